This is an optimization exercise on Yosys and OpenROAD, whose aim is small area and a short achievable clock period, not a production implementation.
Where RTL was checked, it was by simulation tests only, not by an equivalence proof against the original.
The runs stand in the order in which they began. Some may have run side by side, so a run need not build on the results above it, and the first need not be the original design.
Some runs may be left out. An edit can pass the tests and still lose a function that they never use.
Only the layout flow was run in runs 4 to 6, 9 to 12, 16, 17, 21, 23, 24, 26 and 29 to 31; the RTL was not checked for function there.
Power figures rest on the tool's default switching activity, not on a simulated workload.

$ cat flow/config.mk
export PLATFORM = sky130hd
export DESIGN_NAME = FIR_filter
export DESIGN_NICKNAME = FIR_filter
export VERILOG_FILES = /design/flow/design.v
export SDC_FILE = /design/flow/constraint.sdc
export NUM_CORES = 4
export LEC_CHECK = 0
export CAP_MARGIN = 20
export CORE_MARGIN = 2
export CORE_UTILIZATION = 40
export PLACE_DENSITY = 0.6
export SLEW_MARGIN = 20
$ cat flow/constraint.sdc
create_clock -name core_clock -period 12.0 [get_ports {clk}]
set_input_delay 2.4000 -clock core_clock [delete_from_list [all_inputs] [get_ports {clk}]]
set_output_delay 2.4000 -clock core_clock [all_outputs]
set_load 0.01 [all_outputs]
$ cat flow/design.v
`timescale 1ns / 1ps
module FIR_filter #(
    parameter  N1   = 8,    
    parameter  N2 = 16 ,
    parameter integer N3  = 32    
)(
    input  wire                      clk,
    input  wire                      rst,
    input  wire                      enable,
    input  wire signed [N2-1:0]    input_data,
    output  signed [N3-1:0]   sampleT,
   output   signed [N3-1:0] output_data
);
  reg signed [N3-1:0] output_data_reg;
  reg signed [N1-1:0] b [0:7] ;
  reg signed [N2-1:0] samples[0:6] ;
  integer i ;
   initial 
   begin   $readmemb("coeff.mem", b);
      end
    always @(posedge clk ) begin
        if (rst) begin
            for (i = 0; i < N1-1; i = i + 1) 
            samples[i]<= 7'b0 ;
            output_data_reg<= 0 ;
        end
         else if (enable) begin
            output_data_reg<=b[0]*input_data 
                            +b[1]*samples[0]
                            +b[2]*samples[1]
                            +b[3]*samples[2]
                            +b[4]*samples[3]
                            +b[5]*samples[4]
                            +b[6]*samples[5]
                            +b[7]*samples[6] ;
              samples[0]<=input_data ;
              samples[1]<=samples[0] ;
              samples[2]<=samples[1] ;
              samples[3]<=samples[2] ;
              samples[4]<=samples[3] ;
              samples[5]<=samples[4] ;
              samples[6]<=samples[5] ;
              end
              end
         assign output_data=output_data_reg ;
         assign sampleT=samples[0];
              endmodule
$ cat flow/coeff.mem
11111011
00001011
00100101
01010101
01010101
00100101
00001011
11111011
$ cat flow/run.sh
#!/bin/bash
# synth_recipe.tcl (not shown) runs the flow's synth.tcl, then flattens the netlist and writes it again
# the make line also repeats each setting of config.mk as NAME=value (left out here)
make -C /OpenROAD-flow-scripts/flow DESIGN_CONFIG=/design/flow/config.mk WORK_HOME=/design/flow/orfs CLKGATE_MAP_FILE= SYNTH_SCRIPT=/design/flow/synth_recipe.tcl finish
==> run summary, run 1 <==
Post-DRT Antenna Nets 0; Post-CTS Setup Inserts 0; Cells after Synth 2632; CTS H-Tree Depth 4; routability cong. 0.879; number of synthesized flops with an enable pin 0; Syn-to-layout area delta 8.34%; clk slew on worst S/H paths 0.06 ns; Worst slew margin 32.9%; die width 263 µm; Sink Count 143; Max Root-Sink Buffers 2; Fin Setup TNS 0 ns; initial drt markers 656; post-DR wirelength/cell 16.9 µm; CP endpoint kind register; register area share after synthesis 10.6%; Synthesis Warnings 2; Worst Setup Start Kind input pin; Rows 95; HP Class reg -> reg; final hold vios 0; max reg flops 112; largest net degree at the start of global routing 83; worst slack at placement 1.15 ns; final setup vio count 0; Ports 83; Layout Skew 0.0165 ns; die area 0.0693 mm²; worst-margin pin slew 1.01 ns; Yosys reg bits 143; chip height 263 µm; number of global-route vias before repair 19100; Post-Syn Area 0.0269 mm²; GR Overflow Total 0; post-synthesis cell type count 57; Resize count post-CTS 0; R2R cell count 26; CTS tree yes; share of cells above drive strength 1 1.86%; RSZ-0062 raised after global routing false; total iterations of the first detailed-routing run 5; fmax 96.9 MHz; initial antenna violation count 0; # diodes 0; Arr. time, crit path 10.70 ns; Vias/cell 4.67; core area 0.0668 mm²; Syn Area/Cell 10.2 µm²; first-pass GRT wire length 102000 µm; Slew Viols, Final 0; Num CTS Buffers 17; Post-Route WL 60300 µm; Post-synth top flop dfxtp_1; Post-Route Utilization 43.6%; # port buffers 82; critical path required time 12.38 ns; max cap viols 0; async set-reset flop share out of synthesis 0%; Crit Path Category in -> reg; Final period util 86.0%; Initial Util 40.2%; dpl hpwl 52200 µm; outcome timing/DRC/antenna clean; Period minus WS final 10.32 ns; register-to-register setup slack 3.66 ns; WHS Path Cells 2; Vias 16600; Worst Path Max Fanout 8; CTS root buffer clkbuf_16; Skew-Pair Late Insertion Delay 0.50 ns; final worst slack 1.68 ns; fin nets 3704; CTS Hold Bufs 0; DRC 0; GRT Util Overall 18.9%
## per-stage QoR
stage | cells | area [µm²] | hold slack [ns]
finish | 3566 | 29100 | 0.459
global route | 3566 | 29100 | 0.488
CTS | 3566 | 29100 | 0.461
detailed placement | 3534 | 28600 | 0.451
global placement | 3534 | 28600 | 0.445
floorplan | 2632 | 26900 | 0.472
## path summary, 6_finish.rpt
check,startpoint,to
setup / recovery,input_data[1],output_data_reg[30]
hold / removal,output_data_reg[24],output_data_reg[24]
setup reg to reg,samples[6][3],output_data_reg[26]
hold reg to reg,output_data_reg[24],output_data_reg[24]
## synthesized netlist by cell type (8+ instances only)
master / count / area share (%)
inv_1: 916 / 13
fa_1: 580 / 43
ha_1: 425 / 20
nor2_1: 145 / 2.0
dfxtp_1: 143 / 11
mux2i_1: 128 / 4.8
a21oi_1: 36 / 0.67
nand2_1: 29 / 0.40
clkbuf_1: 23 / 0.32
buf_4: 17 / 0.47
xnor2_1: 17 / 0.55
xor2_1: 17 / 0.55
o21ai_1: 16 / 0.30
buf_1: 15 / 0.21
a21o_1: 14 / 0.39
nand3_1: 10 / 0.19
a31oi_1: 9 / 0.21
o21ai_0: 9 / 0.17
nand2b_1: 8 / 0.19
## final cells by class
cell class / instances / area (µm²)
Inverter: 916 / 3440
Clock inverter: 12 / 136
Timing Repair Buffer: 88 / 867
Sequential cell: 143 / 2860
Clock buffer: 20 / 437
Fill cell: 6436 / 37700
Multi-Input combinational cell: 1514 / 20300
Tap cell: 873 / 1090
## cell usage in the layout (no fill, tap or decap), types with 10 or more instances in the layout
cell type / instances
nor2_1: 145
xnor2_1: 17
xor2_1: 17
a21oi_1: 36
clkbuf_16: 17
a21o_1: 14
inv_1: 916
o21ai_1: 16
nand3_1: 10
mux2i_1: 128
ha_1: 425
nand2_1: 29
clkdlybuf4s50_1: 80
fa_1: 580
dfxtp_1: 143
## logic make-up after synthesis
kind of cell | share of synthesized area, %
buffers and inverters | 13.9
adders and majority gates | 63.0
xor gates and xnor gates | 1.11
DFF | 10.6
muxes | 4.77
AOI/OAI and AO/OA | 2.90
and+or+nand+nor | 3.73
## critical path: stages
cell and delay (ns):
clkdlybuf4s50_1 0.77, inv_1 0.13, fa_1 0.61, inv_1 0.07, fa_1 0.53, inv_1 0.05
fa_1 0.46, fa_1 0.51, inv_1 0.05, fa_1 0.50, inv_1 0.05, fa_1 0.47
inv_1 0.05, fa_1 0.48, fa_1 0.50, fa_1 0.49, inv_1 0.05, fa_1 0.51
inv_1 0.05, ha_1 0.44, nand4b_2 0.23, a2111oi_4 0.44, o2111ai_2 0.22, a21oi_2 0.22
nor2_1 0.07, a2111oi_2 0.33
## per-layer routing
metal,vias up,wire (µm),track usage [%]
met5,-,0,0
met4,0,1470,5.95
met3,72,1460,2.24
met2,232,31300,33.4
met1,8546,26000,24.2
li1,7787,-,-
Power of run 1 is left out: the tool's default activity adds up to more than one toggle a clock period on the data nets, which glitch-free logic cannot reach.
==> run 2: changes to the inputs <==
==> flow/design.v (replaced) <==
`timescale 1ns / 1ps
module FIR_filter #(
    parameter  N1   = 8,
    parameter  N2 = 16 ,
    parameter integer N3  = 32
)(
    input  wire                      clk,
    input  wire                      rst,
    input  wire                      enable,
    input  wire signed [N2-1:0]    input_data,
    output  signed [N3-1:0]   sampleT,
   output   signed [N3-1:0] output_data
);
  reg [15:0] s0;
  reg [16:0] u0, u1, u2, u3, u4, u5;
  reg [24:0] yr;
  wire vs1, vc2;
  fir_fa u_vs1 (.a(u1[0]), .b(u3[0]), .c(~s0[0]), .s(vs1), .co(vc2));
  wire vs3, vc4;
  fir_fa u_vs3 (.a(u1[1]), .b(u3[1]), .c(~s0[1]), .s(vs3), .co(vc4));
  wire vs5, vc6;
  fir_fa u_vs5 (.a(~u5[1]), .b(vc2), .c(vs3), .s(vs5), .co(vc6));
  wire vs7, vc8;
  fir_fa u_vs7 (.a(u1[2]), .b(u3[2]), .c(~s0[2]), .s(vs7), .co(vc8));
  wire vs9, vc10;
  fir_fa u_vs9 (.a(~u5[2]), .b(vc4), .c(vs7), .s(vs9), .co(vc10));
  wire vs11, vc12;
  fir_fa u_vs11 (.a(u1[3]), .b(u3[3]), .c(~s0[3]), .s(vs11), .co(vc12));
  wire vs13, vc14;
  fir_fa u_vs13 (.a(~u5[3]), .b(vc8), .c(vs11), .s(vs13), .co(vc14));
  wire vs15, vc16;
  fir_fa u_vs15 (.a(u1[4]), .b(u3[4]), .c(~s0[4]), .s(vs15), .co(vc16));
  wire vs17, vc18;
  fir_fa u_vs17 (.a(~u5[4]), .b(vc12), .c(vs15), .s(vs17), .co(vc18));
  wire vs19, vc20;
  fir_fa u_vs19 (.a(u1[5]), .b(u3[5]), .c(~s0[5]), .s(vs19), .co(vc20));
  wire vs21, vc22;
  fir_fa u_vs21 (.a(~u5[5]), .b(vc16), .c(vs19), .s(vs21), .co(vc22));
  wire vs23, vc24;
  fir_fa u_vs23 (.a(u1[6]), .b(u3[6]), .c(~s0[6]), .s(vs23), .co(vc24));
  wire vs25, vc26;
  fir_fa u_vs25 (.a(~u5[6]), .b(vc20), .c(vs23), .s(vs25), .co(vc26));
  wire vs27, vc28;
  fir_fa u_vs27 (.a(u1[7]), .b(u3[7]), .c(~s0[7]), .s(vs27), .co(vc28));
  wire vs29, vc30;
  fir_fa u_vs29 (.a(~u5[7]), .b(vc24), .c(vs27), .s(vs29), .co(vc30));
  wire vs31, vc32;
  fir_fa u_vs31 (.a(u1[8]), .b(u3[8]), .c(~s0[8]), .s(vs31), .co(vc32));
  wire vs33, vc34;
  fir_fa u_vs33 (.a(~u5[8]), .b(vc28), .c(vs31), .s(vs33), .co(vc34));
  wire vs35, vc36;
  fir_fa u_vs35 (.a(u1[9]), .b(u3[9]), .c(~s0[9]), .s(vs35), .co(vc36));
  wire vs37, vc38;
  fir_fa u_vs37 (.a(~u5[9]), .b(vc32), .c(vs35), .s(vs37), .co(vc38));
  wire vs39, vc40;
  fir_fa u_vs39 (.a(u1[10]), .b(u3[10]), .c(~s0[10]), .s(vs39), .co(vc40));
  wire vs41, vc42;
  fir_fa u_vs41 (.a(~u5[10]), .b(vc36), .c(vs39), .s(vs41), .co(vc42));
  wire vs43, vc44;
  fir_fa u_vs43 (.a(u1[11]), .b(u3[11]), .c(~s0[11]), .s(vs43), .co(vc44));
  wire vs45, vc46;
  fir_fa u_vs45 (.a(~u5[11]), .b(vc40), .c(vs43), .s(vs45), .co(vc46));
  wire vs47, vc48;
  fir_fa u_vs47 (.a(u1[12]), .b(u3[12]), .c(~s0[12]), .s(vs47), .co(vc48));
  wire vs49, vc50;
  fir_fa u_vs49 (.a(~u5[12]), .b(vc44), .c(vs47), .s(vs49), .co(vc50));
  wire vs51, vc52;
  fir_fa u_vs51 (.a(u1[13]), .b(u3[13]), .c(~s0[13]), .s(vs51), .co(vc52));
  wire vs53, vc54;
  fir_fa u_vs53 (.a(~u5[13]), .b(vc48), .c(vs51), .s(vs53), .co(vc54));
  wire vs55, vc56;
  fir_fa u_vs55 (.a(u1[14]), .b(u3[14]), .c(~s0[14]), .s(vs55), .co(vc56));
  wire vs57, vc58;
  fir_fa u_vs57 (.a(~u5[14]), .b(vc52), .c(vs55), .s(vs57), .co(vc58));
  wire vs59, vc60;
  fir_fa u_vs59 (.a(u1[15]), .b(u3[15]), .c(s0[15]), .s(vs59), .co(vc60));
  wire vs61, vc62;
  fir_fa u_vs61 (.a(~u5[15]), .b(vc56), .c(vs59), .s(vs61), .co(vc62));
  wire vs63, vc64;
  fir_fa u_vs63 (.a(~u1[16]), .b(~u3[16]), .c(u5[16]), .s(vs63), .co(vc64));
  wire vs65, vc66;
  fir_ha u_vs65 (.a(vc60), .b(vs63), .s(vs65), .co(vc66));
  wire qs67 = ~(~u5[0] ^ vs1);
  wire qc68 = ~u5[0] | vs1;
  wire qs69 = ~(qc68 ^ vs5);
  wire qc70 = qc68 | vs5;
  wire qs71 = ~(~u5[0] ^ vs1);
  wire qc72 = ~u5[0] | vs1;
  wire qs73, qc74;
  fir_fa u_qs73 (.a(vc6), .b(vs9), .c(qs71), .s(qs73), .co(qc74));
  wire qs75, qc76;
  fir_fa u_qs75 (.a(qc70), .b(qs73), .c(~input_data[0]), .s(qs75), .co(qc76));
  wire qs77 = ~(vc10 ^ qc72);
  wire qc78 = vc10 | qc72;
  wire qs79, qc80;
  fir_fa u_qs79 (.a(vs5), .b(vs13), .c(qc74), .s(qs79), .co(qc80));
  wire qs81, qc82;
  fir_fa u_qs81 (.a(qs77), .b(qs79), .c(~input_data[1]), .s(qs81), .co(qc82));
  wire qs83, qc84;
  fir_fa u_qs83 (.a(~input_data[3]), .b(qc76), .c(qs81), .s(qs83), .co(qc84));
  wire qs85, qc86;
  fir_fa u_qs85 (.a(u0[0]), .b(u1[0]), .c(u3[0]), .s(qs85), .co(qc86));
  wire qs87, qc88;
  fir_fa u_qs87 (.a(u4[0]), .b(qs85), .c(vc6), .s(qs87), .co(qc88));
  wire qs89, qc90;
  fir_fa u_qs89 (.a(vc14), .b(vs9), .c(vs17), .s(qs89), .co(qc90));
  wire qs91, qc92;
  fir_fa u_qs91 (.a(qc78), .b(qs87), .c(qs89), .s(qs91), .co(qc92));
  wire qs93, qc94;
  fir_fa u_qs93 (.a(qc80), .b(qs91), .c(~input_data[2]), .s(qs93), .co(qc94));
  wire qs95, qc96;
  fir_fa u_qs95 (.a(~input_data[4]), .b(qc82), .c(qs93), .s(qs95), .co(qc96));
  wire qs97, qc98;
  fir_fa u_qs97 (.a(u0[1]), .b(u1[1]), .c(u3[1]), .s(qs97), .co(qc98));
  wire qs99, qc100;
  fir_fa u_qs99 (.a(u4[1]), .b(qc86), .c(qs97), .s(qs99), .co(qc100));
  wire qs101, qc102;
  fir_fa u_qs101 (.a(vc10), .b(vc18), .c(vs13), .s(qs101), .co(qc102));
  wire qs103, qc104;
  fir_fa u_qs103 (.a(vs21), .b(qs99), .c(qc88), .s(qs103), .co(qc104));
  wire qs105, qc106;
  fir_fa u_qs105 (.a(qc90), .b(qs101), .c(qs103), .s(qs105), .co(qc106));
  wire qs107, qc108;
  fir_fa u_qs107 (.a(qc92), .b(qs105), .c(~input_data[3]), .s(qs107), .co(qc108));
  wire qs109, qc110;
  fir_fa u_qs109 (.a(~input_data[5]), .b(qc94), .c(qs107), .s(qs109), .co(qc110));
  wire qs111, qc112;
  fir_fa u_qs111 (.a(u0[2]), .b(u1[2]), .c(u3[2]), .s(qs111), .co(qc112));
  wire qs113, qc114;
  fir_fa u_qs113 (.a(u4[2]), .b(u2[0]), .c(qc98), .s(qs113), .co(qc114));
  wire qs115, qc116;
  fir_fa u_qs115 (.a(qs111), .b(vc14), .c(vc22), .s(qs115), .co(qc116));
  wire qs117, qc118;
  fir_fa u_qs117 (.a(qc100), .b(qs113), .c(vs17), .s(qs117), .co(qc118));
  wire qs119, qc120;
  fir_fa u_qs119 (.a(vs25), .b(qc102), .c(qs115), .s(qs119), .co(qc120));
  wire qs121, qc122;
  fir_fa u_qs121 (.a(qs117), .b(qc104), .c(qs119), .s(qs121), .co(qc122));
  wire qs123, qc124;
  fir_fa u_qs123 (.a(qc106), .b(~input_data[4]), .c(~input_data[6]), .s(qs123), .co(qc124));
  wire qs125, qc126;
  fir_fa u_qs125 (.a(qs121), .b(qc108), .c(qs123), .s(qs125), .co(qc126));
  wire qs127, qc128;
  fir_fa u_qs127 (.a(u0[3]), .b(u1[3]), .c(u3[3]), .s(qs127), .co(qc128));
  wire qs129, qc130;
  fir_fa u_qs129 (.a(u4[3]), .b(u2[1]), .c(qc112), .s(qs129), .co(qc130));
  wire qs131, qc132;
  fir_fa u_qs131 (.a(qs127), .b(qc114), .c(vc18), .s(qs131), .co(qc132));
  wire qs133, qc134;
  fir_fa u_qs133 (.a(vc26), .b(qs129), .c(vs21), .s(qs133), .co(qc134));
  wire qs135, qc136;
  fir_fa u_qs135 (.a(vs29), .b(qc116), .c(qc118), .s(qs135), .co(qc136));
  wire qs137, qc138;
  fir_fa u_qs137 (.a(qs131), .b(qs133), .c(qc120), .s(qs137), .co(qc138));
  wire qs139, qc140;
  fir_fa u_qs139 (.a(qs135), .b(qc122), .c(qs137), .s(qs139), .co(qc140));
  wire qs141, qc142;
  fir_fa u_qs141 (.a(~input_data[5]), .b(~input_data[7]), .c(qc124), .s(qs141), .co(qc142));
  wire qs143, qc144;
  fir_fa u_qs143 (.a(qs139), .b(qc126), .c(qs141), .s(qs143), .co(qc144));
  wire qs145, qc146;
  fir_fa u_qs145 (.a(u0[4]), .b(u1[4]), .c(u3[4]), .s(qs145), .co(qc146));
  wire qs147, qc148;
  fir_fa u_qs147 (.a(u4[4]), .b(u2[2]), .c(qc128), .s(qs147), .co(qc148));
  wire qs149, qc150;
  fir_fa u_qs149 (.a(qs145), .b(qc130), .c(vc22), .s(qs149), .co(qc150));
  wire qs151, qc152;
  fir_fa u_qs151 (.a(vc30), .b(qs147), .c(vs25), .s(qs151), .co(qc152));
  wire qs153, qc154;
  fir_fa u_qs153 (.a(vs33), .b(qc132), .c(qc134), .s(qs153), .co(qc154));
  wire qs155, qc156;
  fir_fa u_qs155 (.a(qs149), .b(qs151), .c(qc136), .s(qs155), .co(qc156));
  wire qs157, qc158;
  fir_fa u_qs157 (.a(qs153), .b(qc138), .c(qs155), .s(qs157), .co(qc158));
  wire qs159, qc160;
  fir_fa u_qs159 (.a(~input_data[6]), .b(~input_data[8]), .c(qc140), .s(qs159), .co(qc160));
  wire qs161, qc162;
  fir_fa u_qs161 (.a(qs157), .b(qc142), .c(qs159), .s(qs161), .co(qc162));
  wire qs163, qc164;
  fir_fa u_qs163 (.a(u0[5]), .b(u1[5]), .c(u3[5]), .s(qs163), .co(qc164));
  wire qs165, qc166;
  fir_fa u_qs165 (.a(u4[5]), .b(u2[3]), .c(qc146), .s(qs165), .co(qc166));
  wire qs167, qc168;
  fir_fa u_qs167 (.a(qs163), .b(qc148), .c(vc26), .s(qs167), .co(qc168));
  wire qs169, qc170;
  fir_fa u_qs169 (.a(vc34), .b(qs165), .c(vs29), .s(qs169), .co(qc170));
  wire qs171, qc172;
  fir_fa u_qs171 (.a(vs37), .b(qc150), .c(qc152), .s(qs171), .co(qc172));
  wire qs173, qc174;
  fir_fa u_qs173 (.a(qs167), .b(qs169), .c(qc154), .s(qs173), .co(qc174));
  wire qs175, qc176;
  fir_fa u_qs175 (.a(qs171), .b(qc156), .c(qs173), .s(qs175), .co(qc176));
  wire qs177, qc178;
  fir_fa u_qs177 (.a(~input_data[7]), .b(~input_data[9]), .c(qc158), .s(qs177), .co(qc178));
  wire qs179, qc180;
  fir_fa u_qs179 (.a(qs175), .b(qc160), .c(qs177), .s(qs179), .co(qc180));
  wire qs181, qc182;
  fir_fa u_qs181 (.a(u0[6]), .b(u1[6]), .c(u3[6]), .s(qs181), .co(qc182));
  wire qs183, qc184;
  fir_fa u_qs183 (.a(u4[6]), .b(u2[4]), .c(qc164), .s(qs183), .co(qc184));
  wire qs185, qc186;
  fir_fa u_qs185 (.a(qs181), .b(qc166), .c(vc30), .s(qs185), .co(qc186));
  wire qs187, qc188;
  fir_fa u_qs187 (.a(vc38), .b(qs183), .c(vs33), .s(qs187), .co(qc188));
  wire qs189, qc190;
  fir_fa u_qs189 (.a(vs41), .b(qc168), .c(qc170), .s(qs189), .co(qc190));
  wire qs191, qc192;
  fir_fa u_qs191 (.a(qs185), .b(qs187), .c(qc172), .s(qs191), .co(qc192));
  wire qs193, qc194;
  fir_fa u_qs193 (.a(qs189), .b(qc174), .c(qs191), .s(qs193), .co(qc194));
  wire qs195, qc196;
  fir_fa u_qs195 (.a(~input_data[8]), .b(~input_data[10]), .c(qc176), .s(qs195), .co(qc196));
  wire qs197, qc198;
  fir_fa u_qs197 (.a(qs193), .b(qc178), .c(qs195), .s(qs197), .co(qc198));
  wire qs199, qc200;
  fir_fa u_qs199 (.a(u0[7]), .b(u1[7]), .c(u3[7]), .s(qs199), .co(qc200));
  wire qs201, qc202;
  fir_fa u_qs201 (.a(u4[7]), .b(u2[5]), .c(qc182), .s(qs201), .co(qc202));
  wire qs203, qc204;
  fir_fa u_qs203 (.a(qs199), .b(qc184), .c(vc34), .s(qs203), .co(qc204));
  wire qs205, qc206;
  fir_fa u_qs205 (.a(vc42), .b(qs201), .c(vs37), .s(qs205), .co(qc206));
  wire qs207, qc208;
  fir_fa u_qs207 (.a(vs45), .b(qc186), .c(qc188), .s(qs207), .co(qc208));
  wire qs209, qc210;
  fir_fa u_qs209 (.a(qs203), .b(qs205), .c(qc190), .s(qs209), .co(qc210));
  wire qs211, qc212;
  fir_fa u_qs211 (.a(qs207), .b(qc192), .c(qs209), .s(qs211), .co(qc212));
  wire qs213, qc214;
  fir_fa u_qs213 (.a(~input_data[9]), .b(~input_data[11]), .c(qc194), .s(qs213), .co(qc214));
  wire qs215, qc216;
  fir_fa u_qs215 (.a(qs211), .b(qc196), .c(qs213), .s(qs215), .co(qc216));
  wire qs217, qc218;
  fir_fa u_qs217 (.a(u0[8]), .b(u1[8]), .c(u3[8]), .s(qs217), .co(qc218));
  wire qs219, qc220;
  fir_fa u_qs219 (.a(u4[8]), .b(u2[6]), .c(qc200), .s(qs219), .co(qc220));
  wire qs221, qc222;
  fir_fa u_qs221 (.a(qs217), .b(qc202), .c(vc38), .s(qs221), .co(qc222));
  wire qs223, qc224;
  fir_fa u_qs223 (.a(vc46), .b(qs219), .c(vs41), .s(qs223), .co(qc224));
  wire qs225, qc226;
  fir_fa u_qs225 (.a(vs49), .b(qc204), .c(qc206), .s(qs225), .co(qc226));
  wire qs227, qc228;
  fir_fa u_qs227 (.a(qs221), .b(qs223), .c(qc208), .s(qs227), .co(qc228));
  wire qs229, qc230;
  fir_fa u_qs229 (.a(qs225), .b(qc210), .c(qs227), .s(qs229), .co(qc230));
  wire qs231, qc232;
  fir_fa u_qs231 (.a(~input_data[10]), .b(~input_data[12]), .c(qc212), .s(qs231), .co(qc232));
  wire qs233, qc234;
  fir_fa u_qs233 (.a(qs229), .b(qc214), .c(qs231), .s(qs233), .co(qc234));
  wire qs235, qc236;
  fir_fa u_qs235 (.a(u0[9]), .b(u1[9]), .c(u3[9]), .s(qs235), .co(qc236));
  wire qs237, qc238;
  fir_fa u_qs237 (.a(u4[9]), .b(u2[7]), .c(qc218), .s(qs237), .co(qc238));
  wire qs239, qc240;
  fir_fa u_qs239 (.a(qs235), .b(qc220), .c(vc42), .s(qs239), .co(qc240));
  wire qs241, qc242;
  fir_fa u_qs241 (.a(vc50), .b(qs237), .c(vs45), .s(qs241), .co(qc242));
  wire qs243, qc244;
  fir_fa u_qs243 (.a(vs53), .b(qc222), .c(qc224), .s(qs243), .co(qc244));
  wire qs245, qc246;
  fir_fa u_qs245 (.a(qs239), .b(qs241), .c(qc226), .s(qs245), .co(qc246));
  wire qs247, qc248;
  fir_fa u_qs247 (.a(qs243), .b(qc228), .c(qs245), .s(qs247), .co(qc248));
  wire qs249, qc250;
  fir_fa u_qs249 (.a(~input_data[11]), .b(~input_data[13]), .c(qc230), .s(qs249), .co(qc250));
  wire qs251, qc252;
  fir_fa u_qs251 (.a(qs247), .b(qc232), .c(qs249), .s(qs251), .co(qc252));
  wire qs253, qc254;
  fir_fa u_qs253 (.a(u0[10]), .b(u1[10]), .c(u3[10]), .s(qs253), .co(qc254));
  wire qs255, qc256;
  fir_fa u_qs255 (.a(u4[10]), .b(u2[8]), .c(qc236), .s(qs255), .co(qc256));
  wire qs257, qc258;
  fir_fa u_qs257 (.a(qs253), .b(qc238), .c(vc46), .s(qs257), .co(qc258));
  wire qs259, qc260;
  fir_fa u_qs259 (.a(vc54), .b(qs255), .c(vs49), .s(qs259), .co(qc260));
  wire qs261, qc262;
  fir_fa u_qs261 (.a(vs57), .b(qc240), .c(qc242), .s(qs261), .co(qc262));
  wire qs263, qc264;
  fir_fa u_qs263 (.a(qs257), .b(qs259), .c(qc244), .s(qs263), .co(qc264));
  wire qs265, qc266;
  fir_fa u_qs265 (.a(qs261), .b(qc246), .c(qs263), .s(qs265), .co(qc266));
  wire qs267, qc268;
  fir_fa u_qs267 (.a(~input_data[12]), .b(~input_data[14]), .c(qc248), .s(qs267), .co(qc268));
  wire qs269, qc270;
  fir_fa u_qs269 (.a(qs265), .b(qc250), .c(qs267), .s(qs269), .co(qc270));
  wire qs271, qc272;
  fir_fa u_qs271 (.a(u0[11]), .b(u1[11]), .c(u3[11]), .s(qs271), .co(qc272));
  wire qs273, qc274;
  fir_fa u_qs273 (.a(u4[11]), .b(u2[9]), .c(qc254), .s(qs273), .co(qc274));
  wire qs275, qc276;
  fir_fa u_qs275 (.a(qs271), .b(qc256), .c(vc50), .s(qs275), .co(qc276));
  wire qs277, qc278;
  fir_fa u_qs277 (.a(vc58), .b(qs273), .c(vs53), .s(qs277), .co(qc278));
  wire qs279, qc280;
  fir_fa u_qs279 (.a(vs61), .b(qc258), .c(qc260), .s(qs279), .co(qc280));
  wire qs281, qc282;
  fir_fa u_qs281 (.a(qs275), .b(qs277), .c(qc262), .s(qs281), .co(qc282));
  wire qs283, qc284;
  fir_fa u_qs283 (.a(qs279), .b(qc264), .c(qs281), .s(qs283), .co(qc284));
  wire qs285, qc286;
  fir_fa u_qs285 (.a(~input_data[13]), .b(input_data[15]), .c(qc266), .s(qs285), .co(qc286));
  wire qs287, qc288;
  fir_fa u_qs287 (.a(qs283), .b(qc268), .c(qs285), .s(qs287), .co(qc288));
  wire qs289, qc290;
  fir_fa u_qs289 (.a(u0[12]), .b(u1[12]), .c(u3[12]), .s(qs289), .co(qc290));
  wire qs291, qc292;
  fir_fa u_qs291 (.a(u4[12]), .b(u2[10]), .c(qc272), .s(qs291), .co(qc292));
  wire qs293, qc294;
  fir_fa u_qs293 (.a(qs289), .b(vs65), .c(qc274), .s(qs293), .co(qc294));
  wire qs295, qc296;
  fir_fa u_qs295 (.a(vc54), .b(vc62), .c(qs291), .s(qs295), .co(qc296));
  wire qs297, qc298;
  fir_fa u_qs297 (.a(vs57), .b(qc276), .c(qs293), .s(qs297), .co(qc298));
  wire qs299, qc300;
  fir_fa u_qs299 (.a(qc278), .b(qs295), .c(qs297), .s(qs299), .co(qc300));
  wire qs301, qc302;
  fir_fa u_qs301 (.a(qc280), .b(qc282), .c(qs299), .s(qs301), .co(qc302));
  wire qs303, qc304;
  fir_fa u_qs303 (.a(~input_data[14]), .b(qc284), .c(qs301), .s(qs303), .co(qc304));
  wire qs305, qc306;
  fir_ha u_qs305 (.a(qc286), .b(qs303), .s(qs305), .co(qc306));
  wire qs307, qc308;
  fir_fa u_qs307 (.a(u0[13]), .b(u1[13]), .c(u3[13]), .s(qs307), .co(qc308));
  wire qs309, qc310;
  fir_fa u_qs309 (.a(u4[13]), .b(u2[11]), .c(vc64), .s(qs309), .co(qc310));
  wire qs311, qc312;
  fir_fa u_qs311 (.a(qc290), .b(qs307), .c(vc66), .s(qs311), .co(qc312));
  wire qs313, qc314;
  fir_fa u_qs313 (.a(qc292), .b(vc58), .c(qs309), .s(qs313), .co(qc314));
  wire qs315, qc316;
  fir_fa u_qs315 (.a(vs61), .b(qs311), .c(qc294), .s(qs315), .co(qc316));
  wire qs317, qc318;
  fir_fa u_qs317 (.a(qc296), .b(qs313), .c(qc298), .s(qs317), .co(qc318));
  wire qs319, qc320;
  fir_fa u_qs319 (.a(qs315), .b(qc300), .c(qs317), .s(qs319), .co(qc320));
  wire qs321, qc322;
  fir_fa u_qs321 (.a(input_data[15]), .b(qc302), .c(qs319), .s(qs321), .co(qc322));
  wire qs323, qc324;
  fir_fa u_qs323 (.a(qc304), .b(qs321), .c(qc306), .s(qs323), .co(qc324));
  wire qs325, qc326;
  fir_fa u_qs325 (.a(u0[14]), .b(u1[14]), .c(u3[14]), .s(qs325), .co(qc326));
  wire qs327 = ~(u4[14] ^ u2[12]);
  wire qc328 = u4[14] | u2[12];
  wire qs329, qc330;
  fir_fa u_qs329 (.a(qc308), .b(qs325), .c(qs327), .s(qs329), .co(qc330));
  wire qs331, qc332;
  fir_fa u_qs331 (.a(vs65), .b(qc310), .c(vc62), .s(qs331), .co(qc332));
  wire qs333, qc334;
  fir_fa u_qs333 (.a(qs329), .b(qc312), .c(qc314), .s(qs333), .co(qc334));
  wire qs335, qc336;
  fir_fa u_qs335 (.a(qs331), .b(qc316), .c(qs333), .s(qs335), .co(qc336));
  wire qs337, qc338;
  fir_fa u_qs337 (.a(qc318), .b(qs335), .c(qc320), .s(qs337), .co(qc338));
  wire qs339, qc340;
  fir_ha u_qs339 (.a(qc322), .b(qs337), .s(qs339), .co(qc340));
  wire qs341, qc342;
  fir_fa u_qs341 (.a(u0[15]), .b(u1[15]), .c(u3[15]), .s(qs341), .co(qc342));
  wire qs343 = ~(u4[15] ^ u2[13]);
  wire qc344 = u4[15] | u2[13];
  wire qs345, qc346;
  fir_fa u_qs345 (.a(vc64), .b(qc326), .c(qc328), .s(qs345), .co(qc346));
  wire qs347, qc348;
  fir_fa u_qs347 (.a(qs341), .b(qs343), .c(vc66), .s(qs347), .co(qc348));
  wire qs349, qc350;
  fir_fa u_qs349 (.a(qc330), .b(qs345), .c(qs347), .s(qs349), .co(qc350));
  wire qs351, qc352;
  fir_fa u_qs351 (.a(qc332), .b(qs349), .c(qc334), .s(qs351), .co(qc352));
  wire qs353, qc354;
  fir_fa u_qs353 (.a(qc336), .b(qs351), .c(qc338), .s(qs353), .co(qc354));
  wire qs355, qc356;
  fir_fa u_qs355 (.a(~u0[16]), .b(~u1[16]), .c(~u3[16]), .s(qs355), .co(qc356));
  wire qs357, qc358;
  fir_fa u_qs357 (.a(~u4[16]), .b(u2[14]), .c(qc342), .s(qs357), .co(qc358));
  wire qs359, qc360;
  fir_fa u_qs359 (.a(qc344), .b(qs355), .c(qc346), .s(qs359), .co(qc360));
  wire qs361, qc362;
  fir_fa u_qs361 (.a(qs357), .b(qc348), .c(qs359), .s(qs361), .co(qc362));
  wire qs363, qc364;
  fir_fa u_qs363 (.a(qc350), .b(qs361), .c(qc352), .s(qs363), .co(qc364));
  wire qs365 = ~(u2[15] ^ qc356);
  wire qc366 = u2[15] | qc356;
  wire qs367, qc368;
  fir_fa u_qs367 (.a(qc358), .b(qs365), .c(qc360), .s(qs367), .co(qc368));
  wire qs369, qc370;
  fir_ha u_qs369 (.a(qc362), .b(qs367), .s(qs369), .co(qc370));
  wire qs371 = ~(~u2[16] ^ qc366);
  wire qc372 = ~u2[16] | qc366;
  wire qs373, qc374;
  fir_fa u_qs373 (.a(qs371), .b(qc368), .c(qc370), .s(qs373), .co(qc374));
  wire [24:0] qa = {1'b1, qc372, qs373, qs369, qs363, qc340, qs339, qs323, qs305, qc270, qc252, qc234, qc216, qc198, qc180, qc162, qc144, qs143, qc110, qc96, qc84, qs83, ~input_data[2], qs69, qs67};
  wire [24:0] qb = {1'b0, qc374, 1'b0, qc364, qc354, qs353, qc324, 1'b0, qc288, qs287, qs269, qs251, qs233, qs215, qs197, qs179, qs161, 1'b0, qs125, qs109, qs95, 1'b0, qs75, ~input_data[1], ~input_data[0]};
  wire [24:0] y_next_p = qa ^ qb;
  wire [24:0] y_next_g = qa & qb;
  wire [23:0] y_next_c;
  fir_pfx_y_next u_pfx_y_next (.p(y_next_p[23:0]), .g(y_next_g[23:0]), .c(y_next_c));
  wire [24:0] y_next = y_next_p ^ {y_next_c, 1'b0};
  wire [16:0] ui_a = {input_data[15], input_data};
  wire [16:0] ui_b = {s0[15], s0};
  wire [16:0] u_in_p = ui_a ^ ui_b;
  wire [16:0] u_in_g = ui_a & ui_b;
  wire [15:0] u_in_c;
  fir_pfx_u_in u_pfx_u_in (.p(u_in_p[15:0]), .g(u_in_g[15:0]), .c(u_in_c));
  wire [16:0] u_in = u_in_p ^ {u_in_c, 1'b0};
  always @(posedge clk) begin
    if (rst) begin
      s0 <= 16'd0;
      u0 <= 17'd0; u1 <= 17'd0; u2 <= 17'd0; u3 <= 17'd0; u4 <= 17'd0; u5 <= 17'd0;
      yr <= 25'd0;
    end else if (enable) begin
      yr <= y_next;
      s0 <= input_data;
      u0 <= u_in; u1 <= u0; u2 <= u1; u3 <= u2; u4 <= u3; u5 <= u4;
    end
  end
  assign output_data = {{7{yr[24]}}, yr};
  assign sampleT = {{16{s0[15]}}, s0};
endmodule
module fir_fa (input wire a, input wire b, input wire c, output wire s, output wire co);
  assign s = a ^ b ^ c;
  assign co = (a & b) | (a & c) | (b & c);
endmodule
module fir_ha (input wire a, input wire b, output wire s, output wire co);
  assign s = a ^ b;
  assign co = a & b;
endmodule
module fir_pfx_y_next (input wire [23:0] p, input wire [23:0] g, output wire [23:0] c);
  wire G1 = g[1] | (p[1] & g[0]);
  wire P2 = p[1] & p[0];
  wire G3 = g[3] | (p[3] & g[2]);
  wire P4 = p[3] & p[2];
  wire G5 = g[5] | (p[5] & g[4]);
  wire P6 = p[5] & p[4];
  wire G7 = g[7] | (p[7] & g[6]);
  wire P8 = p[7] & p[6];
  wire G9 = g[9] | (p[9] & g[8]);
  wire P10 = p[9] & p[8];
  wire G11 = g[11] | (p[11] & g[10]);
  wire P12 = p[11] & p[10];
  wire G13 = g[13] | (p[13] & g[12]);
  wire P14 = p[13] & p[12];
  wire G15 = g[15] | (p[15] & g[14]);
  wire P16 = p[15] & p[14];
  wire G17 = g[17] | (p[17] & g[16]);
  wire P18 = p[17] & p[16];
  wire G19 = g[19] | (p[19] & g[18]);
  wire P20 = p[19] & p[18];
  wire G21 = g[21] | (p[21] & g[20]);
  wire P22 = p[21] & p[20];
  wire G23 = g[23] | (p[23] & g[22]);
  wire P24 = p[23] & p[22];
  wire G25 = g[2] | (p[2] & G1);
  wire P26 = p[2] & P2;
  wire G27 = G3 | (P4 & G1);
  wire P28 = P4 & P2;
  wire G29 = g[6] | (p[6] & G5);
  wire P30 = p[6] & P6;
  wire G31 = G7 | (P8 & G5);
  wire P32 = P8 & P6;
  wire G33 = g[10] | (p[10] & G9);
  wire P34 = p[10] & P10;
  wire G35 = G11 | (P12 & G9);
  wire P36 = P12 & P10;
  wire G37 = g[14] | (p[14] & G13);
  wire P38 = p[14] & P14;
  wire G39 = G15 | (P16 & G13);
  wire P40 = P16 & P14;
  wire G41 = g[18] | (p[18] & G17);
  wire P42 = p[18] & P18;
  wire G43 = G19 | (P20 & G17);
  wire P44 = P20 & P18;
  wire G45 = g[22] | (p[22] & G21);
  wire P46 = p[22] & P22;
  wire G47 = G23 | (P24 & G21);
  wire P48 = P24 & P22;
  wire G49 = g[4] | (p[4] & G27);
  wire P50 = p[4] & P28;
  wire G51 = G5 | (P6 & G27);
  wire P52 = P6 & P28;
  wire G53 = G29 | (P30 & G27);
  wire P54 = P30 & P28;
  wire G55 = G31 | (P32 & G27);
  wire P56 = P32 & P28;
  wire G57 = g[12] | (p[12] & G35);
  wire P58 = p[12] & P36;
  wire G59 = G13 | (P14 & G35);
  wire P60 = P14 & P36;
  wire G61 = G37 | (P38 & G35);
  wire P62 = P38 & P36;
  wire G63 = G39 | (P40 & G35);
  wire P64 = P40 & P36;
  wire G65 = g[20] | (p[20] & G43);
  wire P66 = p[20] & P44;
  wire G67 = G21 | (P22 & G43);
  wire P68 = P22 & P44;
  wire G69 = G45 | (P46 & G43);
  wire P70 = P46 & P44;
  wire G71 = G47 | (P48 & G43);
  wire P72 = P48 & P44;
  wire G73 = g[8] | (p[8] & G55);
  wire P74 = p[8] & P56;
  wire G75 = G9 | (P10 & G55);
  wire P76 = P10 & P56;
  wire G77 = G33 | (P34 & G55);
  wire P78 = P34 & P56;
  wire G79 = G35 | (P36 & G55);
  wire P80 = P36 & P56;
  wire G81 = G57 | (P58 & G55);
  wire P82 = P58 & P56;
  wire G83 = G59 | (P60 & G55);
  wire P84 = P60 & P56;
  wire G85 = G61 | (P62 & G55);
  wire P86 = P62 & P56;
  wire G87 = G63 | (P64 & G55);
  wire P88 = P64 & P56;
  wire G89 = g[16] | (p[16] & G87);
  wire P90 = p[16] & P88;
  wire G91 = G17 | (P18 & G87);
  wire P92 = P18 & P88;
  wire G93 = G41 | (P42 & G87);
  wire P94 = P42 & P88;
  wire G95 = G43 | (P44 & G87);
  wire P96 = P44 & P88;
  wire G97 = G65 | (P66 & G87);
  wire P98 = P66 & P88;
  wire G99 = G67 | (P68 & G87);
  wire P100 = P68 & P88;
  wire G101 = G69 | (P70 & G87);
  wire P102 = P70 & P88;
  wire G103 = G71 | (P72 & G87);
  wire P104 = P72 & P88;
  assign c = {G103, G101, G99, G97, G95, G93, G91, G89, G87, G85, G83, G81, G79, G77, G75, G73, G55, G53, G51, G49, G27, G25, G1, g[0]};
endmodule
module fir_pfx_u_in (input wire [15:0] p, input wire [15:0] g, output wire [15:0] c);
  wire G1 = g[1] | (p[1] & g[0]);
  wire P2 = p[1] & p[0];
  wire G3 = g[3] | (p[3] & g[2]);
  wire P4 = p[3] & p[2];
  wire G5 = g[5] | (p[5] & g[4]);
  wire P6 = p[5] & p[4];
  wire G7 = g[7] | (p[7] & g[6]);
  wire P8 = p[7] & p[6];
  wire G9 = g[9] | (p[9] & g[8]);
  wire P10 = p[9] & p[8];
  wire G11 = g[11] | (p[11] & g[10]);
  wire P12 = p[11] & p[10];
  wire G13 = g[13] | (p[13] & g[12]);
  wire P14 = p[13] & p[12];
  wire G15 = g[15] | (p[15] & g[14]);
  wire P16 = p[15] & p[14];
  wire G17 = g[2] | (p[2] & G1);
  wire P18 = p[2] & P2;
  wire G19 = G3 | (P4 & G1);
  wire P20 = P4 & P2;
  wire G21 = g[6] | (p[6] & G5);
  wire P22 = p[6] & P6;
  wire G23 = G7 | (P8 & G5);
  wire P24 = P8 & P6;
  wire G25 = g[10] | (p[10] & G9);
  wire P26 = p[10] & P10;
  wire G27 = G11 | (P12 & G9);
  wire P28 = P12 & P10;
  wire G29 = g[14] | (p[14] & G13);
  wire P30 = p[14] & P14;
  wire G31 = G15 | (P16 & G13);
  wire P32 = P16 & P14;
  wire G33 = g[4] | (p[4] & G19);
  wire P34 = p[4] & P20;
  wire G35 = G5 | (P6 & G19);
  wire P36 = P6 & P20;
  wire G37 = G21 | (P22 & G19);
  wire P38 = P22 & P20;
  wire G39 = G23 | (P24 & G19);
  wire P40 = P24 & P20;
  wire G41 = g[12] | (p[12] & G27);
  wire P42 = p[12] & P28;
  wire G43 = G13 | (P14 & G27);
  wire P44 = P14 & P28;
  wire G45 = G29 | (P30 & G27);
  wire P46 = P30 & P28;
  wire G47 = G31 | (P32 & G27);
  wire P48 = P32 & P28;
  wire G49 = g[8] | (p[8] & G39);
  wire P50 = p[8] & P40;
  wire G51 = G9 | (P10 & G39);
  wire P52 = P10 & P40;
  wire G53 = G25 | (P26 & G39);
  wire P54 = P26 & P40;
  wire G55 = G27 | (P28 & G39);
  wire P56 = P28 & P40;
  wire G57 = G41 | (P42 & G39);
  wire P58 = P42 & P40;
  wire G59 = G43 | (P44 & G39);
  wire P60 = P44 & P40;
  wire G61 = G45 | (P46 & G39);
  wire P62 = P46 & P40;
  wire G63 = G47 | (P48 & G39);
  wire P64 = P48 & P40;
  assign c = {G63, G61, G59, G57, G55, G53, G51, G49, G39, G37, G35, G33, G19, G17, G1, g[0]};
endmodule
--- a/flow/config.mk
+++ b/flow/config.mk
@@ -11,2 +11,4 @@
 export PLACE_DENSITY = 0.6
 export SLEW_MARGIN = 20
+export SYNTH_HIERARCHICAL = 1
+export SYNTH_MINIMUM_KEEP_SIZE = 0
removed: flow/coeff.mem
==> run summary, run 2 <==
outcome timing/DRC/antenna clean (unchanged); Worst slew margin 37.2% (was 32.9%); async set-reset flop share out of synthesis 0% (unchanged); Period minus WS final 6.04 ns (was 10.32 ns); Layout Skew 0.0175 ns (was 0.0165 ns); GR Overflow Total 0 (unchanged); Post-CTS Setup Inserts 0 (unchanged); CTS H-Tree Depth 4 (unchanged); Fin Setup TNS 0 ns (unchanged); most frequent cells in the layout fa_1 (175), dfxtp_1 (143), nor2_1 (129) (was inv_1 (916), fa_1 (580), ha_1 (425)); routability cong. 0.779 (was 0.879); RSZ-0062 raised after global routing false (unchanged); most frequent cell after synthesis fa_1 (was inv_1); Ports 83 (unchanged); post-synthesis cell type count 43 (was 57); Rows 61 (was 95); HP Start yr[1] (was output_data_reg[24]); DRC 0 (unchanged); Post-Syn Area 0.0112 mm² (was 0.0269 mm²); Skew-Pair Late Insertion Delay 0.43 ns (was 0.50 ns); Worst Setup SP s0[12] (was input_data[1]); CTS root buffer clkbuf_16 (unchanged); core area 0.0276 mm² (was 0.0668 mm²); Vias/cell 4.72 (was 4.67); CTS Hold Bufs 0 (unchanged); Sink Count 143 (unchanged); initial antenna violation count 1 (was 0); Slew Viols, Final 0 (unchanged); Largest Register yr; number of global-route vias before repair 6718 (was 19100); die area 0.0293 mm² (was 0.0693 mm²); Crit Path Category reg -> reg (was in -> reg); Initial Util 40.4% (was 40.2%); Arr. time, crit path 6.39 ns (was 10.70 ns); max cap viols 0 (unchanged); die width 171 µm (was 263 µm); CTS tree yes (unchanged); Synthesis Warnings 7 (was 2); top cells by count, synth fa_1 (175), dfxtp_1 (143), nor2_1 (129) (was inv_1 (916), fa_1 (580), ha_1 (425)); final setup vio count 0 (unchanged); critical path required time 12.35 ns (was 12.38 ns); Cells after Synth 973 (was 2632); Syn-to-layout area delta 9.65% (was 8.34%); Post-Route WL 21400 µm (was 60300 µm); most common cell after layout, fill and taps aside fa_1 (was inv_1); fin nets 1224 (was 3704); Resize count post-CTS 0 (unchanged); clk slew on worst S/H paths 0.07 ns (was 0.06 ns); fillcell total 2649 (was 6436); largest net degree at the start of global routing 82 (was 83); GRT Util Overall 15.6% (was 18.9%); Max Root-Sink Buffers 2 (unchanged); Worst Setup Start Kind register (was input pin); Worst Path Max Fanout 4 (was 8); Post-DRT Antenna Nets 0 (unchanged); first-pass GRT wire length 35100 µm (was 102000 µm); Post-synth top flop dfxtp_1 (unchanged); max reg flops 25 (was 112); HP Class reg -> reg (unchanged); number of synthesized flops with an enable pin 0 (unchanged); worst-margin pin slew 0.941 ns (was 1.01 ns); Synth area leader fa_1 (unchanged); register area share after synthesis 25.7% (was 10.6%); dpl hpwl 16700 µm (was 52200 µm); share of cells above drive strength 1 9.44% (was 1.86%); top cell type's share of synthesized area 31.4% (was 43.2%); Vias 6492 (was 16600); # port buffers 82 (unchanged); chip height 171 µm (was 263 µm); top post-synthesis cells by area fa_1 (31%), dfxtp_1 (26%), mux2i_1 (9.2%) (was fa_1 (43%), ha_1 (20%), inv_1 (13%)); CP endpoint kind register (unchanged); final hold vios 0 (unchanged); Final period util 50.3% (was 86.0%); Num CTS Buffers 17 (unchanged); post-DR wirelength/cell 15.5 µm (was 16.9 µm); total iterations of the first detailed-routing run 4 (was 5); initial drt markers 313 (was 656); Yosys reg bits 143 (unchanged); R2R Path Start s0[12] (was samples[6][3]); fmax 166 MHz (was 96.9 MHz); Syn Area/Cell 11.5 µm² (was 10.2 µm²)
[run 2: cell count changes in the layout (fill, tap and decap cells not counted), moves of 19 or more]
cell      delta
fa_1       -405
inv_1      -840
a211oi_2    +27
ha_1       -378
xnor2_1     +22
a21oi_1     -19
nor2_2      +25
mux2i_1     -25
[run 2: path summary, 6_finish.rpt]
check | endpoint | slack, ns | depth (start not counted)
setup / recovery | yr[22] | 5.96 | 19
hold / removal | yr[1] | 0.49 | 2
setup reg to reg | yr[22] | 5.96 | 19
hold reg to reg | yr[1] | 0.49 | 2
[run 2: cells by family (layout without fill, tap and decap cells)]
kind of cell    count (synthesis)  count (layout)  share of synthesized area (%)
xor+xnor                       39              39                           3.06
flops                         143             143                           25.7
mux                           103             103                           9.24
simple gates                  183             183                           7.07
fa+ha+maj                     222             222                           36.7
buf+inv                       176             194                           10.1
compound gates                106             106                           8.20
other cells                     1               7                         0.0336
[run 2: area by class of cell]
type,count,area [µm²],share of cell area (%)
Antenna cell,1,2.50,0.0204
Clock buffer,18,429,3.51
Clock inverter,14,144,1.18
Inverter,77,289,2.36
Multi-Input combinational cell,659,7190,58.8
Sequential cell,143,2860,23.4
Tap cell,378,473,3.87
Timing Repair Buffer,85,846,6.91
[run 2: through the flow]
step | cell area (µm²) | instances | setup WS, ns | hold WS, ns | utilization [%]
6_report | 12200 | 1375 | 5.96 | 0.493 | 44.3
5_1_grt | 12200 | 1374 | 5.64 | 0.515 | 44.3
4_1_cts | 12200 | 1374 | 5.94 | 0.498 | 44.3
3_5_place_dp | 11700 | 1342 | 5.72 | 0.484 | 42.2
3_3_place_gp | 11700 | 1342 | 5.72 | 0.472 | 42.2
2_1_floorplan | 11200 | 978 | 6.27 | 0.460 | -
[run 2: critical path: stages (launching register included)]
cell and delay (ns):
dfxtp_1 0.41, inv_1 0.10, fa_1 0.48, fa_1 0.46
fa_1 0.43, fa_1 0.53, fa_1 0.43, fa_1 0.51
fa_1 0.41, ha_1 0.20, fa_1 0.36, ha_1 0.34
inv_1 0.07, o21bai_1 0.21, nor3_1 0.10, nor2_1 0.21
nor3_1 0.07, a311oi_1 0.29, xnor2_1 0.13, a211oi_2 0.21
[run 2: routing by layer]
layer	vias to the layer above	global-route usage (%)	wire (µm)	share of wire, %
li1	3130	-	-	-
met1	3275	20.5	9880	46
met2	77	26.6	10800	50
met3	10	2.87	540	2.5
met4	0	3.87	165	0.77
met5	-	0	0	0
[run 2: Yosys stat by module (local to each module, per instance)]
module	cell area, µm²	copies in the design
fir_ha	12.5	4
fir_pfx_u_in	382	1
fir_pfx_y_next	614	1
FIR_filter	6610	1
fir_fa	20.0	175
Power of run 2 is not shown: the default activity estimate is doubtful for this run.
==> run 3: changes to the inputs <==
--- a/flow/config.mk
+++ b/flow/config.mk
@@ -8,6 +8,9 @@
 export CAP_MARGIN = 20
 export CORE_MARGIN = 2
-export CORE_UTILIZATION = 40
-export PLACE_DENSITY = 0.6
+export CORE_UTILIZATION = 60
+export CTS_BUF_LIST = sky130_fd_sc_hd__clkbuf_8
+export CTS_CLUSTER_DIAMETER = 100
+export CTS_CLUSTER_SIZE = 40
+export PLACE_DENSITY = 0.7
 export SLEW_MARGIN = 20
 export SYNTH_HIERARCHICAL = 1
==> run summary, run 3 <==
Post-Syn Area 0.0112 mm² (unchanged); Syn-to-layout area delta 6.47% (was 9.65%); number of synthesized flops with an enable pin 0 (unchanged); Initial Util 61.7% (was 40.4%); share of cells above drive strength 1 9.44% (unchanged); max cap viols 0 (unchanged); top post-synthesis cells by area fa_1 (31%), dfxtp_1 (26%), mux2i_1 (9.2%) (unchanged); Crit path largest cell delay 0.52 ns (was 0.53 ns); Yosys reg bits 143 (unchanged); final worst slack 5.97 ns (was 5.96 ns); max reg flops 25 (unchanged); total iterations of the first detailed-routing run 5 (was 4); HP Class reg -> reg (unchanged); die width 140 µm (was 171 µm); top cells by count, synth fa_1 (175), dfxtp_1 (143), nor2_1 (129) (unchanged); Ports 83 (unchanged); async set-reset flop share out of synthesis 0% (unchanged); crit-path cells fa_1 -> ha_1 -> fa_1 -> fa_1 -> fa_1 -> fa_1 -> fa_1 -> ha_1 -> fa_1 -> ha_1 -> inv_1 -> o21bai_1 -> nor3_1 -> nor2_1 -> nor3_1 -> a311oi_1 -> xnor2_1 -> a211oi_2 (was inv_1 -> fa_1 -> fa_1 -> fa_1 -> fa_1 -> fa_1 -> fa_1 -> fa_1 -> ha_1 -> fa_1 -> ha_1 -> inv_1 -> o21bai_1 -> nor3_1 -> nor2_1 -> nor3_1 -> a311oi_1 -> xnor2_1 -> a211oi_2); initial antenna violation count 0 (was 1); Worst Setup Start Kind register (unchanged); post-DR wirelength/cell 16.2 µm (was 15.5 µm); core area 0.0181 mm² (was 0.0276 mm²); Worst Path Max Fanout 20 (was 4); # diodes 0 (was 1); R2R cell count 18 (was 19); Crit Path Category reg -> reg (unchanged); Fin Setup TNS 0 ns (unchanged); Resize count post-CTS 0 (unchanged); CTS tree yes (unchanged); Sink Count 143 (unchanged); fillcell total 1441 (was 2649); Post-DRT Antenna Nets 0 (unchanged); Skew-Pair Late Insertion Delay 0.46 ns (was 0.43 ns); Synth area leader fa_1 (unchanged); top cell type's share of synthesized area 31.4% (unchanged); routability cong. 0.765 (was 0.779); RSZ-0062 raised after global routing false (unchanged); CTS root buffer clkbuf_8 (was clkbuf_16); Final period util 50.3% (about the same); Placement Cell Area 0.0115 mm² (was 0.0117 mm²); most used cell, CP fa_1 (unchanged); worst slack at placement 5.81 ns (was 5.72 ns); Synthesis Warnings 7 (unchanged); chip height 140 µm (was 171 µm); Vias/cell 5.27 (was 4.72); post-synthesis cell type count 43 (unchanged); Num CTS Buffers 17 (unchanged); number of global-route vias before repair 6821 (was 6718); DRC 0 (unchanged); CTS H-Tree Depth 4 (unchanged); first-pass GRT wire length 33400 µm (was 35100 µm); Worst slew margin 36.0% (was 37.2%); Syn Area/Cell 11.5 µm² (unchanged); fin nets 1224 (unchanged); worst-margin pin slew 0.960 ns (was 0.941 ns); Arr. time, crit path 6.41 ns (was 6.39 ns); GRT Util Overall 21.5% (was 15.6%); critical path required time 12.38 ns (was 12.35 ns); die area 0.0197 mm² (was 0.0293 mm²); Largest Register yr (unchanged); most frequent cell after synthesis fa_1 (unchanged); outcome timing/DRC/antenna clean (unchanged); fmax 166 MHz (about the same); CTS Hold Bufs 0 (unchanged); slowest cell on the critical path fa_1 (unchanged); largest net degree at the start of global routing 79 (was 82); # port buffers 82 (unchanged); CP endpoint kind register (unchanged); most common cell after layout, fill and taps aside fa_1 (unchanged); register area share after synthesis 25.7% (unchanged); Max Root-Sink Buffers 2 (unchanged); M1 GR Usage 27.3% (was 20.5%); Cells after Synth 973 (unchanged); clk slew on worst S/H paths 0.09 ns (was 0.07 ns); Post-Route WL 19900 µm (was 21400 µm); Vias 6456 (was 6492); Post-CTS Setup Inserts 0 (unchanged); Post-synth top flop dfxtp_1 (unchanged); Most Crowded Layer GR met2 (unchanged); met2 Use GR 38.3% (was 26.6%); Rows 49 (was 61); dpl hpwl 15600 µm (was 16700 µm); routing usage on met3 3.56% (was 2.87%); Layout Skew 0.0159 ns (was 0.0175 ns); most frequent cells in the layout fa_1 (175), dfxtp_1 (143), nor2_1 (129) (unchanged); final setup vio count 0 (unchanged); Finished Cell Area 0.0119 mm² (was 0.0122 mm²); Slew Viols, Final 0 (unchanged); final hold vios 0 (unchanged); GR Overflow Total 0 (unchanged); WHS Path Cells 2 (unchanged); initial drt markers 347 (was 313); Period minus WS final 6.03 ns (was 6.04 ns)
## run 3: cell type report
type | instances | area [µm²] | share of cell area, %
Clock buffer | 20 | 275 | 2.32
Clock inverter | 12 | 133 | 1.12
Inverter | 77 | 289 | 2.43
Multi-Input combinational cell | 659 | 7190 | 60.5
Sequential cell | 143 | 2860 | 24.1
Tap cell | 229 | 287 | 2.41
Timing Repair Buffer | 85 | 845 | 7.11
## run 3: routing by layer
metal  vias up  share of wire [%]  wire length [µm]
met5         -                  0                 0
met4         0                1.4               287
met3        19                2.4               472
met2        76                 52             10300
met1      3234                 44              8780
li1       3127                  -                 -
## run 3: worst paths after layout
kind	startpoint	end	slack, ns
min	yr[1]	yr[1]	0.49
max	s0[15]	yr[22]	5.97
min reg2reg	yr[1]	yr[1]	0.49
max reg2reg	s0[15]	yr[22]	5.97
## run 3: worst max-delay path: cells and delay by family (launching register included)
family | cells | cell delay (ns)
AOI/OAI and AO/OA | 3 | 0.73
xor gates and xnor gates | 1 | 0.13
adders and majority gates | 10 | 4.14
buffers and inverters | 1 | 0.07
DFF | 1 | 0.51
and+or+nand+nor | 3 | 0.38
## run 3: logic make-up (layout without fill, tap and decap cells)
logic type                 count (synthesis)  in the layout  synth area share [%]
adders and majority gates                222            222                  36.7
and+or+nand+nor                          183            183                  7.07
buffers and inverters                    176            194                  10.1
DFF                                      143            143                  25.7
AOI/OAI and AO/OA                        106            106                  8.20
muxes                                    103            103                  9.24
xor gates and xnor gates                  39             39                  3.06
other                                      1              6                0.0336
## run 3: Yosys stat by module (local to each module, per instance)
module / cells / cell area (µm²)
FIR_filter: 641 / 6610
fir_pfx_y_next: 96 / 614
fir_pfx_u_in: 57 / 382
fir_fa: 1 / 20.0
fir_ha: 1 / 12.5
## run 3: through the flow
step,util [%],hold slack [ns],cells
after floorplan,-,0.460,978
after global placement,63.4,0.474,1193
after detailed placement,63.4,0.483,1193
after CTS,65.7,0.500,1225
after global routing,65.7,0.524,1225
final,65.7,0.493,1225
Power of run 3 is not shown: the default activity estimate is doubtful for this run.
==> run 4: changes to the inputs <==
--- a/flow/design.v
+++ b/flow/design.v
@@ -14,5 +14,7 @@
   reg [15:0] s0;
   reg [16:0] u0, u1, u2, u3, u4, u5;
-  reg [24:0] yr;
+  reg [7:0] ylo;
+  reg yc;
+  reg [16:0] yha, yhb;
   wire vs1, vc2;
   fir_fa u_vs1 (.a(u1[0]), .b(u3[0]), .c(~s0[0]), .s(vs1), .co(vc2));
@@ -389,11 +391,13 @@
   wire qs373, qc374;
   fir_fa u_qs373 (.a(qs371), .b(qc368), .c(qc370), .s(qs373), .co(qc374));
-  wire [24:0] qa = {1'b1, qc372, qs373, qs369, qs363, qc340, qs339, qs323, qs305, qc270, qc252, qc234, qc216, qc198, qc180, qc162, qc144, qs143, qc110, qc96, qc84, qs83, ~input_data[2], qs69, qs67};
-  wire [24:0] qb = {1'b0, qc374, 1'b0, qc364, qc354, qs353, qc324, 1'b0, qc288, qs287, qs269, qs251, qs233, qs215, qs197, qs179, qs161, 1'b0, qs125, qs109, qs95, 1'b0, qs75, ~input_data[1], ~input_data[0]};
-  wire [24:0] y_next_p = qa ^ qb;
-  wire [24:0] y_next_g = qa & qb;
-  wire [23:0] y_next_c;
-  fir_pfx_y_next u_pfx_y_next (.p(y_next_p[23:0]), .g(y_next_g[23:0]), .c(y_next_c));
-  wire [24:0] y_next = y_next_p ^ {y_next_c, 1'b0};
+  wire [8:0] qa = {1'b0, qs143, qc110, qc96, qc84, qs83, ~input_data[2], qs69, qs67};
+  wire [8:0] qb = {1'b0, 1'b0, qs125, qs109, qs95, 1'b0, qs75, ~input_data[1], ~input_data[0]};
+  wire [8:0] ylo_next_p = qa ^ qb;
+  wire [8:0] ylo_next_g = qa & qb;
+  wire [7:0] ylo_next_c;
+  fir_pfx_ylo_next u_pfx_ylo_next (.p(ylo_next_p[7:0]), .g(ylo_next_g[7:0]), .c(ylo_next_c));
+  wire [8:0] ylo_next = ylo_next_p ^ {ylo_next_c, 1'b0};
+  wire [16:0] yha_next = {1'b1, qc372, qs373, qs369, qs363, qc340, qs339, qs323, qs305, qc270, qc252, qc234, qc216, qc198, qc180, qc162, qc144};
+  wire [16:0] yhb_next = {1'b0, qc374, 1'b0, qc364, qc354, qs353, qc324, 1'b0, qc288, qs287, qs269, qs251, qs233, qs215, qs197, qs179, qs161};
   wire [16:0] ui_a = {input_data[15], input_data};
   wire [16:0] ui_b = {s0[15], s0};
@@ -403,16 +407,24 @@
   fir_pfx_u_in u_pfx_u_in (.p(u_in_p[15:0]), .g(u_in_g[15:0]), .c(u_in_c));
   wire [16:0] u_in = u_in_p ^ {u_in_c, 1'b0};
+  wire [17:0] yo_a = {yha, yc};
+  wire [17:0] yo_b = {yhb, yc};
+  wire [17:0] yo_p = yo_a ^ yo_b;
+  wire [17:0] yo_g = yo_a & yo_b;
+  wire [16:0] yo_c;
+  fir_pfx_yo u_pfx_yo (.p(yo_p[16:0]), .g(yo_g[16:0]), .c(yo_c));
+  wire [17:0] yo = yo_p ^ {yo_c, 1'b0};
+  wire [24:0] y = {yo[17:1], ylo};
   always @(posedge clk) begin
     if (rst) begin
       s0 <= 16'd0;
       u0 <= 17'd0; u1 <= 17'd0; u2 <= 17'd0; u3 <= 17'd0; u4 <= 17'd0; u5 <= 17'd0;
-      yr <= 25'd0;
+      ylo <= 8'd0; yc <= 1'b0; yha <= 17'd0; yhb <= 17'd0;
     end else if (enable) begin
-      yr <= y_next;
+      ylo <= ylo_next[7:0]; yc <= ylo_next[8]; yha <= yha_next; yhb <= yhb_next;
       s0 <= input_data;
       u0 <= u_in; u1 <= u0; u2 <= u1; u3 <= u2; u4 <= u3; u5 <= u4;
     end
   end
-  assign output_data = {{7{yr[24]}}, yr};
+  assign output_data = {{7{y[24]}}, y};
   assign sampleT = {{16{s0[15]}}, s0};
 endmodule
@@ -425,5 +437,32 @@
   assign co = a & b;
 endmodule
-module fir_pfx_y_next (input wire [23:0] p, input wire [23:0] g, output wire [23:0] c);
+module fir_pfx_ylo_next (input wire [7:0] p, input wire [7:0] g, output wire [7:0] c);
+  wire G1 = g[1] | (p[1] & g[0]);
+  wire P2 = p[1] & p[0];
+  wire G3 = g[3] | (p[3] & g[2]);
+  wire P4 = p[3] & p[2];
+  wire G5 = g[5] | (p[5] & g[4]);
+  wire P6 = p[5] & p[4];
+  wire G7 = g[7] | (p[7] & g[6]);
+  wire P8 = p[7] & p[6];
+  wire G9 = g[2] | (p[2] & G1);
+  wire P10 = p[2] & P2;
+  wire G11 = G3 | (P4 & G1);
+  wire P12 = P4 & P2;
+  wire G13 = g[6] | (p[6] & G5);
+  wire P14 = p[6] & P6;
+  wire G15 = G7 | (P8 & G5);
+  wire P16 = P8 & P6;
+  wire G17 = g[4] | (p[4] & G11);
+  wire P18 = p[4] & P12;
+  wire G19 = G5 | (P6 & G11);
+  wire P20 = P6 & P12;
+  wire G21 = G13 | (P14 & G11);
+  wire P22 = P14 & P12;
+  wire G23 = G15 | (P16 & G11);
+  wire P24 = P16 & P12;
+  assign c = {G23, G21, G19, G17, G11, G9, G1, g[0]};
+endmodule
+module fir_pfx_yo (input wire [16:0] p, input wire [16:0] g, output wire [16:0] c);
   wire G1 = g[1] | (p[1] & g[0]);
   wire P2 = p[1] & p[0];
@@ -442,93 +481,55 @@
   wire G15 = g[15] | (p[15] & g[14]);
   wire P16 = p[15] & p[14];
-  wire G17 = g[17] | (p[17] & g[16]);
-  wire P18 = p[17] & p[16];
-  wire G19 = g[19] | (p[19] & g[18]);
-  wire P20 = p[19] & p[18];
-  wire G21 = g[21] | (p[21] & g[20]);
-  wire P22 = p[21] & p[20];
-  wire G23 = g[23] | (p[23] & g[22]);
-  wire P24 = p[23] & p[22];
-  wire G25 = g[2] | (p[2] & G1);
-  wire P26 = p[2] & P2;
-  wire G27 = G3 | (P4 & G1);
-  wire P28 = P4 & P2;
-  wire G29 = g[6] | (p[6] & G5);
-  wire P30 = p[6] & P6;
-  wire G31 = G7 | (P8 & G5);
-  wire P32 = P8 & P6;
-  wire G33 = g[10] | (p[10] & G9);
-  wire P34 = p[10] & P10;
-  wire G35 = G11 | (P12 & G9);
-  wire P36 = P12 & P10;
-  wire G37 = g[14] | (p[14] & G13);
-  wire P38 = p[14] & P14;
-  wire G39 = G15 | (P16 & G13);
-  wire P40 = P16 & P14;
-  wire G41 = g[18] | (p[18] & G17);
-  wire P42 = p[18] & P18;
-  wire G43 = G19 | (P20 & G17);
-  wire P44 = P20 & P18;
-  wire G45 = g[22] | (p[22] & G21);
-  wire P46 = p[22] & P22;
-  wire G47 = G23 | (P24 & G21);
-  wire P48 = P24 & P22;
-  wire G49 = g[4] | (p[4] & G27);
-  wire P50 = p[4] & P28;
-  wire G51 = G5 | (P6 & G27);
-  wire P52 = P6 & P28;
-  wire G53 = G29 | (P30 & G27);
-  wire P54 = P30 & P28;
-  wire G55 = G31 | (P32 & G27);
-  wire P56 = P32 & P28;
-  wire G57 = g[12] | (p[12] & G35);
-  wire P58 = p[12] & P36;
-  wire G59 = G13 | (P14 & G35);
-  wire P60 = P14 & P36;
-  wire G61 = G37 | (P38 & G35);
-  wire P62 = P38 & P36;
-  wire G63 = G39 | (P40 & G35);
-  wire P64 = P40 & P36;
-  wire G65 = g[20] | (p[20] & G43);
-  wire P66 = p[20] & P44;
-  wire G67 = G21 | (P22 & G43);
-  wire P68 = P22 & P44;
-  wire G69 = G45 | (P46 & G43);
-  wire P70 = P46 & P44;
-  wire G71 = G47 | (P48 & G43);
-  wire P72 = P48 & P44;
-  wire G73 = g[8] | (p[8] & G55);
-  wire P74 = p[8] & P56;
-  wire G75 = G9 | (P10 & G55);
-  wire P76 = P10 & P56;
-  wire G77 = G33 | (P34 & G55);
-  wire P78 = P34 & P56;
-  wire G79 = G35 | (P36 & G55);
-  wire P80 = P36 & P56;
-  wire G81 = G57 | (P58 & G55);
-  wire P82 = P58 & P56;
-  wire G83 = G59 | (P60 & G55);
-  wire P84 = P60 & P56;
-  wire G85 = G61 | (P62 & G55);
-  wire P86 = P62 & P56;
-  wire G87 = G63 | (P64 & G55);
-  wire P88 = P64 & P56;
-  wire G89 = g[16] | (p[16] & G87);
-  wire P90 = p[16] & P88;
-  wire G91 = G17 | (P18 & G87);
-  wire P92 = P18 & P88;
-  wire G93 = G41 | (P42 & G87);
-  wire P94 = P42 & P88;
-  wire G95 = G43 | (P44 & G87);
-  wire P96 = P44 & P88;
-  wire G97 = G65 | (P66 & G87);
-  wire P98 = P66 & P88;
-  wire G99 = G67 | (P68 & G87);
-  wire P100 = P68 & P88;
-  wire G101 = G69 | (P70 & G87);
-  wire P102 = P70 & P88;
-  wire G103 = G71 | (P72 & G87);
-  wire P104 = P72 & P88;
-  assign c = {G103, G101, G99, G97, G95, G93, G91, G89, G87, G85, G83, G81, G79, G77, G75, G73, G55, G53, G51, G49, G27, G25, G1, g[0]};
+  wire G17 = g[2] | (p[2] & G1);
+  wire P18 = p[2] & P2;
+  wire G19 = G3 | (P4 & G1);
+  wire P20 = P4 & P2;
+  wire G21 = g[6] | (p[6] & G5);
+  wire P22 = p[6] & P6;
+  wire G23 = G7 | (P8 & G5);
+  wire P24 = P8 & P6;
+  wire G25 = g[10] | (p[10] & G9);
+  wire P26 = p[10] & P10;
+  wire G27 = G11 | (P12 & G9);
+  wire P28 = P12 & P10;
+  wire G29 = g[14] | (p[14] & G13);
+  wire P30 = p[14] & P14;
+  wire G31 = G15 | (P16 & G13);
+  wire P32 = P16 & P14;
+  wire G33 = g[4] | (p[4] & G19);
+  wire P34 = p[4] & P20;
+  wire G35 = G5 | (P6 & G19);
+  wire P36 = P6 & P20;
+  wire G37 = G21 | (P22 & G19);
+  wire P38 = P22 & P20;
+  wire G39 = G23 | (P24 & G19);
+  wire P40 = P24 & P20;
+  wire G41 = g[12] | (p[12] & G27);
+  wire P42 = p[12] & P28;
+  wire G43 = G13 | (P14 & G27);
+  wire P44 = P14 & P28;
+  wire G45 = G29 | (P30 & G27);
+  wire P46 = P30 & P28;
+  wire G47 = G31 | (P32 & G27);
+  wire P48 = P32 & P28;
+  wire G49 = g[8] | (p[8] & G39);
+  wire P50 = p[8] & P40;
+  wire G51 = G9 | (P10 & G39);
+  wire P52 = P10 & P40;
+  wire G53 = G25 | (P26 & G39);
+  wire P54 = P26 & P40;
+  wire G55 = G27 | (P28 & G39);
+  wire P56 = P28 & P40;
+  wire G57 = G41 | (P42 & G39);
+  wire P58 = P42 & P40;
+  wire G59 = G43 | (P44 & G39);
+  wire P60 = P44 & P40;
+  wire G61 = G45 | (P46 & G39);
+  wire P62 = P46 & P40;
+  wire G63 = G47 | (P48 & G39);
+  wire P64 = P48 & P40;
+  wire G65 = g[16] | (p[16] & G63);
+  wire P66 = p[16] & P64;
+  assign c = {G65, G63, G61, G59, G57, G55, G53, G51, G49, G39, G37, G35, G33, G19, G17, G1, g[0]};
 endmodule
 module fir_pfx_u_in (input wire [15:0] p, input wire [15:0] g, output wire [15:0] c);
==> run summary, run 4 <==
Skew-Pair Late Insertion Delay 0.46 ns (about the same); Initial Util 61.0% (was 61.7%); Post-CTS Setup Inserts 0 (unchanged); Finished Cell Area 0.0125 mm² (was 0.0119 mm²); largest family of logic cells by synthesized area adder cells (unchanged); CTS tree yes (unchanged); R2R cell count 14 (was 18); hold_ws 0.489 ns (was 0.493 ns); max cap viols 0 (unchanged); Final period util 45.2% (was 50.3%); Worst slew margin 29.8% (was 36.0%); Post-Synth XOR/XNOR Area 2.96% (was 3.06%); first-pass GRT wire length 35100 µm (was 33400 µm); Synth Area in Simple Gates 7.23% (was 7.07%); top post-synthesis cells by area fa_1 (30%), dfxtp_1 (27%), mux2i_1 (11%) (was fa_1 (31%), dfxtp_1 (26%), mux2i_1 (9.2%)); Num CTS Buffers 17 (unchanged); Vias 6803 (was 6456); Vias/cell 5.20 (was 5.27); Psw 0.953 mW; Seq pwr share 25.4%; WHS Path Cells 2 (unchanged); register area share after synthesis 26.7% (was 25.7%); Post-synth top flop dfxtp_1 (unchanged); Layout Skew 0.0154 ns (was 0.0159 ns); share of cells above drive strength 1 9.20% (was 9.44%); die width 144 µm (was 140 µm); DRC 0 (unchanged); Ports 83 (unchanged); Synth area leader fa_1 (unchanged); total iterations of the first detailed-routing run 5 (unchanged); largest net degree at the start of global routing 112 (was 79); Cells after Synth 1024 (was 973); fillcell total 1625 (was 1441); worst-margin pin slew 1.05 ns (was 0.960 ns); Power Total 2.46 mW; CP endpoint kind output port (was register); dpl hpwl 17200 µm (was 15600 µm); GRT Util Overall 22.4% (was 21.5%); most common cell after layout, fill and taps aside fa_1 (unchanged); internal power 1.51 mW; outcome timing/DRC/antenna clean (unchanged); worst slack at placement 6.53 ns (was 5.81 ns); initial antenna violation count 0 (unchanged); slowest cell on the critical path clkdlybuf4s50_1 (was fa_1); GR Overflow Total 0 (unchanged); CTS root buffer clkbuf_8 (unchanged); top cells by count, synth fa_1 (175), dfxtp_1 (158), nor2_1 (151) (was fa_1 (175), dfxtp_1 (143), nor2_1 (129)); Worst Setup Start Kind register (unchanged); most frequent cells in the layout fa_1 (175), dfxtp_1 (158), nor2_1 (151) (was fa_1 (175), dfxtp_1 (143), nor2_1 (129)); chip height 144 µm (was 140 µm); placed cells 1277 (was 1193); async set-reset flop share out of synthesis 0% (unchanged); Syn-to-layout area delta 6.04% (was 6.47%); Synth Area in Compound Gates 6.85% (was 8.20%); Syn Area/Cell 11.5 µm² (about the same); RSZ-0062 raised after global routing false (unchanged); clk slew on worst S/H paths 0.09 ns (about the same); final worst slack 6.58 ns (was 5.97 ns); Period minus WS final 5.42 ns (was 6.03 ns); most frequent cell after synthesis fa_1 (unchanged); number of global-route vias before repair 7031 (was 6821); Placement Cell Area 0.0121 mm² (was 0.0115 mm²); critical path required time 9.60 ns (was 12.38 ns); # diodes 0 (unchanged); Crit path largest cell delay 0.63 ns (was 0.52 ns); initial drt markers 212 (was 347); Slew Viols, Final 0 (unchanged); final hold vios 0 (unchanged); Post-Route WL 21700 µm (was 19900 µm); CTS H-Tree Depth 4 (unchanged); HP Class reg -> reg (unchanged); CTS Hold Bufs 0 (unchanged); die area 0.0208 mm² (was 0.0197 mm²); fmax 185 MHz (was 166 MHz); Post-Route Utilization 64.6% (was 65.7%); Fin Setup TNS 0 ns (unchanged); Post-DRT Antenna Nets 0 (unchanged); fin cells 1309 (was 1225); Resize count post-CTS 0 (unchanged); fin nets 1272 (was 1224); final setup vio count 0 (unchanged); Worst Path Max Fanout 8 (was 20); Synthesis Warnings 7 (unchanged); switching share of total power 38.7%; post-synthesis cell type count 55 (was 43); number of synthesized flops with an enable pin 0 (unchanged); Clock Power Share 18.3%; Max Root-Sink Buffers 2 (unchanged); peak supply drop 111 µV; LEAKAGE 5.57 nW; combinational group share of total power 56.3%; Crit Path Category reg -> out (was reg -> reg); Arr. time, crit path 3.02 ns (was 6.41 ns); crit-path cells ha_1 -> a21oi_2 -> o22ai_2 -> a22oi_2 -> a221oi_2 -> xor2_1 -> clkdlybuf4s50_1 (was fa_1 -> ha_1 -> fa_1 -> fa_1 -> fa_1 -> fa_1 -> fa_1 -> ha_1 -> fa_1 -> ha_1 -> inv_1 -> o21bai_1 -> nor3_1 -> nor2_1 -> nor3_1 -> a311oi_1 -> xnor2_1 -> a211oi_2); routability cong. 0.851 (was 0.765); post-DR wirelength/cell 16.6 µm (was 16.2 µm); Post-Syn Area 0.0118 mm² (was 0.0112 mm²); Sink Count 158 (was 143); power per cell area 196 mW/mm²; Rows 51 (was 49); core area 0.0194 mm² (was 0.0181 mm²); proportion of synthesized area in mux cells 11.3% (was 9.24%); Yosys reg bits 158 (was 143); top cell type's share of synthesized area 29.6% (was 31.4%); # port buffers 82 (unchanged); Synth Area in Adders 34.6% (was 36.7%)
-- run 4: per-module statistics from Yosys (local to each module, per instance) --
module | flops+latches | cell area [µm²] | cells | copies in the design
FIR_filter | 158 | 7210 | 688 | 1
fir_pfx_yo | 0 | 490 | 73 | 1
fir_pfx_u_in | 0 | 382 | 57 | 1
fir_pfx_ylo_next | 0 | 190 | 27 | 1
fir_fa | 0 | 20.0 | 1 | 175
fir_ha | 0 | 12.5 | 1 | 4
-- run 4: layout make-up --
class	count	area, µm²	area share (%)
timing repair buffer	84	842	6.71
tap	265	332	2.64
clock inverter	13	190	1.52
inverter	77	289	2.30
clock buffer	19	262	2.09
multi-input combinational	693	7460	59.5
sequential	158	3160	25.2
-- run 4: kinds of logic after synthesis --
kind of cell / count (synthesis)
adders and majority gates: 222
and+or+nand+nor: 201
AOI/OAI and AO/OA: 90
muxes: 133
xor gates and xnor gates: 40
other: 1
buffers and inverters: 179
DFF: 158
-- run 4: power by group through the flow --
stage               clock network (mW)  logic (mW)  registers (mW)
global placement                     0        1.40           0.637
global route                     0.481        1.56           0.634
finish                           0.449        1.39           0.626
detailed placement                   0        1.42           0.639
floorplan                            0        1.10           0.631
CTS                              0.460        1.43           0.627
-- run 4: metal layers --
metal / global-route usage (%) / vias up / part of all wire (%)
li1: - / 3283 / -
met2: 42.4 / 85 / 56
met5: 0 / - / 0
met3: 4.14 / 23 / 2.5
met4: 6.29 / 0 / 1.7
met1: 25.6 / 3412 / 40
-- run 4: worst max-delay path, delay by kind of cell, from the launching register on --
kind / cells / cell delay (ns)
adders and majority gates: 1 / 0.33
xor gates and xnor gates: 1 / 0.40
AOI/OAI and AO/OA: 4 / 0.87
DFF: 1 / 0.33
buffers and inverters: 1 / 0.63
-- run 4: final timing paths --
check,start,to,slack (ns)
worst min register to register,yha[16],yha[16],0.49
worst max register to register,s0[1],ylo[7],6.91
worst min-delay path,yha[16],yha[16],0.49
worst max-delay path,yha[0],output_data[29],6.58
==> run 5: changes to the inputs <==
--- a/flow/design.v
+++ b/flow/design.v
@@ -14,7 +14,7 @@
   reg [15:0] s0;
   reg [16:0] u0, u1, u2, u3, u4, u5;
-  reg [7:0] ylo;
+  reg [9:0] ylo;
   reg yc;
-  reg [16:0] yha, yhb;
+  reg [14:0] yha, yhb;
   wire vs1, vc2;
   fir_fa u_vs1 (.a(u1[0]), .b(u3[0]), .c(~s0[0]), .s(vs1), .co(vc2));
@@ -391,13 +391,13 @@
   wire qs373, qc374;
   fir_fa u_qs373 (.a(qs371), .b(qc368), .c(qc370), .s(qs373), .co(qc374));
-  wire [8:0] qa = {1'b0, qs143, qc110, qc96, qc84, qs83, ~input_data[2], qs69, qs67};
-  wire [8:0] qb = {1'b0, 1'b0, qs125, qs109, qs95, 1'b0, qs75, ~input_data[1], ~input_data[0]};
-  wire [8:0] ylo_next_p = qa ^ qb;
-  wire [8:0] ylo_next_g = qa & qb;
-  wire [7:0] ylo_next_c;
-  fir_pfx_ylo_next u_pfx_ylo_next (.p(ylo_next_p[7:0]), .g(ylo_next_g[7:0]), .c(ylo_next_c));
-  wire [8:0] ylo_next = ylo_next_p ^ {ylo_next_c, 1'b0};
-  wire [16:0] yha_next = {1'b1, qc372, qs373, qs369, qs363, qc340, qs339, qs323, qs305, qc270, qc252, qc234, qc216, qc198, qc180, qc162, qc144};
-  wire [16:0] yhb_next = {1'b0, qc374, 1'b0, qc364, qc354, qs353, qc324, 1'b0, qc288, qs287, qs269, qs251, qs233, qs215, qs197, qs179, qs161};
+  wire [10:0] qa = {1'b0, qc162, qc144, qs143, qc110, qc96, qc84, qs83, ~input_data[2], qs69, qs67};
+  wire [10:0] qb = {1'b0, qs179, qs161, 1'b0, qs125, qs109, qs95, 1'b0, qs75, ~input_data[1], ~input_data[0]};
+  wire [10:0] ylo_next_p = qa ^ qb;
+  wire [10:0] ylo_next_g = qa & qb;
+  wire [9:0] ylo_next_c;
+  fir_pfx_ylo_next u_pfx_ylo_next (.p(ylo_next_p[9:0]), .g(ylo_next_g[9:0]), .c(ylo_next_c));
+  wire [10:0] ylo_next = ylo_next_p ^ {ylo_next_c, 1'b0};
+  wire [14:0] yha_next = {1'b1, qc372, qs373, qs369, qs363, qc340, qs339, qs323, qs305, qc270, qc252, qc234, qc216, qc198, qc180};
+  wire [14:0] yhb_next = {1'b0, qc374, 1'b0, qc364, qc354, qs353, qc324, 1'b0, qc288, qs287, qs269, qs251, qs233, qs215, qs197};
   wire [16:0] ui_a = {input_data[15], input_data};
   wire [16:0] ui_b = {s0[15], s0};
@@ -407,19 +407,19 @@
   fir_pfx_u_in u_pfx_u_in (.p(u_in_p[15:0]), .g(u_in_g[15:0]), .c(u_in_c));
   wire [16:0] u_in = u_in_p ^ {u_in_c, 1'b0};
-  wire [17:0] yo_a = {yha, yc};
-  wire [17:0] yo_b = {yhb, yc};
-  wire [17:0] yo_p = yo_a ^ yo_b;
-  wire [17:0] yo_g = yo_a & yo_b;
-  wire [16:0] yo_c;
-  fir_pfx_yo u_pfx_yo (.p(yo_p[16:0]), .g(yo_g[16:0]), .c(yo_c));
-  wire [17:0] yo = yo_p ^ {yo_c, 1'b0};
-  wire [24:0] y = {yo[17:1], ylo};
+  wire [15:0] yo_a = {yha, yc};
+  wire [15:0] yo_b = {yhb, yc};
+  wire [15:0] yo_p = yo_a ^ yo_b;
+  wire [15:0] yo_g = yo_a & yo_b;
+  wire [14:0] yo_c;
+  fir_pfx_yo u_pfx_yo (.p(yo_p[14:0]), .g(yo_g[14:0]), .c(yo_c));
+  wire [15:0] yo = yo_p ^ {yo_c, 1'b0};
+  wire [24:0] y = {yo[15:1], ylo};
   always @(posedge clk) begin
     if (rst) begin
       s0 <= 16'd0;
       u0 <= 17'd0; u1 <= 17'd0; u2 <= 17'd0; u3 <= 17'd0; u4 <= 17'd0; u5 <= 17'd0;
-      ylo <= 8'd0; yc <= 1'b0; yha <= 17'd0; yhb <= 17'd0;
+      ylo <= 10'd0; yc <= 1'b0; yha <= 15'd0; yhb <= 15'd0;
     end else if (enable) begin
-      ylo <= ylo_next[7:0]; yc <= ylo_next[8]; yha <= yha_next; yhb <= yhb_next;
+      ylo <= ylo_next[9:0]; yc <= ylo_next[10]; yha <= yha_next; yhb <= yhb_next;
       s0 <= input_data;
       u0 <= u_in; u1 <= u0; u2 <= u1; u3 <= u2; u4 <= u3; u5 <= u4;
@@ -437,5 +437,5 @@
   assign co = a & b;
 endmodule
-module fir_pfx_ylo_next (input wire [7:0] p, input wire [7:0] g, output wire [7:0] c);
+module fir_pfx_ylo_next (input wire [9:0] p, input wire [9:0] g, output wire [9:0] c);
   wire G1 = g[1] | (p[1] & g[0]);
   wire P2 = p[1] & p[0];
@@ -446,23 +446,29 @@
   wire G7 = g[7] | (p[7] & g[6]);
   wire P8 = p[7] & p[6];
-  wire G9 = g[2] | (p[2] & G1);
-  wire P10 = p[2] & P2;
-  wire G11 = G3 | (P4 & G1);
-  wire P12 = P4 & P2;
-  wire G13 = g[6] | (p[6] & G5);
-  wire P14 = p[6] & P6;
-  wire G15 = G7 | (P8 & G5);
-  wire P16 = P8 & P6;
-  wire G17 = g[4] | (p[4] & G11);
-  wire P18 = p[4] & P12;
-  wire G19 = G5 | (P6 & G11);
-  wire P20 = P6 & P12;
-  wire G21 = G13 | (P14 & G11);
-  wire P22 = P14 & P12;
-  wire G23 = G15 | (P16 & G11);
-  wire P24 = P16 & P12;
-  assign c = {G23, G21, G19, G17, G11, G9, G1, g[0]};
+  wire G9 = g[9] | (p[9] & g[8]);
+  wire P10 = p[9] & p[8];
+  wire G11 = g[2] | (p[2] & G1);
+  wire P12 = p[2] & P2;
+  wire G13 = G3 | (P4 & G1);
+  wire P14 = P4 & P2;
+  wire G15 = g[6] | (p[6] & G5);
+  wire P16 = p[6] & P6;
+  wire G17 = G7 | (P8 & G5);
+  wire P18 = P8 & P6;
+  wire G19 = g[4] | (p[4] & G13);
+  wire P20 = p[4] & P14;
+  wire G21 = G5 | (P6 & G13);
+  wire P22 = P6 & P14;
+  wire G23 = G15 | (P16 & G13);
+  wire P24 = P16 & P14;
+  wire G25 = G17 | (P18 & G13);
+  wire P26 = P18 & P14;
+  wire G27 = g[8] | (p[8] & G25);
+  wire P28 = p[8] & P26;
+  wire G29 = G9 | (P10 & G25);
+  wire P30 = P10 & P26;
+  assign c = {G29, G27, G25, G23, G21, G19, G13, G11, G1, g[0]};
 endmodule
-module fir_pfx_yo (input wire [16:0] p, input wire [16:0] g, output wire [16:0] c);
+module fir_pfx_yo (input wire [14:0] p, input wire [14:0] g, output wire [14:0] c);
   wire G1 = g[1] | (p[1] & g[0]);
   wire P2 = p[1] & p[0];
@@ -479,57 +485,47 @@
   wire G13 = g[13] | (p[13] & g[12]);
   wire P14 = p[13] & p[12];
-  wire G15 = g[15] | (p[15] & g[14]);
-  wire P16 = p[15] & p[14];
-  wire G17 = g[2] | (p[2] & G1);
-  wire P18 = p[2] & P2;
-  wire G19 = G3 | (P4 & G1);
-  wire P20 = P4 & P2;
-  wire G21 = g[6] | (p[6] & G5);
-  wire P22 = p[6] & P6;
-  wire G23 = G7 | (P8 & G5);
-  wire P24 = P8 & P6;
-  wire G25 = g[10] | (p[10] & G9);
-  wire P26 = p[10] & P10;
-  wire G27 = G11 | (P12 & G9);
-  wire P28 = P12 & P10;
-  wire G29 = g[14] | (p[14] & G13);
-  wire P30 = p[14] & P14;
-  wire G31 = G15 | (P16 & G13);
-  wire P32 = P16 & P14;
-  wire G33 = g[4] | (p[4] & G19);
-  wire P34 = p[4] & P20;
-  wire G35 = G5 | (P6 & G19);
-  wire P36 = P6 & P20;
-  wire G37 = G21 | (P22 & G19);
-  wire P38 = P22 & P20;
-  wire G39 = G23 | (P24 & G19);
-  wire P40 = P24 & P20;
-  wire G41 = g[12] | (p[12] & G27);
-  wire P42 = p[12] & P28;
-  wire G43 = G13 | (P14 & G27);
-  wire P44 = P14 & P28;
-  wire G45 = G29 | (P30 & G27);
-  wire P46 = P30 & P28;
-  wire G47 = G31 | (P32 & G27);
-  wire P48 = P32 & P28;
-  wire G49 = g[8] | (p[8] & G39);
-  wire P50 = p[8] & P40;
-  wire G51 = G9 | (P10 & G39);
-  wire P52 = P10 & P40;
-  wire G53 = G25 | (P26 & G39);
-  wire P54 = P26 & P40;
-  wire G55 = G27 | (P28 & G39);
-  wire P56 = P28 & P40;
-  wire G57 = G41 | (P42 & G39);
-  wire P58 = P42 & P40;
-  wire G59 = G43 | (P44 & G39);
-  wire P60 = P44 & P40;
-  wire G61 = G45 | (P46 & G39);
-  wire P62 = P46 & P40;
-  wire G63 = G47 | (P48 & G39);
-  wire P64 = P48 & P40;
-  wire G65 = g[16] | (p[16] & G63);
-  wire P66 = p[16] & P64;
-  assign c = {G65, G63, G61, G59, G57, G55, G53, G51, G49, G39, G37, G35, G33, G19, G17, G1, g[0]};
+  wire G15 = g[2] | (p[2] & G1);
+  wire P16 = p[2] & P2;
+  wire G17 = G3 | (P4 & G1);
+  wire P18 = P4 & P2;
+  wire G19 = g[6] | (p[6] & G5);
+  wire P20 = p[6] & P6;
+  wire G21 = G7 | (P8 & G5);
+  wire P22 = P8 & P6;
+  wire G23 = g[10] | (p[10] & G9);
+  wire P24 = p[10] & P10;
+  wire G25 = G11 | (P12 & G9);
+  wire P26 = P12 & P10;
+  wire G27 = g[14] | (p[14] & G13);
+  wire P28 = p[14] & P14;
+  wire G29 = g[4] | (p[4] & G17);
+  wire P30 = p[4] & P18;
+  wire G31 = G5 | (P6 & G17);
+  wire P32 = P6 & P18;
+  wire G33 = G19 | (P20 & G17);
+  wire P34 = P20 & P18;
+  wire G35 = G21 | (P22 & G17);
+  wire P36 = P22 & P18;
+  wire G37 = g[12] | (p[12] & G25);
+  wire P38 = p[12] & P26;
+  wire G39 = G13 | (P14 & G25);
+  wire P40 = P14 & P26;
+  wire G41 = G27 | (P28 & G25);
+  wire P42 = P28 & P26;
+  wire G43 = g[8] | (p[8] & G35);
+  wire P44 = p[8] & P36;
+  wire G45 = G9 | (P10 & G35);
+  wire P46 = P10 & P36;
+  wire G47 = G23 | (P24 & G35);
+  wire P48 = P24 & P36;
+  wire G49 = G25 | (P26 & G35);
+  wire P50 = P26 & P36;
+  wire G51 = G37 | (P38 & G35);
+  wire P52 = P38 & P36;
+  wire G53 = G39 | (P40 & G35);
+  wire P54 = P40 & P36;
+  wire G55 = G41 | (P42 & G35);
+  wire P56 = P42 & P36;
+  assign c = {G55, G53, G51, G49, G47, G45, G43, G35, G33, G31, G29, G17, G15, G1, g[0]};
 endmodule
 module fir_pfx_u_in (input wire [15:0] p, input wire [15:0] g, output wire [15:0] c);
==> run summary, run 5 <==
register-to-register setup slack 6.72 ns (was 6.91 ns); Post-DRT Antenna Nets 0 (unchanged); R2R cell count 15 (was 14); # port buffers 82 (unchanged); initial antenna violation count 0 (unchanged); Worst Setup Start Kind register (unchanged); M1 WL 8040 µm (was 8670 µm); Resize count post-CTS 0 (unchanged); Crit Path Category reg -> out (unchanged); Sink Count 156 (was 158); HP Start u5[11] (was yha[16]); Post-Route WL 21100 µm (was 21700 µm); max cap viols 0 (unchanged); Initial Util 61.1% (was 61.0%); worst-margin pin slew 1.10 ns (was 1.05 ns); Ports 83 (unchanged); top post-synthesis cells by area fa_1 (31%), dfxtp_1 (27%), mux2i_1 (11%) (was fa_1 (30%), dfxtp_1 (27%), mux2i_1 (11%)); register area share after synthesis 27.3% (was 26.7%); # diodes 0 (unchanged); Cells after Synth 1005 (was 1024); number of synthesized flops with an enable pin 0 (unchanged); initial drt markers 246 (was 212); Yosys reg bits 156 (was 158); most frequent cell after synthesis fa_1 (unchanged); Vias 6634 (was 6803); first-pass GRT wire length 35100 µm (about the same); async set-reset flop share out of synthesis 0% (unchanged); Crit Reg-Reg Endpoint ylo[9] (was ylo[7]); CTS root buffer clkbuf_8 (unchanged); Worst Path Max Fanout 8 (unchanged); Max Root-Sink Buffers 2 (unchanged); Num CTS Buffers 17 (unchanged); Worst slew margin 26.9% (was 29.8%); Max Used Layer met4 (unchanged); CP endpoint kind output port (unchanged); Syn Area/Cell 11.4 µm² (was 11.5 µm²); GRT Util Overall 22.7% (was 22.4%); most common cell after layout, fill and taps aside fa_1 (unchanged); WHS Path Cells 2 (unchanged); fin nets 1254 (was 1272); post-synthesis cell type count 47 (was 55); Slew Viols, Final 0 (unchanged); Synth area leader fa_1 (unchanged); Layout Skew 0.0217 ns (was 0.0154 ns); power per cell area 211 mW/mm² (was 196 mW/mm²); total iterations of the first detailed-routing run 4 (was 5); Worst Hold End u5[11] (was yha[16]); die area 0.0202 mm² (was 0.0208 mm²); Post-CTS Setup Inserts 0 (unchanged); sequential cell area 0.00312 mm² (was 0.00316 mm²); LEAKAGE 5.52 nW (was 5.57 nW); outcome timing/DRC/antenna clean (unchanged); fmax 175 MHz (was 185 MHz); GR Overflow Total 0 (unchanged); CTS Hold Bufs 0 (unchanged); Post-synth top flop dfxtp_1 (unchanged); routability cong. 0.838 (was 0.851); area of the multi-input gates 0.00730 mm² (was 0.00746 mm²); placed cells 1228 (was 1277); final hold vios 0 (unchanged); Final period util 47.6% (was 45.2%); CTS tree yes (unchanged); most frequent cells in the layout fa_1 (175), nor2_1 (166), dfxtp_1 (156) (was fa_1 (175), dfxtp_1 (158), nor2_1 (151)); Fin Setup TNS 0 ns (unchanged); met2 WL 12100 µm (about the same); fin cells 1260 (was 1309); chip height 142 µm (was 144 µm); RSZ-0062 raised after global routing false (unchanged); share of cells above drive strength 1 6.63% (was 9.20%); Period minus WS final 5.72 ns (was 5.42 ns); R2R Path Start s0[1] (unchanged); dpl hpwl 16700 µm (was 17200 µm); Skew-Pair Late Insertion Delay 0.46 ns (about the same); clk slew on worst S/H paths 0.08 ns (was 0.09 ns); largest net degree at the start of global routing 117 (was 112); die width 142 µm (was 144 µm); core area 0.0187 mm² (was 0.0194 mm²); CTS H-Tree Depth 4 (unchanged); Syn-to-layout area delta 7.37% (was 6.04%); top cells by count, synth fa_1 (175), nor2_1 (166), dfxtp_1 (156) (was fa_1 (175), dfxtp_1 (158), nor2_1 (151)); critical path required time 9.60 ns (about the same); final setup vio count 0 (unchanged); Vias/cell 5.27 (was 5.20); number of global-route vias before repair 7146 (was 7031); Rows 50 (was 51); Arr. time, crit path 3.32 ns (was 3.02 ns); Synthesis Warnings 7 (unchanged); post-DR wirelength/cell 16.8 µm (was 16.6 µm); DRC 0 (unchanged); Worst Setup SP yha[0] (unchanged); fillcell total 1464 (was 1625); peak supply drop 140 µV (was 111 µV); Post-Syn Area 0.0114 mm² (was 0.0118 mm²); top cell type's share of synthesized area 30.6% (was 29.6%); met3 routed WL 481 µm (was 532 µm); HP Class reg -> reg (unchanged)
==> run 5: cell types whose count changed in the layout (fill, tap and decap cells not counted), sizes merged, moves of 3 or more <==
cell    delta
o21ai      +3
nor2       -6
nand2b     +3
a21oi      -5
clkinv     -3
mux2i      -4
==> run 5: how the worst max path moves through the flow <==
stage,end,slack (ns)
final,output_data[26],6.28
after floorplan,ylo[9],6.79
after global routing,output_data[27],6.06
after CTS,output_data[26],6.21
after global placement,ylo[9],6.40
after detailed placement,ylo[9],6.37
==> run 5: area by class of cell <==
type / instances / area share, %
multi-input combinational: 678 / 59.5
sequential: 156 / 25.4
clock inverter: 14 / 1.57
timing repair buffer: 84 / 6.82
clock buffer: 18 / 2.02
inverter: 76 / 2.32
tap: 234 / 2.38
==> run 5: cell families (layout without fill, tap and decap cells) <==
family / count (synthesis) / in the layout / synth area share [%]
adder cells (fa/ha/maj): 222 / 222 / 35.8
AND/OR/NAND/NOR: 197 / 197 / 6.85
buffers and inverters: 177 / 192 / 9.05
flip-flops: 156 / 156 / 27.3
multiplexers: 129 / 129 / 11.3
AO/OA/AOI/OAI: 83 / 83 / 6.62
XOR/XNOR: 40 / 40 / 3.06
other: 1 / 7 / 0.0328
==> run 5: per-stage QoR <==
stage	utilization [%]	cell area [µm²]	hold slack (ns)	worst slack, ns	total power [mW]
floorplan	-	11500	0.454	6.79	1.91
global placement	63.3	11800	0.465	6.40	2.19
detailed placement	63.3	11800	0.484	6.37	2.21
CTS	65.6	12300	0.508	6.21	2.66
global route	65.6	12300	0.530	6.06	2.83
finish	65.6	12300	0.499	6.28	2.60
==> run 5: critical path: stages (launching register included) <==
cell	delay [ns]
dfxtp_1	0.32
ha_1	0.32
a21o_1	0.23
a31o_4	0.28
a22oi_4	0.19
o221ai_2	0.15
o31a_1	0.31
xor2_1	0.42
clkdlybuf4s50_1	0.64
==> run 5: report_power, final <==
group,leakage (nW),switching (mW),internal (mW)
clock,0.209,0.208,0.232
sequential,1.27,0.0409,0.573
combinational,4.04,0.770,0.772
total,5.52,1.02,1.58
==> run 5: per-module statistics from Yosys (local to each module, per instance) <==
module            times used  area [µm²]
fir_pfx_ylo_next           1         234
fir_pfx_yo                 1         359
fir_fa                   175        20.0
fir_ha                     4        12.5
FIR_filter                 1        6910
fir_pfx_u_in               1         382
==> run 5: metal layers <==
metal | track usage [%] | up-vias
met5 | 0 | -
li1 | - | 3195
met4 | 7.26 | 0
met1 | 25.2 | 3340
met3 | 3.94 | 28
met2 | 43.6 | 71
==> run 6: changes to the inputs <==
--- a/flow/design.v
+++ b/flow/design.v
@@ -14,7 +14,7 @@
   reg [15:0] s0;
   reg [16:0] u0, u1, u2, u3, u4, u5;
-  reg [9:0] ylo;
+  reg [7:0] ylo;
   reg yc;
-  reg [14:0] yha, yhb;
+  reg [16:0] yha, yhb;
   wire vs1, vc2;
   fir_fa u_vs1 (.a(u1[0]), .b(u3[0]), .c(~s0[0]), .s(vs1), .co(vc2));
@@ -391,13 +391,13 @@
   wire qs373, qc374;
   fir_fa u_qs373 (.a(qs371), .b(qc368), .c(qc370), .s(qs373), .co(qc374));
-  wire [10:0] qa = {1'b0, qc162, qc144, qs143, qc110, qc96, qc84, qs83, ~input_data[2], qs69, qs67};
-  wire [10:0] qb = {1'b0, qs179, qs161, 1'b0, qs125, qs109, qs95, 1'b0, qs75, ~input_data[1], ~input_data[0]};
-  wire [10:0] ylo_next_p = qa ^ qb;
-  wire [10:0] ylo_next_g = qa & qb;
-  wire [9:0] ylo_next_c;
-  fir_pfx_ylo_next u_pfx_ylo_next (.p(ylo_next_p[9:0]), .g(ylo_next_g[9:0]), .c(ylo_next_c));
-  wire [10:0] ylo_next = ylo_next_p ^ {ylo_next_c, 1'b0};
-  wire [14:0] yha_next = {1'b1, qc372, qs373, qs369, qs363, qc340, qs339, qs323, qs305, qc270, qc252, qc234, qc216, qc198, qc180};
-  wire [14:0] yhb_next = {1'b0, qc374, 1'b0, qc364, qc354, qs353, qc324, 1'b0, qc288, qs287, qs269, qs251, qs233, qs215, qs197};
+  wire [8:0] qa = {1'b0, qs143, qc110, qc96, qc84, qs83, ~input_data[2], qs69, qs67};
+  wire [8:0] qb = {1'b0, 1'b0, qs125, qs109, qs95, 1'b0, qs75, ~input_data[1], ~input_data[0]};
+  wire [8:0] ylo_next_p = qa ^ qb;
+  wire [8:0] ylo_next_g = qa & qb;
+  wire [7:0] ylo_next_c;
+  fir_pfx_ylo_next u_pfx_ylo_next (.p(ylo_next_p[7:0]), .g(ylo_next_g[7:0]), .c(ylo_next_c));
+  wire [8:0] ylo_next = ylo_next_p ^ {ylo_next_c, 1'b0};
+  wire [16:0] yha_next = {1'b1, qc372, qs373, qs369, qs363, qc340, qs339, qs323, qs305, qc270, qc252, qc234, qc216, qc198, qc180, qc162, qc144};
+  wire [16:0] yhb_next = {1'b0, qc374, 1'b0, qc364, qc354, qs353, qc324, 1'b0, qc288, qs287, qs269, qs251, qs233, qs215, qs197, qs179, qs161};
   wire [16:0] ui_a = {input_data[15], input_data};
   wire [16:0] ui_b = {s0[15], s0};
@@ -407,24 +407,33 @@
   fir_pfx_u_in u_pfx_u_in (.p(u_in_p[15:0]), .g(u_in_g[15:0]), .c(u_in_c));
   wire [16:0] u_in = u_in_p ^ {u_in_c, 1'b0};
-  wire [15:0] yo_a = {yha, yc};
-  wire [15:0] yo_b = {yhb, yc};
-  wire [15:0] yo_p = yo_a ^ yo_b;
-  wire [15:0] yo_g = yo_a & yo_b;
-  wire [14:0] yo_c;
-  fir_pfx_yo u_pfx_yo (.p(yo_p[14:0]), .g(yo_g[14:0]), .c(yo_c));
-  wire [15:0] yo = yo_p ^ {yo_c, 1'b0};
-  wire [24:0] y = {yo[15:1], ylo};
+  wire [17:0] yo_a = {yha, yc};
+  wire [17:0] yo_b = {yhb, yc};
+  wire [17:0] yo_p = yo_a ^ yo_b;
+  wire [17:0] yo_g = yo_a & yo_b;
+  wire [16:0] yo_c;
+  fir_pfx_yo u_pfx_yo (.p(yo_p[16:0]), .g(yo_g[16:0]), .c(yo_c));
+  wire [17:0] yo = yo_p ^ {yo_c, 1'b0};
+  wire yo_sgn0;
+  fir_xor u_yo_sgn0 (.a(yo_p[17]), .b(yo_c[16]), .y(yo_sgn0));
+  wire yo_sgn1;
+  fir_xor u_yo_sgn1 (.a(yo_p[17]), .b(yo_c[16]), .y(yo_sgn1));
+  wire yo_sgn2;
+  fir_xor u_yo_sgn2 (.a(yo_p[17]), .b(yo_c[16]), .y(yo_sgn2));
+  wire yo_sgn3;
+  fir_xor u_yo_sgn3 (.a(yo_p[17]), .b(yo_c[16]), .y(yo_sgn3));
+  wire [24:0] y = {yo[17:1], ylo};
+  wire [7:0] ysign = {{2{yo_sgn3}}, {2{yo_sgn2}}, {2{yo_sgn1}}, {2{yo_sgn0}}};
   always @(posedge clk) begin
     if (rst) begin
       s0 <= 16'd0;
       u0 <= 17'd0; u1 <= 17'd0; u2 <= 17'd0; u3 <= 17'd0; u4 <= 17'd0; u5 <= 17'd0;
-      ylo <= 10'd0; yc <= 1'b0; yha <= 15'd0; yhb <= 15'd0;
+      ylo <= 8'd0; yc <= 1'b0; yha <= 17'd0; yhb <= 17'd0;
     end else if (enable) begin
-      ylo <= ylo_next[9:0]; yc <= ylo_next[10]; yha <= yha_next; yhb <= yhb_next;
+      ylo <= ylo_next[7:0]; yc <= ylo_next[8]; yha <= yha_next; yhb <= yhb_next;
       s0 <= input_data;
       u0 <= u_in; u1 <= u0; u2 <= u1; u3 <= u2; u4 <= u3; u5 <= u4;
     end
   end
-  assign output_data = {{7{y[24]}}, y};
+  assign output_data = {ysign, y[23:0]};
   assign sampleT = {{16{s0[15]}}, s0};
 endmodule
@@ -437,5 +446,8 @@
   assign co = a & b;
 endmodule
-module fir_pfx_ylo_next (input wire [9:0] p, input wire [9:0] g, output wire [9:0] c);
+module fir_xor (input wire a, input wire b, output wire y);
+  assign y = a ^ b;
+endmodule
+module fir_pfx_ylo_next (input wire [7:0] p, input wire [7:0] g, output wire [7:0] c);
   wire G1 = g[1] | (p[1] & g[0]);
   wire P2 = p[1] & p[0];
@@ -446,29 +458,23 @@
   wire G7 = g[7] | (p[7] & g[6]);
   wire P8 = p[7] & p[6];
-  wire G9 = g[9] | (p[9] & g[8]);
-  wire P10 = p[9] & p[8];
-  wire G11 = g[2] | (p[2] & G1);
-  wire P12 = p[2] & P2;
-  wire G13 = G3 | (P4 & G1);
-  wire P14 = P4 & P2;
-  wire G15 = g[6] | (p[6] & G5);
-  wire P16 = p[6] & P6;
-  wire G17 = G7 | (P8 & G5);
-  wire P18 = P8 & P6;
-  wire G19 = g[4] | (p[4] & G13);
-  wire P20 = p[4] & P14;
-  wire G21 = G5 | (P6 & G13);
-  wire P22 = P6 & P14;
-  wire G23 = G15 | (P16 & G13);
-  wire P24 = P16 & P14;
-  wire G25 = G17 | (P18 & G13);
-  wire P26 = P18 & P14;
-  wire G27 = g[8] | (p[8] & G25);
-  wire P28 = p[8] & P26;
-  wire G29 = G9 | (P10 & G25);
-  wire P30 = P10 & P26;
-  assign c = {G29, G27, G25, G23, G21, G19, G13, G11, G1, g[0]};
+  wire G9 = g[2] | (p[2] & G1);
+  wire P10 = p[2] & P2;
+  wire G11 = G3 | (P4 & G1);
+  wire P12 = P4 & P2;
+  wire G13 = g[6] | (p[6] & G5);
+  wire P14 = p[6] & P6;
+  wire G15 = G7 | (P8 & G5);
+  wire P16 = P8 & P6;
+  wire G17 = g[4] | (p[4] & G11);
+  wire P18 = p[4] & P12;
+  wire G19 = G5 | (P6 & G11);
+  wire P20 = P6 & P12;
+  wire G21 = G13 | (P14 & G11);
+  wire P22 = P14 & P12;
+  wire G23 = G15 | (P16 & G11);
+  wire P24 = P16 & P12;
+  assign c = {G23, G21, G19, G17, G11, G9, G1, g[0]};
 endmodule
-module fir_pfx_yo (input wire [14:0] p, input wire [14:0] g, output wire [14:0] c);
+module fir_pfx_yo (input wire [16:0] p, input wire [16:0] g, output wire [16:0] c);
   wire G1 = g[1] | (p[1] & g[0]);
   wire P2 = p[1] & p[0];
@@ -485,47 +491,57 @@
   wire G13 = g[13] | (p[13] & g[12]);
   wire P14 = p[13] & p[12];
-  wire G15 = g[2] | (p[2] & G1);
-  wire P16 = p[2] & P2;
-  wire G17 = G3 | (P4 & G1);
-  wire P18 = P4 & P2;
-  wire G19 = g[6] | (p[6] & G5);
-  wire P20 = p[6] & P6;
-  wire G21 = G7 | (P8 & G5);
-  wire P22 = P8 & P6;
-  wire G23 = g[10] | (p[10] & G9);
-  wire P24 = p[10] & P10;
-  wire G25 = G11 | (P12 & G9);
-  wire P26 = P12 & P10;
-  wire G27 = g[14] | (p[14] & G13);
-  wire P28 = p[14] & P14;
-  wire G29 = g[4] | (p[4] & G17);
-  wire P30 = p[4] & P18;
-  wire G31 = G5 | (P6 & G17);
-  wire P32 = P6 & P18;
-  wire G33 = G19 | (P20 & G17);
-  wire P34 = P20 & P18;
-  wire G35 = G21 | (P22 & G17);
-  wire P36 = P22 & P18;
-  wire G37 = g[12] | (p[12] & G25);
-  wire P38 = p[12] & P26;
-  wire G39 = G13 | (P14 & G25);
-  wire P40 = P14 & P26;
-  wire G41 = G27 | (P28 & G25);
-  wire P42 = P28 & P26;
-  wire G43 = g[8] | (p[8] & G35);
-  wire P44 = p[8] & P36;
-  wire G45 = G9 | (P10 & G35);
-  wire P46 = P10 & P36;
-  wire G47 = G23 | (P24 & G35);
-  wire P48 = P24 & P36;
-  wire G49 = G25 | (P26 & G35);
-  wire P50 = P26 & P36;
-  wire G51 = G37 | (P38 & G35);
-  wire P52 = P38 & P36;
-  wire G53 = G39 | (P40 & G35);
-  wire P54 = P40 & P36;
-  wire G55 = G41 | (P42 & G35);
-  wire P56 = P42 & P36;
-  assign c = {G55, G53, G51, G49, G47, G45, G43, G35, G33, G31, G29, G17, G15, G1, g[0]};
+  wire G15 = g[15] | (p[15] & g[14]);
+  wire P16 = p[15] & p[14];
+  wire G17 = g[2] | (p[2] & G1);
+  wire P18 = p[2] & P2;
+  wire G19 = G3 | (P4 & G1);
+  wire P20 = P4 & P2;
+  wire G21 = g[6] | (p[6] & G5);
+  wire P22 = p[6] & P6;
+  wire G23 = G7 | (P8 & G5);
+  wire P24 = P8 & P6;
+  wire G25 = g[10] | (p[10] & G9);
+  wire P26 = p[10] & P10;
+  wire G27 = G11 | (P12 & G9);
+  wire P28 = P12 & P10;
+  wire G29 = g[14] | (p[14] & G13);
+  wire P30 = p[14] & P14;
+  wire G31 = G15 | (P16 & G13);
+  wire P32 = P16 & P14;
+  wire G33 = g[4] | (p[4] & G19);
+  wire P34 = p[4] & P20;
+  wire G35 = G5 | (P6 & G19);
+  wire P36 = P6 & P20;
+  wire G37 = G21 | (P22 & G19);
+  wire P38 = P22 & P20;
+  wire G39 = G23 | (P24 & G19);
+  wire P40 = P24 & P20;
+  wire G41 = g[12] | (p[12] & G27);
+  wire P42 = p[12] & P28;
+  wire G43 = G13 | (P14 & G27);
+  wire P44 = P14 & P28;
+  wire G45 = G29 | (P30 & G27);
+  wire P46 = P30 & P28;
+  wire G47 = G31 | (P32 & G27);
+  wire P48 = P32 & P28;
+  wire G49 = g[8] | (p[8] & G39);
+  wire P50 = p[8] & P40;
+  wire G51 = G9 | (P10 & G39);
+  wire P52 = P10 & P40;
+  wire G53 = G25 | (P26 & G39);
+  wire P54 = P26 & P40;
+  wire G55 = G27 | (P28 & G39);
+  wire P56 = P28 & P40;
+  wire G57 = G41 | (P42 & G39);
+  wire P58 = P42 & P40;
+  wire G59 = G43 | (P44 & G39);
+  wire P60 = P44 & P40;
+  wire G61 = G45 | (P46 & G39);
+  wire P62 = P46 & P40;
+  wire G63 = G47 | (P48 & G39);
+  wire P64 = P48 & P40;
+  wire G65 = g[16] | (p[16] & G63);
+  wire P66 = p[16] & P64;
+  assign c = {G65, G63, G61, G59, G57, G55, G53, G51, G49, G39, G37, G35, G33, G19, G17, G1, g[0]};
 endmodule
 module fir_pfx_u_in (input wire [15:0] p, input wire [15:0] g, output wire [15:0] c);
==> run summary, run 6 <==
outcome timing/DRC/antenna clean (unchanged); fmax 183 MHz (was 175 MHz); share of cells above drive strength 1 9.07% (was 6.63%); dpl hpwl 17000 µm (was 16700 µm); GR Overflow Total 0 (unchanged); Worst Setup Start Kind register (unchanged); number of global-route vias before repair 7141 (was 7146); Cells after Synth 1028 (was 1005); final hold vios 0 (unchanged); HP Class reg -> reg (unchanged); crit path capture output_data[31] (was output_data[26]); Final period util 45.6% (was 47.6%); Sink Count 158 (was 156); die width 144 µm (was 142 µm); hold_ws 0.495 ns (was 0.499 ns); Resize count post-CTS 0 (unchanged); first-pass GRT wire length 35700 µm (was 35100 µm); Power Total 2.42 mW (was 2.60 mW); Worst slew margin 27.5% (was 26.9%); most frequent cells in the layout fa_1 (175), dfxtp_1 (158), nor2_1 (151) (was fa_1 (175), nor2_1 (166), dfxtp_1 (156)); number of synthesized flops with an enable pin 0 (unchanged); post-synthesis cell type count 55 (was 47); top post-synthesis cells by area fa_1 (30%), dfxtp_1 (27%), mux2i_1 (11%) (was fa_1 (31%), dfxtp_1 (27%), mux2i_1 (11%)); routability cong. 0.861 (was 0.838); GRT Util Overall 22.6% (was 22.7%); top cell type's share of synthesized area 29.6% (was 30.6%); Period minus WS final 5.48 ns (was 5.72 ns); register area share after synthesis 26.7% (was 27.3%); Yosys reg bits 158 (was 156); Synth area leader fa_1 (unchanged); Skew-Pair Late Insertion Delay 0.46 ns (about the same); Max Root-Sink Buffers 2 (unchanged); Post-Route Utilization 64.5% (was 65.6%); # port buffers 82 (unchanged); largest net degree at the start of global routing 116 (was 117); power per cell area 194 mW/mm² (was 211 mW/mm²); R2R Path Start s0[1] (unchanged); R2R cell count 14 (was 15); post-DR wirelength/cell 16.5 µm (was 16.8 µm); Slew Viols, Final 0 (unchanged); Arr. time, crit path 3.08 ns (was 3.32 ns); Vias/cell 5.17 (was 5.27); fillcell total 1582 (was 1464); Crit Path Category reg -> out (unchanged); CTS tree yes (unchanged); worst-margin pin slew 1.09 ns (was 1.10 ns); CTS root buffer clkbuf_8 (unchanged); fin cells 1312 (was 1260); Post-synth top flop dfxtp_1 (unchanged); Fin Setup TNS 0 ns (unchanged); chip height 144 µm (was 142 µm); peak supply drop 121 µV (was 140 µV); top cells by count, synth fa_1 (175), dfxtp_1 (158), nor2_1 (151) (was fa_1 (175), nor2_1 (166), dfxtp_1 (156)); core area 0.0194 mm² (was 0.0187 mm²); initial antenna violation count 0 (unchanged); fin nets 1275 (was 1254); critical path required time 9.60 ns (about the same); Syn-to-layout area delta 5.82% (was 7.37%); CP endpoint kind output port (unchanged); CTS H-Tree Depth 4 (unchanged); DRC 0 (unchanged); most common cell after layout, fill and taps aside fa_1 (unchanged); async set-reset flop share out of synthesis 0% (unchanged); initial drt markers 318 (was 246); Vias 6786 (was 6634); Synthesis Warnings 7 (unchanged); Post-Syn Area 0.0118 mm² (was 0.0114 mm²); most frequent cell after synthesis fa_1 (unchanged); die area 0.0208 mm² (was 0.0202 mm²); RSZ-0062 raised after global routing false (unchanged); max cap viols 0 (unchanged); Crit Reg-Reg Endpoint ylo[7] (was ylo[9]); total iterations of the first detailed-routing run 6 (was 4); Worst Setup SP yha[6] (was yha[0]); Post-CTS Setup Inserts 0 (unchanged); placed cells 1280 (was 1228); LEAKAGE 5.58 nW (was 5.52 nW); Initial Util 61.0% (was 61.1%); Rows 51 (was 50); Post-DRT Antenna Nets 0 (unchanged); register-to-register setup slack 6.90 ns (was 6.72 ns); Post-Route WL 21600 µm (was 21100 µm); Ports 83 (unchanged); clk slew on worst S/H paths 0.10 ns (was 0.08 ns); final setup vio count 0 (unchanged); CTS Hold Bufs 0 (unchanged); Syn Area/Cell 11.5 µm² (was 11.4 µm²); Worst Path Max Fanout 6 (was 8); Layout Skew 0.0223 ns (was 0.0217 ns); Num CTS Buffers 17 (unchanged); # diodes 0 (unchanged)
run 6: cell count changes after synthesis, sizes merged, moves of 4 or more:
cell | previous run | this run
buf | 91 | 100
clkbuf | 10 | 3
nor2 | 166 | 172
a21oi | 14 | 19
xor2 | 15 | 20
mux2i | 129 | 133
run 6: power breakdown:
group	internal (mW)	total (mW)	switching [mW]
Clock	0.197	0.411	0.215
Sequential	0.581	0.626	0.0445
Combinational	0.691	1.38	0.694
Total	1.47	2.42	0.953
run 6: cells by family after synthesis:
logic type / count (synthesis) / share of synthesized area [%]
simple gates: 201 / 7.23
xor+xnor: 43 / 3.18
other cells: 1 / 0.0317
flops: 158 / 26.7
fa+ha+maj: 222 / 34.6
mux: 133 / 11.3
buf+inv: 180 / 10.1
compound gates: 90 / 6.85
run 6: per-layer routing:
layer	global-route usage [%]	up-vias	share of wire (%)
met4	5.98	0	1.4
met1	26.7	3407	40
met3	3.68	16	2.4
li1	-	3285	-
met5	0	-	0
met2	42.3	78	56
run 6: Yosys stat by module, one instance, submodules excluded:
module,cells inside,times used
FIR_filter,688,1
fir_pfx_yo,73,1
fir_pfx_u_in,57,1
fir_pfx_ylo_next,27,1
fir_fa,1,175
fir_ha,1,4
fir_xor,1,4
run 6: final cells by class:
cell class	count	area [µm²]	area share, %
clock inverters	13	140	1.12
repair buffers	84	838	6.70
well taps	265	332	2.65
inverters	77	289	2.31
flip-flops and latches	158	3160	25.3
clock buffers	19	262	2.09
multi-input cells	696	7490	59.9
run 6: metrics by stage:
stage	setup WS, ns	area [µm²]
floorplan	7.00	11800
global placement	6.56	12100
detailed placement	6.53	12100
CTS	6.49	12500
global route	6.28	12500
finish	6.52	12500
run 6: worst min path at each step:
stage,from,cells past startpoint,endpoint,slack (ns)
after floorplan,u5[10],2,u5[10],0.46
after global placement,u5[11],2,u5[11],0.47
after detailed placement,u5[5],2,u5[5],0.48
after CTS,u5[5],2,u5[5],0.51
after global routing,u5[8],2,u5[8],0.52
final,u5[5],2,u5[5],0.50
run 6: critical path, cell delays in order (launching register included):
cell,delay [ns]
dfxtp_1,0.33
ha_1,0.37
nand3_1,0.14
nor3_2,0.22
a22oi_2,0.14
a221oi_2,0.60
xor2_1,0.24
clkdlybuf4s50_1,0.57
==> run 7: changes to the inputs <==
--- a/flow/design.v
+++ b/flow/design.v
@@ -16,5 +16,5 @@
   reg [7:0] ylo;
   reg yc;
-  reg [16:0] yha, yhb;
+  reg [16:0] yhp, yhg;
   wire vs1, vc2;
   fir_fa u_vs1 (.a(u1[0]), .b(u3[0]), .c(~s0[0]), .s(vs1), .co(vc2));
@@ -400,4 +400,6 @@
   wire [16:0] yha_next = {1'b1, qc372, qs373, qs369, qs363, qc340, qs339, qs323, qs305, qc270, qc252, qc234, qc216, qc198, qc180, qc162, qc144};
   wire [16:0] yhb_next = {1'b0, qc374, 1'b0, qc364, qc354, qs353, qc324, 1'b0, qc288, qs287, qs269, qs251, qs233, qs215, qs197, qs179, qs161};
+  wire [16:0] yhp_next = yha_next ^ yhb_next;
+  wire [16:0] yhg_next = yha_next & yhb_next;
   wire [16:0] ui_a = {input_data[15], input_data};
   wire [16:0] ui_b = {s0[15], s0};
@@ -407,8 +409,6 @@
   fir_pfx_u_in u_pfx_u_in (.p(u_in_p[15:0]), .g(u_in_g[15:0]), .c(u_in_c));
   wire [16:0] u_in = u_in_p ^ {u_in_c, 1'b0};
-  wire [17:0] yo_a = {yha, yc};
-  wire [17:0] yo_b = {yhb, yc};
-  wire [17:0] yo_p = yo_a ^ yo_b;
-  wire [17:0] yo_g = yo_a & yo_b;
+  wire [17:0] yo_p = {yhp, 1'b0};
+  wire [17:0] yo_g = {yhg, yc};
   wire [16:0] yo_c;
   fir_pfx_yo u_pfx_yo (.p(yo_p[16:0]), .g(yo_g[16:0]), .c(yo_c));
@@ -428,7 +428,7 @@
       s0 <= 16'd0;
       u0 <= 17'd0; u1 <= 17'd0; u2 <= 17'd0; u3 <= 17'd0; u4 <= 17'd0; u5 <= 17'd0;
-      ylo <= 8'd0; yc <= 1'b0; yha <= 17'd0; yhb <= 17'd0;
+      ylo <= 8'd0; yc <= 1'b0; yhp <= 17'd0; yhg <= 17'd0;
     end else if (enable) begin
-      ylo <= ylo_next[7:0]; yc <= ylo_next[8]; yha <= yha_next; yhb <= yhb_next;
+      ylo <= ylo_next[7:0]; yc <= ylo_next[8]; yhp <= yhp_next; yhg <= yhg_next;
       s0 <= input_data;
       u0 <= u_in; u1 <= u0; u2 <= u1; u3 <= u2; u4 <= u3; u5 <= u4;
==> flow/flow/run.sh (new file) <==
#!/bin/bash
# The standard layout (standard.sh, unchanged synthesis and steps), with the
# port buffers that the flow inserts on every input and output made from buf_2 cells.
# make's output goes to layout.log; each tool's own log is under orfs/logs/.
set -euo pipefail
bash standard.sh 'BUFFER_PORTS_ARGS=-buffer_cell sky130_fd_sc_hd__buf_2' finish > layout.log 2>&1
==> flow/standard.sh (new file) <==
#!/bin/bash
# synth_recipe.tcl (not shown) runs the flow's synth.tcl, then flattens the netlist and writes it again
# the make line also repeats each setting of config.mk as NAME=value (left out here)
make -C /OpenROAD-flow-scripts/flow DESIGN_CONFIG=/design/flow/config.mk WORK_HOME=/design/flow/orfs CLKGATE_MAP_FILE= SYNTH_SCRIPT=/design/flow/synth_recipe.tcl "${@:-finish}"
removed: flow/run.sh
==> run summary, run 7 <==
most frequent cells in the layout fa_1 (175), nor2_1 (172), dfxtp_1 (158) (was fa_1 (175), dfxtp_1 (158), nor2_1 (151)); fin nets 1276 (was 1275); GRT Util Overall 23.2% (was 22.6%); number of global-route vias before repair 7375 (was 7141); R2R Path Start s0[1] (unchanged); RSZ-0062 raised after global routing false (unchanged); CP endpoint kind register (was output port); total iterations of the first detailed-routing run 8 (was 6); CTS Hold Bufs 0 (unchanged); Fin Setup TNS 0 ns (unchanged); Skew-Pair Late Insertion Delay 0.46 ns (about the same); CTS root buffer clkbuf_8 (unchanged); # diodes 0 (unchanged); chip height 142 µm (was 144 µm); dpl hpwl 17000 µm (about the same); Layout Skew 0.00948 ns (was 0.0223 ns); most used cell, CP fa_1; top post-synthesis cells by area fa_1 (30%), dfxtp_1 (28%), mux2i_1 (12%) (was fa_1 (30%), dfxtp_1 (27%), mux2i_1 (11%)); crit-path cells inv_1 -> fa_1 -> fa_1 -> fa_1 -> fa_1 -> fa_1 -> fa_1 -> fa_1 -> ha_1 -> and2_1 -> a31o_1 -> or3_1 -> xnor2_1 -> a211oi_1 (was ha_1 -> nand3_1 -> nor3_2 -> a22oi_2 -> a221oi_2 -> xor2_1 -> clkdlybuf4s50_1); final setup vio count 0 (unchanged); Resize count post-CTS 0 (unchanged); Crit Path Category reg -> reg (was reg -> out); Post-CTS Setup Inserts 0 (unchanged); core area 0.0188 mm² (was 0.0194 mm²); async set-reset flop share out of synthesis 0% (unchanged); largest net degree at the start of global routing 117 (was 116); top cells by count, synth fa_1 (175), nor2_1 (172), dfxtp_1 (158) (was fa_1 (175), dfxtp_1 (158), nor2_1 (151)); Yosys reg bits 158 (unchanged); slowest cell on the critical path fa_1 (was a221oi_2); routability cong. 0.859 (was 0.861); Post-synth top flop dfxtp_1 (unchanged); Sink Count 158 (unchanged); power per cell area 204 mW/mm² (was 194 mW/mm²); Max Root-Sink Buffers 2 (unchanged); Rows 50 (was 51); Synthesis Warnings 7 (unchanged); HP Start ylo[3] (was u5[5]); Post-Route WL 21600 µm (about the same); Slew Viols, Final 0 (unchanged); DRC 0 (unchanged); Post-DRT Antenna Nets 0 (unchanged); Post-Syn Area 0.0115 mm² (was 0.0118 mm²); HP Class reg -> reg (unchanged); LEAKAGE 5.58 nW (about the same); Num CTS Buffers 17 (unchanged); Initial Util 61.3% (was 61.0%); Vias 6857 (was 6786); outcome timing/DRC/antenna clean (unchanged); Post-Route Utilization 63.3% (was 64.5%); most common cell after layout, fill and taps aside fa_1 (unchanged); R2R cell count 14 (unchanged); Final period util 42.5% (was 45.6%); Worst Path Max Fanout 5 (was 6); Synth area leader fa_1 (unchanged); first-pass GRT wire length 36200 µm (was 35700 µm); critical path required time 12.38 ns (was 9.60 ns); die width 142 µm (was 144 µm); initial drt markers 289 (was 318); max cap viols 0 (unchanged); worst-margin pin slew 1.02 ns (was 1.09 ns); Vias/cell 5.35 (was 5.17); post-synthesis cell type count 53 (was 55); number of synthesized flops with an enable pin 0 (unchanged); Worst slew margin 31.8% (was 27.5%); top cell type's share of synthesized area 30.5% (was 29.6%); CTS tree yes (unchanged); CTS H-Tree Depth 4 (unchanged); most frequent cell after synthesis fa_1 (unchanged); share of cells above drive strength 1 12.6% (was 9.07%); Syn Area/Cell 11.2 µm² (was 11.5 µm²); Cells after Synth 1029 (was 1028); GR Overflow Total 0 (unchanged); die area 0.0203 mm² (was 0.0208 mm²); initial antenna violation count 0 (unchanged); Period minus WS final 5.10 ns (was 5.48 ns); Arr. time, crit path 5.48 ns (was 3.08 ns); Syn-to-layout area delta 3.35% (was 5.82%); register area share after synthesis 27.5% (was 26.7%); Worst Setup Start Kind register (unchanged); clk slew on worst S/H paths 0.09 ns (was 0.10 ns); post-DR wirelength/cell 16.9 µm (was 16.5 µm); Crit path largest cell delay 0.56 ns (was 0.60 ns); final hold vios 0 (unchanged); fmax 196 MHz (was 183 MHz); Ports 83 (unchanged); # port buffers 82 (unchanged); WHS Path Cells 2 (unchanged); Crit Reg-Reg Endpoint ylo[7] (unchanged); register-to-register setup slack 6.90 ns (about the same); Worst Hold End ylo[3] (was u5[5]); peak supply drop 150 µV (was 121 µV)
run 7: worst max-delay path by stage:
| stage | startpoint | to | slack [ns] |
|---|---|---|---|
| after floorplan | s0[1] | ylo[7] | 7.00 |
| after global placement | s0[1] | ylo[7] | 6.99 |
| after detailed placement | s0[1] | ylo[7] | 6.90 |
| after CTS | s0[1] | ylo[7] | 6.89 |
| after global routing | s0[1] | ylo[7] | 6.71 |
| final | s0[1] | ylo[7] | 6.90 |
run 7: layout make-up:
class,instances,area [µm²]
Clock buffer,18,248
Multi-Input combinational cell,696,7330
Inverter,78,293
Sequential cell,158,3160
Timing Repair Buffer,84,437
Fill cell,1543,6880
Clock inverter,14,119
Tap cell,234,293
run 7: per-layer routing:
metal / GRT usage [%] / wire length (µm) / up-vias
met1: 25.0 / 8130 / 3420
met4: 7.14 / 454 / 0
li1: - / - / 3288
met5: 0 / 0 / -
met3: 4.34 / 620 / 28
met2: 45.5 / 12400 / 121
run 7: where the power goes:
part	internal (mW)	leakage [nW]	switching, mW	total [mW]
logic	0.697	4.11	0.718	1.42
clock network	0.169	0.182	0.206	0.375
registers	0.579	1.29	0.0535	0.633
total	1.44	5.58	0.978	2.42
run 7: worst max-delay path: cells and delay by family (launching register included):
kind / cells / cell delay (ns)
buf+inv: 1 / 0.07
compound gates: 2 / 0.38
xor+xnor: 1 / 0.14
fa+ha+maj: 8 / 3.52
simple gates: 2 / 0.52
flops: 1 / 0.38
run 7: cells by family after synthesis:
family                   Yosys count  synth area share [%]
AO/OA/AOI/OAI                     89                  6.06
XOR/XNOR                          43                  3.27
adder cells (fa/ha/maj)          222                  35.6
buffers and inverters            181                  8.92
flip-flops                       158                  27.5
multiplexers                     134                  11.7
other                              1                0.0326
AND/OR/NAND/NOR                  201                  6.97
run 7: per-stage QoR:
step | power, mW | worst slack (ns) | hold slack (ns) | instance area (µm²) | std cells
after floorplan | 1.81 | 7.00 | 0.460 | 11500 | 1035
after global routing | 2.68 | 6.71 | 0.500 | 11900 | 1282
after global placement | 2.06 | 6.99 | 0.470 | 11500 | 1250
after detailed placement | 2.10 | 6.90 | 0.474 | 11500 | 1250
final | 2.42 | 6.90 | 0.481 | 11900 | 1282
after CTS | 2.48 | 6.89 | 0.486 | 11900 | 1282
run 7: per-module statistics from Yosys, one instance, submodules excluded:
module	area [µm²]	flip-flops and latches	cells
fir_pfx_u_in	382	0	57
fir_ha	12.5	0	1
fir_pfx_yo	490	0	73
fir_fa	20.0	0	1
fir_xor	8.76	0	1
FIR_filter	6850	158	689
fir_pfx_ylo_next	190	0	27
==> run 8: changes to the inputs <==
==> flow/run.sh (new file) <==
#!/bin/bash
# synth_recipe.tcl (not shown) runs the flow's synth.tcl, then flattens the netlist and writes it again
# the make line also repeats each setting of config.mk as NAME=value (left out here)
make -C /OpenROAD-flow-scripts/flow DESIGN_CONFIG=/design/flow/config.mk WORK_HOME=/design/flow/orfs CLKGATE_MAP_FILE= SYNTH_SCRIPT=/design/flow/synth_recipe.tcl finish
removed: flow/flow/run.sh
removed: flow/standard.sh
==> run summary, run 8 <==
outcome timing/DRC/antenna clean (unchanged); Resize count post-CTS 0 (unchanged); Post-Route WL 21200 µm (was 21600 µm); DRC 0 (unchanged); Final period util 43.1% (was 42.5%); Arr. time, crit path 2.77 ns (was 5.48 ns); dpl hpwl 16800 µm (was 17000 µm); # port buffers 82 (unchanged); share of cells above drive strength 1 5.15% (was 12.6%); Fin Setup TNS 0 ns (unchanged); most common cell after layout, fill and taps aside fa_1 (unchanged); die width 142 µm (unchanged); sequential cell area 0.00316 mm² (unchanged); die area 0.0203 mm² (unchanged); internal power 1.58 mW (was 1.44 mW); Yosys reg bits 158 (unchanged); power per cell area 207 mW/mm² (was 204 mW/mm²); final hold vios 0 (unchanged); CP endpoint kind output port (was register); Rows 50 (unchanged); Sink Count 158 (unchanged); CTS tree yes (unchanged); Vias 6769 (was 6857); most frequent cell after synthesis fa_1 (unchanged); largest net degree at the start of global routing 116 (was 117); register area share after synthesis 27.5% (unchanged); Syn-to-layout area delta 7.77% (was 3.35%); final setup vio count 0 (unchanged); clk slew on worst S/H paths 0.09 ns (about the same); combinational group share of total power 57.2% (was 58.4%); Worst slew margin 28.9% (was 31.8%); max cap viols 0 (unchanged); top post-synthesis cells by area fa_1 (30%), dfxtp_1 (28%), mux2i_1 (12%) (unchanged); proportion of synthesized area in mux cells 11.7% (unchanged); Worst Setup Start Kind register (unchanged); switching share of total power 38.4% (was 40.4%); Layout Skew 0.0151 ns (was 0.00948 ns); CTS Hold Bufs 0 (unchanged); GR Overflow Total 0 (unchanged); Slew Viols, Final 0 (unchanged); Cells after Synth 1029 (unchanged); fin nets 1276 (unchanged); peak supply drop 125 µV (was 150 µV); slowest cell on the critical path clkdlybuf4s50_1 (was fa_1); number of synthesized flops with an enable pin 0 (unchanged); Max Root-Sink Buffers 2 (unchanged); total iterations of the first detailed-routing run 5 (was 8); top cells by count, synth fa_1 (175), nor2_1 (172), dfxtp_1 (158) (unchanged); Post-synth top flop dfxtp_1 (unchanged); Post-DRT Antenna Nets 0 (unchanged); fmax 193 MHz (was 196 MHz); area of the multi-input gates 0.00733 mm² (unchanged); Vias/cell 5.28 (was 5.35); chip height 142 µm (unchanged); crit-path cells nand3_2 -> o22ai_2 -> a22oi_2 -> a221oi_2 -> xor2_1 -> clkdlybuf4s50_1 (was inv_1 -> fa_1 -> fa_1 -> fa_1 -> fa_1 -> fa_1 -> fa_1 -> fa_1 -> ha_1 -> and2_1 -> a31o_1 -> or3_1 -> xnor2_1 -> a211oi_1); Ports 83 (unchanged); top cell type's share of synthesized area 30.5% (unchanged); # diodes 0 (unchanged); Synth Area in Simple Gates 6.97% (unchanged); CTS root buffer clkbuf_8 (unchanged); Post-Synth XOR/XNOR Area 3.27% (unchanged); Crit path largest cell delay 0.57 ns (was 0.56 ns); Post-CTS Setup Inserts 0 (unchanged); hold_ws 0.489 ns (was 0.481 ns); post-synthesis cell type count 53 (unchanged); Synth Area in Adders 35.6% (unchanged); Worst Path Max Fanout 6 (was 5); post-DR wirelength/cell 16.6 µm (was 16.9 µm); routability cong. 0.842 (was 0.859); initial drt markers 260 (was 289); Period minus WS final 5.17 ns (was 5.10 ns); Power Total 2.57 mW (was 2.42 mW); GRT Util Overall 22.6% (was 23.2%); Skew-Pair Late Insertion Delay 0.47 ns (was 0.46 ns); Seq pwr share 24.6% (was 26.1%); Psw 0.985 mW (was 0.978 mW); worst-margin pin slew 1.07 ns (was 1.02 ns); HP Class reg -> reg (unchanged); critical path required time 9.60 ns (was 12.38 ns); fillcell total 1499 (was 1543); largest family of logic cells by synthesized area adder cells (unchanged); async set-reset flop share out of synthesis 0% (unchanged); RSZ-0062 raised after global routing false (unchanged); Synth Area in Compound Gates 6.06% (unchanged); Syn Area/Cell 11.2 µm² (unchanged); most frequent cells in the layout fa_1 (175), nor2_1 (172), dfxtp_1 (158) (unchanged); Initial Util 61.3% (unchanged); Post-Syn Area 0.0115 mm² (unchanged); core area 0.0188 mm² (unchanged); Clock Power Share 18.2% (was 15.5%); Num CTS Buffers 17 (unchanged); LEAKAGE 5.55 nW (was 5.58 nW); Synthesis Warnings 7 (unchanged); CTS H-Tree Depth 4 (unchanged); first-pass GRT wire length 35200 µm (was 36200 µm); Synth area leader fa_1 (unchanged); initial antenna violation count 0 (unchanged); number of global-route vias before repair 7163 (was 7375); Crit Path Category reg -> out (was reg -> reg)
-- run 8: cell types whose count changed in the layout (fill, tap and decap cells not counted) --
cell	before	now
clkinv_4	1	4
clkbuf_8	19	20
clkdlybuf4s50_1	0	80
bufinv_16	1	5
inv_1	80	78
clkinvlp_4	5	2
buf_2	80	0
clkinv_2	1	0
inv_6	3	1
-- run 8: path summary, 6_finish.rpt --
kind                from               to  slack (ns)  cells after the start
setup / recovery  yhp[2]  output_data[29]        6.83                      6
hold / removal    ylo[3]           ylo[3]        0.49                      2
setup reg to reg   s0[1]           ylo[7]        6.89                     14
hold reg to reg   ylo[3]           ylo[3]        0.49                      2
-- run 8: stage by stage --
stage | utilization [%] | cell area [µm²] | instances | worst slack (ns)
after floorplan | - | 11500 | 1035 | 7.00
after global placement | 63.5 | 11900 | 1250 | 6.61
after detailed placement | 63.5 | 11900 | 1250 | 6.55
after CTS | 66.0 | 12400 | 1282 | 6.78
after global routing | 66.0 | 12400 | 1282 | 6.60
final | 66.0 | 12400 | 1282 | 6.83
-- run 8: cells by family (layout without fill, tap and decap cells) --
group / Yosys count / after routing
adders and majority gates: 222 / 222
AOI/OAI and AO/OA: 89 / 89
DFF: 158 / 158
other: 1 / 7
buffers and inverters: 181 / 194
muxes: 134 / 134
xor gates and xnor gates: 43 / 43
and+or+nand+nor: 201 / 201
-- run 8: layer usage --
layer,vias to the layer above,part of all wire [%],GRT usage (%),wire (µm)
li1,3301,-,-,-
met1,3371,39,25.4,8360
met5,-,0,0,0
met3,21,2.3,4.04,499
met2,76,57,43.6,12100
met4,0,1.5,6.20,328
-- run 8: final cells by class --
type,count,area share [%]
clock inverter,13,1.72
inverter,78,2.36
multi-input combinational,696,59.2
tap,234,2.36
timing repair buffer,84,6.75
clock buffer,19,2.11
sequential,158,25.5
-- run 8: Yosys stat by module, one instance, submodules excluded, excerpt --
module / cells / flip-flops and latches / times used / area [µm²]
fir_ha: 1 / 0 / 4 / 12.5
fir_pfx_yo: 73 / 0 / 1 / 490
fir_fa: 1 / 0 / 175 / 20.0
fir_pfx_ylo_next: 27 / 0 / 1 / 190
fir_xor: 1 / 0 / 4 / 8.76
FIR_filter: 689 / 158 / 1 / 6850
-- run 8: power groups by stage --
stage / Sequential [mW] / Clock, mW / Combinational [mW]
2_1_floorplan: 0.637 / 0 / 1.17
3_3_place_gp: 0.646 / 0 / 1.48
3_5_place_dp: 0.646 / 0 / 1.51
4_1_cts: 0.634 / 0.480 / 1.52
5_1_grt: 0.643 / 0.499 / 1.67
6_report: 0.633 / 0.467 / 1.47
-- run 8: worst max-delay path: cells and delay by family (launching register included) --
kind,cells,cell delay (ns)
compound gates,3,0.93
buf+inv,1,0.57
flops,1,0.45
xor+xnor,1,0.23
simple gates,1,0.12
--- run 9: outline of the changes from run 8 ---
flow/design.v: 613 -> 615 lines; modules unchanged: 4
  FIR_filter: edited, 438 -> 429 lines, shown in part
  fir_pfx_yo: edited, 69 -> 107 lines, not shown
  removed: fir_pfx_ylo_next
==> module FIR_filter, changes in run 9, first 36 of 224 lines <==
@@ -13,7 +13,5 @@
   reg [15:0] s0;
   reg [16:0] u0, u1, u2, u3, u4, u5;
-  reg [7:0] ylo;
-  reg yc;
-  reg [16:0] yhp, yhg;
+  reg [24:0] yhp, yhg;
   wire vs1, vc2;
   fir_fa u_vs1 (.a(u1[0]), .b(u3[0]), .c(~s0[0]), .s(vs1), .co(vc2));
@@ -109,7 +107,7 @@
   fir_fa u_qs91 (.a(qc78), .b(qs87), .c(qs89), .s(qs91), .co(qc92));
   wire qs93, qc94;
-  fir_fa u_qs93 (.a(qc80), .b(qs91), .c(~input_data[2]), .s(qs93), .co(qc94));
+  fir_fa u_qs93 (.a(qc80), .b(~input_data[2]), .c(~input_data[4]), .s(qs93), .co(qc94));
   wire qs95, qc96;
-  fir_fa u_qs95 (.a(~input_data[4]), .b(qc82), .c(qs93), .s(qs95), .co(qc96));
+  fir_fa u_qs95 (.a(qs91), .b(qc82), .c(qs93), .s(qs95), .co(qc96));
   wire qs97, qc98;
   fir_fa u_qs97 (.a(u0[1]), .b(u1[1]), .c(u3[1]), .s(qs97), .co(qc98));
@@ -123,7 +121,7 @@
   fir_fa u_qs105 (.a(qc90), .b(qs101), .c(qs103), .s(qs105), .co(qc106));
   wire qs107, qc108;
-  fir_fa u_qs107 (.a(qc92), .b(qs105), .c(~input_data[3]), .s(qs107), .co(qc108));
+  fir_fa u_qs107 (.a(qc92), .b(~input_data[3]), .c(~input_data[5]), .s(qs107), .co(qc108));
   wire qs109, qc110;
-  fir_fa u_qs109 (.a(~input_data[5]), .b(qc94), .c(qs107), .s(qs109), .co(qc110));
+  fir_fa u_qs109 (.a(qs105), .b(qc94), .c(qs107), .s(qs109), .co(qc110));
   wire qs111, qc112;
   fir_fa u_qs111 (.a(u0[2]), .b(u1[2]), .c(u3[2]), .s(qs111), .co(qc112));
@@ -139,7 +137,7 @@
   fir_fa u_qs121 (.a(qs117), .b(qc104), .c(qs119), .s(qs121), .co(qc122));
   wire qs123, qc124;
-  fir_fa u_qs123 (.a(qc106), .b(~input_data[4]), .c(~input_data[6]), .s(qs123), .co(qc124));
+  fir_fa u_qs123 (.a(~input_data[4]), .b(~input_data[6]), .c(qc106), .s(qs123), .co(qc124));
   wire qs125, qc126;
-  fir_fa u_qs125 (.a(qs121), .b(qc108), .c(qs123), .s(qs125), .co(qc126));
removed: flow/run.sh
==> flow/flow/run.sh (new file) <==
#!/bin/bash
# The standard layout (standard.sh, unchanged synthesis and steps), with the
# port buffers that the flow inserts on every input and output made from buf_2 cells.
# make's output goes to layout.log; each tool's own log is under orfs/logs/.
set -euo pipefail
bash standard.sh 'BUFFER_PORTS_ARGS=-buffer_cell sky130_fd_sc_hd__buf_2' finish > layout.log 2>&1
==> flow/standard.sh (new file) <==
#!/bin/bash
# synth_recipe.tcl (not shown) runs the flow's synth.tcl, then flattens the netlist and writes it again
# the make line also repeats each setting of config.mk as NAME=value (left out here)
make -C /OpenROAD-flow-scripts/flow DESIGN_CONFIG=/design/flow/config.mk WORK_HOME=/design/flow/orfs CLKGATE_MAP_FILE= SYNTH_SCRIPT=/design/flow/synth_recipe.tcl "${@:-finish}"
==> run summary, run 9 <==
Skew-Pair Late Insertion Delay 0.46 ns (was 0.47 ns); number of synthesized flops with an enable pin 0 (unchanged); HP Class reg -> reg (unchanged); fin nets 1284 (was 1276); post-DR wirelength/cell 16.0 µm (was 16.6 µm); Crit Path Category reg -> out (unchanged); slowest cell on the critical path dfxtp_1 (was clkdlybuf4s50_1); R2R cell count 12 (was 14); die area 0.0206 mm² (was 0.0203 mm²); Yosys reg bits 162 (was 158); HP Start u5[3] (was ylo[3]); met2 WL 11500 µm (was 12100 µm); CP endpoint kind output port (unchanged); final setup vio count 0 (unchanged); top cells by count, synth fa_1 (176), nor2_1 (174), dfxtp_1 (162) (was fa_1 (175), nor2_1 (172), dfxtp_1 (158)); total iterations of the first detailed-routing run 4 (was 5); Vias 6745 (was 6769); most frequent cell after synthesis fa_1 (unchanged); most frequent cells in the layout fa_1 (176), nor2_1 (174), dfxtp_1 (162) (was fa_1 (175), nor2_1 (172), dfxtp_1 (158)); Crit Reg-Reg Endpoint yhp[19] (was ylo[7]); RSZ-0062 raised after global routing false (unchanged); largest net degree at the start of global routing 112 (was 116); Post-Syn Area 0.0117 mm² (was 0.0115 mm²); initial antenna violation count 0 (unchanged); Syn Area/Cell 11.2 µm² (about the same); top post-synthesis cells by area fa_1 (30%), dfxtp_1 (28%), mux2i_1 (12%) (unchanged); met3 routed WL 447 µm (was 499 µm); CTS root buffer clkbuf_8 (unchanged); DRC 0 (unchanged); Arr. time, crit path 2.76 ns (was 2.77 ns); die width 143 µm (was 142 µm); # port buffers 82 (unchanged); Worst Path Max Fanout 9 (was 6); Period minus WS final 5.16 ns (was 5.17 ns); power per cell area 181 mW/mm² (was 207 mW/mm²); top cell type's share of synthesized area 30.2% (was 30.5%); Worst Setup Start Kind register (unchanged); initial drt markers 277 (was 260); GR Overflow Total 0 (unchanged); CTS H-Tree Depth 4 (unchanged); Sink Count 162 (was 158); Fin Setup TNS 0 ns (unchanged); Largest Register yhp; most common cell after layout, fill and taps aside fa_1 (unchanged); Final period util 43.0% (was 43.1%); first-pass GRT wire length 34700 µm (was 35200 µm); Initial Util 61.7% (was 61.3%); routability cong. 0.816 (was 0.842); max reg flops 25; async set-reset flop share out of synthesis 0% (unchanged); M1 WL 8620 µm (was 8360 µm); Cells after Synth 1037 (was 1029); Synthesis Warnings 7 (unchanged); Power Total 2.18 mW (was 2.57 mW); register area share after synthesis 27.8% (was 27.5%); worst-margin pin slew 1.10 ns (was 1.07 ns); peak supply drop 119 µV (was 125 µV); fmax 194 MHz (was 193 MHz); CTS Hold Bufs 0 (unchanged); Resize count post-CTS 0 (unchanged); Rows 50 (unchanged); Vias/cell 5.12 (was 5.28); LEAKAGE 5.71 nW (was 5.55 nW); number of global-route vias before repair 6950 (was 7163); Ports 83 (unchanged); Layout Skew 0.0159 ns (was 0.0151 ns); Syn-to-layout area delta 3.24% (was 7.77%); final hold vios 0 (unchanged); Post-DRT Antenna Nets 0 (unchanged); WHS Path Cells 2 (unchanged); Post-Route WL 21000 µm (was 21200 µm); register-to-register setup slack 7.20 ns (was 6.89 ns); Crit path largest cell delay 0.35 ns (was 0.57 ns); CTS tree yes (unchanged); outcome timing/DRC/antenna clean (unchanged); # diodes 0 (unchanged); clk slew on worst S/H paths 0.10 ns (was 0.09 ns); Num CTS Buffers 17 (unchanged); Worst slew margin 26.8% (was 28.9%); Synth area leader fa_1 (unchanged); post-synthesis cell type count 42 (was 53); critical path required time 9.60 ns (about the same); core area 0.0189 mm² (was 0.0188 mm²); Post-synth top flop dfxtp_1 (unchanged); Worst Hold End u5[3] (was ylo[3]); Slew Viols, Final 0 (unchanged); max cap viols 0 (unchanged); GRT Util Overall 22.0% (was 22.6%); chip height 143 µm (was 142 µm); Max Used Layer met4 (unchanged); Post-CTS Setup Inserts 0 (unchanged); share of cells above drive strength 1 11.5% (was 5.15%); Max Root-Sink Buffers 2 (unchanged); R2R Path Start s0[15] (was s0[1]); dpl hpwl 16400 µm (was 16800 µm); crit-path cells a21o_1 -> a22o_1 -> a41o_1 -> a31o_4 -> a31oi_4 -> o21ai_1 -> xor2_1 -> buf_2 (was nand3_2 -> o22ai_2 -> a22oi_2 -> a221oi_2 -> xor2_1 -> clkdlybuf4s50_1)
## run 9: how the worst max path moves through the flow
stage	startpoint	endpoint	slack [ns]	depth (start not counted)
6_report	yhp[1]	output_data[24]	6.84	8
3_3_place_gp	input_data[14]	yhp[17]	7.15	9
2_1_floorplan	input_data[12]	yhp[17]	7.38	8
4_1_cts	yhp[1]	output_data[24]	6.81	8
3_5_place_dp	input_data[11]	yhp[17]	7.09	9
5_1_grt	yhp[1]	output_data[28]	6.66	8
## run 9: logic make-up (layout without fill, tap and decap cells)
kind of cell               count (synthesis)  count (layout)  share of synthesized area (%)
adders and majority gates                221             221                           35.1
and+or+nand+nor                          203             203                           6.88
buffers and inverters                    180             193                           9.35
DFF                                      162             162                           27.8
muxes                                    145             145                           12.5
AOI/OAI and AO/OA                         82              82                           5.14
xor gates and xnor gates                  43              43                           3.23
other                                      1               8                         0.0322
## run 9: per-stage QoR
step / hold WS (ns) / util [%] / setup slack, ns / std cells / cell area, µm²
finish: 0.501 / 63.7 / 6.84 / 1317 / 12000
global route: 0.540 / 63.7 / 6.66 / 1317 / 12000
CTS: 0.504 / 63.7 / 6.81 / 1317 / 12000
detailed placement: 0.482 / 61.6 / 7.09 / 1285 / 11600
global placement: 0.468 / 61.6 / 7.15 / 1285 / 11600
floorplan: 0.460 / - / 7.38 / 1044 / 11700
## run 9: report_power, final
group / internal (mW) / total [mW] / switching [mW]
sequential: 0.593 / 0.653 / 0.0603
combinational: 0.552 / 1.12 / 0.569
clock: 0.187 / 0.405 / 0.218
total: 1.33 / 2.18 / 0.848
## run 9: Yosys stat by module (local to each module, per instance)
| module | cell area [µm²] | cells inside | copies in the design |
|---|---|---|---|
| fir_pfx_yo | 614 | 96 | 1 |
| fir_fa | 20.0 | 1 | 176 |
| FIR_filter | 7060 | 701 | 1 |
| fir_xor | 8.76 | 1 | 4 |
| fir_pfx_u_in | 382 | 57 | 1 |
| fir_ha | 12.5 | 1 | 3 |
## run 9: critical path, delay by kind of cell, from the launching register on
family	cells	cell delay (ns)
buffers and inverters	1	0.16
xor gates and xnor gates	1	0.23
DFF	1	0.35
AOI/OAI and AO/OA	6	1.54
## run 9: layer usage
metal,track usage [%],vias to the layer above
met5,0,-
met2,39.6,70
li1,-,3297
met1,26.7,3356
met4,6.71,0
met3,4.33,22
## run 9: layout make-up
cell class	instances	area, µm²
Multi-Input combinational cell	702	7350
Fill cell	1566	6860
Sequential cell	162	3240
Timing Repair Buffer	84	437
Tap cell	260	325
Inverter	77	289
Clock buffer	17	234
Clock inverter	15	156
==> run 10: changes to the inputs <==
--- a/flow/design.v
+++ b/flow/design.v
@@ -14,5 +14,7 @@
   reg [15:0] s0;
   reg [16:0] u0, u1, u2, u3, u4, u5;
-  reg [24:0] yhp, yhg;
+  reg [3:0] ylo;
+  reg yc;
+  reg [20:0] yhp, yhg;
   wire vs1, vc2;
   fir_fa u_vs1 (.a(u1[0]), .b(u3[0]), .c(~s0[0]), .s(vs1), .co(vc2));
@@ -389,8 +391,15 @@
   wire qs373, qc374;
   fir_fa u_qs373 (.a(qs371), .b(qc368), .c(qc370), .s(qs373), .co(qc374));
-  wire [24:0] yha_next = {1'b1, qc372, qs373, qs369, qs363, qs353, qs339, qs323, qs305, qc270, qc252, qc234, qc216, qc198, qc180, qc162, qs161, qs143, qc110, qc96, qc84, qs83, ~input_data[2], qs69, qs67};
-  wire [24:0] yhb_next = {1'b0, qc374, 1'b0, qc364, qc354, qc340, 1'b0, qc306, 1'b0, qs287, qs269, qs251, qs233, qs215, qs197, qs179, qc144, 1'b0, qs125, qs109, qs95, 1'b0, qs75, ~input_data[1], ~input_data[0]};
-  wire [24:0] yhp_next = yha_next ^ yhb_next;
-  wire [24:0] yhg_next = yha_next & yhb_next;
+  wire [4:0] qa = {1'b0, qs83, ~input_data[2], qs69, qs67};
+  wire [4:0] qb = {1'b0, 1'b0, qs75, ~input_data[1], ~input_data[0]};
+  wire [4:0] ylo_next_p = qa ^ qb;
+  wire [4:0] ylo_next_g = qa & qb;
+  wire [3:0] ylo_next_c;
+  fir_pfx_ylo_next u_pfx_ylo_next (.p(ylo_next_p[3:0]), .g(ylo_next_g[3:0]), .c(ylo_next_c));
+  wire [4:0] ylo_next = ylo_next_p ^ {ylo_next_c, 1'b0};
+  wire [20:0] yha_next = {1'b1, qc372, qs373, qs369, qs363, qs353, qs339, qs323, qs305, qc270, qc252, qc234, qc216, qc198, qc180, qc162, qs161, qs143, qc110, qc96, qc84};
+  wire [20:0] yhb_next = {1'b0, qc374, 1'b0, qc364, qc354, qc340, 1'b0, qc306, 1'b0, qs287, qs269, qs251, qs233, qs215, qs197, qs179, qc144, 1'b0, qs125, qs109, qs95};
+  wire [20:0] yhp_next = yha_next ^ yhb_next;
+  wire [20:0] yhg_next = yha_next & yhb_next;
   wire [16:0] ui_a = {input_data[15], input_data};
   wire [16:0] ui_b = {s0[15], s0};
@@ -400,18 +409,18 @@
   fir_pfx_u_in u_pfx_u_in (.p(u_in_p[15:0]), .g(u_in_g[15:0]), .c(u_in_c));
   wire [16:0] u_in = u_in_p ^ {u_in_c, 1'b0};
-  wire [24:0] yo_p = yhp;
-  wire [24:0] yo_g = yhg;
-  wire [23:0] yo_c;
-  fir_pfx_yo u_pfx_yo (.p(yo_p[23:0]), .g(yo_g[23:0]), .c(yo_c));
-  wire [24:0] yo = yo_p ^ {yo_c, 1'b0};
+  wire [21:0] yo_p = {yhp, 1'b0};
+  wire [21:0] yo_g = {yhg, yc};
+  wire [20:0] yo_c;
+  fir_pfx_yo u_pfx_yo (.p(yo_p[20:0]), .g(yo_g[20:0]), .c(yo_c));
+  wire [21:0] yo = yo_p ^ {yo_c, 1'b0};
   wire yo_sgn0;
-  fir_xor u_yo_sgn0 (.a(yo_p[24]), .b(yo_c[23]), .y(yo_sgn0));
+  fir_xor u_yo_sgn0 (.a(yo_p[21]), .b(yo_c[20]), .y(yo_sgn0));
   wire yo_sgn1;
-  fir_xor u_yo_sgn1 (.a(yo_p[24]), .b(yo_c[23]), .y(yo_sgn1));
+  fir_xor u_yo_sgn1 (.a(yo_p[21]), .b(yo_c[20]), .y(yo_sgn1));
   wire yo_sgn2;
-  fir_xor u_yo_sgn2 (.a(yo_p[24]), .b(yo_c[23]), .y(yo_sgn2));
+  fir_xor u_yo_sgn2 (.a(yo_p[21]), .b(yo_c[20]), .y(yo_sgn2));
   wire yo_sgn3;
-  fir_xor u_yo_sgn3 (.a(yo_p[24]), .b(yo_c[23]), .y(yo_sgn3));
-  wire [24:0] y = yo;
+  fir_xor u_yo_sgn3 (.a(yo_p[21]), .b(yo_c[20]), .y(yo_sgn3));
+  wire [24:0] y = {yo[21:1], ylo};
   wire [7:0] ysign = {{2{yo_sgn3}}, {2{yo_sgn2}}, {2{yo_sgn1}}, {2{yo_sgn0}}};
   always @(posedge clk) begin
@@ -419,7 +428,7 @@
       s0 <= 16'd0;
       u0 <= 17'd0; u1 <= 17'd0; u2 <= 17'd0; u3 <= 17'd0; u4 <= 17'd0; u5 <= 17'd0;
-      yhp <= 25'd0; yhg <= 25'd0;
+      ylo <= 4'd0; yc <= 1'b0; yhp <= 21'd0; yhg <= 21'd0;
     end else if (enable) begin
-      yhp <= yhp_next; yhg <= yhg_next;
+      ylo <= ylo_next[3:0]; yc <= ylo_next[4]; yhp <= yhp_next; yhg <= yhg_next;
       s0 <= input_data;
       u0 <= u_in; u1 <= u0; u2 <= u1; u3 <= u2; u4 <= u3; u5 <= u4;
@@ -440,110 +449,165 @@
   assign y = a ^ b;
 endmodule
-module fir_pfx_yo (input wire [23:0] p, input wire [23:0] g, output wire [23:0] c);
+module fir_pfx_ylo_next (input wire [3:0] p, input wire [3:0] g, output wire [3:0] c);
   wire G1 = g[1] | (p[1] & g[0]);
   wire P2 = p[1] & p[0];
   wire G3 = g[3] | (p[3] & g[2]);
   wire P4 = p[3] & p[2];
-  wire G5 = g[5] | (p[5] & g[4]);
-  wire P6 = p[5] & p[4];
-  wire G7 = g[7] | (p[7] & g[6]);
-  wire P8 = p[7] & p[6];
-  wire G9 = g[9] | (p[9] & g[8]);
-  wire P10 = p[9] & p[8];
-  wire G11 = g[11] | (p[11] & g[10]);
-  wire P12 = p[11] & p[10];
-  wire G13 = g[13] | (p[13] & g[12]);
-  wire P14 = p[13] & p[12];
-  wire G15 = g[15] | (p[15] & g[14]);
-  wire P16 = p[15] & p[14];
-  wire G17 = g[17] | (p[17] & g[16]);
-  wire P18 = p[17] & p[16];
-  wire G19 = g[19] | (p[19] & g[18]);
-  wire P20 = p[19] & p[18];
-  wire G21 = g[21] | (p[21] & g[20]);
-  wire P22 = p[21] & p[20];
-  wire G23 = g[23] | (p[23] & g[22]);
-  wire P24 = p[23] & p[22];
-  wire G25 = g[2] | (p[2] & G1);
-  wire P26 = p[2] & P2;
-  wire G27 = G3 | (P4 & G1);
-  wire P28 = P4 & P2;
-  wire G29 = g[6] | (p[6] & G5);
-  wire P30 = p[6] & P6;
-  wire G31 = G7 | (P8 & G5);
-  wire P32 = P8 & P6;
-  wire G33 = g[10] | (p[10] & G9);
-  wire P34 = p[10] & P10;
-  wire G35 = G11 | (P12 & G9);
-  wire P36 = P12 & P10;
-  wire G37 = g[14] | (p[14] & G13);
-  wire P38 = p[14] & P14;
-  wire G39 = G15 | (P16 & G13);
-  wire P40 = P16 & P14;
-  wire G41 = g[18] | (p[18] & G17);
-  wire P42 = p[18] & P18;
-  wire G43 = G19 | (P20 & G17);
-  wire P44 = P20 & P18;
-  wire G45 = g[22] | (p[22] & G21);
-  wire P46 = p[22] & P22;
-  wire G47 = G23 | (P24 & G21);
-  wire P48 = P24 & P22;
-  wire G49 = g[4] | (p[4] & G27);
-  wire P50 = p[4] & P28;
-  wire G51 = G5 | (P6 & G27);
-  wire P52 = P6 & P28;
-  wire G53 = G29 | (P30 & G27);
-  wire P54 = P30 & P28;
-  wire G55 = G31 | (P32 & G27);
-  wire P56 = P32 & P28;
-  wire G57 = g[12] | (p[12] & G35);
-  wire P58 = p[12] & P36;
-  wire G59 = G13 | (P14 & G35);
-  wire P60 = P14 & P36;
-  wire G61 = G37 | (P38 & G35);
-  wire P62 = P38 & P36;
-  wire G63 = G39 | (P40 & G35);
-  wire P64 = P40 & P36;
-  wire G65 = g[20] | (p[20] & G43);
-  wire P66 = p[20] & P44;
-  wire G67 = G21 | (P22 & G43);
-  wire P68 = P22 & P44;
-  wire G69 = G45 | (P46 & G43);
-  wire P70 = P46 & P44;
-  wire G71 = G47 | (P48 & G43);
-  wire P72 = P48 & P44;
-  wire G73 = g[8] | (p[8] & G55);
-  wire P74 = p[8] & P56;
-  wire G75 = G9 | (P10 & G55);
-  wire P76 = P10 & P56;
-  wire G77 = G33 | (P34 & G55);
-  wire P78 = P34 & P56;
-  wire G79 = G35 | (P36 & G55);
-  wire P80 = P36 & P56;
-  wire G81 = G57 | (P58 & G55);
-  wire P82 = P58 & P56;
-  wire G83 = G59 | (P60 & G55);
-  wire P84 = P60 & P56;
-  wire G85 = G61 | (P62 & G55);
-  wire P86 = P62 & P56;
-  wire G87 = G63 | (P64 & G55);
-  wire P88 = P64 & P56;
-  wire G89 = g[16] | (p[16] & G87);
-  wire P90 = p[16] & P88;
-  wire G91 = G17 | (P18 & G87);
-  wire P92 = P18 & P88;
-  wire G93 = G41 | (P42 & G87);
-  wire P94 = P42 & P88;
-  wire G95 = G43 | (P44 & G87);
-  wire P96 = P44 & P88;
-  wire G97 = G65 | (P66 & G87);
-  wire P98 = P66 & P88;
-  wire G99 = G67 | (P68 & G87);
-  wire P100 = P68 & P88;
-  wire G101 = G69 | (P70 & G87);
-  wire P102 = P70 & P88;
-  wire G103 = G71 | (P72 & G87);
-  wire P104 = P72 & P88;
-  assign c = {G103, G101, G99, G97, G95, G93, G91, G89, G87, G85, G83, G81, G79, G77, G75, G73, G55, G53, G51, G49, G27, G25, G1, g[0]};
+  wire G5 = g[2] | (p[2] & G1);
+  wire P6 = p[2] & P2;
+  wire G7 = G3 | (P4 & G1);
+  wire P8 = P4 & P2;
+  assign c = {G7, G5, G1, g[0]};
+endmodule
+module fir_pfx_yo (input wire [20:0] p, input wire [20:0] g, output wire [20:0] c);
+  wire G1 = g[1] | (p[1] & g[0]);
+  wire P2 = p[1] & p[0];
+  wire G3 = g[2] | (p[2] & g[1]);
+  wire P4 = p[2] & p[1];
+  wire G5 = g[3] | (p[3] & g[2]);
+  wire P6 = p[3] & p[2];
+  wire G7 = g[4] | (p[4] & g[3]);
+  wire P8 = p[4] & p[3];
+  wire G9 = g[5] | (p[5] & g[4]);
+  wire P10 = p[5] & p[4];
+  wire G11 = g[6] | (p[6] & g[5]);
+  wire P12 = p[6] & p[5];
+  wire G13 = g[7] | (p[7] & g[6]);
+  wire P14 = p[7] & p[6];
+  wire G15 = g[8] | (p[8] & g[7]);
+  wire P16 = p[8] & p[7];
+  wire G17 = g[9] | (p[9] & g[8]);
+  wire P18 = p[9] & p[8];
+  wire G19 = g[10] | (p[10] & g[9]);
+  wire P20 = p[10] & p[9];
+  wire G21 = g[11] | (p[11] & g[10]);
+  wire P22 = p[11] & p[10];
+  wire G23 = g[12] | (p[12] & g[11]);
+  wire P24 = p[12] & p[11];
+  wire G25 = g[13] | (p[13] & g[12]);
+  wire P26 = p[13] & p[12];
+  wire G27 = g[14] | (p[14] & g[13]);
+  wire P28 = p[14] & p[13];
+  wire G29 = g[15] | (p[15] & g[14]);
+  wire P30 = p[15] & p[14];
+  wire G31 = g[16] | (p[16] & g[15]);
+  wire P32 = p[16] & p[15];
+  wire G33 = g[17] | (p[17] & g[16]);
+  wire P34 = p[17] & p[16];
+  wire G35 = g[18] | (p[18] & g[17]);
+  wire P36 = p[18] & p[17];
+  wire G37 = g[19] | (p[19] & g[18]);
+  wire P38 = p[19] & p[18];
+  wire G39 = g[20] | (p[20] & g[19]);
+  wire P40 = p[20] & p[19];
+  wire G41 = G3 | (P4 & g[0]);
+  wire P42 = P4 & p[0];
+  wire G43 = G5 | (P6 & G1);
+  wire P44 = P6 & P2;
+  wire G45 = G7 | (P8 & G3);
+  wire P46 = P8 & P4;
+  wire G47 = G9 | (P10 & G5);
+  wire P48 = P10 & P6;
+  wire G49 = G11 | (P12 & G7);
+  wire P50 = P12 & P8;
+  wire G51 = G13 | (P14 & G9);
+  wire P52 = P14 & P10;
+  wire G53 = G15 | (P16 & G11);
+  wire P54 = P16 & P12;
+  wire G55 = G17 | (P18 & G13);
+  wire P56 = P18 & P14;
+  wire G57 = G19 | (P20 & G15);
+  wire P58 = P20 & P16;
+  wire G59 = G21 | (P22 & G17);
+  wire P60 = P22 & P18;
+  wire G61 = G23 | (P24 & G19);
+  wire P62 = P24 & P20;
+  wire G63 = G25 | (P26 & G21);
+  wire P64 = P26 & P22;
+  wire G65 = G27 | (P28 & G23);
+  wire P66 = P28 & P24;
+  wire G67 = G29 | (P30 & G25);
+  wire P68 = P30 & P26;
+  wire G69 = G31 | (P32 & G27);
+  wire P70 = P32 & P28;
+  wire G71 = G33 | (P34 & G29);
+  wire P72 = P34 & P30;
+  wire G73 = G35 | (P36 & G31);
+  wire P74 = P36 & P32;
+  wire G75 = G37 | (P38 & G33);
+  wire P76 = P38 & P34;
+  wire G77 = G39 | (P40 & G35);
+  wire P78 = P40 & P36;
+  wire G79 = G45 | (P46 & g[0]);
+  wire P80 = P46 & p[0];
+  wire G81 = G47 | (P48 & G1);
+  wire P82 = P48 & P2;
+  wire G83 = G49 | (P50 & G41);
+  wire P84 = P50 & P42;
+  wire G85 = G51 | (P52 & G43);
+  wire P86 = P52 & P44;
+  wire G87 = G53 | (P54 & G45);
+  wire P88 = P54 & P46;
+  wire G89 = G55 | (P56 & G47);
+  wire P90 = P56 & P48;
+  wire G91 = G57 | (P58 & G49);
+  wire P92 = P58 & P50;
+  wire G93 = G59 | (P60 & G51);
+  wire P94 = P60 & P52;
+  wire G95 = G61 | (P62 & G53);
+  wire P96 = P62 & P54;
+  wire G97 = G63 | (P64 & G55);
+  wire P98 = P64 & P56;
+  wire G99 = G65 | (P66 & G57);
+  wire P100 = P66 & P58;
+  wire G101 = G67 | (P68 & G59);
+  wire P102 = P68 & P60;
+  wire G103 = G69 | (P70 & G61);
+  wire P104 = P70 & P62;
+  wire G105 = G71 | (P72 & G63);
+  wire P106 = P72 & P64;
+  wire G107 = G73 | (P74 & G65);
+  wire P108 = P74 & P66;
+  wire G109 = G75 | (P76 & G67);
+  wire P110 = P76 & P68;
+  wire G111 = G77 | (P78 & G69);
+  wire P112 = P78 & P70;
+  wire G113 = G87 | (P88 & g[0]);
+  wire P114 = P88 & p[0];
+  wire G115 = G89 | (P90 & G1);
+  wire P116 = P90 & P2;
+  wire G117 = G91 | (P92 & G41);
+  wire P118 = P92 & P42;
+  wire G119 = G93 | (P94 & G43);
+  wire P120 = P94 & P44;
+  wire G121 = G95 | (P96 & G79);
+  wire P122 = P96 & P80;
+  wire G123 = G97 | (P98 & G81);
+  wire P124 = P98 & P82;
+  wire G125 = G99 | (P100 & G83);
+  wire P126 = P100 & P84;
+  wire G127 = G101 | (P102 & G85);
+  wire P128 = P102 & P86;
+  wire G129 = G103 | (P104 & G87);
+  wire P130 = P104 & P88;
+  wire G131 = G105 | (P106 & G89);
+  wire P132 = P106 & P90;
+  wire G133 = G107 | (P108 & G91);
+  wire P134 = P108 & P92;
+  wire G135 = G109 | (P110 & G93);
+  wire P136 = P110 & P94;
+  wire G137 = G111 | (P112 & G95);
+  wire P138 = P112 & P96;
+  wire G139 = G129 | (P130 & g[0]);
+  wire P140 = P130 & p[0];
+  wire G141 = G131 | (P132 & G1);
+  wire P142 = P132 & P2;
+  wire G143 = G133 | (P134 & G41);
+  wire P144 = P134 & P42;
+  wire G145 = G135 | (P136 & G43);
+  wire P146 = P136 & P44;
+  wire G147 = G137 | (P138 & G79);
+  wire P148 = P138 & P80;
+  assign c = {G147, G145, G143, G141, G139, G127, G125, G123, G121, G119, G117, G115, G113, G85, G83, G81, G79, G43, G41, G1, g[0]};
 endmodule
 module fir_pfx_u_in (input wire [15:0] p, input wire [15:0] g, output wire [15:0] c);
==> run summary, run 10 <==
outcome timing/DRC/antenna clean (unchanged); Yosys reg bits 160 (was 162); combinational group share of total power 52.7% (was 51.4%); Skew-Pair Late Insertion Delay 0.47 ns (was 0.46 ns); CTS root buffer clkbuf_8 (unchanged); fin nets 1279 (was 1284); most common cell after layout, fill and taps aside fa_1 (unchanged); critical path required time 9.60 ns (about the same); Syn Area/Cell 11.2 µm² (about the same); max reg flops 21 (was 25); R2R cell count 13 (was 12); # port buffers 82 (unchanged); total iterations of the first detailed-routing run 4 (unchanged); CTS Hold Bufs 0 (unchanged); worst-margin pin slew 1.07 ns (was 1.10 ns); Final period util 41.1% (was 43.0%); met2 Use GR 38.7% (was 39.6%); initial antenna violation count 1 (was 0); Fin Setup TNS 0 ns (unchanged); CP endpoint kind output port (unchanged); Ports 83 (unchanged); HP Class reg -> reg (unchanged); CTS tree yes (unchanged); GR Overflow Total 0 (unchanged); Rows 50 (unchanged); HP Start ylo[1] (was u5[3]); fillcell total 1494 (was 1566); RSZ-0062 raised after global routing false (unchanged); M1 GR Usage 28.2% (was 26.7%); die width 143 µm (about the same); Vias 6750 (was 6745); Post-Syn Area 0.0115 mm² (was 0.0117 mm²); Post-synth top flop dfxtp_1 (unchanged); Resize count post-CTS 0 (unchanged); Clock Power Share 17.7% (was 18.6%); Psw 0.862 mW (was 0.848 mW); post-synthesis cell type count 45 (was 42); most frequent cells in the layout fa_1 (176), nor2_1 (168), dfxtp_1 (160) (was fa_1 (176), nor2_1 (174), dfxtp_1 (162)); Seq pwr share 29.6% (was 30.0%); register area share after synthesis 27.8% (about the same); GRT Util Overall 22.5% (was 22.0%); top cells by count, synth fa_1 (176), nor2_1 (168), dfxtp_1 (160) (was fa_1 (176), nor2_1 (174), dfxtp_1 (162)); register-to-register setup slack 7.21 ns (was 7.20 ns); Most Crowded Layer GR met2 (unchanged); Initial Util 61.4% (was 61.7%); Worst slew margin 28.6% (was 26.8%); first-pass GRT wire length 35200 µm (was 34700 µm); Arr. time, crit path 2.54 ns (was 2.76 ns); top post-synthesis cells by area fa_1 (31%), dfxtp_1 (28%), mux2i_1 (12%) (was fa_1 (30%), dfxtp_1 (28%), mux2i_1 (12%)); Post-Route WL 20900 µm (was 21000 µm); peak supply drop 107 µV (was 119 µV); Crit Reg-Reg Endpoint yhp[15] (was yhp[19]); LEAKAGE 5.64 nW (was 5.71 nW); internal power 1.32 mW (was 1.33 mW); R2R Path Start u1[16] (was s0[15]); most frequent cell after synthesis fa_1 (unchanged); post-DR wirelength/cell 16.3 µm (was 16.0 µm); Sink Count 160 (was 162); number of global-route vias before repair 7168 (was 6950); crit-path cells a21o_1 -> and4_4 -> o21ai_4 -> o2bb2ai_2 -> a31oi_1 -> o21bai_1 -> xor2_1 -> buf_2 (was a21o_1 -> a22o_1 -> a41o_1 -> a31o_4 -> a31oi_4 -> o21ai_1 -> xor2_1 -> buf_2); Num CTS Buffers 17 (unchanged); Layout Skew 0.0193 ns (was 0.0159 ns); Period minus WS final 4.94 ns (was 5.16 ns); initial drt markers 274 (was 277); clk slew on worst S/H paths 0.09 ns (was 0.10 ns); Crit path largest cell delay 0.41 ns (was 0.35 ns); Cells after Synth 1032 (was 1037); Worst Path Max Fanout 5 (was 9); Max Root-Sink Buffers 2 (unchanged); Synth area leader fa_1 (unchanged); routability cong. 0.901 (was 0.816); final setup vio count 0 (unchanged); share of cells above drive strength 1 12.0% (was 11.5%); routing usage on met3 4.48% (was 4.33%); die area 0.0203 mm² (was 0.0206 mm²); max cap viols 0 (unchanged); Worst Hold End ylo[1] (was u5[3]); Power Total 2.18 mW (about the same); fmax 203 MHz (was 194 MHz); Synthesis Warnings 7 (unchanged); largest net degree at the start of global routing 114 (was 112); slowest cell on the critical path o21bai_1 (was dfxtp_1); CTS H-Tree Depth 4 (unchanged); Worst Setup Start Kind register (unchanged); async set-reset flop share out of synthesis 0% (unchanged); dpl hpwl 16600 µm (was 16400 µm); Syn-to-layout area delta 3.45% (was 3.24%); Post-DRT Antenna Nets 0 (unchanged); Vias/cell 5.24 (was 5.12); Largest Register yhp (unchanged); core area 0.0188 mm² (was 0.0189 mm²); final hold vios 0 (unchanged); Post-CTS Setup Inserts 0 (unchanged); Crit Path Category reg -> out (unchanged); Slew Viols, Final 0 (unchanged); DRC 0 (unchanged); chip height 143 µm (about the same); power per cell area 183 mW/mm² (was 181 mW/mm²); WHS Path Cells 2 (unchanged); number of synthesized flops with an enable pin 0 (unchanged); top cell type's share of synthesized area 30.6% (was 30.2%); switching share of total power 39.5% (was 38.9%)
==> run 10: changes by cell type after synthesis, moves of 5 or more <==
| cell | before | now |
|---|---|---|
| clkbuf_1 | 8 | 13 |
| nor2_1 | 174 | 168 |
| nand2_1 | 11 | 20 |
| buf_6 | 2 | 10 |
| buf_2 | 13 | 6 |
| buf_8 | 11 | 0 |
| mux2i_1 | 145 | 140 |
==> run 10: area by class of cell <==
type	instances	area [µm²]	share of cell area (%)
diodes	1	2.50	0.0210
inverters	77	289	2.43
well taps	234	293	2.46
multi-input cells	699	7310	61.4
clock buffers	18	248	2.08
flip-flops and latches	160	3200	26.9
repair buffers	84	437	3.67
clock inverters	14	131	1.10
==> run 10: worst max-delay path by stage <==
stage                         from              end  slack (ns)  cells after the start
detailed placement  input_data[12]          yhp[13]        7.12                      9
global route                yhp[9]  output_data[27]        6.82                      8
CTS                             yc  output_data[27]        7.02                      8
global placement    input_data[12]          yhp[13]        7.15                      9
floorplan           input_data[12]          yhp[13]        7.38                      8
finish                          yc  output_data[27]        7.06                      8
==> run 10: through the flow <==
stage	utilization, %	std cells	hold slack [ns]	area [µm²]	setup slack (ns)
finish	63.5	1287	0.483	11900	7.06
global route	63.5	1287	0.514	11900	6.82
CTS	63.5	1286	0.486	11900	7.02
detailed placement	61.4	1254	0.474	11500	7.12
global placement	61.4	1254	0.470	11500	7.15
floorplan	-	1039	0.454	11500	7.38
==> run 10: cells by family (layout without fill, tap and decap cells) <==
group / Yosys count / count (layout) / share of synthesized area (%)
AOI/OAI and AO/OA: 82 / 82 / 5.24
xor gates and xnor gates: 43 / 43 / 3.27
adders and majority gates: 221 / 221 / 35.5
buffers and inverters: 180 / 193 / 8.93
DFF: 160 / 160 / 27.8
muxes: 140 / 140 / 12.2
other: 1 / 9 / 0.0326
and+or+nand+nor: 205 / 205 / 7.06
==> run 10: per-layer routing <==
layer | vias to the layer above | wire length [µm]
met5 | - | 0
met4 | 0 | 529
met3 | 36 | 587
met2 | 93 | 11000
met1 | 3331 | 8830
li1 | 3290 | -
==> run 10: worst max-delay path: cells and delay by family, from the launching register on <==
kind                      cells  cell delay, ns
buffers and inverters         1            0.17
and+or+nand+nor               1            0.26
AOI/OAI and AO/OA             5            1.06
xor gates and xnor gates      1            0.22
DFF                           1            0.38
==> run 10: modules after synthesis (local to each module, per instance) <==
module            flops+latches  cell area [µm²]
fir_ha                        0             12.5
FIR_filter                  160             6920
fir_pfx_u_in                  0              382
fir_pfx_ylo_next              0             61.3
fir_fa                        0             20.0
fir_xor                       0             8.76
fir_pfx_yo                    0              556
==> run 10: power groups by stage <==
stage               combinational, mW  clock [mW]  sequential, mW
finish                           1.15       0.387           0.646
CTS                              1.19       0.398           0.647
floorplan                       0.910           0           0.645
detailed placement               1.19           0           0.660
global placement                 1.16           0           0.658
global route                     1.34       0.422           0.655
==> run 11: changes to the inputs <==
--- a/flow/design.v
+++ b/flow/design.v
@@ -463,151 +463,87 @@
   wire G1 = g[1] | (p[1] & g[0]);
   wire P2 = p[1] & p[0];
-  wire G3 = g[2] | (p[2] & g[1]);
-  wire P4 = p[2] & p[1];
-  wire G5 = g[3] | (p[3] & g[2]);
-  wire P6 = p[3] & p[2];
-  wire G7 = g[4] | (p[4] & g[3]);
-  wire P8 = p[4] & p[3];
-  wire G9 = g[5] | (p[5] & g[4]);
-  wire P10 = p[5] & p[4];
-  wire G11 = g[6] | (p[6] & g[5]);
-  wire P12 = p[6] & p[5];
-  wire G13 = g[7] | (p[7] & g[6]);
-  wire P14 = p[7] & p[6];
-  wire G15 = g[8] | (p[8] & g[7]);
-  wire P16 = p[8] & p[7];
-  wire G17 = g[9] | (p[9] & g[8]);
-  wire P18 = p[9] & p[8];
-  wire G19 = g[10] | (p[10] & g[9]);
-  wire P20 = p[10] & p[9];
-  wire G21 = g[11] | (p[11] & g[10]);
-  wire P22 = p[11] & p[10];
-  wire G23 = g[12] | (p[12] & g[11]);
-  wire P24 = p[12] & p[11];
-  wire G25 = g[13] | (p[13] & g[12]);
-  wire P26 = p[13] & p[12];
-  wire G27 = g[14] | (p[14] & g[13]);
-  wire P28 = p[14] & p[13];
-  wire G29 = g[15] | (p[15] & g[14]);
-  wire P30 = p[15] & p[14];
-  wire G31 = g[16] | (p[16] & g[15]);
-  wire P32 = p[16] & p[15];
-  wire G33 = g[17] | (p[17] & g[16]);
-  wire P34 = p[17] & p[16];
-  wire G35 = g[18] | (p[18] & g[17]);
-  wire P36 = p[18] & p[17];
-  wire G37 = g[19] | (p[19] & g[18]);
-  wire P38 = p[19] & p[18];
-  wire G39 = g[20] | (p[20] & g[19]);
-  wire P40 = p[20] & p[19];
-  wire G41 = G3 | (P4 & g[0]);
-  wire P42 = P4 & p[0];
-  wire G43 = G5 | (P6 & G1);
-  wire P44 = P6 & P2;
-  wire G45 = G7 | (P8 & G3);
-  wire P46 = P8 & P4;
-  wire G47 = G9 | (P10 & G5);
-  wire P48 = P10 & P6;
-  wire G49 = G11 | (P12 & G7);
-  wire P50 = P12 & P8;
-  wire G51 = G13 | (P14 & G9);
-  wire P52 = P14 & P10;
-  wire G53 = G15 | (P16 & G11);
-  wire P54 = P16 & P12;
-  wire G55 = G17 | (P18 & G13);
-  wire P56 = P18 & P14;
-  wire G57 = G19 | (P20 & G15);
-  wire P58 = P20 & P16;
-  wire G59 = G21 | (P22 & G17);
-  wire P60 = P22 & P18;
-  wire G61 = G23 | (P24 & G19);
-  wire P62 = P24 & P20;
-  wire G63 = G25 | (P26 & G21);
-  wire P64 = P26 & P22;
-  wire G65 = G27 | (P28 & G23);
-  wire P66 = P28 & P24;
-  wire G67 = G29 | (P30 & G25);
-  wire P68 = P30 & P26;
-  wire G69 = G31 | (P32 & G27);
-  wire P70 = P32 & P28;
-  wire G71 = G33 | (P34 & G29);
-  wire P72 = P34 & P30;
-  wire G73 = G35 | (P36 & G31);
-  wire P74 = P36 & P32;
-  wire G75 = G37 | (P38 & G33);
-  wire P76 = P38 & P34;
-  wire G77 = G39 | (P40 & G35);
-  wire P78 = P40 & P36;
-  wire G79 = G45 | (P46 & g[0]);
-  wire P80 = P46 & p[0];
-  wire G81 = G47 | (P48 & G1);
-  wire P82 = P48 & P2;
-  wire G83 = G49 | (P50 & G41);
-  wire P84 = P50 & P42;
-  wire G85 = G51 | (P52 & G43);
-  wire P86 = P52 & P44;
-  wire G87 = G53 | (P54 & G45);
-  wire P88 = P54 & P46;
-  wire G89 = G55 | (P56 & G47);
-  wire P90 = P56 & P48;
-  wire G91 = G57 | (P58 & G49);
-  wire P92 = P58 & P50;
-  wire G93 = G59 | (P60 & G51);
-  wire P94 = P60 & P52;
-  wire G95 = G61 | (P62 & G53);
-  wire P96 = P62 & P54;
-  wire G97 = G63 | (P64 & G55);
-  wire P98 = P64 & P56;
-  wire G99 = G65 | (P66 & G57);
-  wire P100 = P66 & P58;
-  wire G101 = G67 | (P68 & G59);
-  wire P102 = P68 & P60;
-  wire G103 = G69 | (P70 & G61);
-  wire P104 = P70 & P62;
-  wire G105 = G71 | (P72 & G63);
-  wire P106 = P72 & P64;
-  wire G107 = G73 | (P74 & G65);
-  wire P108 = P74 & P66;
-  wire G109 = G75 | (P76 & G67);
-  wire P110 = P76 & P68;
-  wire G111 = G77 | (P78 & G69);
-  wire P112 = P78 & P70;
-  wire G113 = G87 | (P88 & g[0]);
-  wire P114 = P88 & p[0];
-  wire G115 = G89 | (P90 & G1);
-  wire P116 = P90 & P2;
-  wire G117 = G91 | (P92 & G41);
-  wire P118 = P92 & P42;
-  wire G119 = G93 | (P94 & G43);
-  wire P120 = P94 & P44;
-  wire G121 = G95 | (P96 & G79);
-  wire P122 = P96 & P80;
-  wire G123 = G97 | (P98 & G81);
-  wire P124 = P98 & P82;
-  wire G125 = G99 | (P100 & G83);
-  wire P126 = P100 & P84;
-  wire G127 = G101 | (P102 & G85);
-  wire P128 = P102 & P86;
-  wire G129 = G103 | (P104 & G87);
-  wire P130 = P104 & P88;
-  wire G131 = G105 | (P106 & G89);
-  wire P132 = P106 & P90;
-  wire G133 = G107 | (P108 & G91);
-  wire P134 = P108 & P92;
-  wire G135 = G109 | (P110 & G93);
-  wire P136 = P110 & P94;
-  wire G137 = G111 | (P112 & G95);
-  wire P138 = P112 & P96;
-  wire G139 = G129 | (P130 & g[0]);
-  wire P140 = P130 & p[0];
-  wire G141 = G131 | (P132 & G1);
-  wire P142 = P132 & P2;
-  wire G143 = G133 | (P134 & G41);
-  wire P144 = P134 & P42;
-  wire G145 = G135 | (P136 & G43);
-  wire P146 = P136 & P44;
-  wire G147 = G137 | (P138 & G79);
-  wire P148 = P138 & P80;
-  assign c = {G147, G145, G143, G141, G139, G127, G125, G123, G121, G119, G117, G115, G113, G85, G83, G81, G79, G43, G41, G1, g[0]};
+  wire G3 = g[3] | (p[3] & g[2]);
+  wire P4 = p[3] & p[2];
+  wire G5 = g[5] | (p[5] & g[4]);
+  wire P6 = p[5] & p[4];
+  wire G7 = g[7] | (p[7] & g[6]);
+  wire P8 = p[7] & p[6];
+  wire G9 = g[9] | (p[9] & g[8]);
+  wire P10 = p[9] & p[8];
+  wire G11 = g[11] | (p[11] & g[10]);
+  wire P12 = p[11] & p[10];
+  wire G13 = g[13] | (p[13] & g[12]);
+  wire P14 = p[13] & p[12];
+  wire G15 = g[15] | (p[15] & g[14]);
+  wire P16 = p[15] & p[14];
+  wire G17 = g[17] | (p[17] & g[16]);
+  wire P18 = p[17] & p[16];
+  wire G19 = g[19] | (p[19] & g[18]);
+  wire P20 = p[19] & p[18];
+  wire G21 = g[2] | (p[2] & G1);
+  wire P22 = p[2] & P2;
+  wire G23 = G3 | (P4 & G1);
+  wire P24 = P4 & P2;
+  wire G25 = g[6] | (p[6] & G5);
+  wire P26 = p[6] & P6;
+  wire G27 = G7 | (P8 & G5);
+  wire P28 = P8 & P6;
+  wire G29 = g[10] | (p[10] & G9);
+  wire P30 = p[10] & P10;
+  wire G31 = G11 | (P12 & G9);
+  wire P32 = P12 & P10;
+  wire G33 = g[14] | (p[14] & G13);
+  wire P34 = p[14] & P14;
+  wire G35 = G15 | (P16 & G13);
+  wire P36 = P16 & P14;
+  wire G37 = g[18] | (p[18] & G17);
+  wire P38 = p[18] & P18;
+  wire G39 = G19 | (P20 & G17);
+  wire P40 = P20 & P18;
+  wire G41 = g[4] | (p[4] & G23);
+  wire P42 = p[4] & P24;
+  wire G43 = G5 | (P6 & G23);
+  wire P44 = P6 & P24;
+  wire G45 = G25 | (P26 & G23);
+  wire P46 = P26 & P24;
+  wire G47 = G27 | (P28 & G23);
+  wire P48 = P28 & P24;
+  wire G49 = g[12] | (p[12] & G31);
+  wire P50 = p[12] & P32;
+  wire G51 = G13 | (P14 & G31);
+  wire P52 = P14 & P32;
+  wire G53 = G33 | (P34 & G31);
+  wire P54 = P34 & P32;
+  wire G55 = G35 | (P36 & G31);
+  wire P56 = P36 & P32;
+  wire G57 = g[20] | (p[20] & G39);
+  wire P58 = p[20] & P40;
+  wire G59 = g[8] | (p[8] & G47);
+  wire P60 = p[8] & P48;
+  wire G61 = G9 | (P10 & G47);
+  wire P62 = P10 & P48;
+  wire G63 = G29 | (P30 & G47);
+  wire P64 = P30 & P48;
+  wire G65 = G31 | (P32 & G47);
+  wire P66 = P32 & P48;
+  wire G67 = G49 | (P50 & G47);
+  wire P68 = P50 & P48;
+  wire G69 = G51 | (P52 & G47);
+  wire P70 = P52 & P48;
+  wire G71 = G53 | (P54 & G47);
+  wire P72 = P54 & P48;
+  wire G73 = G55 | (P56 & G47);
+  wire P74 = P56 & P48;
+  wire G75 = g[16] | (p[16] & G73);
+  wire P76 = p[16] & P74;
+  wire G77 = G17 | (P18 & G73);
+  wire P78 = P18 & P74;
+  wire G79 = G37 | (P38 & G73);
+  wire P80 = P38 & P74;
+  wire G81 = G39 | (P40 & G73);
+  wire P82 = P40 & P74;
+  wire G83 = G57 | (P58 & G73);
+  wire P84 = P58 & P74;
+  assign c = {G83, G81, G79, G77, G75, G73, G71, G69, G67, G65, G63, G61, G59, G47, G45, G43, G41, G23, G21, G1, g[0]};
 endmodule
 module fir_pfx_u_in (input wire [15:0] p, input wire [15:0] g, output wire [15:0] c);
==> run summary, run 11 <==
outcome timing/DRC/antenna clean (unchanged); Resize count post-CTS 0 (unchanged); Fin Setup TNS 0 ns (unchanged); Post-DRT Antenna Nets 0 (unchanged); Largest Register yhp (unchanged); final hold vios 0 (unchanged); most frequent cell after synthesis fa_1 (unchanged); Arr. time, crit path 2.83 ns (was 2.54 ns); # diodes 0 (was 1); Final period util 43.5% (was 41.1%); Syn Area/Cell 11.3 µm² (was 11.2 µm²); Worst Path Max Fanout 5 (unchanged); DRC 0 (unchanged); largest net degree at the start of global routing 112 (was 114); CP endpoint kind output port (unchanged); Syn-to-layout area delta 3.32% (was 3.45%); die width 142 µm (was 143 µm); dpl hpwl 16300 µm (was 16600 µm); Cells after Synth 1016 (was 1032); top cell type's share of synthesized area 30.8% (was 30.6%); critical path's top delay family compound AO/OA/AOI/OAI gates (unchanged); max cap viols 0 (unchanged); crit-path cells and3_1 -> a22o_1 -> a41o_1 -> and4_4 -> nor4_1 -> o31ai_1 -> xor2_1 -> buf_2 (was a21o_1 -> and4_4 -> o21ai_4 -> o2bb2ai_2 -> a31oi_1 -> o21bai_1 -> xor2_1 -> buf_2); # port buffers 82 (unchanged); Sink Count 160 (unchanged); Post-synth top flop dfxtp_1 (unchanged); final worst slack 6.77 ns (was 7.06 ns); async set-reset flop share out of synthesis 0% (unchanged); clk slew on worst S/H paths 0.09 ns (about the same); Crit path buffers/inverters 1 (unchanged); Crit path largest cell delay 0.63 ns (was 0.41 ns); Period minus WS final 5.23 ns (was 4.94 ns); CTS root buffer clkbuf_8 (unchanged); Post-Syn Area 0.0114 mm² (was 0.0115 mm²); first-pass GRT wire length 34400 µm (was 35200 µm); Ports 83 (unchanged); CTS Hold Bufs 0 (unchanged); Worst Setup Start Kind register (unchanged); CTS H-Tree Depth 4 (unchanged); post-DR wirelength/cell 16.3 µm (about the same); power per cell area 184 mW/mm² (was 183 mW/mm²); Synthesis Warnings 7 (unchanged); routability cong. 0.857 (was 0.901); fmax 191 MHz (was 203 MHz); Post-CTS Setup Inserts 0 (unchanged); initial drt markers 280 (was 274); worst-margin pin slew 1.13 ns (was 1.07 ns); Initial Util 61.1% (was 61.4%); top cells by count, synth fa_1 (176), nor2_1 (168), dfxtp_1 (160) (unchanged); CTS tree yes (unchanged); Synth area leader fa_1 (unchanged); Num CTS Buffers 17 (unchanged); most common cell after layout, fill and taps aside fa_1 (unchanged); Rows 50 (unchanged); Skew-Pair Late Insertion Delay 0.46 ns (was 0.47 ns); Vias 6616 (was 6750); total iterations of the first detailed-routing run 6 (was 4); chip height 142 µm (was 143 µm); share of cells above drive strength 1 11.7% (was 12.0%); worst slack at placement 7.10 ns (was 7.12 ns); LEAKAGE 5.65 nW (was 5.64 nW); top post-synthesis cells by area fa_1 (31%), dfxtp_1 (28%), mux2i_1 (12%) (unchanged); slowest cell on the critical path o31ai_1 (was o21bai_1); initial antenna violation count 0 (was 1); number of global-route vias before repair 6932 (was 7168); register area share after synthesis 28.0% (was 27.8%); Power Total 2.17 mW (was 2.18 mW); Worst slew margin 24.7% (was 28.6%); GRT Util Overall 22.1% (was 22.5%); most frequent cells in the layout fa_1 (176), nor2_1 (168), dfxtp_1 (160) (unchanged); max reg flops 21 (unchanged); peak supply drop 117 µV (was 107 µV); Layout Skew 0.0111 ns (was 0.0193 ns); critical path required time 9.60 ns (about the same); HP Class reg -> reg (unchanged); die area 0.0202 mm² (was 0.0203 mm²); number of synthesized flops with an enable pin 0 (unchanged); Post-Route WL 20700 µm (was 20900 µm); post-synthesis cell type count 42 (was 45); GR Overflow Total 0 (unchanged); core area 0.0187 mm² (was 0.0188 mm²); Slew Viols, Final 0 (unchanged); final setup vio count 0 (unchanged); RSZ-0062 raised after global routing false (unchanged); fin nets 1262 (was 1279); Vias/cell 5.21 (was 5.24); Max Root-Sink Buffers 2 (unchanged); Crit Path Category reg -> out (unchanged); Yosys reg bits 160 (unchanged)
-- run 11: changes by cell type in the layout (fill, tap and decap cells not counted), sizes merged, moves of 2 or more --
cell      before  now
clkinv         1    7
o21ai         11    9
nand4          2    0
nand2         20   12
nand3          5    1
clkinvlp       7    3
o31ai          0    2
a21oi         19   13
a21o          19   23
-- run 11: through the flow --
step	utilization (%)	instances	area, µm²	hold WS (ns)
after CTS	63.1	1269	11800	0.486
after global placement	61.2	1237	11400	0.468
final	63.1	1269	11800	0.483
after floorplan	-	1022	11500	0.460
after detailed placement	61.2	1237	11400	0.474
after global routing	63.1	1269	11800	0.502
-- run 11: power by group --
group | switching [mW] | internal [mW] | total, mW | leakage [nW]
registers | 0.0533 | 0.586 | 0.639 | 1.31
clock network | 0.209 | 0.168 | 0.377 | 0.187
logic | 0.587 | 0.564 | 1.15 | 4.16
total | 0.850 | 1.32 | 2.17 | 5.65
-- run 11: logic make-up after synthesis --
group | count (synthesis) | share of synthesized area (%)
AO/OA/AOI/OAI | 77 | 4.91
XOR/XNOR | 43 | 3.29
adder cells (fa/ha/maj) | 221 | 35.7
buffers and inverters | 181 | 9.03
flip-flops | 160 | 28.0
multiplexers | 140 | 12.3
other | 1 | 0.0328
AND/OR/NAND/NOR | 193 | 6.71
-- run 11: Yosys stat by module (local to each module, per instance) --
module / area [µm²] / flops+latches / cells
FIR_filter: 6920 / 160 / 694
fir_pfx_u_in: 382 / 0 / 57
fir_xor: 8.76 / 0 / 1
fir_pfx_yo: 472 / 0 / 74
fir_fa: 20.0 / 0 / 1
fir_ha: 12.5 / 0 / 1
fir_pfx_ylo_next: 61.3 / 0 / 8
-- run 11: worst min-delay path: cells and delay by family (launching register included) --
kind	cells	cell delay [ns]
AO/OA/AOI/OAI	1	0.05
flip-flops	1	0.31
AND/OR/NAND/NOR	1	0.08
-- run 11: final timing paths --
kind	from	end	slack [ns]	depth (start not counted)
setup / recovery	yhp[2]	output_data[26]	6.77	8
hold reg to reg	ylo[2]	ylo[2]	0.48	2
setup reg to reg	u1[16]	yhp[15]	7.14	13
hold / removal	ylo[2]	ylo[2]	0.48	2
-- run 11: per-layer routing --
layer	vias up	share of wire (%)	global-route usage, %
met4	0	1.5	5.95
met3	21	2.7	4.31
met5	-	0	0
met1	3297	41	26.5
met2	79	55	40.7
li1	3219	-	-
-- run 11: area by class of cell --
| type | instances | area (µm²) |
|---|---|---|
| Clock buffer | 18 | 248 |
| Timing Repair Buffer | 84 | 437 |
| Multi-Input combinational cell | 681 | 7220 |
| Tap cell | 234 | 293 |
| Sequential cell | 160 | 3200 |
| Clock inverter | 14 | 119 |
| Fill cell | 1552 | 6890 |
| Inverter | 78 | 293 |
==> run 12: changes to the inputs <==
==> flow/design.v: back to that of run 10 <==
==> flow/flow/run.sh (replaced) <==
#!/bin/bash
# The standard layout (standard.sh, unchanged synthesis and steps), with the
# port buffers that the flow inserts on every input and output made from buf_2 cells,
# and repair_timing asked for more setup slack than the 12 ns clock needs.
# make's output goes to layout.log; each tool's own log is under orfs/logs/.
set -euo pipefail
bash standard.sh 'BUFFER_PORTS_ARGS=-buffer_cell sky130_fd_sc_hd__buf_2' SETUP_SLACK_MARGIN=7.5 finish > layout.log 2>&1
==> run summary, run 12 <==
most frequent cell after synthesis fa_1 (unchanged); Clock Power Share 20.1% (was 17.4%); Finished Cell Area 0.0124 mm² (was 0.0118 mm²); met2 Use GR 40.4% (was 40.7%); total iterations of the first detailed-routing run 4 (was 6); outcome timing/DRC/antenna clean (unchanged); placed cells 1254 (was 1237); register-to-register setup slack 7.46 ns (was 7.14 ns); most frequent cells in the layout nor2_1 (166), fa_1 (153), mux2i_1 (139) (was fa_1 (176), nor2_1 (168), dfxtp_1 (160)); Crit Path Category reg -> out (unchanged); Sink Count 160 (unchanged); Syn-to-layout area delta 7.84% (was 3.32%); # port buffers 82 (unchanged); Num CTS Buffers 17 (unchanged); number of global-route vias before repair 7222 (was 6932); post-synthesis cell type count 45 (was 42); Largest Register yhp (unchanged); Psw 0.905 mW (was 0.850 mW); critical path's top delay family compound AO/OA/AOI/OAI gates (unchanged); Yosys reg bits 160 (unchanged); Post-DRT Antenna Nets 0 (unchanged); Synthesis Warnings 7 (unchanged); chip height 143 µm (was 142 µm); switching share of total power 37.9% (was 39.2%); slowest cell on the critical path dfxtp_2 (was o31ai_1); RSZ-0062 raised after global routing true (was false); fin nets 1298 (was 1262); worst-margin pin slew 1.15 ns (was 1.13 ns); DRC 0 (unchanged); M1 GR Usage 28.4% (was 26.5%); most common cell after layout, fill and taps aside nor2_1 (was fa_1); GRT Util Overall 23.0% (was 22.1%); Worst Hold End ylo[2] (unchanged); CTS tree yes (unchanged); Final period util 38.7% (was 43.5%); Arr. time, crit path 2.24 ns (was 2.83 ns); top cell type's share of synthesized area 30.6% (was 30.8%); Worst Path Max Fanout 5 (unchanged); Most Crowded Layer GR met2 (unchanged); Seq pwr share 27.2% (was 29.5%); Post-synth top flop dfxtp_1 (unchanged); hold_ws 0.483 ns (about the same); core area 0.0188 mm² (was 0.0187 mm²); register area share after synthesis 27.8% (was 28.0%); peak supply drop 109 µV (was 117 µV); Post-Route WL 21500 µm (was 20700 µm); initial antenna violation count 1 (was 0); Cells after Synth 1032 (was 1016); final hold vios 0 (unchanged); Vias/cell 5.27 (was 5.21); combinational group share of total power 52.7% (was 53.1%); top cells by count, synth fa_1 (176), nor2_1 (168), dfxtp_1 (160) (unchanged); max reg flops 21 (unchanged); CP endpoint kind output port (unchanged); clk slew on worst S/H paths 0.09 ns (about the same); async set-reset flop share out of synthesis 0% (unchanged); Skew-Pair Late Insertion Delay 0.47 ns (was 0.46 ns); max cap viols 0 (unchanged); Syn Area/Cell 11.2 µm² (was 11.3 µm²); routing usage on met3 4.88% (was 4.31%); die area 0.0203 mm² (was 0.0202 mm²); largest net degree at the start of global routing 114 (was 112); Placement Cell Area 0.0116 mm² (was 0.0114 mm²); CTS root buffer clkbuf_8 (unchanged); fin cells 1306 (was 1269); dpl hpwl 16500 µm (was 16300 µm); internal power 1.49 mW (was 1.32 mW); share of cells above drive strength 1 20.7% (was 11.7%); CTS H-Tree Depth 4 (unchanged); Worst slew margin 23.0% (was 24.7%); Initial Util 61.4% (was 61.1%); Synth area leader fa_1 (unchanged); power per cell area 192 mW/mm² (was 184 mW/mm²); HP Class reg -> reg (unchanged); die width 143 µm (was 142 µm); initial drt markers 247 (was 280); routability cong. 0.905 (was 0.857); Crit path buffers/inverters 1 (unchanged); LEAKAGE 5.80 nW (was 5.65 nW); post-DR wirelength/cell 16.4 µm (was 16.3 µm); Rows 50 (unchanged); R2R cell count 13 (unchanged); Crit Reg-Reg Endpoint yhp[15] (unchanged); crit-path cells a21o_1 -> and4_4 -> o21ai_4 -> o2bb2ai_4 -> a41o_1 -> a31o_1 -> xor2_1 -> buf_2 (was and3_1 -> a22o_1 -> a41o_1 -> and4_4 -> nor4_1 -> o31ai_1 -> xor2_1 -> buf_2); R2R Path Start u3[16] (was u1[16]); Fin Setup TNS 0 ns (unchanged); fmax 215 MHz (was 191 MHz); Crit path largest cell delay 0.33 ns (was 0.63 ns); Post-Syn Area 0.0115 mm² (was 0.0114 mm²); Slew Viols, Final 0 (unchanged); first-pass GRT wire length 36000 µm (was 34400 µm); WHS Path Cells 2 (unchanged); Period minus WS final 4.64 ns (was 5.23 ns); Worst Setup Start Kind register (unchanged); Max Root-Sink Buffers 2 (unchanged); Vias 6879 (was 6616); GR Overflow Total 0 (unchanged); final setup vio count 0 (unchanged); HP Start ylo[2] (unchanged); Power Total 2.39 mW (was 2.17 mW); number of synthesized flops with an enable pin 0 (unchanged); top post-synthesis cells by area fa_1 (31%), dfxtp_1 (28%), mux2i_1 (12%) (unchanged); critical path required time 9.60 ns (about the same); Layout Skew 0.0133 ns (was 0.0111 ns); Ports 83 (unchanged)
-- run 12: cell types whose count changed in the layout (fill, tap and decap cells not counted), moves of 8 or more --
cell     before  now
dfxtp_1     160  126
nand2_1      12   20
dfxtp_2       0   31
fa_2          0   23
fa_1        176  153
buf_4         3   20
-- run 12: modules after synthesis (local to each module, per instance) --
module | area [µm²] | copies in the design | cells inside
FIR_filter | 6920 | 1 | 694
fir_pfx_yo | 556 | 1 | 90
fir_pfx_u_in | 382 | 1 | 57
fir_pfx_ylo_next | 61.3 | 1 | 8
fir_fa | 20.0 | 176 | 1
fir_ha | 12.5 | 3 | 1
fir_xor | 8.76 | 4 | 1
-- run 12: worst max path at each step --
stage | start | end | slack, ns | cells after the start
floorplan | input_data[14] | yhp[13] | 7.50 | 8
global placement | input_data[14] | yhp[13] | 7.25 | 9
detailed placement | input_data[14] | yhp[13] | 7.21 | 9
CTS | u1[16] | yhp[15] | 7.34 | 13
global route | yc | output_data[28] | 7.21 | 9
finish | yhp[0] | output_data[18] | 7.36 | 8
-- run 12: cell type report --
type / instances / area [µm²]
antenna: 1 / 2.50
clock buffer: 17 / 234
clock inverter: 15 / 243
fill: 1475 / 6350
inverter: 77 / 292
multi-input combinational: 699 / 7520
sequential: 160 / 3250
tap: 234 / 293
timing repair buffer: 103 / 587
-- run 12: worst register-to-register path: cells and delay by family (launching register included) --
family,cells,cell delay (ns)
adder cells (fa/ha/maj),10,3.79
buffers and inverters,1,0.05
flip-flops,1,0.36
multiplexers,1,0.15
AND/OR/NAND/NOR,1,0.06
-- run 12: cell families (layout without fill, tap and decap cells) --
family / count (synthesis) / in the layout / share of synthesized area [%]
other: 1 / 9 / 0.0326
muxes: 140 / 140 / 12.2
buffers and inverters: 180 / 212 / 8.93
adders and majority gates: 221 / 221 / 35.5
xor gates and xnor gates: 43 / 43 / 3.27
AOI/OAI and AO/OA: 82 / 82 / 5.24
DFF: 160 / 160 / 27.8
and+or+nand+nor: 205 / 205 / 7.06
-- run 12: through the flow --
stage | setup slack, ns | utilization [%]
CTS | 7.34 | 65.2
global route | 7.21 | 66.2
finish | 7.36 | 66.2
detailed placement | 7.21 | 61.7
floorplan | 7.50 | -
global placement | 7.25 | 61.7
-- run 12: power groups by stage --
stage	clock, mW	combinational [mW]	sequential (mW)
6_report	0.479	1.26	0.650
3_5_place_dp	0	1.21	0.660
5_1_grt	0.513	1.45	0.660
2_1_floorplan	0	0.935	0.645
3_3_place_gp	0	1.18	0.659
4_1_cts	0.490	1.27	0.649
-- run 12: routing by layer --
metal	part of all wire, %	up-vias
met1	41	3426
li1	-	3322
met2	54	96
met5	0	-
met4	2.2	0
met3	2.7	35
-- run 12: timing repair --
action	CTS	global route
gates cloned	0	0
endpoints found under the setup margin	27	34
pin swaps	26	19
gates resized for setup	43	39
buffers inserted	10	9
hold buffers	0	0
==> run 13: changes to the inputs <==
--- a/flow/design.v
+++ b/flow/design.v
@@ -14,7 +14,7 @@
   reg [15:0] s0;
   reg [16:0] u0, u1, u2, u3, u4, u5;
-  reg [3:0] ylo;
+  reg [5:0] ylo;
   reg yc;
-  reg [20:0] yhp, yhg;
+  reg [18:0] yhp, yhg;
   wire vs1, vc2;
   fir_fa u_vs1 (.a(u1[0]), .b(u3[0]), .c(~s0[0]), .s(vs1), .co(vc2));
@@ -391,15 +391,15 @@
   wire qs373, qc374;
   fir_fa u_qs373 (.a(qs371), .b(qc368), .c(qc370), .s(qs373), .co(qc374));
-  wire [4:0] qa = {1'b0, qs83, ~input_data[2], qs69, qs67};
-  wire [4:0] qb = {1'b0, 1'b0, qs75, ~input_data[1], ~input_data[0]};
-  wire [4:0] ylo_next_p = qa ^ qb;
-  wire [4:0] ylo_next_g = qa & qb;
-  wire [3:0] ylo_next_c;
-  fir_pfx_ylo_next u_pfx_ylo_next (.p(ylo_next_p[3:0]), .g(ylo_next_g[3:0]), .c(ylo_next_c));
-  wire [4:0] ylo_next = ylo_next_p ^ {ylo_next_c, 1'b0};
-  wire [20:0] yha_next = {1'b1, qc372, qs373, qs369, qs363, qs353, qs339, qs323, qs305, qc270, qc252, qc234, qc216, qc198, qc180, qc162, qs161, qs143, qc110, qc96, qc84};
-  wire [20:0] yhb_next = {1'b0, qc374, 1'b0, qc364, qc354, qc340, 1'b0, qc306, 1'b0, qs287, qs269, qs251, qs233, qs215, qs197, qs179, qc144, 1'b0, qs125, qs109, qs95};
-  wire [20:0] yhp_next = yha_next ^ yhb_next;
-  wire [20:0] yhg_next = yha_next & yhb_next;
+  wire [6:0] qa = {1'b0, qc96, qc84, qs83, ~input_data[2], qs69, qs67};
+  wire [6:0] qb = {1'b0, qs109, qs95, 1'b0, qs75, ~input_data[1], ~input_data[0]};
+  wire [6:0] ylo_next_p = qa ^ qb;
+  wire [6:0] ylo_next_g = qa & qb;
+  wire [5:0] ylo_next_c;
+  fir_pfx_ylo_next u_pfx_ylo_next (.p(ylo_next_p[5:0]), .g(ylo_next_g[5:0]), .c(ylo_next_c));
+  wire [6:0] ylo_next = ylo_next_p ^ {ylo_next_c, 1'b0};
+  wire [18:0] yha_next = {1'b1, qc372, qs373, qs369, qs363, qs353, qs339, qs323, qs305, qc270, qc252, qc234, qc216, qc198, qc180, qc162, qs161, qs143, qc110};
+  wire [18:0] yhb_next = {1'b0, qc374, 1'b0, qc364, qc354, qc340, 1'b0, qc306, 1'b0, qs287, qs269, qs251, qs233, qs215, qs197, qs179, qc144, 1'b0, qs125};
+  wire [18:0] yhp_next = yha_next ^ yhb_next;
+  wire [18:0] yhg_next = yha_next & yhb_next;
   wire [16:0] ui_a = {input_data[15], input_data};
   wire [16:0] ui_b = {s0[15], s0};
@@ -409,18 +409,18 @@
   fir_pfx_u_in u_pfx_u_in (.p(u_in_p[15:0]), .g(u_in_g[15:0]), .c(u_in_c));
   wire [16:0] u_in = u_in_p ^ {u_in_c, 1'b0};
-  wire [21:0] yo_p = {yhp, 1'b0};
-  wire [21:0] yo_g = {yhg, yc};
-  wire [20:0] yo_c;
-  fir_pfx_yo u_pfx_yo (.p(yo_p[20:0]), .g(yo_g[20:0]), .c(yo_c));
-  wire [21:0] yo = yo_p ^ {yo_c, 1'b0};
+  wire [19:0] yo_p = {yhp, 1'b0};
+  wire [19:0] yo_g = {yhg, yc};
+  wire [18:0] yo_c;
+  fir_pfx_yo u_pfx_yo (.p(yo_p[18:0]), .g(yo_g[18:0]), .c(yo_c));
+  wire [19:0] yo = yo_p ^ {yo_c, 1'b0};
   wire yo_sgn0;
-  fir_xor u_yo_sgn0 (.a(yo_p[21]), .b(yo_c[20]), .y(yo_sgn0));
+  fir_xor u_yo_sgn0 (.a(yo_p[19]), .b(yo_c[18]), .y(yo_sgn0));
   wire yo_sgn1;
-  fir_xor u_yo_sgn1 (.a(yo_p[21]), .b(yo_c[20]), .y(yo_sgn1));
+  fir_xor u_yo_sgn1 (.a(yo_p[19]), .b(yo_c[18]), .y(yo_sgn1));
   wire yo_sgn2;
-  fir_xor u_yo_sgn2 (.a(yo_p[21]), .b(yo_c[20]), .y(yo_sgn2));
+  fir_xor u_yo_sgn2 (.a(yo_p[19]), .b(yo_c[18]), .y(yo_sgn2));
   wire yo_sgn3;
-  fir_xor u_yo_sgn3 (.a(yo_p[21]), .b(yo_c[20]), .y(yo_sgn3));
-  wire [24:0] y = {yo[21:1], ylo};
+  fir_xor u_yo_sgn3 (.a(yo_p[19]), .b(yo_c[18]), .y(yo_sgn3));
+  wire [24:0] y = {yo[19:1], ylo};
   wire [7:0] ysign = {{2{yo_sgn3}}, {2{yo_sgn2}}, {2{yo_sgn1}}, {2{yo_sgn0}}};
   always @(posedge clk) begin
@@ -428,7 +428,7 @@
       s0 <= 16'd0;
       u0 <= 17'd0; u1 <= 17'd0; u2 <= 17'd0; u3 <= 17'd0; u4 <= 17'd0; u5 <= 17'd0;
-      ylo <= 4'd0; yc <= 1'b0; yhp <= 21'd0; yhg <= 21'd0;
+      ylo <= 6'd0; yc <= 1'b0; yhp <= 19'd0; yhg <= 19'd0;
     end else if (enable) begin
-      ylo <= ylo_next[3:0]; yc <= ylo_next[4]; yhp <= yhp_next; yhg <= yhg_next;
+      ylo <= ylo_next[5:0]; yc <= ylo_next[6]; yhp <= yhp_next; yhg <= yhg_next;
       s0 <= input_data;
       u0 <= u_in; u1 <= u0; u2 <= u1; u3 <= u2; u4 <= u3; u5 <= u4;
@@ -449,16 +449,22 @@
   assign y = a ^ b;
 endmodule
-module fir_pfx_ylo_next (input wire [3:0] p, input wire [3:0] g, output wire [3:0] c);
+module fir_pfx_ylo_next (input wire [5:0] p, input wire [5:0] g, output wire [5:0] c);
   wire G1 = g[1] | (p[1] & g[0]);
   wire P2 = p[1] & p[0];
   wire G3 = g[3] | (p[3] & g[2]);
   wire P4 = p[3] & p[2];
-  wire G5 = g[2] | (p[2] & G1);
-  wire P6 = p[2] & P2;
-  wire G7 = G3 | (P4 & G1);
-  wire P8 = P4 & P2;
-  assign c = {G7, G5, G1, g[0]};
+  wire G5 = g[5] | (p[5] & g[4]);
+  wire P6 = p[5] & p[4];
+  wire G7 = g[2] | (p[2] & G1);
+  wire P8 = p[2] & P2;
+  wire G9 = G3 | (P4 & G1);
+  wire P10 = P4 & P2;
+  wire G11 = g[4] | (p[4] & G9);
+  wire P12 = p[4] & P10;
+  wire G13 = G5 | (P6 & G9);
+  wire P14 = P6 & P10;
+  assign c = {G13, G11, G9, G7, G1, g[0]};
 endmodule
-module fir_pfx_yo (input wire [20:0] p, input wire [20:0] g, output wire [20:0] c);
+module fir_pfx_yo (input wire [18:0] p, input wire [18:0] g, output wire [18:0] c);
   wire G1 = g[1] | (p[1] & g[0]);
   wire P2 = p[1] & p[0];
@@ -497,117 +503,97 @@
   wire G35 = g[18] | (p[18] & g[17]);
   wire P36 = p[18] & p[17];
-  wire G37 = g[19] | (p[19] & g[18]);
-  wire P38 = p[19] & p[18];
-  wire G39 = g[20] | (p[20] & g[19]);
-  wire P40 = p[20] & p[19];
-  wire G41 = G3 | (P4 & g[0]);
-  wire P42 = P4 & p[0];
-  wire G43 = G5 | (P6 & G1);
-  wire P44 = P6 & P2;
-  wire G45 = G7 | (P8 & G3);
-  wire P46 = P8 & P4;
-  wire G47 = G9 | (P10 & G5);
-  wire P48 = P10 & P6;
-  wire G49 = G11 | (P12 & G7);
-  wire P50 = P12 & P8;
-  wire G51 = G13 | (P14 & G9);
-  wire P52 = P14 & P10;
-  wire G53 = G15 | (P16 & G11);
-  wire P54 = P16 & P12;
-  wire G55 = G17 | (P18 & G13);
-  wire P56 = P18 & P14;
-  wire G57 = G19 | (P20 & G15);
-  wire P58 = P20 & P16;
-  wire G59 = G21 | (P22 & G17);
-  wire P60 = P22 & P18;
-  wire G61 = G23 | (P24 & G19);
-  wire P62 = P24 & P20;
-  wire G63 = G25 | (P26 & G21);
-  wire P64 = P26 & P22;
-  wire G65 = G27 | (P28 & G23);
-  wire P66 = P28 & P24;
-  wire G67 = G29 | (P30 & G25);
-  wire P68 = P30 & P26;
-  wire G69 = G31 | (P32 & G27);
-  wire P70 = P32 & P28;
-  wire G71 = G33 | (P34 & G29);
-  wire P72 = P34 & P30;
-  wire G73 = G35 | (P36 & G31);
-  wire P74 = P36 & P32;
-  wire G75 = G37 | (P38 & G33);
-  wire P76 = P38 & P34;
-  wire G77 = G39 | (P40 & G35);
-  wire P78 = P40 & P36;
-  wire G79 = G45 | (P46 & g[0]);
-  wire P80 = P46 & p[0];
-  wire G81 = G47 | (P48 & G1);
-  wire P82 = P48 & P2;
-  wire G83 = G49 | (P50 & G41);
-  wire P84 = P50 & P42;
-  wire G85 = G51 | (P52 & G43);
-  wire P86 = P52 & P44;
-  wire G87 = G53 | (P54 & G45);
-  wire P88 = P54 & P46;
-  wire G89 = G55 | (P56 & G47);
-  wire P90 = P56 & P48;
-  wire G91 = G57 | (P58 & G49);
-  wire P92 = P58 & P50;
-  wire G93 = G59 | (P60 & G51);
-  wire P94 = P60 & P52;
-  wire G95 = G61 | (P62 & G53);
-  wire P96 = P62 & P54;
-  wire G97 = G63 | (P64 & G55);
-  wire P98 = P64 & P56;
-  wire G99 = G65 | (P66 & G57);
-  wire P100 = P66 & P58;
-  wire G101 = G67 | (P68 & G59);
-  wire P102 = P68 & P60;
-  wire G103 = G69 | (P70 & G61);
-  wire P104 = P70 & P62;
-  wire G105 = G71 | (P72 & G63);
-  wire P106 = P72 & P64;
-  wire G107 = G73 | (P74 & G65);
-  wire P108 = P74 & P66;
-  wire G109 = G75 | (P76 & G67);
-  wire P110 = P76 & P68;
-  wire G111 = G77 | (P78 & G69);
-  wire P112 = P78 & P70;
-  wire G113 = G87 | (P88 & g[0]);
-  wire P114 = P88 & p[0];
-  wire G115 = G89 | (P90 & G1);
-  wire P116 = P90 & P2;
-  wire G117 = G91 | (P92 & G41);
-  wire P118 = P92 & P42;
-  wire G119 = G93 | (P94 & G43);
-  wire P120 = P94 & P44;
-  wire G121 = G95 | (P96 & G79);
-  wire P122 = P96 & P80;
-  wire G123 = G97 | (P98 & G81);
-  wire P124 = P98 & P82;
-  wire G125 = G99 | (P100 & G83);
-  wire P126 = P100 & P84;
-  wire G127 = G101 | (P102 & G85);
-  wire P128 = P102 & P86;
-  wire G129 = G103 | (P104 & G87);
-  wire P130 = P104 & P88;
-  wire G131 = G105 | (P106 & G89);
-  wire P132 = P106 & P90;
-  wire G133 = G107 | (P108 & G91);
-  wire P134 = P108 & P92;
-  wire G135 = G109 | (P110 & G93);
-  wire P136 = P110 & P94;
-  wire G137 = G111 | (P112 & G95);
-  wire P138 = P112 & P96;
-  wire G139 = G129 | (P130 & g[0]);
-  wire P140 = P130 & p[0];
-  wire G141 = G131 | (P132 & G1);
-  wire P142 = P132 & P2;
-  wire G143 = G133 | (P134 & G41);
-  wire P144 = P134 & P42;
-  wire G145 = G135 | (P136 & G43);
-  wire P146 = P136 & P44;
-  wire G147 = G137 | (P138 & G79);
-  wire P148 = P138 & P80;
-  assign c = {G147, G145, G143, G141, G139, G127, G125, G123, G121, G119, G117, G115, G113, G85, G83, G81, G79, G43, G41, G1, g[0]};
+  wire G37 = G3 | (P4 & g[0]);
+  wire P38 = P4 & p[0];
+  wire G39 = G5 | (P6 & G1);
+  wire P40 = P6 & P2;
+  wire G41 = G7 | (P8 & G3);
+  wire P42 = P8 & P4;
+  wire G43 = G9 | (P10 & G5);
+  wire P44 = P10 & P6;
+  wire G45 = G11 | (P12 & G7);
+  wire P46 = P12 & P8;
+  wire G47 = G13 | (P14 & G9);
+  wire P48 = P14 & P10;
+  wire G49 = G15 | (P16 & G11);
+  wire P50 = P16 & P12;
+  wire G51 = G17 | (P18 & G13);
+  wire P52 = P18 & P14;
+  wire G53 = G19 | (P20 & G15);
+  wire P54 = P20 & P16;
+  wire G55 = G21 | (P22 & G17);
+  wire P56 = P22 & P18;
+  wire G57 = G23 | (P24 & G19);
+  wire P58 = P24 & P20;
+  wire G59 = G25 | (P26 & G21);
+  wire P60 = P26 & P22;
+  wire G61 = G27 | (P28 & G23);
+  wire P62 = P28 & P24;
+  wire G63 = G29 | (P30 & G25);
+  wire P64 = P30 & P26;
+  wire G65 = G31 | (P32 & G27);
+  wire P66 = P32 & P28;
+  wire G67 = G33 | (P34 & G29);
+  wire P68 = P34 & P30;
+  wire G69 = G35 | (P36 & G31);
+  wire P70 = P36 & P32;
+  wire G71 = G41 | (P42 & g[0]);
+  wire P72 = P42 & p[0];
+  wire G73 = G43 | (P44 & G1);
+  wire P74 = P44 & P2;
+  wire G75 = G45 | (P46 & G37);
+  wire P76 = P46 & P38;
+  wire G77 = G47 | (P48 & G39);
+  wire P78 = P48 & P40;
+  wire G79 = G49 | (P50 & G41);
+  wire P80 = P50 & P42;
+  wire G81 = G51 | (P52 & G43);
+  wire P82 = P52 & P44;
+  wire G83 = G53 | (P54 & G45);
+  wire P84 = P54 & P46;
+  wire G85 = G55 | (P56 & G47);
+  wire P86 = P56 & P48;
+  wire G87 = G57 | (P58 & G49);
+  wire P88 = P58 & P50;
+  wire G89 = G59 | (P60 & G51);
+  wire P90 = P60 & P52;
+  wire G91 = G61 | (P62 & G53);
+  wire P92 = P62 & P54;
+  wire G93 = G63 | (P64 & G55);
+  wire P94 = P64 & P56;
+  wire G95 = G65 | (P66 & G57);
+  wire P96 = P66 & P58;
+  wire G97 = G67 | (P68 & G59);
+  wire P98 = P68 & P60;
+  wire G99 = G69 | (P70 & G61);
+  wire P100 = P70 & P62;
+  wire G101 = G79 | (P80 & g[0]);
+  wire P102 = P80 & p[0];
+  wire G103 = G81 | (P82 & G1);
+  wire P104 = P82 & P2;
+  wire G105 = G83 | (P84 & G37);
+  wire P106 = P84 & P38;
+  wire G107 = G85 | (P86 & G39);
+  wire P108 = P86 & P40;
+  wire G109 = G87 | (P88 & G71);
+  wire P110 = P88 & P72;
+  wire G111 = G89 | (P90 & G73);
+  wire P112 = P90 & P74;
+  wire G113 = G91 | (P92 & G75);
+  wire P114 = P92 & P76;
+  wire G115 = G93 | (P94 & G77);
+  wire P116 = P94 & P78;
+  wire G117 = G95 | (P96 & G79);
+  wire P118 = P96 & P80;
+  wire G119 = G97 | (P98 & G81);
+  wire P120 = P98 & P82;
+  wire G121 = G99 | (P100 & G83);
+  wire P122 = P100 & P84;
+  wire G123 = G117 | (P118 & g[0]);
+  wire P124 = P118 & p[0];
+  wire G125 = G119 | (P120 & G1);
+  wire P126 = P120 & P2;
+  wire G127 = G121 | (P122 & G37);
+  wire P128 = P122 & P38;
+  assign c = {G127, G125, G123, G115, G113, G111, G109, G107, G105, G103, G101, G77, G75, G73, G71, G39, G37, G1, g[0]};
 endmodule
 module fir_pfx_u_in (input wire [15:0] p, input wire [15:0] g, output wire [15:0] c);
==> flow/flow/run.sh (replaced) <==
#!/bin/bash
# The standard layout (standard.sh, unchanged synthesis and steps), with the
# port buffers that the flow inserts on every input and output made from buf_2 cells.
# make's output goes to layout.log; each tool's own log is under orfs/logs/.
set -euo pipefail
bash standard.sh 'BUFFER_PORTS_ARGS=-buffer_cell sky130_fd_sc_hd__buf_2' finish > layout.log 2>&1
==> run summary, run 13 <==
outcome timing/DRC/antenna clean (unchanged); Post-Route WL 21100 µm (was 21500 µm); Syn-to-layout area delta 3.27% (was 7.84%); Seq pwr share 28.3% (was 27.2%); max reg flops 19 (was 21); number of synthesized flops with an enable pin 0 (unchanged); Worst Path Max Fanout 4 (was 5); power per cell area 188 mW/mm² (was 192 mW/mm²); initial drt markers 278 (was 247); Max Root-Sink Buffers 2 (unchanged); top post-synthesis cells by area fa_1 (31%), dfxtp_1 (27%), mux2i_1 (12%) (was fa_1 (31%), dfxtp_1 (28%), mux2i_1 (12%)); CTS root buffer clkbuf_8 (unchanged); clk slew on worst S/H paths 0.09 ns (about the same); LEAKAGE 5.67 nW (was 5.80 nW); internal power 1.36 mW (was 1.49 mW); Num CTS Buffers 17 (unchanged); max cap viols 0 (unchanged); Post-synth top flop dfxtp_1 (unchanged); Resize count post-CTS 0 (was 43); initial antenna violation count 0 (was 1); Layout Skew 0.0157 ns (was 0.0133 ns); RSZ-0062 raised after global routing false (was true); async set-reset flop share out of synthesis 0% (unchanged); Ports 83 (unchanged); Cells after Synth 1024 (was 1032); Sink Count 158 (was 160); Yosys reg bits 158 (was 160); Fin Setup TNS 0 ns (unchanged); most common cell after layout, fill and taps aside fa_1 (was nor2_1); Vias 6760 (was 6879); # port buffers 82 (unchanged); dpl hpwl 16600 µm (was 16500 µm); fin nets 1273 (was 1298); most frequent cell after synthesis fa_1 (unchanged); register area share after synthesis 27.5% (was 27.8%); hold_ws 0.485 ns (was 0.483 ns); core area 0.0188 mm² (unchanged); routability cong. 0.846 (was 0.905); top cells by count, synth fa_1 (176), nor2_1 (169), dfxtp_1 (158) (was fa_1 (176), nor2_1 (168), dfxtp_1 (160)); Clock Power Share 18.2% (was 20.1%); Post-Syn Area 0.0115 mm² (about the same); Synth area leader fa_1 (unchanged); Initial Util 61.4% (about the same); # diodes 0 (was 1); final setup vio count 0 (unchanged); Skew-Pair Late Insertion Delay 0.47 ns (about the same); CTS tree yes (unchanged); Largest Register yhp (unchanged); chip height 143 µm (about the same); Post-DRT Antenna Nets 0 (unchanged); HP Class reg -> reg (unchanged); Crit Path Category reg -> out (unchanged); most frequent cells in the layout fa_1 (176), nor2_1 (169), dfxtp_1 (158) (was nor2_1 (166), fa_1 (153), mux2i_1 (139)); number of global-route vias before repair 6958 (was 7222); post-DR wirelength/cell 16.5 µm (was 16.4 µm); Worst slew margin 26.3% (was 23.0%); slowest cell on the critical path a21oi_1 (was dfxtp_2); Final period util 40.2% (was 38.7%); worst-margin pin slew 1.11 ns (was 1.15 ns); top cell type's share of synthesized area 30.6% (about the same); Synthesis Warnings 7 (unchanged); GRT Util Overall 22.5% (was 23.0%); peak supply drop 108 µV (was 109 µV); Worst Setup Start Kind register (unchanged); Slew Viols, Final 0 (unchanged); Arr. time, crit path 2.42 ns (was 2.24 ns); share of cells above drive strength 1 12.4% (was 20.7%); CTS Hold Bufs 0 (unchanged); GR Overflow Total 0 (unchanged); Psw 0.880 mW (was 0.905 mW); die area 0.0203 mm² (about the same); final hold vios 0 (unchanged); fmax 207 MHz (was 215 MHz); switching share of total power 39.3% (was 37.9%); Crit path largest cell delay 0.44 ns (was 0.33 ns); Post-CTS Setup Inserts 0 (was 10); critical path required time 9.60 ns (about the same); post-synthesis cell type count 51 (was 45); CTS H-Tree Depth 4 (unchanged); CP endpoint kind output port (unchanged); worst slack at placement 7.09 ns (was 7.21 ns); Period minus WS final 4.82 ns (was 4.64 ns); total iterations of the first detailed-routing run 5 (was 4); crit-path cells nand2_1 -> o211ai_2 -> a41o_1 -> nand4_1 -> a21oi_1 -> xor2_1 -> buf_2 (was a21o_1 -> and4_4 -> o21ai_4 -> o2bb2ai_4 -> a41o_1 -> a31o_1 -> xor2_1 -> buf_2); Rows 50 (unchanged); Syn Area/Cell 11.3 µm² (was 11.2 µm²); first-pass GRT wire length 35300 µm (was 36000 µm); DRC 0 (unchanged); final worst slack 7.18 ns (was 7.36 ns); combinational group share of total power 53.5% (was 52.7%); largest net degree at the start of global routing 115 (was 114); Vias/cell 5.29 (was 5.27); die width 143 µm (about the same)
[run 13: worst paths after layout]
path	depth (start not counted)	startpoint	slack, ns	end
max	7	yhp[2]	7.18	output_data[25]
min	2	ylo[3]	0.49	ylo[3]
max reg2reg	13	s0[12]	7.23	yhp[13]
min reg2reg	2	ylo[3]	0.49	ylo[3]
[run 13: per-module statistics from Yosys (local to each module, per instance)]
module	copies in the design	cell area [µm²]	flip-flops and latches
FIR_filter	1	6890	158
fir_pfx_yo	1	522	0
fir_pfx_u_in	1	382	0
fir_pfx_ylo_next	1	133	0
fir_fa	176	20.0	0
fir_ha	3	12.5	0
fir_xor	4	8.76	0
[run 13: power groups by stage]
stage / Sequential [mW] / Combinational (mW) / Clock, mW
after floorplan: 0.635 / 0.981 / 0
after global placement: 0.647 / 1.21 / 0
after detailed placement: 0.648 / 1.24 / 0
after CTS: 0.635 / 1.24 / 0.417
after global routing: 0.643 / 1.39 / 0.437
final: 0.634 / 1.20 / 0.408
[run 13: stage by stage]
stage	utilization [%]	power, mW	cells	instance area (µm²)
6_report	63.4	2.24	1279	11900
5_1_grt	63.4	2.47	1279	11900
4_1_cts	63.4	2.29	1279	11900
3_5_place_dp	61.3	1.88	1248	11500
3_3_place_gp	61.3	1.85	1248	11500
2_1_floorplan	-	1.62	1033	11600
[run 13: final cells by class]
cell class,count,area (µm²)
fill,1539,6870
timing repair buffer,84,437
multi-input combinational,696,7320
tap,234,293
inverter,76,285
clock buffer,19,262
clock inverter,12,138
sequential,158,3160
[run 13: layer usage]
layer / global-route usage (%) / share of wire [%]
met1: 28.1 / 42
met2: 39.9 / 54
met4: 7.71 / 2.4
met3: 3.43 / 1.8
met5: 0 / 0
[run 13: logic make-up after synthesis]
logic type / synth area share (%)
buf+inv: 9.30
simple gates: 6.95
mux: 11.8
xor+xnor: 3.27
other cells: 0.0325
fa+ha+maj: 35.5
flops: 27.5
compound gates: 5.72
[run 13: critical path: cells and delay by family, from the launching register on]
kind                      cells  cell delay (ns)
DFF                           1             0.43
xor gates and xnor gates      1             0.21
buffers and inverters         1             0.16
AOI/OAI and AO/OA             3             0.93
and+or+nand+nor               2             0.23
==> run 14: changes to the inputs <==
==> flow/flow/run.sh (replaced) <==
#!/bin/bash
# The standard layout (standard.sh, unchanged synthesis and steps), with the
# port buffers that the flow inserts on every input and output made from buf_2 cells,
# and repair_timing asked for more setup slack than the 12 ns clock needs.
# make's output goes to layout.log; each tool's own log is under orfs/logs/.
set -euo pipefail
bash standard.sh 'BUFFER_PORTS_ARGS=-buffer_cell sky130_fd_sc_hd__buf_2' SETUP_SLACK_MARGIN=7.6 TNS_END_PERCENT=5 finish > layout.log 2>&1
==> run summary, run 14 <==
Finished Cell Area 0.0121 mm² (was 0.0119 mm²); Skew-Pair Late Insertion Delay 0.46 ns (was 0.47 ns); Synthesis Warnings 7 (unchanged); fillcell total 1535 (was 1539); async set-reset flop share out of synthesis 0% (unchanged); die width 143 µm (unchanged); critical path required time 9.60 ns (about the same); fin cells 1287 (was 1279); most frequent cells in the layout nor2_1 (168), fa_1 (164), dfxtp_1 (138) (was fa_1 (176), nor2_1 (169), dfxtp_1 (158)); HP Class reg -> reg (unchanged); Worst slew margin 30.2% (was 26.3%); clk slew on worst S/H paths 0.09 ns (about the same); R2R Path Start u3[16] (was s0[12]); Initial Util 61.4% (unchanged); CP endpoint kind output port (unchanged); final hold vios 0 (unchanged); Num CTS Buffers 17 (unchanged); max cap viols 0 (unchanged); outcome timing/DRC/antenna clean (unchanged); share of cells above drive strength 1 17.3% (was 12.4%); Slew Viols, Final 0 (unchanged); Post-DRT Antenna Nets 0 (unchanged); Post-Syn Area 0.0115 mm² (unchanged); chip height 143 µm (unchanged); Largest Register yhp (unchanged); Synth area leader fa_1 (unchanged); Most Crowded Layer GR met2 (unchanged); hold_ws 0.486 ns (was 0.485 ns); CTS tree yes (unchanged); largest net degree at the start of global routing 113 (was 115); Crit Path Category reg -> out (unchanged); HP Start ylo[5] (was ylo[3]); Syn-to-layout area delta 5.06% (was 3.27%); DRC 0 (unchanged); first-pass GRT wire length 35300 µm (about the same); met2 Use GR 40.3% (was 39.9%); Post-synth top flop dfxtp_1 (unchanged); total iterations of the first detailed-routing run 4 (was 5); worst-margin pin slew 1.05 ns (was 1.11 ns); # port buffers 82 (unchanged); Max Root-Sink Buffers 2 (unchanged); top cell type's share of synthesized area 30.6% (unchanged); most common cell after layout, fill and taps aside nor2_1 (was fa_1); post-synthesis cell type count 51 (unchanged); number of global-route vias before repair 6948 (was 6958); post-DR wirelength/cell 16.4 µm (was 16.5 µm); sequential cell area 0.00320 mm² (was 0.00316 mm²); number of synthesized flops with an enable pin 0 (unchanged); routing usage on met3 3.97% (was 3.43%); max reg flops 19 (unchanged); Vias 6765 (was 6760); Yosys reg bits 158 (unchanged); Placement Cell Area 0.0116 mm² (was 0.0115 mm²); core area 0.0188 mm² (unchanged); routability cong. 0.808 (was 0.846); Cells after Synth 1024 (unchanged); fin nets 1280 (was 1273); fmax 217 MHz (was 207 MHz); RSZ-0062 raised after global routing true (was false); Rows 50 (unchanged); Period minus WS final 4.61 ns (was 4.82 ns); M1 GR Usage 28.2% (was 28.1%); Layout Skew 0.0153 ns (was 0.0157 ns); WHS Path Cells 2 (unchanged); R2R cell count 13 (unchanged); initial drt markers 313 (was 278); top cells by count, synth fa_1 (176), nor2_1 (169), dfxtp_1 (158) (unchanged); Worst Path Max Fanout 4 (unchanged); area of the multi-input gates 0.00748 mm² (was 0.00732 mm²); Post-Route WL 21000 µm (was 21100 µm); register area share after synthesis 27.5% (unchanged); dpl hpwl 16400 µm (was 16600 µm); Vias/cell 5.26 (was 5.29); Worst Hold End ylo[5] (was ylo[3]); power per cell area 187 mW/mm² (was 188 mW/mm²); CTS H-Tree Depth 4 (unchanged); Post-Route Utilization 64.5% (was 63.4%); GRT Util Overall 22.6% (was 22.5%); CTS Hold Bufs 0 (unchanged); CTS root buffer clkbuf_8 (unchanged); Ports 83 (unchanged); initial antenna violation count 0 (unchanged); final setup vio count 0 (unchanged); # diodes 0 (unchanged); most frequent cell after synthesis fa_1 (unchanged); Sink Count 158 (unchanged); top post-synthesis cells by area fa_1 (31%), dfxtp_1 (27%), mux2i_1 (12%) (unchanged); Crit Reg-Reg Endpoint yhp[13] (unchanged); Arr. time, crit path 2.21 ns (was 2.42 ns); GR Overflow Total 0 (unchanged); placed cells 1248 (unchanged); die area 0.0203 mm² (unchanged); Fin Setup TNS 0 ns (unchanged); Final period util 38.4% (was 40.2%); LEAKAGE 5.70 nW (was 5.67 nW); peak supply drop 118 µV (was 108 µV); Syn Area/Cell 11.3 µm² (unchanged); register-to-register setup slack 7.40 ns (was 7.23 ns); Worst Setup Start Kind register (unchanged)
## run 14: through the flow
| stage | worst slack, ns | total power, mW |
|---|---|---|
| floorplan | 7.51 | 1.64 |
| global placement | 7.20 | 1.87 |
| detailed placement | 7.20 | 1.90 |
| CTS | 7.36 | 2.29 |
| global route | 7.26 | 2.50 |
| finish | 7.39 | 2.27 |
## run 14: area by class of cell
| cell class | count | area share (%) |
|---|---|---|
| clock inverter | 15 | 0.910 |
| inverter | 76 | 2.46 |
| clock buffer | 17 | 1.93 |
| sequential | 158 | 26.4 |
| multi-input combinational | 696 | 61.8 |
| tap | 234 | 2.42 |
| timing repair buffer | 91 | 4.04 |
## run 14: how the worst max path moves through the flow
stage,to,cells past startpoint,start
detailed placement,yhp[11],9,input_data[14]
global route,output_data[29],7,yhp[13]
floorplan,yhp[11],8,input_data[14]
finish,output_data[20],7,yhp[0]
global placement,yhp[11],9,input_data[14]
CTS,yhp[13],13,u1[16]
## run 14: what timing repair did
action	4_1_cts	5_1_grt
pin swaps	17	14
setup endpoints to repair	29	44
gates resized for setup	26	23
buffers inserted	4	3
## run 14: critical path: stages (launching register included)
cell and delay, ns:
dfxtp_4 0.37, a21oi_4 0.20, o211ai_4 0.12, a41o_1 0.28, a21o_1 0.22, a211o_1 0.27
xor2_1 0.14, buf_2 0.14
## run 14: power breakdown
group	internal, mW	switching [mW]
Combinational	0.628	0.639
Sequential	0.582	0.0581
Clock	0.159	0.199
Total	1.37	0.896
## run 14: Yosys stat by module (local to each module, per instance)
module            area [µm²]  copies in the design  cells inside
FIR_filter              6890                     1           688
fir_pfx_yo               522                     1            78
fir_pfx_u_in             382                     1            57
fir_pfx_ylo_next         133                     1            18
fir_fa                  20.0                   176             1
fir_ha                  12.5                     3             1
fir_xor                 8.76                     4             1
## run 14: metal layers
metal,vias to the layer above,wire (µm)
met5,-,0
met4,0,391
li1,3286,-
met1,3356,8490
met3,23,513
met2,100,11700
## run 14: logic make-up (layout without fill, tap and decap cells)
| kind of cell | count (synthesis) | count (layout) | share of synthesized area [%] |
|---|---|---|---|
| compound gates | 87 | 87 | 5.72 |
| xor+xnor | 43 | 43 | 3.27 |
| fa+ha+maj | 221 | 221 | 35.5 |
| buf+inv | 179 | 199 | 9.30 |
| flops | 158 | 158 | 27.5 |
| mux | 136 | 136 | 11.8 |
| other cells | 1 | 10 | 0.0325 |
| simple gates | 199 | 199 | 6.95 |
==> run 15: changes to the inputs <==
--- a/flow/flow/run.sh
+++ b/flow/flow/run.sh
@@ -5,3 +5,3 @@
 # make's output goes to layout.log; each tool's own log is under orfs/logs/.
 set -euo pipefail
-bash standard.sh 'BUFFER_PORTS_ARGS=-buffer_cell sky130_fd_sc_hd__buf_2' SETUP_SLACK_MARGIN=7.6 TNS_END_PERCENT=5 finish > layout.log 2>&1
+bash standard.sh 'BUFFER_PORTS_ARGS=-buffer_cell sky130_fd_sc_hd__buf_2' SETUP_SLACK_MARGIN=8.0 TNS_END_PERCENT=5 finish > layout.log 2>&1
==> run summary, run 15 <==
Synth area leader fa_1 (unchanged); outcome timing/DRC/antenna clean (unchanged); Slew Viols, Final 0 (unchanged); Most Crowded Layer GR met2 (unchanged); Skew-Pair Late Insertion Delay 0.46 ns (about the same); Vias/cell 5.24 (was 5.26); CTS tree yes (unchanged); most common cell after layout, fill and taps aside nor2_1 (unchanged); die width 143 µm (unchanged); register-to-register setup slack 7.47 ns (was 7.40 ns); Final period util 38.1% (was 38.4%); fmax 219 MHz (was 217 MHz); register area share after synthesis 27.5% (unchanged); Post-synth top flop dfxtp_1 (unchanged); # port buffers 82 (unchanged); Ports 83 (unchanged); Worst Setup Start Kind register (unchanged); initial antenna violation count 0 (unchanged); top post-synthesis cells by area fa_1 (31%), dfxtp_1 (27%), mux2i_1 (12%) (unchanged); max cap viols 0 (unchanged); HP Start ylo[1] (was ylo[5]); Power Total 2.38 mW (was 2.27 mW); final hold vios 0 (unchanged); Period minus WS final 4.57 ns (was 4.61 ns); R2R Path Start u1[16] (was u3[16]); Post-DRT Antenna Nets 0 (unchanged); most frequent cell after synthesis fa_1 (unchanged); Cells after Synth 1024 (unchanged); power per cell area 195 mW/mm² (was 187 mW/mm²); routing usage on met3 4.14% (was 3.97%); routability cong. 0.807 (was 0.808); Post-Syn Area 0.0115 mm² (unchanged); number of synthesized flops with an enable pin 0 (unchanged); Vias 6736 (was 6765); Post-Route WL 21200 µm (was 21000 µm); Synthesis Warnings 7 (unchanged); async set-reset flop share out of synthesis 0% (unchanged); Worst Path Max Fanout 4 (unchanged); Yosys reg bits 158 (unchanged); Max Root-Sink Buffers 2 (unchanged); Syn Area/Cell 11.3 µm² (unchanged); Rows 50 (unchanged); initial drt markers 283 (was 313); HP Class reg -> reg (unchanged); RSZ-0062 raised after global routing true (unchanged); largest net degree at the start of global routing 117 (was 113); CTS H-Tree Depth 4 (unchanged); most frequent cells in the layout nor2_1 (168), fa_1 (161), mux2i_1 (136) (was nor2_1 (168), fa_1 (164), dfxtp_1 (138)); CTS root buffer clkbuf_8 (unchanged); DRC 0 (unchanged); Num CTS Buffers 17 (unchanged); share of cells above drive strength 1 18.2% (was 17.3%); Worst slew margin 31.4% (was 30.2%); Worst Setup SP yc (was yhp[0]); top cell type's share of synthesized area 30.6% (unchanged); first-pass GRT wire length 35400 µm (was 35300 µm); GRT Util Overall 22.5% (was 22.6%); GR Overflow Total 0 (unchanged); worst-margin pin slew 1.03 ns (was 1.05 ns); M1 GR Usage 27.1% (was 28.2%); clk slew on worst S/H paths 0.09 ns (about the same); LEAKAGE 5.75 nW (was 5.70 nW); Layout Skew 0.0155 ns (was 0.0153 ns); post-DR wirelength/cell 16.5 µm (was 16.4 µm); chip height 143 µm (unchanged); hold_ws 0.487 ns (was 0.486 ns); post-synthesis cell type count 51 (unchanged); critical path required time 9.60 ns (about the same); Largest Register yhp (unchanged); Arr. time, crit path 2.17 ns (was 2.21 ns); dpl hpwl 16300 µm (was 16400 µm); Sink Count 158 (unchanged); Crit Path Category reg -> out (unchanged); Initial Util 61.4% (unchanged); top cells by count, synth fa_1 (176), nor2_1 (169), dfxtp_1 (158) (unchanged); fin nets 1281 (was 1280); Fin Setup TNS 0 ns (unchanged); met2 Use GR 41.1% (was 40.3%); die area 0.0203 mm² (unchanged); final setup vio count 0 (unchanged); number of global-route vias before repair 6992 (was 6948); total iterations of the first detailed-routing run 5 (was 4); CTS Hold Bufs 0 (unchanged); peak supply drop 136 µV (was 118 µV); CP endpoint kind output port (unchanged); Syn-to-layout area delta 5.92% (was 5.06%); # diodes 0 (unchanged); core area 0.0188 mm² (unchanged); max reg flops 19 (unchanged)
run 15: cell type report:
| type | count | area, µm² |
|---|---|---|
| fill | 1523 | 6560 |
| timing repair buffer | 92 | 497 |
| inverter | 76 | 298 |
| sequential | 158 | 3200 |
| tap | 234 | 293 |
| clock inverter | 9 | 155 |
| multi-input combinational | 696 | 7470 |
| clock buffer | 21 | 289 |
run 15: worst paths after layout:
| check | end | cells after the start |
|---|---|---|
| max | output_data[20] | 7 |
| min | ylo[1] | 2 |
| max reg2reg | yhp[13] | 13 |
| min reg2reg | ylo[1] | 2 |
run 15: Yosys stat by module, one instance, submodules excluded:
module / flip-flops and latches / cell area, µm²
fir_pfx_yo: 0 / 522
FIR_filter: 158 / 6890
fir_xor: 0 / 8.76
fir_pfx_ylo_next: 0 / 133
fir_fa: 0 / 20.0
fir_pfx_u_in: 0 / 382
fir_ha: 0 / 12.5
run 15: routing by layer:
metal  wire length, µm  part of all wire, %
met2             11700                   55
met1              8550                   40
met3               501                  2.4
met5                 0                    0
met4               498                  2.3
run 15: timing repair:
action / in CTS / in global routing
resized for setup: 46 / 5
setup endpoints to repair: 92 / 95
pin swaps: 24 / 2
setup buffers: 8 / 0
run 15: cells by family (layout without fill, tap and decap cells):
kind of cell / Yosys count / count (layout) / share of synthesized area [%]
XOR/XNOR: 43 / 43 / 3.27
AND/OR/NAND/NOR: 199 / 199 / 6.95
buffers and inverters: 179 / 198 / 9.30
multiplexers: 136 / 136 / 11.8
adder cells (fa/ha/maj): 221 / 221 / 35.5
flip-flops: 158 / 158 / 27.5
other: 1 / 10 / 0.0325
AO/OA/AOI/OAI: 87 / 87 / 5.72
run 15: stage by stage:
step	utilization, %	cell area (µm²)	instances	worst slack, ns
after detailed placement	61.6	11600	1248	7.18
after global routing	65.0	12200	1286	7.28
after CTS	65.0	12200	1286	7.40
after floorplan	-	11600	1033	7.51
after global placement	61.6	11600	1248	7.21
final	65.0	12200	1286	7.43
run 15: power breakdown:
part	internal, mW	leakage, nW	switching [mW]
combinational	0.646	4.22	0.646
sequential	0.582	1.30	0.0583
clock	0.248	0.225	0.200
total	1.48	5.75	0.905
run 15: worst max-delay path, cell delays in order, from the launching register on:
cell      delay (ns)
dfxtp_4         0.37
a21oi_4         0.18
o211ai_2        0.13
a41o_1          0.24
a21o_1          0.21
a211o_1         0.28
xor2_1          0.15
buf_2           0.16
==> run 16: changes to the inputs <==
--- a/flow/design.v
+++ b/flow/design.v
@@ -13,5 +13,6 @@
 );
   reg [15:0] s0;
-  reg [16:0] u0, u1, u2, u3, u4, u5;
+  reg [16:0] u0, u1, u2, u3, u4;
+  reg [16:0] u5n;   
   reg [5:0] ylo;
   reg yc;
@@ -22,71 +23,71 @@
   fir_fa u_vs3 (.a(u1[1]), .b(u3[1]), .c(~s0[1]), .s(vs3), .co(vc4));
   wire vs5, vc6;
-  fir_fa u_vs5 (.a(~u5[1]), .b(vc2), .c(vs3), .s(vs5), .co(vc6));
+  fir_fa u_vs5 (.a(u5n[1]), .b(vc2), .c(vs3), .s(vs5), .co(vc6));
   wire vs7, vc8;
   fir_fa u_vs7 (.a(u1[2]), .b(u3[2]), .c(~s0[2]), .s(vs7), .co(vc8));
   wire vs9, vc10;
-  fir_fa u_vs9 (.a(~u5[2]), .b(vc4), .c(vs7), .s(vs9), .co(vc10));
+  fir_fa u_vs9 (.a(u5n[2]), .b(vc4), .c(vs7), .s(vs9), .co(vc10));
   wire vs11, vc12;
   fir_fa u_vs11 (.a(u1[3]), .b(u3[3]), .c(~s0[3]), .s(vs11), .co(vc12));
   wire vs13, vc14;
-  fir_fa u_vs13 (.a(~u5[3]), .b(vc8), .c(vs11), .s(vs13), .co(vc14));
+  fir_fa u_vs13 (.a(u5n[3]), .b(vc8), .c(vs11), .s(vs13), .co(vc14));
   wire vs15, vc16;
   fir_fa u_vs15 (.a(u1[4]), .b(u3[4]), .c(~s0[4]), .s(vs15), .co(vc16));
   wire vs17, vc18;
-  fir_fa u_vs17 (.a(~u5[4]), .b(vc12), .c(vs15), .s(vs17), .co(vc18));
+  fir_fa u_vs17 (.a(u5n[4]), .b(vc12), .c(vs15), .s(vs17), .co(vc18));
   wire vs19, vc20;
   fir_fa u_vs19 (.a(u1[5]), .b(u3[5]), .c(~s0[5]), .s(vs19), .co(vc20));
   wire vs21, vc22;
-  fir_fa u_vs21 (.a(~u5[5]), .b(vc16), .c(vs19), .s(vs21), .co(vc22));
+  fir_fa u_vs21 (.a(u5n[5]), .b(vc16), .c(vs19), .s(vs21), .co(vc22));
   wire vs23, vc24;
   fir_fa u_vs23 (.a(u1[6]), .b(u3[6]), .c(~s0[6]), .s(vs23), .co(vc24));
   wire vs25, vc26;
-  fir_fa u_vs25 (.a(~u5[6]), .b(vc20), .c(vs23), .s(vs25), .co(vc26));
+  fir_fa u_vs25 (.a(u5n[6]), .b(vc20), .c(vs23), .s(vs25), .co(vc26));
   wire vs27, vc28;
   fir_fa u_vs27 (.a(u1[7]), .b(u3[7]), .c(~s0[7]), .s(vs27), .co(vc28));
   wire vs29, vc30;
-  fir_fa u_vs29 (.a(~u5[7]), .b(vc24), .c(vs27), .s(vs29), .co(vc30));
+  fir_fa u_vs29 (.a(u5n[7]), .b(vc24), .c(vs27), .s(vs29), .co(vc30));
   wire vs31, vc32;
   fir_fa u_vs31 (.a(u1[8]), .b(u3[8]), .c(~s0[8]), .s(vs31), .co(vc32));
   wire vs33, vc34;
-  fir_fa u_vs33 (.a(~u5[8]), .b(vc28), .c(vs31), .s(vs33), .co(vc34));
+  fir_fa u_vs33 (.a(u5n[8]), .b(vc28), .c(vs31), .s(vs33), .co(vc34));
   wire vs35, vc36;
   fir_fa u_vs35 (.a(u1[9]), .b(u3[9]), .c(~s0[9]), .s(vs35), .co(vc36));
   wire vs37, vc38;
-  fir_fa u_vs37 (.a(~u5[9]), .b(vc32), .c(vs35), .s(vs37), .co(vc38));
+  fir_fa u_vs37 (.a(u5n[9]), .b(vc32), .c(vs35), .s(vs37), .co(vc38));
   wire vs39, vc40;
   fir_fa u_vs39 (.a(u1[10]), .b(u3[10]), .c(~s0[10]), .s(vs39), .co(vc40));
   wire vs41, vc42;
-  fir_fa u_vs41 (.a(~u5[10]), .b(vc36), .c(vs39), .s(vs41), .co(vc42));
+  fir_fa u_vs41 (.a(u5n[10]), .b(vc36), .c(vs39), .s(vs41), .co(vc42));
   wire vs43, vc44;
   fir_fa u_vs43 (.a(u1[11]), .b(u3[11]), .c(~s0[11]), .s(vs43), .co(vc44));
   wire vs45, vc46;
-  fir_fa u_vs45 (.a(~u5[11]), .b(vc40), .c(vs43), .s(vs45), .co(vc46));
+  fir_fa u_vs45 (.a(u5n[11]), .b(vc40), .c(vs43), .s(vs45), .co(vc46));
   wire vs47, vc48;
   fir_fa u_vs47 (.a(u1[12]), .b(u3[12]), .c(~s0[12]), .s(vs47), .co(vc48));
   wire vs49, vc50;
-  fir_fa u_vs49 (.a(~u5[12]), .b(vc44), .c(vs47), .s(vs49), .co(vc50));
+  fir_fa u_vs49 (.a(u5n[12]), .b(vc44), .c(vs47), .s(vs49), .co(vc50));
   wire vs51, vc52;
   fir_fa u_vs51 (.a(u1[13]), .b(u3[13]), .c(~s0[13]), .s(vs51), .co(vc52));
   wire vs53, vc54;
-  fir_fa u_vs53 (.a(~u5[13]), .b(vc48), .c(vs51), .s(vs53), .co(vc54));
+  fir_fa u_vs53 (.a(u5n[13]), .b(vc48), .c(vs51), .s(vs53), .co(vc54));
   wire vs55, vc56;
   fir_fa u_vs55 (.a(u1[14]), .b(u3[14]), .c(~s0[14]), .s(vs55), .co(vc56));
   wire vs57, vc58;
-  fir_fa u_vs57 (.a(~u5[14]), .b(vc52), .c(vs55), .s(vs57), .co(vc58));
+  fir_fa u_vs57 (.a(u5n[14]), .b(vc52), .c(vs55), .s(vs57), .co(vc58));
   wire vs59, vc60;
   fir_fa u_vs59 (.a(u1[15]), .b(u3[15]), .c(s0[15]), .s(vs59), .co(vc60));
   wire vs61, vc62;
-  fir_fa u_vs61 (.a(~u5[15]), .b(vc56), .c(vs59), .s(vs61), .co(vc62));
+  fir_fa u_vs61 (.a(u5n[15]), .b(vc56), .c(vs59), .s(vs61), .co(vc62));
   wire vs63, vc64;
-  fir_fa u_vs63 (.a(~u1[16]), .b(~u3[16]), .c(u5[16]), .s(vs63), .co(vc64));
+  fir_fa u_vs63 (.a(~u1[16]), .b(~u3[16]), .c(~u5n[16]), .s(vs63), .co(vc64));
   wire vs65, vc66;
   fir_ha u_vs65 (.a(vc60), .b(vs63), .s(vs65), .co(vc66));
-  wire qs67 = ~(~u5[0] ^ vs1);
-  wire qc68 = ~u5[0] | vs1;
+  wire qs67 = ~(u5n[0] ^ vs1);
+  wire qc68 = u5n[0] | vs1;
   wire qs69 = ~(qc68 ^ vs5);
   wire qc70 = qc68 | vs5;
-  wire qs71 = ~(~u5[0] ^ vs1);
-  wire qc72 = ~u5[0] | vs1;
+  wire qs71 = ~(u5n[0] ^ vs1);
+  wire qc72 = u5n[0] | vs1;
   wire qs73, qc74;
   fir_fa u_qs73 (.a(vc6), .b(vs9), .c(qs71), .s(qs73), .co(qc74));
@@ -427,10 +428,10 @@
     if (rst) begin
       s0 <= 16'd0;
-      u0 <= 17'd0; u1 <= 17'd0; u2 <= 17'd0; u3 <= 17'd0; u4 <= 17'd0; u5 <= 17'd0;
+      u0 <= 17'd0; u1 <= 17'd0; u2 <= 17'd0; u3 <= 17'd0; u4 <= 17'd0; u5n <= ~17'd0;
       ylo <= 6'd0; yc <= 1'b0; yhp <= 19'd0; yhg <= 19'd0;
     end else if (enable) begin
       ylo <= ylo_next[5:0]; yc <= ylo_next[6]; yhp <= yhp_next; yhg <= yhg_next;
       s0 <= input_data;
-      u0 <= u_in; u1 <= u0; u2 <= u1; u3 <= u2; u4 <= u3; u5 <= u4;
+      u0 <= u_in; u1 <= u0; u2 <= u1; u3 <= u2; u4 <= u3; u5n <= ~u4;
     end
   end
@@ -614,52 +615,40 @@
   wire G15 = g[15] | (p[15] & g[14]);
   wire P16 = p[15] & p[14];
-  wire G17 = g[2] | (p[2] & G1);
-  wire P18 = p[2] & P2;
-  wire G19 = G3 | (P4 & G1);
-  wire P20 = P4 & P2;
-  wire G21 = g[6] | (p[6] & G5);
-  wire P22 = p[6] & P6;
-  wire G23 = G7 | (P8 & G5);
-  wire P24 = P8 & P6;
-  wire G25 = g[10] | (p[10] & G9);
-  wire P26 = p[10] & P10;
-  wire G27 = G11 | (P12 & G9);
-  wire P28 = P12 & P10;
-  wire G29 = g[14] | (p[14] & G13);
-  wire P30 = p[14] & P14;
-  wire G31 = G15 | (P16 & G13);
-  wire P32 = P16 & P14;
-  wire G33 = g[4] | (p[4] & G19);
-  wire P34 = p[4] & P20;
-  wire G35 = G5 | (P6 & G19);
-  wire P36 = P6 & P20;
-  wire G37 = G21 | (P22 & G19);
-  wire P38 = P22 & P20;
-  wire G39 = G23 | (P24 & G19);
-  wire P40 = P24 & P20;
-  wire G41 = g[12] | (p[12] & G27);
-  wire P42 = p[12] & P28;
-  wire G43 = G13 | (P14 & G27);
-  wire P44 = P14 & P28;
-  wire G45 = G29 | (P30 & G27);
-  wire P46 = P30 & P28;
-  wire G47 = G31 | (P32 & G27);
-  wire P48 = P32 & P28;
-  wire G49 = g[8] | (p[8] & G39);
-  wire P50 = p[8] & P40;
-  wire G51 = G9 | (P10 & G39);
-  wire P52 = P10 & P40;
-  wire G53 = G25 | (P26 & G39);
-  wire P54 = P26 & P40;
-  wire G55 = G27 | (P28 & G39);
-  wire P56 = P28 & P40;
-  wire G57 = G41 | (P42 & G39);
-  wire P58 = P42 & P40;
-  wire G59 = G43 | (P44 & G39);
-  wire P60 = P44 & P40;
-  wire G61 = G45 | (P46 & G39);
-  wire P62 = P46 & P40;
-  wire G63 = G47 | (P48 & G39);
-  wire P64 = P48 & P40;
-  assign c = {G63, G61, G59, G57, G55, G53, G51, G49, G39, G37, G35, G33, G19, G17, G1, g[0]};
+  wire G17 = G3 | (P4 & G1);
+  wire P18 = P4 & P2;
+  wire G19 = G7 | (P8 & G5);
+  wire P20 = P8 & P6;
+  wire G21 = G11 | (P12 & G9);
+  wire P22 = P12 & P10;
+  wire G23 = G15 | (P16 & G13);
+  wire P24 = P16 & P14;
+  wire G25 = G19 | (P20 & G17);
+  wire P26 = P20 & P18;
+  wire G27 = G23 | (P24 & G21);
+  wire P28 = P24 & P22;
+  wire G29 = G27 | (P28 & G25);
+  wire P30 = P28 & P26;
+  wire G31 = G21 | (P22 & G25);
+  wire P32 = P22 & P26;
+  wire G33 = G5 | (P6 & G17);
+  wire P34 = P6 & P18;
+  wire G35 = G9 | (P10 & G25);
+  wire P36 = P10 & P26;
+  wire G37 = G13 | (P14 & G31);
+  wire P38 = P14 & P32;
+  wire G39 = g[2] | (p[2] & G1);
+  wire P40 = p[2] & P2;
+  wire G41 = g[4] | (p[4] & G17);
+  wire P42 = p[4] & P18;
+  wire G43 = g[6] | (p[6] & G33);
+  wire P44 = p[6] & P34;
+  wire G45 = g[8] | (p[8] & G25);
+  wire P46 = p[8] & P26;
+  wire G47 = g[10] | (p[10] & G35);
+  wire P48 = p[10] & P36;
+  wire G49 = g[12] | (p[12] & G31);
+  wire P50 = p[12] & P32;
+  wire G51 = g[14] | (p[14] & G37);
+  wire P52 = p[14] & P38;
+  assign c = {G29, G51, G37, G49, G31, G47, G35, G45, G25, G43, G33, G41, G17, G39, G1, g[0]};
 endmodule
--- a/flow/flow/run.sh
+++ b/flow/flow/run.sh
@@ -5,3 +5,3 @@
 # make's output goes to layout.log; each tool's own log is under orfs/logs/.
 set -euo pipefail
-bash standard.sh 'BUFFER_PORTS_ARGS=-buffer_cell sky130_fd_sc_hd__buf_2' SETUP_SLACK_MARGIN=8.0 TNS_END_PERCENT=5 finish > layout.log 2>&1
+bash standard.sh 'BUFFER_PORTS_ARGS=-buffer_cell sky130_fd_sc_hd__buf_2' SETUP_SLACK_MARGIN=7.6 TNS_END_PERCENT=5 finish > layout.log 2>&1
==> run summary, run 16 <==
worst-margin pin slew 0.981 ns (was 1.03 ns); LEAKAGE 5.73 nW (was 5.75 nW); final hold vios 0 (unchanged); fmax 216 MHz (was 219 MHz); Syn Area/Cell 11.4 µm² (was 11.3 µm²); power per cell area 197 mW/mm² (was 195 mW/mm²); total iterations of the first detailed-routing run 4 (was 5); largest net degree at the start of global routing 89 (was 117); initial antenna violation count 0 (unchanged); Crit Path Category reg -> out (unchanged); CTS tree yes (unchanged); chip height 143 µm (about the same); top cells by count, synth fa_1 (176), dfxtp_1 (158), nor2_1 (150) (was fa_1 (176), nor2_1 (169), dfxtp_1 (158)); share of cells above drive strength 1 18.4% (was 18.2%); Vias/cell 5.23 (was 5.24); Skew-Pair Late Insertion Delay 0.46 ns (about the same); die width 143 µm (about the same); Cells after Synth 1021 (was 1024); CTS H-Tree Depth 4 (unchanged); met2 WL 11300 µm (was 11700 µm); Finished Cell Area 0.0123 mm² (was 0.0122 mm²); Max Used Layer met4 (unchanged); Period minus WS final 4.64 ns (was 4.57 ns); number of global-route vias before repair 6916 (was 6992); number of synthesized flops with an enable pin 0 (unchanged); most common cell after layout, fill and taps aside fa_1 (was nor2_1); CP endpoint kind output port (unchanged); Arr. time, crit path 2.24 ns (was 2.17 ns); Sink Count 158 (unchanged); HP Class reg -> reg (unchanged); CTS Hold Bufs 0 (unchanged); critical path required time 9.60 ns (about the same); Slew Viols, Final 0 (unchanged); Layout Skew 0.00993 ns (was 0.0155 ns); post-DR wirelength/cell 16.6 µm (was 16.5 µm); Post-DRT Antenna Nets 0 (unchanged); placed cells 1270 (was 1248); most frequent cell after synthesis fa_1 (unchanged); Initial Util 61.6% (was 61.4%); Worst Path Max Fanout 4 (unchanged); Post-synth top flop dfxtp_1 (unchanged); fillcell total 1516 (was 1523); dpl hpwl 16800 µm (was 16300 µm); Placement Cell Area 0.0116 mm² (about the same); Vias 6841 (was 6736); top cell type's share of synthesized area 30.3% (was 30.6%); outcome timing/DRC/antenna clean (unchanged); CTS root buffer clkbuf_8 (unchanged); worst slack at placement 7.18 ns (about the same); fin cells 1309 (was 1286); core area 0.0189 mm² (was 0.0188 mm²); Worst Setup Start Kind register (unchanged); Final period util 38.6% (was 38.1%); Post-Route Utilization 65.0% (about the same); sequential cell area 0.00320 mm² (unchanged); Max Root-Sink Buffers 2 (unchanged); Syn-to-layout area delta 5.58% (was 5.92%); peak supply drop 147 µV (was 136 µV); max cap viols 0 (unchanged); post-synthesis cell type count 52 (was 51); # diodes 0 (unchanged); Synthesis Warnings 7 (unchanged); async set-reset flop share out of synthesis 0% (unchanged); fin nets 1276 (was 1281); die area 0.0205 mm² (was 0.0203 mm²); Yosys reg bits 158 (unchanged); RSZ-0062 raised after global routing true (unchanged); area of the multi-input gates 0.00755 mm² (was 0.00747 mm²); initial drt markers 300 (was 283); GRT Util Overall 22.7% (was 22.5%); # port buffers 82 (unchanged); Num CTS Buffers 17 (unchanged); M1 WL 9650 µm (was 8550 µm); final setup vio count 0 (unchanged); Post-Syn Area 0.0116 mm² (was 0.0115 mm²); final worst slack 7.36 ns (was 7.43 ns); routability cong. 0.843 (was 0.807); first-pass GRT wire length 35400 µm (about the same); met3 routed WL 604 µm (was 501 µm); top post-synthesis cells by area fa_1 (30%), dfxtp_1 (27%), mux2i_1 (10%) (was fa_1 (31%), dfxtp_1 (27%), mux2i_1 (12%)); max reg flops 19 (unchanged); clk slew on worst S/H paths 0.09 ns (about the same); DRC 0 (unchanged); Fin Setup TNS 0 ns (unchanged); GR Overflow Total 0 (unchanged); register area share after synthesis 27.2% (was 27.5%); most frequent cells in the layout fa_1 (166), nor2_1 (148), dfxtp_1 (136) (was nor2_1 (168), fa_1 (161), mux2i_1 (136)); Rows 50 (unchanged); Synth area leader fa_1 (unchanged); Worst slew margin 34.6% (was 31.4%); Largest Register yhp (unchanged); Post-Route WL 21800 µm (was 21200 µm); Ports 83 (unchanged)
[run 16: cell count changes in the layout (fill, tap and decap cells not counted), moves of 9 or more]
cell and change:
nor2_1 -20, a211oi_1 -10, or2_0 +13, mux2i_1 -17, a21o_1 +16, inv_1 -9, a211oi_2 +12, nand2_1 +9
[run 16: worst max-delay path, stage by stage, from the launching register on]
cell	delay, ns
dfxtp_2	0.34
a21oi_4	0.20
o211ai_4	0.13
a41o_1	0.31
a21o_1	0.24
a211o_1	0.28
xor2_1	0.14
buf_2	0.14
[run 16: worst paths after layout]
path           start               to  slack [ns]  depth (start not counted)
max               yc  output_data[20]        7.36                          7
min           ylo[2]           ylo[2]        0.48                          2
max reg2reg  u5n[16]          yhp[13]        7.41                         13
min reg2reg   ylo[2]           ylo[2]        0.48                          2
[run 16: layout make-up]
type                    count  area share [%]
multi-input cells         706            61.5
flip-flops and latches    158            26.0
repair buffers             92            4.04
well taps                 260            2.65
clock buffers              18            2.02
inverters                  61            1.97
clock inverters            14            1.83
[run 16: layer usage]
metal | GRT usage (%) | vias up
met1 | 30.0 | 3437
met5 | 0 | -
li1 | - | 3284
met2 | 39.4 | 103
met4 | 4.95 | 0
met3 | 3.99 | 17
[run 16: kinds of logic (layout without fill, tap and decap cells)]
group                    after synthesis  in the layout  synth area share [%]
other                                  1             10                0.0322
buffers and inverters                166            185                  9.35
adder cells (fa/ha/maj)              221            221                  35.1
AND/OR/NAND/NOR                      209            209                  7.59
XOR/XNOR                              43             43                  3.24
multiplexers                         119            119                  10.2
flip-flops                           158            158                  27.2
AO/OA/AOI/OAI                        104            104                  7.27
[run 16: per-module statistics from Yosys, one instance, submodules excluded]
| module | area [µm²] | flip-flops and latches | cells | times used |
|---|---|---|---|---|
| fir_ha | 12.5 | 0 | 1 | 3 |
| fir_xor | 8.76 | 0 | 1 | 4 |
| fir_pfx_yo | 522 | 0 | 78 | 1 |
| fir_pfx_ylo_next | 133 | 0 | 18 | 1 |
| fir_fa | 20.0 | 0 | 1 | 176 |
| fir_pfx_u_in | 357 | 0 | 51 | 1 |
| FIR_filter | 7030 | 158 | 691 | 1 |
[run 16: timing repair]
item | in CTS | in global routing
pin swaps | 11 | 4
resized for setup | 39 | 7
setup endpoints to repair | 27 | 38
setup buffers | 6 | 1
[run 16: power by group]
group          switching, mW  internal [mW]  total [mW]
logic                  0.662          0.637        1.30
clock network          0.204          0.271       0.475
registers             0.0587          0.583       0.642
total                  0.925           1.49        2.42
[run 16: per-stage QoR]
stage | hold WS, ns | power (mW)
after global routing | 0.505 | 2.64
after global placement | 0.470 | 1.92
after CTS | 0.487 | 2.46
after detailed placement | 0.474 | 1.96
final | 0.484 | 2.42
after floorplan | 0.460 | 1.67
==> run 17: changes to the inputs <==
==> flow/flow/run.sh (replaced) <==
#!/bin/bash
# The standard layout (standard.sh, unchanged synthesis and steps), with the
# port buffers that the flow inserts on every input and output made from buf_1 cells,
# and repair_timing asked for more setup slack than the 12 ns clock needs.
# make's output goes to layout.log; each tool's own log is under orfs/logs/.
set -euo pipefail
bash standard.sh 'BUFFER_PORTS_ARGS=-buffer_cell sky130_fd_sc_hd__buf_1' SETUP_SLACK_MARGIN=7.6 TNS_END_PERCENT=5 finish > layout.log 2>&1
==> run summary, run 17 <==
Rows 50 (unchanged); Vias/cell 5.21 (was 5.23); Slew Viols, Final 0 (unchanged); Post-synth top flop dfxtp_1 (unchanged); Yosys reg bits 158 (unchanged); fmax 217 MHz (was 216 MHz); CTS Hold Bufs 0 (unchanged); clk slew on worst S/H paths 0.09 ns (about the same); # diodes 0 (unchanged); final setup vio count 0 (unchanged); share of cells above drive strength 1 12.8% (was 18.4%); largest family of logic cells by synthesized area adder cells (unchanged); Ports 83 (unchanged); Most Crowded Layer GR met2 (unchanged); Post-DRT Antenna Nets 0 (unchanged); Sink Count 158 (unchanged); routability cong. 0.839 (was 0.843); Period minus WS final 4.61 ns (was 4.64 ns); Layout Skew 0.0161 ns (was 0.00993 ns); outcome timing/DRC/antenna clean (unchanged); Vias 6832 (was 6841); fillcell total 1522 (was 1516); Worst Path Max Fanout 6 (was 4); most common cell after layout, fill and taps aside fa_1 (unchanged); top cells by count, synth fa_1 (176), dfxtp_1 (158), nor2_1 (150) (unchanged); R2R Path Start s0[1] (was u5n[16]); Syn-to-layout area delta 4.78% (was 5.58%); die area 0.0205 mm² (unchanged); routing usage on met3 4.43% (was 3.99%); Worst Setup SP yhp[12] (was yc); M1 GR Usage 29.7% (was 30.0%); critical path required time 9.60 ns (about the same); Crit Path Category reg -> out (unchanged); final hold vios 0 (unchanged); DRC 0 (unchanged); Cells after Synth 1021 (unchanged); hold_ws 0.486 ns (was 0.484 ns); largest net degree at the start of global routing 197 (was 89); Skew-Pair Late Insertion Delay 0.46 ns (about the same); fin nets 1278 (was 1276); initial antenna violation count 0 (unchanged); most frequent cell after synthesis fa_1 (unchanged); max cap viols 0 (unchanged); async set-reset flop share out of synthesis 0% (unchanged); CP endpoint kind output port (unchanged); number of global-route vias before repair 7012 (was 6916); RSZ-0062 raised after global routing true (unchanged); Synth Area in Adders 35.1% (unchanged); Worst Setup Start Kind register (unchanged); Post-Syn Area 0.0116 mm² (unchanged); chip height 143 µm (unchanged); GRT Util Overall 22.5% (was 22.7%); Post-Synth XOR/XNOR Area 3.24% (unchanged); final worst slack 7.39 ns (was 7.36 ns); post-synthesis cell type count 52 (unchanged); Arr. time, crit path 2.21 ns (was 2.24 ns); Initial Util 61.6% (unchanged); top post-synthesis cells by area fa_1 (30%), dfxtp_1 (27%), mux2i_1 (10%) (unchanged); power per cell area 189 mW/mm² (was 197 mW/mm²); proportion of synthesized area in mux cells 10.2% (unchanged); die width 143 µm (unchanged); initial drt markers 262 (was 300); Max Root-Sink Buffers 2 (unchanged); HP Start ylo[1] (was ylo[2]); Largest Register yhp (unchanged); CTS root buffer clkbuf_8 (unchanged); Synth area leader fa_1 (unchanged); Fin Setup TNS 0 ns (unchanged); most frequent cells in the layout fa_1 (164), nor2_1 (149), dfxtp_1 (132) (was fa_1 (166), nor2_1 (148), dfxtp_1 (136)); met2 Use GR 37.9% (was 39.4%); HP Class reg -> reg (unchanged); register area share after synthesis 27.2% (unchanged); first-pass GRT wire length 35300 µm (was 35400 µm); post-DR wirelength/cell 16.0 µm (was 16.6 µm); total iterations of the first detailed-routing run 4 (unchanged); Synth Area in Compound Gates 7.27% (unchanged); Worst slew margin 30.7% (was 34.6%); LEAKAGE 5.46 nW (was 5.73 nW); Post-Route WL 21000 µm (was 21800 µm); # port buffers 82 (unchanged); max reg flops 19 (unchanged); dpl hpwl 16000 µm (was 16800 µm); GR Overflow Total 0 (unchanged); Synthesis Warnings 7 (unchanged); top cell type's share of synthesized area 30.3% (unchanged); worst slack at placement 7.04 ns (was 7.18 ns); CTS H-Tree Depth 4 (unchanged); CTS tree yes (unchanged); core area 0.0189 mm² (unchanged); number of synthesized flops with an enable pin 0 (unchanged); Synth Area in Simple Gates 7.59% (unchanged); Final period util 38.4% (was 38.6%); Num CTS Buffers 17 (unchanged); peak supply drop 126 µV (was 147 µV); Syn Area/Cell 11.4 µm² (unchanged); worst-margin pin slew 1.04 ns (was 0.981 ns)
-- run 17: cell counts after synthesis --
Identical to the previous run, type by type.
-- run 17: critical path, stage by stage, from the launching register on --
cell and delay (ns):
dfxtp_4 0.38, and4_1 0.22, a21oi_1 0.14, o21ai_1 0.12, a2111oi_4 0.42, a21oi_4 0.13, xor2_1 0.20, buf_2 0.16
-- run 17: final timing paths --
kind / slack, ns / to / cells past startpoint
max reg2reg: 7.40 / yhp[2] / 12
min reg2reg: 0.49 / ylo[1] / 2
min: 0.49 / ylo[1] / 2
max: 7.39 / output_data[29] / 7
-- run 17: logic make-up (layout without fill, tap and decap cells) --
| kind of cell | after synthesis | in the layout |
|---|---|---|
| adder cells (fa/ha/maj) | 221 | 221 |
| AO/OA/AOI/OAI | 104 | 104 |
| XOR/XNOR | 43 | 43 |
| flip-flops | 158 | 158 |
| multiplexers | 119 | 119 |
| buffers and inverters | 166 | 187 |
| AND/OR/NAND/NOR | 209 | 209 |
| other | 1 | 10 |
-- run 17: layout make-up --
class                   instances  area [µm²]  area share (%)
flip-flops and latches        158        3210            26.3
inverters                      61         241            1.98
multi-input cells             706        7570            62.1
repair buffers                 94         449            3.68
clock buffers                  18         248            2.03
well taps                     260         325            2.67
clock inverters                14         155            1.27
-- run 17: modules after synthesis, one instance, submodules excluded --
module            cells inside  times used  cell area, µm²  flops+latches
FIR_filter                 691           1            7030            158
fir_pfx_yo                  78           1             522              0
fir_pfx_u_in                51           1             357              0
fir_pfx_ylo_next            18           1             133              0
fir_fa                       1         176            20.0              0
fir_ha                       1           3            12.5              0
fir_xor                      1           4            8.76              0
-- run 17: metrics by stage --
step                      instance area [µm²]  instances  util, %  total power [mW]
final                                   12200       1311     64.5              2.31
after global routing                    12200       1311     64.5              2.56
after CTS                               12100       1310     64.2              2.36
after detailed placement                11500       1269     61.1              1.91
after global placement                  11500       1269     61.1              1.88
after floorplan                         11700       1030        -              1.67
-- run 17: power breakdown --
| group | switching (mW) | internal, mW |
|---|---|---|
| registers | 0.0591 | 0.584 |
| clock network | 0.217 | 0.194 |
| logic | 0.638 | 0.618 |
-- run 17: layer usage --
layer  wire length, µm  share of wire, %  vias up
met1              9370                45     3398
met5                 0                 0        -
met3               630               3.0       29
met2             10600                51      100
met4               400               1.9        0
li1                  -                 -     3305
-- run 17: repair_timing --
item,4_1_cts,5_1_grt
resized for setup,55,10
pin swaps,17,4
setup buffers,9,0
endpoints found under the setup margin,28,44
==> run 18: changes to the inputs <==
--- a/flow/design.v
+++ b/flow/design.v
@@ -13,6 +13,5 @@
 );
   reg [15:0] s0;
-  reg [16:0] u0, u1, u2, u3, u4;
-  reg [16:0] u5n;   
+  reg [16:0] u0, u1, u2, u3, u4, u5;
   reg [5:0] ylo;
   reg yc;
@@ -23,71 +22,71 @@
   fir_fa u_vs3 (.a(u1[1]), .b(u3[1]), .c(~s0[1]), .s(vs3), .co(vc4));
   wire vs5, vc6;
-  fir_fa u_vs5 (.a(u5n[1]), .b(vc2), .c(vs3), .s(vs5), .co(vc6));
+  fir_fa u_vs5 (.a(~u5[1]), .b(vc2), .c(vs3), .s(vs5), .co(vc6));
   wire vs7, vc8;
   fir_fa u_vs7 (.a(u1[2]), .b(u3[2]), .c(~s0[2]), .s(vs7), .co(vc8));
   wire vs9, vc10;
-  fir_fa u_vs9 (.a(u5n[2]), .b(vc4), .c(vs7), .s(vs9), .co(vc10));
+  fir_fa u_vs9 (.a(~u5[2]), .b(vc4), .c(vs7), .s(vs9), .co(vc10));
   wire vs11, vc12;
   fir_fa u_vs11 (.a(u1[3]), .b(u3[3]), .c(~s0[3]), .s(vs11), .co(vc12));
   wire vs13, vc14;
-  fir_fa u_vs13 (.a(u5n[3]), .b(vc8), .c(vs11), .s(vs13), .co(vc14));
+  fir_fa u_vs13 (.a(~u5[3]), .b(vc8), .c(vs11), .s(vs13), .co(vc14));
   wire vs15, vc16;
   fir_fa u_vs15 (.a(u1[4]), .b(u3[4]), .c(~s0[4]), .s(vs15), .co(vc16));
   wire vs17, vc18;
-  fir_fa u_vs17 (.a(u5n[4]), .b(vc12), .c(vs15), .s(vs17), .co(vc18));
+  fir_fa u_vs17 (.a(~u5[4]), .b(vc12), .c(vs15), .s(vs17), .co(vc18));
   wire vs19, vc20;
   fir_fa u_vs19 (.a(u1[5]), .b(u3[5]), .c(~s0[5]), .s(vs19), .co(vc20));
   wire vs21, vc22;
-  fir_fa u_vs21 (.a(u5n[5]), .b(vc16), .c(vs19), .s(vs21), .co(vc22));
+  fir_fa u_vs21 (.a(~u5[5]), .b(vc16), .c(vs19), .s(vs21), .co(vc22));
   wire vs23, vc24;
   fir_fa u_vs23 (.a(u1[6]), .b(u3[6]), .c(~s0[6]), .s(vs23), .co(vc24));
   wire vs25, vc26;
-  fir_fa u_vs25 (.a(u5n[6]), .b(vc20), .c(vs23), .s(vs25), .co(vc26));
+  fir_fa u_vs25 (.a(~u5[6]), .b(vc20), .c(vs23), .s(vs25), .co(vc26));
   wire vs27, vc28;
   fir_fa u_vs27 (.a(u1[7]), .b(u3[7]), .c(~s0[7]), .s(vs27), .co(vc28));
   wire vs29, vc30;
-  fir_fa u_vs29 (.a(u5n[7]), .b(vc24), .c(vs27), .s(vs29), .co(vc30));
+  fir_fa u_vs29 (.a(~u5[7]), .b(vc24), .c(vs27), .s(vs29), .co(vc30));
   wire vs31, vc32;
   fir_fa u_vs31 (.a(u1[8]), .b(u3[8]), .c(~s0[8]), .s(vs31), .co(vc32));
   wire vs33, vc34;
-  fir_fa u_vs33 (.a(u5n[8]), .b(vc28), .c(vs31), .s(vs33), .co(vc34));
+  fir_fa u_vs33 (.a(~u5[8]), .b(vc28), .c(vs31), .s(vs33), .co(vc34));
   wire vs35, vc36;
   fir_fa u_vs35 (.a(u1[9]), .b(u3[9]), .c(~s0[9]), .s(vs35), .co(vc36));
   wire vs37, vc38;
-  fir_fa u_vs37 (.a(u5n[9]), .b(vc32), .c(vs35), .s(vs37), .co(vc38));
+  fir_fa u_vs37 (.a(~u5[9]), .b(vc32), .c(vs35), .s(vs37), .co(vc38));
   wire vs39, vc40;
   fir_fa u_vs39 (.a(u1[10]), .b(u3[10]), .c(~s0[10]), .s(vs39), .co(vc40));
   wire vs41, vc42;
-  fir_fa u_vs41 (.a(u5n[10]), .b(vc36), .c(vs39), .s(vs41), .co(vc42));
+  fir_fa u_vs41 (.a(~u5[10]), .b(vc36), .c(vs39), .s(vs41), .co(vc42));
   wire vs43, vc44;
   fir_fa u_vs43 (.a(u1[11]), .b(u3[11]), .c(~s0[11]), .s(vs43), .co(vc44));
   wire vs45, vc46;
-  fir_fa u_vs45 (.a(u5n[11]), .b(vc40), .c(vs43), .s(vs45), .co(vc46));
+  fir_fa u_vs45 (.a(~u5[11]), .b(vc40), .c(vs43), .s(vs45), .co(vc46));
   wire vs47, vc48;
   fir_fa u_vs47 (.a(u1[12]), .b(u3[12]), .c(~s0[12]), .s(vs47), .co(vc48));
   wire vs49, vc50;
-  fir_fa u_vs49 (.a(u5n[12]), .b(vc44), .c(vs47), .s(vs49), .co(vc50));
+  fir_fa u_vs49 (.a(~u5[12]), .b(vc44), .c(vs47), .s(vs49), .co(vc50));
   wire vs51, vc52;
   fir_fa u_vs51 (.a(u1[13]), .b(u3[13]), .c(~s0[13]), .s(vs51), .co(vc52));
   wire vs53, vc54;
-  fir_fa u_vs53 (.a(u5n[13]), .b(vc48), .c(vs51), .s(vs53), .co(vc54));
+  fir_fa u_vs53 (.a(~u5[13]), .b(vc48), .c(vs51), .s(vs53), .co(vc54));
   wire vs55, vc56;
   fir_fa u_vs55 (.a(u1[14]), .b(u3[14]), .c(~s0[14]), .s(vs55), .co(vc56));
   wire vs57, vc58;
-  fir_fa u_vs57 (.a(u5n[14]), .b(vc52), .c(vs55), .s(vs57), .co(vc58));
+  fir_fa u_vs57 (.a(~u5[14]), .b(vc52), .c(vs55), .s(vs57), .co(vc58));
   wire vs59, vc60;
   fir_fa u_vs59 (.a(u1[15]), .b(u3[15]), .c(s0[15]), .s(vs59), .co(vc60));
   wire vs61, vc62;
-  fir_fa u_vs61 (.a(u5n[15]), .b(vc56), .c(vs59), .s(vs61), .co(vc62));
+  fir_fa u_vs61 (.a(~u5[15]), .b(vc56), .c(vs59), .s(vs61), .co(vc62));
   wire vs63, vc64;
-  fir_fa u_vs63 (.a(~u1[16]), .b(~u3[16]), .c(~u5n[16]), .s(vs63), .co(vc64));
+  fir_fa u_vs63 (.a(~u1[16]), .b(~u3[16]), .c(u5[16]), .s(vs63), .co(vc64));
   wire vs65, vc66;
   fir_ha u_vs65 (.a(vc60), .b(vs63), .s(vs65), .co(vc66));
-  wire qs67 = ~(u5n[0] ^ vs1);
-  wire qc68 = u5n[0] | vs1;
+  wire qs67 = ~(~u5[0] ^ vs1);
+  wire qc68 = ~u5[0] | vs1;
   wire qs69 = ~(qc68 ^ vs5);
   wire qc70 = qc68 | vs5;
-  wire qs71 = ~(u5n[0] ^ vs1);
-  wire qc72 = u5n[0] | vs1;
+  wire qs71 = ~(~u5[0] ^ vs1);
+  wire qc72 = ~u5[0] | vs1;
   wire qs73, qc74;
   fir_fa u_qs73 (.a(vc6), .b(vs9), .c(qs71), .s(qs73), .co(qc74));
@@ -428,10 +427,10 @@
     if (rst) begin
       s0 <= 16'd0;
-      u0 <= 17'd0; u1 <= 17'd0; u2 <= 17'd0; u3 <= 17'd0; u4 <= 17'd0; u5n <= ~17'd0;
+      u0 <= 17'd0; u1 <= 17'd0; u2 <= 17'd0; u3 <= 17'd0; u4 <= 17'd0; u5 <= 17'd0;
       ylo <= 6'd0; yc <= 1'b0; yhp <= 19'd0; yhg <= 19'd0;
     end else if (enable) begin
       ylo <= ylo_next[5:0]; yc <= ylo_next[6]; yhp <= yhp_next; yhg <= yhg_next;
       s0 <= input_data;
-      u0 <= u_in; u1 <= u0; u2 <= u1; u3 <= u2; u4 <= u3; u5n <= ~u4;
+      u0 <= u_in; u1 <= u0; u2 <= u1; u3 <= u2; u4 <= u3; u5 <= u4;
     end
   end
--- a/flow/config.mk
+++ b/flow/config.mk
@@ -9,5 +9,5 @@
 export CORE_MARGIN = 2
 export CORE_UTILIZATION = 60
-export CTS_BUF_LIST = sky130_fd_sc_hd__clkbuf_8
+export CTS_BUF_LIST = sky130_fd_sc_hd__clkbuf_4 sky130_fd_sc_hd__clkbuf_8
 export CTS_CLUSTER_DIAMETER = 100
 export CTS_CLUSTER_SIZE = 40
==> run summary, run 18 <==
chip height 142 µm (was 143 µm); register area share after synthesis 27.5% (was 27.2%); CTS Hold Bufs 0 (unchanged); worst slack at placement 7.03 ns (was 7.04 ns); number of synthesized flops with an enable pin 0 (unchanged); Period minus WS final 4.61 ns (about the same); final setup vio count 0 (unchanged); LEAKAGE 5.51 nW (was 5.46 nW); Rows 50 (unchanged); Post-Syn Area 0.0115 mm² (was 0.0116 mm²); max cap viols 0 (unchanged); first-pass GRT wire length 34800 µm (was 35300 µm); Crit Path Category reg -> out (unchanged); Initial Util 61.3% (was 61.6%); post-DR wirelength/cell 16.5 µm (was 16.0 µm); final hold vios 0 (unchanged); HP Class reg -> reg (unchanged); Worst Setup Start Kind register (unchanged); # diodes 0 (unchanged); Syn-to-layout area delta 5.23% (was 4.78%); GR Overflow Total 0 (unchanged); total iterations of the first detailed-routing run 4 (unchanged); Post-DRT Antenna Nets 0 (unchanged); core area 0.0188 mm² (was 0.0189 mm²); post-synthesis cell type count 49 (was 52); top cell type's share of synthesized area 30.6% (was 30.3%); Syn Area/Cell 11.3 µm² (was 11.4 µm²); outcome timing/DRC/antenna clean (unchanged); CTS tree yes (unchanged); Synth area leader fa_1 (unchanged); Max Root-Sink Buffers 2 (unchanged); die area 0.0203 mm² (was 0.0205 mm²); clk slew on worst S/H paths 0.08 ns (was 0.09 ns); RSZ-0062 raised after global routing true (unchanged); # port buffers 82 (unchanged); DRC 0 (unchanged); max reg flops 19 (unchanged); R2R cell count 14 (was 12); Skew-Pair Late Insertion Delay 0.47 ns (was 0.46 ns); final worst slack 7.39 ns (about the same); critical path required time 9.60 ns (about the same); Yosys reg bits 158 (unchanged); die width 142 µm (was 143 µm); initial drt markers 237 (was 262); dpl hpwl 16300 µm (was 16000 µm); Vias 6726 (was 6832); WHS Path Cells 2 (unchanged); most frequent cell after synthesis fa_1 (unchanged); power per cell area 192 mW/mm² (was 189 mW/mm²); Worst slew margin 31.8% (was 30.7%); Post-synth top flop dfxtp_1 (unchanged); Sink Count 158 (unchanged); fmax 217 MHz (about the same); Worst Path Max Fanout 5 (was 6); Ports 83 (unchanged); most common cell after layout, fill and taps aside nor2_1 (was fa_1); CTS H-Tree Depth 4 (unchanged); Vias/cell 5.25 (was 5.21); worst-margin pin slew 1.02 ns (was 1.04 ns); routability cong. 0.808 (was 0.839); number of global-route vias before repair 6827 (was 7012); Fin Setup TNS 0 ns (unchanged); top post-synthesis cells by area fa_1 (31%), dfxtp_1 (28%), mux2i_1 (12%) (was fa_1 (30%), dfxtp_1 (27%), mux2i_1 (10%)); fin nets 1277 (was 1278); share of cells above drive strength 1 11.3% (was 12.8%); async set-reset flop share out of synthesis 0% (unchanged); Post-Route WL 21100 µm (was 21000 µm); CP endpoint kind output port (unchanged); Largest Register yhp (unchanged); most frequent cells in the layout nor2_1 (166), fa_1 (162), dfxtp_1 (140) (was fa_1 (164), nor2_1 (149), dfxtp_1 (132)); initial antenna violation count 0 (unchanged); Cells after Synth 1018 (was 1021); Slew Viols, Final 0 (unchanged); Synthesis Warnings 7 (unchanged); GRT Util Overall 22.3% (was 22.5%); Arr. time, crit path 2.21 ns (about the same); Num CTS Buffers 17 (unchanged); top cells by count, synth fa_1 (176), nor2_1 (167), dfxtp_1 (158) (was fa_1 (176), dfxtp_1 (158), nor2_1 (150)); Layout Skew 0.0193 ns (was 0.0161 ns); largest net degree at the start of global routing 180 (was 197); peak supply drop 105 µV (was 126 µV); CTS root buffer clkbuf_8 (unchanged); Final period util 38.4% (about the same)
-- run 18: cell count changes after synthesis, sizes merged --
cell / change
mux2i: +17
nor2: +17
a21o: -14
nand2: -14
or2: -14
inv: +13
buf: -8
clkbuf: +6
a211o: -3
nor2b: -3
-- run 18: what timing repair did --
item / in CTS / in global routing
pin swaps: 14 / 18
endpoints found under the hold margin: 0 / 0
endpoints found under the setup margin: 34 / 50
setup buffers: 5 / 4
gates resized for setup: 30 / 28
-- run 18: metrics by stage --
| step | power, mW | util [%] | area, µm² | cells | hold slack (ns) |
|---|---|---|---|---|---|
| after detailed placement | 1.90 | 60.9 | 11400 | 1242 | 0.480 |
| after floorplan | 1.65 | - | 11600 | 1027 | 0.460 |
| after CTS | 2.36 | 63.7 | 12000 | 1277 | 0.491 |
| after global routing | 2.58 | 64.5 | 12100 | 1282 | 0.504 |
| after global placement | 1.85 | 60.9 | 11400 | 1242 | 0.474 |
| final | 2.33 | 64.5 | 12100 | 1282 | 0.491 |
-- run 18: cells by family (layout without fill, tap and decap cells) --
group	count (synthesis)	after routing	share of synthesized area (%)
fa+ha+maj	221	221	35.5
simple gates	195	195	6.86
mux	136	136	11.8
flops	158	158	27.5
other cells	1	10	0.0326
xor+xnor	43	43	3.28
buf+inv	177	198	9.25
compound gates	87	87	5.69
-- run 18: final cells by class --
type / count / area [µm²]
Inverter: 74 / 290
Sequential cell: 158 / 3190
Tap cell: 234 / 293
Timing Repair Buffer: 94 / 450
Clock inverter: 9 / 135
Fill cell: 1534 / 6670
Clock buffer: 21 / 277
Multi-Input combinational cell: 692 / 7460
-- run 18: layer usage --
layer	GRT usage (%)	routed length (µm)	vias up
li1	-	-	3271
met1	26.5	8410	3362
met2	41.9	11900	73
met3	4.21	493	20
met4	5.37	293	0
met5	0	0	-
-- run 18: power breakdown --
part	internal [mW]	total (mW)	switching (mW)
clock	0.220	0.424	0.203
sequential	0.582	0.644	0.0616
combinational	0.618	1.26	0.642
-- run 18: path summary, 6_finish.rpt --
path	startpoint	endpoint	slack [ns]
min	ylo[3]	ylo[3]	0.49
max	yhg[4]	output_data[20]	7.39
max reg2reg	s0[12]	yhp[13]	7.41
min reg2reg	ylo[3]	ylo[3]	0.49
-- run 18: critical path, cell delays in order, from the launching register on --
cell	delay, ns
dfxtp_1	0.36
nor2_1	0.20
o211ai_4	0.13
a41o_1	0.28
a21o_1	0.23
a211o_1	0.27
xor2_1	0.14
buf_2	0.15
-- run 18: Yosys stat by module (local to each module, per instance) --
| module | flops+latches | cell area (µm²) | cells | times used |
|---|---|---|---|---|
| FIR_filter | 158 | 6890 | 688 | 1 |
| fir_pfx_yo | 0 | 522 | 78 | 1 |
| fir_pfx_u_in | 0 | 357 | 51 | 1 |
| fir_pfx_ylo_next | 0 | 133 | 18 | 1 |
| fir_fa | 0 | 20.0 | 1 | 176 |
| fir_ha | 0 | 12.5 | 1 | 3 |
| fir_xor | 0 | 8.76 | 1 | 4 |
==> run 19: changes to the inputs <==
--- a/flow/config.mk
+++ b/flow/config.mk
@@ -8,9 +8,9 @@
 export CAP_MARGIN = 20
 export CORE_MARGIN = 2
-export CORE_UTILIZATION = 60
-export CTS_BUF_LIST = sky130_fd_sc_hd__clkbuf_4 sky130_fd_sc_hd__clkbuf_8
+export CORE_UTILIZATION = 75
+export CTS_BUF_LIST = sky130_fd_sc_hd__clkbuf_8
 export CTS_CLUSTER_DIAMETER = 100
 export CTS_CLUSTER_SIZE = 40
-export PLACE_DENSITY = 0.7
+export PLACE_DENSITY = 0.8
 export SLEW_MARGIN = 20
 export SYNTH_HIERARCHICAL = 1
==> run summary, run 19 <==
outcome timing/DRC/antenna clean (unchanged); Initial Util 76.2% (was 61.3%); # port buffers 82 (unchanged); die area 0.0163 mm² (was 0.0203 mm²); combinational group share of total power 55.4% (was 54.1%); post-DR wirelength/cell 17.3 µm (was 16.5 µm); # diodes 0 (unchanged); Seq pwr share 28.0% (was 27.7%); Max Root-Sink Buffers 2 (unchanged); core area 0.0151 mm² (was 0.0188 mm²); Synth area leader fa_1 (unchanged); Skew-Pair Late Insertion Delay 0.46 ns (was 0.47 ns); top cells by count, synth fa_1 (176), nor2_1 (167), dfxtp_1 (158) (unchanged); Crit path largest cell delay 0.36 ns (about the same); Clock Power Share 16.6% (was 18.2%); HP Class reg -> reg (unchanged); post-synthesis cell type count 49 (unchanged); clk slew on worst S/H paths 0.08 ns (about the same); Rows 45 (was 50); Cells after Synth 1018 (unchanged); final hold vios 0 (unchanged); Psw 0.908 mW (was 0.907 mW); most common cell after layout, fill and taps aside nor2_1 (unchanged); max cap viols 0 (unchanged); Vias 6855 (was 6726); Ports 83 (unchanged); fin cells 1232 (was 1282); die width 128 µm (was 142 µm); Post-Route WL 21300 µm (was 21100 µm); RSZ-0062 raised after global routing true (unchanged); top post-synthesis cells by area fa_1 (31%), dfxtp_1 (28%), mux2i_1 (12%) (unchanged); Worst Setup Start Kind register (unchanged); Sink Count 158 (unchanged); first-pass GRT wire length 34800 µm (about the same); CTS H-Tree Depth 4 (unchanged); Post-synth top flop dfxtp_1 (unchanged); Period minus WS final 4.61 ns (about the same); async set-reset flop share out of synthesis 0% (unchanged); critical path required time 9.60 ns (about the same); Num CTS Buffers 17 (unchanged); fin nets 1274 (was 1277); CP endpoint kind output port (unchanged); fmax 217 MHz (about the same); routability cong. 0.833 (was 0.808); Post-Route Utilization 79.0% (was 64.5%); peak supply drop 134 µV (was 105 µV); final setup vio count 0 (unchanged); R2R cell count 12 (was 14); Post-Syn Area 0.0115 mm² (unchanged); dpl hpwl 16500 µm (was 16300 µm); CTS tree yes (unchanged); crit-path cells a21oi_4 -> o211ai_2 -> a41o_1 -> a21o_1 -> a211o_1 -> xor2_1 -> buf_2 (was nor2_1 -> o211ai_4 -> a41o_1 -> a21o_1 -> a211o_1 -> xor2_1 -> buf_2); Post-DRT Antenna Nets 0 (unchanged); internal power 1.39 mW (was 1.42 mW); total iterations of the first detailed-routing run 4 (unchanged); Power Total 2.30 mW (was 2.33 mW); largest net degree at the start of global routing 94 (was 180); Largest Register yhp (unchanged); max reg flops 19 (unchanged); DRC 0 (unchanged); WHS Path Cells 2 (unchanged); CTS Hold Bufs 0 (unchanged); Yosys reg bits 158 (unchanged); Vias/cell 5.56 (was 5.25); register-to-register setup slack 7.40 ns (was 7.41 ns); Syn-to-layout area delta 3.69% (was 5.23%); Crit path buffers/inverters 1 (unchanged); initial antenna violation count 0 (unchanged); Fin Setup TNS 0 ns (unchanged); Layout Skew 0.0120 ns (was 0.0193 ns); Worst slew margin 36.5% (was 31.8%); number of synthesized flops with an enable pin 0 (unchanged); WP depth 7 (unchanged); top cell type's share of synthesized area 30.6% (unchanged); GR Overflow Total 0 (unchanged); GRT Util Overall 27.9% (was 22.3%); slowest cell on the critical path dfxtp_4 (was dfxtp_1); worst-margin pin slew 0.952 ns (was 1.02 ns); Slew Viols, Final 0 (unchanged); most frequent cells in the layout nor2_1 (166), fa_1 (164), dfxtp_1 (137) (was nor2_1 (166), fa_1 (162), dfxtp_1 (140)); Worst Path Max Fanout 4 (was 5); power per cell area 193 mW/mm² (was 192 mW/mm²); chip height 128 µm (was 142 µm); LEAKAGE 5.48 nW (was 5.51 nW); initial drt markers 313 (was 237); Arr. time, crit path 2.21 ns (about the same); hold_ws 0.491 ns (about the same); placed cells 1197 (was 1242); share of cells above drive strength 1 10.3% (was 11.3%); critical path's top delay family compound AO/OA/AOI/OAI gates (unchanged); most frequent cell after synthesis fa_1 (unchanged); Syn Area/Cell 11.3 µm² (unchanged); register area share after synthesis 27.5% (unchanged); number of global-route vias before repair 7149 (was 6827); switching share of total power 39.4% (was 39.0%); Synthesis Warnings 7 (unchanged); Final period util 38.4% (about the same); Crit Path Category reg -> out (unchanged); CTS root buffer clkbuf_8 (unchanged)
[run 19: cell counts after synthesis]
Identical to the previous run, type by type.
[run 19: through the flow]
stage | area [µm²] | setup slack, ns
2_1_floorplan | 11600 | 7.51
3_3_place_gp | 11400 | 6.68
3_5_place_dp | 11400 | 6.58
4_1_cts | 11800 | 7.38
5_1_grt | 11900 | 7.26
6_report | 11900 | 7.39
[run 19: power groups by stage]
stage               sequential, mW  clock, mW  combinational, mW
detailed placement           0.649          0               1.26
CTS                          0.641      0.391               1.28
finish                       0.643      0.382               1.28
floorplan                    0.637          0               1.01
global route                 0.652      0.415               1.46
global placement             0.649          0               1.22
[run 19: worst paths after layout]
| path | startpoint | end |
|---|---|---|
| setup / recovery | yc | output_data[20] |
| hold / removal | ylo[1] | ylo[1] |
| setup reg to reg | s0[1] | yhp[2] |
| hold reg to reg | ylo[1] | ylo[1] |
[run 19: layer usage]
layer  vias to the layer above  track usage, %  share of wire [%]
met4                         0            11.3                3.1
met3                        37            5.68                2.0
met2                        85            50.7                 55
li1                       3282               -                  -
met5                         -               0                  0
met1                      3451            32.3                 39
[run 19: layout make-up]
type,instances,area [µm²]
multi-input combinational,692,7430
sequential,158,3200
fill,992,3170
timing repair buffer,91,407
inverter,74,290
clock buffer,19,262
tap,188,235
clock inverter,10,100
[run 19: cell families after synthesis]
family | synth area share [%]
adders and majority gates | 35.5
and+or+nand+nor | 6.86
buffers and inverters | 9.25
DFF | 27.5
muxes | 11.8
AOI/OAI and AO/OA | 5.69
xor gates and xnor gates | 3.28
other | 0.0326
[run 19: worst register-to-register path, stage by stage (launching register included)]
cell     delay [ns]
dfxtp_1        0.39
inv_1          0.10
fa_1           0.48
fa_1           0.46
fa_1           0.42
fa_1           0.46
fa_1           0.40
fa_1           0.46
fa_1           0.40
fa_1           0.39
ha_1           0.31
mux2i_1        0.15
nor2_1         0.05
[run 19: Yosys stat by module (local to each module, per instance)]
module,cells inside,cell area [µm²],flip-flops and latches,copies in the design
fir_fa,1,20.0,0,176
fir_ha,1,12.5,0,3
FIR_filter,688,6890,158,1
fir_pfx_yo,78,522,0,1
fir_xor,1,8.76,0,4
fir_pfx_u_in,51,357,0,1
fir_pfx_ylo_next,18,133,0,1
[run 19: timing repair]
action                                  4_1_cts  5_1_grt
endpoints found under the setup margin       81       94
pin swaps                                    17        8
buffers inserted                              2        4
gates resized for setup                      43       17
==> run 20: changes to the inputs <==
--- a/flow/flow/run.sh
+++ b/flow/flow/run.sh
@@ -5,3 +5,3 @@
 # make's output goes to layout.log; each tool's own log is under orfs/logs/.
 set -euo pipefail
-bash standard.sh 'BUFFER_PORTS_ARGS=-buffer_cell sky130_fd_sc_hd__buf_1' SETUP_SLACK_MARGIN=7.6 TNS_END_PERCENT=5 finish > layout.log 2>&1
+bash standard.sh 'BUFFER_PORTS_ARGS=-buffer_cell sky130_fd_sc_hd__buf_1' SETUP_SLACK_MARGIN=7.9 TNS_END_PERCENT=2 finish > layout.log 2>&1
==> run summary, run 20 <==
outcome timing/DRC/antenna clean (unchanged); # port buffers 82 (unchanged); Num CTS Buffers 17 (unchanged); Post-DRT Antenna Nets 0 (unchanged); max reg flops 19 (unchanged); Largest Register yhp (unchanged); placed cells 1197 (unchanged); Clock Power Share 16.6% (about the same); Post-Route WL 21300 µm (about the same); Sink Count 158 (unchanged); Syn Area/Cell 11.3 µm² (unchanged); final setup vio count 0 (unchanged); post-synthesis cell type count 49 (unchanged); Rows 45 (unchanged); top cells by count, synth fa_1 (176), nor2_1 (167), dfxtp_1 (158) (unchanged); Vias/cell 5.59 (was 5.56); largest net degree at the start of global routing 94 (unchanged); Worst slew margin 37.9% (was 36.5%); routability cong. 0.833 (unchanged); initial antenna violation count 0 (unchanged); total iterations of the first detailed-routing run 4 (unchanged); die width 128 µm (unchanged); DRC 0 (unchanged); sequential cell area 0.00320 mm² (unchanged); Arr. time, crit path 2.21 ns (about the same); post-DR wirelength/cell 17.3 µm (about the same); M1 GR Usage 32.4% (was 32.3%); Ports 83 (unchanged); GR Overflow Total 0 (unchanged); Initial Util 76.2% (unchanged); core area 0.0151 mm² (unchanged); area of the multi-input gates 0.00743 mm² (unchanged); CP endpoint kind output port (unchanged); chip height 128 µm (unchanged); dpl hpwl 16500 µm (unchanged); Skew-Pair Late Insertion Delay 0.46 ns (about the same); worst slack at placement 6.58 ns (unchanged); power per cell area 193 mW/mm² (about the same); Synth area leader fa_1 (unchanged); Max Root-Sink Buffers 2 (unchanged); Post-Syn Area 0.0115 mm² (unchanged); most frequent cell after synthesis fa_1 (unchanged); worst-margin pin slew 0.931 ns (was 0.952 ns); critical path required time 9.60 ns (about the same); clk slew on worst S/H paths 0.08 ns (about the same); fin cells 1232 (unchanged); Slew Viols, Final 0 (unchanged); Synthesis Warnings 7 (unchanged); Vias 6883 (was 6855); internal power 1.39 mW (about the same); combinational group share of total power 55.4% (about the same); fillcell total 987 (was 992); Worst Setup Start Kind register (unchanged); async set-reset flop share out of synthesis 0% (unchanged); final worst slack 7.39 ns (about the same); Fin Setup TNS 0 ns (unchanged); Layout Skew 0.0125 ns (was 0.0120 ns); number of global-route vias before repair 7155 (was 7149); # diodes 0 (unchanged); Crit Path Category reg -> out (unchanged); switching share of total power 39.4% (about the same); Period minus WS final 4.61 ns (about the same); routing usage on met3 5.68% (unchanged); Worst Path Max Fanout 4 (unchanged); die area 0.0163 mm² (unchanged); first-pass GRT wire length 34800 µm (about the same); met2 Use GR 50.8% (was 50.7%); Psw 0.907 mW (was 0.908 mW); most frequent cells in the layout nor2_1 (166), fa_1 (164), dfxtp_1 (137) (unchanged); fmax 217 MHz (about the same); Cells after Synth 1018 (unchanged); initial drt markers 311 (was 313); most common cell after layout, fill and taps aside nor2_1 (unchanged); LEAKAGE 5.48 nW (about the same); final hold vios 0 (unchanged); fin nets 1274 (unchanged); top post-synthesis cells by area fa_1 (31%), dfxtp_1 (28%), mux2i_1 (12%) (unchanged); number of synthesized flops with an enable pin 0 (unchanged); hold_ws 0.492 ns (was 0.491 ns); register area share after synthesis 27.5% (unchanged); CTS H-Tree Depth 4 (unchanged); RSZ-0062 raised after global routing true (unchanged); Syn-to-layout area delta 3.79% (was 3.69%); GRT Util Overall 27.9% (about the same); max cap viols 0 (unchanged); Seq pwr share 28.0% (about the same); CTS tree yes (unchanged); HP Class reg -> reg (unchanged); Yosys reg bits 158 (unchanged); Final period util 38.4% (about the same); CTS root buffer clkbuf_8 (unchanged); peak supply drop 133 µV (was 134 µV); share of cells above drive strength 1 10.3% (unchanged); Post-synth top flop dfxtp_1 (unchanged); Most Crowded Layer GR met2 (unchanged); top cell type's share of synthesized area 30.6% (unchanged)
## run 20: cell counts after synthesis
Identical to the previous run, type by type.
## run 20: cell type report
class	instances	share of cell area [%]
sequential	158	26.8
multi-input combinational	692	62.3
clock inverter	10	0.839
clock buffer	19	2.19
inverter	74	2.43
tap	188	1.97
timing repair buffer	91	3.50
## run 20: cells by family after synthesis
family,synth area share [%]
AO/OA/AOI/OAI,5.69
XOR/XNOR,3.28
adder cells (fa/ha/maj),35.5
buffers and inverters,9.25
flip-flops,27.5
multiplexers,11.8
other,0.0326
AND/OR/NAND/NOR,6.86
## run 20: timing repair
item | CTS | global route
hold buffers | 0 | 0
gates resized for setup | 47 | 13
pin swaps | 17 | 8
endpoints found under the setup margin | 103 | 57
setup buffers | 2 | 4
## run 20: per-stage QoR
| stage | instance area [µm²] | total power [mW] | util [%] |
|---|---|---|---|
| after floorplan | 11600 | 1.65 | - |
| after global placement | 11400 | 1.87 | 75.4 |
| after detailed placement | 11400 | 1.91 | 75.4 |
| after CTS | 11900 | 2.31 | 78.6 |
| after global routing | 11900 | 2.53 | 79.1 |
| final | 11900 | 2.30 | 79.1 |
## run 20: per-layer routing
metal / wire length, µm / share of wire (%)
met2: 11800 / 56
met1: 8350 / 39
met5: 0 / 0
met3: 424 / 2.0
met4: 663 / 3.1
## run 20: critical path, stage by stage (launching register included)
cell      delay [ns]
dfxtp_4         0.36
a21oi_4         0.17
o211ai_2        0.15
a41o_1          0.30
a21o_1          0.20
a211o_1         0.27
xor2_1          0.14
buf_2           0.15
## run 20: Yosys stat by module (local to each module, per instance), a selection
| module | flip-flops and latches | cells | cell area [µm²] |
|---|---|---|---|
| fir_ha | 0 | 1 | 12.5 |
| fir_pfx_u_in | 0 | 51 | 357 |
| FIR_filter | 158 | 688 | 6890 |
| fir_pfx_yo | 0 | 78 | 522 |
| fir_fa | 0 | 1 | 20.0 |
| fir_pfx_ylo_next | 0 | 18 | 133 |
## run 20: power groups by stage
stage | logic [mW] | registers, mW | clock network (mW)
5_1_grt | 1.46 | 0.652 | 0.415
6_report | 1.28 | 0.643 | 0.382
2_1_floorplan | 1.01 | 0.637 | 0
3_5_place_dp | 1.26 | 0.649 | 0
4_1_cts | 1.28 | 0.641 | 0.391
3_3_place_gp | 1.22 | 0.649 | 0
## run 20: path summary, 6_finish.rpt
check | cells after the start | slack (ns) | end | startpoint
worst max-delay path | 7 | 7.39 | output_data[20] | yc
worst min-delay path | 2 | 0.49 | ylo[4] | ylo[4]
worst max register to register | 12 | 7.40 | yhp[2] | s0[1]
worst min register to register | 2 | 0.49 | ylo[4] | ylo[4]
==> run 21: changes to the inputs <==
--- a/flow/design.v
+++ b/flow/design.v
@@ -98,7 +98,7 @@
   fir_fa u_qs79 (.a(vs5), .b(vs13), .c(qc74), .s(qs79), .co(qc80));
   wire qs81, qc82;
-  fir_fa u_qs81 (.a(qs77), .b(qs79), .c(~input_data[1]), .s(qs81), .co(qc82));
+  fir_fa u_qs81 (.a(qs77), .b(~input_data[1]), .c(~input_data[3]), .s(qs81), .co(qc82));
   wire qs83, qc84;
-  fir_fa u_qs83 (.a(~input_data[3]), .b(qc76), .c(qs81), .s(qs83), .co(qc84));
+  fir_fa u_qs83 (.a(qs79), .b(qc76), .c(qs81), .s(qs83), .co(qc84));
   wire qs85, qc86;
   fir_fa u_qs85 (.a(u0[0]), .b(u1[0]), .c(u3[0]), .s(qs85), .co(qc86));
@@ -110,5 +110,5 @@
   fir_fa u_qs91 (.a(qc78), .b(qs87), .c(qs89), .s(qs91), .co(qc92));
   wire qs93, qc94;
-  fir_fa u_qs93 (.a(qc80), .b(~input_data[2]), .c(~input_data[4]), .s(qs93), .co(qc94));
+  fir_fa u_qs93 (.a(~input_data[2]), .b(~input_data[4]), .c(qc80), .s(qs93), .co(qc94));
   wire qs95, qc96;
   fir_fa u_qs95 (.a(qs91), .b(qc82), .c(qs93), .s(qs95), .co(qc96));
@@ -122,9 +122,9 @@
   fir_fa u_qs103 (.a(vs21), .b(qs99), .c(qc88), .s(qs103), .co(qc104));
   wire qs105, qc106;
-  fir_fa u_qs105 (.a(qc90), .b(qs101), .c(qs103), .s(qs105), .co(qc106));
+  fir_fa u_qs105 (.a(qc90), .b(qs101), .c(~input_data[3]), .s(qs105), .co(qc106));
   wire qs107, qc108;
-  fir_fa u_qs107 (.a(qc92), .b(~input_data[3]), .c(~input_data[5]), .s(qs107), .co(qc108));
+  fir_fa u_qs107 (.a(~input_data[5]), .b(qs103), .c(qc92), .s(qs107), .co(qc108));
   wire qs109, qc110;
-  fir_fa u_qs109 (.a(qs105), .b(qc94), .c(qs107), .s(qs109), .co(qc110));
+  fir_fa u_qs109 (.a(qc94), .b(qs105), .c(qs107), .s(qs109), .co(qc110));
   wire qs111, qc112;
   fir_fa u_qs111 (.a(u0[2]), .b(u1[2]), .c(u3[2]), .s(qs111), .co(qc112));
@@ -138,9 +138,9 @@
   fir_fa u_qs119 (.a(vs25), .b(qc102), .c(qs115), .s(qs119), .co(qc120));
   wire qs121, qc122;
-  fir_fa u_qs121 (.a(qs117), .b(qc104), .c(qs119), .s(qs121), .co(qc122));
+  fir_fa u_qs121 (.a(qs117), .b(qc104), .c(~input_data[4]), .s(qs121), .co(qc122));
   wire qs123, qc124;
-  fir_fa u_qs123 (.a(~input_data[4]), .b(~input_data[6]), .c(qc106), .s(qs123), .co(qc124));
+  fir_fa u_qs123 (.a(~input_data[6]), .b(qs119), .c(qc106), .s(qs123), .co(qc124));
   wire qs125, qc126;
-  fir_fa u_qs125 (.a(qc108), .b(qs121), .c(qs123), .s(qs125), .co(qc126));
+  fir_fa u_qs125 (.a(qs121), .b(qc108), .c(qs123), .s(qs125), .co(qc126));
   wire qs127, qc128;
   fir_fa u_qs127 (.a(u0[3]), .b(u1[3]), .c(u3[3]), .s(qs127), .co(qc128));
@@ -154,7 +154,7 @@
   fir_fa u_qs135 (.a(vs29), .b(qc116), .c(qc118), .s(qs135), .co(qc136));
   wire qs137, qc138;
-  fir_fa u_qs137 (.a(qs131), .b(qs133), .c(qc120), .s(qs137), .co(qc138));
+  fir_fa u_qs137 (.a(qs131), .b(qs133), .c(~input_data[5]), .s(qs137), .co(qc138));
   wire qs139, qc140;
-  fir_fa u_qs139 (.a(qs135), .b(~input_data[5]), .c(~input_data[7]), .s(qs139), .co(qc140));
+  fir_fa u_qs139 (.a(~input_data[7]), .b(qc120), .c(qs135), .s(qs139), .co(qc140));
   wire qs141, qc142;
   fir_fa u_qs141 (.a(qc122), .b(qs137), .c(qs139), .s(qs141), .co(qc142));
@@ -172,7 +172,7 @@
   fir_fa u_qs153 (.a(vs33), .b(qc132), .c(qc134), .s(qs153), .co(qc154));
   wire qs155, qc156;
-  fir_fa u_qs155 (.a(qs149), .b(qs151), .c(qc136), .s(qs155), .co(qc156));
+  fir_fa u_qs155 (.a(qs149), .b(qs151), .c(~input_data[6]), .s(qs155), .co(qc156));
   wire qs157, qc158;
-  fir_fa u_qs157 (.a(qs153), .b(~input_data[6]), .c(~input_data[8]), .s(qs157), .co(qc158));
+  fir_fa u_qs157 (.a(~input_data[8]), .b(qc136), .c(qs153), .s(qs157), .co(qc158));
   wire qs159, qc160;
   fir_fa u_qs159 (.a(qc138), .b(qs155), .c(qc140), .s(qs159), .co(qc160));
@@ -190,7 +190,7 @@
   fir_fa u_qs171 (.a(vs37), .b(qc150), .c(qc152), .s(qs171), .co(qc172));
   wire qs173, qc174;
-  fir_fa u_qs173 (.a(qs167), .b(qs169), .c(qc154), .s(qs173), .co(qc174));
+  fir_fa u_qs173 (.a(qs167), .b(qs169), .c(~input_data[7]), .s(qs173), .co(qc174));
   wire qs175, qc176;
-  fir_fa u_qs175 (.a(qs171), .b(~input_data[7]), .c(~input_data[9]), .s(qs175), .co(qc176));
+  fir_fa u_qs175 (.a(~input_data[9]), .b(qc154), .c(qs171), .s(qs175), .co(qc176));
   wire qs177, qc178;
   fir_fa u_qs177 (.a(qc156), .b(qs173), .c(qc158), .s(qs177), .co(qc178));
@@ -208,7 +208,7 @@
   fir_fa u_qs189 (.a(vs41), .b(qc168), .c(qc170), .s(qs189), .co(qc190));
   wire qs191, qc192;
-  fir_fa u_qs191 (.a(qs185), .b(qs187), .c(qc172), .s(qs191), .co(qc192));
+  fir_fa u_qs191 (.a(qs185), .b(qs187), .c(~input_data[8]), .s(qs191), .co(qc192));
   wire qs193, qc194;
-  fir_fa u_qs193 (.a(qs189), .b(~input_data[8]), .c(~input_data[10]), .s(qs193), .co(qc194));
+  fir_fa u_qs193 (.a(~input_data[10]), .b(qc172), .c(qs189), .s(qs193), .co(qc194));
   wire qs195, qc196;
   fir_fa u_qs195 (.a(qc174), .b(qs191), .c(qc176), .s(qs195), .co(qc196));
@@ -226,7 +226,7 @@
   fir_fa u_qs207 (.a(vs45), .b(qc186), .c(qc188), .s(qs207), .co(qc208));
   wire qs209, qc210;
-  fir_fa u_qs209 (.a(qs203), .b(qs205), .c(qc190), .s(qs209), .co(qc210));
+  fir_fa u_qs209 (.a(qs203), .b(qs205), .c(~input_data[9]), .s(qs209), .co(qc210));
   wire qs211, qc212;
-  fir_fa u_qs211 (.a(qs207), .b(~input_data[9]), .c(~input_data[11]), .s(qs211), .co(qc212));
+  fir_fa u_qs211 (.a(~input_data[11]), .b(qc190), .c(qs207), .s(qs211), .co(qc212));
   wire qs213, qc214;
   fir_fa u_qs213 (.a(qc192), .b(qs209), .c(qc194), .s(qs213), .co(qc214));
@@ -244,7 +244,7 @@
   fir_fa u_qs225 (.a(vs49), .b(qc204), .c(qc206), .s(qs225), .co(qc226));
   wire qs227, qc228;
-  fir_fa u_qs227 (.a(qs221), .b(qs223), .c(qc208), .s(qs227), .co(qc228));
+  fir_fa u_qs227 (.a(qs221), .b(qs223), .c(~input_data[10]), .s(qs227), .co(qc228));
   wire qs229, qc230;
-  fir_fa u_qs229 (.a(qs225), .b(~input_data[10]), .c(~input_data[12]), .s(qs229), .co(qc230));
+  fir_fa u_qs229 (.a(~input_data[12]), .b(qc208), .c(qs225), .s(qs229), .co(qc230));
   wire qs231, qc232;
   fir_fa u_qs231 (.a(qc210), .b(qs227), .c(qc212), .s(qs231), .co(qc232));
@@ -262,7 +262,7 @@
   fir_fa u_qs243 (.a(vs53), .b(qc222), .c(qc224), .s(qs243), .co(qc244));
   wire qs245, qc246;
-  fir_fa u_qs245 (.a(qs239), .b(qs241), .c(qc226), .s(qs245), .co(qc246));
+  fir_fa u_qs245 (.a(qs239), .b(qs241), .c(~input_data[11]), .s(qs245), .co(qc246));
   wire qs247, qc248;
-  fir_fa u_qs247 (.a(qs243), .b(~input_data[11]), .c(~input_data[13]), .s(qs247), .co(qc248));
+  fir_fa u_qs247 (.a(~input_data[13]), .b(qc226), .c(qs243), .s(qs247), .co(qc248));
   wire qs249, qc250;
   fir_fa u_qs249 (.a(qc228), .b(qs245), .c(qc230), .s(qs249), .co(qc250));
@@ -280,7 +280,7 @@
   fir_fa u_qs261 (.a(vs57), .b(qc240), .c(qc242), .s(qs261), .co(qc262));
   wire qs263, qc264;
-  fir_fa u_qs263 (.a(qs257), .b(qs259), .c(qc244), .s(qs263), .co(qc264));
+  fir_fa u_qs263 (.a(qs257), .b(qs259), .c(~input_data[12]), .s(qs263), .co(qc264));
   wire qs265, qc266;
-  fir_fa u_qs265 (.a(qs261), .b(~input_data[12]), .c(~input_data[14]), .s(qs265), .co(qc266));
+  fir_fa u_qs265 (.a(~input_data[14]), .b(qc244), .c(qs261), .s(qs265), .co(qc266));
   wire qs267, qc268;
   fir_fa u_qs267 (.a(qc246), .b(qs263), .c(qc248), .s(qs267), .co(qc268));
@@ -298,7 +298,7 @@
   fir_fa u_qs279 (.a(vs61), .b(qc258), .c(qc260), .s(qs279), .co(qc280));
   wire qs281, qc282;
-  fir_fa u_qs281 (.a(qs275), .b(qs277), .c(qc262), .s(qs281), .co(qc282));
+  fir_fa u_qs281 (.a(qs275), .b(qs277), .c(~input_data[13]), .s(qs281), .co(qc282));
   wire qs283, qc284;
-  fir_fa u_qs283 (.a(qs279), .b(~input_data[13]), .c(input_data[15]), .s(qs283), .co(qc284));
+  fir_fa u_qs283 (.a(input_data[15]), .b(qc262), .c(qs279), .s(qs283), .co(qc284));
   wire qs285, qc286;
   fir_fa u_qs285 (.a(qc264), .b(qs281), .c(qc266), .s(qs285), .co(qc286));
@@ -316,7 +316,7 @@
   fir_fa u_qs297 (.a(vs57), .b(qc276), .c(qs293), .s(qs297), .co(qc298));
   wire qs299, qc300;
-  fir_fa u_qs299 (.a(qc278), .b(qs295), .c(qs297), .s(qs299), .co(qc300));
+  fir_fa u_qs299 (.a(qc278), .b(qs295), .c(~input_data[14]), .s(qs299), .co(qc300));
   wire qs301, qc302;
-  fir_fa u_qs301 (.a(qc280), .b(~input_data[14]), .c(qc282), .s(qs301), .co(qc302));
+  fir_fa u_qs301 (.a(qc280), .b(qs297), .c(qc282), .s(qs301), .co(qc302));
   wire qs303, qc304;
   fir_fa u_qs303 (.a(qs299), .b(qc284), .c(qs301), .s(qs303), .co(qc304));
@@ -332,5 +332,5 @@
   fir_fa u_qs313 (.a(qc292), .b(vc58), .c(qs309), .s(qs313), .co(qc314));
   wire qs315, qc316;
-  fir_fa u_qs315 (.a(vs61), .b(qs311), .c(qc294), .s(qs315), .co(qc316));
+  fir_fa u_qs315 (.a(vs61), .b(qc294), .c(qs311), .s(qs315), .co(qc316));
   wire qs317, qc318;
   fir_fa u_qs317 (.a(qc296), .b(qs313), .c(qc298), .s(qs317), .co(qc318));
@@ -356,5 +356,5 @@
   fir_fa u_qs337 (.a(qc318), .b(qs335), .c(qc320), .s(qs337), .co(qc338));
   wire qs339, qc340;
-  fir_fa u_qs339 (.a(qc322), .b(qs337), .c(qc324), .s(qs339), .co(qc340));
+  fir_ha u_qs339 (.a(qc322), .b(qs337), .s(qs339), .co(qc340));
   wire qs341, qc342;
   fir_fa u_qs341 (.a(u0[15]), .b(u1[15]), .c(u3[15]), .s(qs341), .co(qc342));
@@ -368,5 +368,5 @@
   fir_fa u_qs349 (.a(qc330), .b(qs345), .c(qs347), .s(qs349), .co(qc350));
   wire qs351, qc352;
-  fir_fa u_qs351 (.a(qc332), .b(qs349), .c(qc334), .s(qs351), .co(qc352));
+  fir_fa u_qs351 (.a(qc332), .b(qc334), .c(qs349), .s(qs351), .co(qc352));
   wire qs353, qc354;
   fir_fa u_qs353 (.a(qc336), .b(qs351), .c(qc338), .s(qs353), .co(qc354));
@@ -390,5 +390,5 @@
   wire qc372 = ~u2[16] | qc366;
   wire qs373, qc374;
-  fir_fa u_qs373 (.a(qs371), .b(qc368), .c(qc370), .s(qs373), .co(qc374));
+  fir_ha u_qs373 (.a(qs371), .b(qc368), .s(qs373), .co(qc374));
   wire [6:0] qa = {1'b0, qc96, qc84, qs83, ~input_data[2], qs69, qs67};
   wire [6:0] qb = {1'b0, qs109, qs95, 1'b0, qs75, ~input_data[1], ~input_data[0]};
@@ -398,6 +398,6 @@
   fir_pfx_ylo_next u_pfx_ylo_next (.p(ylo_next_p[5:0]), .g(ylo_next_g[5:0]), .c(ylo_next_c));
   wire [6:0] ylo_next = ylo_next_p ^ {ylo_next_c, 1'b0};
-  wire [18:0] yha_next = {1'b1, qc372, qs373, qs369, qs363, qs353, qs339, qs323, qs305, qc270, qc252, qc234, qc216, qc198, qc180, qc162, qs161, qs143, qc110};
-  wire [18:0] yhb_next = {1'b0, qc374, 1'b0, qc364, qc354, qc340, 1'b0, qc306, 1'b0, qs287, qs269, qs251, qs233, qs215, qs197, qs179, qc144, 1'b0, qs125};
+  wire [18:0] yha_next = {1'b1, qc372, qs373, qs369, qs363, qc340, qs339, qs323, qs305, qc270, qc252, qc234, qc216, qc198, qc180, qc162, qs161, qs143, qc110};
+  wire [18:0] yhb_next = {1'b0, qc374, qc370, qc364, qc354, qs353, qc324, qc306, 1'b0, qs287, qs269, qs251, qs233, qs215, qs197, qs179, qc144, 1'b0, qs125};
   wire [18:0] yhp_next = yha_next ^ yhb_next;
   wire [18:0] yhg_next = yha_next & yhb_next;
--- a/flow/flow/run.sh
+++ b/flow/flow/run.sh
@@ -5,3 +5,3 @@
 # make's output goes to layout.log; each tool's own log is under orfs/logs/.
 set -euo pipefail
-bash standard.sh 'BUFFER_PORTS_ARGS=-buffer_cell sky130_fd_sc_hd__buf_1' SETUP_SLACK_MARGIN=7.9 TNS_END_PERCENT=2 finish > layout.log 2>&1
+bash standard.sh 'BUFFER_PORTS_ARGS=-buffer_cell sky130_fd_sc_hd__buf_1' SETUP_SLACK_MARGIN=7.6 TNS_END_PERCENT=5 finish > layout.log 2>&1
==> run summary, run 21 <==
Yosys reg bits 160 (was 158); Rows 45 (unchanged); number of global-route vias before repair 7317 (was 7155); Syn-to-layout area delta 2.88% (was 3.79%); power per cell area 189 mW/mm² (was 193 mW/mm²); Post-DRT Antenna Nets 0 (unchanged); hold_ws 0.490 ns (was 0.492 ns); outcome timing/DRC/antenna clean (unchanged); DRC 0 (unchanged); CTS H-Tree Depth 4 (unchanged); Synthesis Warnings 7 (unchanged); RSZ-0062 raised after global routing true (unchanged); Vias 6938 (was 6883); Final period util 38.7% (was 38.4%); Finished Cell Area 0.0119 mm² (about the same); critical path required time 9.60 ns (about the same); initial drt markers 299 (was 311); Synth Area in Simple Gates 6.89% (was 6.86%); Num CTS Buffers 17 (unchanged); final setup vio count 0 (unchanged); GR Overflow Total 0 (unchanged); Synth area leader fa_1 (unchanged); fmax 216 MHz (was 217 MHz); Sink Count 160 (was 158); top post-synthesis cells by area fa_1 (30%), dfxtp_1 (28%), mux2i_1 (12%) (was fa_1 (31%), dfxtp_1 (28%), mux2i_1 (12%)); number of synthesized flops with an enable pin 0 (unchanged); post-synthesis cell type count 48 (was 49); Max Root-Sink Buffers 2 (unchanged); first-pass GRT wire length 36100 µm (was 34800 µm); Slew Viols, Final 0 (unchanged); largest family of logic cells by synthesized area adder cells (unchanged); Largest Register yhp (unchanged); register-to-register setup slack 7.43 ns (was 7.40 ns); Period minus WS final 4.64 ns (was 4.61 ns); Cells after Synth 1026 (was 1018); Skew-Pair Late Insertion Delay 0.45 ns (was 0.46 ns); Post-synth top flop dfxtp_1 (unchanged); top cells by count, synth fa_1 (174), nor2_1 (169), dfxtp_1 (160) (was fa_1 (176), nor2_1 (167), dfxtp_1 (158)); die width 128 µm (about the same); CTS Hold Bufs 0 (unchanged); async set-reset flop share out of synthesis 0% (unchanged); max reg flops 19 (unchanged); die area 0.0164 mm² (was 0.0163 mm²); # port buffers 82 (unchanged); Crit Path Category reg -> out (unchanged); Worst Setup Start Kind register (unchanged); Worst Path Max Fanout 4 (unchanged); Initial Util 76.2% (about the same); Post-Syn Area 0.0115 mm² (about the same); CTS tree yes (unchanged); Fin Setup TNS 0 ns (unchanged); worst-margin pin slew 0.875 ns (was 0.931 ns); Post-Synth XOR/XNOR Area 3.26% (was 3.28%); Placement Cell Area 0.0114 mm² (about the same); GRT Util Overall 28.8% (was 27.9%); Worst Setup SP yc (unchanged); max cap viols 0 (unchanged); # diodes 0 (unchanged); routability cong. 0.860 (was 0.833); Post-Route WL 21600 µm (was 21300 µm); fin nets 1277 (was 1274); Power Total 2.25 mW (was 2.30 mW); Syn Area/Cell 11.3 µm² (about the same); LEAKAGE 5.50 nW (was 5.48 nW); R2R Path Start s0[10] (was s0[1]); Synth Area in Compound Gates 5.67% (was 5.69%); top cell type's share of synthesized area 30.2% (was 30.6%); worst slack at placement 6.59 ns (was 6.58 ns); total iterations of the first detailed-routing run 4 (unchanged); initial antenna violation count 0 (unchanged); core area 0.0151 mm² (about the same); final worst slack 7.36 ns (was 7.39 ns); most frequent cells in the layout fa_1 (170), nor2_1 (168), dfxtp_1 (148) (was nor2_1 (166), fa_1 (164), dfxtp_1 (137)); Layout Skew 0.0143 ns (was 0.0125 ns); Synth Area in Adders 35.5% (about the same); HP Start ylo[4] (unchanged); Worst slew margin 41.7% (was 37.9%); most common cell after layout, fill and taps aside fa_1 (was nor2_1); Arr. time, crit path 2.24 ns (was 2.21 ns); post-DR wirelength/cell 17.5 µm (was 17.3 µm); HP Class reg -> reg (unchanged); clk slew on worst S/H paths 0.08 ns (about the same); CTS root buffer clkbuf_8 (unchanged); final hold vios 0 (unchanged); chip height 128 µm (about the same); largest net degree at the start of global routing 84 (was 94); Ports 83 (unchanged); most frequent cell after synthesis fa_1 (unchanged); dpl hpwl 17100 µm (was 16500 µm); Vias/cell 5.62 (was 5.59); proportion of synthesized area in mux cells 12.0% (was 11.8%); CP endpoint kind output port (unchanged); peak supply drop 176 µV (was 133 µV); register area share after synthesis 27.7% (was 27.5%); share of cells above drive strength 1 7.93% (was 10.3%)
-- run 21: worst paths after layout --
path	to	depth (start not counted)
min reg2reg	ylo[4]	2
max reg2reg	yhp[11]	12
min	ylo[4]	2
max	output_data[29]	7
-- run 21: Yosys stat by module, one instance, submodules excluded --
module,flip-flops and latches,copies in the design,area [µm²]
FIR_filter,160,1,6960
fir_pfx_ylo_next,0,1,133
fir_xor,0,4,8.76
fir_pfx_u_in,0,1,357
fir_pfx_yo,0,1,522
fir_ha,0,5,12.5
fir_fa,0,174,20.0
-- run 21: repair_timing --
item,CTS,global route
pin swaps,11,1
endpoints found under the setup margin,83,88
setup buffers,3,0
gates resized for setup,39,1
-- run 21: routing by layer --
metal / wire (µm) / track usage, % / vias to the layer above
met5: 0 / 0 / -
met4: 522 / 9.83 / 0
met3: 736 / 5.88 / 35
met2: 11400 / 49.8 / 127
met1: 8990 / 36.6 / 3475
li1: - / - / 3301
-- run 21: cells by family after synthesis --
family	Yosys count
other cells	1
mux	138
fa+ha+maj	223
xor+xnor	43
compound gates	87
simple gates	197
buf+inv	177
flops	160
-- run 21: layout make-up --
| class | count | area (µm²) |
|---|---|---|
| fill | 1005 | 3260 |
| tap | 188 | 235 |
| timing repair buffer | 88 | 378 |
| multi-input combinational | 694 | 7400 |
| clock inverter | 13 | 101 |
| sequential | 160 | 3230 |
| inverter | 74 | 290 |
| clock buffer | 18 | 248 |
-- run 21: worst max-delay path, stage by stage (launching register included) --
cell	delay [ns]
dfxtp_2	0.37
a21oi_2	0.09
o211ai_4	0.24
a41o_1	0.28
nand4_1	0.18
a21oi_4	0.26
xor2_1	0.21
buf_2	0.17
-- run 21: power by group --
part / switching [mW] / internal (mW) / total [mW]
clock: 0.196 / 0.165 / 0.361
combinational: 0.645 / 0.593 / 1.24
sequential: 0.0602 / 0.589 / 0.650
total: 0.901 / 1.35 / 2.25
-- run 21: metrics by stage --
stage	utilization (%)	std cells
2_1_floorplan	-	1031
3_3_place_gp	75.4	1201
3_5_place_dp	75.4	1201
4_1_cts	78.4	1235
5_1_grt	78.4	1235
6_report	78.4	1235
==> run 22: changes to the inputs <==
--- a/flow/design.v
+++ b/flow/design.v
@@ -424,14 +424,18 @@
   wire [24:0] y = {yo[19:1], ylo};
   wire [7:0] ysign = {{2{yo_sgn3}}, {2{yo_sgn2}}, {2{yo_sgn1}}, {2{yo_sgn0}}};
+  wire ld, hold;
+  fir_ctl u_ctl (.rst(rst), .enable(enable), .ld(ld), .hold(hold));
   always @(posedge clk) begin
-    if (rst) begin
-      s0 <= 16'd0;
-      u0 <= 17'd0; u1 <= 17'd0; u2 <= 17'd0; u3 <= 17'd0; u4 <= 17'd0; u5 <= 17'd0;
-      ylo <= 6'd0; yc <= 1'b0; yhp <= 19'd0; yhg <= 19'd0;
-    end else if (enable) begin
-      ylo <= ylo_next[5:0]; yc <= ylo_next[6]; yhp <= yhp_next; yhg <= yhg_next;
-      s0 <= input_data;
-      u0 <= u_in; u1 <= u0; u2 <= u1; u3 <= u2; u4 <= u3; u5 <= u4;
-    end
+    ylo <= ({6{ld}} & ylo_next[5:0]) | ({6{hold}} & ylo);
+    yc <= ({1{ld}} & ylo_next[6]) | ({1{hold}} & yc);
+    yhp <= ({19{ld}} & yhp_next) | ({19{hold}} & yhp);
+    yhg <= (({19{ld}} & yhg_next) | ({19{hold}} & yhg)) & 19'b0111111101111111101;
+    s0 <= ({16{ld}} & input_data) | ({16{hold}} & s0);
+    u0 <= ({17{ld}} & u_in) | ({17{hold}} & u0);
+    u1 <= ({17{ld}} & u0) | ({17{hold}} & u1);
+    u2 <= ({17{ld}} & u1) | ({17{hold}} & u2);
+    u3 <= ({17{ld}} & u2) | ({17{hold}} & u3);
+    u4 <= ({17{ld}} & u3) | ({17{hold}} & u4);
+    u5 <= ({17{ld}} & u4) | ({17{hold}} & u5);
   end
   assign output_data = {ysign, y[23:0]};
@@ -446,4 +450,8 @@
   assign co = a & b;
 endmodule
+module fir_ctl (input wire rst, input wire enable, output wire ld, output wire hold);
+  assign ld = enable & ~rst;
+  assign hold = ~enable & ~rst;
+endmodule
 module fir_xor (input wire a, input wire b, output wire y);
   assign y = a ^ b;
==> run summary, run 22 <==
Sink Count 160 (unchanged); GR Overflow Total 0 (unchanged); Largest Register yhp (unchanged); Arr. time, crit path 2.16 ns (was 2.24 ns); die area 0.0155 mm² (was 0.0164 mm²); async set-reset flop share out of synthesis 0% (unchanged); share of cells above drive strength 1 11.2% (was 7.93%); Ports 83 (unchanged); # port buffers 82 (unchanged); Post-Route WL 21300 µm (was 21600 µm); Layout Skew 0.00963 ns (was 0.0143 ns); Syn Area/Cell 12.6 µm² (was 11.3 µm²); Synth area leader fa_1 (unchanged); Max Root-Sink Buffers 2 (unchanged); Post-synth top flop dfxtp_1 (unchanged); max cap viols 0 (unchanged); CTS H-Tree Depth 4 (unchanged); Yosys reg bits 160 (unchanged); Fin Setup TNS 0 ns (unchanged); fmax 219 MHz (was 216 MHz); HP Class reg -> reg (unchanged); top cell type's share of synthesized area 32.0% (was 30.2%); Post-Syn Area 0.0109 mm² (was 0.0115 mm²); Rows 44 (was 45); crit-path cells a21o_1 -> a21o_1 -> a21oi_2 -> a31oi_2 -> a221o_1 -> xor2_1 -> buf_2 (was a21oi_2 -> o211ai_4 -> a41o_1 -> nand4_1 -> a21oi_4 -> xor2_1 -> buf_2); outcome timing/DRC/antenna clean (unchanged); Slew Viols, Final 0 (unchanged); routability cong. 0.891 (was 0.860); max reg flops 19 (unchanged); fin nets 1120 (was 1277); # diodes 0 (unchanged); final hold vios 0 (unchanged); R2R cell count 11 (was 12); Vias/cell 6.13 (was 5.62); Crit Path Category reg -> out (unchanged); register-to-register setup slack 7.49 ns (was 7.43 ns); DRC 0 (unchanged); post-synthesis cell type count 45 (was 48); fin cells 1073 (was 1235); dpl hpwl 16200 µm (was 17100 µm); post-DR wirelength/cell 19.8 µm (was 17.5 µm); crit path capture output_data[23] (was output_data[29]); Crit path buffers/inverters 1 (unchanged); chip height 124 µm (was 128 µm); total iterations of the first detailed-routing run 5 (was 4); CTS root buffer clkbuf_8 (unchanged); Worst Setup SP yhp[10] (was yc); power per cell area 189 mW/mm² (about the same); Final period util 38.0% (was 38.7%); Cells after Synth 866 (was 1026); Synthesis Warnings 7 (unchanged); LEAKAGE 5.08 nW (was 5.50 nW); core area 0.0144 mm² (was 0.0151 mm²); worst-margin pin slew 0.947 ns (was 0.875 ns); CP endpoint kind output port (unchanged); clk slew on worst S/H paths 0.09 ns (was 0.08 ns); Worst Path Max Fanout 7 (was 4); Syn-to-layout area delta 3.51% (was 2.88%); Initial Util 75.7% (was 76.2%); CTS tree yes (unchanged); Crit path largest cell delay 0.38 ns (was 0.37 ns); top cells by count, synth fa_1 (174), a22o_1 (160), dfxtp_1 (160) (was fa_1 (174), nor2_1 (169), dfxtp_1 (160)); Period minus WS final 4.56 ns (was 4.64 ns); die width 124 µm (was 128 µm); final setup vio count 0 (unchanged); register area share after synthesis 29.4% (was 27.7%); first-pass GRT wire length 35400 µm (was 36100 µm); critical path's top delay family compound AO/OA/AOI/OAI gates (unchanged); Post-DRT Antenna Nets 0 (unchanged); Vias 6575 (was 6938); RSZ-0062 raised after global routing true (unchanged); Skew-Pair Late Insertion Delay 0.47 ns (was 0.45 ns); initial antenna violation count 0 (unchanged); most frequent cell after synthesis fa_1 (unchanged); critical path required time 9.60 ns (about the same); Crit Reg-Reg Endpoint yhp[11] (unchanged); GRT Util Overall 28.9% (was 28.8%); initial drt markers 404 (was 299); top post-synthesis cells by area fa_1 (32%), dfxtp_1 (29%), a22o_1 (13%) (was fa_1 (30%), dfxtp_1 (28%), mux2i_1 (12%)); WP depth 7 (unchanged); most used cell, CP a21o_1; Power Total 2.13 mW (was 2.25 mW); largest net degree at the start of global routing 95 (was 84); number of global-route vias before repair 6920 (was 7317); R2R Path Start s0[11] (was s0[10]); Worst slew margin 36.9% (was 41.7%); hold_ws 0.479 ns (was 0.490 ns); most common cell after layout, fill and taps aside fa_1 (unchanged); number of synthesized flops with an enable pin 0 (unchanged); Worst Setup Start Kind register (unchanged); most frequent cells in the layout fa_1 (169), a22o_1 (160), dfxtp_1 (142) (was fa_1 (170), nor2_1 (168), dfxtp_1 (148)); peak supply drop 127 µV (was 176 µV); slowest cell on the critical path dfxtp_2 (unchanged); Num CTS Buffers 17 (unchanged); placed cells 1040 (was 1201)
==> run 22: logic make-up (layout without fill, tap and decap cells) <==
group / Yosys count / after routing / synth area share, %
buffers and inverters: 175 / 193 / 10.1
AOI/OAI and AO/OA: 226 / 226 / 17.4
xor gates and xnor gates: 43 / 43 / 3.46
adders and majority gates: 223 / 223 / 37.6
DFF: 160 / 160 / 29.4
other: 1 / 6 / 0.0345
and+or+nand+nor: 38 / 38 / 1.92
==> run 22: per-stage QoR <==
stage,area [µm²],setup slack (ns),utilization (%)
floorplan,10900,7.37,-
global placement,10700,6.94,74.4
detailed placement,10700,6.87,74.4
CTS,11200,7.42,78.2
global route,11300,7.30,78.4
finish,11300,7.44,78.4
==> run 22: where the power goes <==
group / switching [mW] / internal, mW / total [mW]
registers: 0.0601 / 0.588 / 0.648
logic: 0.537 / 0.518 / 1.05
clock network: 0.201 / 0.228 / 0.429
==> run 22: final cells by class <==
class | count | area (µm²)
clock inverters | 12 | 171
flip-flops and latches | 160 | 3240
multi-input cells | 536 | 6710
well taps | 184 | 230
inverters | 74 | 290
repair buffers | 89 | 377
fillers | 895 | 3110
clock buffers | 18 | 248
==> run 22: how the worst min path moves through the flow <==
stage               startpoint  endpoint  slack (ns)  depth (start not counted)
detailed placement      u5[13]    u5[13]        0.45                          1
global route             u5[3]     u5[3]        0.49                          1
CTS                      u5[1]     u5[1]        0.48                          1
global placement         u5[8]     u5[8]        0.45                          1
finish                   u5[5]     u5[5]        0.48                          1
floorplan               u5[14]    u5[14]        0.44                          1
==> run 22: per-layer routing <==
layer,up-vias,wire [µm],track usage [%]
met1,3413,9850,41.2
li1,2958,-,-
met5,-,0,0
met4,0,344,8.26
met3,28,1020,6.23
met2,176,10000,45.6
==> run 22: Yosys stat by module (local to each module, per instance) <==
module | copies in the design | cells inside | area [µm²]
fir_pfx_ylo_next | 1 | 18 | 133
fir_ctl | 1 | 2 | 17.5
fir_pfx_u_in | 1 | 51 | 357
FIR_filter | 1 | 534 | 6270
fir_ha | 5 | 1 | 12.5
fir_fa | 174 | 1 | 20.0
fir_pfx_yo | 1 | 78 | 522
fir_xor | 4 | 1 | 8.76
==> run 22: timing repair <==
action	in CTS	in global routing
setup buffers	3	0
hold buffers	0	0
setup endpoints to repair	28	36
gates resized for setup	44	13
pin swaps	13	6
==> run 23: changes to the inputs <==
--- a/flow/design.v
+++ b/flow/design.v
@@ -424,18 +424,24 @@
   wire [24:0] y = {yo[19:1], ylo};
   wire [7:0] ysign = {{2{yo_sgn3}}, {2{yo_sgn2}}, {2{yo_sgn1}}, {2{yo_sgn0}}};
-  wire ld, hold;
-  fir_ctl u_ctl (.rst(rst), .enable(enable), .ld(ld), .hold(hold));
+  wire ld0, hold0;
+  fir_ctl u_ctl0 (.rst(rst), .enable(enable), .ld(ld0), .hold(hold0));
+  wire ld1, hold1;
+  fir_ctl u_ctl1 (.rst(rst), .enable(enable), .ld(ld1), .hold(hold1));
+  wire ld2, hold2;
+  fir_ctl u_ctl2 (.rst(rst), .enable(enable), .ld(ld2), .hold(hold2));
+  wire ld3, hold3;
+  fir_ctl u_ctl3 (.rst(rst), .enable(enable), .ld(ld3), .hold(hold3));
   always @(posedge clk) begin
-    ylo <= ({6{ld}} & ylo_next[5:0]) | ({6{hold}} & ylo);
-    yc <= ({1{ld}} & ylo_next[6]) | ({1{hold}} & yc);
-    yhp <= ({19{ld}} & yhp_next) | ({19{hold}} & yhp);
-    yhg <= (({19{ld}} & yhg_next) | ({19{hold}} & yhg)) & 19'b0111111101111111101;
-    s0 <= ({16{ld}} & input_data) | ({16{hold}} & s0);
-    u0 <= ({17{ld}} & u_in) | ({17{hold}} & u0);
-    u1 <= ({17{ld}} & u0) | ({17{hold}} & u1);
-    u2 <= ({17{ld}} & u1) | ({17{hold}} & u2);
-    u3 <= ({17{ld}} & u2) | ({17{hold}} & u3);
-    u4 <= ({17{ld}} & u3) | ({17{hold}} & u4);
-    u5 <= ({17{ld}} & u4) | ({17{hold}} & u5);
+    ylo <= ({6{ld0}} & ylo_next[5:0]) | ({6{hold0}} & ylo);
+    yc <= ({1{ld1}} & ylo_next[6]) | ({1{hold1}} & yc);
+    yhp <= ({19{ld2}} & yhp_next) | ({19{hold2}} & yhp);
+    yhg <= (({19{ld3}} & yhg_next) | ({19{hold3}} & yhg)) & 19'b0111111101111111101;
+    s0 <= ({16{ld0}} & input_data) | ({16{hold0}} & s0);
+    u0 <= ({17{ld1}} & u_in) | ({17{hold1}} & u0);
+    u1 <= ({17{ld2}} & u0) | ({17{hold2}} & u1);
+    u2 <= ({17{ld3}} & u1) | ({17{hold3}} & u2);
+    u3 <= ({17{ld0}} & u2) | ({17{hold0}} & u3);
+    u4 <= ({17{ld1}} & u3) | ({17{hold1}} & u4);
+    u5 <= ({17{ld2}} & u4) | ({17{hold2}} & u5);
   end
   assign output_data = {ysign, y[23:0]};
@@ -476,132 +482,112 @@
 module fir_pfx_yo (input wire [18:0] p, input wire [18:0] g, output wire [18:0] c);
   wire G1 = g[1] | (p[1] & g[0]);
-  wire P2 = p[1] & p[0];
-  wire G3 = g[2] | (p[2] & g[1]);
-  wire P4 = p[2] & p[1];
-  wire G5 = g[3] | (p[3] & g[2]);
-  wire P6 = p[3] & p[2];
-  wire G7 = g[4] | (p[4] & g[3]);
-  wire P8 = p[4] & p[3];
-  wire G9 = g[5] | (p[5] & g[4]);
-  wire P10 = p[5] & p[4];
-  wire G11 = g[6] | (p[6] & g[5]);
-  wire P12 = p[6] & p[5];
-  wire G13 = g[7] | (p[7] & g[6]);
-  wire P14 = p[7] & p[6];
-  wire G15 = g[8] | (p[8] & g[7]);
-  wire P16 = p[8] & p[7];
-  wire G17 = g[9] | (p[9] & g[8]);
-  wire P18 = p[9] & p[8];
-  wire G19 = g[10] | (p[10] & g[9]);
-  wire P20 = p[10] & p[9];
-  wire G21 = g[11] | (p[11] & g[10]);
-  wire P22 = p[11] & p[10];
-  wire G23 = g[12] | (p[12] & g[11]);
-  wire P24 = p[12] & p[11];
-  wire G25 = g[13] | (p[13] & g[12]);
-  wire P26 = p[13] & p[12];
-  wire G27 = g[14] | (p[14] & g[13]);
-  wire P28 = p[14] & p[13];
-  wire G29 = g[15] | (p[15] & g[14]);
-  wire P30 = p[15] & p[14];
-  wire G31 = g[16] | (p[16] & g[15]);
-  wire P32 = p[16] & p[15];
-  wire G33 = g[17] | (p[17] & g[16]);
-  wire P34 = p[17] & p[16];
-  wire G35 = g[18] | (p[18] & g[17]);
-  wire P36 = p[18] & p[17];
-  wire G37 = G3 | (P4 & g[0]);
-  wire P38 = P4 & p[0];
-  wire G39 = G5 | (P6 & G1);
-  wire P40 = P6 & P2;
-  wire G41 = G7 | (P8 & G3);
-  wire P42 = P8 & P4;
-  wire G43 = G9 | (P10 & G5);
-  wire P44 = P10 & P6;
-  wire G45 = G11 | (P12 & G7);
-  wire P46 = P12 & P8;
-  wire G47 = G13 | (P14 & G9);
-  wire P48 = P14 & P10;
-  wire G49 = G15 | (P16 & G11);
-  wire P50 = P16 & P12;
-  wire G51 = G17 | (P18 & G13);
-  wire P52 = P18 & P14;
-  wire G53 = G19 | (P20 & G15);
-  wire P54 = P20 & P16;
-  wire G55 = G21 | (P22 & G17);
-  wire P56 = P22 & P18;
-  wire G57 = G23 | (P24 & G19);
-  wire P58 = P24 & P20;
-  wire G59 = G25 | (P26 & G21);
-  wire P60 = P26 & P22;
-  wire G61 = G27 | (P28 & G23);
-  wire P62 = P28 & P24;
-  wire G63 = G29 | (P30 & G25);
-  wire P64 = P30 & P26;
-  wire G65 = G31 | (P32 & G27);
-  wire P66 = P32 & P28;
-  wire G67 = G33 | (P34 & G29);
-  wire P68 = P34 & P30;
-  wire G69 = G35 | (P36 & G31);
-  wire P70 = P36 & P32;
-  wire G71 = G41 | (P42 & g[0]);
-  wire P72 = P42 & p[0];
-  wire G73 = G43 | (P44 & G1);
-  wire P74 = P44 & P2;
-  wire G75 = G45 | (P46 & G37);
-  wire P76 = P46 & P38;
-  wire G77 = G47 | (P48 & G39);
-  wire P78 = P48 & P40;
-  wire G79 = G49 | (P50 & G41);
-  wire P80 = P50 & P42;
-  wire G81 = G51 | (P52 & G43);
-  wire P82 = P52 & P44;
-  wire G83 = G53 | (P54 & G45);
-  wire P84 = P54 & P46;
-  wire G85 = G55 | (P56 & G47);
-  wire P86 = P56 & P48;
-  wire G87 = G57 | (P58 & G49);
-  wire P88 = P58 & P50;
-  wire G89 = G59 | (P60 & G51);
-  wire P90 = P60 & P52;
-  wire G91 = G61 | (P62 & G53);
-  wire P92 = P62 & P54;
-  wire G93 = G63 | (P64 & G55);
-  wire P94 = P64 & P56;
-  wire G95 = G65 | (P66 & G57);
-  wire P96 = P66 & P58;
-  wire G97 = G67 | (P68 & G59);
-  wire P98 = P68 & P60;
-  wire G99 = G69 | (P70 & G61);
-  wire P100 = P70 & P62;
-  wire G101 = G79 | (P80 & g[0]);
-  wire P102 = P80 & p[0];
-  wire G103 = G81 | (P82 & G1);
-  wire P104 = P82 & P2;
-  wire G105 = G83 | (P84 & G37);
-  wire P106 = P84 & P38;
-  wire G107 = G85 | (P86 & G39);
-  wire P108 = P86 & P40;
-  wire G109 = G87 | (P88 & G71);
-  wire P110 = P88 & P72;
-  wire G111 = G89 | (P90 & G73);
-  wire P112 = P90 & P74;
-  wire G113 = G91 | (P92 & G75);
-  wire P114 = P92 & P76;
-  wire G115 = G93 | (P94 & G77);
-  wire P116 = P94 & P78;
-  wire G117 = G95 | (P96 & G79);
-  wire P118 = P96 & P80;
-  wire G119 = G97 | (P98 & G81);
-  wire P120 = P98 & P82;
-  wire G121 = G99 | (P100 & G83);
-  wire P122 = P100 & P84;
-  wire G123 = G117 | (P118 & g[0]);
-  wire P124 = P118 & p[0];
-  wire G125 = G119 | (P120 & G1);
-  wire P126 = P120 & P2;
-  wire G127 = G121 | (P122 & G37);
-  wire P128 = P122 & P38;
-  assign c = {G127, G125, G123, G115, G113, G111, G109, G107, G105, G103, G101, G77, G75, G73, G71, G39, G37, G1, g[0]};
+  wire G2 = (p[2] & g[1]);
+  wire P3 = (p[2] & p[1]);
+  wire P4 = (p[3] & p[2]);
+  wire G5 = g[4] | (p[4] & g[3]);
+  wire P6 = (p[4] & p[3]);
+  wire G7 = g[5] | (p[5] & g[4]);
+  wire P8 = (p[5] & p[4]);
+  wire G9 = g[6] | (p[6] & g[5]);
+  wire P10 = (p[6] & p[5]);
+  wire G11 = g[7] | (p[7] & g[6]);
+  wire P12 = (p[7] & p[6]);
+  wire G13 = g[8] | (p[8] & g[7]);
+  wire P14 = (p[8] & p[7]);
+  wire G15 = g[9] | (p[9] & g[8]);
+  wire P16 = (p[9] & p[8]);
+  wire G17 = g[10] | (p[10] & g[9]);
+  wire P18 = (p[10] & p[9]);
+  wire G19 = (p[11] & g[10]);
+  wire P20 = (p[11] & p[10]);
+  wire P21 = (p[12] & p[11]);
+  wire G22 = g[13] | (p[13] & g[12]);
+  wire P23 = (p[13] & p[12]);
+  wire G24 = g[14] | (p[14] & g[13]);
+  wire P25 = (p[14] & p[13]);
+  wire G26 = g[15] | (p[15] & g[14]);
+  wire P27 = (p[15] & p[14]);
+  wire G28 = g[16] | (p[16] & g[15]);
+  wire P29 = (p[16] & p[15]);
+  wire G30 = g[17] | (p[17] & g[16]);
+  wire P31 = (p[17] & p[16]);
+  wire G32 = g[18] | (p[18] & g[17]);
+  wire P33 = (p[18] & p[17]);
+  wire G34 = G2 | (P3 & g[0]);
+  wire G35 = g[3] | (P4 & G1);
+  wire G36 = G5 | (P6 & G2);
+  wire P37 = (P6 & P3);
+  wire G38 = G7 | (P8 & g[3]);
+  wire P39 = (P8 & P4);
+  wire G40 = G9 | (P10 & G5);
+  wire P41 = (P10 & P6);
+  wire G42 = G11 | (P12 & G7);
+  wire P43 = (P12 & P8);
+  wire G44 = G13 | (P14 & G9);
+  wire P45 = (P14 & P10);
+  wire G46 = G15 | (P16 & G11);
+  wire P47 = (P16 & P12);
+  wire G48 = G17 | (P18 & G13);
+  wire P49 = (P18 & P14);
+  wire G50 = G19 | (P20 & G15);
+  wire P51 = (P20 & P16);
+  wire G52 = g[12] | (P21 & G17);
+  wire P53 = (P21 & P18);
+  wire G54 = G22 | (P23 & G19);
+  wire P55 = (P23 & P20);
+  wire G56 = G24 | (P25 & g[12]);
+  wire P57 = (P25 & P21);
+  wire G58 = G26 | (P27 & G22);
+  wire P59 = (P27 & P23);
+  wire G60 = G28 | (P29 & G24);
+  wire P61 = (P29 & P25);
+  wire G62 = G30 | (P31 & G26);
+  wire P63 = (P31 & P27);
+  wire G64 = G32 | (P33 & G28);
+  wire P65 = (P33 & P29);
+  wire G66 = G36 | (P37 & g[0]);
+  wire G67 = G38 | (P39 & G1);
+  wire G68 = G40 | (P41 & G34);
+  wire G69 = G42 | (P43 & G35);
+  wire G70 = G44 | (P45 & G36);
+  wire P71 = (P45 & P37);
+  wire G72 = G46 | (P47 & G38);
+  wire P73 = (P47 & P39);
+  wire G74 = G48 | (P49 & G40);
+  wire P75 = (P49 & P41);
+  wire G76 = G50 | (P51 & G42);
+  wire P77 = (P51 & P43);
+  wire G78 = G52 | (P53 & G44);
+  wire P79 = (P53 & P45);
+  wire G80 = G54 | (P55 & G46);
+  wire P81 = (P55 & P47);
+  wire G82 = G56 | (P57 & G48);
+  wire P83 = (P57 & P49);
+  wire G84 = G58 | (P59 & G50);
+  wire P85 = (P59 & P51);
+  wire G86 = G60 | (P61 & G52);
+  wire P87 = (P61 & P53);
+  wire G88 = G62 | (P63 & G54);
+  wire P89 = (P63 & P55);
+  wire G90 = G64 | (P65 & G56);
+  wire P91 = (P65 & P57);
+  wire G92 = G70 | (P71 & g[0]);
+  wire G93 = G72 | (P73 & G1);
+  wire G94 = G74 | (P75 & G34);
+  wire G95 = G76 | (P77 & G35);
+  wire G96 = G78 | (P79 & G66);
+  wire G97 = G80 | (P81 & G67);
+  wire G98 = G82 | (P83 & G68);
+  wire G99 = G84 | (P85 & G69);
+  wire G100 = G86 | (P87 & G70);
+  wire P101 = (P87 & P71);
+  wire G102 = G88 | (P89 & G72);
+  wire P103 = (P89 & P73);
+  wire G104 = G90 | (P91 & G74);
+  wire P105 = (P91 & P75);
+  wire G106 = G100 | (P101 & g[0]);
+  wire G107 = G102 | (P103 & G1);
+  wire G108 = G104 | (P105 & G34);
+  assign c = {G108, G107, G106, G99, G98, G97, G96, G95, G94, G93, G92, G69, G68, G67, G66, G35, G34, G1, g[0]};
 endmodule
 module fir_pfx_u_in (input wire [15:0] p, input wire [15:0] g, output wire [15:0] c);
==> run summary, run 23 <==
outcome timing/DRC/antenna clean (unchanged); top cells by count, synth fa_1 (174), a22o_1 (161), dfxtp_1 (160) (was fa_1 (174), a22o_1 (160), dfxtp_1 (160)); top cell type's share of synthesized area 31.9% (was 32.0%); R2R cell count 9 (was 11); Vias/cell 6.28 (was 6.13); die area 0.0155 mm² (about the same); Fin Setup TNS 0 ns (unchanged); Cells after Synth 873 (was 866); Synth area leader fa_1 (unchanged); GR Overflow Total 0 (unchanged); final hold vios 0 (unchanged); Rows 44 (unchanged); Syn Area/Cell 12.5 µm² (was 12.6 µm²); Post-synth top flop dfxtp_1 (unchanged); CP endpoint kind output port (unchanged); Ports 83 (unchanged); routability cong. 0.916 (was 0.891); die width 125 µm (was 124 µm); # port buffers 82 (unchanged); number of synthesized flops with an enable pin 0 (unchanged); switching share of total power 37.9% (was 37.4%); Post-Route Utilization 78.7% (was 78.4%); initial drt markers 520 (was 404); Worst slew margin 25.7% (was 36.9%); # diodes 0 (unchanged); Sink Count 160 (unchanged); Worst Path Max Fanout 4 (was 7); share of cells above drive strength 1 10.2% (was 11.2%); dpl hpwl 16900 µm (was 16200 µm); Worst Setup Start Kind register (unchanged); Slew Viols, Final 0 (unchanged); Yosys reg bits 160 (unchanged); CTS root buffer clkbuf_8 (unchanged); DRC 0 (unchanged); Final period util 39.6% (was 38.0%); max reg flops 19 (unchanged); Period minus WS final 4.75 ns (was 4.56 ns); Largest Register yhp (unchanged); register-to-register setup slack 7.47 ns (was 7.49 ns); sequential cell area 0.00323 mm² (was 0.00324 mm²); area of the multi-input gates 0.00669 mm² (was 0.00671 mm²); Power Total 2.13 mW (about the same); CTS H-Tree Depth 4 (unchanged); fmax 210 MHz (was 219 MHz); most frequent cell after synthesis fa_1 (unchanged); largest net degree at the start of global routing 54 (was 95); Syn-to-layout area delta 3.62% (was 3.51%); CTS tree yes (unchanged); Synthesis Warnings 7 (unchanged); number of global-route vias before repair 7487 (was 6920); Placement Cell Area 0.0107 mm² (about the same); first-pass GRT wire length 38500 µm (was 35400 µm); Post-Route WL 23900 µm (was 21300 µm); final setup vio count 0 (unchanged); Seq pwr share 30.1% (was 30.4%); Clock Power Share 19.5% (was 20.1%); Crit path largest cell delay 0.36 ns (was 0.38 ns); critical path required time 9.60 ns (about the same); max cap viols 0 (unchanged); Worst Setup SP yhp[5] (was yhp[10]); clk slew on worst S/H paths 0.09 ns (about the same); Num CTS Buffers 17 (unchanged); chip height 125 µm (was 124 µm); total iterations of the first detailed-routing run 7 (was 5); top post-synthesis cells by area fa_1 (32%), dfxtp_1 (29%), a22o_1 (13%) (unchanged); slowest cell on the critical path dfxtp_4 (was dfxtp_2); placed cells 1042 (was 1040); fin cells 1083 (was 1073); Vias 6806 (was 6575); power per cell area 189 mW/mm² (about the same); HP Class reg -> reg (unchanged); most used cell, CP a21oi_4 (was a21o_1); GRT Util Overall 32.3% (was 28.9%); RSZ-0062 raised after global routing true (unchanged); most common cell after layout, fill and taps aside fa_1 (unchanged); Finished Cell Area 0.0113 mm² (about the same); Initial Util 75.9% (was 75.7%); Post-DRT Antenna Nets 0 (unchanged); Layout Skew 0.0149 ns (was 0.00963 ns); Post-Syn Area 0.0109 mm² (about the same); post-synthesis cell type count 47 (was 45); crit path capture output_data[29] (was output_data[23]); Crit Path Category reg -> out (unchanged); internal power 1.32 mW (was 1.33 mW); core area 0.0144 mm² (unchanged); fin nets 1131 (was 1120); register area share after synthesis 29.4% (about the same); R2R Path Start s0[15] (was s0[11]); most frequent cells in the layout fa_1 (170), a22o_1 (160), dfxtp_1 (148) (was fa_1 (169), a22o_1 (160), dfxtp_1 (142)); fillcell total 896 (was 895); combinational group share of total power 50.4% (was 49.5%); post-DR wirelength/cell 22.0 µm (was 19.8 µm); initial antenna violation count 0 (unchanged); Skew-Pair Late Insertion Delay 0.48 ns (was 0.47 ns); Arr. time, crit path 2.35 ns (was 2.16 ns); Crit Reg-Reg Endpoint yhp[13] (was yhp[11]); crit-path cells buf_4 -> and3_1 -> nand4_4 -> a21oi_4 -> nand3_2 -> a21oi_4 -> xor2_1 -> buf_2 (was a21o_1 -> a21o_1 -> a21oi_2 -> a31oi_2 -> a221o_1 -> xor2_1 -> buf_2); peak supply drop 131 µV (was 127 µV); Psw 0.808 mW (was 0.798 mW); Max Root-Sink Buffers 2 (unchanged); async set-reset flop share out of synthesis 0% (unchanged); worst-margin pin slew 1.11 ns (was 0.947 ns); LEAKAGE 5.04 nW (was 5.08 nW)
==> run 23: cell types whose count changed in the layout (fill, tap and decap cells not counted), sizes merged, moves of 2 or more <==
| cell | before | now |
|---|---|---|
| a21o | 27 | 20 |
| a21oi | 10 | 13 |
| and2 | 1 | 3 |
| buf | 89 | 98 |
| clkinv | 2 | 4 |
| clkinvlp | 3 | 1 |
| conb | 6 | 1 |
| nand2 | 7 | 9 |
| nor2 | 9 | 15 |
| nor2b | 2 | 6 |
==> run 23: layout make-up <==
type                       instances  area share (%)
clock buffer                      19            2.31
tap                              184            2.04
timing repair buffer              98            4.06
sequential                       160            28.6
clock inverter                    10            1.22
inverter                          75            2.60
multi-input combinational        537            59.2
==> run 23: per-module statistics from Yosys (local to each module, per instance) <==
module,cell area (µm²),times used,cells,flops+latches
fir_fa,20.0,174,1,0
fir_pfx_u_in,357,1,51,0
FIR_filter,6280,1,534,160
fir_ha,12.5,5,1,0
fir_xor,8.76,4,1,0
fir_pfx_yo,488,1,79,0
fir_ctl,17.5,4,2,0
fir_pfx_ylo_next,133,1,18,0
==> run 23: worst max-delay path: cells and delay by family (launching register included) <==
| family | cells | cell delay (ns) |
|---|---|---|
| simple gates | 3 | 0.52 |
| buf+inv | 2 | 0.30 |
| flops | 1 | 0.36 |
| compound gates | 2 | 0.47 |
| xor+xnor | 1 | 0.21 |
==> run 23: worst min path at each step <==
| stage | slack (ns) | end | cells after the start | startpoint |
|---|---|---|---|---|
| CTS | 0.48 | u5[8] | 1 | u5[8] |
| global route | 0.50 | u5[6] | 1 | u5[6] |
| global placement | 0.45 | u5[2] | 1 | u5[2] |
| detailed placement | 0.46 | u5[6] | 1 | u5[6] |
| finish | 0.48 | u5[4] | 1 | u5[4] |
| floorplan | 0.44 | u5[14] | 1 | u5[14] |
==> run 23: repair_timing <==
| action | 4_1_cts | 5_1_grt |
|---|---|---|
| setup buffers | 8 | 2 |
| pin swaps | 7 | 4 |
| gates cloned | 0 | 0 |
| resized for setup | 24 | 6 |
| setup endpoints to repair | 27 | 39 |
| hold buffers | 0 | 0 |
==> run 23: metal layers <==
layer	GRT usage [%]	vias to the layer above	wire length, µm
met3	9.15	64	1480
met1	38.2	3496	9190
met2	55.1	270	12400
met5	0	-	0
li1	-	2976	-
met4	14.9	0	750
==> run 23: power by group through the flow <==
stage | clock network [mW] | registers [mW] | logic (mW)
after global placement | 0 | 0.648 | 0.984
after detailed placement | 0 | 0.651 | 1.03
final | 0.415 | 0.642 | 1.07
after CTS | 0.417 | 0.640 | 1.07
after floorplan | 0 | 0.639 | 0.828
after global routing | 0.442 | 0.648 | 1.21
==> run 23: kinds of logic (layout without fill, tap and decap cells) <==
group                      count (synthesis)  in the layout  share of synthesized area (%)
xor gates and xnor gates                  43             43                           3.45
DFF                                      160            160                           29.4
buffers and inverters                    176            202                           10.2
AOI/OAI and AO/OA                        220            220                           16.8
other                                      1              1                         0.0344
and+or+nand+nor                           50             50                           2.68
adders and majority gates                223            223                           37.5
==> run 23: per-stage QoR <==
step	setup WS (ns)	hold slack (ns)
2_1_floorplan	7.37	0.439
3_3_place_gp	6.99	0.452
3_5_place_dp	6.93	0.457
4_1_cts	7.25	0.481
5_1_grt	7.11	0.495
6_report	7.25	0.480
==> run 24: changes to the inputs <==
--- a/flow/design.v
+++ b/flow/design.v
@@ -424,24 +424,18 @@
   wire [24:0] y = {yo[19:1], ylo};
   wire [7:0] ysign = {{2{yo_sgn3}}, {2{yo_sgn2}}, {2{yo_sgn1}}, {2{yo_sgn0}}};
-  wire ld0, hold0;
-  fir_ctl u_ctl0 (.rst(rst), .enable(enable), .ld(ld0), .hold(hold0));
-  wire ld1, hold1;
-  fir_ctl u_ctl1 (.rst(rst), .enable(enable), .ld(ld1), .hold(hold1));
-  wire ld2, hold2;
-  fir_ctl u_ctl2 (.rst(rst), .enable(enable), .ld(ld2), .hold(hold2));
-  wire ld3, hold3;
-  fir_ctl u_ctl3 (.rst(rst), .enable(enable), .ld(ld3), .hold(hold3));
+  wire ld, hold;
+  fir_ctl u_ctl (.rst(rst), .enable(enable), .ld(ld), .hold(hold));
   always @(posedge clk) begin
-    ylo <= ({6{ld0}} & ylo_next[5:0]) | ({6{hold0}} & ylo);
-    yc <= ({1{ld1}} & ylo_next[6]) | ({1{hold1}} & yc);
-    yhp <= ({19{ld2}} & yhp_next) | ({19{hold2}} & yhp);
-    yhg <= (({19{ld3}} & yhg_next) | ({19{hold3}} & yhg)) & 19'b0111111101111111101;
-    s0 <= ({16{ld0}} & input_data) | ({16{hold0}} & s0);
-    u0 <= ({17{ld1}} & u_in) | ({17{hold1}} & u0);
-    u1 <= ({17{ld2}} & u0) | ({17{hold2}} & u1);
-    u2 <= ({17{ld3}} & u1) | ({17{hold3}} & u2);
-    u3 <= ({17{ld0}} & u2) | ({17{hold0}} & u3);
-    u4 <= ({17{ld1}} & u3) | ({17{hold1}} & u4);
-    u5 <= ({17{ld2}} & u4) | ({17{hold2}} & u5);
+    ylo <= ({6{ld}} & ylo_next[5:0]) | ({6{hold}} & ylo);
+    yc <= ({1{ld}} & ylo_next[6]) | ({1{hold}} & yc);
+    yhp <= ({19{ld}} & yhp_next) | ({19{hold}} & yhp);
+    yhg <= (({19{ld}} & yhg_next) | ({19{hold}} & yhg)) & 19'b0111111101111111101;
+    s0 <= ({16{ld}} & input_data) | ({16{hold}} & s0);
+    u0 <= ({17{ld}} & u_in) | ({17{hold}} & u0);
+    u1 <= ({17{ld}} & u0) | ({17{hold}} & u1);
+    u2 <= ({17{ld}} & u1) | ({17{hold}} & u2);
+    u3 <= ({17{ld}} & u2) | ({17{hold}} & u3);
+    u4 <= ({17{ld}} & u3) | ({17{hold}} & u4);
+    u5 <= ({17{ld}} & u4) | ({17{hold}} & u5);
   end
   assign output_data = {ysign, y[23:0]};
==> run summary, run 24 <==
top cells by count, synth fa_1 (174), a22o_1 (161), dfxtp_1 (160) (unchanged); Crit Path Category reg -> out (unchanged); top cell type's share of synthesized area 32.1% (was 31.9%); HP Class reg -> reg (unchanged); Period minus WS final 4.69 ns (was 4.75 ns); Worst Setup Start Kind register (unchanged); R2R cell count 9 (unchanged); Seq pwr share 30.7% (was 30.1%); sequential cell area 0.00322 mm² (was 0.00323 mm²); R2R Path Start s0[15] (unchanged); Vias/cell 5.95 (was 6.28); GRT Util Overall 28.5% (was 32.3%); power per cell area 187 mW/mm² (was 189 mW/mm²); internal power 1.30 mW (was 1.32 mW); Yosys reg bits 160 (unchanged); Initial Util 77.5% (was 75.9%); first-pass GRT wire length 35000 µm (was 38500 µm); die width 124 µm (was 125 µm); fin nets 1119 (was 1131); Post-Route WL 20500 µm (was 23900 µm); final setup vio count 0 (unchanged); Post-Syn Area 0.0108 mm² (was 0.0109 mm²); switching share of total power 37.7% (was 37.9%); Skew-Pair Late Insertion Delay 0.46 ns (was 0.48 ns); largest net degree at the start of global routing 92 (was 54); worst-margin pin slew 0.926 ns (was 1.11 ns); Synthesis Warnings 7 (unchanged); CP endpoint kind output port (unchanged); Sink Count 160 (unchanged); Num CTS Buffers 17 (unchanged); largest family of logic cells by synthesized area adder cells (unchanged); fillcell total 849 (was 896); Max Root-Sink Buffers 2 (unchanged); Post-Route Utilization 79.6% (was 78.7%); Worst Path Max Fanout 4 (unchanged); routability cong. 0.895 (was 0.916); DRC 0 (unchanged); Power Total 2.09 mW (was 2.13 mW); area of the multi-input gates 0.00660 mm² (was 0.00669 mm²); Vias 6362 (was 6806); Worst slew margin 38.3% (was 25.7%); total iterations of the first detailed-routing run 4 (was 7); Cells after Synth 867 (was 873); initial antenna violation count 0 (unchanged); combinational group share of total power 49.8% (was 50.4%); initial drt markers 316 (was 520); clk slew on worst S/H paths 0.08 ns (was 0.09 ns); max reg flops 19 (unchanged); Placement Cell Area 0.0106 mm² (was 0.0107 mm²); Synth Area in Adders 37.8% (was 37.5%); HP Start ylo[0] (was u5[4]); most common cell after layout, fill and taps aside fa_1 (unchanged); chip height 124 µm (was 125 µm); final hold vios 0 (unchanged); Clock Power Share 19.5% (about the same); Psw 0.786 mW (was 0.808 mW); critical path required time 9.60 ns (about the same); proportion of synthesized area in mux cells 0% (unchanged); core area 0.0140 mm² (was 0.0144 mm²); dpl hpwl 15800 µm (was 16900 µm); CTS tree yes (unchanged); Slew Viols, Final 0 (unchanged); async set-reset flop share out of synthesis 0% (unchanged); fmax 213 MHz (was 210 MHz); # diodes 0 (unchanged); Final period util 39.1% (was 39.6%); max cap viols 0 (unchanged); CTS root buffer clkbuf_8 (unchanged); peak supply drop 112 µV (was 131 µV); GR Overflow Total 0 (unchanged); Post-synth top flop dfxtp_1 (unchanged); LEAKAGE 4.97 nW (was 5.04 nW); Post-Synth XOR/XNOR Area 3.47% (was 3.45%); most frequent cells in the layout fa_1 (170), a22o_1 (161), dfxtp_1 (152) (was fa_1 (170), a22o_1 (160), dfxtp_1 (148)); Synth area leader fa_1 (unchanged); Layout Skew 0.0203 ns (was 0.0149 ns); CTS Hold Bufs 0 (unchanged); Ports 83 (unchanged); post-DR wirelength/cell 19.1 µm (was 22.0 µm); Rows 43 (was 44); Worst Setup SP yhp[3] (was yhp[5]); register area share after synthesis 29.5% (was 29.4%); share of cells above drive strength 1 8.88% (was 10.2%); number of global-route vias before repair 7020 (was 7487); top post-synthesis cells by area fa_1 (32%), dfxtp_1 (30%), a22o_1 (13%) (was fa_1 (32%), dfxtp_1 (29%), a22o_1 (13%)); Arr. time, crit path 2.29 ns (was 2.35 ns); CTS H-Tree Depth 4 (unchanged); RSZ-0062 raised after global routing true (unchanged); post-synthesis cell type count 47 (unchanged); Largest Register yhp (unchanged); WHS Path Cells 1 (unchanged); Synth Area in Simple Gates 2.21% (was 2.68%); outcome timing/DRC/antenna clean (unchanged); number of synthesized flops with an enable pin 0 (unchanged); Post-DRT Antenna Nets 0 (unchanged); most frequent cell after synthesis fa_1 (unchanged); Synth Area in Compound Gates 16.9% (was 16.8%); hold_ws 0.470 ns (was 0.480 ns); # port buffers 82 (unchanged); Finished Cell Area 0.0111 mm² (was 0.0113 mm²); Syn Area/Cell 12.5 µm² (about the same); Syn-to-layout area delta 2.66% (was 3.62%); Fin Setup TNS 0 ns (unchanged); die area 0.0154 mm² (was 0.0155 mm²)
-- run 24: changes by cell type in the layout (fill, tap and decap cells not counted), moves of 2 or more --
| cell | previous run | this run |
|---|---|---|
| buf_4 | 14 | 10 |
| dfxtp_1 | 148 | 152 |
| buf_1 | 77 | 74 |
| buf_2 | 5 | 8 |
| clkinvlp_4 | 1 | 4 |
| dfxtp_4 | 5 | 2 |
| nor2b_4 | 4 | 1 |
| buf_12 | 2 | 0 |
| clkinv_2 | 2 | 0 |
| inv_6 | 1 | 3 |
| nor2_2 | 2 | 0 |
-- run 24: final timing paths --
kind / to / slack [ns]
setup / recovery: output_data[26] / 7.31
hold / removal: ylo[0] / 0.47
setup reg to reg: yhp[13] / 7.44
hold reg to reg: ylo[0] / 0.47
-- run 24: area by class of cell --
cell class / count / share of cell area (%)
Sequential cell: 160 / 28.9
Multi-Input combinational cell: 531 / 59.3
Timing Repair Buffer: 92 / 3.53
Inverter: 75 / 2.64
Tap cell: 180 / 2.02
Clock buffer: 20 / 2.47
Clock inverter: 12 / 1.19
-- run 24: power by group through the flow --
| stage | sequential (mW) | combinational (mW) | clock (mW) |
|---|---|---|---|
| floorplan | 0.639 | 0.827 | 0 |
| global placement | 0.647 | 0.964 | 0 |
| detailed placement | 0.651 | 1.03 | 0 |
| CTS | 0.639 | 1.04 | 0.416 |
| global route | 0.648 | 1.19 | 0.440 |
| finish | 0.640 | 1.04 | 0.408 |
-- run 24: metrics by stage --
stage	setup WS (ns)	instances
final	7.31	1070
after global routing	7.16	1070
after CTS	7.27	1069
after detailed placement	6.92	1032
after global placement	6.96	1032
after floorplan	7.37	867
-- run 24: worst max-delay path, stage by stage (launching register included) --
cell and delay [ns]:
dfxtp_4 0.36, and4_1 0.19, a22o_1 0.21, nand4_2 0.15, a21oi_2 0.20, nand3_2 0.13, a21oi_4 0.25, xor2_1 0.19
buf_2 0.16
-- run 24: timing repair --
| action | CTS | global route |
|---|---|---|
| cloned | 0 | 0 |
| setup buffers | 5 | 1 |
| endpoints found under the setup margin | 26 | 38 |
| pin swaps | 4 | 6 |
| gates resized for setup | 20 | 2 |
-- run 24: logic make-up (layout without fill, tap and decap cells) --
| logic type | after synthesis | in the layout |
|---|---|---|
| AOI/OAI and AO/OA | 220 | 220 |
| other | 1 | 1 |
| adders and majority gates | 223 | 223 |
| buffers and inverters | 176 | 199 |
| and+or+nand+nor | 44 | 44 |
| DFF | 160 | 160 |
| xor gates and xnor gates | 43 | 43 |
-- run 24: layer usage --
| metal | wire length (µm) | global-route usage, % | vias up | share of wire, % |
|---|---|---|---|---|
| li1 | - | - | 2947 | - |
| met1 | 9490 | 40.4 | 3242 | 46 |
| met2 | 9680 | 44.4 | 150 | 47 |
| met3 | 1030 | 7.17 | 23 | 5.0 |
| met4 | 259 | 7.93 | 0 | 1.3 |
| met5 | 0 | 0 | - | 0 |
-- run 24: Yosys stat by module (local to each module, per instance) --
module	flip-flops and latches	area, µm²	times used	cells inside
FIR_filter	160	6270	1	534
fir_ctl	0	17.5	1	2
fir_fa	0	20.0	174	1
fir_ha	0	12.5	5	1
fir_pfx_u_in	0	357	1	51
fir_pfx_ylo_next	0	133	1	18
fir_pfx_yo	0	488	1	79
fir_xor	0	8.76	4	1
==> run 25: changes to the inputs <==
==> flow/design.v: back to that of run 22 <==
--- a/flow/flow/run.sh
+++ b/flow/flow/run.sh
@@ -5,3 +5,3 @@
 # make's output goes to layout.log; each tool's own log is under orfs/logs/.
 set -euo pipefail
-bash standard.sh 'BUFFER_PORTS_ARGS=-buffer_cell sky130_fd_sc_hd__buf_1' SETUP_SLACK_MARGIN=7.6 TNS_END_PERCENT=5 finish > layout.log 2>&1
+bash standard.sh 'BUFFER_PORTS_ARGS=-buffer_cell sky130_fd_sc_hd__buf_1' SETUP_SLACK_MARGIN=7.9 TNS_END_PERCENT=5 finish > layout.log 2>&1
==> run summary, run 25 <==
Yosys reg bits 160 (unchanged); internal power 1.28 mW (was 1.30 mW); Seq pwr share 30.8% (was 30.7%); final hold vios 0 (unchanged); CTS tree yes (unchanged); clk slew on worst S/H paths 0.09 ns (was 0.08 ns); met2 Use GR 44.3% (was 44.4%); register area share after synthesis 29.4% (was 29.5%); critical path required time 9.60 ns (about the same); power per cell area 186 mW/mm² (was 187 mW/mm²); register-to-register setup slack 7.47 ns (was 7.44 ns); Ports 83 (unchanged); fmax 218 MHz (was 213 MHz); post-synthesis cell type count 45 (was 47); dpl hpwl 16000 µm (was 15800 µm); async set-reset flop share out of synthesis 0% (unchanged); initial antenna violation count 0 (unchanged); switching share of total power 38.8% (was 37.7%); Synthesis Warnings 7 (unchanged); max reg flops 19 (unchanged); Worst Hold End u5[13] (was ylo[0]); Cells after Synth 866 (was 867); routing usage on met3 6.14% (was 7.17%); GRT Util Overall 28.5% (about the same); top post-synthesis cells by area fa_1 (32%), dfxtp_1 (29%), a22o_1 (13%) (was fa_1 (32%), dfxtp_1 (30%), a22o_1 (13%)); CTS root buffer clkbuf_8 (unchanged); Post-synth top flop dfxtp_1 (unchanged); number of global-route vias before repair 6944 (was 7020); DRC 0 (unchanged); most frequent cell after synthesis fa_1 (unchanged); peak supply drop 120 µV (was 112 µV); first-pass GRT wire length 34800 µm (was 35000 µm); Placement Cell Area 0.0107 mm² (was 0.0106 mm²); Num CTS Buffers 17 (unchanged); worst-margin pin slew 0.936 ns (was 0.926 ns); fillcell total 872 (was 849); largest net degree at the start of global routing 95 (was 92); Fin Setup TNS 0 ns (unchanged); R2R cell count 11 (was 9); Crit Reg-Reg Endpoint yhp[11] (was yhp[13]); # diodes 0 (unchanged); share of cells above drive strength 1 12.4% (was 8.88%); total iterations of the first detailed-routing run 5 (was 4); R2R Path Start s0[10] (was s0[15]); post-DR wirelength/cell 19.1 µm (about the same); HP Start u5[13] (was ylo[0]); initial drt markers 346 (was 316); WHS Path Cells 1 (unchanged); Post-DRT Antenna Nets 0 (unchanged); Largest Register yhp (unchanged); Crit Path Category reg -> out (unchanged); CP endpoint kind output port (unchanged); RSZ-0062 raised after global routing true (unchanged); Slew Viols, Final 0 (unchanged); Worst Path Max Fanout 5 (was 4); combinational group share of total power 51.2% (was 49.8%); Vias/cell 6.01 (was 5.95); chip height 124 µm (about the same); final setup vio count 0 (unchanged); top cells by count, synth fa_1 (174), a22o_1 (160), dfxtp_1 (160) (was fa_1 (174), a22o_1 (161), dfxtp_1 (160)); most common cell after layout, fill and taps aside fa_1 (unchanged); Syn-to-layout area delta 3.63% (was 2.66%); Worst Setup Start Kind register (unchanged); die area 0.0155 mm² (was 0.0154 mm²); CTS Hold Bufs 0 (unchanged); Synth area leader fa_1 (unchanged); Layout Skew 0.0132 ns (was 0.0203 ns); Final period util 38.2% (was 39.1%); Most Crowded Layer GR met2 (unchanged); die width 124 µm (about the same); Initial Util 75.7% (was 77.5%); outcome timing/DRC/antenna clean (unchanged); top cell type's share of synthesized area 32.0% (was 32.1%); Sink Count 160 (unchanged); HP Class reg -> reg (unchanged); GR Overflow Total 0 (unchanged); Post-Route WL 20600 µm (was 20500 µm); fin nets 1128 (was 1119); Clock Power Share 18.0% (was 19.5%); M1 GR Usage 41.0% (was 40.4%); Post-Syn Area 0.0109 mm² (was 0.0108 mm²); Finished Cell Area 0.0113 mm² (was 0.0111 mm²); Skew-Pair Late Insertion Delay 0.48 ns (was 0.46 ns); core area 0.0144 mm² (was 0.0140 mm²); Max Root-Sink Buffers 2 (unchanged); Syn Area/Cell 12.6 µm² (was 12.5 µm²); Psw 0.814 mW (was 0.786 mW); Arr. time, crit path 2.19 ns (was 2.29 ns); Rows 44 (was 43); Period minus WS final 4.59 ns (was 4.69 ns); routability cong. 0.889 (was 0.895); # port buffers 82 (unchanged); max cap viols 0 (unchanged); number of synthesized flops with an enable pin 0 (unchanged); CTS H-Tree Depth 4 (unchanged); LEAKAGE 5.08 nW (was 4.97 nW); Vias 6500 (was 6362); most frequent cells in the layout fa_1 (170), a22o_1 (160), dfxtp_1 (142) (was fa_1 (170), a22o_1 (161), dfxtp_1 (152)); Worst slew margin 37.6% (was 38.3%)
==> run 25: cell types whose count changed in the layout (fill, tap and decap cells not counted), sizes merged, moves of 3 or more <==
cell / before / now
a21oi: 13 / 10
a21o: 20 / 27
inv: 80 / 77
buf: 92 / 97
conb: 1 / 6
nor2: 12 / 9
==> run 25: logic make-up after synthesis <==
group,share of synthesized area [%]
AO/OA/AOI/OAI,17.4
AND/OR/NAND/NOR,1.92
adder cells (fa/ha/maj),37.6
flip-flops,29.4
XOR/XNOR,3.46
other,0.0345
buffers and inverters,10.1
==> run 25: per-module statistics from Yosys (local to each module, per instance), excerpt <==
module | flip-flops and latches | times used
FIR_filter | 160 | 1
fir_ctl | 0 | 1
fir_pfx_u_in | 0 | 1
fir_xor | 0 | 4
fir_fa | 0 | 174
fir_pfx_yo | 0 | 1
==> run 25: worst max-delay path by stage <==
stage,slack [ns],cells past startpoint,startpoint,to
final,7.41,7,yhg[4],output_data[18]
after CTS,7.43,7,yhp[6],output_data[28]
after global placement,6.94,8,input_data[13],yhp[11]
after floorplan,7.37,7,input_data[13],yhp[11]
after detailed placement,6.86,8,input_data[13],yhp[11]
after global routing,7.34,7,yhg[11],output_data[25]
==> run 25: stage by stage <==
stage	instances	worst slack, ns	utilization, %	hold slack [ns]	power (mW)
6_report	1082	7.41	78.5	0.480	2.10
5_1_grt	1082	7.34	78.5	0.493	2.28
3_5_place_dp	1040	6.86	74.4	0.454	1.70
3_3_place_gp	1040	6.94	74.4	0.451	1.63
4_1_cts	1080	7.43	78.1	0.480	2.10
2_1_floorplan	871	7.37	-	0.439	1.48
==> run 25: critical path, cell delays in order, from the launching register on <==
cell,delay [ns]
dfxtp_4,0.37
o211ai_1,0.24
nor2_2,0.08
a41o_1,0.25
a21o_1,0.21
a31o_2,0.26
xor2_1,0.14
buf_1,0.17
==> run 25: power by group through the flow <==
stage | clock network (mW) | logic (mW) | registers [mW]
after floorplan | 0 | 0.840 | 0.640
after global placement | 0 | 0.978 | 0.648
after detailed placement | 0 | 1.04 | 0.652
after CTS | 0.383 | 1.08 | 0.641
after global routing | 0.403 | 1.23 | 0.652
final | 0.378 | 1.07 | 0.645
==> run 25: layer usage <==
metal  vias to the layer above  wire length [µm]  share of wire [%]
met2                       165              9810                 48
met3                        31              1110                5.4
met4                         0               316                1.5
li1                       2986                 -                  -
met1                      3318              9410                 46
met5                         -                 0                  0
==> run 25: what timing repair did <==
action,4_1_cts,5_1_grt
pin swaps,10,8
resized for setup,44,16
setup buffers,9,2
setup endpoints to repair,52,118
==> run 25: cell type report <==
class                           instances  area, µm²  area share [%]
Inverter                               74        290            2.57
Clock buffer                           18        248            2.20
Timing Repair Buffer                   97        435            3.86
Sequential cell                       160       3240            28.8
Tap cell                              184        230            2.04
Multi-Input combinational cell        536       6720            59.5
Clock inverter                         13        115            1.02
==> run 26: changes to the inputs <==
--- a/flow/design.v
+++ b/flow/design.v
@@ -14,7 +14,7 @@
   reg [15:0] s0;
   reg [16:0] u0, u1, u2, u3, u4, u5;
-  reg [5:0] ylo;
+  reg [8:0] ylo;
   reg yc;
-  reg [18:0] yhp, yhg;
+  reg [15:0] yhp, yhg;
   wire vs1, vc2;
   fir_fa u_vs1 (.a(u1[0]), .b(u3[0]), .c(~s0[0]), .s(vs1), .co(vc2));
@@ -391,15 +391,15 @@
   wire qs373, qc374;
   fir_ha u_qs373 (.a(qs371), .b(qc368), .s(qs373), .co(qc374));
-  wire [6:0] qa = {1'b0, qc96, qc84, qs83, ~input_data[2], qs69, qs67};
-  wire [6:0] qb = {1'b0, qs109, qs95, 1'b0, qs75, ~input_data[1], ~input_data[0]};
-  wire [6:0] ylo_next_p = qa ^ qb;
-  wire [6:0] ylo_next_g = qa & qb;
-  wire [5:0] ylo_next_c;
-  fir_pfx_ylo_next u_pfx_ylo_next (.p(ylo_next_p[5:0]), .g(ylo_next_g[5:0]), .c(ylo_next_c));
-  wire [6:0] ylo_next = ylo_next_p ^ {ylo_next_c, 1'b0};
-  wire [18:0] yha_next = {1'b1, qc372, qs373, qs369, qs363, qc340, qs339, qs323, qs305, qc270, qc252, qc234, qc216, qc198, qc180, qc162, qs161, qs143, qc110};
-  wire [18:0] yhb_next = {1'b0, qc374, qc370, qc364, qc354, qs353, qc324, qc306, 1'b0, qs287, qs269, qs251, qs233, qs215, qs197, qs179, qc144, 1'b0, qs125};
-  wire [18:0] yhp_next = yha_next ^ yhb_next;
-  wire [18:0] yhg_next = yha_next & yhb_next;
+  wire [9:0] qa = {1'b0, qs161, qs143, qc110, qc96, qc84, qs83, ~input_data[2], qs69, qs67};
+  wire [9:0] qb = {1'b0, qc144, 1'b0, qs125, qs109, qs95, 1'b0, qs75, ~input_data[1], ~input_data[0]};
+  wire [9:0] ylo_next_p = qa ^ qb;
+  wire [9:0] ylo_next_g = qa & qb;
+  wire [8:0] ylo_next_c;
+  fir_pfx_ylo_next u_pfx_ylo_next (.p(ylo_next_p[8:0]), .g(ylo_next_g[8:0]), .c(ylo_next_c));
+  wire [9:0] ylo_next = ylo_next_p ^ {ylo_next_c, 1'b0};
+  wire [15:0] yha_next = {1'b1, qc372, qs373, qs369, qs363, qc340, qs339, qs323, qs305, qc270, qc252, qc234, qc216, qc198, qc180, qc162};
+  wire [15:0] yhb_next = {1'b0, qc374, qc370, qc364, qc354, qs353, qc324, qc306, 1'b0, qs287, qs269, qs251, qs233, qs215, qs197, qs179};
+  wire [15:0] yhp_next = yha_next ^ yhb_next;
+  wire [15:0] yhg_next = yha_next & yhb_next;
   wire [16:0] ui_a = {input_data[15], input_data};
   wire [16:0] ui_b = {s0[15], s0};
@@ -409,26 +409,26 @@
   fir_pfx_u_in u_pfx_u_in (.p(u_in_p[15:0]), .g(u_in_g[15:0]), .c(u_in_c));
   wire [16:0] u_in = u_in_p ^ {u_in_c, 1'b0};
-  wire [19:0] yo_p = {yhp, 1'b0};
-  wire [19:0] yo_g = {yhg, yc};
-  wire [18:0] yo_c;
-  fir_pfx_yo u_pfx_yo (.p(yo_p[18:0]), .g(yo_g[18:0]), .c(yo_c));
-  wire [19:0] yo = yo_p ^ {yo_c, 1'b0};
+  wire [16:0] yo_p = {yhp, 1'b0};
+  wire [16:0] yo_g = {yhg, yc};
+  wire [15:0] yo_c;
+  fir_pfx_yo u_pfx_yo (.p(yo_p[15:0]), .g(yo_g[15:0]), .c(yo_c));
+  wire [16:0] yo = yo_p ^ {yo_c, 1'b0};
   wire yo_sgn0;
-  fir_xor u_yo_sgn0 (.a(yo_p[19]), .b(yo_c[18]), .y(yo_sgn0));
+  fir_xor u_yo_sgn0 (.a(yo_p[16]), .b(yo_c[15]), .y(yo_sgn0));
   wire yo_sgn1;
-  fir_xor u_yo_sgn1 (.a(yo_p[19]), .b(yo_c[18]), .y(yo_sgn1));
+  fir_xor u_yo_sgn1 (.a(yo_p[16]), .b(yo_c[15]), .y(yo_sgn1));
   wire yo_sgn2;
-  fir_xor u_yo_sgn2 (.a(yo_p[19]), .b(yo_c[18]), .y(yo_sgn2));
+  fir_xor u_yo_sgn2 (.a(yo_p[16]), .b(yo_c[15]), .y(yo_sgn2));
   wire yo_sgn3;
-  fir_xor u_yo_sgn3 (.a(yo_p[19]), .b(yo_c[18]), .y(yo_sgn3));
-  wire [24:0] y = {yo[19:1], ylo};
+  fir_xor u_yo_sgn3 (.a(yo_p[16]), .b(yo_c[15]), .y(yo_sgn3));
+  wire [24:0] y = {yo[16:1], ylo};
   wire [7:0] ysign = {{2{yo_sgn3}}, {2{yo_sgn2}}, {2{yo_sgn1}}, {2{yo_sgn0}}};
   wire ld, hold;
   fir_ctl u_ctl (.rst(rst), .enable(enable), .ld(ld), .hold(hold));
   always @(posedge clk) begin
-    ylo <= ({6{ld}} & ylo_next[5:0]) | ({6{hold}} & ylo);
-    yc <= ({1{ld}} & ylo_next[6]) | ({1{hold}} & yc);
-    yhp <= ({19{ld}} & yhp_next) | ({19{hold}} & yhp);
-    yhg <= (({19{ld}} & yhg_next) | ({19{hold}} & yhg)) & 19'b0111111101111111101;
+    ylo <= ({9{ld}} & ylo_next[8:0]) | ({9{hold}} & ylo);
+    yc <= ({1{ld}} & ylo_next[9]) | ({1{hold}} & yc);
+    yhp <= ({16{ld}} & yhp_next) | ({16{hold}} & yhp);
+    yhg <= (({16{ld}} & yhg_next) | ({16{hold}} & yhg)) & 16'b0111111101111111;
     s0 <= ({16{ld}} & input_data) | ({16{hold}} & s0);
     u0 <= ({17{ld}} & u_in) | ({17{hold}} & u0);
@@ -457,5 +457,5 @@
   assign y = a ^ b;
 endmodule
-module fir_pfx_ylo_next (input wire [5:0] p, input wire [5:0] g, output wire [5:0] c);
+module fir_pfx_ylo_next (input wire [8:0] p, input wire [8:0] g, output wire [8:0] c);
   wire G1 = g[1] | (p[1] & g[0]);
   wire P2 = p[1] & p[0];
@@ -464,144 +464,126 @@
   wire G5 = g[5] | (p[5] & g[4]);
   wire P6 = p[5] & p[4];
-  wire G7 = g[2] | (p[2] & G1);
-  wire P8 = p[2] & P2;
-  wire G9 = G3 | (P4 & G1);
-  wire P10 = P4 & P2;
-  wire G11 = g[4] | (p[4] & G9);
-  wire P12 = p[4] & P10;
-  wire G13 = G5 | (P6 & G9);
-  wire P14 = P6 & P10;
-  assign c = {G13, G11, G9, G7, G1, g[0]};
+  wire G7 = g[7] | (p[7] & g[6]);
+  wire P8 = p[7] & p[6];
+  wire G9 = g[2] | (p[2] & G1);
+  wire P10 = p[2] & P2;
+  wire G11 = G3 | (P4 & G1);
+  wire P12 = P4 & P2;
+  wire G13 = g[6] | (p[6] & G5);
+  wire P14 = p[6] & P6;
+  wire G15 = G7 | (P8 & G5);
+  wire P16 = P8 & P6;
+  wire G17 = g[4] | (p[4] & G11);
+  wire P18 = p[4] & P12;
+  wire G19 = G5 | (P6 & G11);
+  wire P20 = P6 & P12;
+  wire G21 = G13 | (P14 & G11);
+  wire P22 = P14 & P12;
+  wire G23 = G15 | (P16 & G11);
+  wire P24 = P16 & P12;
+  wire G25 = g[8] | (p[8] & G23);
+  wire P26 = p[8] & P24;
+  assign c = {G25, G23, G21, G19, G17, G11, G9, G1, g[0]};
 endmodule
-module fir_pfx_yo (input wire [18:0] p, input wire [18:0] g, output wire [18:0] c);
+module fir_pfx_yo (input wire [15:0] p, input wire [15:0] g, output wire [15:0] c);
   wire G1 = g[1] | (p[1] & g[0]);
-  wire P2 = p[1] & p[0];
+  wire P2 = (p[1] & p[0]);
   wire G3 = g[2] | (p[2] & g[1]);
-  wire P4 = p[2] & p[1];
+  wire P4 = (p[2] & p[1]);
   wire G5 = g[3] | (p[3] & g[2]);
-  wire P6 = p[3] & p[2];
+  wire P6 = (p[3] & p[2]);
   wire G7 = g[4] | (p[4] & g[3]);
-  wire P8 = p[4] & p[3];
+  wire P8 = (p[4] & p[3]);
   wire G9 = g[5] | (p[5] & g[4]);
-  wire P10 = p[5] & p[4];
+  wire P10 = (p[5] & p[4]);
   wire G11 = g[6] | (p[6] & g[5]);
-  wire P12 = p[6] & p[5];
+  wire P12 = (p[6] & p[5]);
   wire G13 = g[7] | (p[7] & g[6]);
-  wire P14 = p[7] & p[6];
+  wire P14 = (p[7] & p[6]);
   wire G15 = g[8] | (p[8] & g[7]);
-  wire P16 = p[8] & p[7];
+  wire P16 = (p[8] & p[7]);
   wire G17 = g[9] | (p[9] & g[8]);
-  wire P18 = p[9] & p[8];
+  wire P18 = (p[9] & p[8]);
   wire G19 = g[10] | (p[10] & g[9]);
-  wire P20 = p[10] & p[9];
+  wire P20 = (p[10] & p[9]);
   wire G21 = g[11] | (p[11] & g[10]);
-  wire P22 = p[11] & p[10];
+  wire P22 = (p[11] & p[10]);
   wire G23 = g[12] | (p[12] & g[11]);
-  wire P24 = p[12] & p[11];
+  wire P24 = (p[12] & p[11]);
   wire G25 = g[13] | (p[13] & g[12]);
-  wire P26 = p[13] & p[12];
+  wire P26 = (p[13] & p[12]);
   wire G27 = g[14] | (p[14] & g[13]);
-  wire P28 = p[14] & p[13];
+  wire P28 = (p[14] & p[13]);
   wire G29 = g[15] | (p[15] & g[14]);
-  wire P30 = p[15] & p[14];
-  wire G31 = g[16] | (p[16] & g[15]);
-  wire P32 = p[16] & p[15];
-  wire G33 = g[17] | (p[17] & g[16]);
-  wire P34 = p[17] & p[16];
-  wire G35 = g[18] | (p[18] & g[17]);
-  wire P36 = p[18] & p[17];
-  wire G37 = G3 | (P4 & g[0]);
-  wire P38 = P4 & p[0];
-  wire G39 = G5 | (P6 & G1);
-  wire P40 = P6 & P2;
-  wire G41 = G7 | (P8 & G3);
-  wire P42 = P8 & P4;
-  wire G43 = G9 | (P10 & G5);
-  wire P44 = P10 & P6;
-  wire G45 = G11 | (P12 & G7);
-  wire P46 = P12 & P8;
-  wire G47 = G13 | (P14 & G9);
-  wire P48 = P14 & P10;
-  wire G49 = G15 | (P16 & G11);
-  wire P50 = P16 & P12;
-  wire G51 = G17 | (P18 & G13);
-  wire P52 = P18 & P14;
-  wire G53 = G19 | (P20 & G15);
-  wire P54 = P20 & P16;
-  wire G55 = G21 | (P22 & G17);
-  wire P56 = P22 & P18;
-  wire G57 = G23 | (P24 & G19);
-  wire P58 = P24 & P20;
-  wire G59 = G25 | (P26 & G21);
-  wire P60 = P26 & P22;
-  wire G61 = G27 | (P28 & G23);
-  wire P62 = P28 & P24;
-  wire G63 = G29 | (P30 & G25);
-  wire P64 = P30 & P26;
-  wire G65 = G31 | (P32 & G27);
-  wire P66 = P32 & P28;
-  wire G67 = G33 | (P34 & G29);
-  wire P68 = P34 & P30;
-  wire G69 = G35 | (P36 & G31);
-  wire P70 = P36 & P32;
-  wire G71 = G41 | (P42 & g[0]);
-  wire P72 = P42 & p[0];
-  wire G73 = G43 | (P44 & G1);
-  wire P74 = P44 & P2;
-  wire G75 = G45 | (P46 & G37);
-  wire P76 = P46 & P38;
-  wire G77 = G47 | (P48 & G39);
-  wire P78 = P48 & P40;
-  wire G79 = G49 | (P50 & G41);
-  wire P80 = P50 & P42;
-  wire G81 = G51 | (P52 & G43);
-  wire P82 = P52 & P44;
-  wire G83 = G53 | (P54 & G45);
-  wire P84 = P54 & P46;
-  wire G85 = G55 | (P56 & G47);
-  wire P86 = P56 & P48;
-  wire G87 = G57 | (P58 & G49);
-  wire P88 = P58 & P50;
-  wire G89 = G59 | (P60 & G51);
-  wire P90 = P60 & P52;
-  wire G91 = G61 | (P62 & G53);
-  wire P92 = P62 & P54;
-  wire G93 = G63 | (P64 & G55);
-  wire P94 = P64 & P56;
-  wire G95 = G65 | (P66 & G57);
-  wire P96 = P66 & P58;
-  wire G97 = G67 | (P68 & G59);
-  wire P98 = P68 & P60;
-  wire G99 = G69 | (P70 & G61);
-  wire P100 = P70 & P62;
-  wire G101 = G79 | (P80 & g[0]);
-  wire P102 = P80 & p[0];
-  wire G103 = G81 | (P82 & G1);
-  wire P104 = P82 & P2;
-  wire G105 = G83 | (P84 & G37);
-  wire P106 = P84 & P38;
-  wire G107 = G85 | (P86 & G39);
-  wire P108 = P86 & P40;
-  wire G109 = G87 | (P88 & G71);
-  wire P110 = P88 & P72;
-  wire G111 = G89 | (P90 & G73);
-  wire P112 = P90 & P74;
-  wire G113 = G91 | (P92 & G75);
-  wire P114 = P92 & P76;
-  wire G115 = G93 | (P94 & G77);
-  wire P116 = P94 & P78;
-  wire G117 = G95 | (P96 & G79);
-  wire P118 = P96 & P80;
-  wire G119 = G97 | (P98 & G81);
-  wire P120 = P98 & P82;
-  wire G121 = G99 | (P100 & G83);
-  wire P122 = P100 & P84;
-  wire G123 = G117 | (P118 & g[0]);
-  wire P124 = P118 & p[0];
-  wire G125 = G119 | (P120 & G1);
-  wire P126 = P120 & P2;
-  wire G127 = G121 | (P122 & G37);
-  wire P128 = P122 & P38;
-  assign c = {G127, G125, G123, G115, G113, G111, G109, G107, G105, G103, G101, G77, G75, G73, G71, G39, G37, G1, g[0]};
+  wire P30 = (p[15] & p[14]);
+  wire G31 = G3 | (P4 & g[0]);
+  wire P32 = (P4 & p[0]);
+  wire G33 = G5 | (P6 & G1);
+  wire P34 = (P6 & P2);
+  wire G35 = G7 | (P8 & G3);
+  wire P36 = (P8 & P4);
+  wire G37 = G9 | (P10 & G5);
+  wire P38 = (P10 & P6);
+  wire G39 = G11 | (P12 & G7);
+  wire P40 = (P12 & P8);
+  wire G41 = G13 | (P14 & G9);
+  wire P42 = (P14 & P10);
+  wire G43 = G15 | (P16 & G11);
+  wire P44 = (P16 & P12);
+  wire G45 = G17 | (P18 & G13);
+  wire P46 = (P18 & P14);
+  wire G47 = G19 | (P20 & G15);
+  wire P48 = (P20 & P16);
+  wire G49 = G21 | (P22 & G17);
+  wire P50 = (P22 & P18);
+  wire G51 = G23 | (P24 & G19);
+  wire P52 = (P24 & P20);
+  wire G53 = G25 | (P26 & G21);
+  wire P54 = (P26 & P22);
+  wire G55 = G27 | (P28 & G23);
+  wire P56 = (P28 & P24);
+  wire G57 = G29 | (P30 & G25);
+  wire P58 = (P30 & P26);
+  wire G59 = G35 | (P36 & g[0]);
+  wire P60 = (P36 & p[0]);
+  wire G61 = G37 | (P38 & G1);
+  wire P62 = (P38 & P2);
+  wire G63 = G39 | (P40 & G31);
+  wire P64 = (P40 & P32);
+  wire G65 = G41 | (P42 & G33);
+  wire P66 = (P42 & P34);
+  wire G67 = G43 | (P44 & G35);
+  wire P68 = (P44 & P36);
+  wire G69 = G45 | (P46 & G37);
+  wire P70 = (P46 & P38);
+  wire G71 = G47 | (P48 & G39);
+  wire P72 = (P48 & P40);
+  wire G73 = G49 | (P50 & G41);
+  wire P74 = (P50 & P42);
+  wire G75 = G51 | (P52 & G43);
+  wire P76 = (P52 & P44);
+  wire G77 = G53 | (P54 & G45);
+  wire P78 = (P54 & P46);
+  wire G79 = G55 | (P56 & G47);
+  wire P80 = (P56 & P48);
+  wire G81 = G57 | (P58 & G49);
+  wire P82 = (P58 & P50);
+  wire G83 = G67 | (P68 & g[0]);
+  wire P84 = (P68 & p[0]);
+  wire G85 = G69 | (P70 & G1);
+  wire P86 = (P70 & P2);
+  wire G87 = G71 | (P72 & G31);
+  wire P88 = (P72 & P32);
+  wire G89 = G73 | (P74 & G33);
+  wire P90 = (P74 & P34);
+  wire G91 = G75 | (P76 & G59);
+  wire P92 = (P76 & P60);
+  wire G93 = G77 | (P78 & G61);
+  wire P94 = (P78 & P62);
+  wire G95 = G79 | (P80 & G63);
+  wire P96 = (P80 & P64);
+  wire G97 = G81 | (P82 & G65);
+  wire P98 = (P82 & P66);
+  assign c = {G97, G95, G93, G91, G89, G87, G85, G83, G65, G63, G61, G59, G33, G31, G1, g[0]};
 endmodule
 module fir_pfx_u_in (input wire [15:0] p, input wire [15:0] g, output wire [15:0] c);
--- a/flow/flow/run.sh
+++ b/flow/flow/run.sh
@@ -5,3 +5,3 @@
 # make's output goes to layout.log; each tool's own log is under orfs/logs/.
 set -euo pipefail
-bash standard.sh 'BUFFER_PORTS_ARGS=-buffer_cell sky130_fd_sc_hd__buf_1' SETUP_SLACK_MARGIN=7.9 TNS_END_PERCENT=5 finish > layout.log 2>&1
+bash standard.sh 'BUFFER_PORTS_ARGS=-buffer_cell sky130_fd_sc_hd__buf_1' SETUP_SLACK_MARGIN=7.6 TNS_END_PERCENT=5 finish > layout.log 2>&1
==> run summary, run 26 <==
sequential cell area 0.00318 mm² (was 0.00324 mm²); GRT Util Overall 29.3% (was 28.5%); Yosys reg bits 158 (was 160); CTS root buffer clkbuf_8 (unchanged); crit-path cells buf_6 -> inv_12 -> fa_2 -> fa_1 -> fa_2 -> ha_2 -> o21a_4 -> a21oi_2 -> o21ai_2 -> xor2_1 -> a22o_1 (was o211ai_1 -> nor2_2 -> a41o_1 -> a21o_1 -> a31o_2 -> xor2_1 -> buf_1); final setup vio count 0 (unchanged); dpl hpwl 16400 µm (was 16000 µm); area of the multi-input gates 0.00673 mm² (was 0.00672 mm²); most used cell, CP fa_2; core area 0.0140 mm² (was 0.0144 mm²); Final period util 39.0% (was 38.2%); Syn-to-layout area delta 2.89% (was 3.63%); critical path required time 12.36 ns (was 9.60 ns); Clock Power Share 16.9% (was 18.0%); outcome timing/DRC/antenna clean (unchanged); most frequent cell after synthesis fa_1 (unchanged); Rows 43 (was 44); number of synthesized flops with an enable pin 0 (unchanged); Synthesis Warnings 7 (unchanged); clk slew on worst S/H paths 0.09 ns (about the same); most frequent cells in the layout fa_1 (162), a22o_1 (158), dfxtp_1 (143) (was fa_1 (170), a22o_1 (160), dfxtp_1 (142)); largest net degree at the start of global routing 84 (was 95); Vias 6585 (was 6500); Slew Viols, Final 0 (unchanged); total iterations of the first detailed-routing run 5 (unchanged); top cells by count, synth fa_1 (174), a22o_1 (158), dfxtp_1 (158) (was fa_1 (174), a22o_1 (160), dfxtp_1 (160)); post-synthesis cell type count 48 (was 45); die width 124 µm (about the same); max cap viols 0 (unchanged); Synth area leader fa_1 (unchanged); first-pass GRT wire length 35800 µm (was 34800 µm); post-DR wirelength/cell 20.1 µm (was 19.1 µm); Worst Setup Start Kind input pin (was register); chip height 124 µm (about the same); RSZ-0062 raised after global routing true (unchanged); Fin Setup TNS 0 ns (unchanged); Psw 0.943 mW (was 0.814 mW); Arr. time, crit path 5.04 ns (was 2.19 ns); HP Class reg -> reg (unchanged); # port buffers 82 (unchanged); fmax 214 MHz (was 218 MHz); Crit Path Category in -> reg (was reg -> out); Initial Util 77.4% (was 75.7%); Crit path largest cell delay 0.55 ns (was 0.37 ns); worst-margin pin slew 0.852 ns (was 0.936 ns); Post-Route Utilization 79.7% (was 78.5%); Seq pwr share 26.4% (was 30.8%); initial drt markers 323 (was 346); top cell type's share of synthesized area 32.0% (about the same); fin nets 1124 (was 1128); CP endpoint kind register (was output port); Vias/cell 6.14 (was 6.01); final hold vios 0 (unchanged); most common cell after layout, fill and taps aside fa_1 (unchanged); Post-Syn Area 0.0109 mm² (about the same); combinational group share of total power 56.7% (was 51.2%); Num CTS Buffers 17 (unchanged); Worst slew margin 43.2% (was 37.6%); Max Root-Sink Buffers 2 (unchanged); Sink Count 158 (was 160); slowest cell on the critical path fa_2 (was dfxtp_4); CTS tree yes (unchanged); peak supply drop 138 µV (was 120 µV); Post-Route WL 21500 µm (was 20600 µm); Period minus WS final 4.68 ns (was 4.59 ns); power per cell area 214 mW/mm² (was 186 mW/mm²); Skew-Pair Late Insertion Delay 0.47 ns (was 0.48 ns); top post-synthesis cells by area fa_1 (32%), dfxtp_1 (29%), a22o_1 (13%) (unchanged); async set-reset flop share out of synthesis 0% (unchanged); Post-DRT Antenna Nets 0 (unchanged); Ports 83 (unchanged); fillcell total 839 (was 872); switching share of total power 39.4% (was 38.8%); CTS H-Tree Depth 4 (unchanged); Layout Skew 0.0139 ns (was 0.0132 ns); Post-synth top flop dfxtp_1 (unchanged); GR Overflow Total 0 (unchanged); DRC 0 (unchanged); initial antenna violation count 0 (unchanged); Cells after Synth 869 (was 866); # diodes 0 (unchanged); share of cells above drive strength 1 9.85% (was 12.4%); die area 0.0155 mm² (about the same); number of global-route vias before repair 7277 (was 6944); internal power 1.45 mW (was 1.28 mW); routability cong. 0.873 (was 0.889); register area share after synthesis 29.1% (was 29.4%); Worst Path Max Fanout 4 (was 5); LEAKAGE 4.98 nW (was 5.08 nW); Syn Area/Cell 12.5 µm² (was 12.6 µm²)
==> run 26: cell count changes after synthesis, sizes merged, moves of 2 or more <==
cell	change
a21o	-5
and3	+3
o21ai	+4
a221oi	+2
a22o	-2
nand4	-2
dfxtp	-2
o211ai	-2
a21oi	+3
a211oi	+3
==> run 26: final timing paths <==
check | startpoint | to | slack (ns) | cells after the start
setup / recovery | input_data[3] | ylo[8] | 7.32 | 11
hold / removal | u5[8] | u5[8] | 0.48 | 1
setup reg to reg | s0[2] | ylo[8] | 7.34 | 13
hold reg to reg | u5[8] | u5[8] | 0.48 | 1
==> run 26: what timing repair did <==
item	CTS	global route
endpoints found under the setup margin	31	40
buffers inserted	2	1
hold buffers	0	0
gates cloned	0	0
resized for setup	18	24
pin swaps	5	13
==> run 26: logic make-up (layout without fill, tap and decap cells) <==
group | after synthesis | after routing | synth area share, %
simple gates | 41 | 41 | 2.12
buf+inv | 174 | 192 | 10.2
flops | 158 | 158 | 29.1
other cells | 1 | 7 | 0.0345
fa+ha+maj | 223 | 223 | 37.7
compound gates | 229 | 229 | 17.4
xor+xnor | 43 | 43 | 3.46
==> run 26: area by class of cell <==
cell class | instances | area share (%)
flip-flops and latches | 158 | 28.4
well taps | 180 | 2.01
multi-input cells | 543 | 60.2
inverters | 73 | 2.56
repair buffers | 89 | 3.29
clock buffers | 19 | 2.34
clock inverters | 11 | 1.15
==> run 26: metal layers <==
layer / up-vias / routed length (µm) / GRT usage (%)
li1: 2969 / - / -
met1: 3398 / 8260 / 35.3
met2: 172 / 11900 / 52.8
met3: 46 / 823 / 5.37
met4: 0 / 597 / 10.4
met5: - / 0 / 0
==> run 26: worst max-delay path: cells and delay by family <==
kind | cells | cell delay (ns)
buffers and inverters | 2 | 0.15
AOI/OAI and AO/OA | 4 | 0.65
adders and majority gates | 4 | 1.69
xor gates and xnor gates | 1 | 0.16
==> run 26: per-stage QoR <==
step                      hold slack [ns]  std cells  power, mW  cell area, µm²  worst slack, ns
after floorplan                     0.439        875       1.63           10900             6.98
after global placement              0.452       1040       1.80           10700             6.66
after detailed placement            0.454       1040       1.88           10700             6.58
after CTS                           0.480       1072       2.34           11100             7.34
after global routing                0.494       1073       2.57           11200             7.23
final                               0.476       1073       2.39           11200             7.32
==> run 26: power groups by stage <==
| stage | clock, mW | combinational, mW | sequential, mW |
|---|---|---|---|
| 3_3_place_gp | 0 | 1.16 | 0.640 |
| 5_1_grt | 0.432 | 1.50 | 0.640 |
| 3_5_place_dp | 0 | 1.24 | 0.642 |
| 6_report | 0.403 | 1.36 | 0.632 |
| 2_1_floorplan | 0 | 0.996 | 0.632 |
| 4_1_cts | 0.410 | 1.30 | 0.631 |
==> run 26: Yosys stat by module, one instance, submodules excluded, a selection <==
module	flip-flops and latches	area (µm²)
fir_ctl	0	17.5
fir_fa	0	20.0
fir_ha	0	12.5
fir_pfx_u_in	0	357
fir_pfx_ylo_next	0	225
fir_pfx_yo	0	458
==> run 27: changes to the inputs <==
==> flow/design.v: back to that of run 22 <==
--- a/flow/config.mk
+++ b/flow/config.mk
@@ -8,9 +8,9 @@
 export CAP_MARGIN = 20
 export CORE_MARGIN = 2
-export CORE_UTILIZATION = 75
+export CORE_UTILIZATION = 85
 export CTS_BUF_LIST = sky130_fd_sc_hd__clkbuf_8
 export CTS_CLUSTER_DIAMETER = 100
 export CTS_CLUSTER_SIZE = 40
-export PLACE_DENSITY = 0.8
+export PLACE_DENSITY = 0.9
 export SLEW_MARGIN = 20
 export SYNTH_HIERARCHICAL = 1
==> run summary, run 27 <==
outcome timing/DRC/antenna clean (unchanged); final setup vio count 0 (unchanged); HP Class reg -> reg (unchanged); top cells by count, synth fa_1 (174), a22o_1 (160), dfxtp_1 (160) (was fa_1 (174), a22o_1 (158), dfxtp_1 (158)); WHS Path Cells 1 (unchanged); Ports 83 (unchanged); Skew-Pair Late Insertion Delay 0.46 ns (was 0.47 ns); Post-Syn Area 0.0109 mm² (about the same); Layout Skew 0.00959 ns (was 0.0139 ns); register-to-register setup slack 7.38 ns (was 7.34 ns); top post-synthesis cells by area fa_1 (32%), dfxtp_1 (29%), a22o_1 (13%) (unchanged); async set-reset flop share out of synthesis 0% (unchanged); chip height 117 µm (was 124 µm); routing usage on met3 9.17% (was 5.37%); # diodes 0 (unchanged); GR Overflow Total 0 (unchanged); first-pass GRT wire length 40600 µm (was 35800 µm); R2R cell count 11 (was 13); final hold vios 0 (unchanged); die width 117 µm (was 124 µm); CTS tree yes (unchanged); routability cong. 0.890 (was 0.873); crit-path cells nand2_1 -> o211ai_2 -> a41o_1 -> nand4_1 -> a21oi_4 -> buf_6 -> xor2_2 -> buf_2 (was buf_6 -> inv_12 -> fa_2 -> fa_1 -> fa_2 -> ha_2 -> o21a_4 -> a21oi_2 -> o21ai_2 -> xor2_1 -> a22o_1); fin nets 1131 (was 1124); Initial Util 86.6% (was 77.4%); critical path required time 9.60 ns (was 12.36 ns); Num CTS Buffers 17 (unchanged); Crit path largest cell delay 0.37 ns (was 0.55 ns); Seq pwr share 28.5% (was 26.4%); fmax 209 MHz (was 214 MHz); slowest cell on the critical path dfxtp_4 (was fa_2); initial drt markers 890 (was 323); Finished Cell Area 0.0113 mm² (was 0.0112 mm²); R2R Path Start s0[9] (was s0[2]); Most Crowded Layer GR met2 (unchanged); LEAKAGE 5.13 nW (was 4.98 nW); RSZ-0062 raised after global routing true (unchanged); Crit Reg-Reg Endpoint yhp[11] (was ylo[8]); HP Start ylo[0] (was u5[8]); number of synthesized flops with an enable pin 0 (unchanged); clk slew on worst S/H paths 0.09 ns (about the same); met2 Use GR 66.2% (was 52.8%); Crit Path Category reg -> out (was in -> reg); Syn Area/Cell 12.6 µm² (was 12.5 µm²); Synth area leader fa_1 (unchanged); peak supply drop 117 µV (was 138 µV); Psw 0.925 mW (was 0.943 mW); Vias/cell 6.94 (was 6.14); combinational group share of total power 53.7% (was 56.7%); internal power 1.36 mW (was 1.45 mW); largest net degree at the start of global routing 106 (was 84); Post-DRT Antenna Nets 0 (unchanged); dpl hpwl 17200 µm (was 16400 µm); Max Root-Sink Buffers 2 (unchanged); max reg flops 19; CTS H-Tree Depth 4 (unchanged); DRC 0 (unchanged); power per cell area 202 mW/mm² (was 214 mW/mm²); die area 0.0137 mm² (was 0.0155 mm²); Post-Route WL 27500 µm (was 21500 µm); share of cells above drive strength 1 12.1% (was 9.85%); Worst Hold End ylo[0] (was u5[8]); CP endpoint kind output port (was register); Rows 41 (was 43); Arr. time, crit path 2.38 ns (was 5.04 ns); post-DR wirelength/cell 25.6 µm (was 20.1 µm); most common cell after layout, fill and taps aside fa_1 (unchanged); total iterations of the first detailed-routing run 5 (unchanged); Worst Setup Start Kind register (was input pin); Placement Cell Area 0.0107 mm² (about the same); most frequent cells in the layout fa_1 (170), a22o_1 (160), dfxtp_1 (143) (was fa_1 (162), a22o_1 (158), dfxtp_1 (143)); initial antenna violation count 0 (unchanged); number of global-route vias before repair 7566 (was 7277); # port buffers 82 (unchanged); Post-synth top flop dfxtp_1 (unchanged); Yosys reg bits 160 (was 158); CTS root buffer clkbuf_8 (unchanged); max cap viols 0 (unchanged); register area share after synthesis 29.4% (was 29.1%); Synthesis Warnings 7 (unchanged); post-synthesis cell type count 45 (was 48); Slew Viols, Final 0 (unchanged); switching share of total power 40.4% (was 39.4%); critical path's top delay family compound AO/OA/AOI/OAI gates (was adder cells); Cells after Synth 866 (was 869); M1 GR Usage 51.6% (was 35.3%); worst-margin pin slew 1.10 ns (was 0.852 ns); Largest Register yhp; GRT Util Overall 40.3% (was 29.3%); Final period util 39.8% (was 39.0%); Post-Route Utilization 90.1% (was 79.7%); Vias 7452 (was 6585); Worst slew margin 27.0% (was 43.2%); Worst Path Max Fanout 3 (was 4); most frequent cell after synthesis fa_1 (unchanged); Sink Count 160 (was 158); Fin Setup TNS 0 ns (unchanged); Clock Power Share 17.8% (was 16.9%); Syn-to-layout area delta 4.11% (was 2.89%); core area 0.0126 mm² (was 0.0140 mm²); top cell type's share of synthesized area 32.0% (about the same); Crit path buffers/inverters 2 (unchanged); Period minus WS final 4.78 ns (was 4.68 ns)
[run 27: cell types whose count changed in the layout (fill, tap and decap cells not counted), moves of 6 or more]
cell     before  now
dfxtp_2      15    9
fa_1        162  170
buf_2         0    8
a21oi_1       8    1
buf_4         7   17
buf_1        81   74
dfxtp_4       0    8
fa_2         12    4
[run 27: worst max path at each step]
stage | startpoint | end | depth (start not counted)
after global placement | input_data[13] | yhp[11] | 8
after global routing | yhp[6] | output_data[23] | 7
after detailed placement | input_data[13] | yhp[11] | 8
after CTS | yhg[4] | output_data[31] | 7
after floorplan | input_data[13] | yhp[11] | 7
final | yhp[2] | output_data[28] | 8
[run 27: per-stage QoR]
step / power, mW / worst slack (ns) / hold slack (ns) / instances
finish: 2.29 / 7.22 / 0.486 / 1074
global route: 2.43 / 7.09 / 0.509 / 1074
CTS: 2.15 / 7.35 / 0.485 / 1064
detailed placement: 1.72 / 6.88 / 0.459 / 1028
global placement: 1.62 / 6.97 / 0.451 / 1028
floorplan: 1.48 / 7.37 / 0.439 / 871
[run 27: power groups by stage]
stage | sequential (mW) | clock [mW] | combinational [mW]
floorplan | 0.640 | 0 | 0.840
global placement | 0.648 | 0 | 0.969
detailed placement | 0.654 | 0 | 1.07
CTS | 0.644 | 0.404 | 1.10
global route | 0.657 | 0.430 | 1.35
finish | 0.653 | 0.407 | 1.23
[run 27: per-module statistics from Yosys, one instance, submodules excluded]
module / times used / cells inside / flops+latches
FIR_filter: 1 / 534 / 160
fir_ctl: 1 / 2 / 0
fir_fa: 174 / 1 / 0
fir_ha: 5 / 1 / 0
fir_pfx_u_in: 1 / 51 / 0
fir_pfx_ylo_next: 1 / 18 / 0
fir_pfx_yo: 1 / 78 / 0
fir_xor: 4 / 1 / 0
[run 27: cells by family (layout without fill, tap and decap cells)]
family | count (synthesis) | after routing | synth area share (%)
and+or+nand+nor | 38 | 38 | 1.92
AOI/OAI and AO/OA | 226 | 226 | 17.4
adders and majority gates | 223 | 223 | 37.6
other | 1 | 6 | 0.0345
buffers and inverters | 175 | 206 | 10.1
DFF | 160 | 160 | 29.4
xor gates and xnor gates | 43 | 43 | 3.46
[run 27: layer usage]
| layer | share of wire [%] | vias to the layer above |
|---|---|---|
| met5 | 0 | - |
| met1 | 36 | 3724 |
| li1 | - | 2981 |
| met3 | 9.5 | 149 |
| met2 | 49 | 598 |
| met4 | 5.5 | 0 |
[run 27: repair_timing]
action / in CTS / in global routing
hold buffers: 0 / 0
resized for setup: 41 / 16
endpoints found under the setup margin: 30 / 40
pin swaps: 8 / 6
setup buffers: 4 / 10
[run 27: area by class of cell]
| type | instances | area [µm²] |
|---|---|---|
| Timing Repair Buffer | 100 | 457 |
| Multi-Input combinational cell | 536 | 6730 |
| Clock inverter | 15 | 154 |
| Clock buffer | 17 | 234 |
| Tap cell | 172 | 215 |
| Sequential cell | 160 | 3240 |
| Inverter | 74 | 290 |
| Fill cell | 477 | 1240 |
==> run 28: changes to the inputs <==
--- a/flow/config.mk
+++ b/flow/config.mk
@@ -8,9 +8,9 @@
 export CAP_MARGIN = 20
 export CORE_MARGIN = 2
-export CORE_UTILIZATION = 85
-export CTS_BUF_LIST = sky130_fd_sc_hd__clkbuf_8
-export CTS_CLUSTER_DIAMETER = 100
-export CTS_CLUSTER_SIZE = 40
-export PLACE_DENSITY = 0.9
+export CORE_UTILIZATION = 75
+export CTS_BUF_LIST = sky130_fd_sc_hd__clkbuf_8 sky130_fd_sc_hd__clkbuf_16
+export CTS_CLUSTER_DIAMETER = 60
+export CTS_CLUSTER_SIZE = 25
+export PLACE_DENSITY = 0.8
 export SLEW_MARGIN = 20
 export SYNTH_HIERARCHICAL = 1
==> run summary, run 28 <==
Synth area leader fa_1 (unchanged); Post-Route WL 22400 µm (was 27500 µm); total iterations of the first detailed-routing run 5 (unchanged); Post-synth top flop dfxtp_1 (unchanged); WHS Path Cells 1 (unchanged); Worst slew margin 35.2% (was 27.0%); GRT Util Overall 30.6% (was 40.3%); Worst Setup Start Kind register (unchanged); Crit path largest cell delay 0.42 ns (was 0.37 ns); internal power 1.47 mW (was 1.36 mW); Initial Util 75.7% (was 86.6%); Max Root-Sink Buffers 2 (unchanged); CTS root buffer clkbuf_16 (was clkbuf_8); Period minus WS final 4.57 ns (was 4.78 ns); Cells after Synth 866 (unchanged); switching share of total power 36.3% (was 40.4%); dpl hpwl 16200 µm (was 17200 µm); number of global-route vias before repair 7201 (was 7566); Sink Count 160 (unchanged); outcome timing/DRC/antenna clean (unchanged); core area 0.0144 mm² (was 0.0126 mm²); Layout Skew 0.0126 ns (was 0.00959 ns); power per cell area 202 mW/mm² (about the same); Final period util 38.1% (was 39.8%); # diodes 0 (unchanged); Rows 44 (was 41); post-synthesis cell type count 45 (unchanged); worst-margin pin slew 0.973 ns (was 1.10 ns); die width 124 µm (was 117 µm); area of the multi-input gates 0.00671 mm² (was 0.00673 mm²); Skew-Pair Late Insertion Delay 0.44 ns (was 0.46 ns); Largest Register yhp (unchanged); initial drt markers 414 (was 890); crit-path cells and4_1 -> a21oi_2 -> o21ai_2 -> a2111oi_4 -> a21oi_4 -> xor2_1 -> buf_2 (was nand2_1 -> o211ai_2 -> a41o_1 -> nand4_1 -> a21oi_4 -> buf_6 -> xor2_2 -> buf_2); top cell type's share of synthesized area 32.0% (unchanged); Vias/cell 6.19 (was 6.94); fin cells 1076 (was 1074); max cap viols 0 (unchanged); combinational group share of total power 47.4% (was 53.7%); Synthesis Warnings 7 (unchanged); CTS tree yes (unchanged); Seq pwr share 28.0% (was 28.5%); register area share after synthesis 29.4% (unchanged); CTS Hold Bufs 0 (unchanged); final setup vio count 0 (unchanged); top cells by count, synth fa_1 (174), a22o_1 (160), dfxtp_1 (160) (unchanged); most frequent cell after synthesis fa_1 (unchanged); Ports 83 (unchanged); Fin Setup TNS 0 ns (unchanged); final hold vios 0 (unchanged); Post-Syn Area 0.0109 mm² (unchanged); fillcell total 847 (was 477); fmax 219 MHz (was 209 MHz); DRC 0 (unchanged); async set-reset flop share out of synthesis 0% (unchanged); placed cells 1040 (was 1028); Post-DRT Antenna Nets 0 (unchanged); Arr. time, crit path 2.17 ns (was 2.38 ns); Slew Viols, Final 0 (unchanged); Vias 6663 (was 7452); top post-synthesis cells by area fa_1 (32%), dfxtp_1 (29%), a22o_1 (13%) (unchanged); R2R cell count 11 (unchanged); Num CTS Buffers 17 (unchanged); Syn Area/Cell 12.6 µm² (unchanged); Worst Path Max Fanout 6 (was 3); fin nets 1123 (was 1131); HP Class reg -> reg (unchanged); largest net degree at the start of global routing 95 (was 106); Yosys reg bits 160 (unchanged); CTS H-Tree Depth 4 (unchanged); number of synthesized flops with an enable pin 0 (unchanged); share of cells above drive strength 1 11.4% (was 12.1%); die area 0.0155 mm² (was 0.0137 mm²); chip height 124 µm (was 117 µm); initial antenna violation count 0 (unchanged); CP endpoint kind output port (unchanged); most frequent cells in the layout fa_1 (168), a22o_1 (160), dfxtp_1 (143) (was fa_1 (170), a22o_1 (160), dfxtp_1 (143)); LEAKAGE 5.18 nW (was 5.13 nW); Clock Power Share 24.5% (was 17.8%); Psw 0.842 mW (was 0.925 mW); GR Overflow Total 0 (unchanged); max reg flops 19 (unchanged); peak supply drop 144 µV (was 117 µV); RSZ-0062 raised after global routing true (unchanged); # port buffers 82 (unchanged); sequential cell area 0.00323 mm² (was 0.00324 mm²); most common cell after layout, fill and taps aside fa_1 (unchanged); first-pass GRT wire length 37100 µm (was 40600 µm); slowest cell on the critical path a2111oi_4 (was dfxtp_4); Crit Path Category reg -> out (unchanged); post-DR wirelength/cell 20.8 µm (was 25.6 µm); critical path required time 9.60 ns (about the same); Syn-to-layout area delta 5.48% (was 4.11%); routability cong. 0.891 (was 0.890); clk slew on worst S/H paths 0.06 ns (was 0.09 ns)
## run 28: cell counts after synthesis
Identical to the previous run, type by type.
## run 28: Yosys stat by module, one instance, submodules excluded
| module | cells inside | copies in the design | cell area, µm² | flops+latches |
|---|---|---|---|---|
| fir_pfx_ylo_next | 18 | 1 | 133 | 0 |
| FIR_filter | 534 | 1 | 6270 | 160 |
| fir_pfx_yo | 78 | 1 | 522 | 0 |
| fir_fa | 1 | 174 | 20.0 | 0 |
| fir_ctl | 2 | 1 | 17.5 | 0 |
| fir_pfx_u_in | 51 | 1 | 357 | 0 |
| fir_ha | 1 | 5 | 12.5 | 0 |
| fir_xor | 1 | 4 | 8.76 | 0 |
## run 28: worst max-delay path, delay by kind of cell (launching register included)
family          cells  cell delay, ns
compound gates      4            0.79
flops               1            0.37
xor+xnor            1            0.17
simple gates        1            0.24
buf+inv             1            0.16
## run 28: cell families (layout without fill, tap and decap cells)
family	count (synthesis)	after routing	share of synthesized area (%)
fa+ha+maj	223	223	37.6
xor+xnor	43	43	3.46
other cells	1	6	0.0345
simple gates	38	38	1.92
compound gates	226	226	17.4
buf+inv	175	196	10.1
flops	160	160	29.4
## run 28: path summary, 6_finish.rpt
path                start              end  slack [ns]
setup / recovery  yhp[12]  output_data[25]        7.43
hold / removal      u5[2]            u5[2]        0.47
setup reg to reg   s0[10]          yhp[11]        7.46
hold reg to reg     u5[2]            u5[2]        0.47
## run 28: layout make-up
class	count	area share, %
Multi-Input combinational cell	536	58.5
Sequential cell	160	28.2
Clock buffer	18	3.83
Timing Repair Buffer	92	3.48
Inverter	74	2.53
Tap cell	184	2.01
Clock inverter	12	1.49
## run 28: timing repair
action / 4_1_cts / 5_1_grt
cloned: 0 / 0
setup endpoints to repair: 29 / 37
setup buffers: 6 / 0
pin swaps: 13 / 2
endpoints found under the hold margin: 0 / 0
gates resized for setup: 48 / 6
## run 28: through the flow
stage / cell area, µm² / power (mW) / setup WS (ns) / hold slack [ns] / util, %
2_1_floorplan: 10900 / 1.48 / 7.37 / 0.439 / -
3_3_place_gp: 10700 / 1.63 / 6.94 / 0.451 / 74.4
3_5_place_dp: 10700 / 1.69 / 6.87 / 0.452 / 74.4
4_1_cts: 11500 / 2.30 / 7.47 / 0.474 / 79.7
5_1_grt: 11500 / 2.50 / 7.33 / 0.487 / 79.9
6_report: 11500 / 2.32 / 7.43 / 0.472 / 79.9
## run 28: routing by layer
layer	part of all wire [%]	vias up	track usage (%)	wire [µm]
li1	-	2973	-	-
met1	45	3459	42.1	10100
met2	48	197	48.8	10800
met3	5.1	34	7.30	1140
met4	1.9	0	10.1	421
met5	0	-	0	0
## run 28: power groups by stage
stage | logic (mW) | clock network (mW) | registers [mW]
floorplan | 0.840 | 0 | 0.640
global placement | 0.978 | 0 | 0.648
detailed placement | 1.04 | 0 | 0.653
CTS | 1.08 | 0.574 | 0.645
global route | 1.25 | 0.594 | 0.655
finish | 1.10 | 0.568 | 0.649
--- run 29: outline of the changes from run 28 ---
flow/design.v: 661 -> 667 lines; modules unchanged: 5
  FIR_filter: edited, 442 -> 442 lines, not shown
  fir_pfx_ylo_next: edited, 17 -> 13 lines
  fir_pfx_yo: edited, 131 -> 141 lines, shown in part
==> module fir_pfx_ylo_next as of run 29 <==
module fir_pfx_ylo_next (input wire [4:0] p, input wire [4:0] g, output wire [4:0] c);
  wire G1 = g[1] | (p[1] & g[0]);
  wire P2 = p[1] & p[0];
  wire G3 = g[3] | (p[3] & g[2]);
  wire P4 = p[3] & p[2];
  wire G5 = g[2] | (p[2] & G1);
  wire P6 = p[2] & P2;
  wire G7 = G3 | (P4 & G1);
  wire P8 = P4 & P2;
  wire G9 = g[4] | (p[4] & G7);
  wire P10 = p[4] & P8;
  assign c = {G9, G7, G5, G1, g[0]};
endmodule
==> module fir_pfx_yo, changes in run 29, first 54 of 254 lines <==
@@ -1,131 +1,141 @@
-module fir_pfx_yo (input wire [18:0] p, input wire [18:0] g, output wire [18:0] c);
+module fir_pfx_yo (input wire [19:0] p, input wire [19:0] g, output wire [19:0] c);
   wire G1 = g[1] | (p[1] & g[0]);
-  wire P2 = p[1] & p[0];
+  wire P2 = (p[1] & p[0]);
   wire G3 = g[2] | (p[2] & g[1]);
-  wire P4 = p[2] & p[1];
+  wire P4 = (p[2] & p[1]);
   wire G5 = g[3] | (p[3] & g[2]);
-  wire P6 = p[3] & p[2];
+  wire P6 = (p[3] & p[2]);
   wire G7 = g[4] | (p[4] & g[3]);
-  wire P8 = p[4] & p[3];
+  wire P8 = (p[4] & p[3]);
   wire G9 = g[5] | (p[5] & g[4]);
-  wire P10 = p[5] & p[4];
+  wire P10 = (p[5] & p[4]);
   wire G11 = g[6] | (p[6] & g[5]);
-  wire P12 = p[6] & p[5];
+  wire P12 = (p[6] & p[5]);
   wire G13 = g[7] | (p[7] & g[6]);
-  wire P14 = p[7] & p[6];
+  wire P14 = (p[7] & p[6]);
   wire G15 = g[8] | (p[8] & g[7]);
-  wire P16 = p[8] & p[7];
+  wire P16 = (p[8] & p[7]);
   wire G17 = g[9] | (p[9] & g[8]);
-  wire P18 = p[9] & p[8];
+  wire P18 = (p[9] & p[8]);
   wire G19 = g[10] | (p[10] & g[9]);
-  wire P20 = p[10] & p[9];
+  wire P20 = (p[10] & p[9]);
   wire G21 = g[11] | (p[11] & g[10]);
-  wire P22 = p[11] & p[10];
+  wire P22 = (p[11] & p[10]);
   wire G23 = g[12] | (p[12] & g[11]);
-  wire P24 = p[12] & p[11];
+  wire P24 = (p[12] & p[11]);
   wire G25 = g[13] | (p[13] & g[12]);
-  wire P26 = p[13] & p[12];
+  wire P26 = (p[13] & p[12]);
   wire G27 = g[14] | (p[14] & g[13]);
-  wire P28 = p[14] & p[13];
+  wire P28 = (p[14] & p[13]);
   wire G29 = g[15] | (p[15] & g[14]);
-  wire P30 = p[15] & p[14];
+  wire P30 = (p[15] & p[14]);
   wire G31 = g[16] | (p[16] & g[15]);
-  wire P32 = p[16] & p[15];
+  wire P32 = (p[16] & p[15]);
   wire G33 = g[17] | (p[17] & g[16]);
-  wire P34 = p[17] & p[16];
+  wire P34 = (p[17] & p[16]);
--- a/flow/config.mk
+++ b/flow/config.mk
@@ -9,7 +9,7 @@
 export CORE_MARGIN = 2
 export CORE_UTILIZATION = 75
-export CTS_BUF_LIST = sky130_fd_sc_hd__clkbuf_8 sky130_fd_sc_hd__clkbuf_16
-export CTS_CLUSTER_DIAMETER = 60
-export CTS_CLUSTER_SIZE = 25
+export CTS_BUF_LIST = sky130_fd_sc_hd__clkbuf_8
+export CTS_CLUSTER_DIAMETER = 100
+export CTS_CLUSTER_SIZE = 40
 export PLACE_DENSITY = 0.8
 export SLEW_MARGIN = 20
==> run summary, run 29 <==
CTS tree yes (unchanged); top cells by count, synth fa_1 (174), a22o_1 (161), dfxtp_1 (161) (was fa_1 (174), a22o_1 (160), dfxtp_1 (160)); Rows 44 (unchanged); fmax 211 MHz (was 219 MHz); Worst slew margin 39.5% (was 35.2%); R2R cell count 11 (unchanged); Syn-to-layout area delta 3.05% (was 5.48%); peak supply drop 125 µV (was 144 µV); Post-Route WL 21200 µm (was 22400 µm); Crit Reg-Reg Endpoint yhp[12] (was yhp[11]); Vias/cell 6.13 (was 6.19); Vias 6589 (was 6663); Num CTS Buffers 17 (unchanged); Ports 83 (unchanged); post-synthesis cell type count 45 (unchanged); most frequent cells in the layout fa_1 (170), a22o_1 (161), dfxtp_1 (153) (was fa_1 (168), a22o_1 (160), dfxtp_1 (143)); DRC 0 (unchanged); routability cong. 0.846 (was 0.891); switching share of total power 37.9% (was 36.3%); Worst Path Max Fanout 4 (was 6); Post-synth top flop dfxtp_1 (unchanged); die width 124 µm (about the same); Worst Setup SP yc (was yhp[12]); Max Root-Sink Buffers 2 (unchanged); Period minus WS final 4.73 ns (was 4.57 ns); async set-reset flop share out of synthesis 0% (unchanged); Fin Setup TNS 0 ns (unchanged); Post-DRT Antenna Nets 0 (unchanged); max cap viols 0 (unchanged); combinational group share of total power 50.0% (was 47.4%); critical path required time 9.60 ns (about the same); Layout Skew 0.0128 ns (was 0.0126 ns); # port buffers 82 (unchanged); Crit Path Category reg -> out (unchanged); worst slack at placement 6.91 ns (was 6.87 ns); CTS root buffer clkbuf_8 (was clkbuf_16); Clock Power Share 19.0% (was 24.5%); HP Class reg -> reg (unchanged); Initial Util 75.7% (about the same); fillcell total 924 (was 847); crit path capture output_data[18] (was output_data[25]); top cell type's share of synthesized area 32.0% (about the same); Finished Cell Area 0.0112 mm² (was 0.0115 mm²); final hold vios 0 (unchanged); dpl hpwl 16300 µm (was 16200 µm); CTS H-Tree Depth 4 (unchanged); number of global-route vias before repair 7233 (was 7201); RSZ-0062 raised after global routing true (unchanged); Slew Viols, Final 0 (unchanged); Placement Cell Area 0.0107 mm² (about the same); GRT Util Overall 29.5% (was 30.6%); Synth area leader fa_1 (unchanged); Sink Count 161 (was 160); outcome timing/DRC/antenna clean (unchanged); core area 0.0144 mm² (unchanged); most frequent cell after synthesis fa_1 (unchanged); Final period util 39.5% (was 38.1%); final setup vio count 0 (unchanged); Worst Setup Start Kind register (unchanged); power per cell area 189 mW/mm² (was 202 mW/mm²); Seq pwr share 31.0% (was 28.0%); Psw 0.801 mW (was 0.842 mW); Syn Area/Cell 12.6 µm² (about the same); register area share after synthesis 29.6% (was 29.4%); max reg flops 20 (was 19); GR Overflow Total 0 (unchanged); final worst slack 7.27 ns (was 7.43 ns); clk slew on worst S/H paths 0.08 ns (was 0.06 ns); Skew-Pair Late Insertion Delay 0.47 ns (was 0.44 ns); internal power 1.31 mW (was 1.47 mW); R2R Path Start s0[11] (was s0[10]); fin nets 1120 (was 1123); total iterations of the first detailed-routing run 5 (unchanged); first-pass GRT wire length 35600 µm (was 37100 µm); Synthesis Warnings 7 (unchanged); most common cell after layout, fill and taps aside fa_1 (unchanged); largest net degree at the start of global routing 91 (was 95); Yosys reg bits 161 (was 160); number of synthesized flops with an enable pin 0 (unchanged); LEAKAGE 5.04 nW (was 5.18 nW); register-to-register setup slack 7.48 ns (was 7.46 ns); share of cells above drive strength 1 8.42% (was 11.4%); # diodes 0 (unchanged); Post-Syn Area 0.0109 mm² (about the same); worst-margin pin slew 0.908 ns (was 0.973 ns); initial antenna violation count 0 (unchanged); Cells after Synth 863 (was 866); top post-synthesis cells by area fa_1 (32%), dfxtp_1 (30%), a22o_1 (13%) (was fa_1 (32%), dfxtp_1 (29%), a22o_1 (13%)); CP endpoint kind output port (unchanged); CTS Hold Bufs 0 (unchanged); post-DR wirelength/cell 19.7 µm (was 20.8 µm); Arr. time, crit path 2.33 ns (was 2.17 ns); die area 0.0155 mm² (about the same); Largest Register yhp (unchanged); chip height 124 µm (about the same); initial drt markers 376 (was 414)
## run 29: cell count changes in the layout (fill, tap and decap cells not counted), sizes merged, moves of 2 or more
cell	delta
a211oi	+2
and4	-2
buf	-3
bufinv	-2
clkbuf	+5
clkinvlp	+2
nand2b	-2
nor2	-6
o21ai	+3
## run 29: worst max-delay path: stages (launching register included)
cell	delay [ns]
dfxtp_2	0.34
a211oi_2	0.22
o21bai_2	0.16
a311oi_4	0.40
o31ai_2	0.13
a21o_1	0.18
a21o_1	0.16
xor2_1	0.14
buf_2	0.14
## run 29: worst min path at each step
stage                   to  slack, ns  depth (start not counted)    from
global placement    u5[12]       0.45                          1  u5[12]
detailed placement  ylo[0]       0.45                          1  ylo[0]
global route        u5[11]       0.49                          1  u5[11]
floorplan           u5[14]       0.44                          1  u5[14]
CTS                 u5[12]       0.48                          1  u5[12]
finish              u5[11]       0.47                          1  u5[11]
## run 29: modules after synthesis, one instance, submodules excluded
module	area, µm²	copies in the design
fir_xor	8.76	4
fir_pfx_ylo_next	76.3	1
fir_pfx_yo	563	1
fir_ha	12.5	5
fir_ctl	17.5	1
fir_fa	20.0	174
FIR_filter	6280	1
fir_pfx_u_in	357	1
## run 29: cell type report
| type | instances | area, µm² | share of cell area (%) |
|---|---|---|---|
| inverters | 75 | 294 | 2.62 |
| clock buffers | 21 | 289 | 2.58 |
| well taps | 184 | 230 | 2.05 |
| multi-input cells | 532 | 6670 | 59.5 |
| flip-flops and latches | 161 | 3230 | 28.8 |
| repair buffers | 91 | 380 | 3.39 |
| clock inverters | 11 | 114 | 1.02 |
## run 29: through the flow
stage	total power, mW	instances	hold WS [ns]	util [%]
after global routing	2.30	1075	0.495	78.0
after CTS	2.13	1075	0.478	77.7
final	2.11	1075	0.473	78.0
after detailed placement	1.72	1038	0.450	74.5
after global placement	1.64	1038	0.453	74.5
after floorplan	1.45	869	0.439	-
## run 29: what timing repair did
| item | 4_1_cts | 5_1_grt |
|---|---|---|
| endpoints found under the hold margin | 0 | 0 |
| pin swaps | 9 | 2 |
| buffers inserted | 5 | 0 |
| resized for setup | 12 | 9 |
| setup endpoints to repair | 30 | 39 |
## run 29: power groups by stage
stage	sequential (mW)	clock, mW	combinational (mW)
after floorplan	0.649	0	0.798
after global placement	0.661	0	0.976
after detailed placement	0.664	0	1.05
after CTS	0.653	0.410	1.07
after global routing	0.662	0.432	1.20
final	0.655	0.402	1.06
## run 29: cell families (layout without fill, tap and decap cells)
family          Yosys count  after routing  synth area share [%]
compound gates          231            231                  17.8
fa+ha+maj               223            223                  37.7
buf+inv                 176            198                  9.94
flops                   161            161                  29.6
xor+xnor                 43             43                  3.46
simple gates             28             28                  1.44
other cells               1              7                0.0345
## run 29: routing by layer
layer | global-route usage, % | part of all wire (%) | up-vias
met5 | 0 | 0 | -
met4 | 11.4 | 2.9 | 0
met3 | 6.92 | 4.3 | 50
met2 | 53.5 | 55 | 165
met1 | 33.9 | 38 | 3424
li1 | - | - | 2950
==> run 30: changes to the inputs <==
--- a/flow/design.v
+++ b/flow/design.v
@@ -14,7 +14,7 @@
   reg [15:0] s0;
   reg [16:0] u0, u1, u2, u3, u4, u5;
-  reg [4:0] ylo;
+  reg [6:0] ylo;
   reg yc;
-  reg [19:0] yhp, yhg;
+  reg [17:0] yhp, yhg;
   wire vs1, vc2;
   fir_fa u_vs1 (.a(u1[0]), .b(u3[0]), .c(~s0[0]), .s(vs1), .co(vc2));
@@ -391,15 +391,15 @@
   wire qs373, qc374;
   fir_ha u_qs373 (.a(qs371), .b(qc368), .s(qs373), .co(qc374));
-  wire [5:0] qa = {1'b0, qc84, qs83, ~input_data[2], qs69, qs67};
-  wire [5:0] qb = {1'b0, qs95, 1'b0, qs75, ~input_data[1], ~input_data[0]};
-  wire [5:0] ylo_next_p = qa ^ qb;
-  wire [5:0] ylo_next_g = qa & qb;
-  wire [4:0] ylo_next_c;
-  fir_pfx_ylo_next u_pfx_ylo_next (.p(ylo_next_p[4:0]), .g(ylo_next_g[4:0]), .c(ylo_next_c));
-  wire [5:0] ylo_next = ylo_next_p ^ {ylo_next_c, 1'b0};
-  wire [19:0] yha_next = {1'b1, qc372, qs373, qs369, qs363, qc340, qs339, qs323, qs305, qc270, qc252, qc234, qc216, qc198, qc180, qc162, qs161, qs143, qc110, qc96};
-  wire [19:0] yhb_next = {1'b0, qc374, qc370, qc364, qc354, qs353, qc324, qc306, 1'b0, qs287, qs269, qs251, qs233, qs215, qs197, qs179, qc144, 1'b0, qs125, qs109};
-  wire [19:0] yhp_next = yha_next ^ yhb_next;
-  wire [19:0] yhg_next = yha_next & yhb_next;
+  wire [7:0] qa = {1'b0, qc110, qc96, qc84, qs83, ~input_data[2], qs69, qs67};
+  wire [7:0] qb = {1'b0, qs125, qs109, qs95, 1'b0, qs75, ~input_data[1], ~input_data[0]};
+  wire [7:0] ylo_next_p = qa ^ qb;
+  wire [7:0] ylo_next_g = qa & qb;
+  wire [6:0] ylo_next_c;
+  fir_pfx_ylo_next u_pfx_ylo_next (.p(ylo_next_p[6:0]), .g(ylo_next_g[6:0]), .c(ylo_next_c));
+  wire [7:0] ylo_next = ylo_next_p ^ {ylo_next_c, 1'b0};
+  wire [17:0] yha_next = {1'b1, qc372, qs373, qs369, qs363, qc340, qs339, qs323, qs305, qc270, qc252, qc234, qc216, qc198, qc180, qc162, qs161, qs143};
+  wire [17:0] yhb_next = {1'b0, qc374, qc370, qc364, qc354, qs353, qc324, qc306, 1'b0, qs287, qs269, qs251, qs233, qs215, qs197, qs179, qc144, 1'b0};
+  wire [17:0] yhp_next = yha_next ^ yhb_next;
+  wire [17:0] yhg_next = yha_next & yhb_next;
   wire [16:0] ui_a = {input_data[15], input_data};
   wire [16:0] ui_b = {s0[15], s0};
@@ -409,26 +409,26 @@
   fir_pfx_u_in u_pfx_u_in (.p(u_in_p[15:0]), .g(u_in_g[15:0]), .c(u_in_c));
   wire [16:0] u_in = u_in_p ^ {u_in_c, 1'b0};
-  wire [20:0] yo_p = {yhp, 1'b0};
-  wire [20:0] yo_g = {yhg, yc};
-  wire [19:0] yo_c;
-  fir_pfx_yo u_pfx_yo (.p(yo_p[19:0]), .g(yo_g[19:0]), .c(yo_c));
-  wire [20:0] yo = yo_p ^ {yo_c, 1'b0};
+  wire [18:0] yo_p = {yhp, 1'b0};
+  wire [18:0] yo_g = {yhg, yc};
+  wire [17:0] yo_c;
+  fir_pfx_yo u_pfx_yo (.p(yo_p[17:0]), .g(yo_g[17:0]), .c(yo_c));
+  wire [18:0] yo = yo_p ^ {yo_c, 1'b0};
   wire yo_sgn0;
-  fir_xor u_yo_sgn0 (.a(yo_p[20]), .b(yo_c[19]), .y(yo_sgn0));
+  fir_xor u_yo_sgn0 (.a(yo_p[18]), .b(yo_c[17]), .y(yo_sgn0));
   wire yo_sgn1;
-  fir_xor u_yo_sgn1 (.a(yo_p[20]), .b(yo_c[19]), .y(yo_sgn1));
+  fir_xor u_yo_sgn1 (.a(yo_p[18]), .b(yo_c[17]), .y(yo_sgn1));
   wire yo_sgn2;
-  fir_xor u_yo_sgn2 (.a(yo_p[20]), .b(yo_c[19]), .y(yo_sgn2));
+  fir_xor u_yo_sgn2 (.a(yo_p[18]), .b(yo_c[17]), .y(yo_sgn2));
   wire yo_sgn3;
-  fir_xor u_yo_sgn3 (.a(yo_p[20]), .b(yo_c[19]), .y(yo_sgn3));
-  wire [24:0] y = {yo[20:1], ylo};
+  fir_xor u_yo_sgn3 (.a(yo_p[18]), .b(yo_c[17]), .y(yo_sgn3));
+  wire [24:0] y = {yo[18:1], ylo};
   wire [7:0] ysign = {{2{yo_sgn3}}, {2{yo_sgn2}}, {2{yo_sgn1}}, {2{yo_sgn0}}};
   wire ld, hold;
   fir_ctl u_ctl (.rst(rst), .enable(enable), .ld(ld), .hold(hold));
   always @(posedge clk) begin
-    ylo <= ({5{ld}} & ylo_next[4:0]) | ({5{hold}} & ylo);
-    yc <= ({1{ld}} & ylo_next[5]) | ({1{hold}} & yc);
-    yhp <= ({20{ld}} & yhp_next) | ({20{hold}} & yhp);
-    yhg <= (({20{ld}} & yhg_next) | ({20{hold}} & yhg)) & 20'b01111111011111111011;
+    ylo <= ({7{ld}} & ylo_next[6:0]) | ({7{hold}} & ylo);
+    yc <= ({1{ld}} & ylo_next[7]) | ({1{hold}} & yc);
+    yhp <= ({18{ld}} & yhp_next) | ({18{hold}} & yhp);
+    yhg <= (({18{ld}} & yhg_next) | ({18{hold}} & yhg)) & 18'b011111110111111110;
     s0 <= ({16{ld}} & input_data) | ({16{hold}} & s0);
     u0 <= ({17{ld}} & u_in) | ({17{hold}} & u0);
@@ -457,18 +457,26 @@
   assign y = a ^ b;
 endmodule
-module fir_pfx_ylo_next (input wire [4:0] p, input wire [4:0] g, output wire [4:0] c);
+module fir_pfx_ylo_next (input wire [6:0] p, input wire [6:0] g, output wire [6:0] c);
   wire G1 = g[1] | (p[1] & g[0]);
   wire P2 = p[1] & p[0];
   wire G3 = g[3] | (p[3] & g[2]);
   wire P4 = p[3] & p[2];
-  wire G5 = g[2] | (p[2] & G1);
-  wire P6 = p[2] & P2;
-  wire G7 = G3 | (P4 & G1);
-  wire P8 = P4 & P2;
-  wire G9 = g[4] | (p[4] & G7);
-  wire P10 = p[4] & P8;
-  assign c = {G9, G7, G5, G1, g[0]};
+  wire G5 = g[5] | (p[5] & g[4]);
+  wire P6 = p[5] & p[4];
+  wire G7 = g[2] | (p[2] & G1);
+  wire P8 = p[2] & P2;
+  wire G9 = G3 | (P4 & G1);
+  wire P10 = P4 & P2;
+  wire G11 = g[6] | (p[6] & G5);
+  wire P12 = p[6] & P6;
+  wire G13 = g[4] | (p[4] & G9);
+  wire P14 = p[4] & P10;
+  wire G15 = G5 | (P6 & G9);
+  wire P16 = P6 & P10;
+  wire G17 = G11 | (P12 & G9);
+  wire P18 = P12 & P10;
+  assign c = {G17, G15, G13, G9, G7, G1, g[0]};
 endmodule
-module fir_pfx_yo (input wire [19:0] p, input wire [19:0] g, output wire [19:0] c);
+module fir_pfx_yo (input wire [17:0] p, input wire [17:0] g, output wire [17:0] c);
   wire G1 = g[1] | (p[1] & g[0]);
   wire P2 = (p[1] & p[0]);
@@ -505,109 +513,89 @@
   wire G33 = g[17] | (p[17] & g[16]);
   wire P34 = (p[17] & p[16]);
-  wire G35 = g[18] | (p[18] & g[17]);
-  wire P36 = (p[18] & p[17]);
-  wire G37 = g[19] | (p[19] & g[18]);
-  wire P38 = (p[19] & p[18]);
-  wire G39 = G3 | (P4 & g[0]);
-  wire P40 = (P4 & p[0]);
-  wire G41 = G5 | (P6 & G1);
-  wire P42 = (P6 & P2);
-  wire G43 = G7 | (P8 & G3);
-  wire P44 = (P8 & P4);
-  wire G45 = G9 | (P10 & G5);
-  wire P46 = (P10 & P6);
-  wire G47 = G11 | (P12 & G7);
-  wire P48 = (P12 & P8);
-  wire G49 = G13 | (P14 & G9);
-  wire P50 = (P14 & P10);
-  wire G51 = G15 | (P16 & G11);
-  wire P52 = (P16 & P12);
-  wire G53 = G17 | (P18 & G13);
-  wire P54 = (P18 & P14);
-  wire G55 = G19 | (P20 & G15);
-  wire P56 = (P20 & P16);
-  wire G57 = G21 | (P22 & G17);
-  wire P58 = (P22 & P18);
-  wire G59 = G23 | (P24 & G19);
-  wire P60 = (P24 & P20);
-  wire G61 = G25 | (P26 & G21);
-  wire P62 = (P26 & P22);
-  wire G63 = G27 | (P28 & G23);
-  wire P64 = (P28 & P24);
-  wire G65 = G29 | (P30 & G25);
-  wire P66 = (P30 & P26);
-  wire G67 = G31 | (P32 & G27);
-  wire P68 = (P32 & P28);
-  wire G69 = G33 | (P34 & G29);
-  wire P70 = (P34 & P30);
-  wire G71 = G35 | (P36 & G31);
-  wire P72 = (P36 & P32);
-  wire G73 = G37 | (P38 & G33);
-  wire P74 = (P38 & P34);
-  wire G75 = G43 | (P44 & g[0]);
-  wire P76 = (P44 & p[0]);
-  wire G77 = G45 | (P46 & G1);
-  wire P78 = (P46 & P2);
-  wire G79 = G47 | (P48 & G39);
-  wire P80 = (P48 & P40);
-  wire G81 = G49 | (P50 & G41);
-  wire P82 = (P50 & P42);
-  wire G83 = G51 | (P52 & G43);
-  wire P84 = (P52 & P44);
-  wire G85 = G53 | (P54 & G45);
-  wire P86 = (P54 & P46);
-  wire G87 = G55 | (P56 & G47);
-  wire P88 = (P56 & P48);
-  wire G89 = G57 | (P58 & G49);
-  wire P90 = (P58 & P50);
-  wire G91 = G59 | (P60 & G51);
-  wire P92 = (P60 & P52);
-  wire G93 = G61 | (P62 & G53);
-  wire P94 = (P62 & P54);
-  wire G95 = G63 | (P64 & G55);
-  wire P96 = (P64 & P56);
-  wire G97 = G65 | (P66 & G57);
-  wire P98 = (P66 & P58);
-  wire G99 = G67 | (P68 & G59);
-  wire P100 = (P68 & P60);
-  wire G101 = G69 | (P70 & G61);
-  wire P102 = (P70 & P62);
-  wire G103 = G71 | (P72 & G63);
-  wire P104 = (P72 & P64);
-  wire G105 = G73 | (P74 & G65);
-  wire P106 = (P74 & P66);
-  wire G107 = G83 | (P84 & g[0]);
-  wire P108 = (P84 & p[0]);
-  wire G109 = G85 | (P86 & G1);
-  wire P110 = (P86 & P2);
-  wire G111 = G87 | (P88 & G39);
-  wire P112 = (P88 & P40);
-  wire G113 = G89 | (P90 & G41);
-  wire P114 = (P90 & P42);
-  wire G115 = G91 | (P92 & G75);
-  wire P116 = (P92 & P76);
-  wire G117 = G93 | (P94 & G77);
-  wire P118 = (P94 & P78);
-  wire G119 = G95 | (P96 & G79);
-  wire P120 = (P96 & P80);
-  wire G121 = G97 | (P98 & G81);
-  wire P122 = (P98 & P82);
-  wire G123 = G99 | (P100 & G83);
-  wire P124 = (P100 & P84);
-  wire G125 = G101 | (P102 & G85);
-  wire P126 = (P102 & P86);
-  wire G127 = G103 | (P104 & G87);
-  wire P128 = (P104 & P88);
-  wire G129 = G105 | (P106 & G89);
-  wire P130 = (P106 & P90);
-  wire G131 = G123 | (P124 & g[0]);
-  wire P132 = (P124 & p[0]);
-  wire G133 = G125 | (P126 & G1);
-  wire P134 = (P126 & P2);
-  wire G135 = G127 | (P128 & G39);
-  wire P136 = (P128 & P40);
-  wire G137 = G129 | (P130 & G41);
-  wire P138 = (P130 & P42);
-  assign c = {G137, G135, G133, G131, G121, G119, G117, G115, G113, G111, G109, G107, G81, G79, G77, G75, G41, G39, G1, g[0]};
+  wire G35 = G3 | (P4 & g[0]);
+  wire P36 = (P4 & p[0]);
+  wire G37 = G5 | (P6 & G1);
+  wire P38 = (P6 & P2);
+  wire G39 = G7 | (P8 & G3);
+  wire P40 = (P8 & P4);
+  wire G41 = G9 | (P10 & G5);
+  wire P42 = (P10 & P6);
+  wire G43 = G11 | (P12 & G7);
+  wire P44 = (P12 & P8);
+  wire G45 = G13 | (P14 & G9);
+  wire P46 = (P14 & P10);
+  wire G47 = G15 | (P16 & G11);
+  wire P48 = (P16 & P12);
+  wire G49 = G17 | (P18 & G13);
+  wire P50 = (P18 & P14);
+  wire G51 = G19 | (P20 & G15);
+  wire P52 = (P20 & P16);
+  wire G53 = G21 | (P22 & G17);
+  wire P54 = (P22 & P18);
+  wire G55 = G23 | (P24 & G19);
+  wire P56 = (P24 & P20);
+  wire G57 = G25 | (P26 & G21);
+  wire P58 = (P26 & P22);
+  wire G59 = G27 | (P28 & G23);
+  wire P60 = (P28 & P24);
+  wire G61 = G29 | (P30 & G25);
+  wire P62 = (P30 & P26);
+  wire G63 = G31 | (P32 & G27);
+  wire P64 = (P32 & P28);
+  wire G65 = G33 | (P34 & G29);
+  wire P66 = (P34 & P30);
+  wire G67 = G39 | (P40 & g[0]);
+  wire P68 = (P40 & p[0]);
+  wire G69 = G41 | (P42 & G1);
+  wire P70 = (P42 & P2);
+  wire G71 = G43 | (P44 & G35);
+  wire P72 = (P44 & P36);
+  wire G73 = G45 | (P46 & G37);
+  wire P74 = (P46 & P38);
+  wire G75 = G47 | (P48 & G39);
+  wire P76 = (P48 & P40);
+  wire G77 = G49 | (P50 & G41);
+  wire P78 = (P50 & P42);
+  wire G79 = G51 | (P52 & G43);
+  wire P80 = (P52 & P44);
+  wire G81 = G53 | (P54 & G45);
+  wire P82 = (P54 & P46);
+  wire G83 = G55 | (P56 & G47);
+  wire P84 = (P56 & P48);
+  wire G85 = G57 | (P58 & G49);
+  wire P86 = (P58 & P50);
+  wire G87 = G59 | (P60 & G51);
+  wire P88 = (P60 & P52);
+  wire G89 = G61 | (P62 & G53);
+  wire P90 = (P62 & P54);
+  wire G91 = G63 | (P64 & G55);
+  wire P92 = (P64 & P56);
+  wire G93 = G65 | (P66 & G57);
+  wire P94 = (P66 & P58);
+  wire G95 = G75 | (P76 & g[0]);
+  wire P96 = (P76 & p[0]);
+  wire G97 = G77 | (P78 & G1);
+  wire P98 = (P78 & P2);
+  wire G99 = G79 | (P80 & G35);
+  wire P100 = (P80 & P36);
+  wire G101 = G81 | (P82 & G37);
+  wire P102 = (P82 & P38);
+  wire G103 = G83 | (P84 & G67);
+  wire P104 = (P84 & P68);
+  wire G105 = G85 | (P86 & G69);
+  wire P106 = (P86 & P70);
+  wire G107 = G87 | (P88 & G71);
+  wire P108 = (P88 & P72);
+  wire G109 = G89 | (P90 & G73);
+  wire P110 = (P90 & P74);
+  wire G111 = G91 | (P92 & G75);
+  wire P112 = (P92 & P76);
+  wire G113 = G93 | (P94 & G77);
+  wire P114 = (P94 & P78);
+  wire G115 = G111 | (P112 & g[0]);
+  wire P116 = (P112 & p[0]);
+  wire G117 = G113 | (P114 & G1);
+  wire P118 = (P114 & P2);
+  assign c = {G117, G115, G109, G107, G105, G103, G101, G99, G97, G95, G73, G71, G69, G67, G37, G35, G1, g[0]};
 endmodule
 module fir_pfx_u_in (input wire [15:0] p, input wire [15:0] g, output wire [15:0] c);
==> run summary, run 30 <==
Slew Viols, Final 0 (unchanged); total iterations of the first detailed-routing run 4 (was 5); WHS Path Cells 1 (unchanged); core area 0.0144 mm² (unchanged); dpl hpwl 16100 µm (was 16300 µm); chip height 124 µm (about the same); die area 0.0155 mm² (about the same); post-DR wirelength/cell 19.7 µm (about the same); Crit Reg-Reg Endpoint ylo[6] (was yhp[12]); Post-synth top flop dfxtp_1 (unchanged); CTS root buffer clkbuf_8 (unchanged); R2R Path Start s0[2] (was s0[11]); Worst Hold End u5[1] (was u5[11]); Syn-to-layout area delta 3.86% (was 3.05%); top cells by count, synth fa_1 (174), a22o_1 (159), dfxtp_1 (159) (was fa_1 (174), a22o_1 (161), dfxtp_1 (161)); worst slack at placement 6.91 ns (about the same); Num CTS Buffers 17 (unchanged); Worst Path Max Fanout 5 (was 4); Synthesis Warnings 7 (unchanged); combinational group share of total power 51.1% (was 50.0%); LEAKAGE 5.04 nW (about the same); clk slew on worst S/H paths 0.08 ns (about the same); Vias 6580 (was 6589); Initial Util 75.7% (about the same); Power Total 2.13 mW (was 2.11 mW); GRT Util Overall 28.9% (was 29.5%); final worst slack 7.45 ns (was 7.27 ns); async set-reset flop share out of synthesis 0% (unchanged); post-synthesis cell type count 48 (was 45); Psw 0.805 mW (was 0.801 mW); number of global-route vias before repair 7110 (was 7233); switching share of total power 37.8% (was 37.9%); Period minus WS final 4.55 ns (was 4.73 ns); Seq pwr share 30.1% (was 31.0%); Skew-Pair Late Insertion Delay 0.47 ns (about the same); GR Overflow Total 0 (unchanged); Fin Setup TNS 0 ns (unchanged); Worst Setup Start Kind register (unchanged); outcome timing/DRC/antenna clean (unchanged); final setup vio count 0 (unchanged); top cell type's share of synthesized area 32.0% (about the same); critical path required time 9.60 ns (about the same); Ports 83 (unchanged); # port buffers 82 (unchanged); CTS H-Tree Depth 4 (unchanged); Clock Power Share 18.8% (was 19.0%); fmax 220 MHz (was 211 MHz); final hold vios 0 (unchanged); CTS Hold Bufs 0 (unchanged); routability cong. 0.863 (was 0.846); Post-Route Utilization 78.7% (was 78.0%); most frequent cells in the layout a22o_1 (159), fa_1 (159), dfxtp_1 (140) (was fa_1 (170), a22o_1 (161), dfxtp_1 (153)); fin nets 1127 (was 1120); HP Start u5[1] (was u5[11]); register area share after synthesis 29.2% (was 29.6%); number of synthesized flops with an enable pin 0 (unchanged); Largest Register yhp (unchanged); register-to-register setup slack 7.52 ns (was 7.48 ns); R2R cell count 13 (was 11); Worst slew margin 36.1% (was 39.5%); RSZ-0062 raised after global routing true (unchanged); max cap viols 0 (unchanged); initial drt markers 447 (was 376); Arr. time, crit path 2.15 ns (was 2.33 ns); Sink Count 159 (was 161); Synth area leader fa_1 (unchanged); Rows 44 (unchanged); largest net degree at the start of global routing 96 (was 91); power per cell area 188 mW/mm² (was 189 mW/mm²); die width 124 µm (about the same); most frequent cell after synthesis fa_1 (unchanged); first-pass GRT wire length 35400 µm (was 35600 µm); Post-DRT Antenna Nets 0 (unchanged); worst-margin pin slew 0.959 ns (was 0.908 ns); Syn Area/Cell 12.6 µm² (about the same); Cells after Synth 866 (was 863); CTS tree yes (unchanged); CP endpoint kind output port (unchanged); DRC 0 (unchanged); internal power 1.32 mW (was 1.31 mW); top post-synthesis cells by area fa_1 (32%), dfxtp_1 (29%), a22o_1 (13%) (was fa_1 (32%), dfxtp_1 (30%), a22o_1 (13%)); hold_ws 0.477 ns (was 0.473 ns); Post-Syn Area 0.0109 mm² (about the same); peak supply drop 128 µV (was 125 µV); # diodes 0 (unchanged); HP Class reg -> reg (unchanged); Max Root-Sink Buffers 2 (unchanged); Vias/cell 6.08 (was 6.13); max reg flops 18 (was 20); initial antenna violation count 0 (unchanged); Crit Path Category reg -> out (unchanged); Final period util 37.9% (was 39.5%); share of cells above drive strength 1 12.8% (was 8.42%); Yosys reg bits 159 (was 161); Post-Route WL 21300 µm (was 21200 µm); Layout Skew 0.0124 ns (was 0.0128 ns)
run 30: final cells by class:
cell class                      count  area (µm²)
Clock buffer                       21         289
Clock inverter                     11         116
Fill cell                         881        3060
Inverter                           74         290
Multi-Input combinational cell    538        6740
Sequential cell                   159        3210
Tap cell                          184         230
Timing Repair Buffer               95         424
run 30: how the worst max path moves through the flow:
stage,start,endpoint,cells past startpoint
after floorplan,input_data[3],yc,9
after global placement,input_data[3],yc,9
after detailed placement,input_data[3],yc,9
after CTS,yc,output_data[17],7
after global routing,yhp[3],output_data[28],8
final,yhp[3],output_data[26],8
run 30: metal layers:
layer,up-vias,part of all wire (%),GRT usage (%)
met3,48,3.6,5.88
met5,-,0,0
met4,0,2.6,10.7
met2,149,55,50.7
met1,3413,39,35.5
li1,2970,-,-
run 30: worst max-delay path, cell delays in order, from the launching register on:
cell,delay (ns)
dfxtp_4,0.37
and3_4,0.18
a31oi_4,0.10
a21oi_2,0.17
o21ai_2,0.07
buf_6,0.14
o21ai_4,0.29
xor2_2,0.19
clkbuf_2,0.17
run 30: timing repair:
item,CTS,global route
endpoints found under the hold margin,0,0
buffers inserted,5,4
setup endpoints to repair,27,40
pin swaps,10,8
gates resized for setup,24,41
run 30: logic make-up (layout without fill, tap and decap cells):
logic type / after synthesis / count (layout) / synth area share (%)
flops: 159 / 159 / 29.2
simple gates: 34 / 34 / 1.80
fa+ha+maj: 223 / 223 / 37.6
compound gates: 231 / 231 / 17.6
xor+xnor: 43 / 43 / 3.46
other cells: 1 / 7 / 0.0345
buf+inv: 175 / 201 / 10.2
run 30: stage by stage:
step,instances,area (µm²)
2_1_floorplan,872,10900
3_3_place_gp,1041,10700
3_5_place_dp,1041,10700
4_1_cts,1078,11200
5_1_grt,1082,11300
6_report,1082,11300
run 30: power by group through the flow:
stage | Sequential (mW) | Combinational (mW) | Clock [mW]
floorplan | 0.636 | 0.858 | 0
global placement | 0.646 | 1.03 | 0
detailed placement | 0.648 | 1.08 | 0
CTS | 0.638 | 1.09 | 0.408
global route | 0.648 | 1.23 | 0.432
finish | 0.640 | 1.09 | 0.401
run 30: per-module statistics from Yosys, one instance, submodules excluded, a selection:
module,flops+latches,times used,cells inside
FIR_filter,159,1,532
fir_fa,0,174,1
fir_pfx_u_in,0,1,51
fir_ctl,0,1,2
fir_ha,0,5,1
fir_xor,0,4,1
fir_pfx_yo,0,1,81
==> run 31: changes to the inputs <==
--- a/flow/design.v
+++ b/flow/design.v
@@ -14,7 +14,7 @@
   reg [15:0] s0;
   reg [16:0] u0, u1, u2, u3, u4, u5;
-  reg [6:0] ylo;
+  reg [5:0] ylo;
   reg yc;
-  reg [17:0] yhp, yhg;
+  reg [18:0] yhp, yhg;
   wire vs1, vc2;
   fir_fa u_vs1 (.a(u1[0]), .b(u3[0]), .c(~s0[0]), .s(vs1), .co(vc2));
@@ -391,15 +391,15 @@
   wire qs373, qc374;
   fir_ha u_qs373 (.a(qs371), .b(qc368), .s(qs373), .co(qc374));
-  wire [7:0] qa = {1'b0, qc110, qc96, qc84, qs83, ~input_data[2], qs69, qs67};
-  wire [7:0] qb = {1'b0, qs125, qs109, qs95, 1'b0, qs75, ~input_data[1], ~input_data[0]};
-  wire [7:0] ylo_next_p = qa ^ qb;
-  wire [7:0] ylo_next_g = qa & qb;
-  wire [6:0] ylo_next_c;
-  fir_pfx_ylo_next u_pfx_ylo_next (.p(ylo_next_p[6:0]), .g(ylo_next_g[6:0]), .c(ylo_next_c));
-  wire [7:0] ylo_next = ylo_next_p ^ {ylo_next_c, 1'b0};
-  wire [17:0] yha_next = {1'b1, qc372, qs373, qs369, qs363, qc340, qs339, qs323, qs305, qc270, qc252, qc234, qc216, qc198, qc180, qc162, qs161, qs143};
-  wire [17:0] yhb_next = {1'b0, qc374, qc370, qc364, qc354, qs353, qc324, qc306, 1'b0, qs287, qs269, qs251, qs233, qs215, qs197, qs179, qc144, 1'b0};
-  wire [17:0] yhp_next = yha_next ^ yhb_next;
-  wire [17:0] yhg_next = yha_next & yhb_next;
+  wire [6:0] qa = {1'b0, qc96, qc84, qs83, ~input_data[2], qs69, qs67};
+  wire [6:0] qb = {1'b0, qs109, qs95, 1'b0, qs75, ~input_data[1], ~input_data[0]};
+  wire [6:0] ylo_next_p = qa ^ qb;
+  wire [6:0] ylo_next_g = qa & qb;
+  wire [5:0] ylo_next_c;
+  fir_pfx_ylo_next u_pfx_ylo_next (.p(ylo_next_p[5:0]), .g(ylo_next_g[5:0]), .c(ylo_next_c));
+  wire [6:0] ylo_next = ylo_next_p ^ {ylo_next_c, 1'b0};
+  wire [18:0] yha_next = {1'b1, qc372, qs373, qs369, qs363, qc340, qs339, qs323, qs305, qc270, qc252, qc234, qc216, qc198, qc180, qc162, qs161, qs143, qc110};
+  wire [18:0] yhb_next = {1'b0, qc374, qc370, qc364, qc354, qs353, qc324, qc306, 1'b0, qs287, qs269, qs251, qs233, qs215, qs197, qs179, qc144, 1'b0, qs125};
+  wire [18:0] yhp_next = yha_next ^ yhb_next;
+  wire [18:0] yhg_next = yha_next & yhb_next;
   wire [16:0] ui_a = {input_data[15], input_data};
   wire [16:0] ui_b = {s0[15], s0};
@@ -409,33 +409,35 @@
   fir_pfx_u_in u_pfx_u_in (.p(u_in_p[15:0]), .g(u_in_g[15:0]), .c(u_in_c));
   wire [16:0] u_in = u_in_p ^ {u_in_c, 1'b0};
-  wire [18:0] yo_p = {yhp, 1'b0};
-  wire [18:0] yo_g = {yhg, yc};
-  wire [17:0] yo_c;
-  fir_pfx_yo u_pfx_yo (.p(yo_p[17:0]), .g(yo_g[17:0]), .c(yo_c));
-  wire [18:0] yo = yo_p ^ {yo_c, 1'b0};
+  wire [19:0] yo_p = {yhp, 1'b0};
+  wire [19:0] yo_g = {yhg, yc};
+  wire [18:0] yo_c;
+  fir_pfx_yo u_pfx_yo (.p(yo_p[18:0]), .g(yo_g[18:0]), .c(yo_c));
+  wire [19:0] yo = yo_p ^ {yo_c, 1'b0};
   wire yo_sgn0;
-  fir_xor u_yo_sgn0 (.a(yo_p[18]), .b(yo_c[17]), .y(yo_sgn0));
+  fir_xor u_yo_sgn0 (.a(yo_p[19]), .b(yo_c[18]), .y(yo_sgn0));
   wire yo_sgn1;
-  fir_xor u_yo_sgn1 (.a(yo_p[18]), .b(yo_c[17]), .y(yo_sgn1));
+  fir_xor u_yo_sgn1 (.a(yo_p[19]), .b(yo_c[18]), .y(yo_sgn1));
   wire yo_sgn2;
-  fir_xor u_yo_sgn2 (.a(yo_p[18]), .b(yo_c[17]), .y(yo_sgn2));
+  fir_xor u_yo_sgn2 (.a(yo_p[19]), .b(yo_c[18]), .y(yo_sgn2));
   wire yo_sgn3;
-  fir_xor u_yo_sgn3 (.a(yo_p[18]), .b(yo_c[17]), .y(yo_sgn3));
-  wire [24:0] y = {yo[18:1], ylo};
+  fir_xor u_yo_sgn3 (.a(yo_p[19]), .b(yo_c[18]), .y(yo_sgn3));
+  wire [24:0] y = {yo[19:1], ylo};
   wire [7:0] ysign = {{2{yo_sgn3}}, {2{yo_sgn2}}, {2{yo_sgn1}}, {2{yo_sgn0}}};
-  wire ld, hold;
-  fir_ctl u_ctl (.rst(rst), .enable(enable), .ld(ld), .hold(hold));
+  wire ld0, hold0;
+  fir_ctl u_ctl0 (.rst(rst), .enable(enable), .ld(ld0), .hold(hold0));
+  wire ld1, hold1;
+  fir_ctl u_ctl1 (.rst(rst), .enable(enable), .ld(ld1), .hold(hold1));
   always @(posedge clk) begin
-    ylo <= ({7{ld}} & ylo_next[6:0]) | ({7{hold}} & ylo);
-    yc <= ({1{ld}} & ylo_next[7]) | ({1{hold}} & yc);
-    yhp <= ({18{ld}} & yhp_next) | ({18{hold}} & yhp);
-    yhg <= (({18{ld}} & yhg_next) | ({18{hold}} & yhg)) & 18'b011111110111111110;
-    s0 <= ({16{ld}} & input_data) | ({16{hold}} & s0);
-    u0 <= ({17{ld}} & u_in) | ({17{hold}} & u0);
-    u1 <= ({17{ld}} & u0) | ({17{hold}} & u1);
-    u2 <= ({17{ld}} & u1) | ({17{hold}} & u2);
-    u3 <= ({17{ld}} & u2) | ({17{hold}} & u3);
-    u4 <= ({17{ld}} & u3) | ({17{hold}} & u4);
-    u5 <= ({17{ld}} & u4) | ({17{hold}} & u5);
+    ylo <= ({6{ld0}} & ylo_next[5:0]) | ({6{hold0}} & ylo);
+    yc <= ({1{ld1}} & ylo_next[6]) | ({1{hold1}} & yc);
+    yhp <= ({19{ld0}} & yhp_next) | ({19{hold0}} & yhp);
+    yhg <= (({19{ld1}} & yhg_next) | ({19{hold1}} & yhg)) & 19'b0111111101111111101;
+    s0 <= ({16{ld0}} & input_data) | ({16{hold0}} & s0);
+    u0 <= ({17{ld1}} & u_in) | ({17{hold1}} & u0);
+    u1 <= ({17{ld0}} & u0) | ({17{hold0}} & u1);
+    u2 <= ({17{ld1}} & u1) | ({17{hold1}} & u2);
+    u3 <= ({17{ld0}} & u2) | ({17{hold0}} & u3);
+    u4 <= ({17{ld1}} & u3) | ({17{hold1}} & u4);
+    u5 <= ({17{ld0}} & u4) | ({17{hold0}} & u5);
   end
   assign output_data = {ysign, y[23:0]};
@@ -457,5 +459,5 @@
   assign y = a ^ b;
 endmodule
-module fir_pfx_ylo_next (input wire [6:0] p, input wire [6:0] g, output wire [6:0] c);
+module fir_pfx_ylo_next (input wire [5:0] p, input wire [5:0] g, output wire [5:0] c);
   wire G1 = g[1] | (p[1] & g[0]);
   wire P2 = p[1] & p[0];
@@ -468,15 +470,11 @@
   wire G9 = G3 | (P4 & G1);
   wire P10 = P4 & P2;
-  wire G11 = g[6] | (p[6] & G5);
-  wire P12 = p[6] & P6;
-  wire G13 = g[4] | (p[4] & G9);
-  wire P14 = p[4] & P10;
-  wire G15 = G5 | (P6 & G9);
-  wire P16 = P6 & P10;
-  wire G17 = G11 | (P12 & G9);
-  wire P18 = P12 & P10;
-  assign c = {G17, G15, G13, G9, G7, G1, g[0]};
+  wire G11 = g[4] | (p[4] & G9);
+  wire P12 = p[4] & P10;
+  wire G13 = G5 | (P6 & G9);
+  wire P14 = P6 & P10;
+  assign c = {G13, G11, G9, G7, G1, g[0]};
 endmodule
-module fir_pfx_yo (input wire [17:0] p, input wire [17:0] g, output wire [17:0] c);
+module fir_pfx_yo (input wire [18:0] p, input wire [18:0] g, output wire [18:0] c);
   wire G1 = g[1] | (p[1] & g[0]);
   wire P2 = (p[1] & p[0]);
@@ -513,89 +511,99 @@
   wire G33 = g[17] | (p[17] & g[16]);
   wire P34 = (p[17] & p[16]);
-  wire G35 = G3 | (P4 & g[0]);
-  wire P36 = (P4 & p[0]);
-  wire G37 = G5 | (P6 & G1);
-  wire P38 = (P6 & P2);
-  wire G39 = G7 | (P8 & G3);
-  wire P40 = (P8 & P4);
-  wire G41 = G9 | (P10 & G5);
-  wire P42 = (P10 & P6);
-  wire G43 = G11 | (P12 & G7);
-  wire P44 = (P12 & P8);
-  wire G45 = G13 | (P14 & G9);
-  wire P46 = (P14 & P10);
-  wire G47 = G15 | (P16 & G11);
-  wire P48 = (P16 & P12);
-  wire G49 = G17 | (P18 & G13);
-  wire P50 = (P18 & P14);
-  wire G51 = G19 | (P20 & G15);
-  wire P52 = (P20 & P16);
-  wire G53 = G21 | (P22 & G17);
-  wire P54 = (P22 & P18);
-  wire G55 = G23 | (P24 & G19);
-  wire P56 = (P24 & P20);
-  wire G57 = G25 | (P26 & G21);
-  wire P58 = (P26 & P22);
-  wire G59 = G27 | (P28 & G23);
-  wire P60 = (P28 & P24);
-  wire G61 = G29 | (P30 & G25);
-  wire P62 = (P30 & P26);
-  wire G63 = G31 | (P32 & G27);
-  wire P64 = (P32 & P28);
-  wire G65 = G33 | (P34 & G29);
-  wire P66 = (P34 & P30);
-  wire G67 = G39 | (P40 & g[0]);
-  wire P68 = (P40 & p[0]);
-  wire G69 = G41 | (P42 & G1);
-  wire P70 = (P42 & P2);
-  wire G71 = G43 | (P44 & G35);
-  wire P72 = (P44 & P36);
-  wire G73 = G45 | (P46 & G37);
-  wire P74 = (P46 & P38);
-  wire G75 = G47 | (P48 & G39);
-  wire P76 = (P48 & P40);
-  wire G77 = G49 | (P50 & G41);
-  wire P78 = (P50 & P42);
-  wire G79 = G51 | (P52 & G43);
-  wire P80 = (P52 & P44);
-  wire G81 = G53 | (P54 & G45);
-  wire P82 = (P54 & P46);
-  wire G83 = G55 | (P56 & G47);
-  wire P84 = (P56 & P48);
-  wire G85 = G57 | (P58 & G49);
-  wire P86 = (P58 & P50);
-  wire G87 = G59 | (P60 & G51);
-  wire P88 = (P60 & P52);
-  wire G89 = G61 | (P62 & G53);
-  wire P90 = (P62 & P54);
-  wire G91 = G63 | (P64 & G55);
-  wire P92 = (P64 & P56);
-  wire G93 = G65 | (P66 & G57);
-  wire P94 = (P66 & P58);
-  wire G95 = G75 | (P76 & g[0]);
-  wire P96 = (P76 & p[0]);
-  wire G97 = G77 | (P78 & G1);
-  wire P98 = (P78 & P2);
-  wire G99 = G79 | (P80 & G35);
-  wire P100 = (P80 & P36);
-  wire G101 = G81 | (P82 & G37);
-  wire P102 = (P82 & P38);
-  wire G103 = G83 | (P84 & G67);
-  wire P104 = (P84 & P68);
-  wire G105 = G85 | (P86 & G69);
-  wire P106 = (P86 & P70);
-  wire G107 = G87 | (P88 & G71);
-  wire P108 = (P88 & P72);
-  wire G109 = G89 | (P90 & G73);
-  wire P110 = (P90 & P74);
-  wire G111 = G91 | (P92 & G75);
-  wire P112 = (P92 & P76);
-  wire G113 = G93 | (P94 & G77);
-  wire P114 = (P94 & P78);
-  wire G115 = G111 | (P112 & g[0]);
-  wire P116 = (P112 & p[0]);
-  wire G117 = G113 | (P114 & G1);
-  wire P118 = (P114 & P2);
-  assign c = {G117, G115, G109, G107, G105, G103, G101, G99, G97, G95, G73, G71, G69, G67, G37, G35, G1, g[0]};
+  wire G35 = g[18] | (p[18] & g[17]);
+  wire P36 = (p[18] & p[17]);
+  wire G37 = G3 | (P4 & g[0]);
+  wire P38 = (P4 & p[0]);
+  wire G39 = G5 | (P6 & G1);
+  wire P40 = (P6 & P2);
+  wire G41 = G7 | (P8 & G3);
+  wire P42 = (P8 & P4);
+  wire G43 = G9 | (P10 & G5);
+  wire P44 = (P10 & P6);
+  wire G45 = G11 | (P12 & G7);
+  wire P46 = (P12 & P8);
+  wire G47 = G13 | (P14 & G9);
+  wire P48 = (P14 & P10);
+  wire G49 = G15 | (P16 & G11);
+  wire P50 = (P16 & P12);
+  wire G51 = G17 | (P18 & G13);
+  wire P52 = (P18 & P14);
+  wire G53 = G19 | (P20 & G15);
+  wire P54 = (P20 & P16);
+  wire G55 = G21 | (P22 & G17);
+  wire P56 = (P22 & P18);
+  wire G57 = G23 | (P24 & G19);
+  wire P58 = (P24 & P20);
+  wire G59 = G25 | (P26 & G21);
+  wire P60 = (P26 & P22);
+  wire G61 = G27 | (P28 & G23);
+  wire P62 = (P28 & P24);
+  wire G63 = G29 | (P30 & G25);
+  wire P64 = (P30 & P26);
+  wire G65 = G31 | (P32 & G27);
+  wire P66 = (P32 & P28);
+  wire G67 = G33 | (P34 & G29);
+  wire P68 = (P34 & P30);
+  wire G69 = G35 | (P36 & G31);
+  wire P70 = (P36 & P32);
+  wire G71 = G41 | (P42 & g[0]);
+  wire P72 = (P42 & p[0]);
+  wire G73 = G43 | (P44 & G1);
+  wire P74 = (P44 & P2);
+  wire G75 = G45 | (P46 & G37);
+  wire P76 = (P46 & P38);
+  wire G77 = G47 | (P48 & G39);
+  wire P78 = (P48 & P40);
+  wire G79 = G49 | (P50 & G41);
+  wire P80 = (P50 & P42);
+  wire G81 = G51 | (P52 & G43);
+  wire P82 = (P52 & P44);
+  wire G83 = G53 | (P54 & G45);
+  wire P84 = (P54 & P46);
+  wire G85 = G55 | (P56 & G47);
+  wire P86 = (P56 & P48);
+  wire G87 = G57 | (P58 & G49);
+  wire P88 = (P58 & P50);
+  wire G89 = G59 | (P60 & G51);
+  wire P90 = (P60 & P52);
+  wire G91 = G61 | (P62 & G53);
+  wire P92 = (P62 & P54);
+  wire G93 = G63 | (P64 & G55);
+  wire P94 = (P64 & P56);
+  wire G95 = G65 | (P66 & G57);
+  wire P96 = (P66 & P58);
+  wire G97 = G67 | (P68 & G59);
+  wire P98 = (P68 & P60);
+  wire G99 = G69 | (P70 & G61);
+  wire P100 = (P70 & P62);
+  wire G101 = G79 | (P80 & g[0]);
+  wire P102 = (P80 & p[0]);
+  wire G103 = G81 | (P82 & G1);
+  wire P104 = (P82 & P2);
+  wire G105 = G83 | (P84 & G37);
+  wire P106 = (P84 & P38);
+  wire G107 = G85 | (P86 & G39);
+  wire P108 = (P86 & P40);
+  wire G109 = G87 | (P88 & G71);
+  wire P110 = (P88 & P72);
+  wire G111 = G89 | (P90 & G73);
+  wire P112 = (P90 & P74);
+  wire G113 = G91 | (P92 & G75);
+  wire P114 = (P92 & P76);
+  wire G115 = G93 | (P94 & G77);
+  wire P116 = (P94 & P78);
+  wire G117 = G95 | (P96 & G79);
+  wire P118 = (P96 & P80);
+  wire G119 = G97 | (P98 & G81);
+  wire P120 = (P98 & P82);
+  wire G121 = G99 | (P100 & G83);
+  wire P122 = (P100 & P84);
+  wire G123 = G117 | (P118 & g[0]);
+  wire P124 = (P118 & p[0]);
+  wire G125 = G119 | (P120 & G1);
+  wire P126 = (P120 & P2);
+  wire G127 = G121 | (P122 & G37);
+  wire P128 = (P122 & P38);
+  assign c = {G127, G125, G123, G115, G113, G111, G109, G107, G105, G103, G101, G77, G75, G73, G71, G39, G37, G1, g[0]};
 endmodule
 module fir_pfx_u_in (input wire [15:0] p, input wire [15:0] g, output wire [15:0] c);
==> run summary, run 31 <==
outcome timing/DRC/antenna clean (unchanged); routing usage on met3 7.33% (was 5.88%); Worst Setup Start Kind register (unchanged); DRC 0 (unchanged); combinational group share of total power 50.6% (was 51.1%); top cells by count, synth fa_1 (174), a22o_1 (160), dfxtp_1 (160) (was fa_1 (174), a22o_1 (159), dfxtp_1 (159)); CTS tree yes (unchanged); routability cong. 0.883 (was 0.863); top post-synthesis cells by area fa_1 (32%), dfxtp_1 (30%), a22o_1 (13%) (was fa_1 (32%), dfxtp_1 (29%), a22o_1 (13%)); post-DR wirelength/cell 20.7 µm (was 19.7 µm); peak supply drop 135 µV (was 128 µV); die width 124 µm (about the same); max cap viols 0 (unchanged); largest net degree at the start of global routing 93 (was 96); Most Crowded Layer GR met2 (unchanged); Worst slew margin 26.9% (was 36.1%); placed cells 1038 (was 1041); Slew Viols, Final 0 (unchanged); Psw 0.832 mW (was 0.805 mW); fin cells 1083 (was 1082); Worst Path Max Fanout 6 (was 5); number of global-route vias before repair 6783 (was 7110); Synth area leader fa_1 (unchanged); Power Total 2.19 mW (was 2.13 mW); worst-margin pin slew 1.10 ns (was 0.959 ns); most frequent cell after synthesis fa_1 (unchanged); initial antenna violation count 0 (unchanged); async set-reset flop share out of synthesis 0% (unchanged); most frequent cells in the layout fa_1 (170), a22o_1 (160), dfxtp_1 (142) (was a22o_1 (159), fa_1 (159), dfxtp_1 (140)); Post-synth top flop dfxtp_1 (unchanged); M1 GR Usage 46.1% (was 35.5%); Arr. time, crit path 2.27 ns (was 2.15 ns); initial drt markers 500 (was 447); CTS Hold Bufs 0 (unchanged); Final period util 39.0% (was 37.9%); register area share after synthesis 29.7% (was 29.2%); Largest Register yhp (unchanged); Crit Path Category reg -> out (unchanged); CTS H-Tree Depth 4 (unchanged); fmax 214 MHz (was 220 MHz); Seq pwr share 29.4% (was 30.1%); Ports 83 (unchanged); Syn-to-layout area delta 5.65% (was 3.86%); CP endpoint kind output port (unchanged); Vias/cell 6.20 (was 6.08); core area 0.0140 mm² (was 0.0144 mm²); first-pass GRT wire length 35300 µm (was 35400 µm); HP Class reg -> reg (unchanged); final worst slack 7.33 ns (was 7.45 ns); clk slew on worst S/H paths 0.09 ns (was 0.08 ns); hold_ws 0.477 ns (about the same); Finished Cell Area 0.0114 mm² (was 0.0113 mm²); Layout Skew 0.0154 ns (was 0.0124 ns); Vias 6715 (was 6580); Max Root-Sink Buffers 2 (unchanged); GRT Util Overall 31.1% (was 28.9%); max reg flops 19 (was 18); share of cells above drive strength 1 12.6% (was 12.8%); met2 Use GR 46.9% (was 50.7%); Yosys reg bits 160 (was 159); Post-DRT Antenna Nets 0 (unchanged); sequential cell area 0.00324 mm² (was 0.00321 mm²); Period minus WS final 4.67 ns (was 4.55 ns); Syn Area/Cell 12.4 µm² (was 12.6 µm²); Synthesis Warnings 7 (unchanged); die area 0.0154 mm² (was 0.0155 mm²); final setup vio count 0 (unchanged); Post-Route Utilization 81.4% (was 78.7%); top cell type's share of synthesized area 32.3% (was 32.0%); chip height 124 µm (about the same); switching share of total power 38.0% (was 37.8%); # diodes 0 (unchanged); post-synthesis cell type count 47 (was 48); Clock Power Share 20.1% (was 18.8%); Fin Setup TNS 0 ns (unchanged); most common cell after layout, fill and taps aside fa_1; fillcell total 831 (was 881); number of synthesized flops with an enable pin 0 (unchanged); Post-Syn Area 0.0108 mm² (was 0.0109 mm²); total iterations of the first detailed-routing run 5 (was 4); Cells after Synth 868 (was 866); final hold vios 0 (unchanged); RSZ-0062 raised after global routing true (unchanged); Placement Cell Area 0.0107 mm² (about the same); critical path required time 9.60 ns (about the same); Post-Route WL 22500 µm (was 21300 µm); Num CTS Buffers 17 (unchanged); Sink Count 160 (was 159); Rows 43 (was 44); power per cell area 192 mW/mm² (was 188 mW/mm²); fin nets 1132 (was 1127); Skew-Pair Late Insertion Delay 0.46 ns (was 0.47 ns); CTS root buffer clkbuf_8 (unchanged); internal power 1.36 mW (was 1.32 mW); # port buffers 82 (unchanged); dpl hpwl 16200 µm (was 16100 µm); worst slack at placement 6.86 ns (was 6.91 ns); Initial Util 77.1% (was 75.7%); area of the multi-input gates 0.00673 mm² (was 0.00674 mm²); GR Overflow Total 0 (unchanged); LEAKAGE 5.15 nW (was 5.04 nW)
-- run 31: cell types whose count changed after synthesis, moves of 3 or more --
cell      delta
o21bai_1     -3
buf_6       -20
a21oi_1      -5
a21oi_2      +4
buf_2       +18
nor2_1       +7
nand2_1      -3
-- run 31: power by group through the flow --
stage | Sequential [mW] | Clock (mW) | Combinational [mW]
2_1_floorplan | 0.640 | 0 | 0.836
3_3_place_gp | 0.649 | 0 | 0.988
3_5_place_dp | 0.652 | 0 | 1.06
4_1_cts | 0.640 | 0.443 | 1.10
5_1_grt | 0.650 | 0.466 | 1.25
6_report | 0.643 | 0.439 | 1.11
-- run 31: worst paths after layout --
path	from	endpoint	slack (ns)	depth (start not counted)
worst max-delay path	yhp[9]	output_data[29]	7.33	8
worst min-delay path	u5[9]	u5[9]	0.48	1
worst max register to register	s0[15]	yhp[13]	7.45	9
worst min register to register	u5[9]	u5[9]	0.48	1
-- run 31: cells by family after synthesis --
family | Yosys count | synth area share (%)
compound gates | 226 | 17.6
xor+xnor | 43 | 3.49
fa+ha+maj | 223 | 38.0
buf+inv | 175 | 9.10
flops | 160 | 29.7
other cells | 1 | 0.0348
simple gates | 40 | 2.10
-- run 31: what timing repair did --
| action | CTS | global route |
|---|---|---|
| setup endpoints to repair | 27 | 38 |
| gates resized for setup | 41 | 13 |
| setup buffers | 8 | 5 |
| pin swaps | 8 | 3 |
-- run 31: area by class of cell --
| type | count | share of cell area [%] |
|---|---|---|
| Tap cell | 180 | 1.98 |
| Clock inverter | 15 | 1.82 |
| Sequential cell | 160 | 28.5 |
| Multi-Input combinational cell | 538 | 59.1 |
| Timing Repair Buffer | 99 | 4.05 |
| Clock buffer | 17 | 2.05 |
| Inverter | 74 | 2.55 |
-- run 31: critical path, stage by stage, from the launching register on --
cell       delay [ns]
dfxtp_4          0.37
a21o_1           0.21
a21oi_2          0.13
o21ai_2          0.09
a2111oi_4        0.44
a21oi_4          0.11
buf_12           0.15
xor2_2           0.17
buf_2            0.16
-- run 31: Yosys stat by module, one instance, submodules excluded --
module / copies in the design / flip-flops and latches / cell area (µm²)
FIR_filter: 1 / 160 / 6160
fir_ctl: 2 / 0 / 17.5
fir_fa: 174 / 0 / 20.0
fir_ha: 5 / 0 / 12.5
fir_pfx_u_in: 1 / 0 / 357
fir_pfx_ylo_next: 1 / 0 / 133
fir_pfx_yo: 1 / 0 / 522
fir_xor: 4 / 0 / 8.76
-- run 31: layer usage --
layer  part of all wire [%]  vias up
li1                       -     2979
met1                     44     3448
met2                     47      253
met3                    7.4       35
met4                    1.6        0
met5                      0        -
==> run 32: changes to the inputs <==
==> flow/design.v: back to that of run 22 <==
--- a/flow/config.mk
+++ b/flow/config.mk
@@ -12,4 +12,5 @@
 export CTS_CLUSTER_DIAMETER = 100
 export CTS_CLUSTER_SIZE = 40
+export GPL_TIMING_DRIVEN = 1
 export PLACE_DENSITY = 0.8
 export SLEW_MARGIN = 20
==> run summary, run 32 <==
HP Class reg -> reg (unchanged); Worst slew margin 36.9% (was 26.9%); critical path required time 9.60 ns (about the same); Synth area leader fa_1 (unchanged); CP endpoint kind output port (unchanged); die area 0.0155 mm² (was 0.0154 mm²); first-pass GRT wire length 35400 µm (was 35300 µm); Worst Setup SP yhp[10] (was yhp[9]); power per cell area 189 mW/mm² (was 192 mW/mm²); chip height 124 µm (about the same); Ports 83 (unchanged); fin nets 1120 (was 1132); Cells after Synth 866 (was 868); Power Total 2.13 mW (was 2.19 mW); Post-Syn Area 0.0109 mm² (was 0.0108 mm²); DRC 0 (unchanged); CTS tree yes (unchanged); Post-Route WL 21300 µm (was 22500 µm); max cap viols 0 (unchanged); CTS Hold Bufs 0 (unchanged); peak supply drop 127 µV (was 135 µV); Post-DRT Antenna Nets 0 (unchanged); GRT Util Overall 28.9% (was 31.1%); max reg flops 19 (unchanged); Skew-Pair Late Insertion Delay 0.47 ns (was 0.46 ns); core area 0.0144 mm² (was 0.0140 mm²); dpl hpwl 16200 µm (about the same); HP Start u5[5] (was u5[9]); GR Overflow Total 0 (unchanged); Synth Area in Compound Gates 17.4% (was 17.6%); Rows 44 (was 43); initial drt markers 404 (was 500); Period minus WS final 4.56 ns (was 4.67 ns); # port buffers 82 (unchanged); CTS root buffer clkbuf_8 (unchanged); largest net degree at the start of global routing 95 (was 93); Arr. time, crit path 2.16 ns (was 2.27 ns); Slew Viols, Final 0 (unchanged); most frequent cells in the layout fa_1 (169), a22o_1 (160), dfxtp_1 (142) (was fa_1 (170), a22o_1 (160), dfxtp_1 (142)); routability cong. 0.891 (was 0.883); clk slew on worst S/H paths 0.09 ns (about the same); # diodes 0 (unchanged); Post-Synth XOR/XNOR Area 3.46% (was 3.49%); Num CTS Buffers 17 (unchanged); Placement Cell Area 0.0107 mm² (about the same); Finished Cell Area 0.0113 mm² (was 0.0114 mm²); Initial Util 75.7% (was 77.1%); Layout Skew 0.00963 ns (was 0.0154 ns); number of synthesized flops with an enable pin 0 (unchanged); Syn Area/Cell 12.6 µm² (was 12.4 µm²); post-synthesis cell type count 45 (was 47); Synthesis Warnings 7 (unchanged); final setup vio count 0 (unchanged); register area share after synthesis 29.4% (was 29.7%); Crit Path Category reg -> out (unchanged); top post-synthesis cells by area fa_1 (32%), dfxtp_1 (29%), a22o_1 (13%) (was fa_1 (32%), dfxtp_1 (30%), a22o_1 (13%)); top cell type's share of synthesized area 32.0% (was 32.3%); die width 124 µm (about the same); worst-margin pin slew 0.947 ns (was 1.10 ns); most common cell after layout, fill and taps aside fa_1 (unchanged); top cells by count, synth fa_1 (174), a22o_1 (160), dfxtp_1 (160) (unchanged); Synth Area in Adders 37.6% (was 38.0%); Worst Setup Start Kind register (unchanged); RSZ-0062 raised after global routing true (unchanged); Largest Register yhp (unchanged); CTS H-Tree Depth 4 (unchanged); Max Root-Sink Buffers 2 (unchanged); final hold vios 0 (unchanged); proportion of synthesized area in mux cells 0% (unchanged); Sink Count 160 (unchanged); outcome timing/DRC/antenna clean (unchanged); number of global-route vias before repair 6920 (was 6783); total iterations of the first detailed-routing run 5 (unchanged); Post-synth top flop dfxtp_1 (unchanged); Syn-to-layout area delta 3.51% (was 5.65%); LEAKAGE 5.08 nW (was 5.15 nW); Final period util 38.0% (was 39.0%); most frequent cell after synthesis fa_1 (unchanged); initial antenna violation count 0 (unchanged); Yosys reg bits 160 (unchanged); largest family of logic cells by synthesized area adder cells (unchanged); Vias/cell 6.13 (was 6.20); Worst Path Max Fanout 7 (was 6); fmax 219 MHz (was 214 MHz); share of cells above drive strength 1 11.2% (was 12.6%); Vias 6575 (was 6715); Synth Area in Simple Gates 1.92% (was 2.10%); Fin Setup TNS 0 ns (unchanged); R2R Path Start s0[11] (was s0[15]); post-DR wirelength/cell 19.8 µm (was 20.7 µm); async set-reset flop share out of synthesis 0% (unchanged)
run 32: changes by cell type after synthesis:
cell	change
clkbuf_1	-2
clkbuf_2	-1
buf_2	-15
nor2_1	-1
buf_6	+18
nor2b_4	-1
run 32: stage by stage:
step | setup WS (ns) | std cells | utilization, % | hold WS (ns)
final | 7.44 | 1073 | 78.4 | 0.479
after detailed placement | 6.87 | 1040 | 74.4 | 0.452
after global routing | 7.30 | 1073 | 78.4 | 0.492
after floorplan | 7.37 | 871 | - | 0.439
after global placement | 6.94 | 1040 | 74.4 | 0.451
after CTS | 7.42 | 1073 | 78.2 | 0.479
run 32: modules after synthesis, one instance, submodules excluded, excerpt:
module        copies in the design  flip-flops and latches
fir_fa                         174                       0
fir_pfx_yo                       1                       0
fir_xor                          4                       0
FIR_filter                       1                     160
fir_ha                           5                       0
fir_pfx_u_in                     1                       0
fir_ctl                          1                       0
run 32: timing repair:
| item | 4_1_cts | 5_1_grt |
|---|---|---|
| pin swaps | 13 | 6 |
| buffers inserted | 3 | 0 |
| endpoints found under the setup margin | 28 | 36 |
| resized for setup | 44 | 13 |
run 32: area by class of cell:
type | instances | area, µm²
fill | 895 | 3110
clock inverter | 12 | 171
multi-input combinational | 536 | 6710
inverter | 74 | 290
sequential | 160 | 3240
clock buffer | 18 | 248
timing repair buffer | 89 | 377
tap | 184 | 230
run 32: metal layers:
layer,track usage [%],wire [µm]
met3,6.23,1020
met5,0,0
met2,45.6,10000
met1,41.2,9850
met4,8.26,344
run 32: path summary, 6_finish.rpt:
path	slack, ns	depth (start not counted)	to
setup / recovery	7.44	7	output_data[23]
hold / removal	0.48	1	u5[5]
setup reg to reg	7.49	11	yhp[11]
hold reg to reg	0.48	1	u5[5]
run 32: power breakdown:
part	leakage, nW	internal (mW)	total (mW)	switching [mW]
sequential	1.31	0.588	0.648	0.0601
clock	0.211	0.228	0.429	0.201
combinational	3.56	0.518	1.05	0.537
total	5.08	1.33	2.13	0.798
run 32: critical path: stages, from the launching register on:
cell and delay, ns:
dfxtp_2 0.38, a21o_1 0.19, a21o_1 0.18, a21oi_2 0.17, a31oi_2 0.14, a221o_1 0.36, xor2_1 0.14, buf_2 0.14
run 32: logic make-up after synthesis:
| kind of cell | Yosys count |
|---|---|
| compound gates | 226 |
| xor+xnor | 43 |
| fa+ha+maj | 223 |
| buf+inv | 175 |
| flops | 160 |
| other cells | 1 |
| simple gates | 38 |

-- re-timing with driven ports --
How much do the figures lean on ideal ports? The routed layouts below were timed once more, with nothing changed but the port constraints. Step 1 (the two cells are an assumption about what drives the block):
set clk [get_ports {clk}]
set_driving_cell -lib_cell sky130_fd_sc_hd__clkbuf_16 $clk
set_driving_cell -lib_cell sky130_fd_sc_hd__buf_2 [delete_from_list [all_inputs] $clk]
Step 2 moves the port delays by t, midway between the first and last clock arrival at a register: inputs arrive t later, outputs are due t later. That takes back most of the time a late clock gives input paths. Slacks: ideal ports / drivers / drivers and shift; pairs: ideal ports / drivers.
run	t (ns)	slack for setup (ns)	worst hold slack (ns)	worst setup path at the end	worst slew at a driven data input, ns
run 1	0.551	1.682 / 1.714 / 1.163	0.459 / 0.459 / 0.459	input to register	0.09
run 2	0.468	5.964 / 5.964 / 5.723	0.493 / 0.493 / 0.493	input to register	0.07
run 3	0.490	5.969 / 5.969 / 5.817	0.493 / 0.493 / 0.493	input to register	0.04
run 4	0.497	6.580 / 6.538 / 6.511	0.489 / 0.489 / 0.489	input to register	0.05
run 5	0.491	6.284 / 6.245 / 6.382	0.499 / 0.499 / 0.499	input to register	0.04
run 6	0.490	6.522 / 6.483 / 6.505	0.495 / 0.495 / 0.495	input to register	0.05
run 7	0.499	6.900 / 6.900 / 6.900	0.481 / 0.481 / 0.481	register to register	0.03
run 8	0.501	6.828 / 6.787 / 6.547	0.489 / 0.489 / 0.489	input to register	0.05
run 9	0.494	6.842 / 6.803 / 7.095	0.501 / 0.501 / 0.501	input to register	0.05
run 10	0.500	7.062 / 7.020 / 7.097	0.483 / 0.483 / 0.483	input to register	0.07
run 11	0.490	6.775 / 6.737 / 7.081	0.483 / 0.483 / 0.483	input to register	0.07
run 12	0.502	7.358 / 7.322 / 7.222	0.483 / 0.483 / 0.483	input to register	0.07
run 13	0.508	7.178 / 7.134 / 7.107	0.485 / 0.485 / 0.485	input to register	0.04
run 14	0.493	7.394 / 7.350 / 7.167	0.486 / 0.486 / 0.486	input to register	0.03
run 15	0.487	7.432 / 7.395 / 7.199	0.487 / 0.487 / 0.487	input to register	0.04
run 16	0.496	7.364 / 7.323 / 7.190	0.484 / 0.484 / 0.484	input to register	0.04
run 17	0.488	7.391 / 7.352 / 7.035	0.486 / 0.486 / 0.486	input to register	0.05
run 18	0.499	7.392 / 7.351 / 7.032	0.491 / 0.491 / 0.491	input to register	0.03
run 19	0.491	7.394 / 7.358 / 7.000	0.491 / 0.491 / 0.491	input to register	0.03
run 20	0.492	7.394 / 7.358 / 7.006	0.492 / 0.492 / 0.492	input to register	0.04
run 21	0.485	7.361 / 7.322 / 6.900	0.490 / 0.490 / 0.490	input to register	0.03
run 22	0.499	7.442 / 7.407 / 7.018	0.479 / 0.479 / 0.479	input to register	0.03
run 23	0.511	7.247 / 7.207 / 6.933	0.480 / 0.480 / 0.480	input to register	0.04
run 24	0.487	7.310 / 7.274 / 6.911	0.470 / 0.470 / 0.470	input to register	0.03
run 25	0.510	7.413 / 7.372 / 7.012	0.480 / 0.480 / 0.480	input to register	0.03
run 26	0.501	7.322 / 7.319 / 6.818	0.476 / 0.476 / 0.476	input to register	0.04
run 27	0.487	7.225 / 7.190 / 6.853	0.486 / 0.486 / 0.486	input to register	0.04
run 28	0.474	7.433 / 7.388 / 7.029	0.472 / 0.472 / 0.472	input to register	0.03
run 29	0.506	7.265 / 7.225 / 6.901	0.473 / 0.473 / 0.473	input to register	0.03
run 30	0.503	7.446 / 7.407 / 7.037	0.477 / 0.477 / 0.477	input to register	0.05
run 31	0.498	7.326 / 7.285 / 6.979	0.477 / 0.477 / 0.477	input to register	0.03
run 32	0.499	7.442 / 7.407 / 7.018	0.479 / 0.479 / 0.479	input to register	0.03
After both steps setup and hold are still met in every run listed. For run 1, which loses most, drivers alone change the setup slack by +0.032 ns; drivers and shift together by -0.519 ns.
